Source: an optimization exercise on an open RTL-to-GDS flow (aim: small area and a short achievable clock period). Production flows keep margins and buffers that such runs may drop.
RTL that was checked went through simulation tests only; none was proved equivalent to the original.
Order is by start time. A run may have started before the one above it ended, and the first run may already hold edits.
The series may have gaps, and a smaller design here may also do less where the tests do not look.
Function not checked in runs 4, 8 to 12, 17, 22, 27, 29, 30, 33, 35, 36, 38, 41 and 42: the RTL went through the layout flow alone.

==> design/flow/design.v <==
`timescale 1 ns / 1 ns
module IIR
          (clk,
           reset,
           clk_enable,
           In1,
           ce_out,
           Out1);
  input   clk;
  input   reset;
  input   clk_enable;
  input   [15:0] In1;   
  output  ce_out;
  output  [15:0] Out1;   
  reg  signed [15:0] s;     
  reg  signed [15:0] d1;    
  reg  signed [15:0] d2;    
  reg  signed [15:0] o;     
  wire signed [15:0] In1_signed = In1;
  wire signed [16:0] c_a3 = 17'sh0F268;
  wire signed [16:0] c_b1 = 17'sh0D9E8;
  wire signed [15:0] c_a2 = -16'sh5E65;
  wire signed [15:0] c_b3 = -16'sh6CF4;
  wire signed [32:0] a_3_mul_temp = c_a3 * d1;
  wire signed [15:0] a_3_out1 = a_3_mul_temp[30:15];
  wire signed [31:0] a_2_mul_temp = c_a2 * s;
  wire signed [15:0] a_2_out1 = a_2_mul_temp[29:14];
  wire signed [31:0] sub2_temp = {{16{In1_signed[15]}}, In1_signed} - {{11{a_2_out1[15]}}, a_2_out1, 5'b00000};
  wire signed [15:0] sub2 = sub2_temp[20:5];
  wire signed [31:0] sub1_temp = {{15{sub2[15]}}, sub2, 1'b0} - {{16{a_3_out1[15]}}, a_3_out1};
  wire signed [15:0] s_next = sub1_temp[16:1];
  wire signed [32:0] b_1_mul_temp = c_b1 * s;
  wire signed [15:0] b_1_out1 = b_1_mul_temp[30:15];
  wire signed [31:0] b_3_mul_temp = c_b3 * d2;
  wire signed [15:0] b_3_out1 = b_3_mul_temp[29:14];
  wire signed [31:0] sum_temp = {{16{b_1_out1[15]}}, b_1_out1} + {{16{b_3_out1[15]}}, b_3_out1};
  wire signed [15:0] o_next = sum_temp[16:1];
  always @(posedge clk or posedge reset)
    begin
      if (reset == 1'b1) begin
        s  <= 16'sh0000;
        d1 <= 16'sh0000;
        d2 <= 16'sh0000;
        o  <= 16'sh0000;
      end
      else if (clk_enable) begin
        s  <= s_next;
        d1 <= s;
        d2 <= d1;
        o  <= o_next;
      end
    end
  assign Out1 = o;
  assign ce_out = clk_enable;
endmodule   
==> design/flow/run.sh <==
#!/bin/bash
# synth_recipe.tcl (not shown) runs the flow's synth.tcl, then flattens the netlist and writes it again
# the make line also repeats each setting of config.mk as NAME=value (left out here)
make -C /OpenROAD-flow-scripts/flow DESIGN_CONFIG=/design/flow/config.mk WORK_HOME=/design/flow/orfs CLKGATE_MAP_FILE= SYNTH_SCRIPT=/design/flow/synth_recipe.tcl finish
==> design/flow/config.mk <==
export PLATFORM = sky130hd
export DESIGN_NAME = IIR
export DESIGN_NICKNAME = IIR
export VERILOG_FILES = /design/flow/design.v
export SDC_FILE = /design/flow/constraint.sdc
export NUM_CORES = 4
export LEC_CHECK = 0
export CAP_MARGIN = 20
export CORE_MARGIN = 2
export CORE_UTILIZATION = 40
export SLEW_MARGIN = 20
==> design/flow/constraint.sdc <==
create_clock -name core_clock -period 10.0 [get_ports {clk}]
set_input_delay 2.0000 -clock core_clock [delete_from_list [all_inputs] [get_ports {clk}]]
set_output_delay 2.0000 -clock core_clock [all_outputs]
set_load 0.01 [all_outputs]
==> summary.txt, run 1 <==
Yosys
  – Register area share after synthesis: 0.0782
  – Post-synth EDFFs: 0
  – Ys flop type: dfrtp_1
  – Ys async rst share: 1.00
  – Post-Syn Area per Cell: ~10 µm²
  – YS warnings: 1
  – Synthesized flop and latch total: 64
  – Synth Area in Adders: 0.631
  – Cells after Synth: 1998
  – Compound-Gate Fraction of Synth Area: 0.0708
  – Synth Area in XOR/XNOR: 0.0529
  – Synth Area in Simple Gates: 0.0508
  – Mux cell area share after synthesis: 0.0202
  – Largest family of logic cells by synthesized area: adder cells
  – Synth cell types: 66
  – Cell Area, Synth: a little over 20000 µm²

Setup path
  – End of the worst register-to-register path: s[15]$_DFFE_PP0P_
  – Slowest-stage cell, CP: dfrtp_1
  – RR Startpoint: s[5]$_DFFE_PP0P_
  – Type of origin of the critical path: flop
  – Most common cell on crit path: ha_1
  – Crit end category: flop
  – Critical Path AT: 9.53 ns
  – Worst Path Max Fanout: 11
  – Worst Path Required: 10.24 ns
  – Worst-case reg-to-reg path depth: 35
  – CP peak stage delay: between 0.7 and 0.8 ns
  – Flop2flop setup slack: 0.71 ns
  – WS Path Type: flop to flop

Timing
  – Unrepaired setup endpoints after global routing: false
  – Fin crit share: 0.929
  – Worst-margin pin slew: 0.938 ns
  – Rel. slew slack: 0.375
  – Final Critical Period: 9.29 ns
  – Hold Violations, Final: 0
  – Max frequency: approximately 110 MHz
  – Clock Skew: ~0.019 ns
  – Final Setup Violations: 0
  – Setup TNS: 0 ns
  – Max-slew violation count: 0

GRT
  – Initial antenna violation count: 0
  – GR Util All Layers: 0.180
  – Pin count of the biggest net entering global routing: 68
  – Vias in the first global route: 14600
  – Gr ovfl total: 0
  – First-pass GRT wire length: 75100 µm

Worst hold path
  – Hold_sp: o[2]$_DFFE_PP0P_
  – Hold path depth: 1
  – Worst hold path class: flop to flop
  – Hold EP: o[2]$_DFFE_PP0P_

Placement
  – Half-perimeter wire length after placement: 39500 µm
  – RePlAce Congestion: 0.902
  – Port bufs: 30

Clocking
  – Num CTS Buffers: 9
  – Post-cts resize count: 0
  – Setup bufs post-CTS: 0
  – CTS H-tree lvls: 3
  – # clock sinks: between 60 and 70
  – Clock buffer depth: 2
  – Hold-fix buffers, CTS: 0
  – Worst skew pair latency: 0.36 ns
  – CTS tree: yes
  – Root Driver: clkbuf_16
  – Reg clk slew, reported paths: 0.07 ns

Layout
  – Layout cells sized above 1: 0.0420
  – Layout area overhead: 7.40%
  – Commonest non-fill, non-tap cell in the layout: inv_1
  – N_diodes: 0
  – Final #Nets: 2877
  – Commonest non-fill, non-tap cells in the layout: 511 x inv_1, 450 x ha_1, 364 x fa_1

Drt
  – Final WL: 44700 µm
  – Drt initial violations: 572
  – Drc violations: 0
  – Vias per cell: ~5.0
  – Pre-Repair DR Iteration Count: 5
  – Via count: 13500
  – Mean routed wirelength per cell: 16.4 µm
  – ANT nets after route: 0

Outcome
  – Status: finished clean

Floorplan
  – Core Region: between 50000 and 60000 µm²
  – Number of I/O pins: 36
  – Horiz. Die Dim: 230 µm
  – Die area: 53000 µm²
  – Die Y: 230 µm
  – Row Count: 82
  – Starting Density: 0.406

Job
  – Max-cap check violation count: 0
routing by layer:
metal	GRT usage	up-vias	wire [µm]
li1	-	6465	-
met1	0.248	6811	21000
met2	0.307	166	21800
met3	0.0229	35	1240
met4	0.0304	0	643
met5	0	-	0
area by class of cell:
cell class / count / area (µm²)
Inverter: 512 / 1920
Fill cell: 4782 / 28400
Multi-Input combinational cell: 1411 / 16900
Timing Repair Buffer: 46 / 418
Clock buffer: 11 / 243
Clock inverter: 5 / 56.3
Tap cell: 672 / 841
Sequential cell: 64 / 1600
critical path: cells and delay by family, from the launching register on:
kind,cells,cell delay [ns]
AO/OA/AOI/OAI,13,2.48
adder cells (fa/ha/maj),9,3.42
flip-flops,1,0.78
AND/OR/NAND/NOR,4,0.92
multiplexers,1,0.27
XOR/XNOR,4,0.77
buffers and inverters,4,0.55
synth_stat cells, types with 3 or more instances:
master    count  share of area
clkbuf_1      7         0.0013
nand2b_1      8         0.0024
a21boi_0      6         0.0022
and2_1        3        0.00092
buf_1         3        0.00055
a21oi_1      67          0.016
inv_1       512          0.094
mux2i_1       3         0.0015
and3_1        6         0.0018
fa_1        364           0.36
o41ai_1       3         0.0013
nor2_1       52         0.0095
o21bai_1      4         0.0015
nor3_1       20         0.0049
dfrtp_1      64          0.078
a211oi_1      7         0.0026
mux2_2       34          0.019
o21ai_0      53          0.013
nand3_1      11         0.0027
nand2_1      57          0.010
nand4_1       8         0.0024
a211o_1       8         0.0034
or3_1         9         0.0028
ha_1        450           0.28
a31oi_1       8         0.0024
xnor2_1      83          0.036
a21o_1       22         0.0081
or2_2        12         0.0037
o21a_1       18         0.0066
xor2_1       38          0.016
nor2b_1      18         0.0055
state kept, by name (all words and copies together), names as in the netlist:
signal and cells:
d2 16, s 16, d1 16, o 16
metrics by stage:
step                cell area (µm²)  hold WS (ns)   util  setup slack [ns]  cells
floorplan                     20500         0.518      -              1.36   1998
detailed placement            21700         0.496  0.431             0.763   2705
global placement              21700         0.484  0.431             0.940   2705
finish                        22000         0.505  0.436             0.712   2721
CTS                           22000         0.511  0.436             0.741   2721
global route                  22000         0.530  0.436            0.0251   2721
worst max-delay path by stage:
stage,endpoint,startpoint
after floorplan,s[15]$_DFFE_PP0P_,s[15]$_DFFE_PP0P_
after global placement,s[15]$_DFFE_PP0P_,s[5]$_DFFE_PP0P_
after detailed placement,s[15]$_DFFE_PP0P_,s[5]$_DFFE_PP0P_
after CTS,s[15]$_DFFE_PP0P_,s[5]$_DFFE_PP0P_
after global routing,s[15]$_DFFE_PP0P_,s[5]$_DFFE_PP0P_
final,s[15]$_DFFE_PP0P_,s[5]$_DFFE_PP0P_
logic make-up after synthesis:
group | count (synthesis)
compound gates | 224
fa+ha+maj | 814
xor+xnor | 122
flops | 64
mux | 37
simple gates | 214
buf+inv | 523
Power of run 1 is not shown: default switching activity piles up to over one toggle a cycle in this logic, so the estimate is an artifact.
==> run 2: changes to the inputs <==
==> design/flow/design.v (replaced) <==
`timescale 1 ns / 1 ns
module IIR
          (clk,
           reset,
           clk_enable,
           In1,
           ce_out,
           Out1);
  input   clk;
  input   reset;
  input   clk_enable;
  input   [15:0] In1;   
  output  ce_out;
  output  [15:0] Out1;   
  reg  [15:0] s;      
  reg  [15:0] t;      
  reg         tk;     
  reg  [15:0] r;      
  reg         rnz;    
  reg  [15:0] v;      
  reg  [15:0] o;      
  wire [31:0] xs = {{16{s[15]}}, s};
  wire [31:0] m = (xs << 15) - (xs << 13) - (xs << 9) + (xs << 7)
                - (xs << 5) + (xs << 2) + xs + 32'd16383
                + ({{21{In1[15]}}, In1[15:5]} << 14) + ({16'd0, t} << 14);
  wire [15:0] s_next = {m[29] ^ tk, m[28:14]};
  wire [31:0] n = 32'd32767 - (xs << 16) + (xs << 12) - (xs << 9)
                - (xs << 7) + (xs << 5) - (xs << 3);
  wire tk_next = n[31] ^ (n[30] & (|n[29:15]));
  wire [31:0] q = (xs << 15) - (xs << 12) - (xs << 10) + (xs << 8)
                - (xs << 4) + (xs << 2);
  wire [15:0] w = q[29:14];
  wire        wnz = |q[13:0];
  wire [15:0] v_next = ~r + {15'd0, ~rnz};
  wire [16:0] sum = {w[15], w} + {v[15], v};
  always @(posedge clk or posedge reset)
    begin
      if (reset == 1'b1) begin
        s   <= 16'h0000;
        t   <= 16'h0000;
        tk  <= 1'b0;
        r   <= 16'h0000;
        rnz <= 1'b0;
        v   <= 16'h0000;
        o   <= 16'h0000;
      end
      else if (clk_enable) begin
        s   <= s_next;
        t   <= n[31:16];
        tk  <= tk_next;
        r   <= w;
        rnz <= wnz;
        v   <= v_next;
        o   <= sum[16:1];
      end
    end
  assign Out1 = o;
  assign ce_out = clk_enable;
endmodule   
==> run 2 against run 1 <==
Net effect: largest cell class unchanged; global-route usage fell by 0.89 points; design area fell by 30%; critical endpoint is now o[13]$_DFFE_PP0P_; hold slack got worse by 0.013 ns; via count fell by 30%; core utilization rose by 0.49 points; first-iteration DRC count fell by 41%; die area fell by 31%; register-to-register slack improved by 2.1 ns; synthesized area fell by 31%; maximum frequency rose by 30%; highest routed layer unchanged; sequential cell count rose by 18.
==> summary.txt, run 2 <==
Setup path
  – CP peak stage delay: 0.79 ns (about the same)
  – Critical path depth: 25 (-29%)
  – Crit end category: flop
  – Worst-case reg-to-reg path depth: 25 (-29%)
  – Critical Path AT: 7.40 ns (-2.13 ns)
  – Crit path max-delay family: compound AO/OA/AOI/OAI gates
  – Most common cell on crit path: a21oi_1
  – End of the worst register-to-register path: o[13]$_DFFE_PP0P_
  – Slowest-stage cell, CP: dfrtp_1
  – Flop2flop setup slack: 2.85 ns (+2.14 ns)
  – WS Path Type: flop to flop
  – Worst Path Max Fanout: 11 (unchanged)
  – Buf/Inv on CP: 3 (-1)
  – Worst Path Required: 10.25 ns (about the same)
  – Type of origin of the critical path: flop
  – RR Startpoint: s[2]$_DFFE_PP0P_

GRT
  – First-pass GRT wire length: 49600 µm (-34%)
  – Gr ovfl total: 0 (unchanged)
  – Met2 Resource Use GR: 0.307 (about the same)
  – Met1 usage: 0.227 (-0.0209)
  – GR Util All Layers: 0.171 (-0.00895)
  – Vias in the first global route: 10100 (-31%)
  – Initial antenna violation count: 0 (unchanged)
  – Busiest layer in global routing: met2
  – Global-route met3 utilization: 0.0165 (-0.00642)
  – Pin count of the biggest net entering global routing: 67 (-1.5%)

Clocking
  – Root Driver: clkbuf_16
  – Worst skew pair latency: 0.35 ns (about the same)
  – Post-cts resize count: 0 (unchanged)
  – # clock sinks: 82 (+28%)
  – Reg clk slew, reported paths: 0.07 ns (about the same)
  – Num CTS Buffers: 9 (unchanged)
  – CTS H-tree lvls: 3 (unchanged)
  – Setup bufs post-CTS: 0 (unchanged)
  – CTS tree: yes
  – Clock buffer depth: 2 (unchanged)
  – Hold-fix buffers, CTS: 0 (unchanged)

Yosys
  – Register area share after synthesis: 0.146 (+0.0676)
  – Yosys top cell area share: 0.290 (-0.0657)
  – Post-synth EDFFs: 0 (unchanged)
  – Post-Syn Area per Cell: 10.0 µm² (-2.1%)
  – Most instantiated library cell after synthesis: inv_1
  – Cells after Synth: 1402 (-30%)
  – YS warnings: 1 (unchanged)
  – Yosys top cell by area: fa_1
  – Ys async rst share: 1.00 (unchanged)
  – Synth cell types: 70 (+6.1%)
  – Main area contributors after synthesis: fa_1 29%, ha_1 21%, dfrtp_1 15%
  – Ys flop type: dfrtp_1
  – Cell Area, Synth: 14100 µm² (-31%)
  – Synth top cells by count: 302 x inv_1, 231 x ha_1, 204 x fa_1
  – Synthesized flop and latch total: 82 (+28%)

Layout
  – Layout area overhead: 8.62%
  – Fill count: 3291 (-31%)
  – Final core utilization: 0.441 (+0.00488)
  – FF/Latch Area: 2050 µm² (+28%)
  – N_diodes: 0 (unchanged)
  – Commonest non-fill, non-tap cell in the layout: inv_1
  – Area taken by multi-input logic gates: 10800 µm² (-36%)
  – Non-filler cells, final: 1899 (-30%)
  – Commonest non-fill, non-tap cells in the layout: 301 x inv_1, 231 x ha_1, 204 x fa_1
  – Final #Nets: 1893 (-34%)
  – Layout cells sized above 1: 0.0734 (+0.0314)

Timing
  – Hold Violations, Final: 0 (unchanged)
  – Setup TNS: 0 ns (unchanged)
  – Final Setup Violations: 0 (unchanged)
  – Fin crit share: 0.715 (-0.214)
  – Unrepaired setup endpoints after global routing: false
  – Max-slew violation count: 0 (unchanged)
  – Final Critical Period: 7.15 ns (-2.14 ns)
  – Rel. slew slack: 0.404 (+0.0290)
  – Clock Skew: 0.0116 ns (-0.00730 ns)
  – Max frequency: 140 MHz (+30%)
  – Worst-margin pin slew: 0.895 ns (-0.0435 ns)

Drt
  – Mean routed wirelength per cell: 15.0 µm (-8.3%)
  – ANT nets after route: 0 (unchanged)
  – Drc violations: 0 (unchanged)
  – Vias per cell: 4.95 (-0.16%)
  – Drt initial violations: 338 (-41%)
  – Via count: 9391 (-30%)
  – Final WL: 28600 µm (-36%)
  – Pre-Repair DR Iteration Count: 5 (unchanged)

Worst hold path
  – Hold_sp: t[14]$_DFFE_PP0P_
  – Hold EP: t[14]$_DFFE_PP0P_
  – Hold path depth: 1 (unchanged)
  – Worst hold path class: flop to flop

Floorplan
  – Die area: 36700 µm² (-31%)
  – Starting Density: 0.406 (about the same)
  – Die Y: 192 µm (-17%)
  – Horiz. Die Dim: 192 µm (-17%)
  – Row Count: 68 (-17%)
  – Core Region: 34600 µm² (-31%)
  – Number of I/O pins: 36 (unchanged)

Placement
  – Port bufs: 30 (unchanged)
  – RePlAce Congestion: 0.842 (-6.7%)
  – Placed Instances: 1883 (-30%)
  – Half-perimeter wire length after placement: 22800 µm (-42%)

Outcome
  – Status: finished clean

Job
  – Max-cap check violation count: 0 (unchanged)
==> run 2: cell count changes after synthesis, moves of 11 or more <==
cell,change
ha_1,-219
o21ai_0,-18
nor2b_1,-14
mux2_2,+14
xor2_1,-11
fa_1,-160
inv_1,-210
xnor2_1,-13
dfrtp_1,+18
==> run 2: kinds of logic after synthesis <==
| family | count (synthesis) | synth area share |
|---|---|---|
| XOR/XNOR | 97 | 0.0604 |
| AND/OR/NAND/NOR | 213 | 0.0760 |
| AO/OA/AOI/OAI | 204 | 0.0958 |
| buffers and inverters | 320 | 0.0857 |
| adder cells (fa/ha/maj) | 435 | 0.496 |
| multiplexers | 51 | 0.0406 |
| flip-flops | 82 | 0.146 |
==> run 2: area by class of cell <==
cell class,instances,area share
Clock buffer,10,0.0156
Clock inverter,6,0.00467
Inverter,302,0.0743
Multi-Input combinational cell,1000,0.707
Sequential cell,82,0.134
Tap cell,455,0.0373
Timing Repair Buffer,44,0.0264
==> run 2: metrics by stage <==
step / setup WS [ns] / cell area, µm² / hold WS (ns)
2_1_floorplan: 3.02 / 14100 / 0.459
3_3_place_gp: 2.84 / 15000 / 0.480
3_5_place_dp: 2.80 / 15000 / 0.484
4_1_cts: 2.78 / 15300 / 0.499
5_1_grt: 2.37 / 15300 / 0.527
6_report: 2.85 / 15300 / 0.491
==> run 2: how the worst max path moves through the flow <==
stage / start / end / slack, ns
floorplan: s[15]$_DFFE_PP0P_ / o[13]$_DFFE_PP0P_ / 3.02
global placement: s[2]$_DFFE_PP0P_ / o[13]$_DFFE_PP0P_ / 2.84
detailed placement: s[2]$_DFFE_PP0P_ / o[13]$_DFFE_PP0P_ / 2.80
CTS: s[2]$_DFFE_PP0P_ / o[13]$_DFFE_PP0P_ / 2.78
global route: s[2]$_DFFE_PP0P_ / o[13]$_DFFE_PP0P_ / 2.37
finish: s[2]$_DFFE_PP0P_ / o[13]$_DFFE_PP0P_ / 2.85
==> run 2: metal layers <==
layer  wire length (µm)  part of all wire
met1              13500              0.47
met2              14500              0.51
met3                429             0.015
met4                229            0.0080
met5                  0                 0
Power of run 2 is left out for the same reason.
==> run 3: changes to the inputs <==
--- a/design/flow/config.mk
+++ b/design/flow/config.mk
@@ -5,7 +5,9 @@
 export SDC_FILE = /design/flow/constraint.sdc
 export NUM_CORES = 4
 export LEC_CHECK = 0
+export ABC_CLOCK_PERIOD_IN_PS = 4000
 export CAP_MARGIN = 20
 export CORE_MARGIN = 2
 export CORE_UTILIZATION = 40
+export SETUP_SLACK_MARGIN = 5
 export SLEW_MARGIN = 20
==> run 3 against run 2 <==
Net effect: clock skew is essentially flat; non-clock buffer count rose by 87; worst setup slack improved by 1.3 ns; first-iteration DRC count fell by 15%; still clean; maximum frequency up 23%; synthesized area unchanged; count of clock-buffer cells in the layout unchanged; core utilization grew 5.3 points; sequential share of layout area down 1.3 points; global-route usage rose by 1.8 points.
==> summary.txt, run 3 <==
Yosys
  – Ys async rst share: 1.00 (unchanged)
  – Synth cell types: 70 (unchanged)
  – Post-synth EDFFs: 0 (unchanged)
  – Yosys top cell area share: 0.290 (unchanged)
  – Synthesized flop and latch total: 82 (unchanged)
  – Ys flop type: dfrtp_1
  – Register area share after synthesis: 0.146 (unchanged)
  – Most instantiated library cell after synthesis: inv_1
  – Cell Area, Synth: 14100 µm² (unchanged)
  – Post-Syn Area per Cell: 10.0 µm² (unchanged)
  – Synth top cells by count: 302 x inv_1, 231 x ha_1, 204 x fa_1
  – Cells after Synth: 1402 (unchanged)
  – YS warnings: 1 (unchanged)
  – Main area contributors after synthesis: fa_1 29%, ha_1 21%, dfrtp_1 15%
  – Yosys top cell by area: fa_1

Setup path
  – WS Path Type: flop to flop
  – Buf/Inv on CP: 3 (unchanged)
  – Slowest-stage cell, CP: fa_1
  – Cell Chain, Critical Path: clkinvlp_4, fa_1, fa_1, inv_1, fa_1, inv_2, ha_4, a21o_1, a21o_1, a21o_1, a211o_1, a21o_1, a21oi_2, xnor2_2, ha_4, or3_4, o211ai_1, o22ai_2, o41a_1, a211oi_2, xnor2_1, mux2_2
  – Critical Path AT: 6.06 ns (-1.34 ns)
  – Most common cell on crit path: a21o_1
  – Type of origin of the critical path: flop
  – Worst Path Required: 10.25 ns (about the same)
  – CP peak stage delay: 0.51 ns (-0.28 ns)
  – Crit end category: flop
  – Crit path max-delay family: compound AO/OA/AOI/OAI gates
  – Worst Path Max Fanout: 3 (-8)

Floorplan
  – Core Region: 34600 µm² (unchanged)
  – Number of I/O pins: 36 (unchanged)
  – Horiz. Die Dim: 192 µm (unchanged)
  – Die Y: 192 µm (unchanged)
  – Row Count: 68 (unchanged)
  – Die area: 36700 µm² (unchanged)
  – Starting Density: 0.406 (unchanged)

Placement
  – Half-perimeter wire length after placement: 23300 µm (+2.1%)
  – Port bufs: 30 (unchanged)
  – RePlAce Congestion: 0.793 (-5.8%)

Layout
  – Layout cells sized above 1: 0.247 (+0.173)
  – Commonest non-fill, non-tap cells in the layout: 267 x inv_1, 192 x ha_1, 191 x fa_1
  – Layout area overhead: 21.7%
  – Commonest non-fill, non-tap cell in the layout: inv_1
  – N_diodes: 0 (unchanged)
  – Fill count: 3150 (-4.3%)
  – Final #Nets: 1981 (+4.6%)

Clocking
  – Root Driver: clkbuf_16
  – CTS tree: yes
  – Num CTS Buffers: 9 (unchanged)
  – CTS H-tree lvls: 3 (unchanged)
  – # clock sinks: 82 (unchanged)
  – Clock buffer depth: 2 (unchanged)
  – Worst skew pair latency: 0.36 ns (about the same)
  – Reg clk slew, reported paths: 0.07 ns (about the same)

Timing
  – Max-slew violation count: 0 (unchanged)
  – Final Critical Period: 5.81 ns (-1.34 ns)
  – Fin crit share: 0.581 (-0.134)
  – Rel. slew slack: 0.458 (+0.0549)
  – Clock Skew: 0.0117 ns (+0.000131 ns)
  – Hold Violations, Final: 0 (unchanged)
  – Setup TNS: 0 ns (unchanged)
  – Max frequency: 172 MHz (+23%)
  – Unrepaired setup endpoints after global routing: true
  – Worst-margin pin slew: 0.812 ns (-0.0823 ns)
  – Final Setup Violations: 0 (unchanged)

GRT
  – First-pass GRT wire length: 54000 µm (+9.0%)
  – Pin count of the biggest net entering global routing: 60 (-10%)
  – Vias in the first global route: 10700 (+5.6%)
  – Gr ovfl total: 0 (unchanged)
  – Initial antenna violation count: 0 (unchanged)
  – GR Util All Layers: 0.189 (+0.0179)

Job
  – Max-cap check violation count: 0 (unchanged)

Drt
  – ANT nets after route: 0 (unchanged)
  – Mean routed wirelength per cell: 16.2 µm (+7.7%)
  – Pre-Repair DR Iteration Count: 4 (-1)
  – Drt initial violations: 287 (-15%)
  – Drc violations: 0 (unchanged)
  – Via count: 9940 (+5.8%)
  – Final WL: 32200 µm (+13%)
  – Vias per cell: 5.00 (+1.2%)

Worst hold path
  – Worst hold path class: flop to flop

Outcome
  – Status: finished clean
## run 3: per-stage QoR
stage	setup slack [ns]	hold slack [ns]	utilization	instance area (µm²)	instances
floorplan	3.80	0.459	-	14500	1402
global placement	3.20	0.481	0.443	15400	1882
detailed placement	3.19	0.483	0.443	15400	1882
CTS	4.23	0.499	0.485	16800	1971
global route	3.86	0.513	0.494	17100	1987
finish	4.19	0.496	0.494	17100	1987
## run 3: area by class of cell
| cell class | instances | area (µm²) | area share |
|---|---|---|---|
| Clock buffer | 10 | 229 | 0.0134 |
| Clock inverter | 6 | 51.3 | 0.00300 |
| Inverter | 302 | 1190 | 0.0697 |
| Multi-Input combinational cell | 1000 | 11800 | 0.692 |
| Sequential cell | 82 | 2080 | 0.121 |
| Tap cell | 455 | 569 | 0.0333 |
| Timing Repair Buffer | 131 | 1140 | 0.0668 |
| Timing Repair inverter | 1 | 7.51 | 0.000439 |
## run 3: what timing repair did
item / 4_1_cts / 5_1_grt
pin swaps: 149 / 75
buffers inserted: 72 / 16
hold buffers: 0 / 0
gates cloned: 1 / 0
gates resized for setup: 188 / 43
endpoints found under the setup margin: 58 / 38
## run 3: cells by family after synthesis
family,after synthesis,share of synthesized area
multiplexers,51,0.0406
XOR/XNOR,97,0.0604
adder cells (fa/ha/maj),435,0.496
AND/OR/NAND/NOR,213,0.0760
buffers and inverters,320,0.0857
flip-flops,82,0.146
AO/OA/AOI/OAI,204,0.0958
## run 3: per-layer routing
metal / vias to the layer above / wire [µm] / GRT usage
met5: - / 0 / 0
met4: 0 / 367 / 0.0399
met1: 5044 / 14500 / 0.248
li1: 4776 / - / -
met2: 97 / 16600 / 0.338
met3: 23 / 765 / 0.0178
## run 3: worst paths after layout
check	start	endpoint	slack, ns	depth (start not counted)
worst max-delay path	s[0]$_DFFE_PP0P_	o[12]$_DFFE_PP0P_	4.19	22
worst min-delay path	t[14]$_DFFE_PP0P_	t[14]$_DFFE_PP0P_	0.50	1
worst max register to register	s[0]$_DFFE_PP0P_	o[12]$_DFFE_PP0P_	4.19	22
worst min register to register	t[14]$_DFFE_PP0P_	t[14]$_DFFE_PP0P_	0.50	1
max in group asynchronous	reset	s[1]$_DFFE_PP0P_	6.81	3
min in group asynchronous	reset	o[1]$_DFFE_PP0P_	1.95	2
Power of run 3 is left out for the same reason.
==> run 4: changes to the inputs <==
==> design/flow/design.v (replaced) <==
`timescale 1 ns / 1 ns
module IIR
          (clk,
           reset,
           clk_enable,
           In1,
           ce_out,
           Out1);
  input   clk;
  input   reset;
  input   clk_enable;
  input   [15:0] In1;   
  output  ce_out;
  output  [15:0] Out1;   
  reg  [15:0] s;      
  reg  [15:0] t;      
  reg         tk;     
  reg  [15:0] r;      
  reg         rnz;    
  reg  [15:0] vr;     
  reg         vn;     
  reg  [15:0] o;      
  wire [10:0] In1s = In1[15:5];
  wire m_s1 = 1'b1 ^ s[2] ^ s[0];
  wire m_c2 = (1'b1 & s[2]) | (1'b1 & s[0]) | (s[2] & s[0]);
  wire m_s3 = 1'b1 ^ s[3] ^ s[1];
  wire m_c4 = (1'b1 & s[3]) | (1'b1 & s[1]) | (s[3] & s[1]);
  wire m_s5 = 1'b1 ^ s[4] ^ s[2];
  wire m_c6 = (1'b1 & s[4]) | (1'b1 & s[2]) | (s[4] & s[2]);
  wire m_s7 = s[5] ^ s[3] ^ ~s[0];
  wire m_c8 = (s[5] & s[3]) | (s[5] & ~s[0]) | (s[3] & ~s[0]);
  wire m_s9 = s[6] ^ s[4] ^ ~s[1];
  wire m_c10 = (s[6] & s[4]) | (s[6] & ~s[1]) | (s[4] & ~s[1]);
  wire m_s11 = s[7] ^ s[5] ^ ~s[2];
  wire m_c12 = (s[7] & s[5]) | (s[7] & ~s[2]) | (s[5] & ~s[2]);
  wire m_s13 = s[0] ^ m_c10 ^ m_s11;
  wire m_c14 = (s[0] & m_c10) | (s[0] & m_s11) | (m_c10 & m_s11);
  wire m_s15 = s[8] ^ s[6] ^ ~s[3];
  wire m_c16 = (s[8] & s[6]) | (s[8] & ~s[3]) | (s[6] & ~s[3]);
  wire m_s17 = s[1] ^ m_c12 ^ m_s15;
  wire m_c18 = (s[1] & m_c12) | (s[1] & m_s15) | (m_c12 & m_s15);
  wire m_s19 = 1'b1 ^ s[9] ^ s[7];
  wire m_c20 = (1'b1 & s[9]) | (1'b1 & s[7]) | (s[9] & s[7]);
  wire m_s21 = s[4] ^ ~s[2] ^ s[0];
  wire m_c22 = (s[4] & ~s[2]) | (s[4] & s[0]) | (~s[2] & s[0]);
  wire m_s23 = m_c16 ^ m_s19 ^ ~m_s21;
  wire m_c24 = (m_c16 & m_s19) | (m_c16 & ~m_s21) | (m_s19 & ~m_s21);
  wire m_s25 = s[10] ^ s[8] ^ ~s[5];
  wire m_c26 = (s[10] & s[8]) | (s[10] & ~s[5]) | (s[8] & ~s[5]);
  wire m_s27 = s[3] ^ ~s[1] ^ m_c20;
  wire m_c28 = (s[3] & ~s[1]) | (s[3] & m_c20) | (~s[1] & m_c20);
  wire m_s29 = ~m_c22 ^ m_s25 ^ m_c24;
  wire m_c30 = (~m_c22 & m_s25) | (~m_c22 & m_c24) | (m_s25 & m_c24);
  wire m_s31 = s[11] ^ s[9] ^ ~s[6];
  wire m_c32 = (s[11] & s[9]) | (s[11] & ~s[6]) | (s[9] & ~s[6]);
  wire m_s33 = s[4] ^ ~s[2] ^ m_c26;
  wire m_c34 = (s[4] & ~s[2]) | (s[4] & m_c26) | (~s[2] & m_c26);
  wire m_s35 = m_s31 ^ m_c28 ^ m_s33;
  wire m_c36 = (m_s31 & m_c28) | (m_s31 & m_s33) | (m_c28 & m_s33);
  wire m_s37 = s[12] ^ s[10] ^ ~s[7];
  wire m_c38 = (s[12] & s[10]) | (s[12] & ~s[7]) | (s[10] & ~s[7]);
  wire m_s39 = s[5] ^ ~s[3] ^ m_c32;
  wire m_c40 = (s[5] & ~s[3]) | (s[5] & m_c32) | (~s[3] & m_c32);
  wire m_s41 = m_s37 ^ m_c34 ^ m_s39;
  wire m_c42 = (m_s37 & m_c34) | (m_s37 & m_s39) | (m_c34 & m_s39);
  wire m_s43 = 1'b1 ^ s[13] ^ s[11];
  wire m_c44 = (1'b1 & s[13]) | (1'b1 & s[11]) | (s[13] & s[11]);
  wire m_s45 = s[8] ^ ~s[6] ^ s[4];
  wire m_c46 = (s[8] & ~s[6]) | (s[8] & s[4]) | (~s[6] & s[4]);
  wire m_s47 = ~s[0] ^ m_c38 ^ m_s43;
  wire m_c48 = (~s[0] & m_c38) | (~s[0] & m_s43) | (m_c38 & m_s43);
  wire m_s49 = ~m_s45 ^ m_c40 ^ m_s47;
  wire m_c50 = (~m_s45 & m_c40) | (~m_s45 & m_s47) | (m_c40 & m_s47);
  wire m_s51 = 1'b1 ^ s[14] ^ s[12];
  wire m_c52 = (1'b1 & s[14]) | (1'b1 & s[12]) | (s[14] & s[12]);
  wire m_s53 = s[9] ^ ~s[7] ^ s[5];
  wire m_c54 = (s[9] & ~s[7]) | (s[9] & s[5]) | (~s[7] & s[5]);
  wire m_s55 = ~s[1] ^ t[0] ^ m_c44;
  wire m_c56 = (~s[1] & t[0]) | (~s[1] & m_c44) | (t[0] & m_c44);
  wire m_s57 = m_c46 ^ ~m_s51 ^ m_s53;
  wire m_c58 = (m_c46 & ~m_s51) | (m_c46 & m_s53) | (~m_s51 & m_s53);
  wire m_s59 = m_c48 ^ m_s55 ^ ~m_s57;
  wire m_c60 = (m_c48 & m_s55) | (m_c48 & ~m_s57) | (m_s55 & ~m_s57);
  wire m_s61 = m_c50 ^ m_s59 ^ In1s[0];
  wire m_c62 = (m_c50 & m_s59) | (m_c50 & In1s[0]) | (m_s59 & In1s[0]);
  wire m_s63 = 1'b1 ^ ~s[15] ^ s[13];
  wire m_c64 = (1'b1 & ~s[15]) | (1'b1 & s[13]) | (~s[15] & s[13]);
  wire m_s65 = s[10] ^ ~s[8] ^ s[6];
  wire m_c66 = (s[10] & ~s[8]) | (s[10] & s[6]) | (~s[8] & s[6]);
  wire m_s67 = ~s[2] ^ s[0] ^ t[1];
  wire m_c68 = (~s[2] & s[0]) | (~s[2] & t[1]) | (s[0] & t[1]);
  wire m_s69 = m_c52 ^ ~m_c54 ^ m_s63;
  wire m_c70 = (m_c52 & ~m_c54) | (m_c52 & m_s63) | (~m_c54 & m_s63);
  wire m_s71 = ~m_s65 ^ m_s67 ^ m_c56;
  wire m_c72 = (~m_s65 & m_s67) | (~m_s65 & m_c56) | (m_s67 & m_c56);
  wire m_s73 = ~m_c58 ^ m_s69 ^ m_s71;
  wire m_c74 = (~m_c58 & m_s69) | (~m_c58 & m_s71) | (m_s69 & m_s71);
  wire m_s75 = m_c60 ^ m_s73 ^ In1s[1];
  wire m_c76 = (m_c60 & m_s73) | (m_c60 & In1s[1]) | (m_s73 & In1s[1]);
  wire m_s77 = 1'b1 ^ s[14] ^ ~s[11];
  wire m_c78 = (1'b1 & s[14]) | (1'b1 & ~s[11]) | (s[14] & ~s[11]);
  wire m_s79 = ~s[9] ^ s[7] ^ s[3];
  wire m_c80 = (~s[9] & s[7]) | (~s[9] & s[3]) | (s[7] & s[3]);
  wire m_s81 = s[1] ^ t[2] ^ m_c64;
  wire m_c82 = (s[1] & t[2]) | (s[1] & m_c64) | (t[2] & m_c64);
  wire m_s83 = ~m_c66 ^ m_c68 ^ m_s77;
  wire m_c84 = (~m_c66 & m_c68) | (~m_c66 & m_s77) | (m_c68 & m_s77);
  wire m_s85 = ~m_s79 ^ m_c70 ^ m_s81;
  wire m_c86 = (~m_s79 & m_c70) | (~m_s79 & m_s81) | (m_c70 & m_s81);
  wire m_s87 = m_s83 ^ m_c72 ^ m_s85;
  wire m_c88 = (m_s83 & m_c72) | (m_s83 & m_s85) | (m_c72 & m_s85);
  wire m_s89 = m_c74 ^ m_s87 ^ In1s[2];
  wire m_c90 = (m_c74 & m_s87) | (m_c74 & In1s[2]) | (m_s87 & In1s[2]);
  wire m_s91 = s[15] ^ s[12] ^ ~s[10];
  wire m_c92 = (s[15] & s[12]) | (s[15] & ~s[10]) | (s[12] & ~s[10]);
  wire m_s93 = s[8] ^ s[4] ^ ~s[2];
  wire m_c94 = (s[8] & s[4]) | (s[8] & ~s[2]) | (s[4] & ~s[2]);
  wire m_s95 = t[3] ^ m_c78 ^ ~m_c80;
  wire m_c96 = (t[3] & m_c78) | (t[3] & ~m_c80) | (m_c78 & ~m_c80);
  wire m_s97 = m_s91 ^ m_s93 ^ ~m_c82;
  wire m_c98 = (m_s91 & m_s93) | (m_s91 & ~m_c82) | (m_s93 & ~m_c82);
  wire m_s99 = m_c84 ^ m_s95 ^ ~m_s97;
  wire m_c100 = (m_c84 & m_s95) | (m_c84 & ~m_s97) | (m_s95 & ~m_s97);
  wire m_s101 = m_c86 ^ m_c88 ^ m_s99;
  wire m_c102 = (m_c86 & m_c88) | (m_c86 & m_s99) | (m_c88 & m_s99);
  wire m_s103 = In1s[3] ^ m_s101 ^ m_c90;
  wire m_c104 = (In1s[3] & m_s101) | (In1s[3] & m_c90) | (m_s101 & m_c90);
  wire m_s105 = 1'b1 ^ ~s[13] ^ s[11];
  wire m_c106 = (1'b1 & ~s[13]) | (1'b1 & s[11]) | (~s[13] & s[11]);
  wire m_s107 = s[9] ^ s[5] ^ ~s[3];
  wire m_c108 = (s[9] & s[5]) | (s[9] & ~s[3]) | (s[5] & ~s[3]);
  wire m_s109 = ~t[4] ^ m_c92 ^ m_c94;
  wire m_c110 = (~t[4] & m_c92) | (~t[4] & m_c94) | (m_c92 & m_c94);
  wire m_s111 = m_s105 ^ ~m_s107 ^ m_c96;
  wire m_c112 = (m_s105 & ~m_s107) | (m_s105 & m_c96) | (~m_s107 & m_c96);
  wire m_s113 = m_s109 ^ m_c98 ^ ~m_s111;
  wire m_c114 = (m_s109 & m_c98) | (m_s109 & ~m_s111) | (m_c98 & ~m_s111);
  wire m_s115 = m_c100 ^ ~m_s113 ^ In1s[4];
  wire m_c116 = (m_c100 & ~m_s113) | (m_c100 & In1s[4]) | (~m_s113 & In1s[4]);
  wire m_s117 = m_c102 ^ m_s115 ^ m_c104;
  wire m_c118 = (m_c102 & m_s115) | (m_c102 & m_c104) | (m_s115 & m_c104);
  wire m_s119 = 1'b1 ^ ~s[14] ^ s[12];
  wire m_c120 = (1'b1 & ~s[14]) | (1'b1 & s[12]) | (~s[14] & s[12]);
  wire m_s121 = s[10] ^ s[6] ^ ~s[4];
  wire m_c122 = (s[10] & s[6]) | (s[10] & ~s[4]) | (s[6] & ~s[4]);
  wire m_s123 = t[5] ^ m_c106 ^ ~m_c108;
  wire m_c124 = (t[5] & m_c106) | (t[5] & ~m_c108) | (m_c106 & ~m_c108);
  wire m_s125 = ~m_s119 ^ m_s121 ^ m_c110;
  wire m_c126 = (~m_s119 & m_s121) | (~m_s119 & m_c110) | (m_s121 & m_c110);
  wire m_s127 = m_s123 ^ m_c112 ^ ~m_s125;
  wire m_c128 = (m_s123 & m_c112) | (m_s123 & ~m_s125) | (m_c112 & ~m_s125);
  wire m_s129 = ~m_c114 ^ m_s127 ^ In1s[5];
  wire m_c130 = (~m_c114 & m_s127) | (~m_c114 & In1s[5]) | (m_s127 & In1s[5]);
  wire m_s131 = m_c116 ^ m_s129 ^ m_c118;
  wire m_c132 = (m_c116 & m_s129) | (m_c116 & m_c118) | (m_s129 & m_c118);
  wire m_s133 = s[15] ^ s[13] ^ ~s[11];
  wire m_c134 = (s[15] & s[13]) | (s[15] & ~s[11]) | (s[13] & ~s[11]);
  wire m_s135 = ~s[7] ^ s[5] ^ t[6];
  wire m_c136 = (~s[7] & s[5]) | (~s[7] & t[6]) | (s[5] & t[6]);
  wire m_s137 = m_c120 ^ ~m_c122 ^ m_s133;
  wire m_c138 = (m_c120 & ~m_c122) | (m_c120 & m_s133) | (~m_c122 & m_s133);
  wire m_s139 = m_s135 ^ m_c124 ^ m_s137;
  wire m_c140 = (m_s135 & m_c124) | (m_s135 & m_s137) | (m_c124 & m_s137);
  wire m_s141 = ~m_c126 ^ m_s139 ^ m_c128;
  wire m_c142 = (~m_c126 & m_s139) | (~m_c126 & m_c128) | (m_s139 & m_c128);
  wire m_s143 = In1s[6] ^ m_s141 ^ m_c130;
  wire m_c144 = (In1s[6] & m_s141) | (In1s[6] & m_c130) | (m_s141 & m_c130);
  wire m_s145 = 1'b1 ^ s[14] ^ ~s[12];
  wire m_c146 = (1'b1 & s[14]) | (1'b1 & ~s[12]) | (s[14] & ~s[12]);
  wire m_s147 = ~s[8] ^ s[6] ^ t[7];
  wire m_c148 = (~s[8] & s[6]) | (~s[8] & t[7]) | (s[6] & t[7]);
  wire m_s149 = m_c134 ^ m_c136 ^ m_s145;
  wire m_c150 = (m_c134 & m_c136) | (m_c134 & m_s145) | (m_c136 & m_s145);
  wire m_s151 = m_s147 ^ m_c138 ^ m_s149;
  wire m_c152 = (m_s147 & m_c138) | (m_s147 & m_s149) | (m_c138 & m_s149);
  wire m_s153 = m_c140 ^ m_s151 ^ In1s[7];
  wire m_c154 = (m_c140 & m_s151) | (m_c140 & In1s[7]) | (m_s151 & In1s[7]);
  wire m_s155 = m_c142 ^ m_s153 ^ m_c144;
  wire m_c156 = (m_c142 & m_s153) | (m_c142 & m_c144) | (m_s153 & m_c144);
  wire m_s157 = s[15] ^ s[13] ^ s[9];
  wire m_c158 = (s[15] & s[13]) | (s[15] & s[9]) | (s[13] & s[9]);
  wire m_s159 = s[7] ^ t[8] ^ m_c146;
  wire m_c160 = (s[7] & t[8]) | (s[7] & m_c146) | (t[8] & m_c146);
  wire m_s161 = m_c148 ^ ~m_s157 ^ m_c150;
  wire m_c162 = (m_c148 & ~m_s157) | (m_c148 & m_c150) | (~m_s157 & m_c150);
  wire m_s163 = m_s159 ^ m_c152 ^ m_s161;
  wire m_c164 = (m_s159 & m_c152) | (m_s159 & m_s161) | (m_c152 & m_s161);
  wire m_s165 = m_s163 ^ In1s[8] ^ m_c154;
  wire m_c166 = (m_s163 & In1s[8]) | (m_s163 & m_c154) | (In1s[8] & m_c154);
  wire m_s167 = ~1'b1 ^ s[14] ^ s[10];
  wire m_c168 = (~1'b1 & s[14]) | (~1'b1 & s[10]) | (s[14] & s[10]);
  wire m_s169 = s[8] ^ t[9] ^ ~m_c158;
  wire m_c170 = (s[8] & t[9]) | (s[8] & ~m_c158) | (t[9] & ~m_c158);
  wire m_s171 = ~m_s167 ^ m_c160 ^ m_s169;
  wire m_c172 = (~m_s167 & m_c160) | (~m_s167 & m_s169) | (m_c160 & m_s169);
  wire m_s173 = m_c162 ^ m_s171 ^ m_c164;
  wire m_c174 = (m_c162 & m_s171) | (m_c162 & m_c164) | (m_s171 & m_c164);
  wire m_s175 = In1s[9] ^ m_s173 ^ m_c166;
  wire m_c176 = (In1s[9] & m_s173) | (In1s[9] & m_c166) | (m_s173 & m_c166);
  wire m_s177 = 1'b1 ^ s[15] ^ ~s[11];
  wire m_c178 = (1'b1 & s[15]) | (1'b1 & ~s[11]) | (s[15] & ~s[11]);
  wire m_s179 = s[9] ^ t[10] ^ ~m_c168;
  wire m_c180 = (s[9] & t[10]) | (s[9] & ~m_c168) | (t[10] & ~m_c168);
  wire m_s181 = m_s177 ^ m_c170 ^ m_s179;
  wire m_c182 = (m_s177 & m_c170) | (m_s177 & m_s179) | (m_c170 & m_s179);
  wire m_s183 = m_c172 ^ m_s181 ^ ~In1s[10];
  wire m_c184 = (m_c172 & m_s181) | (m_c172 & ~In1s[10]) | (m_s181 & ~In1s[10]);
  wire m_s185 = m_c174 ^ m_s183 ^ m_c176;
  wire m_c186 = (m_c174 & m_s183) | (m_c174 & m_c176) | (m_s183 & m_c176);
  wire m_s187 = ~s[12] ^ s[10] ^ t[11];
  wire m_c188 = (~s[12] & s[10]) | (~s[12] & t[11]) | (s[10] & t[11]);
  wire m_s189 = m_c178 ^ m_s187 ^ m_c180;
  wire m_c190 = (m_c178 & m_s187) | (m_c178 & m_c180) | (m_s187 & m_c180);
  wire m_s191 = m_s189 ^ m_c182 ^ m_c184;
  wire m_c192 = (m_s189 & m_c182) | (m_s189 & m_c184) | (m_c182 & m_c184);
  wire m_s193 = 1'b1 ^ ~s[13] ^ s[11];
  wire m_c194 = (1'b1 & ~s[13]) | (1'b1 & s[11]) | (~s[13] & s[11]);
  wire m_s195 = t[12] ^ m_c188 ^ m_s193;
  wire m_c196 = (t[12] & m_c188) | (t[12] & m_s193) | (m_c188 & m_s193);
  wire m_s197 = m_s195 ^ m_c190 ^ m_c192;
  wire m_c198 = (m_s195 & m_c190) | (m_s195 & m_c192) | (m_c190 & m_c192);
  wire m_s199 = 1'b1 ^ ~s[14] ^ s[12];
  wire m_c200 = (1'b1 & ~s[14]) | (1'b1 & s[12]) | (~s[14] & s[12]);
  wire m_s201 = t[13] ^ m_c194 ^ m_s199;
  wire m_c202 = (t[13] & m_c194) | (t[13] & m_s199) | (m_c194 & m_s199);
  wire m_s203 = m_c196 ^ m_s201 ^ m_c198;
  wire m_c204 = (m_c196 & m_s201) | (m_c196 & m_c198) | (m_s201 & m_c198);
  wire m_s205 = s[15] ^ s[13] ^ t[14];
  wire m_c206 = (s[15] & s[13]) | (s[15] & t[14]) | (s[13] & t[14]);
  wire m_s207 = m_c200 ^ m_s205 ^ m_c202;
  wire m_c208 = (m_c200 & m_s205) | (m_c200 & m_c202) | (m_s205 & m_c202);
  wire m_s209 = 1'b1 ^ s[14] ^ t[15];
  wire m_c210 = (1'b1 & s[14]) | (1'b1 & t[15]) | (s[14] & t[15]);
  wire m_s211 = tk ^ m_c206 ^ m_s209;
  wire m_c212 = (tk & m_c206) | (tk & m_s209) | (m_c206 & m_s209);
  wire m_g213 = s[0] & 1'b1;
  wire m_p214 = s[0] ^ 1'b1;
  wire m_g215 = s[1] & 1'b1;
  wire m_p216 = s[1] ^ 1'b1;
  wire m_g217 = m_c2 & m_s3;
  wire m_p218 = m_c2 ^ m_s3;
  wire m_g219 = m_c4 & m_s5;
  wire m_p220 = m_c4 ^ m_s5;
  wire m_g221 = m_c6 & m_s7;
  wire m_p222 = m_c6 ^ m_s7;
  wire m_g223 = m_c8 & m_s9;
  wire m_p224 = m_c8 ^ m_s9;
  wire m_g225 = m_c14 & m_s17;
  wire m_p226 = m_c14 ^ m_s17;
  wire m_g227 = m_c18 & m_s23;
  wire m_p228 = m_c18 ^ m_s23;
  wire m_g229 = m_s27 & m_s29;
  wire m_p230 = m_s27 ^ m_s29;
  wire m_g231 = m_c30 & m_s35;
  wire m_p232 = m_c30 ^ m_s35;
  wire m_g233 = m_c36 & m_s41;
  wire m_p234 = m_c36 ^ m_s41;
  wire m_g235 = m_c42 & m_s49;
  wire m_p236 = m_c42 ^ m_s49;
  wire m_g237 = m_c62 & m_s75;
  wire m_p238 = m_c62 ^ m_s75;
  wire m_g239 = m_c76 & m_s89;
  wire m_p240 = m_c76 ^ m_s89;
  wire m_g241 = m_c132 & m_s143;
  wire m_p242 = m_c132 ^ m_s143;
  wire m_g243 = m_c156 & m_s165;
  wire m_p244 = m_c156 ^ m_s165;
  wire m_g245 = m_c186 & m_s191;
  wire m_p246 = m_c186 ^ m_s191;
  wire m_g247 = m_c204 & m_s207;
  wire m_p248 = m_c204 ^ m_s207;
  wire m_g249 = m_c208 & m_s211;
  wire m_p250 = m_c208 ^ m_s211;
  wire m_G251 = m_g215 | (m_p216 & m_g213);
  wire m_G252 = 1'b0 | (m_s1 & m_G251);
  wire m_G253 = m_g217 | (m_p218 & m_G252);
  wire m_G254 = m_g219 | (m_p220 & m_G253);
  wire m_G255 = m_g221 | (m_p222 & m_G254);
  wire m_G256 = m_g223 | (m_p224 & m_G255);
  wire m_G257 = 1'b0 | (m_s13 & m_G256);
  wire m_G258 = m_g225 | (m_p226 & m_G257);
  wire m_G259 = m_g227 | (m_p228 & m_G258);
  wire m_G260 = m_g229 | (m_p230 & m_G259);
  wire m_G261 = m_g231 | (m_p232 & m_G260);
  wire m_G262 = m_g233 | (m_p234 & m_G261);
  wire m_G263 = m_g235 | (m_p236 & m_G262);
  wire m_G264 = 1'b0 | (m_s61 & m_G263);
  wire m_G265 = m_g237 | (m_p238 & m_G264);
  wire m_G266 = m_g239 | (m_p240 & m_G265);
  wire m_G267 = 1'b0 | (m_s103 & m_G266);
  wire m_G268 = 1'b0 | (m_s117 & m_G267);
  wire m_G269 = 1'b0 | (m_s131 & m_G268);
  wire m_G270 = m_g241 | (m_p242 & m_G269);
  wire m_G271 = 1'b0 | (m_s155 & m_G270);
  wire m_G272 = m_g243 | (m_p244 & m_G271);
  wire m_G273 = 1'b0 | (m_s175 & m_G272);
  wire m_G274 = 1'b0 | (m_s185 & m_G273);
  wire m_G275 = m_g245 | (m_p246 & m_G274);
  wire m_G276 = 1'b0 | (m_s197 & m_G275);
  wire m_G277 = 1'b0 | (m_s203 & m_G276);
  wire m_G278 = m_g247 | (m_p248 & m_G277);
  wire m_G279 = m_g249 | (m_p250 & m_G278);
  wire m_o280 = m_s61 ^ m_G263;
  wire m_o281 = m_p238 ^ m_G264;
  wire m_o282 = m_p240 ^ m_G265;
  wire m_o283 = m_s103 ^ m_G266;
  wire m_o284 = m_s117 ^ m_G267;
  wire m_o285 = m_s131 ^ m_G268;
  wire m_o286 = m_p242 ^ m_G269;
  wire m_o287 = m_s155 ^ m_G270;
  wire m_o288 = m_p244 ^ m_G271;
  wire m_o289 = m_s175 ^ m_G272;
  wire m_o290 = m_s185 ^ m_G273;
  wire m_o291 = m_p246 ^ m_G274;
  wire m_o292 = m_s197 ^ m_G275;
  wire m_o293 = m_s203 ^ m_G276;
  wire m_o294 = m_p248 ^ m_G277;
  wire m_o295 = m_p250 ^ m_G278;
  wire n_s296 = 1'b1 ^ ~s[4] ^ s[2];
  wire n_c297 = (1'b1 & ~s[4]) | (1'b1 & s[2]) | (~s[4] & s[2]);
  wire n_s298 = s[5] ^ ~s[3] ^ s[1];
  wire n_c299 = (s[5] & ~s[3]) | (s[5] & s[1]) | (~s[3] & s[1]);
  wire n_s300 = 1'b1 ^ ~s[6] ^ s[4];
  wire n_c301 = (1'b1 & ~s[6]) | (1'b1 & s[4]) | (~s[6] & s[4]);
  wire n_s302 = s[2] ^ s[0] ^ n_c299;
  wire n_c303 = (s[2] & s[0]) | (s[2] & n_c299) | (s[0] & n_c299);
  wire n_s304 = s[7] ^ ~s[5] ^ s[3];
  wire n_c305 = (s[7] & ~s[5]) | (s[7] & s[3]) | (~s[5] & s[3]);
  wire n_s306 = s[1] ^ ~n_c301 ^ n_s304;
  wire n_c307 = (s[1] & ~n_c301) | (s[1] & n_s304) | (~n_c301 & n_s304);
  wire n_s308 = s[8] ^ ~s[6] ^ s[4];
  wire n_c309 = (s[8] & ~s[6]) | (s[8] & s[4]) | (~s[6] & s[4]);
  wire n_s310 = s[2] ^ n_c305 ^ n_s308;
  wire n_c311 = (s[2] & n_c305) | (s[2] & n_s308) | (n_c305 & n_s308);
  wire n_s312 = s[9] ^ ~s[7] ^ s[5];
  wire n_c313 = (s[9] & ~s[7]) | (s[9] & s[5]) | (~s[7] & s[5]);
  wire n_s314 = s[3] ^ ~s[0] ^ n_c309;
  wire n_c315 = (s[3] & ~s[0]) | (s[3] & n_c309) | (~s[0] & n_c309);
  wire n_s316 = n_s312 ^ n_c311 ^ n_s314;
  wire n_c317 = (n_s312 & n_c311) | (n_s312 & n_s314) | (n_c311 & n_s314);
  wire n_s318 = s[10] ^ ~s[8] ^ s[6];
  wire n_c319 = (s[10] & ~s[8]) | (s[10] & s[6]) | (~s[8] & s[6]);
  wire n_s320 = s[4] ^ ~s[1] ^ n_c313;
  wire n_c321 = (s[4] & ~s[1]) | (s[4] & n_c313) | (~s[1] & n_c313);
  wire n_s322 = n_s318 ^ n_c315 ^ n_s320;
  wire n_c323 = (n_s318 & n_c315) | (n_s318 & n_s320) | (n_c315 & n_s320);
  wire n_s324 = s[11] ^ ~s[9] ^ s[7];
  wire n_c325 = (s[11] & ~s[9]) | (s[11] & s[7]) | (~s[9] & s[7]);
  wire n_s326 = s[5] ^ ~s[2] ^ n_c319;
  wire n_c327 = (s[5] & ~s[2]) | (s[5] & n_c319) | (~s[2] & n_c319);
  wire n_s328 = n_s324 ^ n_c321 ^ n_s326;
  wire n_c329 = (n_s324 & n_c321) | (n_s324 & n_s326) | (n_c321 & n_s326);
  wire n_s330 = 1'b1 ^ ~s[12] ^ s[10];
  wire n_c331 = (1'b1 & ~s[12]) | (1'b1 & s[10]) | (~s[12] & s[10]);
  wire n_s332 = s[8] ^ s[6] ^ ~s[3];
  wire n_c333 = (s[8] & s[6]) | (s[8] & ~s[3]) | (s[6] & ~s[3]);
  wire n_s334 = n_c325 ^ ~n_s330 ^ n_s332;
  wire n_c335 = (n_c325 & ~n_s330) | (n_c325 & n_s332) | (~n_s330 & n_s332);
  wire n_s336 = n_c327 ^ n_s334 ^ n_c329;
  wire n_c337 = (n_c327 & n_s334) | (n_c327 & n_c329) | (n_s334 & n_c329);
  wire n_s338 = 1'b1 ^ ~s[13] ^ s[11];
  wire n_c339 = (1'b1 & ~s[13]) | (1'b1 & s[11]) | (~s[13] & s[11]);
  wire n_s340 = s[9] ^ s[7] ^ ~s[4];
  wire n_c341 = (s[9] & s[7]) | (s[9] & ~s[4]) | (s[7] & ~s[4]);
  wire n_s342 = s[0] ^ ~n_c331 ^ n_c333;
  wire n_c343 = (s[0] & ~n_c331) | (s[0] & n_c333) | (~n_c331 & n_c333);
  wire n_s344 = ~n_s338 ^ n_s340 ^ n_c335;
  wire n_c345 = (~n_s338 & n_s340) | (~n_s338 & n_c335) | (n_s340 & n_c335);
  wire n_s346 = n_s342 ^ n_s344 ^ n_c337;
  wire n_c347 = (n_s342 & n_s344) | (n_s342 & n_c337) | (n_s344 & n_c337);
  wire n_s348 = s[14] ^ ~s[12] ^ s[10];
  wire n_c349 = (s[14] & ~s[12]) | (s[14] & s[10]) | (~s[12] & s[10]);
  wire n_s350 = s[8] ^ ~s[5] ^ s[1];
  wire n_c351 = (s[8] & ~s[5]) | (s[8] & s[1]) | (~s[5] & s[1]);
  wire n_s352 = ~n_c339 ^ n_c341 ^ n_s348;
  wire n_c353 = (~n_c339 & n_c341) | (~n_c339 & n_s348) | (n_c341 & n_s348);
  wire n_s354 = n_s350 ^ n_c343 ^ n_s352;
  wire n_c355 = (n_s350 & n_c343) | (n_s350 & n_s352) | (n_c343 & n_s352);
  wire n_s356 = n_c345 ^ n_s354 ^ n_c347;
  wire n_c357 = (n_c345 & n_s354) | (n_c345 & n_c347) | (n_s354 & n_c347);
  wire n_s358 = 1'b1 ^ s[15] ^ s[13];
  wire n_c359 = (1'b1 & s[15]) | (1'b1 & s[13]) | (s[15] & s[13]);
  wire n_s360 = s[11] ^ s[9] ^ ~s[6];
  wire n_c361 = (s[11] & s[9]) | (s[11] & ~s[6]) | (s[9] & ~s[6]);
  wire n_s362 = s[2] ^ n_c349 ^ n_c351;
  wire n_c363 = (s[2] & n_c349) | (s[2] & n_c351) | (n_c349 & n_c351);
  wire n_s364 = ~n_s358 ^ n_s360 ^ n_c353;
  wire n_c365 = (~n_s358 & n_s360) | (~n_s358 & n_c353) | (n_s360 & n_c353);
  wire n_s366 = n_s362 ^ n_c355 ^ n_s364;
  wire n_c367 = (n_s362 & n_c355) | (n_s362 & n_s364) | (n_c355 & n_s364);
  wire n_s368 = 1'b1 ^ s[14] ^ ~s[12];
  wire n_c369 = (1'b1 & s[14]) | (1'b1 & ~s[12]) | (s[14] & ~s[12]);
  wire n_s370 = s[10] ^ ~s[7] ^ s[3];
  wire n_c371 = (s[10] & ~s[7]) | (s[10] & s[3]) | (~s[7] & s[3]);
  wire n_s372 = n_c359 ^ ~n_c361 ^ n_s368;
  wire n_c373 = (n_c359 & ~n_c361) | (n_c359 & n_s368) | (~n_c361 & n_s368);
  wire n_s374 = n_s370 ^ n_c363 ^ ~n_s372;
  wire n_c375 = (n_s370 & n_c363) | (n_s370 & ~n_s372) | (n_c363 & ~n_s372);
  wire n_s376 = n_c365 ^ n_s374 ^ n_c367;
  wire n_c377 = (n_c365 & n_s374) | (n_c365 & n_c367) | (n_s374 & n_c367);
  wire n_s378 = s[15] ^ s[13] ^ s[11];
  wire n_c379 = (s[15] & s[13]) | (s[15] & s[11]) | (s[13] & s[11]);
  wire n_s380 = s[8] ^ ~s[4] ^ n_c369;
  wire n_c381 = (s[8] & ~s[4]) | (s[8] & n_c369) | (~s[4] & n_c369);
  wire n_s382 = n_c371 ^ n_s378 ^ ~n_c373;
  wire n_c383 = (n_c371 & n_s378) | (n_c371 & ~n_c373) | (n_s378 & ~n_c373);
  wire n_s384 = ~n_s380 ^ n_c375 ^ n_s382;
  wire n_c385 = (~n_s380 & n_c375) | (~n_s380 & n_s382) | (n_c375 & n_s382);
  wire n_s386 = ~1'b1 ^ s[14] ^ s[12];
  wire n_c387 = (~1'b1 & s[14]) | (~1'b1 & s[12]) | (s[14] & s[12]);
  wire n_s388 = ~s[9] ^ s[5] ^ n_c379;
  wire n_c389 = (~s[9] & s[5]) | (~s[9] & n_c379) | (s[5] & n_c379);
  wire n_s390 = n_s386 ^ ~n_c381 ^ n_s388;
  wire n_c391 = (n_s386 & ~n_c381) | (n_s386 & n_s388) | (~n_c381 & n_s388);
  wire n_s392 = n_c383 ^ n_s390 ^ n_c385;
  wire n_c393 = (n_c383 & n_s390) | (n_c383 & n_c385) | (n_s390 & n_c385);
  wire n_s394 = s[15] ^ ~s[13] ^ s[10];
  wire n_c395 = (s[15] & ~s[13]) | (s[15] & s[10]) | (~s[13] & s[10]);
  wire n_s396 = s[6] ^ n_c387 ^ ~n_s394;
  wire n_c397 = (s[6] & n_c387) | (s[6] & ~n_s394) | (n_c387 & ~n_s394);
  wire n_s398 = n_c389 ^ n_s396 ^ n_c391;
  wire n_c399 = (n_c389 & n_s396) | (n_c389 & n_c391) | (n_s396 & n_c391);
  wire n_s400 = 1'b1 ^ ~s[14] ^ s[11];
  wire n_c401 = (1'b1 & ~s[14]) | (1'b1 & s[11]) | (~s[14] & s[11]);
  wire n_s402 = ~s[7] ^ n_c395 ^ n_s400;
  wire n_c403 = (~s[7] & n_c395) | (~s[7] & n_s400) | (n_c395 & n_s400);
  wire n_s404 = n_c397 ^ ~n_s402 ^ n_c399;
  wire n_c405 = (n_c397 & ~n_s402) | (n_c397 & n_c399) | (~n_s402 & n_c399);
  wire n_s406 = s[15] ^ s[12] ^ ~s[8];
  wire n_c407 = (s[15] & s[12]) | (s[15] & ~s[8]) | (s[12] & ~s[8]);
  wire n_s408 = n_c401 ^ n_s406 ^ n_c403;
  wire n_c409 = (n_c401 & n_s406) | (n_c401 & n_c403) | (n_s406 & n_c403);
  wire n_s410 = 1'b1 ^ s[13] ^ ~s[9];
  wire n_c411 = (1'b1 & s[13]) | (1'b1 & ~s[9]) | (s[13] & ~s[9]);
  wire n_s412 = n_c407 ^ n_s410 ^ n_c409;
  wire n_c413 = (n_c407 & n_s410) | (n_c407 & n_c409) | (n_s410 & n_c409);
  wire n_s414 = 1'b1 ^ s[14] ^ ~s[10];
  wire n_c415 = (1'b1 & s[14]) | (1'b1 & ~s[10]) | (s[14] & ~s[10]);
  wire n_s416 = n_c411 ^ n_s414 ^ n_c413;
  wire n_c417 = (n_c411 & n_s414) | (n_c411 & n_c413) | (n_s414 & n_c413);
  wire n_s418 = s[15] ^ s[11] ^ ~n_c415;
  wire n_c419 = (s[15] & s[11]) | (s[15] & ~n_c415) | (s[11] & ~n_c415);
  wire n_s420 = ~1'b1 ^ s[12] ^ n_c419;
  wire n_c421 = (~1'b1 & s[12]) | (~1'b1 & n_c419) | (s[12] & n_c419);
  wire n_s422 = ~1'b1 ^ s[13] ^ n_c421;
  wire n_c423 = (~1'b1 & s[13]) | (~1'b1 & n_c421) | (s[13] & n_c421);
  wire n_s424 = ~1'b1 ^ s[14] ^ n_c423;
  wire n_c425 = (~1'b1 & s[14]) | (~1'b1 & n_c423) | (s[14] & n_c423);
  wire n_g426 = ~s[2] & s[0];
  wire n_p427 = ~s[2] ^ s[0];
  wire n_g428 = ~s[3] & s[1];
  wire n_p429 = ~s[3] ^ s[1];
  wire n_g430 = ~s[0] & n_s296;
  wire n_p431 = ~s[0] ^ n_s296;
  wire n_g432 = n_c297 & ~n_s298;
  wire n_p433 = n_c297 ^ ~n_s298;
  wire n_g434 = n_s300 & ~n_s302;
  wire n_p435 = n_s300 ^ ~n_s302;
  wire n_g436 = ~n_c303 & ~n_s306;
  wire n_p437 = ~n_c303 ^ ~n_s306;
  wire n_g438 = ~n_c307 & ~n_s310;
  wire n_p439 = ~n_c307 ^ ~n_s310;
  wire n_g440 = ~n_c317 & ~n_s322;
  wire n_p441 = ~n_c317 ^ ~n_s322;
  wire n_g442 = ~n_c323 & ~n_s328;
  wire n_p443 = ~n_c323 ^ ~n_s328;
  wire n_g444 = ~n_c357 & ~n_s366;
  wire n_p445 = ~n_c357 ^ ~n_s366;
  wire n_g446 = ~n_c377 & ~n_s384;
  wire n_p447 = ~n_c377 ^ ~n_s384;
  wire n_g448 = ~n_c393 & ~n_s398;
  wire n_p449 = ~n_c393 ^ ~n_s398;
  wire n_g450 = ~n_c405 & n_s408;
  wire n_p451 = ~n_c405 ^ n_s408;
  wire n_g452 = n_c417 & ~n_s418;
  wire n_p453 = n_c417 ^ ~n_s418;
  wire n_g454 = s[15] & ~n_c425;
  wire n_p455 = s[15] ^ ~n_c425;
  wire n_G456 = 1'b0 | (1'b1 & 1'b0);
  wire n_G457 = 1'b0 | (1'b1 & n_G456);
  wire n_G458 = 1'b0 | (~s[0] & n_G457);
  wire n_G459 = 1'b0 | (~s[1] & n_G458);
  wire n_G460 = n_g426 | (n_p427 & n_G459);
  wire n_G461 = n_g428 | (n_p429 & n_G460);
  wire n_G462 = n_g430 | (n_p431 & n_G461);
  wire n_G463 = n_g432 | (n_p433 & n_G462);
  wire n_G464 = n_g434 | (n_p435 & n_G463);
  wire n_G465 = n_g436 | (n_p437 & n_G464);
  wire n_G466 = n_g438 | (n_p439 & n_G465);
  wire n_G467 = 1'b0 | (~n_s316 & n_G466);
  wire n_G468 = n_g440 | (n_p441 & n_G467);
  wire n_G469 = n_g442 | (n_p443 & n_G468);
  wire n_G470 = 1'b0 | (~n_s336 & n_G469);
  wire n_G471 = 1'b0 | (~n_s346 & n_G470);
  wire n_G472 = 1'b0 | (~n_s356 & n_G471);
  wire n_G473 = n_g444 | (n_p445 & n_G472);
  wire n_G474 = 1'b0 | (~n_s376 & n_G473);
  wire n_G475 = n_g446 | (n_p447 & n_G474);
  wire n_G476 = 1'b0 | (~n_s392 & n_G475);
  wire n_G477 = n_g448 | (n_p449 & n_G476);
  wire n_G478 = 1'b0 | (~n_s404 & n_G477);
  wire n_G479 = n_g450 | (n_p451 & n_G478);
  wire n_G480 = 1'b0 | (n_s412 & n_G479);
  wire n_G481 = 1'b0 | (n_s416 & n_G480);
  wire n_G482 = n_g452 | (n_p453 & n_G481);
  wire n_G483 = 1'b0 | (~n_s420 & n_G482);
  wire n_G484 = 1'b0 | (~n_s422 & n_G483);
  wire n_G485 = 1'b0 | (~n_s424 & n_G484);
  wire n_G486 = n_g454 | (n_p455 & n_G485);
  wire n_o487 = ~n_s336 ^ n_G469;
  wire n_o488 = ~n_s346 ^ n_G470;
  wire n_o489 = ~n_s356 ^ n_G471;
  wire n_o490 = n_p445 ^ n_G472;
  wire n_o491 = ~n_s376 ^ n_G473;
  wire n_o492 = n_p447 ^ n_G474;
  wire n_o493 = ~n_s392 ^ n_G475;
  wire n_o494 = n_p449 ^ n_G476;
  wire n_o495 = ~n_s404 ^ n_G477;
  wire n_o496 = n_p451 ^ n_G478;
  wire n_o497 = n_s412 ^ n_G479;
  wire n_o498 = n_s416 ^ n_G480;
  wire n_o499 = n_p453 ^ n_G481;
  wire n_o500 = ~n_s420 ^ n_G482;
  wire n_o501 = ~n_s422 ^ n_G483;
  wire n_o502 = ~n_s424 ^ n_G484;
  wire n_o503 = n_p455 ^ n_G485;
  wire q_s504 = 1'b1 ^ s[2] ^ ~s[0];
  wire q_c505 = (1'b1 & s[2]) | (1'b1 & ~s[0]) | (s[2] & ~s[0]);
  wire q_s506 = s[3] ^ ~s[1] ^ q_c505;
  wire q_c507 = (s[3] & ~s[1]) | (s[3] & q_c505) | (~s[1] & q_c505);
  wire q_s508 = s[4] ^ ~s[2] ^ q_c507;
  wire q_c509 = (s[4] & ~s[2]) | (s[4] & q_c507) | (~s[2] & q_c507);
  wire q_s510 = s[5] ^ ~s[3] ^ q_c509;
  wire q_c511 = (s[5] & ~s[3]) | (s[5] & q_c509) | (~s[3] & q_c509);
  wire q_s512 = s[6] ^ ~s[4] ^ s[0];
  wire q_c513 = (s[6] & ~s[4]) | (s[6] & s[0]) | (~s[4] & s[0]);
  wire q_s514 = s[7] ^ ~s[5] ^ s[1];
  wire q_c515 = (s[7] & ~s[5]) | (s[7] & s[1]) | (~s[5] & s[1]);
  wire q_s516 = 1'b1 ^ s[8] ^ ~s[6];
  wire q_c517 = (1'b1 & s[8]) | (1'b1 & ~s[6]) | (s[8] & ~s[6]);
  wire q_s518 = s[2] ^ ~s[0] ^ q_c515;
  wire q_c519 = (s[2] & ~s[0]) | (s[2] & q_c515) | (~s[0] & q_c515);
  wire q_s520 = s[9] ^ ~s[7] ^ s[3];
  wire q_c521 = (s[9] & ~s[7]) | (s[9] & s[3]) | (~s[7] & s[3]);
  wire q_s522 = ~s[1] ^ q_c517 ^ q_s520;
  wire q_c523 = (~s[1] & q_c517) | (~s[1] & q_s520) | (q_c517 & q_s520);
  wire q_s524 = 1'b1 ^ s[10] ^ ~s[8];
  wire q_c525 = (1'b1 & s[10]) | (1'b1 & ~s[8]) | (s[10] & ~s[8]);
  wire q_s526 = ~s[4] ^ s[2] ^ s[0];
  wire q_c527 = (~s[4] & s[2]) | (~s[4] & s[0]) | (s[2] & s[0]);
  wire q_s528 = q_c521 ^ q_s524 ^ ~q_s526;
  wire q_c529 = (q_c521 & q_s524) | (q_c521 & ~q_s526) | (q_s524 & ~q_s526);
  wire q_s530 = s[11] ^ ~s[9] ^ s[5];
  wire q_c531 = (s[11] & ~s[9]) | (s[11] & s[5]) | (~s[9] & s[5]);
  wire q_s532 = s[3] ^ s[1] ^ ~q_c525;
  wire q_c533 = (s[3] & s[1]) | (s[3] & ~q_c525) | (s[1] & ~q_c525);
  wire q_s534 = ~q_c527 ^ q_s530 ^ q_c529;
  wire q_c535 = (~q_c527 & q_s530) | (~q_c527 & q_c529) | (q_s530 & q_c529);
  wire q_s536 = s[12] ^ ~s[10] ^ s[6];
  wire q_c537 = (s[12] & ~s[10]) | (s[12] & s[6]) | (~s[10] & s[6]);
  wire q_s538 = s[4] ^ s[2] ^ ~q_c531;
  wire q_c539 = (s[4] & s[2]) | (s[4] & ~q_c531) | (s[2] & ~q_c531);
  wire q_s540 = ~q_s536 ^ q_c533 ^ q_s538;
  wire q_c541 = (~q_s536 & q_c533) | (~q_s536 & q_s538) | (q_c533 & q_s538);
  wire q_s542 = s[13] ^ ~s[11] ^ s[7];
  wire q_c543 = (s[13] & ~s[11]) | (s[13] & s[7]) | (~s[11] & s[7]);
  wire q_s544 = s[5] ^ s[3] ^ ~s[0];
  wire q_c545 = (s[5] & s[3]) | (s[5] & ~s[0]) | (s[3] & ~s[0]);
  wire q_s546 = q_c537 ^ q_s542 ^ ~q_s544;
  wire q_c547 = (q_c537 & q_s542) | (q_c537 & ~q_s544) | (q_s542 & ~q_s544);
  wire q_s548 = q_c539 ^ ~q_s546 ^ q_c541;
  wire q_c549 = (q_c539 & ~q_s546) | (q_c539 & q_c541) | (~q_s546 & q_c541);
  wire q_s550 = s[14] ^ ~s[12] ^ s[8];
  wire q_c551 = (s[14] & ~s[12]) | (s[14] & s[8]) | (~s[12] & s[8]);
  wire q_s552 = s[6] ^ s[4] ^ ~s[1];
  wire q_c553 = (s[6] & s[4]) | (s[6] & ~s[1]) | (s[4] & ~s[1]);
  wire q_s554 = q_c543 ^ ~q_c545 ^ q_s550;
  wire q_c555 = (q_c543 & ~q_c545) | (q_c543 & q_s550) | (~q_c545 & q_s550);
  wire q_s556 = ~q_s552 ^ q_c547 ^ q_s554;
  wire q_c557 = (~q_s552 & q_c547) | (~q_s552 & q_s554) | (q_c547 & q_s554);
  wire q_s558 = ~1'b1 ^ s[15] ^ s[13];
  wire q_c559 = (~1'b1 & s[15]) | (~1'b1 & s[13]) | (s[15] & s[13]);
  wire q_s560 = ~s[9] ^ s[7] ^ s[5];
  wire q_c561 = (~s[9] & s[7]) | (~s[9] & s[5]) | (s[7] & s[5]);
  wire q_s562 = s[2] ^ q_c551 ^ ~q_c553;
  wire q_c563 = (s[2] & q_c551) | (s[2] & ~q_c553) | (q_c551 & ~q_c553);
  wire q_s564 = q_s558 ^ q_s560 ^ ~q_c555;
  wire q_c565 = (q_s558 & q_s560) | (q_s558 & ~q_c555) | (q_s560 & ~q_c555);
  wire q_s566 = q_s562 ^ q_c557 ^ ~q_s564;
  wire q_c567 = (q_s562 & q_c557) | (q_s562 & ~q_s564) | (q_c557 & ~q_s564);
  wire q_s568 = 1'b1 ^ ~s[14] ^ s[10];
  wire q_c569 = (1'b1 & ~s[14]) | (1'b1 & s[10]) | (~s[14] & s[10]);
  wire q_s570 = s[8] ^ s[6] ^ ~s[3];
  wire q_c571 = (s[8] & s[6]) | (s[8] & ~s[3]) | (s[6] & ~s[3]);
  wire q_s572 = q_c559 ^ q_c561 ^ ~q_s568;
  wire q_c573 = (q_c559 & q_c561) | (q_c559 & ~q_s568) | (q_c561 & ~q_s568);
  wire q_s574 = q_s570 ^ ~q_c563 ^ q_s572;
  wire q_c575 = (q_s570 & ~q_c563) | (q_s570 & q_s572) | (~q_c563 & q_s572);
  wire q_s576 = q_c565 ^ q_s574 ^ ~q_c567;
  wire q_c577 = (q_c565 & q_s574) | (q_c565 & ~q_c567) | (q_s574 & ~q_c567);
  wire q_s578 = s[15] ^ s[11] ^ ~s[9];
  wire q_c579 = (s[15] & s[11]) | (s[15] & ~s[9]) | (s[11] & ~s[9]);
  wire q_s580 = ~s[7] ^ s[4] ^ q_c569;
  wire q_c581 = (~s[7] & s[4]) | (~s[7] & q_c569) | (s[4] & q_c569);
  wire q_s582 = q_c571 ^ ~q_s578 ^ q_c573;
  wire q_c583 = (q_c571 & ~q_s578) | (q_c571 & q_c573) | (~q_s578 & q_c573);
  wire q_s584 = ~q_s580 ^ q_c575 ^ q_s582;
  wire q_c585 = (~q_s580 & q_c575) | (~q_s580 & q_s582) | (q_c575 & q_s582);
  wire q_s586 = 1'b1 ^ s[12] ^ ~s[10];
  wire q_c587 = (1'b1 & s[12]) | (1'b1 & ~s[10]) | (s[12] & ~s[10]);
  wire q_s588 = ~s[8] ^ s[5] ^ q_c579;
  wire q_c589 = (~s[8] & s[5]) | (~s[8] & q_c579) | (s[5] & q_c579);
  wire q_s590 = q_s586 ^ q_c581 ^ q_s588;
  wire q_c591 = (q_s586 & q_c581) | (q_s586 & q_s588) | (q_c581 & q_s588);
  wire q_s592 = q_c583 ^ ~q_s590 ^ q_c585;
  wire q_c593 = (q_c583 & ~q_s590) | (q_c583 & q_c585) | (~q_s590 & q_c585);
  wire q_s594 = 1'b1 ^ s[13] ^ ~s[11];
  wire q_c595 = (1'b1 & s[13]) | (1'b1 & ~s[11]) | (s[13] & ~s[11]);
  wire q_s596 = ~s[9] ^ s[6] ^ q_c587;
  wire q_c597 = (~s[9] & s[6]) | (~s[9] & q_c587) | (s[6] & q_c587);
  wire q_s598 = q_s594 ^ q_c589 ^ q_s596;
  wire q_c599 = (q_s594 & q_c589) | (q_s594 & q_s596) | (q_c589 & q_s596);
  wire q_s600 = q_c591 ^ q_s598 ^ ~q_c593;
  wire q_c601 = (q_c591 & q_s598) | (q_c591 & ~q_c593) | (q_s598 & ~q_c593);
  wire q_s602 = 1'b1 ^ s[14] ^ ~s[12];
  wire q_c603 = (1'b1 & s[14]) | (1'b1 & ~s[12]) | (s[14] & ~s[12]);
  wire q_s604 = ~s[10] ^ s[7] ^ q_c595;
  wire q_c605 = (~s[10] & s[7]) | (~s[10] & q_c595) | (s[7] & q_c595);
  wire q_s606 = q_s602 ^ q_c597 ^ q_s604;
  wire q_c607 = (q_s602 & q_c597) | (q_s602 & q_s604) | (q_c597 & q_s604);
  wire q_s608 = q_c599 ^ q_s606 ^ q_c601;
  wire q_c609 = (q_c599 & q_s606) | (q_c599 & q_c601) | (q_s606 & q_c601);
  wire q_s610 = s[15] ^ s[13] ^ s[11];
  wire q_c611 = (s[15] & s[13]) | (s[15] & s[11]) | (s[13] & s[11]);
  wire q_s612 = s[8] ^ q_c603 ^ ~q_s610;
  wire q_c613 = (s[8] & q_c603) | (s[8] & ~q_s610) | (q_c603 & ~q_s610);
  wire q_s614 = q_c605 ^ q_s612 ^ q_c607;
  wire q_c615 = (q_c605 & q_s612) | (q_c605 & q_c607) | (q_s612 & q_c607);
  wire q_s616 = ~1'b1 ^ s[14] ^ s[12];
  wire q_c617 = (~1'b1 & s[14]) | (~1'b1 & s[12]) | (s[14] & s[12]);
  wire q_s618 = ~s[9] ^ q_c611 ^ q_s616;
  wire q_c619 = (~s[9] & q_c611) | (~s[9] & q_s616) | (q_c611 & q_s616);
  wire q_s620 = q_c613 ^ ~q_s618 ^ q_c615;
  wire q_c621 = (q_c613 & ~q_s618) | (q_c613 & q_c615) | (~q_s618 & q_c615);
  wire q_s622 = s[15] ^ ~s[13] ^ s[10];
  wire q_c623 = (s[15] & ~s[13]) | (s[15] & s[10]) | (~s[13] & s[10]);
  wire q_s624 = q_c617 ^ ~q_s622 ^ q_c619;
  wire q_c625 = (q_c617 & ~q_s622) | (q_c617 & q_c619) | (~q_s622 & q_c619);
  wire q_s626 = 1'b1 ^ ~s[14] ^ s[11];
  wire q_c627 = (1'b1 & ~s[14]) | (1'b1 & s[11]) | (~s[14] & s[11]);
  wire q_s628 = q_c623 ^ q_s626 ^ ~q_c625;
  wire q_c629 = (q_c623 & q_s626) | (q_c623 & ~q_c625) | (q_s626 & ~q_c625);
  wire q_s630 = s[15] ^ s[12] ^ q_c627;
  wire q_c631 = (s[15] & s[12]) | (s[15] & q_c627) | (s[12] & q_c627);
  wire q_s632 = 1'b1 ^ s[13] ^ q_c631;
  wire q_c633 = (1'b1 & s[13]) | (1'b1 & q_c631) | (s[13] & q_c631);
  wire q_s634 = 1'b1 ^ s[14] ^ q_c633;
  wire q_c635 = (1'b1 & s[14]) | (1'b1 & q_c633) | (s[14] & q_c633);
  wire q_g636 = q_c511 & q_s512;
  wire q_p637 = q_c511 ^ q_s512;
  wire q_g638 = q_c513 & q_s514;
  wire q_p639 = q_c513 ^ q_s514;
  wire q_g640 = q_s516 & q_s518;
  wire q_p641 = q_s516 ^ q_s518;
  wire q_g642 = q_c519 & q_s522;
  wire q_p643 = q_c519 ^ q_s522;
  wire q_g644 = q_c523 & q_s528;
  wire q_p645 = q_c523 ^ q_s528;
  wire q_g646 = ~q_s532 & q_s534;
  wire q_p647 = ~q_s532 ^ q_s534;
  wire q_g648 = q_c535 & ~q_s540;
  wire q_p649 = q_c535 ^ ~q_s540;
  wire q_g650 = ~q_c549 & q_s556;
  wire q_p651 = ~q_c549 ^ q_s556;
  wire q_g652 = ~q_c577 & ~q_s584;
  wire q_p653 = ~q_c577 ^ ~q_s584;
  wire q_g654 = q_c609 & q_s614;
  wire q_p655 = q_c609 ^ q_s614;
  wire q_g656 = q_c621 & ~q_s624;
  wire q_p657 = q_c621 ^ ~q_s624;
  wire q_g658 = q_c629 & q_s630;
  wire q_p659 = q_c629 ^ q_s630;
  wire q_G660 = 1'b0 | (1'b0 & 1'b0);
  wire q_G661 = 1'b0 | (s[0] & q_G660);
  wire q_G662 = 1'b0 | (s[1] & q_G661);
  wire q_G663 = 1'b0 | (q_s504 & q_G662);
  wire q_G664 = 1'b0 | (q_s506 & q_G663);
  wire q_G665 = 1'b0 | (q_s508 & q_G664);
  wire q_G666 = 1'b0 | (q_s510 & q_G665);
  wire q_G667 = q_g636 | (q_p637 & q_G666);
  wire q_G668 = q_g638 | (q_p639 & q_G667);
  wire q_G669 = q_g640 | (q_p641 & q_G668);
  wire q_G670 = q_g642 | (q_p643 & q_G669);
  wire q_G671 = q_g644 | (q_p645 & q_G670);
  wire q_G672 = q_g646 | (q_p647 & q_G671);
  wire q_G673 = q_g648 | (q_p649 & q_G672);
  wire q_G674 = 1'b0 | (~q_s548 & q_G673);
  wire q_G675 = q_g650 | (q_p651 & q_G674);
  wire q_G676 = 1'b0 | (q_s566 & q_G675);
  wire q_G677 = 1'b0 | (~q_s576 & q_G676);
  wire q_G678 = q_g652 | (q_p653 & q_G677);
  wire q_G679 = 1'b0 | (~q_s592 & q_G678);
  wire q_G680 = 1'b0 | (q_s600 & q_G679);
  wire q_G681 = 1'b0 | (q_s608 & q_G680);
  wire q_G682 = q_g654 | (q_p655 & q_G681);
  wire q_G683 = 1'b0 | (q_s620 & q_G682);
  wire q_G684 = q_g656 | (q_p657 & q_G683);
  wire q_G685 = 1'b0 | (q_s628 & q_G684);
  wire q_G686 = q_g658 | (q_p659 & q_G685);
  wire q_G687 = 1'b0 | (q_s632 & q_G686);
  wire q_G688 = 1'b0 | (q_s634 & q_G687);
  wire q_o689 = q_p649 ^ q_G672;
  wire q_o690 = ~q_s548 ^ q_G673;
  wire q_o691 = q_p651 ^ q_G674;
  wire q_o692 = q_s566 ^ q_G675;
  wire q_o693 = ~q_s576 ^ q_G676;
  wire q_o694 = q_p653 ^ q_G677;
  wire q_o695 = ~q_s592 ^ q_G678;
  wire q_o696 = q_s600 ^ q_G679;
  wire q_o697 = q_s608 ^ q_G680;
  wire q_o698 = q_p655 ^ q_G681;
  wire q_o699 = q_s620 ^ q_G682;
  wire q_o700 = q_p657 ^ q_G683;
  wire q_o701 = q_s628 ^ q_G684;
  wire q_o702 = q_p659 ^ q_G685;
  wire q_o703 = q_s632 ^ q_G686;
  wire q_o704 = q_s634 ^ q_G687;
  wire x_s705 = vr[0] ^ vn ^ ~q_c535;
  wire x_c706 = (vr[0] & vn) | (vr[0] & ~q_c535) | (vn & ~q_c535);
  wire x_s707 = vr[1] ^ x_c706 ^ q_s548;
  wire x_c708 = (vr[1] & x_c706) | (vr[1] & q_s548) | (x_c706 & q_s548);
  wire x_s709 = vr[2] ^ ~q_s556 ^ q_c549;
  wire x_c710 = (vr[2] & ~q_s556) | (vr[2] & q_c549) | (~q_s556 & q_c549);
  wire x_s711 = vr[3] ^ ~q_s566 ^ x_c710;
  wire x_c712 = (vr[3] & ~q_s566) | (vr[3] & x_c710) | (~q_s566 & x_c710);
  wire x_s713 = vr[4] ^ q_s576 ^ x_c712;
  wire x_c714 = (vr[4] & q_s576) | (vr[4] & x_c712) | (q_s576 & x_c712);
  wire x_s715 = vr[5] ^ q_s584 ^ q_c577;
  wire x_c716 = (vr[5] & q_s584) | (vr[5] & q_c577) | (q_s584 & q_c577);
  wire x_s717 = vr[6] ^ q_s592 ^ x_c716;
  wire x_c718 = (vr[6] & q_s592) | (vr[6] & x_c716) | (q_s592 & x_c716);
  wire x_s719 = vr[7] ^ ~q_s600 ^ x_c718;
  wire x_c720 = (vr[7] & ~q_s600) | (vr[7] & x_c718) | (~q_s600 & x_c718);
  wire x_s721 = vr[8] ^ ~q_s608 ^ x_c720;
  wire x_c722 = (vr[8] & ~q_s608) | (vr[8] & x_c720) | (~q_s608 & x_c720);
  wire x_s723 = ~vr[9] ^ q_s614 ^ q_c609;
  wire x_c724 = (~vr[9] & q_s614) | (~vr[9] & q_c609) | (q_s614 & q_c609);
  wire x_s725 = ~vr[10] ^ q_s620 ^ x_c724;
  wire x_c726 = (~vr[10] & q_s620) | (~vr[10] & x_c724) | (q_s620 & x_c724);
  wire x_s727 = vr[11] ^ q_s624 ^ ~q_c621;
  wire x_c728 = (vr[11] & q_s624) | (vr[11] & ~q_c621) | (q_s624 & ~q_c621);
  wire x_s729 = vr[12] ^ ~q_s628 ^ x_c728;
  wire x_c730 = (vr[12] & ~q_s628) | (vr[12] & x_c728) | (~q_s628 & x_c728);
  wire x_s731 = ~vr[13] ^ q_s630 ^ q_c629;
  wire x_c732 = (~vr[13] & q_s630) | (~vr[13] & q_c629) | (q_s630 & q_c629);
  wire x_s733 = ~vr[14] ^ q_s632 ^ x_c732;
  wire x_c734 = (~vr[14] & q_s632) | (~vr[14] & x_c732) | (q_s632 & x_c732);
  wire x_s735 = 1'b1 ^ vr[15] ^ q_s634;
  wire x_c736 = (1'b1 & vr[15]) | (1'b1 & q_s634) | (vr[15] & q_s634);
  wire x_s737 = 1'b1 ^ ~s[15] ^ s[15];
  wire x_c738 = (1'b1 & ~s[15]) | (1'b1 & s[15]) | (~s[15] & s[15]);
  wire x_s739 = x_s737 ^ q_c635 ^ x_c736;
  wire x_c740 = (x_s737 & q_c635) | (x_s737 & x_c736) | (q_c635 & x_c736);
  wire x_g741 = q_c511 & q_s512;
  wire x_p742 = q_c511 ^ q_s512;
  wire x_g743 = q_c513 & q_s514;
  wire x_p744 = q_c513 ^ q_s514;
  wire x_g745 = q_s516 & q_s518;
  wire x_p746 = q_s516 ^ q_s518;
  wire x_g747 = q_c519 & q_s522;
  wire x_p748 = q_c519 ^ q_s522;
  wire x_g749 = q_c523 & q_s528;
  wire x_p750 = q_c523 ^ q_s528;
  wire x_g751 = ~q_s532 & q_s534;
  wire x_p752 = ~q_s532 ^ q_s534;
  wire x_g753 = ~q_s540 & ~x_s705;
  wire x_p754 = ~q_s540 ^ ~x_s705;
  wire x_g755 = ~x_c708 & ~x_s709;
  wire x_p756 = ~x_c708 ^ ~x_s709;
  wire x_g757 = ~x_c714 & ~x_s715;
  wire x_p758 = ~x_c714 ^ ~x_s715;
  wire x_g759 = ~x_c722 & x_s723;
  wire x_p760 = ~x_c722 ^ x_s723;
  wire x_g761 = x_c726 & ~x_s727;
  wire x_p762 = x_c726 ^ ~x_s727;
  wire x_g763 = ~x_c730 & x_s731;
  wire x_p764 = ~x_c730 ^ x_s731;
  wire x_g765 = x_c734 & x_s735;
  wire x_p766 = x_c734 ^ x_s735;
  wire x_G767 = 1'b0 | (1'b0 & 1'b0);
  wire x_G768 = 1'b0 | (s[0] & x_G767);
  wire x_G769 = 1'b0 | (s[1] & x_G768);
  wire x_G770 = 1'b0 | (q_s504 & x_G769);
  wire x_G771 = 1'b0 | (q_s506 & x_G770);
  wire x_G772 = 1'b0 | (q_s508 & x_G771);
  wire x_G773 = 1'b0 | (q_s510 & x_G772);
  wire x_G774 = x_g741 | (x_p742 & x_G773);
  wire x_G775 = x_g743 | (x_p744 & x_G774);
  wire x_G776 = x_g745 | (x_p746 & x_G775);
  wire x_G777 = x_g747 | (x_p748 & x_G776);
  wire x_G778 = x_g749 | (x_p750 & x_G777);
  wire x_G779 = x_g751 | (x_p752 & x_G778);
  wire x_G780 = x_g753 | (x_p754 & x_G779);
  wire x_G781 = 1'b0 | (~x_s707 & x_G780);
  wire x_G782 = x_g755 | (x_p756 & x_G781);
  wire x_G783 = 1'b0 | (~x_s711 & x_G782);
  wire x_G784 = 1'b0 | (~x_s713 & x_G783);
  wire x_G785 = x_g757 | (x_p758 & x_G784);
  wire x_G786 = 1'b0 | (~x_s717 & x_G785);
  wire x_G787 = 1'b0 | (~x_s719 & x_G786);
  wire x_G788 = 1'b0 | (~x_s721 & x_G787);
  wire x_G789 = x_g759 | (x_p760 & x_G788);
  wire x_G790 = 1'b0 | (x_s725 & x_G789);
  wire x_G791 = x_g761 | (x_p762 & x_G790);
  wire x_G792 = 1'b0 | (~x_s729 & x_G791);
  wire x_G793 = x_g763 | (x_p764 & x_G792);
  wire x_G794 = 1'b0 | (x_s733 & x_G793);
  wire x_G795 = x_g765 | (x_p766 & x_G794);
  wire x_G796 = 1'b0 | (x_s739 & x_G795);
  wire x_o797 = ~x_s707 ^ x_G780;
  wire x_o798 = x_p756 ^ x_G781;
  wire x_o799 = ~x_s711 ^ x_G782;
  wire x_o800 = ~x_s713 ^ x_G783;
  wire x_o801 = x_p758 ^ x_G784;
  wire x_o802 = ~x_s717 ^ x_G785;
  wire x_o803 = ~x_s719 ^ x_G786;
  wire x_o804 = ~x_s721 ^ x_G787;
  wire x_o805 = x_p760 ^ x_G788;
  wire x_o806 = x_s725 ^ x_G789;
  wire x_o807 = x_p762 ^ x_G790;
  wire x_o808 = ~x_s729 ^ x_G791;
  wire x_o809 = x_p764 ^ x_G792;
  wire x_o810 = x_s733 ^ x_G793;
  wire x_o811 = x_p766 ^ x_G794;
  wire x_o812 = x_s739 ^ x_G795;
  wire [15:0] s_next = {m_o295, m_o294, m_o293, m_o292, m_o291, m_o290, m_o289, m_o288, m_o287, m_o286, m_o285, m_o284, m_o283, m_o282, m_o281, m_o280};
  wire [15:0] t_next = {n_o503, n_o502, n_o501, n_o500, n_o499, n_o498, n_o497, n_o496, n_o495, n_o494, n_o493, n_o492, n_o491, n_o490, n_o489, n_o488};
  wire        tk_next = n_o503 ^ (n_o502 & (n_o501 | n_o500 | n_o499 | n_o498 | n_o497 | n_o496 | n_o495 | n_o494 | n_o493 | n_o492 | n_o491 | n_o490 | n_o489 | n_o488 | n_o487));
  wire [15:0] w = {q_o704, q_o703, q_o702, q_o701, q_o700, q_o699, q_o698, q_o697, q_o696, q_o695, q_o694, q_o693, q_o692, q_o691, q_o690, q_o689};
  wire [15:0] o_next = {x_o812 ^ q_o704, x_o811, x_o810, x_o809, x_o808, x_o807, x_o806, x_o805, x_o804, x_o803, x_o802, x_o801, x_o800, x_o799, x_o798, x_o797};
  always @(posedge clk or posedge reset)
    begin
      if (reset == 1'b1) begin
        s   <= 16'h0000;
        t   <= 16'h0000;
        tk  <= 1'b0;
        r   <= 16'h0000;
        rnz <= 1'b0;
        vr  <= 16'h0000;
        vn  <= 1'b0;
        o   <= 16'h0000;
      end
      else if (clk_enable) begin
        s   <= s_next;
        t   <= t_next;
        tk  <= tk_next;
        r   <= w;
        rnz <= |s[11:0];
        vr  <= r;
        vn  <= rnz;
        o   <= o_next;
      end
    end
  assign Out1 = o;
  assign ce_out = clk_enable;
endmodule   
==> design/flow/config.mk (replaced) <==
export PLATFORM = sky130hd
export DESIGN_NAME = IIR
export DESIGN_NICKNAME = IIR
export VERILOG_FILES = /design/flow/design.v
export SDC_FILE = /design/flow/constraint.sdc
export NUM_CORES = 4
export LEC_CHECK = 0
export CAP_MARGIN = 20
export CORE_MARGIN = 2
export CORE_UTILIZATION = 40
export SLEW_MARGIN = 20
==> run 4 against run 3 <==
Net effect: sequential share of layout area up 6.2 points; hold slack worse by 0.019 ns; synthesized cell count down 35%; global-route usage down 0.99 points; cell count down 35%; via count down 40%; die area down 27%.
==> summary.txt, run 4 <==
Timing
  – Clock Skew: 0.0127 ns (+0.000937 ns)
  – Final Setup Violations: 0 (unchanged)
  – Final Critical Period: 8.39 ns (+2.58 ns)
  – Worst-margin pin slew: 0.847 ns (+0.0344 ns)
  – Fin crit share: 0.839 (+0.258)
  – Max frequency: 119 MHz (-31%)
  – Rel. slew slack: 0.436 (-0.0229)
  – Unrepaired setup endpoints after global routing: false
  – Hold Violations, Final: 0 (unchanged)
  – Final WS setup: 1.61 ns (-2.58 ns)
  – Max-slew violation count: 0 (unchanged)
  – Setup TNS: 0 ns (unchanged)

Yosys
  – Post-synth EDFFs: 0 (unchanged)
  – Yosys top cell by area: fa_1
  – Most instantiated library cell after synthesis: inv_1
  – Synthesized flop and latch total: 83 (+1.2%)
  – Synth cell types: 34 (-51%)
  – Main area contributors after synthesis: fa_1 43%, dfrtp_1 20%, ha_1 12%
  – YS warnings: 1 (unchanged)
  – Yosys top cell area share: 0.433 (+0.143)
  – Cells after Synth: 908 (-35%)
  – Ys async rst share: 1.00 (unchanged)
  – Cell Area, Synth: 10200 µm² (-27%)
  – Synth top cells by count: 309 x inv_1, 221 x fa_1, 101 x ha_1
  – Ys flop type: dfrtp_1
  – Register area share after synthesis: 0.203 (+0.0575)
  – Post-Syn Area per Cell: 11.3 µm² (+12%)

Setup path
  – Crit end category: flop
  – Most common cell on crit path: ha_1
  – End of the worst register-to-register path: tk$_DFFE_PP0P_
  – Critical Path AT: 8.63 ns (+2.57 ns)
  – Worst-case reg-to-reg path depth: 27 (+23%)
  – CP peak stage delay: 0.67 ns (+0.16 ns)
  – Worst Path Required: 10.24 ns (about the same)
  – Crit path max-delay family: adder cells
  – RR Startpoint: s[1]$_DFFE_PP0P_
  – Flop2flop setup slack: 1.61 ns (-2.58 ns)
  – WS Path Type: flop to flop
  – Slowest-stage cell, CP: dfrtp_1
  – Worst Path Max Fanout: 10 (+7)
  – Type of origin of the critical path: flop
  – Buf/Inv on CP: 1 (-2)

Clocking
  – Post-cts resize count: 0 (-100%)
  – Num CTS Buffers: 9 (unchanged)
  – CTS H-tree lvls: 3 (unchanged)
  – Setup bufs post-CTS: 0 (-100%)
  – Clock buffer depth: 2 (unchanged)
  – CTS tree: yes
  – Reg clk slew, reported paths: 0.07 ns (about the same)
  – Worst skew pair latency: 0.36 ns (about the same)
  – Root Driver: clkbuf_16
  – # clock sinks: 83 (+1.2%)
  – Hold-fix buffers, CTS: 0 (unchanged)

Worst hold path
  – Hold_sp: r[1]$_DFFE_PP0P_
  – Hold EP: vr[1]$_DFFE_PP0P_
  – Worst hold path class: flop to flop
  – Hold path depth: 2 (+1)

Floorplan
  – Horiz. Die Dim: 164 µm (-14%)
  – Row Count: 58 (-15%)
  – Starting Density: 0.407 (+0.000558)
  – Core Region: 25100 µm² (-27%)
  – Die area: 26800 µm² (-27%)
  – Die Y: 164 µm (-14%)
  – Number of I/O pins: 36 (unchanged)

Layout
  – Final #Nets: 1294 (-35%)
  – N_diodes: 0 (unchanged)
  – Commonest non-fill, non-tap cell in the layout: inv_1
  – Layout cells sized above 1: 0.0825 (-0.164)
  – Commonest non-fill, non-tap cells in the layout: 308 x inv_1, 221 x fa_1, 101 x ha_1
  – Layout area overhead: 10.7%
  – Fill count: 2392 (-24%)

Drt
  – ANT nets after route: 0 (unchanged)
  – Drc violations: 0 (unchanged)
  – Mean routed wirelength per cell: 16.5 µm (+1.8%)
  – Via count: 6001 (-40%)
  – Pre-Repair DR Iteration Count: 4 (unchanged)
  – Vias per cell: 4.66 (-6.9%)
  – Drt initial violations: 241 (-16%)
  – Final WL: 21300 µm (-34%)

GRT
  – First-pass GRT wire length: 35800 µm (-34%)
  – Gr ovfl total: 0 (unchanged)
  – Pin count of the biggest net entering global routing: 82 (+37%)
  – Initial antenna violation count: 0 (unchanged)
  – GR Util All Layers: 0.179 (-0.00992)
  – Vias in the first global route: 6817 (-36%)

Placement
  – Port bufs: 30 (unchanged)
  – RePlAce Congestion: 0.846 (+6.6%)
  – Post-placement worst setup slack: 1.64 ns (-1.55 ns)
  – Half-perimeter wire length after placement: 16500 µm (-29%)

Outcome
  – Status: finished clean

Job
  – Max-cap check violation count: 0 (unchanged)
run 4: tightest hold or removal path, stage by stage (launching register included):
cell,delay (ns)
dfrtp_1,0.34
nand2_1,0.05
o21ai_0,0.06
run 4: metrics by stage:
stage / cell area [µm²] / cells / hold slack [ns] / utilization
detailed placement: 11000 / 1272 / 0.469 / 0.438
floorplan: 10200 / 908 / 0.448 / -
finish: 11300 / 1288 / 0.477 / 0.450
global route: 11300 / 1288 / 0.509 / 0.450
global placement: 11000 / 1272 / 0.458 / 0.438
CTS: 11300 / 1288 / 0.484 / 0.450
run 4: final cells by class:
type                    instances  area, µm²  share of cell area
flip-flops and latches         83       2080               0.184
well taps                     330        413              0.0365
repair buffers                 48        433              0.0383
multi-input cells             502       6910               0.612
clock inverters                 7       82.6             0.00730
inverters                     309       1160               0.103
clock buffers                   9        225              0.0199
run 4: logic make-up after synthesis:
| kind of cell | synth area share |
|---|---|
| mux | 0.0474 |
| simple gates | 0.0249 |
| xor+xnor | 0.0102 |
| compound gates | 0.0376 |
| flops | 0.203 |
| buf+inv | 0.120 |
| fa+ha+maj | 0.557 |
run 4: layer usage:
layer	wire length (µm)	part of all wire	GRT usage	vias to the layer above
met1	9280	0.44	0.236	3162
met4	340	0.016	0.0423	0
li1	-	-	-	2745
met5	0	0	0	-
met2	11100	0.52	0.313	71
met3	589	0.028	0.0273	23
run 4: worst max-delay path by stage:
stage | start | end | slack (ns) | depth (start not counted)
2_1_floorplan | s[5]$_DFFE_PP0P_ | tk$_DFFE_PP0P_ | 1.96 | 31
3_3_place_gp | s[1]$_DFFE_PP0P_ | tk$_DFFE_PP0P_ | 1.75 | 27
3_5_place_dp | s[1]$_DFFE_PP0P_ | tk$_DFFE_PP0P_ | 1.64 | 27
4_1_cts | s[1]$_DFFE_PP0P_ | tk$_DFFE_PP0P_ | 1.56 | 27
5_1_grt | s[1]$_DFFE_PP0P_ | tk$_DFFE_PP0P_ | 1.17 | 27
6_report | s[1]$_DFFE_PP0P_ | tk$_DFFE_PP0P_ | 1.61 | 27
Power of run 4 is left out for the same reason.
==> run 5: too many edits to list; what changed since run 4 <==
design/flow/design.v: 866 -> 1169 lines; modules unchanged: 0
  IIR: edited, 865 -> 1168 lines, not shown
==> run 5 against run 4 <==
Net effect: register-to-register slack improved by 1.3 ns; largest cell class unchanged; worst setup slack improved by 1.3 ns; global-route usage rose by 0.92 points; critical path type unchanged; count of clock-buffer cells in the layout increased by 1.
==> summary.txt, run 5 <==
Floorplan
  – Row Count: 60 (+3.4%)
  – Die Y: 169 µm (+2.9%)
  – Horiz. Die Dim: 169 µm (+2.9%)
  – Core Region: 26800 µm² (+6.7%)
  – Number of I/O pins: 36 (unchanged)
  – Starting Density: 0.404 (-0.00271)
  – Die area: 28400 µm² (+5.9%)

Setup path
  – WS Path Type: flop to flop
  – Slowest-stage cell, CP: dfrtp_1
  – Crit end category: flop
  – Worst Path Required: 10.22 ns (-0.02 ns)
  – Flop2flop setup slack: 2.90 ns (+1.28 ns)
  – Critical Path AT: 7.32 ns (-1.31 ns)
  – Cell Chain, Critical Path: inv_1, fa_1, fa_1, inv_1, fa_1, fa_1, inv_1, fa_1, fa_1, inv_1, fa_1, inv_1, fa_1, ha_1, nand3_1, o31ai_1, nand4_1, a21oi_1, fa_1, xnor2_1, xnor2_1, xnor2_1, a21oi_1
  – Worst Path Max Fanout: 11 (+1)
  – Most common cell on crit path: fa_1
  – Type of origin of the critical path: flop
  – CP peak stage delay: 0.75 ns (+0.08 ns)

Clocking
  – Clock buffer depth: 2 (unchanged)
  – Post-cts resize count: 0 (unchanged)
  – Worst skew pair latency: 0.36 ns (about the same)
  – CTS H-tree lvls: 3 (unchanged)
  – CTS tree: yes
  – Hold-fix buffers, CTS: 0 (unchanged)
  – Setup bufs post-CTS: 0 (unchanged)
  – Num CTS Buffers: 9 (unchanged)
  – Reg clk slew, reported paths: 0.07 ns (about the same)
  – Root Driver: clkbuf_16
  – # clock sinks: 83 (unchanged)

Worst hold path
  – Worst hold path class: flop to flop

Layout
  – N_diodes: 0 (unchanged)
  – Layout area overhead: 9.88%
  – Final #Nets: 1403 (+8.4%)
  – Commonest non-fill, non-tap cell in the layout: inv_1
  – Commonest non-fill, non-tap cells in the layout: 288 x inv_1, 209 x fa_1, 106 x ha_1
  – Layout cells sized above 1: 0.0624 (-0.0201)

Yosys
  – Synth top cells by count: 289 x inv_1, 209 x fa_1, 106 x ha_1
  – Cells after Synth: 1030 (+13%)
  – Main area contributors after synthesis: fa_1 39%, dfrtp_1 19%, ha_1 12%
  – YS warnings: 1 (unchanged)
  – Yosys top cell by area: fa_1
  – Yosys top cell area share: 0.386 (-0.0468)
  – Post-synth EDFFs: 0 (unchanged)
  – Most instantiated library cell after synthesis: inv_1
  – Cell Area, Synth: 10800 µm² (+6.0%)
  – Ys flop type: dfrtp_1
  – Post-Syn Area per Cell: 10.5 µm² (-6.5%)
  – Synthesized flop and latch total: 83 (unchanged)
  – Ys async rst share: 1.00 (unchanged)
  – Synth cell types: 57 (+68%)
  – Register area share after synthesis: 0.192 (-0.0116)

Timing
  – Max-slew violation count: 0 (unchanged)
  – Hold Violations, Final: 0 (unchanged)
  – Worst-margin pin slew: 0.863 ns (+0.0167 ns)
  – Clock Skew: 0.0112 ns (-0.00148 ns)
  – Max frequency: 141 MHz (+18%)
  – Final Critical Period: 7.10 ns (-1.28 ns)
  – Setup TNS: 0 ns (unchanged)
  – Fin crit share: 0.710 (-0.128)
  – Rel. slew slack: 0.419 (-0.0161)
  – Unrepaired setup endpoints after global routing: false
  – Final Setup Violations: 0 (unchanged)

Drt
  – Mean routed wirelength per cell: 17.0 µm (+3.0%)
  – Drt initial violations: 286 (+19%)
  – Via count: 7003 (+17%)
  – ANT nets after route: 0 (unchanged)
  – Pre-Repair DR Iteration Count: 4 (unchanged)
  – Drc violations: 0 (unchanged)
  – Final WL: 24000 µm (+13%)
  – Vias per cell: 4.95 (+6.2%)

GRT
  – Pin count of the biggest net entering global routing: 77 (-6.1%)
  – First-pass GRT wire length: 40700 µm (+14%)
  – Vias in the first global route: 7606 (+12%)
  – GR Util All Layers: 0.188 (+0.00921)
  – Initial antenna violation count: 0 (unchanged)
  – Gr ovfl total: 0 (unchanged)

Outcome
  – Status: finished clean

Placement
  – Port bufs: 30 (unchanged)
  – RePlAce Congestion: 0.882 (+4.3%)
  – Half-perimeter wire length after placement: 18800 µm (+14%)

Job
  – Max-cap check violation count: 0 (unchanged)
[run 5: cell count changes after synthesis, moves of 12 or more]
cell / delta
nand2_1: +12
nor2_1: +25
xnor2_1: +24
inv_1: -20
fa_1: -12
a21oi_1: +20
[run 5: cell families after synthesis]
family	synth area share
AO/OA/AOI/OAI	0.0697
adder cells (fa/ha/maj)	0.509
XOR/XNOR	0.0307
buffers and inverters	0.106
multiplexers	0.0311
flip-flops	0.192
AND/OR/NAND/NOR	0.0620
[run 5: per-stage QoR]
step	instances	area [µm²]	hold WS [ns]	utilization	setup slack, ns
6_report	1415	11900	0.481	0.444	2.90
5_1_grt	1415	11900	0.503	0.444	2.31
4_1_cts	1415	11900	0.487	0.444	2.88
3_5_place_dp	1399	11600	0.474	0.433	2.90
3_3_place_gp	1399	11600	0.465	0.433	2.94
2_1_floorplan	1030	10800	0.449	-	3.84
[run 5: worst max-delay path, delay by kind of cell, from the launching register on]
family | cells | cell delay, ns
xor+xnor | 3 | 0.42
flops | 1 | 0.75
fa+ha+maj | 10 | 3.64
compound gates | 3 | 1.03
buf+inv | 5 | 0.81
simple gates | 2 | 0.28
[run 5: path summary, 6_finish.rpt]
kind,start,end,cells after the start
worst max register to register,s[9]$_DFFE_PP0P_,s[15]$_DFFE_PP0P_,23
min in group asynchronous,reset,o[3]$_DFFE_PP0P_,2
worst min-delay path,r[12]$_DFFE_PP0P_,vr[12]$_DFFE_PP0P_,2
worst max-delay path,s[9]$_DFFE_PP0P_,s[15]$_DFFE_PP0P_,23
max in group asynchronous,reset,t[1]$_DFFE_PP0P_,3
worst min register to register,r[12]$_DFFE_PP0P_,vr[12]$_DFFE_PP0P_,2
[run 5: layout make-up]
type / instances / area (µm²)
clock buffers: 10 / 229
repair buffers: 44 / 403
well taps: 341 / 427
fillers: 2509 / 14900
multi-input cells: 642 / 7610
clock inverters: 6 / 73.8
inverters: 289 / 1090
flip-flops and latches: 83 / 2080
[run 5: per-layer routing]
layer / global-route usage / routed length, µm / vias up
met3: 0.0386 / 1070 / 33
met5: 0 / 0 / -
li1: - / - / 3219
met2: 0.302 / 11500 / 141
met4: 0.0573 / 583 / 0
met1: 0.260 / 10900 / 3610
Power of run 5 is left out for the same reason.
==> run 6: changes to the inputs <==
--- a/design/flow/config.mk
+++ b/design/flow/config.mk
@@ -5,7 +5,9 @@
 export SDC_FILE = /design/flow/constraint.sdc
 export NUM_CORES = 4
 export LEC_CHECK = 0
+export ABC_CLOCK_PERIOD_IN_PS = 4500
 export CAP_MARGIN = 20
 export CORE_MARGIN = 2
 export CORE_UTILIZATION = 40
+export SETUP_SLACK_MARGIN = 5
 export SLEW_MARGIN = 20
==> run 6 against run 5 <==
Net effect: cell count grew 6.4%; synthesized cell count is the same; wire length grew 12%; worst setup slack better by 1.2 ns; non-clock buffer count increased by 91; synthesized area stayed put; via count rose by 7.1%; register-to-register slack better by 1.2 ns; critical path depth fell by 2; hold slack improved by 0.0071 ns; die area stayed put; highest routed layer unchanged; global-route usage is 1.3 points higher.
==> summary.txt, run 6 <==
Outcome
  – Status: finished clean

Timing
  – Fin crit share: 0.595 (-0.116)
  – Fin Hold WS: 0.488 ns (+0.00708 ns)
  – Setup TNS: 0 ns (unchanged)
  – Clock Skew: 0.0140 ns (+0.00281 ns)
  – Unrepaired setup endpoints after global routing: true
  – Max frequency: 168 MHz (+19%)
  – Final Setup Violations: 0 (unchanged)
  – Final Critical Period: 5.95 ns (-1.16 ns)
  – Worst-margin pin slew: 0.979 ns (+0.115 ns)
  – Hold Violations, Final: 0 (unchanged)
  – Max-slew violation count: 0 (unchanged)
  – Rel. slew slack: 0.348 (-0.0718)
  – Final WS setup: 4.05 ns (+1.16 ns)

Yosys
  – Synth cell types: 57 (unchanged)
  – Cells after Synth: 1030 (unchanged)
  – Yosys top cell by area: fa_1
  – Post-Syn Area per Cell: 10.5 µm² (unchanged)
  – Most instantiated library cell after synthesis: inv_1
  – Register area share after synthesis: 0.192 (unchanged)
  – Post-synth EDFFs: 0 (unchanged)
  – Cell Area, Synth: 10800 µm² (unchanged)
  – YS warnings: 1 (unchanged)
  – Ys async rst share: 1.00 (unchanged)
  – Synth top cells by count: 289 x inv_1, 209 x fa_1, 106 x ha_1
  – Synthesized flop and latch total: 83 (unchanged)
  – Yosys top cell area share: 0.386 (unchanged)
  – Main area contributors after synthesis: fa_1 39%, dfrtp_1 19%, ha_1 12%
  – Ys flop type: dfrtp_1

Clocking
  – CTS H-tree lvls: 3 (unchanged)
  – Root Driver: clkbuf_16
  – Clock buffer depth: 2 (unchanged)
  – Num CTS Buffers: 9 (unchanged)
  – Reg clk slew, reported paths: 0.07 ns (about the same)
  – # clock sinks: 83 (unchanged)
  – CTS tree: yes
  – Worst skew pair latency: 0.35 ns (about the same)

Layout
  – Layout area overhead: 23.8%
  – FF/Latch Area: 2120 µm² (+2.2%)
  – Final core utilization: 0.500 (+0.0562)
  – Area taken by multi-input logic gates: 8230 µm² (+8.2%)
  – Fill count: 2377 (-5.3%)
  – Commonest non-fill, non-tap cell in the layout: inv_1
  – Layout cells sized above 1: 0.278 (+0.216)
  – Final #Nets: 1494 (+6.5%)
  – Commonest non-fill, non-tap cells in the layout: 248 x inv_1, 164 x fa_1, 90 x ha_1
  – N_diodes: 0 (unchanged)

Setup path
  – Crit path max-delay family: adder cells
  – Slowest-stage cell, CP: fa_1
  – Critical Path AT: 6.14 ns (-1.18 ns)
  – Worst Path Max Fanout: 4 (-7)
  – Cell Chain, Critical Path: buf_12, clkinvlp_4, buf_6, fa_2, fa_1, inv_2, fa_2, fa_2, fa_2, fa_1, or3_4, or2_4, o31ai_4, nand3_2, and3_4, fa_2, xnor2_1, nor3_1, nand4_1, a222oi_1, o211ai_1
  – WS Path Type: flop to flop
  – Type of origin of the critical path: flop
  – CP peak stage delay: 0.52 ns (-0.23 ns)
  – Buf/Inv on CP: 4 (-1)
  – Crit end category: flop
  – Most common cell on crit path: fa_2
  – Worst Path Required: 10.19 ns (-0.03 ns)

Floorplan
  – Die area: 28400 µm² (unchanged)
  – Core Region: 26800 µm² (unchanged)
  – Row Count: 60 (unchanged)
  – Horiz. Die Dim: 169 µm (unchanged)
  – Starting Density: 0.404 (unchanged)
  – Die Y: 169 µm (unchanged)
  – Number of I/O pins: 36 (unchanged)

Drt
  – Pre-Repair DR Iteration Count: 7 (+3)
  – ANT nets after route: 0 (unchanged)
  – Drc violations: 0 (unchanged)
  – Vias per cell: 4.98 (+0.67%)
  – Drt initial violations: 414 (+45%)
  – Via count: 7503 (+7.1%)
  – Mean routed wirelength per cell: 17.9 µm (+5.2%)
  – Final WL: 26900 µm (+12%)

GRT
  – Initial antenna violation count: 0 (unchanged)
  – Pin count of the biggest net entering global routing: 92 (+19%)
  – Vias in the first global route: 8061 (+6.0%)
  – First-pass GRT wire length: 43000 µm (+5.7%)
  – Gr ovfl total: 0 (unchanged)
  – GR Util All Layers: 0.201 (+0.0126)

Placement
  – RePlAce Congestion: 0.907 (+2.8%)
  – Half-perimeter wire length after placement: 18600 µm (-0.75%)
  – Port bufs: 30 (unchanged)
  – Post-placement worst setup slack: 3.09 ns (+0.198 ns)

Job
  – Max-cap check violation count: 0 (unchanged)

Worst hold path
  – Worst hold path class: flop to flop
==> run 6: final timing paths <==
check	start	to	slack (ns)	cells past startpoint
worst min-delay path	r[12]$_DFFE_PP0P_	vr[12]$_DFFE_PP0P_	0.49	2
worst max register to register	s[10]$_DFFE_PP0P_	tk$_DFFE_PP0P_	4.05	21
max in group asynchronous	reset	s[9]$_DFFE_PP0P_	6.75	3
worst max-delay path	s[10]$_DFFE_PP0P_	tk$_DFFE_PP0P_	4.05	21
min in group asynchronous	reset	o[3]$_DFFE_PP0P_	1.98	2
worst min register to register	r[12]$_DFFE_PP0P_	vr[12]$_DFFE_PP0P_	0.49	2
==> run 6: cell families after synthesis <==
kind of cell | Yosys count | synth area share
AOI/OAI and AO/OA | 119 | 0.0697
muxes | 30 | 0.0311
and+or+nand+nor | 140 | 0.0620
xor gates and xnor gates | 38 | 0.0307
buffers and inverters | 305 | 0.106
adders and majority gates | 315 | 0.509
DFF | 83 | 0.192
==> run 6: routing by layer <==
| layer | GRT usage | up-vias | part of all wire |
|---|---|---|---|
| met5 | 0 | - | 0 |
| met4 | 0.0603 | 0 | 0.034 |
| met3 | 0.0421 | 50 | 0.057 |
| met2 | 0.346 | 185 | 0.50 |
| met1 | 0.257 | 3872 | 0.41 |
| li1 | - | 3396 | - |
==> run 6: cell type report <==
class / instances / share of cell area
Timing Repair Buffer: 135 / 0.0896
Inverter: 289 / 0.0855
Multi-Input combinational cell: 642 / 0.614
Clock buffer: 10 / 0.0171
Tap cell: 341 / 0.0318
Sequential cell: 83 / 0.158
Clock inverter: 6 / 0.00373
==> run 6: metrics by stage <==
step           area (µm²)  cells
2_1_floorplan       11100   1030
3_3_place_gp        11700   1388
3_5_place_dp        11700   1388
4_1_cts             13000   1486
5_1_grt             13400   1506
6_report            13400   1506
==> run 6: timing repair <==
action / in CTS / in global routing
pin swaps: 32 / 48
endpoints found under the setup margin: 52 / 40
hold buffers: 0 / 0
gates resized for setup: 74 / 86
buffers inserted: 82 / 20
==> run 6: tightest hold or removal path: cells and delay by family (launching register included) <==
family	cells	cell delay [ns]
flip-flops	1	0.34
AO/OA/AOI/OAI	1	0.07
AND/OR/NAND/NOR	1	0.05
Power of run 6 is left out for the same reason.
==> run 7: changes to the inputs <==
--- a/design/flow/config.mk
+++ b/design/flow/config.mk
@@ -5,7 +5,6 @@
 export SDC_FILE = /design/flow/constraint.sdc
 export NUM_CORES = 4
 export LEC_CHECK = 0
-export ABC_CLOCK_PERIOD_IN_PS = 4500
 export CAP_MARGIN = 20
 export CORE_MARGIN = 2
 export CORE_UTILIZATION = 40
==> run 7 against run 6 <==
Net effect: still clean; critical path depth is the same; core utilization unchanged; synthesized area stayed put; cell count stayed put; design area is the same; sequential cell count unchanged; die area unchanged; via count is the same; synthesized cell count unchanged; count of clock-buffer cells in the layout did not move; first-iteration DRC count unchanged; sequential share of layout area unchanged; critical endpoint unchanged; largest cell class unchanged; highest routed layer unchanged.
==> summary.txt, run 7 <==
GRT
  – Gr ovfl total: 0 (unchanged)
  – Met2 Resource Use GR: 0.346 (unchanged)
  – Vias in the first global route: 8061 (unchanged)
  – First-pass GRT wire length: 43000 µm (unchanged)
  – GR Util All Layers: 0.201 (unchanged)
  – Global-route met3 utilization: 0.0421 (unchanged)
  – Pin count of the biggest net entering global routing: 92 (unchanged)
  – Initial antenna violation count: 0 (unchanged)
  – Busiest layer in global routing: met2
  – Met1 usage: 0.257 (unchanged)

Clocking
  – Hold-fix buffers, CTS: 0 (unchanged)
  – Clock buffer depth: 2 (unchanged)
  – Reg clk slew, reported paths: 0.07 ns (about the same)
  – Root Driver: clkbuf_16
  – Num CTS Buffers: 9 (unchanged)
  – CTS H-tree lvls: 3 (unchanged)
  – CTS tree: yes
  – Worst skew pair latency: 0.35 ns (about the same)
  – # clock sinks: 83 (unchanged)

Setup path
  – Worst-case reg-to-reg path depth: 21 (unchanged)
  – Critical Path AT: 6.14 ns (about the same)
  – Crit end category: flop
  – Worst Path Max Fanout: 4 (unchanged)
  – Flop2flop setup slack: 4.05 ns (about the same)
  – Worst Setup EP: tk$_DFFE_PP0P_
  – Most common cell on crit path: fa_2
  – End of the worst register-to-register path: tk$_DFFE_PP0P_
  – Cell Chain, Critical Path: buf_12, clkinvlp_4, buf_6, fa_2, fa_1, inv_2, fa_2, fa_2, fa_2, fa_1, or3_4, or2_4, o31ai_4, nand3_2, and3_4, fa_2, xnor2_1, nor3_1, nand4_1, a222oi_1, o211ai_1
  – Worst setup path start: s[10]$_DFFE_PP0P_
  – CP peak stage delay: 0.52 ns (about the same)
  – RR Startpoint: s[10]$_DFFE_PP0P_
  – Type of origin of the critical path: flop
  – Worst Path Required: 10.19 ns (about the same)
  – WS Path Type: flop to flop
  – Slowest-stage cell, CP: fa_1

Floorplan
  – Die Y: 169 µm (unchanged)
  – Row Count: 60 (unchanged)
  – Horiz. Die Dim: 169 µm (unchanged)
  – Core Region: 26800 µm² (unchanged)
  – Die area: 28400 µm² (unchanged)
  – Number of I/O pins: 36 (unchanged)
  – Starting Density: 0.404 (unchanged)

Drt
  – Pre-Repair DR Iteration Count: 7 (unchanged)
  – Final WL: 26900 µm (unchanged)
  – Via count: 7503 (unchanged)
  – Drc violations: 0 (unchanged)
  – Vias per cell: 4.98 (unchanged)
  – Mean routed wirelength per cell: 17.9 µm (unchanged)
  – Drt initial violations: 414 (unchanged)
  – ANT nets after route: 0 (unchanged)

Layout
  – Layout cells sized above 1: 0.278 (unchanged)
  – Fill count: 2377 (unchanged)
  – Area taken by multi-input logic gates: 8230 µm² (unchanged)
  – N_diodes: 0 (unchanged)
  – FF/Latch Area: 2120 µm² (unchanged)
  – Commonest non-fill, non-tap cell in the layout: inv_1
  – Final #Nets: 1494 (unchanged)
  – Layout area overhead: 23.8% (unchanged)
  – Commonest non-fill, non-tap cells in the layout: 248 x inv_1, 164 x fa_1, 90 x ha_1

Yosys
  – Synth top cells by count: 289 x inv_1, 209 x fa_1, 106 x ha_1
  – YS warnings: 1 (unchanged)
  – Register area share after synthesis: 0.192 (unchanged)
  – Cells after Synth: 1030 (unchanged)
  – Main area contributors after synthesis: fa_1 39%, dfrtp_1 19%, ha_1 12%
  – Most instantiated library cell after synthesis: inv_1
  – Synthesized flop and latch total: 83 (unchanged)
  – Yosys top cell area share: 0.386 (unchanged)
  – Ys flop type: dfrtp_1
  – Post-Syn Area per Cell: 10.5 µm² (unchanged)
  – Yosys top cell by area: fa_1
  – Synth cell types: 57 (unchanged)
  – Cell Area, Synth: 10800 µm² (unchanged)
  – Post-synth EDFFs: 0 (unchanged)
  – Ys async rst share: 1.00 (unchanged)

Placement
  – Half-perimeter wire length after placement: 18600 µm (unchanged)
  – Port bufs: 30 (unchanged)
  – RePlAce Congestion: 0.907 (unchanged)

Timing
  – Clock Skew: 0.0140 ns (unchanged)
  – Final Setup Violations: 0 (unchanged)
  – Worst-margin pin slew: 0.979 ns (unchanged)
  – Rel. slew slack: 0.348 (unchanged)
  – Final Critical Period: 5.95 ns (unchanged)
  – Unrepaired setup endpoints after global routing: true
  – Fin crit share: 0.595 (unchanged)
  – Setup TNS: 0 ns (unchanged)
  – Hold Violations, Final: 0 (unchanged)
  – Max frequency: 168 MHz (unchanged)
  – Max-slew violation count: 0 (unchanged)

Job
  – Max-cap check violation count: 0 (unchanged)

Worst hold path
  – Hold_sp: r[12]$_DFFE_PP0P_
  – Worst hold path class: flop to flop

Outcome
  – Status: finished clean
run 7: cell counts in the layout (fill, tap and decap cells not counted):
No cell type changed its count.
run 7: worst max-delay path: cells and delay by family, from the launching register on:
family,cells,cell delay (ns)
xor+xnor,1,0.18
buf+inv,4,0.41
flops,1,0.43
compound gates,3,0.60
simple gates,6,1.41
fa+ha+maj,7,2.75
run 7: worst min path at each step:
stage	end	depth (start not counted)
2_1_floorplan	vr[12]$_DFFE_PP0P_	2
3_3_place_gp	vr[8]$_DFFE_PP0P_	2
3_5_place_dp	vr[12]$_DFFE_PP0P_	2
4_1_cts	vr[12]$_DFFE_PP0P_	2
5_1_grt	vr[15]$_DFFE_PP0P_	2
6_report	vr[12]$_DFFE_PP0P_	2
run 7: what timing repair did:
action / CTS / global route
buffers inserted: 82 / 20
pin swaps: 32 / 48
resized for setup: 74 / 86
endpoints found under the setup margin: 52 / 40
run 7: cell type report:
class,instances,area share
clock buffers,10,0.0171
inverters,289,0.0855
flip-flops and latches,83,0.158
multi-input cells,642,0.614
well taps,341,0.0318
repair buffers,135,0.0896
clock inverters,6,0.00373
run 7: kinds of logic (layout without fill, tap and decap cells):
logic type / after synthesis / in the layout / share of synthesized area
adder cells (fa/ha/maj): 315 / 315 / 0.509
buffers and inverters: 305 / 440 / 0.106
AND/OR/NAND/NOR: 140 / 140 / 0.0620
AO/OA/AOI/OAI: 119 / 119 / 0.0697
flip-flops: 83 / 83 / 0.192
XOR/XNOR: 38 / 38 / 0.0307
multiplexers: 30 / 30 / 0.0311
run 7: per-stage QoR:
| step | instances | hold slack, ns | instance area [µm²] | utilization | setup slack [ns] |
|---|---|---|---|---|---|
| after floorplan | 1030 | 0.449 | 11100 | - | 4.25 |
| after global placement | 1388 | 0.466 | 11700 | 0.438 | 3.14 |
| after detailed placement | 1388 | 0.478 | 11700 | 0.438 | 3.09 |
| after CTS | 1486 | 0.485 | 13000 | 0.484 | 4.15 |
| after global routing | 1506 | 0.519 | 13400 | 0.500 | 3.82 |
| final | 1506 | 0.488 | 13400 | 0.500 | 4.05 |
run 7: metal layers:
layer | vias to the layer above | routed length, µm
li1 | 3396 | -
met1 | 3872 | 11000
met2 | 185 | 13500
met3 | 50 | 1530
met4 | 0 | 905
met5 | - | 0
Power of run 7 is left out for the same reason.
## Run 8: large edit since run 7, in outline
design/flow/design.v: 1169 -> 1173 lines; modules unchanged: 0
  IIR: edited, 1168 -> 1168 lines, shown in part
  IIR_fa: new, 4 lines
==> module IIR as of run 8, first 39 of 1168 lines <==
module IIR
          (clk,
           reset,
           clk_enable,
           In1,
           ce_out,
           Out1);
  input   clk;
  input   reset;
  input   clk_enable;
  input   [15:0] In1;   
  output  ce_out;
  output  [15:0] Out1;   
  reg  [15:0] s;      
  reg  [16:0] t;      
  reg  [15:0] r;      
  reg         rnz;    
  reg  [15:0] vr;     
  reg         vn;     
  reg  [15:0] o;      
  wire [10:0] In1s = In1[15:5];
  wire [10:0] In1s_n = ~In1s;
  wire [15:0] s_n = ~s;
  wire [15:0] vr_n = ~vr;
  wire m_s1, m_c2;
  IIR_fa um_s1 (.a(1'b1), .b(s[2]), .c(s[0]), .s(m_s1), .co(m_c2));
  wire m_s3, m_c4;
  IIR_fa um_s3 (.a(1'b1), .b(s[3]), .c(s[1]), .s(m_s3), .co(m_c4));
  wire m_s5, m_c6;
  IIR_fa um_s5 (.a(1'b1), .b(s[4]), .c(s[2]), .s(m_s5), .co(m_c6));
  wire m_s7, m_c8;
  IIR_fa um_s7 (.a(s[5]), .b(s[3]), .c(s_n[0]), .s(m_s7), .co(m_c8));
  wire m_s9, m_c10;
  IIR_fa um_s9 (.a(s[6]), .b(s[4]), .c(s_n[1]), .s(m_s9), .co(m_c10));
  wire m_s11, m_c12;
  IIR_fa um_s11 (.a(s[7]), .b(s[5]), .c(s[0]), .s(m_s11), .co(m_c12));
  wire m_s13, m_c14;
  IIR_fa um_s13 (.a(s_n[2]), .b(m_s11), .c(m_c10), .s(m_s13), .co(m_c14));
  wire m_s15, m_c16;
==> module IIR_fa as of run 8 <==
module IIR_fa(input a, input b, input c, output s, output co);
  assign s = a ^ b ^ c;
  assign co = (a & b) | (a & c) | (b & c);
endmodule
--- a/design/flow/config.mk
+++ b/design/flow/config.mk
@@ -10,3 +10,5 @@
 export CORE_UTILIZATION = 40
 export SETUP_SLACK_MARGIN = 5
 export SLEW_MARGIN = 20
+export SYNTH_HIERARCHICAL = 1
+export SYNTH_MINIMUM_KEEP_SIZE = 0
==> run 8 against run 7 <==
Net effect: still clean; core utilization rose by 2.5 points; critical path depth fell by 2; global-route usage rose by 1.0 points; hold slack got worse by 0.0045 ns; maximum frequency rose by 1.7%; design area fell by 1.0%; clock skew fell by 0.0049 ns; non-clock buffer count rose by 24; wire length fell by 3.6%; critical path type unchanged; critical endpoint is now s[14]$_DFFE_PP0P_; highest routed layer unchanged.
==> summary.txt, run 8 <==
Layout
  – Non-filler cells, final: 1297 (-14%)
  – N_diodes: 0 (unchanged)
  – Final core utilization: 0.525 (+0.0251)
  – Max reg flops: 17
  – Layout cells sized above 1: 0.326 (+0.0476)
  – Commonest non-fill, non-tap cell in the layout: fa_1
  – Commonest non-fill, non-tap cells in the layout: 208 x fa_1, 96 x buf_4, 70 x dfrtp_1
  – Top reg by flops: t
  – Final #Nets: 1313 (-12%)
  – Fill count: 2159 (-9.2%)
  – Layout area overhead: 28.4%

Floorplan
  – Number of I/O pins: 36 (unchanged)
  – Die Y: 165 µm (-2.3%)
  – Horiz. Die Dim: 165 µm (-2.3%)
  – Row Count: 58 (-3.3%)
  – Core Region: 25300 µm² (-5.8%)
  – Starting Density: 0.409 (+0.00503)
  – Die area: 27100 µm² (-4.5%)

Clocking
  – Root Driver: clkbuf_16
  – Reg clk slew, reported paths: 0.07 ns (about the same)
  – # clock sinks: 83 (unchanged)
  – Worst skew pair latency: 0.35 ns (about the same)
  – CTS H-tree lvls: 3 (unchanged)
  – CTS tree: yes
  – Hold-fix buffers, CTS: 0 (unchanged)
  – Num CTS Buffers: 9 (unchanged)
  – Clock buffer depth: 2 (unchanged)

Yosys
  – Yosys top cell area share: 0.515 (+0.129)
  – Ys async rst share: 1.00 (unchanged)
  – Main area contributors after synthesis: fa_1 52%, dfrtp_1 20%, ha_1 8.0%
  – Largest family of logic cells by synthesized area: adder cells
  – Synth Area in XOR/XNOR: 0.0322 (+0.00148)
  – Yosys top cell by area: fa_1
  – Post-synth EDFFs: 0 (unchanged)
  – YS warnings: 7 (+6)
  – Synth top cells by count: 266 x fa_1, 83 x dfrtp_1, 66 x ha_1
  – Most instantiated library cell after synthesis: fa_1
  – Synth Area in Adders: 0.595 (+0.0865)
  – Compound-Gate Fraction of Synth Area: 0.0672 (-0.00246)
  – Register area share after synthesis: 0.201 (+0.00924)
  – Ys flop type: dfrtp_1
  – Cells after Synth: 766 (-26%)
  – Cell Area, Synth: 10300 µm² (-4.6%)
  – Mux cell area share after synthesis: 0.0308 (-0.000319)
  – Synth cell types: 50 (-12%)
  – Synthesized flop and latch total: 83 (unchanged)
  – Synth Area in Simple Gates: 0.0507 (-0.0113)
  – Post-Syn Area per Cell: 13.5 µm² (+28%)

Drt
  – Via count: 6629 (-12%)
  – Drt initial violations: 365 (-12%)
  – Drc violations: 0 (unchanged)
  – Pre-Repair DR Iteration Count: 4 (-3)
  – Vias per cell: 5.11 (+2.6%)
  – Mean routed wirelength per cell: 20.0 µm (+12%)
  – ANT nets after route: 0 (unchanged)
  – Final WL: 26000 µm (-3.6%)

Worst hold path
  – Worst hold path class: flop to flop

Job
  – Max-cap check violation count: 0 (unchanged)

Setup path
  – Type of origin of the critical path: flop
  – Worst Path Max Fanout: 5 (+1)
  – Critical Path AT: 6.04 ns (-0.10 ns)
  – WS Path Type: flop to flop
  – Crit end category: flop
  – Flop2flop setup slack: 4.15 ns (+0.10 ns)
  – Worst Path Required: 10.19 ns (about the same)

GRT
  – Gr ovfl total: 0 (unchanged)
  – Vias in the first global route: 7407 (-8.1%)
  – First-pass GRT wire length: 41900 µm (-2.7%)
  – Pin count of the biggest net entering global routing: 88 (-4.3%)
  – GR Util All Layers: 0.211 (+0.0103)
  – Initial antenna violation count: 0 (unchanged)

Timing
  – Rel. slew slack: 0.387 (+0.0396)
  – Final Setup Violations: 0 (unchanged)
  – Hold Violations, Final: 0 (unchanged)
  – Max-slew violation count: 0 (unchanged)
  – Unrepaired setup endpoints after global routing: true
  – Setup TNS: 0 ns (unchanged)
  – Clock Skew: 0.00910 ns (-0.00491 ns)
  – Final Critical Period: 5.85 ns (-0.0973 ns)
  – Fin crit share: 0.585 (-0.00973)
  – Max frequency: 171 MHz (+1.7%)
  – Worst-margin pin slew: 0.919 ns (-0.0593 ns)
  – Fin Hold WS: 0.483 ns (-0.00454 ns)

Placement
  – Placed Instances: 1157 (-17%)
  – Port bufs: 30 (unchanged)
  – Half-perimeter wire length after placement: 16400 µm (-12%)
  – RePlAce Congestion: 0.806 (-11%)

Outcome
  – Status: finished clean
-- run 8: cell count changes after synthesis, sizes merged, moves of 5 or more --
cell and change:
fa +57, nand2b -5, nor2b -6, nor2 -12, inv -244, a21oi +6
o21ai -5, ha -40, nand2 -7
-- run 8: cell type report --
class / instances / area (µm²) / area share
inverters: 45 / 226 / 0.0171
multi-input cells: 664 / 8730 / 0.658
repair buffers: 159 / 1470 / 0.111
clock inverters: 5 / 60.1 / 0.00453
flip-flops and latches: 83 / 2120 / 0.160
clock buffers: 11 / 243 / 0.0183
well taps: 330 / 413 / 0.0311
-- run 8: kinds of logic (layout without fill, tap and decap cells) --
logic type | count (synthesis) | count (layout)
adder cells (fa/ha/maj) | 332 | 332
multiplexers | 28 | 28
other | 1 | 43
flip-flops | 83 | 83
AO/OA/AOI/OAI | 112 | 112
AND/OR/NAND/NOR | 111 | 111
buffers and inverters | 61 | 220
XOR/XNOR | 38 | 38
-- run 8: stage by stage --
stage	instance area, µm²	setup slack [ns]
floorplan	10600	4.05
global placement	11300	3.26
detailed placement	11300	3.22
CTS	12800	4.13
global route	13300	3.99
finish	13300	4.15
-- run 8: timing repair --
item                                    4_1_cts  5_1_grt
cloned                                        0        0
pin swaps                                    38       42
endpoints found under the setup margin       48       39
gates resized for setup                     100       51
setup buffers                               102       22
-- run 8: critical path: stages, from the launching register on --
cell and delay, ns:
dfrtp_4 0.55, buf_12 0.16, clkinvlp_4 0.12, fa_1 0.45, fa_1 0.51, fa_1 0.55
fa_1 0.44, fa_2 0.35, fa_2 0.34, fa_2 0.38, ha_4 0.27, nand4_1 0.11
nor3b_2 0.22, a22oi_1 0.08, a21bo_2 0.23, a21o_1 0.16, and3_4 0.20, fa_2 0.42
nand2_1 0.07, o21ai_1 0.08
-- run 8: final timing paths --
check                                  startpoint            endpoint  cells after the start
worst max-delay path             s[8]$_DFFE_PP0P_   s[14]$_DFFE_PP0P_                     19
worst min-delay path            r[12]$_DFFE_PP0P_  vr[12]$_DFFE_PP0P_                      2
worst max register to register   s[8]$_DFFE_PP0P_   s[14]$_DFFE_PP0P_                     19
worst min register to register  r[12]$_DFFE_PP0P_  vr[12]$_DFFE_PP0P_                      2
max in group asynchronous                   reset    s[9]$_DFFE_PP0P_                      3
min in group asynchronous                   reset   r[13]$_DFFE_PP0P_                      2
-- run 8: Yosys stat by module (local to each module, per instance) --
module  flip-flops and latches  cells inside  area [µm²]
IIR                         83           511        5230
IIR_fa                       0             1        20.0
-- run 8: layer usage --
layer | share of wire | routed length, µm | vias up | track usage
li1 | - | - | 2899 | -
met1 | 0.44 | 11400 | 3578 | 0.299
met2 | 0.50 | 12900 | 126 | 0.346
met3 | 0.049 | 1260 | 26 | 0.0372
met4 | 0.015 | 402 | 0 | 0.0435
met5 | 0 | 0 | - | 0
Power of run 8 is left out for the same reason.
## Run 9: large edit since run 8, in outline
design/flow/design.v: 1173 -> 1226 lines; modules unchanged: 1
  IIR: edited, 1168 -> 1221 lines, shown in part
==> module IIR as of run 9, first 47 of 1221 lines <==
module IIR
          (clk,
           reset,
           clk_enable,
           In1,
           ce_out,
           Out1);
  input   clk;
  input   reset;
  input   clk_enable;
  input   [15:0] In1;   
  output  ce_out;
  output  [15:0] Out1;   
  reg  [15:0] s;      
  reg  [16:0] t;      
  reg  [15:0] r;      
  reg         rnz;    
  reg  [15:0] vr;     
  reg         vn;     
  reg  [15:0] o;      
  wire [10:0] In1s = In1[15:5];
  wire [10:0] In1s_n = ~In1s;
  wire [15:0] s_n = ~s;
  wire [15:0] vr_n = ~vr;
  wire m_s1, m_c2;
  IIR_fa um_s1 (.a(1'b1), .b(s[2]), .c(s[0]), .s(m_s1), .co(m_c2));
  wire m_s3, m_c4;
  IIR_fa um_s3 (.a(1'b1), .b(s[3]), .c(s[1]), .s(m_s3), .co(m_c4));
  wire m_s5, m_c6;
  IIR_fa um_s5 (.a(1'b1), .b(s[4]), .c(s[2]), .s(m_s5), .co(m_c6));
  wire m_s7, m_c8;
  IIR_fa um_s7 (.a(s[5]), .b(s[3]), .c(s_n[0]), .s(m_s7), .co(m_c8));
  wire m_s9, m_c10;
  IIR_fa um_s9 (.a(s[6]), .b(s[4]), .c(s_n[1]), .s(m_s9), .co(m_c10));
  wire m_s11, m_c12;
  IIR_fa um_s11 (.a(s[7]), .b(s[5]), .c(s[0]), .s(m_s11), .co(m_c12));
  wire m_s13, m_c14;
  IIR_fa um_s13 (.a(s_n[2]), .b(m_s11), .c(m_c10), .s(m_s13), .co(m_c14));
  wire m_s15, m_c16;
  IIR_fa um_s15 (.a(s[8]), .b(s[6]), .c(s[1]), .s(m_s15), .co(m_c16));
  wire m_s17, m_c18;
  IIR_fa um_s17 (.a(s_n[3]), .b(m_c12), .c(m_s15), .s(m_s17), .co(m_c18));
  wire m_s19, m_c20;
  IIR_fa um_s19 (.a(1'b1), .b(s[9]), .c(s[7]), .s(m_s19), .co(m_c20));
  wire m_s21, m_c22;
  IIR_fa um_s21 (.a(s[2]), .b(s_n[4]), .c(s_n[0]), .s(m_s21), .co(m_c22));
  wire m_s23, m_c24;
==> run 9 against run 8 <==
Net effect: still clean; via count increased by 4.9%; worst setup slack improved by 0.15 ns; hold slack improved by 0.0022 ns; design area decreased by 3.1%; maximum frequency increased by 2.6%; first-iteration DRC count increased by 1.4%; register-to-register slack improved by 0.15 ns; clock skew about the same; die area increased by 1.5%; global-route usage decreased by 0.81 points; sequential share of layout area increased by 0.53 points; critical endpoint is now o[15]$_DFFE_PP0P_.
==> summary.txt, run 9 <==
Timing
  – Final Setup Violations: 0 (unchanged)
  – Max frequency: 175 MHz (+2.6%)
  – Unrepaired setup endpoints after global routing: true
  – Setup TNS: 0 ns (unchanged)
  – Fin crit share: 0.570 (-0.0146)
  – Final Critical Period: 5.70 ns (-0.146 ns)
  – Worst-margin pin slew: 0.848 ns (-0.0713 ns)
  – Hold Violations, Final: 0 (unchanged)
  – Rel. slew slack: 0.434 (+0.0469)
  – Max-slew violation count: 0 (unchanged)
  – Clock Skew: 0.00885 ns (-0.000258 ns)

Clocking
  – Num CTS Buffers: 9 (unchanged)
  – Reg clk slew, reported paths: 0.08 ns (about the same)
  – # clock sinks: 83 (unchanged)
  – CTS tree: yes
  – CTS H-tree lvls: 3 (unchanged)
  – Root Driver: clkbuf_16
  – Clock buffer depth: 2 (unchanged)
  – Worst skew pair latency: 0.36 ns (about the same)
  – Hold-fix buffers, CTS: 0 (unchanged)

Floorplan
  – Core Region: 25900 µm² (+2.6%)
  – Row Count: 59 (+1.7%)
  – Die area: 27600 µm² (+1.5%)
  – Number of I/O pins: 36 (unchanged)
  – Horiz. Die Dim: 166 µm (+0.77%)
  – Starting Density: 0.405 (-0.00405)
  – Die Y: 166 µm (+0.77%)

Setup path
  – Worst-case reg-to-reg path depth: 17 (-2)
  – WS Path Type: flop to flop
  – Worst setup path start: s[8]$_DFFE_PP0P_
  – Most common cell on crit path: fa_2
  – Flop2flop setup slack: 4.30 ns (+0.15 ns)
  – End of the worst register-to-register path: o[15]$_DFFE_PP0P_
  – Critical path depth: 17 (-2)
  – Type of origin of the critical path: flop
  – Critical Path AT: 5.95 ns (-0.09 ns)
  – Buf/Inv on CP: 0 (-2)
  – Worst Path Required: 10.25 ns (+0.06 ns)
  – Crit path max-delay family: adder cells
  – Cell Chain, Critical Path: fa_1, fa_2, fa_2, fa_2, fa_2, fa_2, fa_2, fa_2, fa_2, ha_4, nand4_1, a21oi_2, a41oi_2, o21ai_2, xor2_1, xnor3_1, mux2_2
  – Worst Path Max Fanout: 2 (-3)
  – CP peak stage delay: 0.58 ns (+0.03 ns)
  – Worst Setup EP: o[15]$_DFFE_PP0P_
  – Crit end category: flop
  – Slowest-stage cell, CP: fa_1
  – RR Startpoint: s[8]$_DFFE_PP0P_

Drt
  – Via count: 6954 (+4.9%)
  – Final WL: 26100 µm (+0.62%)
  – Vias per cell: 5.20 (+1.7%)
  – ANT nets after route: 0 (unchanged)
  – Drt initial violations: 370 (+1.4%)
  – Mean routed wirelength per cell: 19.5 µm (-2.5%)
  – Drc violations: 0 (unchanged)
  – Pre-Repair DR Iteration Count: 7 (+3)

Layout
  – Layout cells sized above 1: 0.260 (-0.0655)
  – Commonest non-fill, non-tap cells in the layout: 216 x fa_1, 82 x buf_4, 70 x dfrtp_1
  – Final #Nets: 1323 (+0.76%)
  – Layout area overhead: 22.5%
  – N_diodes: 0 (unchanged)
  – Commonest non-fill, non-tap cell in the layout: fa_1
  – Fill count: 2271 (+5.2%)
  – Max reg flops: 17 (unchanged)
  – Top reg by flops: t

Placement
  – Half-perimeter wire length after placement: 16600 µm (+1.4%)
  – RePlAce Congestion: 0.793 (-1.6%)
  – Port bufs: 30 (unchanged)

Yosys
  – Ys async rst share: 1.00 (unchanged)
  – Yosys top cell by area: fa_1
  – Post-Syn Area per Cell: 12.6 µm² (-6.9%)
  – Synthesized flop and latch total: 83 (unchanged)
  – Ys flop type: dfrtp_1
  – Cells after Synth: 836 (+9.1%)
  – Synth cell types: 64 (+28%)
  – Yosys top cell area share: 0.492 (-0.0233)
  – Cell Area, Synth: 10500 µm² (+1.6%)
  – YS warnings: 7 (unchanged)
  – Post-synth EDFFs: 0 (unchanged)
  – Synth top cells by count: 258 x fa_1, 83 x dfrtp_1, 58 x nand2_1
  – Main area contributors after synthesis: fa_1 49%, dfrtp_1 20%, ha_1 5.7%
  – Register area share after synthesis: 0.198 (-0.00314)
  – Most instantiated library cell after synthesis: fa_1

Worst hold path
  – Worst hold path class: flop to flop

GRT
  – GR Util All Layers: 0.203 (-0.00812)
  – Vias in the first global route: 7762 (+4.8%)
  – Pin count of the biggest net entering global routing: 82 (-6.8%)
  – Initial antenna violation count: 0 (unchanged)
  – Gr ovfl total: 0 (unchanged)
  – First-pass GRT wire length: 42600 µm (+1.8%)

Job
  – Max-cap check violation count: 0 (unchanged)

Outcome
  – Status: finished clean
[run 9: changes by cell type after synthesis, moves of 4 or more]
cell	previous run	this run
xor2_1	1	30
nand2_1	32	58
ha_1	66	48
nor2_1	34	52
xnor2_1	37	22
mux2_2	26	16
inv_1	45	54
a21oi_1	42	50
fa_1	266	258
a21oi_2	1	6
nand4_1	7	12
a31o_2	0	4
and3_1	7	3
[run 9: worst register-to-register path: cells and delay by family (launching register included)]
family          cells  cell delay [ns]
fa+ha+maj          10             3.81
compound gates      3             0.55
flops               1             0.51
xor+xnor            2             0.39
mux                 1             0.26
simple gates        1             0.09
[run 9: cells by family (layout without fill, tap and decap cells)]
| logic type | after synthesis | after routing | synth area share |
|---|---|---|---|
| AO/OA/AOI/OAI | 138 | 138 | 0.0881 |
| XOR/XNOR | 53 | 53 | 0.0455 |
| adder cells (fa/ha/maj) | 306 | 306 | 0.549 |
| buffers and inverters | 72 | 197 | 0.0262 |
| flip-flops | 83 | 83 | 0.198 |
| multiplexers | 21 | 21 | 0.0224 |
| other | 1 | 43 | 0.000357 |
| AND/OR/NAND/NOR | 162 | 162 | 0.0703 |
[run 9: final cells by class]
class / instances / area (µm²) / share of cell area
Tap cell: 335 / 419 / 0.0326
Timing Repair Buffer: 127 / 1130 / 0.0881
Inverter: 54 / 249 / 0.0194
Sequential cell: 83 / 2130 / 0.165
Clock buffer: 9 / 225 / 0.0175
Clock inverter: 7 / 66.3 / 0.00516
Multi-Input combinational cell: 723 / 8640 / 0.672
[run 9: modules after synthesis (local to each module, per instance)]
module / copies in the design / flip-flops and latches
IIR: 1 / 83
IIR_fa: 255 / 0
[run 9: routing by layer]
layer,vias to the layer above,global-route usage,routed length [µm]
li1,3064,-,-
met1,3732,0.277,11200
met2,122,0.339,13200
met3,36,0.0307,1060
met4,0,0.0616,615
met5,-,0,0
[run 9: repair_timing]
item / in CTS / in global routing
gates resized for setup: 59 / 35
endpoints found under the setup margin: 45 / 29
buffers inserted: 74 / 16
pin swaps: 26 / 23
[run 9: worst min-delay path by stage]
stage	startpoint	to	slack, ns	cells past startpoint
floorplan	r[0]$_DFFE_PP0P_	r[0]$_DFFE_PP0P_	0.45	2
global placement	r[10]$_DFFE_PP0P_	vr[10]$_DFFE_PP0P_	0.46	2
detailed placement	r[4]$_DFFE_PP0P_	vr[4]$_DFFE_PP0P_	0.47	2
CTS	r[5]$_DFFE_PP0P_	vr[5]$_DFFE_PP0P_	0.49	2
global route	r[0]$_DFFE_PP0P_	r[0]$_DFFE_PP0P_	0.51	2
finish	r[1]$_DFFE_PP0P_	vr[1]$_DFFE_PP0P_	0.49	2
[run 9: per-stage QoR]
step / cell area [µm²] / instances / hold slack, ns / setup slack (ns) / util
2_1_floorplan: 10800 / 878 / 0.447 / 4.13 / -
3_3_place_gp: 11500 / 1232 / 0.457 / 3.37 / 0.444
3_5_place_dp: 11500 / 1232 / 0.469 / 3.31 / 0.444
4_1_cts: 12600 / 1322 / 0.491 / 4.20 / 0.486
5_1_grt: 12900 / 1338 / 0.514 / 4.09 / 0.496
6_report: 12900 / 1338 / 0.486 / 4.30 / 0.496
Power of run 9 is left out for the same reason.
--- run 10: outline of the changes from run 9 ---
design/flow/design.v: 1226 -> 1345 lines; modules unchanged: 1
  IIR: edited, 1221 -> 1340 lines, not shown
==> run 10 against run 9 <==
Net effect: still clean on timing, DRC and antenna; design area is 12% higher; non-clock buffer count is 44 higher; cell count is 16% higher; worst setup slack better by 0.28 ns; maximum frequency is 5.2% higher; wire length is 8.1% higher; register-to-register slack better by 0.28 ns; count of clock-buffer cells in the layout is 4 higher; sequential share of layout area is 1.8 points lower; critical path depth stayed put; critical path type unchanged; critical endpoint is now o[13]$_DFFE_PP0P_.
==> summary.txt, run 10 <==
Outcome
  – Status: finished clean

Floorplan
  – Horiz. Die Dim: 173 µm (+4.5%)
  – Core Region: 28500 µm² (+9.9%)
  – Number of I/O pins: 36 (unchanged)
  – Starting Density: 0.403 (-0.00196)
  – Die Y: 173 µm (+4.5%)
  – Die area: 30100 µm² (+9.1%)
  – Row Count: 62 (+5.1%)

Drt
  – Drc violations: 0 (unchanged)
  – Drt initial violations: 335 (-9.5%)
  – Pre-Repair DR Iteration Count: 5 (-2)
  – Vias per cell: 5.02 (-3.4%)
  – ANT nets after route: 0 (unchanged)
  – Final WL: 28200 µm (+8.1%)
  – Mean routed wirelength per cell: 18.3 µm (-6.5%)
  – Via count: 7764 (+12%)

Timing
  – Worst-margin pin slew: 0.962 ns (+0.114 ns)
  – Unrepaired setup endpoints after global routing: true
  – Max-slew violation count: 0 (unchanged)
  – Fin crit share: 0.542 (-0.0284)
  – Hold Violations, Final: 0 (unchanged)
  – Rel. slew slack: 0.359 (-0.0754)
  – Fin Hold WS: 0.488 ns (+0.00295 ns)
  – Clock Skew: 0.0142 ns (+0.00534 ns)
  – Setup TNS: 0 ns (unchanged)
  – Final Critical Period: 5.42 ns (-0.284 ns)
  – Final Setup Violations: 0 (unchanged)
  – Max frequency: 185 MHz (+5.2%)

Setup path
  – Crit end category: flop
  – End of the worst register-to-register path: o[13]$_DFFE_PP0P_
  – WS Path Type: flop to flop
  – Critical Path AT: 5.65 ns (-0.30 ns)
  – Flop2flop setup slack: 4.58 ns (+0.28 ns)
  – RR Startpoint: s[13]$_DFFE_PP0P_
  – Worst Path Max Fanout: 5 (+3)
  – Type of origin of the critical path: flop
  – Worst Path Required: 10.23 ns (-0.02 ns)
  – Worst-case reg-to-reg path depth: 17 (unchanged)

Placement
  – Placed cell areas: 12300 µm² (+6.8%)
  – RePlAce Congestion: 0.802 (+1.1%)
  – Half-perimeter wire length after placement: 18100 µm (+9.0%)
  – Placed Instances: 1393 (+13%)
  – Port bufs: 30 (unchanged)

Yosys
  – Post-Syn Area per Cell: 11.6 µm² (-7.9%)
  – Register area share after synthesis: 0.181 (-0.0169)
  – Yosys top cell area share: 0.384 (-0.108)
  – Yosys top cell by area: fa_1
  – Largest family of logic cells by synthesized area: adder cells
  – Synthesized flop and latch total: 83 (unchanged)
  – Synth Area in XOR/XNOR: 0.0320 (-0.0135)
  – Most instantiated library cell after synthesis: fa_1
  – Compound-Gate Fraction of Synth Area: 0.0816 (-0.00644)
  – Mux cell area share after synthesis: 0.0290 (+0.00659)
  – Ys async rst share: 1.00 (unchanged)
  – Post-synth EDFFs: 0 (unchanged)
  – Main area contributors after synthesis: fa_1 38%, ha_1 19%, dfrtp_1 18%
  – Synth Area in Simple Gates: 0.0493 (-0.0211)
  – Cells after Synth: 992 (+19%)
  – YS warnings: 7 (unchanged)
  – Synth top cells by count: 220 x fa_1, 172 x ha_1, 154 x inv_1
  – Ys flop type: dfrtp_1
  – Synth Area in Adders: 0.571 (+0.0220)
  – Cell Area, Synth: 11500 µm² (+9.3%)
  – Synth cell types: 49 (-23%)

Worst hold path
  – Hold EP: vr[8]$_DFFE_PP0P_
  – Worst hold path class: flop to flop
  – Hold_sp: r[8]$_DFFE_PP0P_
  – Hold path depth: 2 (unchanged)

Layout
  – Top reg by flops: t
  – Layout cells sized above 1: 0.268 (+0.00805)
  – Commonest non-fill, non-tap cells in the layout: 182 x fa_1, 153 x ha_1, 135 x inv_1
  – Non-filler cells, final: 1547 (+16%)
  – Final cell area excluding filler cells: 14400 µm² (+12%)
  – N_diodes: 0 (unchanged)
  – Max reg flops: 17 (unchanged)
  – Layout area overhead: 25.8%
  – Final #Nets: 1569 (+19%)
  – Commonest non-fill, non-tap cell in the layout: fa_1

Clocking
  – Reg clk slew, reported paths: 0.06 ns (-0.02 ns)
  – Worst skew pair latency: 0.35 ns (about the same)
  – Clock buffer depth: 2 (unchanged)
  – Num CTS Buffers: 9 (unchanged)
  – CTS H-tree lvls: 3 (unchanged)
  – Root Driver: clkbuf_16
  – CTS tree: yes
  – # clock sinks: 83 (unchanged)

GRT
  – Initial antenna violation count: 0 (unchanged)
  – Gr ovfl total: 0 (unchanged)
  – Pin count of the biggest net entering global routing: 81 (-1.2%)
  – First-pass GRT wire length: 44900 µm (+5.3%)
  – Vias in the first global route: 8433 (+8.6%)
  – GR Util All Layers: 0.195 (-0.00862)

Job
  – Max-cap check violation count: 0 (unchanged)
run 10: cell types whose count changed after synthesis, sizes merged, moves of 10 or more:
cell,previous run,this run
ha,48,172
nand2,58,36
a21o,7,27
inv,54,154
nor2,52,42
fa,258,220
xor2,30,2
xnor2,22,40
run 10: kinds of logic after synthesis:
| kind of cell | count (synthesis) |
|---|---|
| adders and majority gates | 392 |
| buffers and inverters | 170 |
| AOI/OAI and AO/OA | 152 |
| and+or+nand+nor | 123 |
| DFF | 83 |
| xor gates and xnor gates | 42 |
| muxes | 30 |
run 10: metrics by stage:
step                 util  setup slack (ns)
floorplan               -              4.58
global placement    0.432              3.74
detailed placement  0.432              3.70
CTS                 0.479              4.55
global route        0.507              4.37
finish              0.507              4.58
run 10: worst max path at each step:
stage | cells past startpoint | from | to
after floorplan | 19 | s[11]$_DFFE_PP0P_ | s[15]$_DFFE_PP0P_
final | 17 | s[13]$_DFFE_PP0P_ | o[13]$_DFFE_PP0P_
after detailed placement | 19 | s[2]$_DFFE_PP0P_ | s[15]$_DFFE_PP0P_
after CTS | 19 | s[7]$_DFFE_PP0P_ | s[15]$_DFFE_PP0P_
after global placement | 19 | s[2]$_DFFE_PP0P_ | s[15]$_DFFE_PP0P_
after global routing | 23 | s[14]$_DFFE_PP0P_ | t[16]$_DFFE_PP0P_
run 10: critical path: stages (launching register included):
cell and delay, ns:
dfrtp_4 0.46, buf_12 0.12, clkinvlp_4 0.07, buf_4 0.18, fa_1 0.57, fa_1 0.45
fa_2 0.63, buf_6 0.11, fa_1 0.44, ha_4 0.27, and2_4 0.16, or4_4 0.43
o21a_1 0.24, nor2_2 0.18, o21a_1 0.20, o21bai_2 0.08, fa_2 0.45, mux2_4 0.26
run 10: metal layers:
| metal | wire length (µm) | up-vias | track usage | part of all wire |
|---|---|---|---|---|
| li1 | - | 3589 | - | - |
| met1 | 11500 | 3971 | 0.245 | 0.41 |
| met2 | 14400 | 147 | 0.338 | 0.51 |
| met3 | 1300 | 57 | 0.0371 | 0.046 |
| met4 | 969 | 0 | 0.0639 | 0.034 |
| met5 | 0 | - | 0 | 0 |
run 10: cell type report:
class                      instances  area (µm²)
clock buffer                      13         270
sequential                        83        2130
fill                            2491       14000
inverter                         154         639
multi-input combinational        739        9290
tap                              384         480
timing repair buffer             171        1600
clock inverter                     3        21.3
run 10: repair_timing:
action	4_1_cts	5_1_grt
buffers inserted	92	46
pin swaps	40	63
setup endpoints to repair	53	36
gates resized for setup	74	94
gates cloned	0	0
hold buffers	0	0
run 10: Yosys stat by module (local to each module, per instance):
module,flops+latches,cells inside
IIR_fa,0,1
IIR,83,803
Power of run 10 is left out for the same reason.
==> run 11: too many edits to list; what changed since run 10 <==
design/flow/design.v: 1345 -> 1344 lines; modules unchanged: 1
  IIR: edited, 1340 -> 1335 lines, not shown
  IIR_ha: new, 4 lines
==> module IIR_ha as of run 11 <==
module IIR_ha(input a, input b, output s, output co);
  assign s = a ^ b;
  assign co = a & b;
endmodule
--- a/design/flow/config.mk
+++ b/design/flow/config.mk
@@ -8,7 +8,6 @@
 export CAP_MARGIN = 20
 export CORE_MARGIN = 2
 export CORE_UTILIZATION = 40
-export SETUP_SLACK_MARGIN = 5
 export SLEW_MARGIN = 20
 export SYNTH_HIERARCHICAL = 1
 export SYNTH_MINIMUM_KEEP_SIZE = 0
==> run 11 against run 10 <==
Net effect: via count down 7.2%; non-clock buffer count down 131; clock skew down 0.0045 ns; die area down 1.9%; synthesized cell count down 1.4%; sequential share of layout area up 2.1 points; maximum frequency down 12%; core utilization down 6.3 points; global-route usage down 1.7 points; first-iteration DRC count up 6.0%; critical endpoint is now o[15]$_DFFE_PP0P_; largest cell class unchanged.
==> summary.txt, run 11 <==
Layout
  – Layout cells sized above 1: 0.0817 (-0.187)
  – Non-filler cells, final: 1406 (-9.1%)
  – Fill count: 2660 (+6.8%)
  – Max reg flops: 17 (unchanged)
  – Commonest non-fill, non-tap cell in the layout: fa_1
  – Final core utilization: 0.444 (-0.0629)
  – Top reg by flops: t
  – Layout area overhead: 9.63%
  – N_diodes: 0 (unchanged)
  – Final #Nets: 1392 (-11%)
  – Commonest non-fill, non-tap cells in the layout: 190 x fa_1, 160 x ha_1, 130 x inv_1

Timing
  – Hold Violations, Final: 0 (unchanged)
  – Rel. slew slack: 0.307 (-0.0517)
  – Max frequency: 163 MHz (-12%)
  – Unrepaired setup endpoints after global routing: false
  – Final Critical Period: 6.14 ns (+0.716 ns)
  – Fin crit share: 0.614 (+0.0716)
  – Final WS setup: 3.86 ns (-0.716 ns)
  – Final Setup Violations: 0 (unchanged)
  – Worst-margin pin slew: 1.04 ns (+0.0775 ns)
  – Clock Skew: 0.00966 ns (-0.00452 ns)
  – Max-slew violation count: 0 (unchanged)
  – Setup TNS: 0 ns (unchanged)

Yosys
  – Ys flop type: dfrtp_1
  – Post-Syn Area per Cell: 11.5 µm² (-0.55%)
  – Yosys top cell by area: fa_1
  – Ys async rst share: 1.00 (unchanged)
  – Synth cell types: 62 (+27%)
  – Post-synth EDFFs: 0 (unchanged)
  – Main area contributors after synthesis: fa_1 34%, dfrtp_1 18%, ha_1 18%
  – Synth top cells by count: 190 x fa_1, 160 x ha_1, 131 x inv_1
  – Most instantiated library cell after synthesis: fa_1
  – YS warnings: 7 (unchanged)
  – Yosys top cell area share: 0.338 (-0.0457)
  – Cells after Synth: 978 (-1.4%)
  – Cell Area, Synth: 11300 µm² (-2.0%)
  – Register area share after synthesis: 0.185 (+0.00360)
  – Synthesized flop and latch total: 83 (unchanged)

Clocking
  – Setup bufs post-CTS: 0 (-100%)
  – Worst skew pair latency: 0.35 ns (about the same)
  – CTS H-tree lvls: 3 (unchanged)
  – Num CTS Buffers: 9 (unchanged)
  – # clock sinks: 83 (unchanged)
  – Post-cts resize count: 0 (-100%)
  – CTS tree: yes
  – Clock buffer depth: 2 (unchanged)
  – Reg clk slew, reported paths: 0.07 ns (about the same)
  – Hold-fix buffers, CTS: 0 (unchanged)
  – Root Driver: clkbuf_16

Job
  – Max-cap check violation count: 0 (unchanged)

Drt
  – Mean routed wirelength per cell: 16.7 µm (-8.7%)
  – Drc violations: 0 (unchanged)
  – Via count: 7206 (-7.2%)
  – ANT nets after route: 0 (unchanged)
  – Pre-Repair DR Iteration Count: 4 (-1)
  – Drt initial violations: 355 (+6.0%)
  – Vias per cell: 5.13 (+2.1%)
  – Final WL: 23400 µm (-17%)

Outcome
  – Status: finished clean

Setup path
  – WS Path Type: flop to flop
  – Critical Path AT: 6.32 ns (+0.67 ns)
  – Worst Path Required: 10.19 ns (-0.04 ns)
  – Worst setup path start: s[5]$_DFFE_PP0P_
  – RR Startpoint: s[5]$_DFFE_PP0P_
  – Worst Path Max Fanout: 12 (+7)
  – Crit end category: flop
  – Type of origin of the critical path: flop

Placement
  – RePlAce Congestion: 0.795 (-0.80%)
  – Post-placement worst setup slack: 3.80 ns (+0.0993 ns)
  – Half-perimeter wire length after placement: 18000 µm (-0.95%)
  – Port bufs: 30 (unchanged)
  – Placed Instances: 1390 (-0.22%)

Floorplan
  – Number of I/O pins: 36 (unchanged)
  – Die Y: 172 µm (-0.96%)
  – Horiz. Die Dim: 172 µm (-0.96%)
  – Starting Density: 0.405 (+0.00193)
  – Die area: 29500 µm² (-1.9%)
  – Core Region: 27800 µm² (-2.4%)
  – Row Count: 61 (-1.6%)

GRT
  – GR Util All Layers: 0.178 (-0.0171)
  – First-pass GRT wire length: 40300 µm (-10%)
  – Pin count of the biggest net entering global routing: 91 (+12%)
  – Initial antenna violation count: 0 (unchanged)
  – Gr ovfl total: 0 (unchanged)
  – Vias in the first global route: 7860 (-6.8%)

Worst hold path
  – Worst hold path class: flop to flop
  – Hold_sp: r[3]$_DFFE_PP0P_
## run 11: metrics by stage
step / instance area (µm²) / hold WS, ns
floorplan: 11300 / 0.446
detailed placement: 12100 / 0.471
CTS: 12300 / 0.486
global route: 12300 / 0.513
finish: 12300 / 0.478
global placement: 12100 / 0.458
## run 11: layer usage
metal	vias to the layer above	routed length [µm]	track usage
met5	-	0	0
met4	0	284	0.0358
met2	72	11600	0.306
met1	3734	10800	0.241
li1	3377	-	-
met3	23	729	0.0225
## run 11: layout make-up
cell class              count  area [µm²]  area share
clock inverters             5        30.0     0.00243
multi-input cells         758        8660       0.702
repair buffers             40         373      0.0302
flip-flops and latches     83        2080       0.168
inverters                 131         493      0.0400
clock buffers              11         233      0.0189
well taps                 378         473      0.0383
## run 11: worst paths after layout
path | to | slack (ns) | depth (start not counted)
min in group asynchronous | o[13]$_DFFE_PP0P_ | 2.10 | 2
max in group asynchronous | vr[15]$_DFFE_PP0P_ | 6.84 | 3
hold / removal | vr[3]$_DFFE_PP0P_ | 0.48 | 2
hold reg to reg | vr[3]$_DFFE_PP0P_ | 0.48 | 2
setup / recovery | o[15]$_DFFE_PP0P_ | 3.86 | 15
setup reg to reg | o[15]$_DFFE_PP0P_ | 3.86 | 15
## run 11: cells by family (layout without fill, tap and decap cells)
kind of cell / Yosys count / in the layout / share of synthesized area
adder cells (fa/ha/maj): 350 / 350 / 0.516
AO/OA/AOI/OAI: 149 / 149 / 0.0896
flip-flops: 83 / 83 / 0.185
multiplexers: 50 / 50 / 0.0488
buffers and inverters: 145 / 187 / 0.0487
other: 2 / 10 / 0.000667
AND/OR/NAND/NOR: 132 / 132 / 0.0597
XOR/XNOR: 67 / 67 / 0.0521
## run 11: worst max-delay path: stages, from the launching register on
cell and delay [ns]:
dfrtp_1 0.81, inv_1 0.63, fa_1 0.65, fa_1 0.40, fa_1 0.42, fa_1 0.56, fa_1 0.40, ha_1 0.39
nand4_1 0.12, or4b_2 0.67, nor3_1 0.20, nor3_1 0.13, a21oi_1 0.19, xnor2_1 0.16, xnor2_1 0.14, a21oi_1 0.08
## run 11: per-module statistics from Yosys (local to each module, per instance)
module | cells inside | flops+latches
IIR | 746 | 83
IIR_fa | 1 | 0
IIR_ha | 1 | 0
Power of run 11 is left out for the same reason.
==> run 12: changes to the inputs <==
--- a/design/flow/config.mk
+++ b/design/flow/config.mk
@@ -8,6 +8,7 @@
 export CAP_MARGIN = 20
 export CORE_MARGIN = 2
 export CORE_UTILIZATION = 40
+export SETUP_SLACK_MARGIN = 5
 export SLEW_MARGIN = 20
 export SYNTH_HIERARCHICAL = 1
 export SYNTH_MINIMUM_KEEP_SIZE = 0
==> run 12 against run 11 <==
Net effect: register-to-register slack better by 1.1 ns; worst setup slack better by 1.1 ns; first-iteration DRC count is 4.2% lower; cell count is 5.6% higher; via count is 4.9% higher; sequential cell count stayed put.
==> summary.txt, run 12 <==
Outcome
  – Status: finished clean

GRT
  – First-pass GRT wire length: 42900 µm (+6.3%)
  – Initial antenna violation count: 0 (unchanged)
  – GR Util All Layers: 0.191 (+0.0138)
  – Pin count of the biggest net entering global routing: 68 (-25%)
  – Gr ovfl total: 0 (unchanged)
  – Vias in the first global route: 8210 (+4.5%)

Setup path
  – Worst setup path start: s[14]$_DFFE_PP0P_
  – Flop2flop setup slack: 5.00 ns (+1.13 ns)
  – RR Startpoint: s[14]$_DFFE_PP0P_
  – Cell Chain, Critical Path: buf_12, fa_2, fa_2, fa_1, fa_2, fa_1, ha_4, nand4_1, or4b_4, nor3_4, nor3_4, buf_4, a21oi_4, xnor2_2, xnor2_1, a21oi_1
  – Worst-case reg-to-reg path depth: 16 (+1)
  – Crit end category: flop
  – Worst Path Max Fanout: 6 (-6)
  – Most common cell on crit path: fa_2
  – WS Path Type: flop to flop
  – CP peak stage delay: 0.57 ns (-0.24 ns)
  – Slowest-stage cell, CP: dfrtp_4
  – End of the worst register-to-register path: o[15]$_DFFE_PP0P_
  – Type of origin of the critical path: flop
  – Worst Path Required: 10.23 ns (+0.04 ns)
  – Critical Path AT: 5.23 ns (-1.09 ns)

Worst hold path
  – Hold path depth: 2 (unchanged)
  – Hold EP: vr[13]$_DFFE_PP0P_
  – Worst hold path class: flop to flop
  – Hold_sp: r[13]$_DFFE_PP0P_

Yosys
  – Most instantiated library cell after synthesis: fa_1
  – Register area share after synthesis: 0.185 (unchanged)
  – Post-Syn Area per Cell: 11.5 µm² (unchanged)
  – Synthesized flop and latch total: 83 (unchanged)
  – Yosys top cell by area: fa_1
  – Ys flop type: dfrtp_1
  – Synth cell types: 62 (unchanged)
  – Ys async rst share: 1.00 (unchanged)
  – Cells after Synth: 978 (unchanged)
  – Cell Area, Synth: 11300 µm² (unchanged)
  – YS warnings: 7 (unchanged)
  – Yosys top cell area share: 0.338 (unchanged)
  – Synth top cells by count: 190 x fa_1, 160 x ha_1, 131 x inv_1
  – Post-synth EDFFs: 0 (unchanged)
  – Main area contributors after synthesis: fa_1 34%, dfrtp_1 18%, ha_1 18%

Drt
  – Pre-Repair DR Iteration Count: 4 (unchanged)
  – Via count: 7559 (+4.9%)
  – Drt initial violations: 340 (-4.2%)
  – ANT nets after route: 0 (unchanged)
  – Vias per cell: 5.09 (-0.68%)
  – Final WL: 25800 µm (+10%)
  – Drc violations: 0 (unchanged)
  – Mean routed wirelength per cell: 17.4 µm (+4.3%)

Clocking
  – CTS tree: yes
  – Num CTS Buffers: 9 (unchanged)
  – Hold-fix buffers, CTS: 0 (unchanged)
  – CTS H-tree lvls: 3 (unchanged)
  – Root Driver: clkbuf_16
  – Worst skew pair latency: 0.35 ns (about the same)
  – Reg clk slew, reported paths: 0.07 ns (about the same)
  – # clock sinks: 83 (unchanged)
  – Clock buffer depth: 2 (unchanged)

Layout
  – Commonest non-fill, non-tap cell in the layout: fa_1
  – Final #Nets: 1471 (+5.7%)
  – Commonest non-fill, non-tap cells in the layout: 173 x fa_1, 154 x ha_1, 115 x inv_1
  – Layout area overhead: 19.0%
  – Top reg by flops: t
  – N_diodes: 0 (unchanged)
  – Fill count: 2566 (-3.5%)
  – Max reg flops: 17 (unchanged)
  – Layout cells sized above 1: 0.209 (+0.127)

Floorplan
  – Row Count: 61 (unchanged)
  – Horiz. Die Dim: 172 µm (unchanged)
  – Die Y: 172 µm (unchanged)
  – Starting Density: 0.405 (unchanged)
  – Number of I/O pins: 36 (unchanged)
  – Die area: 29500 µm² (unchanged)
  – Core Region: 27800 µm² (unchanged)

Timing
  – Final Setup Violations: 0 (unchanged)
  – Fin crit share: 0.500 (-0.113)
  – Worst-margin pin slew: 0.777 ns (-0.263 ns)
  – Hold Violations, Final: 0 (unchanged)
  – Final Critical Period: 5.00 ns (-1.13 ns)
  – Max-slew violation count: 0 (unchanged)
  – Rel. slew slack: 0.482 (+0.175)
  – Max frequency: 200 MHz (+23%)
  – Unrepaired setup endpoints after global routing: true
  – Setup TNS: 0 ns (unchanged)
  – Clock Skew: 0.0145 ns (+0.00484 ns)

Placement
  – RePlAce Congestion: 0.794 (-0.21%)
  – Half-perimeter wire length after placement: 18000 µm (+0.16%)
  – Port bufs: 30 (unchanged)

Job
  – Max-cap check violation count: 0 (unchanged)
==> run 12: cell types whose count changed in the layout (fill, tap and decap cells not counted), moves of 5 or more <==
| cell | previous run | this run |
|---|---|---|
| buf_4 | 11 | 80 |
| fa_1 | 190 | 173 |
| fa_2 | 0 | 17 |
| clkinvlp_4 | 2 | 17 |
| dfrtp_1 | 83 | 68 |
| inv_1 | 130 | 115 |
| dfrtp_4 | 0 | 11 |
| buf_12 | 0 | 7 |
| ha_1 | 160 | 154 |
| ha_4 | 0 | 6 |
| a21oi_1 | 48 | 43 |
==> run 12: kinds of logic after synthesis <==
logic type	share of synthesized area
buffers and inverters	0.0487
muxes	0.0488
xor gates and xnor gates	0.0521
DFF	0.185
adders and majority gates	0.516
and+or+nand+nor	0.0597
AOI/OAI and AO/OA	0.0896
other	0.000667
==> run 12: worst max path at each step <==
stage	depth (start not counted)	slack [ns]	to
final	16	5.00	o[15]$_DFFE_PP0P_
after global routing	17	4.84	s[14]$_DFFE_PP0P_
after detailed placement	17	4.16	o[14]$_DFFE_PP0P_
after global placement	17	4.19	o[14]$_DFFE_PP0P_
after CTS	16	5.01	s[14]$_DFFE_PP0P_
after floorplan	15	4.99	o[14]$_DFFE_PP0P_
==> run 12: metal layers <==
layer / vias to the layer above / wire length [µm] / global-route usage
li1: 3541 / - / -
met1: 3885 / 11300 / 0.251
met2: 102 / 13000 / 0.328
met3: 31 / 1020 / 0.0352
met4: 0 / 554 / 0.0475
met5: - / 0 / 0
==> run 12: Yosys stat by module, one instance, submodules excluded <==
module  area [µm²]  copies in the design  flip-flops and latches
IIR_ha        12.5                    45                       0
IIR_fa        20.0                   187                       0
IIR           6950                     1                      83
==> run 12: area by class of cell <==
cell class	instances	area (µm²)	area share
Clock buffer	10	229	0.0171
Clock inverter	6	71.3	0.00532
Inverter	131	549	0.0410
Multi-Input combinational cell	758	8880	0.663
Sequential cell	83	2120	0.158
Tap cell	378	473	0.0353
Timing Repair Buffer	119	1070	0.0800
==> run 12: stage by stage <==
step | instance area, µm² | hold slack [ns] | util | worst slack (ns) | cells
floorplan | 11400 | 0.446 | - | 4.99 | 986
global placement | 12100 | 0.457 | 0.436 | 4.19 | 1383
detailed placement | 12100 | 0.468 | 0.436 | 4.16 | 1383
CTS | 13200 | 0.483 | 0.474 | 5.01 | 1473
global route | 13400 | 0.506 | 0.482 | 4.84 | 1485
finish | 13400 | 0.475 | 0.482 | 5.00 | 1485
==> run 12: worst max-delay path: cells and delay by family, from the launching register on <==
family / cells / cell delay [ns]
flops: 1 / 0.57
compound gates: 2 / 0.21
buf+inv: 2 / 0.31
fa+ha+maj: 6 / 2.56
xor+xnor: 2 / 0.27
simple gates: 4 / 0.94
==> run 12: timing repair <==
item,4_1_cts,5_1_grt
pin swaps,9,14
gates resized for setup,41,25
setup buffers,74,11
endpoints found under the setup margin,43,17
Power of run 12 is left out for the same reason.
==> run 13: too many edits to list; what changed since run 12 <==
design/flow/design.v: 1344 -> 1324 lines; modules unchanged: 2
  IIR: edited, 1335 -> 1315 lines, not shown
==> run 13 against run 12 <==
Net effect: worst setup slack worse by 0.28 ns; synthesized area is 1.4% lower; maximum frequency is 5.3% lower; global-route usage is 0.59 points higher; via count is 2.6% higher; count of clock-buffer cells in the layout stayed put; non-clock buffer count is 1 higher; highest routed layer unchanged; core utilization is 0.79 points higher; still clean on timing, DRC and antenna; largest cell class unchanged; hold slack better by 0.0023 ns.
==> summary.txt, run 13 <==
GRT
  – Initial antenna violation count: 0 (unchanged)
  – Global-route met3 utilization: 0.0328 (-0.00236)
  – Pin count of the biggest net entering global routing: 81 (+19%)
  – Met2 Resource Use GR: 0.330 (+0.00213)
  – Met1 usage: 0.266 (+0.0154)
  – GR Util All Layers: 0.197 (+0.00592)
  – First-pass GRT wire length: 43600 µm (+1.8%)
  – Busiest layer in global routing: met2
  – Gr ovfl total: 0 (unchanged)
  – Vias in the first global route: 8266 (+0.68%)

Layout
  – Commonest non-fill, non-tap cells in the layout: 171 x fa_1, 144 x ha_1, 118 x inv_1
  – Fill count: 2488 (-3.0%)
  – Commonest non-fill, non-tap cell in the layout: fa_1
  – Top reg by flops: t
  – N_diodes: 0 (unchanged)
  – Layout cells sized above 1: 0.202 (-0.00653)
  – Area taken by multi-input logic gates: 8780 µm² (-1.1%)
  – Final #Nets: 1473 (+0.14%)
  – Final core utilization: 0.490 (+0.00791)
  – Max reg flops: 17 (unchanged)
  – Final cell area excluding filler cells: 13300 µm² (-0.85%)
  – FF/Latch Area: 2120 µm² (-0.12%)
  – Layout area overhead: 19.8%

Worst hold path
  – Worst hold path class: flop to flop
  – Hold path depth: 2 (unchanged)

Drt
  – Drc violations: 0 (unchanged)
  – Vias per cell: 5.21 (+2.3%)
  – Via count: 7758 (+2.6%)
  – Final WL: 26400 µm (+2.1%)
  – Mean routed wirelength per cell: 17.7 µm (+1.8%)
  – Pre-Repair DR Iteration Count: 4 (unchanged)
  – Drt initial violations: 337 (-0.88%)
  – ANT nets after route: 0 (unchanged)

Floorplan
  – Core Region: 27100 µm² (-2.4%)
  – Row Count: 60 (-1.6%)
  – Die area: 29100 µm² (-1.4%)
  – Starting Density: 0.409 (+0.00417)
  – Horiz. Die Dim: 171 µm (-0.71%)
  – Die Y: 171 µm (-0.71%)
  – Number of I/O pins: 36 (unchanged)

Clocking
  – # clock sinks: 83 (unchanged)
  – Root Driver: clkbuf_16
  – Reg clk slew, reported paths: 0.08 ns (about the same)
  – Hold-fix buffers, CTS: 0 (unchanged)
  – Worst skew pair latency: 0.36 ns (about the same)
  – Num CTS Buffers: 9 (unchanged)
  – Clock buffer depth: 2 (unchanged)
  – CTS H-tree lvls: 3 (unchanged)
  – CTS tree: yes

Placement
  – Placed cell areas: 12000 µm² (-0.77%)
  – Half-perimeter wire length after placement: 18600 µm (+3.1%)
  – Port bufs: 30 (unchanged)
  – RePlAce Congestion: 0.821 (+3.5%)
  – Post-placement worst setup slack: 3.82 ns (-0.342 ns)

Yosys
  – Cell Area, Synth: 11100 µm² (-1.4%)
  – Cells after Synth: 998 (+2.0%)
  – Ys async rst share: 1.00 (unchanged)
  – Yosys top cell by area: fa_1
  – Synth top cells by count: 189 x fa_1, 152 x ha_1, 133 x inv_1
  – Post-Syn Area per Cell: 11.1 µm² (-3.4%)
  – Most instantiated library cell after synthesis: fa_1
  – Synthesized flop and latch total: 83 (unchanged)
  – YS warnings: 7 (unchanged)
  – Main area contributors after synthesis: fa_1 34%, dfrtp_1 19%, ha_1 17%
  – Synth cell types: 65 (+4.8%)
  – Register area share after synthesis: 0.187 (+0.00271)
  – Ys flop type: dfrtp_1
  – Yosys top cell area share: 0.341 (+0.00315)
  – Post-synth EDFFs: 0 (unchanged)

Outcome
  – Status: finished clean

Timing
  – Hold Violations, Final: 0 (unchanged)
  – Final Setup Violations: 0 (unchanged)
  – Max-slew violation count: 0 (unchanged)
  – Setup TNS: 0 ns (unchanged)
  – Clock Skew: 0.0106 ns (-0.00394 ns)
  – Max frequency: 189 MHz (-5.3%)
  – Worst-margin pin slew: 0.908 ns (+0.131 ns)
  – Unrepaired setup endpoints after global routing: true
  – Final Critical Period: 5.28 ns (+0.280 ns)
  – Final WS setup: 4.72 ns (-0.280 ns)
  – Fin crit share: 0.528 (+0.0280)
  – Rel. slew slack: 0.395 (-0.0872)

Setup path
  – WS Path Type: flop to flop
  – Crit end category: flop
  – Type of origin of the critical path: flop
  – Critical Path AT: 5.53 ns (+0.30 ns)
  – Worst Path Required: 10.25 ns (+0.02 ns)
  – Worst-case reg-to-reg path depth: 15 (-1)
  – Worst Path Max Fanout: 3 (-3)

Job
  – Max-cap check violation count: 0 (unchanged)
[run 13: layer usage]
layer / wire length [µm] / vias to the layer above
met2: 12900 / 132
met5: 0 / -
li1: - / 3634
met1: 11600 / 3960
met4: 480 / 0
met3: 1380 / 32
[run 13: cell families after synthesis]
logic type | share of synthesized area
adder cells (fa/ha/maj) | 0.513
AO/OA/AOI/OAI | 0.104
AND/OR/NAND/NOR | 0.0754
buffers and inverters | 0.0511
flip-flops | 0.187
XOR/XNOR | 0.0360
multiplexers | 0.0332
other | 0.000338
[run 13: final timing paths]
kind                                        start           endpoint  slack (ns)
worst max-delay path            s[13]$_DFFE_PP0P_  o[15]$_DFFE_PP0P_        4.72
worst min-delay path             r[1]$_DFFE_PP0P_  vr[1]$_DFFE_PP0P_        0.48
worst max register to register  s[13]$_DFFE_PP0P_  o[15]$_DFFE_PP0P_        4.72
worst min register to register   r[1]$_DFFE_PP0P_  vr[1]$_DFFE_PP0P_        0.48
max in group asynchronous                   reset   s[3]$_DFFE_PP0P_        6.80
min in group asynchronous                   reset  o[15]$_DFFE_PP0P_        2.08
[run 13: Yosys stat by module (local to each module, per instance)]
module	cells inside	times used	flops+latches	cell area, µm²
IIR	776	1	83	6920
IIR_fa	1	186	0	20.0
IIR_ha	1	36	0	12.5
[run 13: metrics by stage]
stage / std cells / hold WS, ns
after global routing: 1490 / 0.495
final: 1490 / 0.477
after global placement: 1390 / 0.458
after detailed placement: 1390 / 0.467
after floorplan: 998 / 0.446
after CTS: 1470 / 0.480
[run 13: what timing repair did]
item                                    4_1_cts  5_1_grt
endpoints found under the setup margin       42       29
pin swaps                                    24       18
resized for setup                            50       37
buffers inserted                             64       20
[run 13: worst max-delay path, cell delays in order (launching register included)]
cell and delay [ns]:
dfrtp_4 0.47, clkinvlp_4 0.18, fa_2 0.38, fa_1 0.49, fa_2 0.38, fa_2 0.49
fa_1 0.55, ha_4 0.30, nand4_1 0.10, or2_1 0.26, a2111o_1 0.37, a31o_4 0.26
o211a_1 0.23, a311oi_2 0.21, xnor3_1 0.26, mux2_4 0.26
[run 13: final cells by class]
class                           instances  share of cell area
Clock buffer                           10              0.0180
Clock inverter                          6             0.00396
Inverter                              134              0.0419
Multi-Input combinational cell        765               0.661
Sequential cell                        83               0.160
Tap cell                              372              0.0350
Timing Repair Buffer                  120              0.0805
Power of run 13 is left out for the same reason.
==> run 14: changes to the inputs <==
--- a/design/flow/config.mk
+++ b/design/flow/config.mk
@@ -7,7 +7,7 @@
 export LEC_CHECK = 0
 export CAP_MARGIN = 20
 export CORE_MARGIN = 2
-export CORE_UTILIZATION = 40
+export CORE_UTILIZATION = 65
 export SETUP_SLACK_MARGIN = 5
 export SLEW_MARGIN = 20
 export SYNTH_HIERARCHICAL = 1
==> run 14 against run 13 <==
Net effect: still clean; design area shrank 2.7%; first-iteration DRC count grew 10%; cell count shrank 12%; core utilization grew 29 points; wire length grew 1.5%; sequential cell count is the same; via count grew 1.1%; die area shrank 38%; global-route usage grew 12 points; sequential share of layout area grew 0.46 points; largest cell class unchanged.
==> summary.txt, run 14 <==
Outcome
  – Status: finished clean

Drt
  – Mean routed wirelength per cell: 20.3 µm (+15%)
  – Drt initial violations: 372 (+10%)
  – Drc violations: 0 (unchanged)
  – Final WL: 26800 µm (+1.5%)
  – Pre-Repair DR Iteration Count: 5 (+1)
  – Via count: 7844 (+1.1%)
  – ANT nets after route: 0 (unchanged)
  – Vias per cell: 5.96 (+14%)

Yosys
  – Synth Area in Adders: 0.513 (unchanged)
  – Synthesized flop and latch total: 83 (unchanged)
  – Synth Area in Simple Gates: 0.0754 (unchanged)
  – Cells after Synth: 998 (unchanged)
  – Compound-Gate Fraction of Synth Area: 0.104 (unchanged)
  – Synth cell types: 65 (unchanged)
  – Ys flop type: dfrtp_1
  – Post-Syn Area per Cell: 11.1 µm² (unchanged)
  – Yosys top cell by area: fa_1
  – Yosys top cell area share: 0.341 (unchanged)
  – Main area contributors after synthesis: fa_1 34%, dfrtp_1 19%, ha_1 17%
  – Synth top cells by count: 189 x fa_1, 152 x ha_1, 133 x inv_1
  – Most instantiated library cell after synthesis: fa_1
  – Ys async rst share: 1.00 (unchanged)
  – Mux cell area share after synthesis: 0.0332 (unchanged)
  – Largest family of logic cells by synthesized area: adder cells
  – Synth Area in XOR/XNOR: 0.0360 (unchanged)
  – Register area share after synthesis: 0.187 (unchanged)
  – Post-synth EDFFs: 0 (unchanged)
  – Cell Area, Synth: 11100 µm² (unchanged)
  – YS warnings: 7 (unchanged)

Floorplan
  – Core Region: 16600 µm² (-39%)
  – Starting Density: 0.666 (+0.257)
  – Die Y: 135 µm (-21%)
  – Horiz. Die Dim: 135 µm (-21%)
  – Number of I/O pins: 36 (unchanged)
  – Row Count: 47 (-22%)
  – Die area: 18100 µm² (-38%)

Layout
  – N_diodes: 0 (unchanged)
  – Top reg by flops: t
  – Commonest non-fill, non-tap cells in the layout: 173 x fa_1, 143 x ha_1, 119 x inv_1
  – Commonest non-fill, non-tap cell in the layout: fa_1
  – Final core utilization: 0.777 (+0.287)
  – Non-filler cells, final: 1316 (-12%)
  – Layout cells sized above 1: 0.182 (-0.0197)
  – Max reg flops: 17 (unchanged)
  – Layout area overhead: 16.5%
  – Final #Nets: 1452 (-1.4%)

Placement
  – Port bufs: 30 (unchanged)
  – RePlAce Congestion: 0.861 (+4.8%)
  – Half-perimeter wire length after placement: 18200 µm (-1.8%)
  – Placed Instances: 1237 (-11%)

Timing
  – Final Critical Period: 5.29 ns (+0.00755 ns)
  – Rel. slew slack: 0.396 (+0.000946)
  – Clock Skew: 0.0114 ns (+0.000817 ns)
  – Max frequency: 189 MHz (-0.14%)
  – Final Setup Violations: 0 (unchanged)
  – Max-slew violation count: 0 (unchanged)
  – Hold Violations, Final: 0 (unchanged)
  – Worst-margin pin slew: 0.906 ns (-0.00142 ns)
  – Setup TNS: 0 ns (unchanged)
  – Unrepaired setup endpoints after global routing: true
  – Fin crit share: 0.529 (+0.000755)

GRT
  – Vias in the first global route: 8530 (+3.2%)
  – GR Util All Layers: 0.321 (+0.124)
  – Pin count of the biggest net entering global routing: 82 (+1.2%)
  – First-pass GRT wire length: 43900 µm (+0.63%)
  – Initial antenna violation count: 0 (unchanged)
  – Gr ovfl total: 0 (unchanged)

Setup path
  – Type of origin of the critical path: flop
  – Crit end category: flop
  – WS Path Type: flop to flop
  – Critical Path AT: 5.53 ns (about the same)
  – Worst Path Required: 10.24 ns (about the same)
  – Worst Path Max Fanout: 3 (unchanged)
  – Flop2flop setup slack: 4.71 ns (about the same)

Clocking
  – Worst skew pair latency: 0.35 ns (about the same)
  – Clock buffer depth: 2 (unchanged)
  – # clock sinks: 83 (unchanged)
  – Root Driver: clkbuf_16
  – Reg clk slew, reported paths: 0.07 ns (about the same)
  – CTS tree: yes
  – CTS H-tree lvls: 3 (unchanged)
  – Num CTS Buffers: 9 (unchanged)

Worst hold path
  – Worst hold path class: flop to flop

Job
  – Max-cap check violation count: 0 (unchanged)
==> run 14: cell counts after synthesis <==
No cell type changed its count.
==> run 14: final timing paths <==
check | startpoint | end | depth (start not counted)
min reg2reg | o[6]$_DFFE_PP0P_ | o[6]$_DFFE_PP0P_ | 2
max in group asynchronous | reset | s[3]$_DFFE_PP0P_ | 3
min in group asynchronous | reset | o[13]$_DFFE_PP0P_ | 2
max reg2reg | s[7]$_DFFE_PP0P_ | o[15]$_DFFE_PP0P_ | 15
min | o[6]$_DFFE_PP0P_ | o[6]$_DFFE_PP0P_ | 2
max | s[7]$_DFFE_PP0P_ | o[15]$_DFFE_PP0P_ | 15
==> run 14: metal layers <==
| metal | global-route usage | vias up | share of wire |
|---|---|---|---|
| met1 | 0.427 | 3986 | 0.42 |
| met5 | 0 | - | 0 |
| met3 | 0.0717 | 54 | 0.060 |
| met2 | 0.528 | 206 | 0.49 |
| met4 | 0.108 | 0 | 0.030 |
| li1 | - | 3598 | - |
==> run 14: repair_timing <==
action                     4_1_cts  5_1_grt
hold endpoints to repair         0        0
pin swaps                        8       21
hold buffers                     0        0
gates resized for setup         40       32
setup endpoints to repair       43       23
setup buffers                   57        7
==> run 14: through the flow <==
| stage | cell area (µm²) | worst slack (ns) | hold slack, ns |
|---|---|---|---|
| 2_1_floorplan | 11300 | 4.62 | 0.446 |
| 3_3_place_gp | 11800 | 3.90 | 0.460 |
| 3_5_place_dp | 11800 | 3.87 | 0.473 |
| 4_1_cts | 12700 | 4.76 | 0.489 |
| 5_1_grt | 12900 | 4.57 | 0.506 |
| 6_report | 12900 | 4.71 | 0.483 |
==> run 14: cell type report <==
type	instances	area [µm²]
multi-input cells	765	8790
fillers	1114	3710
flip-flops and latches	83	2120
repair buffers	99	872
inverters	134	553
well taps	220	275
clock buffers	9	225
clock inverters	6	88.8
==> run 14: Yosys stat by module (local to each module, per instance) <==
module | copies in the design | flip-flops and latches
IIR | 1 | 83
IIR_fa | 186 | 0
IIR_ha | 36 | 0
==> run 14: logic make-up after synthesis <==
family	after synthesis
buf+inv	150
other cells	1
flops	83
xor+xnor	44
compound gates	175
simple gates	171
fa+ha+maj	341
mux	33
==> run 14: worst max-delay path, cell delays in order (launching register included) <==
cell and delay [ns]:
dfrtp_4 0.45, clkinvlp_4 0.18, fa_2 0.40, fa_1 0.49
fa_2 0.37, fa_1 0.56, fa_1 0.49, ha_4 0.31
nand4_1 0.11, or2_1 0.27, a2111o_1 0.36, a31o_1 0.23
o211a_1 0.23, a311oi_2 0.20, xnor3_1 0.25, mux2_4 0.26
Power of run 14 is left out for the same reason.
==> run 15: changes to the inputs <==
--- a/design/flow/design.v
+++ b/design/flow/design.v
@@ -248,33 +248,33 @@
   wire m_s223, m_c224;
   IIR_ha um_s223 (.a(m_c190), .b(m_s191), .s(m_s223), .co(m_c224));
   wire m_g225 = s[0] & 1'b1;
-  wire m_p226 = s[0] ^ 1'b1;
+  wire m_p226 = s[0] | 1'b1;
   wire m_g227 = s[1] & 1'b1;
-  wire m_p228 = s[1] ^ 1'b1;
+  wire m_p228 = s[1] | 1'b1;
   wire m_g229 = m_s137 & 1'b1;
-  wire m_p230 = m_s137 ^ 1'b1;
+  wire m_p230 = m_s137 | 1'b1;
   wire m_g231 = m_c138 & m_s139;
-  wire m_p232 = m_c138 ^ m_s139;
+  wire m_p232 = m_c138 | m_s139;
   wire m_g233 = m_c140 & m_s141;
-  wire m_p234 = m_c140 ^ m_s141;
+  wire m_p234 = m_c140 | m_s141;
   wire m_g235 = m_c142 & m_s143;
-  wire m_p236 = m_c142 ^ m_s143;
+  wire m_p236 = m_c142 | m_s143;
   wire m_g237 = m_c144 & m_s145;
-  wire m_p238 = m_c144 ^ m_s145;
+  wire m_p238 = m_c144 | m_s145;
   wire m_g239 = m_c146 & m_s147;
-  wire m_p240 = m_c146 ^ m_s147;
+  wire m_p240 = m_c146 | m_s147;
   wire m_g241 = m_c148 & m_s149;
-  wire m_p242 = m_c148 ^ m_s149;
+  wire m_p242 = m_c148 | m_s149;
   wire m_g243 = m_c150 & m_s151;
-  wire m_p244 = m_c150 ^ m_s151;
+  wire m_p244 = m_c150 | m_s151;
   wire m_g245 = m_c152 & m_s153;
-  wire m_p246 = m_c152 ^ m_s153;
+  wire m_p246 = m_c152 | m_s153;
   wire m_g247 = m_c154 & m_s155;
-  wire m_p248 = m_c154 ^ m_s155;
+  wire m_p248 = m_c154 | m_s155;
   wire m_g249 = m_c156 & m_s157;
-  wire m_p250 = m_c156 ^ m_s157;
+  wire m_p250 = m_c156 | m_s157;
   wire m_g251 = m_c158 & m_s159;
-  wire m_p252 = m_c158 ^ m_s159;
+  wire m_p252 = m_c158 | m_s159;
   wire m_g253 = m_s193 & In1s[0];
   wire m_p254 = m_s193 ^ In1s[0];
   wire m_g255 = m_c194 & m_s195;
@@ -563,23 +563,23 @@
   wire n_s538 = ~(s_n[13] ^ s_n[12]);
   wire n_c539 = s_n[13] | s_n[12];
   wire n_g540 = s_n[2] & s[0];
-  wire n_p541 = s_n[2] ^ s[0];
+  wire n_p541 = s_n[2] | s[0];
   wire n_g542 = s_n[3] & s[1];
-  wire n_p543 = s_n[3] ^ s[1];
+  wire n_p543 = s_n[3] | s[1];
   wire n_g544 = s_n[0] & n_s414;
-  wire n_p545 = s_n[0] ^ n_s414;
+  wire n_p545 = s_n[0] | n_s414;
   wire n_g546 = n_c415 & n_s416;
-  wire n_p547 = n_c415 ^ n_s416;
+  wire n_p547 = n_c415 | n_s416;
   wire n_g548 = n_c417 & n_s420;
-  wire n_p549 = n_c417 ^ n_s420;
+  wire n_p549 = n_c417 | n_s420;
   wire n_g550 = n_c421 & n_s424;
-  wire n_p551 = n_c421 ^ n_s424;
+  wire n_p551 = n_c421 | n_s424;
   wire n_g552 = n_c425 & n_s428;
-  wire n_p553 = n_c425 ^ n_s428;
+  wire n_p553 = n_c425 | n_s428;
   wire n_g554 = n_c435 & n_s440;
-  wire n_p555 = n_c435 ^ n_s440;
+  wire n_p555 = n_c435 | n_s440;
   wire n_g556 = n_c441 & n_s446;
-  wire n_p557 = n_c441 ^ n_s446;
+  wire n_p557 = n_c441 | n_s446;
   wire n_g558 = n_c447 & n_s454;
   wire n_p559 = n_c447 ^ n_s454;
   wire n_g560 = n_c465 & n_s474;
@@ -885,25 +885,25 @@
   wire q_s860 = ~(s[14] ^ s[13]);
   wire q_c861 = s[14] | s[13];
   wire q_g862 = s_n[0] & ~s[2];
-  wire q_p863 = s_n[0] ^ ~s[2];
+  wire q_p863 = s_n[0] | ~s[2];
   wire q_g864 = s_n[1] & q_s734;
-  wire q_p865 = s_n[1] ^ q_s734;
+  wire q_p865 = s_n[1] | q_s734;
   wire q_g866 = q_c735 & q_s736;
-  wire q_p867 = q_c735 ^ q_s736;
+  wire q_p867 = q_c735 | q_s736;
   wire q_g868 = q_c737 & q_s738;
-  wire q_p869 = q_c737 ^ q_s738;
+  wire q_p869 = q_c737 | q_s738;
   wire q_g870 = q_c739 & q_s740;
-  wire q_p871 = q_c739 ^ q_s740;
+  wire q_p871 = q_c739 | q_s740;
   wire q_g872 = q_c741 & q_s742;
-  wire q_p873 = q_c741 ^ q_s742;
+  wire q_p873 = q_c741 | q_s742;
   wire q_g874 = q_c743 & q_s746;
-  wire q_p875 = q_c743 ^ q_s746;
+  wire q_p875 = q_c743 | q_s746;
   wire q_g876 = q_c747 & q_s750;
-  wire q_p877 = q_c747 ^ q_s750;
+  wire q_p877 = q_c747 | q_s750;
   wire q_g878 = q_c751 & q_s756;
-  wire q_p879 = q_c751 ^ q_s756;
+  wire q_p879 = q_c751 | q_s756;
   wire q_g880 = q_c757 & q_s762;
-  wire q_p881 = q_c757 ^ q_s762;
+  wire q_p881 = q_c757 | q_s762;
   wire q_g882 = q_c763 & q_s768;
   wire q_p883 = q_c763 ^ q_s768;
   wire q_g884 = q_c769 & q_s776;
@@ -1098,27 +1098,27 @@
   wire x_s1073, x_c1074;
   IIR_ha ux_s1073 (.a(q_c861), .b(x_s1071), .s(x_s1073), .co(x_c1074));
   wire x_g1075 = s_n[0] & s_n[2];
-  wire x_p1076 = s_n[0] ^ s_n[2];
+  wire x_p1076 = s_n[0] | s_n[2];
   wire x_g1077 = s_n[1] & q_s734;
-  wire x_p1078 = s_n[1] ^ q_s734;
+  wire x_p1078 = s_n[1] | q_s734;
   wire x_g1079 = q_c735 & q_s736;
-  wire x_p1080 = q_c735 ^ q_s736;
+  wire x_p1080 = q_c735 | q_s736;
   wire x_g1081 = q_c737 & q_s738;
-  wire x_p1082 = q_c737 ^ q_s738;
+  wire x_p1082 = q_c737 | q_s738;
   wire x_g1083 = q_c739 & q_s740;
-  wire x_p1084 = q_c739 ^ q_s740;
+  wire x_p1084 = q_c739 | q_s740;
   wire x_g1085 = q_c741 & q_s742;
-  wire x_p1086 = q_c741 ^ q_s742;
+  wire x_p1086 = q_c741 | q_s742;
   wire x_g1087 = q_c743 & q_s746;
-  wire x_p1088 = q_c743 ^ q_s746;
+  wire x_p1088 = q_c743 | q_s746;
   wire x_g1089 = q_c747 & q_s750;
-  wire x_p1090 = q_c747 ^ q_s750;
+  wire x_p1090 = q_c747 | q_s750;
   wire x_g1091 = q_c751 & q_s756;
-  wire x_p1092 = q_c751 ^ q_s756;
+  wire x_p1092 = q_c751 | q_s756;
   wire x_g1093 = q_c757 & q_s762;
-  wire x_p1094 = q_c757 ^ q_s762;
+  wire x_p1094 = q_c757 | q_s762;
   wire x_g1095 = q_s768 & x_s1039;
-  wire x_p1096 = q_s768 ^ x_s1039;
+  wire x_p1096 = q_s768 | x_s1039;
   wire x_g1097 = x_c1040 & x_s1041;
   wire x_p1098 = x_c1040 ^ x_s1041;
   wire x_g1099 = x_c1042 & x_s1043;
==> design/flow/flow/run.sh (new file) <==
#!/bin/bash
# Standard ORFS layout, with port buffers of a plain buffer cell and timing
# repair aimed below the clock period (the SDC is unchanged).
set -euo pipefail
bash standard.sh SETUP_SLACK_MARGIN=5.6 "BUFFER_PORTS_ARGS=-buffer_cell sky130_fd_sc_hd__buf_2" finish > flow_make.log 2>&1
==> design/flow/standard.sh (new file) <==
#!/bin/bash
# synth_recipe.tcl (not shown) runs the flow's synth.tcl, then flattens the netlist and writes it again
# the make line also repeats each setting of config.mk as NAME=value (left out here)
make -C /OpenROAD-flow-scripts/flow DESIGN_CONFIG=/design/flow/config.mk WORK_HOME=/design/flow/orfs CLKGATE_MAP_FILE= SYNTH_SCRIPT=/design/flow/synth_recipe.tcl "${@:-finish}"
--- a/design/flow/config.mk
+++ b/design/flow/config.mk
@@ -7,8 +7,7 @@
 export LEC_CHECK = 0
 export CAP_MARGIN = 20
 export CORE_MARGIN = 2
-export CORE_UTILIZATION = 65
-export SETUP_SLACK_MARGIN = 5
+export CORE_UTILIZATION = 40
 export SLEW_MARGIN = 20
 export SYNTH_HIERARCHICAL = 1
 export SYNTH_MINIMUM_KEEP_SIZE = 0
removed: design/flow/run.sh
==> run 15 against run 14 <==
Net effect: still clean on timing, DRC and antenna; sequential cell count unchanged; synthesized cell count is 2.9% lower; cell count grew 10%; maximum frequency up 9.0%; sequential share of layout area is 0.52 points lower; hold slack about the same; wire length decreased by 3.5%; global-route usage down 13 points; worst setup slack better by 0.44 ns; critical path depth grew 1; critical path type unchanged; critical endpoint is now s[15]$_DFFE_PP0P_.
==> summary.txt, run 15 <==
Drt
  – Drc violations: 0 (unchanged)
  – Drt initial violations: 356 (-4.3%)
  – Vias per cell: 5.26 (-12%)
  – Mean routed wirelength per cell: 17.8 µm (-12%)
  – Pre-Repair DR Iteration Count: 4 (-1)
  – Final WL: 25800 µm (-3.5%)
  – Via count: 7624 (-2.8%)
  – ANT nets after route: 0 (unchanged)

Yosys
  – Ys flop type: dfrtp_1
  – Synthesized flop and latch total: 83 (unchanged)
  – Post-synth EDFFs: 0 (unchanged)
  – Synth top cells by count: 189 x fa_1, 125 x ha_1, 123 x inv_1
  – Cells after Synth: 969 (-2.9%)
  – Ys async rst share: 1.00 (unchanged)
  – Main area contributors after synthesis: fa_1 35%, dfrtp_1 19%, ha_1 15%
  – Synth cell types: 57 (-12%)
  – Post-Syn Area per Cell: 11.1 µm² (about the same)
  – Register area share after synthesis: 0.193 (+0.00543)
  – Most instantiated library cell after synthesis: fa_1
  – Cell Area, Synth: 10800 µm² (-2.8%)
  – Yosys top cell by area: fa_1
  – Yosys top cell area share: 0.351 (+0.00990)
  – YS warnings: 7 (unchanged)

Clocking
  – Num CTS Buffers: 9 (unchanged)
  – Hold-fix buffers, CTS: 0 (unchanged)
  – Reg clk slew, reported paths: 0.07 ns (about the same)
  – CTS H-tree lvls: 3 (unchanged)
  – Root Driver: clkbuf_16
  – CTS tree: yes
  – Worst skew pair latency: 0.36 ns (about the same)
  – # clock sinks: 83 (unchanged)
  – Clock buffer depth: 2 (unchanged)

Setup path
  – End of the worst register-to-register path: s[15]$_DFFE_PP0P_
  – WS Path Type: flop to flop
  – Flop2flop setup slack: 5.15 ns (+0.44 ns)
  – Crit end category: flop
  – Worst Path Required: 10.27 ns (+0.03 ns)
  – Type of origin of the critical path: flop
  – RR Startpoint: s[14]$_DFFE_PP0P_
  – Worst Path Max Fanout: 5 (+2)
  – Critical Path AT: 5.13 ns (-0.40 ns)
  – Worst-case reg-to-reg path depth: 16 (+1)

Layout
  – Commonest non-fill, non-tap cell in the layout: fa_1
  – Commonest non-fill, non-tap cells in the layout: 162 x fa_1, 107 x inv_1, 104 x ha_1
  – Final core utilization: 0.500 (-0.277)
  – Layout area overhead: 23.9%
  – Layout cells sized above 1: 0.299 (+0.116)
  – Final #Nets: 1436 (-1.1%)
  – Max reg flops: 17 (unchanged)
  – N_diodes: 0 (unchanged)
  – Fill count: 2403 (+120%)
  – Top reg by flops: t
  – Non-filler cells, final: 1449 (+10%)

Placement
  – Port bufs: 30 (unchanged)
  – RePlAce Congestion: 0.813 (-5.6%)
  – Placed Instances: 1329 (+7.4%)
  – Post-placement worst setup slack: 4.38 ns (+0.510 ns)
  – Half-perimeter wire length after placement: 17600 µm (-3.7%)

Outcome
  – Status: finished clean

GRT
  – First-pass GRT wire length: 42700 µm (-2.7%)
  – Pin count of the biggest net entering global routing: 106 (+29%)
  – Vias in the first global route: 8036 (-5.8%)
  – GR Util All Layers: 0.196 (-0.125)
  – Gr ovfl total: 0 (unchanged)
  – Initial antenna violation count: 0 (unchanged)

Worst hold path
  – Hold path depth: 2 (unchanged)
  – Worst hold path class: flop to flop
  – Hold_sp: r[10]$_DFFE_PP0P_
  – Hold EP: vr[10]$_DFFE_PP0P_

Job
  – Max-cap check violation count: 0 (unchanged)

Timing
  – Final WS setup: 5.15 ns (+0.436 ns)
  – Max-slew violation count: 0 (unchanged)
  – Rel. slew slack: 0.417 (+0.0209)
  – Setup TNS: 0 ns (unchanged)
  – Fin crit share: 0.485 (-0.0436)
  – Unrepaired setup endpoints after global routing: true
  – Worst-margin pin slew: 0.875 ns (-0.0314 ns)
  – Clock Skew: 0.0119 ns (+0.000551 ns)
  – Max frequency: 206 MHz (+9.0%)
  – Final Critical Period: 4.85 ns (-0.436 ns)
  – Final Setup Violations: 0 (unchanged)
  – Hold Violations, Final: 0 (unchanged)

Floorplan
  – Die Y: 168 µm (+25%)
  – Row Count: 60 (+28%)
  – Number of I/O pins: 36 (unchanged)
  – Die area: 28300 µm² (+56%)
  – Core Region: 26700 µm² (+61%)
  – Horiz. Die Dim: 168 µm (+25%)
  – Starting Density: 0.403 (-0.263)
## run 15: changes by cell type in the layout (fill, tap and decap cells not counted), moves of 12 or more
cell / delta
inv_1: -12
buf_2: +29
buf_4: +20
ha_1: -39
ha_4: +13
buf_6: +18
clkdlybuf4s50_1: -29
## run 15: Yosys stat by module (local to each module, per instance)
module  cells  times used
IIR_fa      1         186
IIR_ha      1          36
IIR       747           1
## run 15: cell type report
class | count | area [µm²] | share of cell area
clock buffer | 10 | 239 | 0.0179
inverter | 124 | 519 | 0.0389
timing repair buffer | 138 | 1120 | 0.0837
clock inverter | 6 | 53.8 | 0.00403
tap | 341 | 427 | 0.0319
multi-input combinational | 747 | 8880 | 0.665
sequential | 83 | 2120 | 0.159
## run 15: cell families after synthesis
logic type	synth area share
adder cells (fa/ha/maj)	0.501
AO/OA/AOI/OAI	0.110
AND/OR/NAND/NOR	0.0644
buffers and inverters	0.0488
flip-flops	0.193
XOR/XNOR	0.0479
multiplexers	0.0353
other	0.000348
## run 15: how the worst max path moves through the flow
stage                     cells after the start           endpoint  slack [ns]               from
final                                        16  s[15]$_DFFE_PP0P_        5.15  s[14]$_DFFE_PP0P_
after global routing                         16   s[8]$_DFFE_PP0P_        4.94  s[14]$_DFFE_PP0P_
after CTS                                    19  o[15]$_DFFE_PP0P_        5.12  s[13]$_DFFE_PP0P_
after detailed placement                     18  o[15]$_DFFE_PP0P_        4.38   s[9]$_DFFE_PP0P_
after global placement                       17  o[15]$_DFFE_PP0P_        4.37  s[11]$_DFFE_PP0P_
after floorplan                              17  o[11]$_DFFE_PP0P_        5.02   s[3]$_DFFE_PP0P_
## run 15: layer usage
metal,global-route usage,part of all wire
met1,0.260,0.43
met2,0.333,0.50
met3,0.0393,0.049
met4,0.0431,0.018
met5,0,0
## run 15: per-stage QoR
step                hold WS [ns]  area [µm²]
floorplan                  0.449       11100
global placement           0.459       11600
detailed placement         0.469       11600
CTS                        0.487       13000
global route               0.514       13400
finish                     0.483       13400
## run 15: repair_timing
action                                  in CTS  in global routing
cloned                                       1                  0
setup buffers                               89                 14
gates resized for setup                     92                 41
pin swaps                                   56                 41
endpoints found under the hold margin        0                  0
endpoints found under the setup margin      57                 44
## run 15: critical path, cell delays in order (launching register included)
cell      delay (ns)
dfrtp_4         0.55
buf_6           0.14
buf_6           0.11
fa_2            0.47
fa_2            0.40
fa_1            0.51
fa_1            0.45
fa_1            0.55
ha_4            0.21
a21o_1          0.16
a21o_1          0.20
a21oi_2         0.20
o211ai_4        0.12
nand4_4         0.12
a211oi_2        0.08
or3_1           0.32
a31oi_1         0.16
Power of run 15 is left out for the same reason.
==> run 16: changes to the inputs <==
==> design/flow/flow/run.sh (replaced) <==
#!/bin/bash
# Standard ORFS layout, with port buffers of a plain buffer cell and timing
# repair aimed below the clock period (the SDC is unchanged).
set -euo pipefail
bash standard.sh SETUP_SLACK_MARGIN=5.3 "BUFFER_PORTS_ARGS=-buffer_cell sky130_fd_sc_hd__buf_2" finish > flow_make.log 2>&1
==> run 16 against run 15 <==
Net effect: still clean; sequential cell count stayed put; global-route usage is 0.31 points higher; hold slack worse by 0.0077 ns; maximum frequency is 0.13% lower; worst setup slack worse by 0.0065 ns; critical path depth stayed put; synthesized area stayed put; largest cell class unchanged.
==> summary.txt, run 16 <==
Setup path
  – Most common cell on crit path: fa_1
  – Crit end category: flop
  – Slowest-stage cell, CP: fa_1
  – Worst Path Max Fanout: 4 (-1)
  – Critical Path AT: 5.13 ns (about the same)
  – Worst Path Required: 10.27 ns (about the same)
  – Cell Chain, Critical Path: clkinvlp_4, buf_6, fa_1, fa_2, fa_1, fa_1, fa_1, ha_4, a21o_1, a21o_1, a21oi_2, o211ai_4, nand4_4, a211oi_2, or3_1, a31oi_1
  – Worst-case reg-to-reg path depth: 16 (unchanged)
  – Type of origin of the critical path: flop
  – WS Path Type: flop to flop
  – CP peak stage delay: 0.53 ns (-0.02 ns)

Layout
  – Fill count: 2436 (+1.4%)
  – Top reg by flops: t
  – Layout cells sized above 1: 0.281 (-0.0177)
  – Layout area overhead: 22.4%
  – Max reg flops: 17 (unchanged)
  – N_diodes: 0 (unchanged)
  – Commonest non-fill, non-tap cells in the layout: 167 x fa_1, 107 x inv_1, 105 x ha_1
  – Final #Nets: 1431 (-0.35%)
  – Commonest non-fill, non-tap cell in the layout: fa_1

Clocking
  – CTS tree: yes
  – Num CTS Buffers: 9 (unchanged)
  – Hold-fix buffers, CTS: 0 (unchanged)
  – # clock sinks: 83 (unchanged)
  – Worst skew pair latency: 0.36 ns (about the same)
  – CTS H-tree lvls: 3 (unchanged)
  – Reg clk slew, reported paths: 0.08 ns (about the same)
  – Root Driver: clkbuf_16
  – Clock buffer depth: 2 (unchanged)

Floorplan
  – Core Region: 26700 µm² (unchanged)
  – Row Count: 60 (unchanged)
  – Starting Density: 0.403 (unchanged)
  – Horiz. Die Dim: 168 µm (unchanged)
  – Die area: 28300 µm² (unchanged)
  – Number of I/O pins: 36 (unchanged)
  – Die Y: 168 µm (unchanged)

Yosys
  – Cells after Synth: 969 (unchanged)
  – Synth cell types: 57 (unchanged)
  – Most instantiated library cell after synthesis: fa_1
  – Main area contributors after synthesis: fa_1 35%, dfrtp_1 19%, ha_1 15%
  – Yosys top cell area share: 0.351 (unchanged)
  – Cell Area, Synth: 10800 µm² (unchanged)
  – Synthesized flop and latch total: 83 (unchanged)
  – Yosys top cell by area: fa_1
  – YS warnings: 7 (unchanged)
  – Ys flop type: dfrtp_1
  – Register area share after synthesis: 0.193 (unchanged)
  – Ys async rst share: 1.00 (unchanged)
  – Synth top cells by count: 189 x fa_1, 125 x ha_1, 123 x inv_1
  – Post-synth EDFFs: 0 (unchanged)
  – Post-Syn Area per Cell: 11.1 µm² (unchanged)

Timing
  – Final Setup Violations: 0 (unchanged)
  – Max frequency: 206 MHz (-0.13%)
  – Final Critical Period: 4.86 ns (+0.00652 ns)
  – Fin crit share: 0.486 (+0.000652)
  – Max-slew violation count: 0 (unchanged)
  – Rel. slew slack: 0.484 (+0.0673)
  – Hold Violations, Final: 0 (unchanged)
  – Worst-margin pin slew: 0.774 ns (-0.101 ns)
  – Clock Skew: 0.0113 ns (-0.000611 ns)
  – Setup TNS: 0 ns (unchanged)
  – Unrepaired setup endpoints after global routing: true

GRT
  – Gr ovfl total: 0 (unchanged)
  – Initial antenna violation count: 0 (unchanged)
  – Pin count of the biggest net entering global routing: 69 (-35%)
  – GR Util All Layers: 0.199 (+0.00307)
  – First-pass GRT wire length: 43600 µm (+2.1%)
  – Vias in the first global route: 8140 (+1.3%)

Placement
  – RePlAce Congestion: 0.840 (+3.2%)
  – Half-perimeter wire length after placement: 17600 µm (+0.30%)
  – Port bufs: 30 (unchanged)

Drt
  – Pre-Repair DR Iteration Count: 5 (+1)
  – Drc violations: 0 (unchanged)
  – Drt initial violations: 293 (-18%)
  – Final WL: 26500 µm (+2.5%)
  – Mean routed wirelength per cell: 18.3 µm (+2.8%)
  – ANT nets after route: 0 (unchanged)
  – Via count: 7654 (+0.39%)
  – Vias per cell: 5.30 (+0.74%)

Job
  – Max-cap check violation count: 0 (unchanged)

Worst hold path
  – Worst hold path class: flop to flop
  – Hold path depth: 2 (unchanged)

Outcome
  – Status: finished clean
run 16: cell families (layout without fill, tap and decap cells):
family | count (synthesis) | count (layout) | share of synthesized area
fa+ha+maj | 319 | 319 | 0.501
flops | 83 | 83 | 0.193
xor+xnor | 59 | 59 | 0.0479
simple gates | 148 | 148 | 0.0644
buf+inv | 139 | 273 | 0.0488
mux | 34 | 34 | 0.0353
compound gates | 186 | 186 | 0.110
other cells | 1 | 1 | 0.000348
run 16: worst paths after layout:
| check | slack [ns] | to | start |
|---|---|---|---|
| max | 5.14 | s[15]$_DFFE_PP0P_ | s[7]$_DFFE_PP0P_ |
| min | 0.48 | vr[3]$_DFFE_PP0P_ | r[3]$_DFFE_PP0P_ |
| max reg2reg | 5.14 | s[15]$_DFFE_PP0P_ | s[7]$_DFFE_PP0P_ |
| min reg2reg | 0.48 | vr[3]$_DFFE_PP0P_ | r[3]$_DFFE_PP0P_ |
| max in group asynchronous | 7.07 | s[4]$_DFFE_PP0P_ | reset |
| min in group asynchronous | 1.68 | r[15]$_DFFE_PP0P_ | reset |
run 16: layout make-up:
| type | count | area [µm²] | area share |
|---|---|---|---|
| Timing Repair Buffer | 133 | 1060 | 0.0801 |
| Tap cell | 341 | 427 | 0.0323 |
| Clock buffer | 10 | 239 | 0.0181 |
| Clock inverter | 6 | 72.6 | 0.00550 |
| Multi-Input combinational cell | 747 | 8750 | 0.663 |
| Inverter | 124 | 523 | 0.0396 |
| Sequential cell | 83 | 2130 | 0.161 |
run 16: repair_timing:
action | in CTS | in global routing
endpoints found under the setup margin | 52 | 27
endpoints found under the hold margin | 0 | 0
pin swaps | 18 | 36
buffers inserted | 80 | 19
resized for setup | 58 | 69
run 16: critical path, delay by kind of cell (launching register included):
family          cells  cell delay, ns
simple gates        2            0.45
compound gates      6            1.00
fa+ha+maj           6            2.50
buf+inv             2            0.34
flops               1            0.49
run 16: modules after synthesis (local to each module, per instance):
module  area [µm²]  copies in the design  cells
IIR           6610                     1    747
IIR_fa        20.0                   186      1
IIR_ha        12.5                    36      1
run 16: metrics by stage:
step | instance area [µm²] | cells | hold slack (ns) | utilization | worst slack, ns
floorplan | 11000 | 969 | 0.449 | - | 5.02
global placement | 11500 | 1329 | 0.458 | 0.431 | 4.31
detailed placement | 11500 | 1329 | 0.469 | 0.431 | 4.29
CTS | 12700 | 1425 | 0.480 | 0.475 | 5.13
global route | 13200 | 1444 | 0.513 | 0.494 | 5.00
finish | 13200 | 1444 | 0.475 | 0.494 | 5.14
run 16: metal layers:
metal,global-route usage,vias to the layer above,part of all wire
li1,-,3520,-
met1,0.270,3972,0.44
met2,0.340,128,0.50
met3,0.0282,34,0.041
met4,0.0450,0,0.019
met5,0,-,0
Power of run 16 is left out for the same reason.
==> run 17: too many edits to list; what changed since run 16 <==
design/flow/design.v: 1324 -> 1235 lines; modules unchanged: 2
  IIR: edited, 1315 -> 1226 lines, not shown
==> run 17 against run 16 <==
Net effect: clock skew grew 0.00079 ns; critical endpoint is now Out1[15]; synthesized area grew 0.85%; worst setup slack lost 0.32 ns; sequential share of layout area grew 0.085 points; core utilization grew 0.15 points; sequential cell count grew 1; hold slack gained 0.0020 ns.
==> summary.txt, run 17 <==
GRT
  – Pin count of the biggest net entering global routing: 74 (+7.2%)
  – GR Util All Layers: 0.185 (-0.0142)
  – Initial antenna violation count: 0 (unchanged)
  – First-pass GRT wire length: 41100 µm (-5.7%)
  – Vias in the first global route: 7984 (-1.9%)
  – Gr ovfl total: 0 (unchanged)

Timing
  – Unrepaired setup endpoints after global routing: true
  – Setup TNS: 0 ns (unchanged)
  – Final Critical Period: 5.18 ns (+0.320 ns)
  – Rel. slew slack: 0.392 (-0.0921)
  – Max frequency: 193 MHz (-6.2%)
  – Fin crit share: 0.518 (+0.0320)
  – Final WS setup: 4.82 ns (-0.320 ns)
  – Max-slew violation count: 0 (unchanged)
  – Final Setup Violations: 0 (unchanged)
  – Clock Skew: 0.0121 ns (+0.000791 ns)
  – Hold Violations, Final: 0 (unchanged)
  – Fin Hold WS: 0.477 ns (+0.00203 ns)
  – Worst-margin pin slew: 0.912 ns (+0.138 ns)

Floorplan
  – Die area: 28500 µm² (+0.83%)
  – Number of I/O pins: 36 (unchanged)
  – Die Y: 169 µm (+0.41%)
  – Horiz. Die Dim: 169 µm (+0.41%)
  – Starting Density: 0.406 (+0.00228)
  – Core Region: 26800 µm² (+0.28%)
  – Row Count: 60 (unchanged)

Layout
  – Layout cells sized above 1: 0.299 (+0.0182)
  – Layout area overhead: 22.1%
  – Fill count: 2348 (-3.6%)
  – Area taken by multi-input logic gates: 8690 µm² (-0.64%)
  – FF/Latch Area: 2150 µm² (+1.1%)
  – Final #Nets: 1436 (+0.35%)
  – Top reg by flops: t
  – Commonest non-fill, non-tap cell in the layout: fa_1
  – Max reg flops: 17 (unchanged)
  – Commonest non-fill, non-tap cells in the layout: 158 x fa_1, 126 x ha_1, 116 x inv_1
  – N_diodes: 0 (unchanged)

Yosys
  – Synthesized flop and latch total: 84 (+1.2%)
  – Yosys top cell area share: 0.326 (-0.0250)
  – Post-Syn Area per Cell: 11.1 µm² (about the same)
  – Synth top cells by count: 177 x fa_1, 139 x ha_1, 137 x inv_1
  – Cell Area, Synth: 10900 µm² (+0.85%)
  – Post-synth EDFFs: 0 (unchanged)
  – Ys flop type: dfrtp_1
  – Most instantiated library cell after synthesis: fa_1
  – YS warnings: 7 (unchanged)
  – Synth cell types: 66 (+16%)
  – Cells after Synth: 978 (+0.93%)
  – Register area share after synthesis: 0.193 (+0.000683)
  – Ys async rst share: 1.00 (unchanged)
  – Yosys top cell by area: fa_1
  – Main area contributors after synthesis: fa_1 33%, dfrtp_1 19%, ha_1 16%

Setup path
  – Critical Path AT: 3.18 ns (-1.95 ns)
  – Most common cell on crit path: a21oi_2
  – CP peak stage delay: 0.40 ns (-0.13 ns)
  – Type of origin of the critical path: flop
  – Worst Path Max Fanout: 3 (-1)
  – Worst Path Required: 8.00 ns (-2.27 ns)
  – Crit end category: output port
  – Cell Chain, Critical Path: inv_2, fa_2, ha_4, a21o_1, a21oi_2, o21bai_1, a21o_1, a21oi_2, o21ai_2, a2111oi_4, buf_4, o311ai_4, a21oi_2, xnor2_1, buf_2
  – Slowest-stage cell, CP: fa_2
  – WS Path Type: flop to output port

Clocking
  – Reg clk slew, reported paths: 0.06 ns (-0.02 ns)
  – # clock sinks: 84 (+1.2%)
  – Root Driver: clkbuf_16
  – Hold-fix buffers, CTS: 0 (unchanged)
  – Num CTS Buffers: 9 (unchanged)
  – CTS H-tree lvls: 3 (unchanged)
  – Clock buffer depth: 2 (unchanged)
  – Worst skew pair latency: 0.35 ns (about the same)
  – CTS tree: yes

Job
  – Max-cap check violation count: 0 (unchanged)

Placement
  – Post-placement worst setup slack: 4.24 ns (-0.0568 ns)
  – Half-perimeter wire length after placement: 16600 µm (-5.6%)
  – RePlAce Congestion: 0.784 (-6.6%)
  – Port bufs: 30 (unchanged)

Worst hold path
  – Worst hold path class: flop to flop

Drt
  – Vias per cell: 5.18 (-2.2%)
  – Drt initial violations: 325 (+11%)
  – Final WL: 24900 µm (-6.0%)
  – Pre-Repair DR Iteration Count: 4 (-1)
  – Drc violations: 0 (unchanged)
  – Mean routed wirelength per cell: 17.2 µm (-6.2%)
  – ANT nets after route: 0 (unchanged)
  – Via count: 7501 (-2.0%)

Outcome
  – Status: finished clean
-- run 17: cell types whose count changed after synthesis, moves of 5 or more --
cell,change
a21oi_1,-14
fa_1,-12
a31o_2,-5
and2_1,+6
xnor2_1,-8
buf_4,+16
o21ai_0,-8
a21o_1,-11
mux2_2,+5
nor2_1,-14
inv_1,+14
ha_1,+14
-- run 17: per-layer routing --
metal	wire length, µm	GRT usage	vias up	part of all wire
met4	388	0.0397	0	0.016
met3	971	0.0344	24	0.039
met2	12700	0.320	117	0.51
met1	10800	0.242	3841	0.44
met5	0	0	-	0
li1	-	-	3519	-
-- run 17: worst max-delay path: cells and delay by family, from the launching register on --
| family | cells | cell delay (ns) |
|---|---|---|
| XOR/XNOR | 1 | 0.13 |
| adder cells (fa/ha/maj) | 2 | 0.57 |
| buffers and inverters | 3 | 0.39 |
| AO/OA/AOI/OAI | 9 | 1.41 |
| flip-flops | 1 | 0.34 |
-- run 17: cell type report --
class,instances,area share
Clock buffer,9,0.0170
Clock inverter,7,0.00575
Inverter,137,0.0431
Multi-Input combinational cell,726,0.655
Sequential cell,84,0.162
Tap cell,341,0.0321
Timing Repair Buffer,143,0.0850
-- run 17: what timing repair did --
item                       4_1_cts  5_1_grt
pin swaps                       41       57
cloned                           0        0
setup endpoints to repair       43       34
resized for setup               86       57
setup buffers                   97       13
-- run 17: logic make-up after synthesis --
| logic type | after synthesis | synth area share |
|---|---|---|
| xor gates and xnor gates | 49 | 0.0395 |
| buffers and inverters | 168 | 0.0639 |
| and+or+nand+nor | 148 | 0.0676 |
| muxes | 42 | 0.0429 |
| DFF | 84 | 0.193 |
| adders and majority gates | 322 | 0.491 |
| AOI/OAI and AO/OA | 165 | 0.101 |
-- run 17: final timing paths --
kind / start / to / slack [ns] / depth (start not counted)
setup / recovery: vn2$_DFFE_PP0P_ / Out1[15] / 4.82 / 15
hold / removal: vr[1]$_DFFE_PP0P_ / vr2[1]$_DFFE_PP0P_ / 0.48 / 2
setup reg to reg: s[11]$_DFFE_PP0P_ / s[14]$_DFFE_PP0P_ / 5.05 / 14
hold reg to reg: vr[1]$_DFFE_PP0P_ / vr2[1]$_DFFE_PP0P_ / 0.48 / 2
max in group asynchronous: reset / s[13]$_DFFE_PP0P_ / 7.10 / 3
min in group asynchronous: reset / vr[4]$_DFFE_PP0P_ / 1.59 / 2
-- run 17: per-module statistics from Yosys (local to each module, per instance) --
module	area, µm²	flops+latches	cells	times used
IIR	6790	84	755	1
IIR_fa	20.0	0	1	172
IIR_ha	12.5	0	1	51
-- run 17: per-stage QoR --
stage | std cells | cell area [µm²] | utilization
final | 1447 | 13300 | 0.495
after global placement | 1321 | 11400 | 0.426
after floorplan | 978 | 11000 | -
after global routing | 1447 | 13300 | 0.495
after CTS | 1434 | 12900 | 0.480
after detailed placement | 1321 | 11400 | 0.426
Power of run 17 is left out for the same reason.
==> run 18: changes to the inputs <==
==> design/flow/design.v: back to that of run 15 <==
--- a/design/flow/config.mk
+++ b/design/flow/config.mk
@@ -7,7 +7,8 @@
 export LEC_CHECK = 0
 export CAP_MARGIN = 20
 export CORE_MARGIN = 2
-export CORE_UTILIZATION = 40
+export CORE_UTILIZATION = 65
 export SLEW_MARGIN = 20
 export SYNTH_HIERARCHICAL = 1
 export SYNTH_MINIMUM_KEEP_SIZE = 0
+export TNS_END_PERCENT = 0
==> run 18 against run 17 <==
Net effect: still clean; sequential cell count fell by 1; first-iteration DRC count is 48% higher; register-to-register slack better by 0.05 ns; largest cell class unchanged; critical endpoint is now o[13]$_DFFE_PP0P_; sequential share of layout area up 0.53 points; design area decreased by 4.4%; via count grew 5.8%; highest routed layer unchanged.
==> summary.txt, run 18 <==
Placement
  – Port bufs: 30 (unchanged)
  – RePlAce Congestion: 0.878 (+12%)
  – Half-perimeter wire length after placement: 17900 µm (+7.8%)
  – Placed Instances: 1208 (-8.6%)
  – Placed cell areas: 11300 µm² (-0.93%)

Outcome
  – Status: finished clean

Layout
  – Commonest non-fill, non-tap cell in the layout: fa_1
  – Final cell area excluding filler cells: 12700 µm² (-4.4%)
  – Top reg by flops: t
  – Non-filler cells, final: 1319 (-8.8%)
  – Final #Nets: 1427 (-0.63%)
  – Commonest non-fill, non-tap cells in the layout: 177 x fa_1, 113 x ha_1, 106 x inv_1
  – Layout area overhead: 17.7%
  – Fill count: 1042 (-56%)
  – N_diodes: 0 (unchanged)
  – Max reg flops: 17 (unchanged)
  – Layout cells sized above 1: 0.239 (-0.0600)

Clocking
  – Worst skew pair latency: 0.36 ns (about the same)
  – Reg clk slew, reported paths: 0.07 ns (about the same)
  – Clock buffer depth: 2 (unchanged)
  – CTS H-tree lvls: 3 (unchanged)
  – # clock sinks: 83 (-1.2%)
  – Num CTS Buffers: 9 (unchanged)
  – CTS tree: yes
  – Hold-fix buffers, CTS: 0 (unchanged)
  – Root Driver: clkbuf_16

Yosys
  – Yosys top cell area share: 0.351 (+0.0250)
  – YS warnings: 7 (unchanged)
  – Synthesized flop and latch total: 83 (-1.2%)
  – Post-Syn Area per Cell: 11.1 µm² (about the same)
  – Most instantiated library cell after synthesis: fa_1
  – Post-synth EDFFs: 0 (unchanged)
  – Cells after Synth: 969 (-0.92%)
  – Main area contributors after synthesis: fa_1 35%, dfrtp_1 19%, ha_1 15%
  – Yosys top cell by area: fa_1
  – Ys async rst share: 1.00 (unchanged)
  – Register area share after synthesis: 0.193 (-0.000683)
  – Synth cell types: 57 (-14%)
  – Cell Area, Synth: 10800 µm² (-0.84%)
  – Synth top cells by count: 189 x fa_1, 125 x ha_1, 123 x inv_1
  – Ys flop type: dfrtp_1

GRT
  – GR Util All Layers: 0.334 (+0.150)
  – Initial antenna violation count: 0 (unchanged)
  – Vias in the first global route: 8878 (+11%)
  – Gr ovfl total: 0 (unchanged)
  – First-pass GRT wire length: 44700 µm (+8.8%)
  – Pin count of the biggest net entering global routing: 81 (+9.5%)

Setup path
  – CP peak stage delay: 0.55 ns (+0.15 ns)
  – WS Path Type: flop to flop
  – Worst Setup EP: o[13]$_DFFE_PP0P_
  – RR Startpoint: s[11]$_DFFE_PP0P_
  – Worst Path Required: 10.25 ns (+2.25 ns)
  – Critical Path AT: 5.15 ns (+1.97 ns)
  – Worst Path Max Fanout: 4 (+1)
  – Worst setup path start: s[11]$_DFFE_PP0P_
  – Flop2flop setup slack: 5.10 ns (+0.05 ns)
  – End of the worst register-to-register path: o[13]$_DFFE_PP0P_
  – Crit end category: flop
  – Type of origin of the critical path: flop
  – Cell Chain, Critical Path: clkinvlp_4, buf_4, buf_4, buf_4, fa_1, fa_1, ha_1, fa_1, ha_1, a21o_1, a21oi_1, o21ai_1, a21o_1, a31o_4, a41oi_2, nor2b_1, nor2_1, xnor2_1, mux2_2
  – Worst-case reg-to-reg path depth: 19 (+5)
  – Slowest-stage cell, CP: fa_1

Floorplan
  – Starting Density: 0.657 (+0.251)
  – Row Count: 47 (-22%)
  – Number of I/O pins: 36 (unchanged)
  – Core Region: 16400 µm² (-39%)
  – Die Y: 133 µm (-21%)
  – Horiz. Die Dim: 133 µm (-21%)
  – Die area: 17600 µm² (-38%)

Timing
  – Max-slew violation count: 0 (unchanged)
  – Clock Skew: 0.0125 ns (+0.000442 ns)
  – Final Critical Period: 4.90 ns (-0.276 ns)
  – Worst-margin pin slew: 0.846 ns (-0.0662 ns)
  – Max frequency: 204 MHz (+5.6%)
  – Fin crit share: 0.490 (-0.0276)
  – Final Setup Violations: 0 (unchanged)
  – Hold Violations, Final: 0 (unchanged)
  – Unrepaired setup endpoints after global routing: true
  – Setup TNS: 0 ns (unchanged)
  – Rel. slew slack: 0.436 (+0.0441)

Drt
  – Mean routed wirelength per cell: 20.9 µm (+22%)
  – Pre-Repair DR Iteration Count: 5 (+1)
  – Via count: 7937 (+5.8%)
  – ANT nets after route: 0 (unchanged)
  – Vias per cell: 6.02 (+16%)
  – Drt initial violations: 482 (+48%)
  – Final WL: 27600 µm (+11%)
  – Drc violations: 0 (unchanged)

Worst hold path
  – Worst hold path class: flop to flop

Job
  – Max-cap check violation count: 0 (unchanged)
-- run 18: cell count changes after synthesis, moves of 5 or more --
cell     previous run  this run
a21o_1              9        20
a21oi_1            40        54
a31o_2              2         7
and2_1              8         2
buf_4              17         1
fa_1              177       189
ha_1              139       125
inv_1             137       123
mux2_2             37        32
nor2_1             30        44
o21ai_0            38        46
xnor2_1            29        37
-- run 18: worst min-delay path by stage --
stage,startpoint,end,slack (ns),cells past startpoint
2_1_floorplan,r[10]$_DFFE_PP0P_,vr[10]$_DFFE_PP0P_,0.45,2
3_3_place_gp,r[13]$_DFFE_PP0P_,vr[13]$_DFFE_PP0P_,0.46,2
3_5_place_dp,r[11]$_DFFE_PP0P_,vr[11]$_DFFE_PP0P_,0.47,2
4_1_cts,r[3]$_DFFE_PP0P_,vr[3]$_DFFE_PP0P_,0.49,2
5_1_grt,r[3]$_DFFE_PP0P_,vr[3]$_DFFE_PP0P_,0.51,2
6_report,r[3]$_DFFE_PP0P_,vr[3]$_DFFE_PP0P_,0.48,2
-- run 18: through the flow --
step / worst slack, ns / utilization / hold WS, ns
final: 5.10 / 0.773 / 0.483
after global routing: 4.94 / 0.773 / 0.509
after CTS: 5.16 / 0.765 / 0.486
after detailed placement: 4.12 / 0.689 / 0.473
after global placement: 4.19 / 0.689 / 0.458
after floorplan: 5.02 / - / 0.449
-- run 18: final cells by class --
type | count | area (µm²) | share of cell area
Clock buffer | 10 | 239 | 0.0188
Inverter | 124 | 523 | 0.0412
Timing Repair Buffer | 129 | 1010 | 0.0794
Sequential cell | 83 | 2120 | 0.167
Clock inverter | 6 | 68.8 | 0.00543
Tap cell | 220 | 275 | 0.0217
Multi-Input combinational cell | 747 | 8450 | 0.666
-- run 18: cell families after synthesis --
family	share of synthesized area
adder cells (fa/ha/maj)	0.501
XOR/XNOR	0.0479
multiplexers	0.0353
flip-flops	0.193
buffers and inverters	0.0488
other	0.000348
AND/OR/NAND/NOR	0.0644
AO/OA/AOI/OAI	0.110
-- run 18: per-module statistics from Yosys, one instance, submodules excluded --
module | copies in the design | area (µm²) | flops+latches
IIR_fa | 186 | 20.0 | 0
IIR | 1 | 6610 | 83
IIR_ha | 36 | 12.5 | 0
-- run 18: routing by layer --
layer / track usage / share of wire
met1: 0.415 / 0.39
met2: 0.564 / 0.51
met3: 0.0782 / 0.062
met5: 0 / 0
met4: 0.144 / 0.035
-- run 18: what timing repair did --
action,4_1_cts,5_1_grt
resized for setup,50,11
cloned,0,0
setup buffers,86,9
pin swaps,13,18
endpoints found under the setup margin,51,31
-- run 18: critical path, delay by kind of cell, from the launching register on --
family / cells / cell delay, ns
AOI/OAI and AO/OA: 6 / 1.03
and+or+nand+nor: 2 / 0.23
muxes: 1 / 0.26
buffers and inverters: 4 / 0.60
DFF: 1 / 0.46
adders and majority gates: 5 / 2.12
xor gates and xnor gates: 1 / 0.09
Power of run 18 is left out for the same reason.
==> run 19: changes to the inputs <==
--- a/design/flow/config.mk
+++ b/design/flow/config.mk
@@ -7,7 +7,7 @@
 export LEC_CHECK = 0
 export CAP_MARGIN = 20
 export CORE_MARGIN = 2
-export CORE_UTILIZATION = 65
+export CORE_UTILIZATION = 40
 export SLEW_MARGIN = 20
 export SYNTH_HIERARCHICAL = 1
 export SYNTH_MINIMUM_KEEP_SIZE = 0
==> run 19 against run 18 <==
Net effect: clock skew about the same; still clean; sequential share of layout area grew 0.055 points; via count decreased by 6.3%; worst setup slack got worse by 0.020 ns; critical path type unchanged; highest routed layer unchanged.
==> summary.txt, run 19 <==
Drt
  – ANT nets after route: 0 (unchanged)
  – Vias per cell: 5.22 (-13%)
  – Final WL: 25300 µm (-8.2%)
  – Pre-Repair DR Iteration Count: 4 (-1)
  – Mean routed wirelength per cell: 17.8 µm (-15%)
  – Drc violations: 0 (unchanged)
  – Via count: 7440 (-6.3%)
  – Drt initial violations: 318 (-34%)

Setup path
  – Type of origin of the critical path: flop
  – RR Startpoint: s[14]$_DFFE_PP0P_
  – Flop2flop setup slack: 5.08 ns (-0.02 ns)
  – Worst Path Required: 10.23 ns (-0.02 ns)
  – CP peak stage delay: 0.54 ns (about the same)
  – Slowest-stage cell, CP: fa_1
  – WS Path Type: flop to flop
  – Most common cell on crit path: fa_1
  – Worst-case reg-to-reg path depth: 18 (-1)
  – Critical Path AT: 5.16 ns (about the same)
  – Crit end category: flop
  – Worst Path Max Fanout: 11 (+7)
  – End of the worst register-to-register path: t[13]$_DFFE_PP0P_
  – Cell Chain, Critical Path: buf_12, clkinvlp_4, fa_1, fa_1, fa_1, fa_1, ha_2, a21o_1, a21oi_2, o21ai_0, a21oi_1, o21ai_1, a21o_1, a41oi_2, nand2b_1, a21oi_2, xnor2_1, mux2_2

Floorplan
  – Horiz. Die Dim: 168 µm (+27%)
  – Core Region: 26700 µm² (+63%)
  – Number of I/O pins: 36 (unchanged)
  – Die Y: 168 µm (+27%)
  – Die area: 28300 µm² (+60%)
  – Starting Density: 0.403 (-0.254)
  – Row Count: 60 (+28%)

Yosys
  – YS warnings: 7 (unchanged)
  – Cell Area, Synth: 10800 µm² (unchanged)
  – Most instantiated library cell after synthesis: fa_1
  – Yosys top cell area share: 0.351 (unchanged)
  – Cells after Synth: 969 (unchanged)
  – Yosys top cell by area: fa_1
  – Main area contributors after synthesis: fa_1 35%, dfrtp_1 19%, ha_1 15%
  – Synthesized flop and latch total: 83 (unchanged)
  – Post-Syn Area per Cell: 11.1 µm² (unchanged)
  – Register area share after synthesis: 0.193 (unchanged)
  – Synth top cells by count: 189 x fa_1, 125 x ha_1, 123 x inv_1
  – Post-synth EDFFs: 0 (unchanged)
  – Ys flop type: dfrtp_1
  – Ys async rst share: 1.00 (unchanged)
  – Synth cell types: 57 (unchanged)

Timing
  – Max-slew violation count: 0 (unchanged)
  – Clock Skew: 0.0126 ns (+0.0000147 ns)
  – Setup TNS: 0 ns (unchanged)
  – Max frequency: 203 MHz (-0.41%)
  – Final WS setup: 5.08 ns (-0.0201 ns)
  – Unrepaired setup endpoints after global routing: true
  – Final Setup Violations: 0 (unchanged)
  – Final Critical Period: 4.92 ns (+0.0201 ns)
  – Hold Violations, Final: 0 (unchanged)
  – Rel. slew slack: 0.500 (+0.0642)
  – Worst-margin pin slew: 0.749 ns (-0.0972 ns)
  – Fin crit share: 0.492 (+0.00201)

Layout
  – N_diodes: 0 (unchanged)
  – Top reg by flops: t
  – Commonest non-fill, non-tap cells in the layout: 182 x fa_1, 117 x ha_1, 107 x inv_1
  – Layout area overhead: 16.9%
  – Final #Nets: 1413 (-0.98%)
  – Max reg flops: 17 (unchanged)
  – Commonest non-fill, non-tap cell in the layout: fa_1
  – Layout cells sized above 1: 0.219 (-0.0200)

Outcome
  – Status: finished clean

Placement
  – Post-placement worst setup slack: 4.28 ns (+0.162 ns)
  – RePlAce Congestion: 0.816 (-7.1%)
  – Port bufs: 30 (unchanged)
  – Half-perimeter wire length after placement: 17700 µm (-1.2%)

GRT
  – Pin count of the biggest net entering global routing: 51 (-37%)
  – Vias in the first global route: 7982 (-10%)
  – Initial antenna violation count: 0 (unchanged)
  – Gr ovfl total: 0 (unchanged)
  – GR Util All Layers: 0.192 (-0.142)
  – First-pass GRT wire length: 42200 µm (-5.7%)

Worst hold path
  – Hold path depth: 2 (unchanged)
  – Hold EP: vr[3]$_DFFE_PP0P_
  – Worst hold path class: flop to flop
  – Hold_sp: r[3]$_DFFE_PP0P_

Clocking
  – Hold-fix buffers, CTS: 0 (unchanged)
  – Reg clk slew, reported paths: 0.07 ns (about the same)
  – CTS tree: yes
  – Num CTS Buffers: 9 (unchanged)
  – Clock buffer depth: 2 (unchanged)
  – # clock sinks: 83 (unchanged)
  – CTS H-tree lvls: 3 (unchanged)
  – Worst skew pair latency: 0.35 ns (about the same)
  – Root Driver: clkbuf_16

Job
  – Max-cap check violation count: 0 (unchanged)
==> run 19: per-stage QoR <==
step / area (µm²) / hold slack (ns) / utilization / std cells
6_report: 12600 / 0.479 / 0.472 / 1426
5_1_grt: 12600 / 0.495 / 0.472 / 1426
4_1_cts: 12400 / 0.484 / 0.465 / 1416
3_5_place_dp: 11500 / 0.468 / 0.429 / 1331
3_3_place_gp: 11500 / 0.457 / 0.429 / 1331
2_1_floorplan: 10900 / 0.449 / - / 969
==> run 19: routing by layer <==
metal / vias up / wire [µm] / global-route usage
met4: 0 / 455 / 0.0476
met2: 87 / 12600 / 0.330
li1: 3479 / - / -
met1: 3850 / 11600 / 0.261
met5: - / 0 / 0
met3: 24 / 673 / 0.0249
==> run 19: worst max-delay path: cells and delay by family, from the launching register on <==
| kind | cells | cell delay (ns) |
|---|---|---|
| AOI/OAI and AO/OA | 8 | 1.43 |
| muxes | 1 | 0.26 |
| adders and majority gates | 5 | 2.18 |
| and+or+nand+nor | 1 | 0.14 |
| DFF | 1 | 0.38 |
| xor gates and xnor gates | 1 | 0.08 |
| buffers and inverters | 2 | 0.34 |
==> run 19: worst max-delay path by stage <==
stage | start | endpoint | slack [ns]
2_1_floorplan | s[3]$_DFFE_PP0P_ | o[11]$_DFFE_PP0P_ | 5.02
3_3_place_gp | s[5]$_DFFE_PP0P_ | o[15]$_DFFE_PP0P_ | 4.31
3_5_place_dp | s[11]$_DFFE_PP0P_ | s[15]$_DFFE_PP0P_ | 4.28
4_1_cts | s[9]$_DFFE_PP0P_ | o[15]$_DFFE_PP0P_ | 5.05
5_1_grt | s[14]$_DFFE_PP0P_ | t[13]$_DFFE_PP0P_ | 4.91
6_report | s[14]$_DFFE_PP0P_ | t[13]$_DFFE_PP0P_ | 5.08
==> run 19: area by class of cell <==
cell class | count | area [µm²]
clock buffer | 9 | 225
fill | 2496 | 14100
clock inverter | 7 | 53.8
multi-input combinational | 747 | 8370
sequential | 83 | 2120
inverter | 124 | 523
timing repair buffer | 115 | 893
tap | 341 | 427
==> run 19: cells by family after synthesis <==
logic type / count (synthesis) / share of synthesized area
adder cells (fa/ha/maj): 319 / 0.501
AND/OR/NAND/NOR: 148 / 0.0644
AO/OA/AOI/OAI: 186 / 0.110
flip-flops: 83 / 0.193
buffers and inverters: 139 / 0.0488
XOR/XNOR: 59 / 0.0479
multiplexers: 34 / 0.0353
other: 1 / 0.000348
==> run 19: Yosys stat by module, one instance, submodules excluded <==
module / cells inside / flops+latches / area (µm²) / times used
IIR: 747 / 83 / 6610 / 1
IIR_fa: 1 / 0 / 20.0 / 186
IIR_ha: 1 / 0 / 12.5 / 36
==> run 19: what timing repair did <==
action	in CTS	in global routing
resized for setup	29	19
setup endpoints to repair	51	30
buffers inserted	69	10
pin swaps	7	14
Power of run 19 is left out for the same reason.
==> run 20: changes to the inputs <==
==> design/flow/flow/run.sh (replaced) <==
#!/bin/bash
# Standard ORFS layout, with port buffers of a plain buffer cell and timing
# repair aimed below the clock period (the SDC is unchanged).
set -euo pipefail
bash standard.sh SETUP_SLACK_MARGIN=5.3 "BUFFER_PORTS_ARGS=-buffer_cell sky130_fd_sc_hd__buf_2" MATCH_CELL_FOOTPRINT=0 finish > flow_make.log 2>&1
==> run 20 against run 19 <==
Net effect: via count is the same; worst setup slack is the same; synthesized cell count is the same; count of clock-buffer cells in the layout is the same; sequential cell count is the same; global-route usage is the same; core utilization is the same; synthesized area is the same; hold slack is the same; wire length is the same.
==> summary.txt, run 20 <==
Outcome
  – Status: finished clean

Timing
  – Hold Violations, Final: 0 (unchanged)
  – Max frequency: 203 MHz (unchanged)
  – Max-slew violation count: 0 (unchanged)
  – Final WS setup: 5.08 ns (unchanged)
  – Fin crit share: 0.492 (unchanged)
  – Unrepaired setup endpoints after global routing: true
  – Clock Skew: 0.0126 ns (unchanged)
  – Final Setup Violations: 0 (unchanged)
  – Worst-margin pin slew: 0.749 ns (unchanged)
  – Setup TNS: 0 ns (unchanged)
  – Rel. slew slack: 0.500 (unchanged)
  – Final Critical Period: 4.92 ns (unchanged)

Setup path
  – RR Startpoint: s[14]$_DFFE_PP0P_
  – Worst Path Max Fanout: 11 (unchanged)
  – Worst-case reg-to-reg path depth: 18 (unchanged)
  – Worst Path Required: 10.23 ns (about the same)
  – Type of origin of the critical path: flop
  – WS Path Type: flop to flop
  – Crit end category: flop
  – Flop2flop setup slack: 5.08 ns (about the same)
  – Critical Path AT: 5.16 ns (about the same)
  – End of the worst register-to-register path: t[13]$_DFFE_PP0P_

Yosys
  – Yosys top cell area share: 0.351 (unchanged)
  – YS warnings: 7 (unchanged)
  – Yosys top cell by area: fa_1
  – Most instantiated library cell after synthesis: fa_1
  – Synth top cells by count: 189 x fa_1, 125 x ha_1, 123 x inv_1
  – Post-Syn Area per Cell: 11.1 µm² (unchanged)
  – Ys async rst share: 1.00 (unchanged)
  – Post-synth EDFFs: 0 (unchanged)
  – Ys flop type: dfrtp_1
  – Register area share after synthesis: 0.193 (unchanged)
  – Synth cell types: 57 (unchanged)
  – Main area contributors after synthesis: fa_1 35%, dfrtp_1 19%, ha_1 15%
  – Cell Area, Synth: 10800 µm² (unchanged)
  – Cells after Synth: 969 (unchanged)
  – Synthesized flop and latch total: 83 (unchanged)

Drt
  – Final WL: 25300 µm (unchanged)
  – Vias per cell: 5.22 (unchanged)
  – Drt initial violations: 318 (unchanged)
  – Pre-Repair DR Iteration Count: 4 (unchanged)
  – Mean routed wirelength per cell: 17.8 µm (unchanged)
  – Via count: 7440 (unchanged)
  – Drc violations: 0 (unchanged)
  – ANT nets after route: 0 (unchanged)

Floorplan
  – Number of I/O pins: 36 (unchanged)
  – Die Y: 168 µm (unchanged)
  – Horiz. Die Dim: 168 µm (unchanged)
  – Die area: 28300 µm² (unchanged)
  – Row Count: 60 (unchanged)
  – Starting Density: 0.403 (unchanged)
  – Core Region: 26700 µm² (unchanged)

Placement
  – Port bufs: 30 (unchanged)
  – Half-perimeter wire length after placement: 17700 µm (unchanged)
  – RePlAce Congestion: 0.816 (unchanged)
  – Post-placement worst setup slack: 4.28 ns (unchanged)

GRT
  – Vias in the first global route: 7982 (unchanged)
  – GR Util All Layers: 0.192 (unchanged)
  – First-pass GRT wire length: 42200 µm (unchanged)
  – Pin count of the biggest net entering global routing: 51 (unchanged)
  – Initial antenna violation count: 0 (unchanged)
  – Gr ovfl total: 0 (unchanged)

Clocking
  – # clock sinks: 83 (unchanged)
  – Num CTS Buffers: 9 (unchanged)
  – CTS H-tree lvls: 3 (unchanged)
  – Hold-fix buffers, CTS: 0 (unchanged)
  – Reg clk slew, reported paths: 0.07 ns (about the same)
  – CTS tree: yes
  – Worst skew pair latency: 0.35 ns (about the same)
  – Clock buffer depth: 2 (unchanged)
  – Root Driver: clkbuf_16

Layout
  – N_diodes: 0 (unchanged)
  – Commonest non-fill, non-tap cell in the layout: fa_1
  – Final #Nets: 1413 (unchanged)
  – Max reg flops: 17 (unchanged)
  – Top reg by flops: t
  – Area taken by multi-input logic gates: 8370 µm² (unchanged)
  – Fill count: 2496 (unchanged)
  – Layout cells sized above 1: 0.219 (unchanged)
  – Layout area overhead: 16.9% (unchanged)
  – Commonest non-fill, non-tap cells in the layout: 182 x fa_1, 117 x ha_1, 107 x inv_1
  – FF/Latch Area: 2120 µm² (unchanged)

Worst hold path
  – Hold EP: vr[3]$_DFFE_PP0P_
  – Worst hold path class: flop to flop
  – Hold_sp: r[3]$_DFFE_PP0P_
  – Hold path depth: 2 (unchanged)

Job
  – Max-cap check violation count: 0 (unchanged)
## run 20: logic make-up after synthesis
family | share of synthesized area
adders and majority gates | 0.501
muxes | 0.0353
DFF | 0.193
AOI/OAI and AO/OA | 0.110
other | 0.000348
xor gates and xnor gates | 0.0479
buffers and inverters | 0.0488
and+or+nand+nor | 0.0644
## run 20: cell type report
cell class / count / area share
Clock buffer: 9 / 0.0179
Clock inverter: 7 / 0.00427
Inverter: 124 / 0.0415
Multi-Input combinational cell: 747 / 0.664
Sequential cell: 83 / 0.168
Tap cell: 341 / 0.0338
Timing Repair Buffer: 115 / 0.0709
## run 20: worst max-delay path by stage
stage | from | end | slack [ns] | depth (start not counted)
finish | s[14]$_DFFE_PP0P_ | t[13]$_DFFE_PP0P_ | 5.08 | 18
global route | s[14]$_DFFE_PP0P_ | t[13]$_DFFE_PP0P_ | 4.91 | 18
CTS | s[9]$_DFFE_PP0P_ | o[15]$_DFFE_PP0P_ | 5.05 | 18
detailed placement | s[11]$_DFFE_PP0P_ | s[15]$_DFFE_PP0P_ | 4.28 | 15
global placement | s[5]$_DFFE_PP0P_ | o[15]$_DFFE_PP0P_ | 4.31 | 17
floorplan | s[3]$_DFFE_PP0P_ | o[11]$_DFFE_PP0P_ | 5.02 | 17
## run 20: per-stage QoR
stage          area [µm²]  hold slack, ns  cells   util
6_report            12600           0.479   1426  0.472
2_1_floorplan       10900           0.449    969      -
3_5_place_dp        11500           0.468   1331  0.429
3_3_place_gp        11500           0.457   1331  0.429
4_1_cts             12400           0.484   1416  0.465
5_1_grt             12600           0.495   1426  0.472
## run 20: what timing repair did
action | CTS | global route
setup buffers | 69 | 10
gates cloned | 0 | 0
resized for setup | 29 | 19
endpoints found under the setup margin | 51 | 30
pin swaps | 7 | 14
## run 20: per-module statistics from Yosys (local to each module, per instance)
module / copies in the design / area, µm²
IIR_ha: 36 / 12.5
IIR_fa: 186 / 20.0
IIR: 1 / 6610
## run 20: worst max-delay path, stage by stage, from the launching register on
cell and delay (ns):
dfrtp_1 0.38, buf_12 0.17, clkinvlp_4 0.17, fa_1 0.47, fa_1 0.39, fa_1 0.47
fa_1 0.54, ha_2 0.31, a21o_1 0.18, a21oi_2 0.15, o21ai_0 0.09, a21oi_1 0.23
o21ai_1 0.10, a21o_1 0.23, a41oi_2 0.28, nand2b_1 0.14, a21oi_2 0.17, xnor2_1 0.08
mux2_2 0.26
## run 20: routing by layer
layer,routed length (µm),share of wire,GRT usage,up-vias
met5,0,0,0,-
met4,455,0.018,0.0476,0
met3,673,0.027,0.0249,24
met2,12600,0.50,0.330,87
met1,11600,0.46,0.261,3850
li1,-,-,-,3479
Power of run 20 is left out for the same reason.
==> run 21: changes to the inputs <==
==> design/flow/flow/run.sh (replaced) <==
#!/bin/bash
# Standard ORFS layout, with port buffers of a plain buffer cell and timing
# repair aimed below the clock period (the SDC is unchanged).
set -euo pipefail
bash standard.sh SETUP_SLACK_MARGIN=5.6 "BUFFER_PORTS_ARGS=-buffer_cell sky130_fd_sc_hd__buf_2"  finish > flow_make.log 2>&1
==> run 21 against run 20 <==
Net effect: still clean; worst setup slack stayed put; hold slack is the same; design area unchanged; sequential cell count stayed put; wire length is the same; maximum frequency unchanged; die area unchanged; core utilization unchanged; register-to-register slack about the same; via count did not move; non-clock buffer count unchanged; sequential share of layout area unchanged; largest cell class unchanged.
==> summary.txt, run 21 <==
Outcome
  – Status: finished clean

Drt
  – Vias per cell: 5.22 (unchanged)
  – ANT nets after route: 0 (unchanged)
  – Drt initial violations: 318 (unchanged)
  – Final WL: 25300 µm (unchanged)
  – Mean routed wirelength per cell: 17.8 µm (unchanged)
  – Via count: 7440 (unchanged)
  – Drc violations: 0 (unchanged)
  – Pre-Repair DR Iteration Count: 4 (unchanged)

Timing
  – Final Critical Period: 4.92 ns (unchanged)
  – Rel. slew slack: 0.500 (unchanged)
  – Final Setup Violations: 0 (unchanged)
  – Worst-margin pin slew: 0.749 ns (unchanged)
  – Fin Hold WS: 0.479 ns (unchanged)
  – Fin crit share: 0.492 (unchanged)
  – Clock Skew: 0.0126 ns (unchanged)
  – Max-slew violation count: 0 (unchanged)
  – Max frequency: 203 MHz (unchanged)
  – Unrepaired setup endpoints after global routing: true
  – Setup TNS: 0 ns (unchanged)
  – Hold Violations, Final: 0 (unchanged)

Yosys
  – Main area contributors after synthesis: fa_1 35%, dfrtp_1 19%, ha_1 15%
  – Yosys top cell area share: 0.351 (unchanged)
  – Ys async rst share: 1.00 (unchanged)
  – Synth cell types: 57 (unchanged)
  – Cell Area, Synth: 10800 µm² (unchanged)
  – Post-synth EDFFs: 0 (unchanged)
  – Register area share after synthesis: 0.193 (unchanged)
  – Synthesized flop and latch total: 83 (unchanged)
  – Post-Syn Area per Cell: 11.1 µm² (unchanged)
  – Most instantiated library cell after synthesis: fa_1
  – Synth top cells by count: 189 x fa_1, 125 x ha_1, 123 x inv_1
  – YS warnings: 7 (unchanged)
  – Ys flop type: dfrtp_1
  – Cells after Synth: 969 (unchanged)
  – Yosys top cell by area: fa_1

Setup path
  – RR Startpoint: s[14]$_DFFE_PP0P_
  – Worst Path Max Fanout: 11 (unchanged)
  – Type of origin of the critical path: flop
  – Most common cell on crit path: fa_1
  – Worst Path Required: 10.23 ns (about the same)
  – Slowest-stage cell, CP: fa_1
  – Cell Chain, Critical Path: buf_12, clkinvlp_4, fa_1, fa_1, fa_1, fa_1, ha_2, a21o_1, a21oi_2, o21ai_0, a21oi_1, o21ai_1, a21o_1, a41oi_2, nand2b_1, a21oi_2, xnor2_1, mux2_2
  – Flop2flop setup slack: 5.08 ns (about the same)
  – Crit end category: flop
  – Worst-case reg-to-reg path depth: 18 (unchanged)
  – CP peak stage delay: 0.54 ns (about the same)
  – Worst setup path start: s[14]$_DFFE_PP0P_
  – WS Path Type: flop to flop
  – End of the worst register-to-register path: t[13]$_DFFE_PP0P_
  – Critical Path AT: 5.16 ns (about the same)

Layout
  – Commonest non-fill, non-tap cell in the layout: fa_1
  – Top reg by flops: t
  – Layout cells sized above 1: 0.219 (unchanged)
  – Final #Nets: 1413 (unchanged)
  – Max reg flops: 17 (unchanged)
  – Fill count: 2496 (unchanged)
  – N_diodes: 0 (unchanged)
  – Commonest non-fill, non-tap cells in the layout: 182 x fa_1, 117 x ha_1, 107 x inv_1
  – Layout area overhead: 16.9% (unchanged)

Clocking
  – # clock sinks: 83 (unchanged)
  – Root Driver: clkbuf_16
  – Num CTS Buffers: 9 (unchanged)
  – Worst skew pair latency: 0.35 ns (about the same)
  – Reg clk slew, reported paths: 0.07 ns (about the same)
  – Clock buffer depth: 2 (unchanged)
  – CTS H-tree lvls: 3 (unchanged)
  – CTS tree: yes

GRT
  – Pin count of the biggest net entering global routing: 51 (unchanged)
  – Initial antenna violation count: 0 (unchanged)
  – Gr ovfl total: 0 (unchanged)
  – GR Util All Layers: 0.192 (unchanged)
  – Vias in the first global route: 7982 (unchanged)
  – First-pass GRT wire length: 42200 µm (unchanged)

Worst hold path
  – Hold_sp: r[3]$_DFFE_PP0P_
  – Hold EP: vr[3]$_DFFE_PP0P_
  – Worst hold path class: flop to flop
  – Hold path depth: 2 (unchanged)

Floorplan
  – Starting Density: 0.403 (unchanged)
  – Core Region: 26700 µm² (unchanged)
  – Number of I/O pins: 36 (unchanged)
  – Die Y: 168 µm (unchanged)
  – Row Count: 60 (unchanged)
  – Horiz. Die Dim: 168 µm (unchanged)
  – Die area: 28300 µm² (unchanged)

Placement
  – RePlAce Congestion: 0.816 (unchanged)
  – Port bufs: 30 (unchanged)
  – Half-perimeter wire length after placement: 17700 µm (unchanged)

Job
  – Max-cap check violation count: 0 (unchanged)
[run 21: cell counts after synthesis]
Identical to the previous run, type by type.
[run 21: worst max-delay path, delay by kind of cell, from the launching register on]
family | cells | cell delay [ns]
XOR/XNOR | 1 | 0.08
buffers and inverters | 2 | 0.34
AO/OA/AOI/OAI | 8 | 1.43
flip-flops | 1 | 0.38
adder cells (fa/ha/maj) | 5 | 2.18
multiplexers | 1 | 0.26
AND/OR/NAND/NOR | 1 | 0.14
[run 21: cell families (layout without fill, tap and decap cells)]
logic type,count (synthesis),after routing,share of synthesized area
fa+ha+maj,319,319,0.501
compound gates,186,186,0.110
simple gates,148,148,0.0644
buf+inv,139,255,0.0488
flops,83,83,0.193
xor+xnor,59,59,0.0479
mux,34,34,0.0353
other cells,1,1,0.000348
[run 21: what timing repair did]
action,in CTS,in global routing
endpoints found under the setup margin,57,50
hold buffers,0,0
gates resized for setup,29,19
setup buffers,69,10
pin swaps,7,14
[run 21: area by class of cell]
type	instances	area (µm²)	area share
Multi-Input combinational cell	747	8370	0.664
Sequential cell	83	2120	0.168
Timing Repair Buffer	115	893	0.0709
Inverter	124	523	0.0415
Tap cell	341	427	0.0338
Clock buffer	9	225	0.0179
Clock inverter	7	53.8	0.00427
[run 21: per-module statistics from Yosys, one instance, submodules excluded]
module  flops+latches  cells
IIR_ha              0      1
IIR                83    747
IIR_fa              0      1
[run 21: how the worst max path moves through the flow]
stage	slack, ns	cells after the start	to
5_1_grt	4.91	18	t[13]$_DFFE_PP0P_
6_report	5.08	18	t[13]$_DFFE_PP0P_
2_1_floorplan	5.02	17	o[11]$_DFFE_PP0P_
3_5_place_dp	4.28	15	s[15]$_DFFE_PP0P_
4_1_cts	5.05	18	o[15]$_DFFE_PP0P_
3_3_place_gp	4.31	17	o[15]$_DFFE_PP0P_
[run 21: metal layers]
layer	up-vias	routed length (µm)	track usage
li1	3479	-	-
met1	3850	11600	0.261
met2	87	12600	0.330
met3	24	673	0.0249
met4	0	455	0.0476
met5	-	0	0
[run 21: stage by stage]
stage	setup WS, ns	std cells	util	cell area [µm²]
floorplan	5.02	969	-	10900
global placement	4.31	1331	0.429	11500
detailed placement	4.28	1331	0.429	11500
CTS	5.05	1416	0.465	12400
global route	4.91	1426	0.472	12600
finish	5.08	1426	0.472	12600
Power of run 21 is left out for the same reason.
--- run 22: outline of the changes from run 21 ---
design/flow/design.v: 1324 -> 796 lines; modules unchanged: 2
  IIR: edited, 1315 -> 787 lines, not shown
==> design/flow/flow/run.sh (replaced) <==
#!/bin/bash
# Standard ORFS layout, with port buffers of a plain buffer cell and timing
# repair aimed below the clock period (the SDC is unchanged).
set -euo pipefail
bash standard.sh SETUP_SLACK_MARGIN=5.3 "BUFFER_PORTS_ARGS=-buffer_cell sky130_fd_sc_hd__buf_2"  finish > flow_make.log 2>&1
==> run 22 against run 21 <==
Net effect: still clean; first-iteration DRC count increased by 52%; die area increased by 3.1%; core utilization increased by 0.77 points; via count increased by 5.8%; register-to-register slack about the same; highest routed layer unchanged.
==> summary.txt, run 22 <==
Setup path
  – WS Path Type: flop to flop
  – Worst-case reg-to-reg path depth: 15 (-3)
  – Worst Path Max Fanout: 4 (-7)
  – Worst setup path start: s[7]$_DFFE_PP0P_
  – Worst Path Required: 10.25 ns (+0.02 ns)
  – Type of origin of the critical path: flop
  – RR Startpoint: s[7]$_DFFE_PP0P_
  – Crit end category: flop
  – Critical Path AT: 5.17 ns (about the same)

Timing
  – Fin crit share: 0.492 (-0.000753)
  – Hold Violations, Final: 0 (unchanged)
  – Unrepaired setup endpoints after global routing: true
  – Setup TNS: 0 ns (unchanged)
  – Fin Hold WS: 0.487 ns (+0.00773 ns)
  – Final Critical Period: 4.92 ns (-0.00753 ns)
  – Rel. slew slack: 0.347 (-0.153)
  – Max frequency: 203 MHz (+0.15%)
  – Final WS setup: 5.08 ns (+0.00753 ns)
  – Max-slew violation count: 0 (unchanged)
  – Clock Skew: 0.00947 ns (-0.00309 ns)
  – Final Setup Violations: 0 (unchanged)
  – Worst-margin pin slew: 0.979 ns (+0.231 ns)

Placement
  – Port bufs: 30 (unchanged)
  – Post-placement worst setup slack: 4.33 ns (+0.0496 ns)
  – Half-perimeter wire length after placement: 18300 µm (+3.5%)
  – RePlAce Congestion: 0.819 (+0.36%)

Floorplan
  – Die Y: 171 µm (+1.5%)
  – Row Count: 61 (+1.7%)
  – Number of I/O pins: 36 (unchanged)
  – Die area: 29200 µm² (+3.1%)
  – Starting Density: 0.404 (about the same)
  – Core Region: 27600 µm² (+3.1%)
  – Horiz. Die Dim: 171 µm (+1.5%)

Yosys
  – Compound-Gate Fraction of Synth Area: 0.109 (-0.00103)
  – Cells after Synth: 996 (+2.8%)
  – Main area contributors after synthesis: fa_1 33%, dfrtp_1 19%, ha_1 17%
  – Mux cell area share after synthesis: 0.0418 (+0.00656)
  – Synth cell types: 61 (+7.0%)
  – Synth Area in Adders: 0.505 (+0.00374)
  – Synth Area in Simple Gates: 0.0648 (+0.000369)
  – Synth Area in XOR/XNOR: 0.0465 (-0.00148)
  – Cell Area, Synth: 11100 µm² (+3.2%)
  – Post-synth EDFFs: 0 (unchanged)
  – Ys flop type: dfrtp_1
  – Yosys top cell by area: fa_1
  – Register area share after synthesis: 0.187 (-0.00596)
  – Synth top cells by count: 186 x fa_1, 151 x ha_1, 122 x inv_1
  – Synthesized flop and latch total: 83 (unchanged)
  – Ys async rst share: 1.00 (unchanged)
  – Largest family of logic cells by synthesized area: adder cells
  – Most instantiated library cell after synthesis: fa_1
  – YS warnings: 7 (unchanged)
  – Post-Syn Area per Cell: 11.2 µm² (+0.39%)
  – Yosys top cell area share: 0.335 (-0.0163)

Worst hold path
  – Worst hold path class: flop to flop
  – Hold_sp: r[11]$_DFFE_PP0P_
  – Hold path depth: 2 (unchanged)

Drt
  – Vias per cell: 5.22 (about the same)
  – Mean routed wirelength per cell: 17.7 µm (-0.47%)
  – Via count: 7870 (+5.8%)
  – Drc violations: 0 (unchanged)
  – ANT nets after route: 0 (unchanged)
  – Pre-Repair DR Iteration Count: 5 (+1)
  – Drt initial violations: 483 (+52%)
  – Final WL: 26700 µm (+5.3%)

Outcome
  – Status: finished clean

Job
  – Max-cap check violation count: 0 (unchanged)

Layout
  – Layout cells sized above 1: 0.239 (+0.0194)
  – Top reg by flops: t
  – FF/Latch Area: 2130 µm² (+0.65%)
  – Final #Nets: 1482 (+4.9%)
  – Layout area overhead: 18.7%
  – Commonest non-fill, non-tap cells in the layout: 174 x fa_1, 139 x ha_1, 105 x inv_1
  – Commonest non-fill, non-tap cell in the layout: fa_1
  – Area taken by multi-input logic gates: 8790 µm² (+5.0%)
  – N_diodes: 0 (unchanged)
  – Fill count: 2535 (+1.6%)
  – Final core utilization: 0.479 (+0.00773)
  – Max reg flops: 17 (unchanged)

GRT
  – First-pass GRT wire length: 44000 µm (+4.3%)
  – Vias in the first global route: 8529 (+6.9%)
  – Initial antenna violation count: 0 (unchanged)
  – Pin count of the biggest net entering global routing: 73 (+43%)
  – Gr ovfl total: 0 (unchanged)
  – GR Util All Layers: 0.198 (+0.00590)

Clocking
  – # clock sinks: 83 (unchanged)
  – CTS tree: yes
  – Worst skew pair latency: 0.36 ns (about the same)
  – CTS H-tree lvls: 3 (unchanged)
  – Reg clk slew, reported paths: 0.07 ns (about the same)
  – Num CTS Buffers: 9 (unchanged)
  – Root Driver: clkbuf_16
  – Clock buffer depth: 2 (unchanged)
[run 22: layout make-up]
type	count	share of cell area
sequential	83	0.161
timing repair buffer	134	0.0763
multi-input combinational	776	0.665
clock inverter	5	0.00455
clock buffer	11	0.0176
inverter	122	0.0393
tap	378	0.0358
[run 22: repair_timing]
item,CTS,global route
setup endpoints to repair,50,41
pin swaps,27,22
setup buffers,91,11
hold buffers,0,0
resized for setup,41,16
[run 22: per-stage QoR]
step	instances	cell area, µm²
after global routing	1509	13200
after floorplan	996	11300
final	1509	13200
after CTS	1498	13000
after detailed placement	1391	11900
after global placement	1391	11900
[run 22: kinds of logic (layout without fill, tap and decap cells)]
family | count (synthesis) | in the layout
AOI/OAI and AO/OA | 188 | 188
xor gates and xnor gates | 59 | 59
adders and majority gates | 337 | 337
buffers and inverters | 137 | 272
DFF | 83 | 83
muxes | 42 | 42
other | 1 | 1
and+or+nand+nor | 149 | 149
[run 22: worst max-delay path, stage by stage, from the launching register on]
cell and delay, ns:
dfrtp_4 0.52, buf_12 0.14, buf_4 0.14, fa_1 0.48, fa_1 0.45, fa_1 0.53, fa_1 0.42, fa_1 0.40
ha_1 0.36, nand4_1 0.12, a221o_2 0.40, nor2_2 0.20, a2111oi_4 0.05, xnor2_1 0.21, xnor2_1 0.09, mux2_2 0.27
[run 22: per-layer routing]
metal / share of wire / track usage / wire [µm]
met4: 0.015 / 0.0628 / 412
met3: 0.042 / 0.0243 / 1120
met2: 0.51 / 0.340 / 13500
met5: 0 / 0 / 0
met1: 0.44 / 0.262 / 11600
[run 22: path summary, 6_finish.rpt]
| kind | endpoint | slack (ns) |
|---|---|---|
| min reg2reg | vr[11]$_DFFE_PP0P_ | 0.49 |
| min | vr[11]$_DFFE_PP0P_ | 0.49 |
| min in group asynchronous | s[15]$_DFFE_PP0P_ | 1.53 |
| max reg2reg | o[15]$_DFFE_PP0P_ | 5.08 |
| max in group asynchronous | s[3]$_DFFE_PP0P_ | 7.18 |
| max | o[15]$_DFFE_PP0P_ | 5.08 |
[run 22: per-module statistics from Yosys (local to each module, per instance)]
| module | cell area [µm²] | flip-flops and latches | times used |
|---|---|---|---|
| IIR_ha | 12.5 | 0 | 36 |
| IIR_fa | 20.0 | 0 | 186 |
| IIR | 6950 | 83 | 1 |
Power of run 22 is left out for the same reason.
==> run 23: changes to the inputs <==
==> design/flow/design.v: back to that of run 15 <==
--- a/design/flow/config.mk
+++ b/design/flow/config.mk
@@ -5,6 +5,7 @@
 export SDC_FILE = /design/flow/constraint.sdc
 export NUM_CORES = 4
 export LEC_CHECK = 0
+export ABC_AREA = 1
 export CAP_MARGIN = 20
 export CORE_MARGIN = 2
 export CORE_UTILIZATION = 40
==> run 23 against run 22 <==
Net effect: worst setup slack improved by 0.34 ns; cell count increased by 22%; hold slack got worse by 0.0058 ns; wire length increased by 5.6%; global-route usage decreased by 0.26 points; die area increased by 6.1%; first-iteration DRC count increased by 1.9%; sequential cell count unchanged; critical path depth decreased by 1; non-clock buffer count decreased by 45; via count increased by 17%; critical path type unchanged.
==> summary.txt, run 23 <==
Floorplan
  – Row Count: 62 (+1.6%)
  – Horiz. Die Dim: 176 µm (+3.0%)
  – Starting Density: 0.409 (+0.00484)
  – Die Y: 176 µm (+3.0%)
  – Die area: 30900 µm² (+6.1%)
  – Core Region: 28900 µm² (+5.0%)
  – Number of I/O pins: 36 (unchanged)

Yosys
  – YS warnings: 7 (unchanged)
  – Yosys top cell area share: 0.320 (-0.0147)
  – Ys flop type: dfrtp_1
  – Synth cell types: 42 (-31%)
  – Ys async rst share: 1.00 (unchanged)
  – Yosys top cell by area: fa_1
  – Main area contributors after synthesis: fa_1 32%, dfrtp_1 18%, ha_1 13%
  – Post-synth EDFFs: 0 (unchanged)
  – Post-Syn Area per Cell: 8.58 µm² (-23%)
  – Synthesized flop and latch total: 83 (unchanged)
  – Cells after Synth: 1378 (+38%)
  – Synth top cells by count: 360 x nand2_1, 198 x inv_1, 189 x fa_1
  – Cell Area, Synth: 11800 µm² (+6.3%)
  – Register area share after synthesis: 0.176 (-0.0110)
  – Most instantiated library cell after synthesis: nand2_1

Setup path
  – Worst Path Max Fanout: 11 (+7)
  – Worst-case reg-to-reg path depth: 14 (-1)
  – Worst setup path start: s[12]$_DFFE_PP0P_
  – Critical Path AT: 4.84 ns (-0.33 ns)
  – Worst Path Required: 10.27 ns (+0.02 ns)
  – Flop2flop setup slack: 5.43 ns (+0.34 ns)
  – Type of origin of the critical path: flop
  – End of the worst register-to-register path: s[2]$_DFFE_PP0P_
  – WS Path Type: flop to flop
  – Crit end category: flop
  – RR Startpoint: s[12]$_DFFE_PP0P_

Drt
  – Via count: 9176 (+17%)
  – Pre-Repair DR Iteration Count: 5 (unchanged)
  – ANT nets after route: 0 (unchanged)
  – Vias per cell: 4.97 (-4.7%)
  – Drt initial violations: 492 (+1.9%)
  – Final WL: 28200 µm (+5.6%)
  – Drc violations: 0 (unchanged)
  – Mean routed wirelength per cell: 15.3 µm (-14%)

Worst hold path
  – Worst hold path class: flop to flop
  – Hold path depth: 2 (unchanged)
  – Hold_sp: r[13]$_DFFE_PP0P_
  – Hold EP: r[13]$_DFFE_PP0P_

Timing
  – Final Critical Period: 4.57 ns (-0.344 ns)
  – Hold Violations, Final: 0 (unchanged)
  – Max frequency: 219 MHz (+7.5%)
  – Worst-margin pin slew: 0.989 ns (+0.00940 ns)
  – Fin Hold WS: 0.481 ns (-0.00580 ns)
  – Max-slew violation count: 0 (unchanged)
  – Clock Skew: 0.0121 ns (+0.00264 ns)
  – Setup TNS: 0 ns (unchanged)
  – Rel. slew slack: 0.341 (-0.00626)
  – Fin crit share: 0.457 (-0.0344)
  – Unrepaired setup endpoints after global routing: true
  – Final Setup Violations: 0 (unchanged)

GRT
  – Met2 Resource Use GR: 0.335 (-0.00510)
  – Gr ovfl total: 0 (unchanged)
  – Vias in the first global route: 9421 (+10%)
  – GR Util All Layers: 0.196 (-0.00263)
  – Pin count of the biggest net entering global routing: 90 (+23%)
  – Busiest layer in global routing: met2
  – Met1 usage: 0.265 (+0.00266)
  – First-pass GRT wire length: 47200 µm (+7.4%)
  – Global-route met3 utilization: 0.0277 (+0.00342)
  – Initial antenna violation count: 0 (unchanged)

Job
  – Max-cap check violation count: 0 (unchanged)

Placement
  – RePlAce Congestion: 0.800 (-2.3%)
  – Port bufs: 30 (unchanged)
  – Half-perimeter wire length after placement: 20200 µm (+10%)
  – Placed Instances: 1783 (+28%)

Layout
  – Non-filler cells, final: 1846 (+22%)
  – N_diodes: 0 (unchanged)
  – Commonest non-fill, non-tap cell in the layout: nand2_1
  – Top reg by flops: t
  – Fill count: 2795 (+10%)
  – Max reg flops: 17 (unchanged)
  – Final core utilization: 0.463 (-0.0165)
  – Layout cells sized above 1: 0.141 (-0.0978)
  – Commonest non-fill, non-tap cells in the layout: 355 x nand2_1, 185 x fa_1, 182 x inv_1
  – Final #Nets: 1790 (+21%)
  – Layout area overhead: 13.3%

Clocking
  – Hold-fix buffers, CTS: 0 (unchanged)
  – Root Driver: clkbuf_16
  – Clock buffer depth: 2 (unchanged)
  – Num CTS Buffers: 9 (unchanged)
  – # clock sinks: 83 (unchanged)
  – Worst skew pair latency: 0.36 ns (about the same)
  – CTS H-tree lvls: 3 (unchanged)
  – Reg clk slew, reported paths: 0.07 ns (about the same)
  – CTS tree: yes

Outcome
  – Status: finished clean
run 23: cell count changes after synthesis, moves of 8 or more:
| cell | delta |
|---|---|
| a21o_1 | -18 |
| ha_1 | -26 |
| inv_1 | +76 |
| inv_2 | +8 |
| mux2_2 | -36 |
| nand2_1 | +305 |
| nand2_2 | +15 |
| nand3_1 | +86 |
| nand3b_1 | +8 |
| nor2_1 | +58 |
| xnor2_1 | -20 |
| xor2_1 | -23 |
run 23: kinds of logic after synthesis:
logic type	count (synthesis)	share of synthesized area
xor gates and xnor gates	16	0.0119
other	1	0.000317
AOI/OAI and AO/OA	133	0.0654
and+or+nand+nor	604	0.220
buffers and inverters	227	0.0745
adders and majority gates	314	0.452
DFF	83	0.176
run 23: per-module statistics from Yosys, one instance, submodules excluded:
module,flops+latches,area (µm²),cells
IIR_fa,0,20.0,1
IIR_ha,0,12.5,1
IIR,83,7650,1156
run 23: final cells by class:
cell class	count	area, µm²	share of cell area
repair buffers	89	641	0.0478
flip-flops and latches	83	2100	0.157
multi-input cells	1068	9030	0.674
inverters	206	823	0.0615
well taps	384	480	0.0359
clock buffers	10	239	0.0178
clock inverters	6	71.3	0.00533
run 23: critical path: stages, from the launching register on:
cell	delay, ns
dfrtp_1	0.43
buf_8	0.19
fa_1	0.43
fa_1	0.48
fa_1	0.52
fa_1	0.43
fa_1	0.55
ha_4	0.23
a21oi_1	0.13
o21ai_0	0.09
a21oi_1	0.22
nand2_4	0.09
inv_2	0.12
fa_1	0.41
o21ai_0	0.16
run 23: what timing repair did:
item / in CTS / in global routing
pin swaps: 1 / 8
hold endpoints to repair: 0 / 0
gates resized for setup: 27 / 45
setup buffers: 37 / 10
setup endpoints to repair: 46 / 29
run 23: worst max-delay path by stage:
stage,to,slack [ns]
2_1_floorplan,s[15]$_DFFE_PP0P_,5.32
3_3_place_gp,s[15]$_DFFE_PP0P_,4.39
3_5_place_dp,s[15]$_DFFE_PP0P_,4.32
4_1_cts,o[15]$_DFFE_PP0P_,5.24
5_1_grt,o[15]$_DFFE_PP0P_,5.24
6_report,s[2]$_DFFE_PP0P_,5.43
run 23: per-layer routing:
layer | vias up | share of wire
li1 | 4509 | -
met4 | 0 | 0.011
met3 | 22 | 0.034
met2 | 118 | 0.49
met5 | - | 0
met1 | 4527 | 0.46
run 23: per-stage QoR:
step / setup slack (ns) / area (µm²)
6_report: 5.43 / 13400
3_3_place_gp: 4.39 / 12400
2_1_floorplan: 5.32 / 11800
5_1_grt: 5.24 / 13400
3_5_place_dp: 4.32 / 12400
4_1_cts: 5.24 / 13100
Power of run 23 is left out for the same reason.
==> run 24: changes to the inputs <==
==> design/flow/flow/run.sh (replaced) <==
#!/bin/bash
# Standard ORFS layout, with port buffers of a plain buffer cell and timing
# repair aimed below the clock period (the SDC is unchanged).
set -euo pipefail
bash standard.sh SETUP_SLACK_MARGIN=5.6 "BUFFER_PORTS_ARGS=-buffer_cell sky130_fd_sc_hd__buf_2" ABC_AREA=1 finish > flow_make.log 2>&1
--- a/design/flow/config.mk
+++ b/design/flow/config.mk
@@ -5,7 +5,6 @@
 export SDC_FILE = /design/flow/constraint.sdc
 export NUM_CORES = 4
 export LEC_CHECK = 0
-export ABC_AREA = 1
 export CAP_MARGIN = 20
 export CORE_MARGIN = 2
 export CORE_UTILIZATION = 40
==> run 24 against run 23 <==
Net effect: sequential share of layout area down 0.44 points; still clean; hold slack got worse by 0.0031 ns; count of clock-buffer cells in the layout up 1; largest cell class unchanged; core utilization increased by 1.5 points.
==> summary.txt, run 24 <==
Yosys
  – Synth cell types: 42 (unchanged)
  – Most instantiated library cell after synthesis: nand2_1
  – Main area contributors after synthesis: fa_1 32%, dfrtp_1 18%, ha_1 13%
  – Synth top cells by count: 360 x nand2_1, 198 x inv_1, 189 x fa_1
  – Cells after Synth: 1378 (unchanged)
  – Yosys top cell by area: fa_1
  – Synthesized flop and latch total: 83 (unchanged)
  – YS warnings: 7 (unchanged)
  – Ys async rst share: 1.00 (unchanged)
  – Cell Area, Synth: 11800 µm² (unchanged)
  – Post-synth EDFFs: 0 (unchanged)
  – Ys flop type: dfrtp_1
  – Yosys top cell area share: 0.320 (unchanged)
  – Post-Syn Area per Cell: 8.58 µm² (unchanged)
  – Register area share after synthesis: 0.176 (unchanged)

Drt
  – Final WL: 29900 µm (+6.3%)
  – Drc violations: 0 (unchanged)
  – Via count: 9415 (+2.6%)
  – Drt initial violations: 532 (+8.1%)
  – Vias per cell: 5.01 (+0.86%)
  – Pre-Repair DR Iteration Count: 5 (unchanged)
  – Mean routed wirelength per cell: 15.9 µm (+4.5%)
  – ANT nets after route: 0 (unchanged)

Timing
  – Rel. slew slack: 0.479 (+0.139)
  – Setup TNS: 0 ns (unchanged)
  – Worst-margin pin slew: 0.781 ns (-0.208 ns)
  – Clock Skew: 0.00896 ns (-0.00315 ns)
  – Hold Violations, Final: 0 (unchanged)
  – Final Setup Violations: 0 (unchanged)
  – Fin crit share: 0.452 (-0.00568)
  – Max frequency: 221 MHz (+1.3%)
  – Final Critical Period: 4.52 ns (-0.0568 ns)
  – Max-slew violation count: 0 (unchanged)
  – Unrepaired setup endpoints after global routing: true

GRT
  – Gr ovfl total: 0 (unchanged)
  – Initial antenna violation count: 1 (+1)
  – GR Util All Layers: 0.208 (+0.0128)
  – Vias in the first global route: 9778 (+3.8%)
  – First-pass GRT wire length: 50100 µm (+6.1%)
  – Pin count of the biggest net entering global routing: 68 (-24%)

Setup path
  – Flop2flop setup slack: 5.48 ns (+0.06 ns)
  – Crit end category: flop
  – Worst Path Max Fanout: 5 (-6)
  – Critical Path AT: 4.75 ns (-0.09 ns)
  – Type of origin of the critical path: flop
  – WS Path Type: flop to flop
  – Worst Path Required: 10.23 ns (-0.04 ns)

Job
  – Max-cap check violation count: 0 (unchanged)

Layout
  – Max reg flops: 17 (unchanged)
  – Fill count: 2759 (-1.3%)
  – Commonest non-fill, non-tap cells in the layout: 354 x nand2_1, 182 x inv_1, 178 x fa_1
  – Layout cells sized above 1: 0.171 (+0.0298)
  – N_diodes: 0 (unchanged)
  – Layout area overhead: 17.1%
  – Final #Nets: 1822 (+1.8%)
  – Non-filler cells, final: 1878 (+1.7%)
  – Commonest non-fill, non-tap cell in the layout: nand2_1
  – Top reg by flops: t

Clocking
  – Root Driver: clkbuf_16
  – Clock buffer depth: 2 (unchanged)
  – # clock sinks: 83 (unchanged)
  – Reg clk slew, reported paths: 0.07 ns (about the same)
  – Hold-fix buffers, CTS: 0 (unchanged)
  – CTS tree: yes
  – Num CTS Buffers: 9 (unchanged)
  – CTS H-tree lvls: 3 (unchanged)
  – Worst skew pair latency: 0.35 ns (about the same)

Floorplan
  – Row Count: 62 (unchanged)
  – Core Region: 28900 µm² (unchanged)
  – Number of I/O pins: 36 (unchanged)
  – Horiz. Die Dim: 176 µm (unchanged)
  – Die Y: 176 µm (unchanged)
  – Die area: 30900 µm² (unchanged)
  – Starting Density: 0.409 (unchanged)

Placement
  – Half-perimeter wire length after placement: 20500 µm (+1.3%)
  – Port bufs: 30 (unchanged)
  – RePlAce Congestion: 0.804 (+0.54%)
  – Placed Instances: 1781 (-0.11%)

Outcome
  – Status: finished clean

Worst hold path
  – Worst hold path class: flop to flop
-- run 24: through the flow --
step,utilization,setup WS [ns],hold WS [ns],cell area [µm²]
after global routing,0.478,5.31,0.501,13800
after detailed placement,0.431,4.43,0.461,12500
final,0.478,5.48,0.478,13800
after floorplan,-,5.39,0.449,11900
after global placement,0.431,4.48,0.461,12500
after CTS,0.471,5.51,0.483,13600
-- run 24: critical path: stages (launching register included) --
cell	delay (ns)
dfrtp_2	0.44
buf_12	0.15
fa_2	0.39
fa_1	0.46
fa_1	0.50
fa_1	0.57
fa_1	0.46
ha_4	0.31
nand2_1	0.08
nor2_2	0.15
nand3_1	0.13
nand2_4	0.12
inv_4	0.04
fa_1	0.36
xor2_1	0.14
o21ai_1	0.07
-- run 24: final cells by class --
| type | count | area, µm² | share of cell area |
|---|---|---|---|
| inverter | 206 | 830 | 0.0600 |
| timing repair buffer | 121 | 990 | 0.0715 |
| sequential | 83 | 2110 | 0.153 |
| clock buffer | 11 | 243 | 0.0175 |
| clock inverter | 5 | 85.1 | 0.00615 |
| multi-input combinational | 1068 | 9100 | 0.657 |
| tap | 384 | 480 | 0.0347 |
-- run 24: routing by layer --
layer | routed length [µm] | global-route usage
met2 | 14400 | 0.347
met1 | 14000 | 0.285
met4 | 554 | 0.0548
met3 | 970 | 0.0318
met5 | 11 | 0
-- run 24: Yosys stat by module (local to each module, per instance) --
module,flip-flops and latches,area [µm²],copies in the design,cells inside
IIR_ha,0,12.5,36,1
IIR,83,7650,1,1156
IIR_fa,0,20.0,186,1
-- run 24: repair_timing --
| item | CTS | global route |
|---|---|---|
| gates resized for setup | 77 | 23 |
| gates cloned | 1 | 0 |
| pin swaps | 22 | 15 |
| setup buffers | 65 | 15 |
| setup endpoints to repair | 57 | 36 |
-- run 24: worst paths after layout --
kind / endpoint / cells after the start / from
worst min register to register: o[14]$_DFFE_PP0P_ / 2 / o[14]$_DFFE_PP0P_
max in group asynchronous: r[2]$_DFFE_PP0P_ / 3 / reset
worst max-delay path: s[3]$_DFFE_PP0P_ / 15 / s[14]$_DFFE_PP0P_
min in group asynchronous: r[12]$_DFFE_PP0P_ / 2 / reset
worst min-delay path: o[14]$_DFFE_PP0P_ / 2 / o[14]$_DFFE_PP0P_
worst max register to register: s[3]$_DFFE_PP0P_ / 15 / s[14]$_DFFE_PP0P_
-- run 24: cells by family (layout without fill, tap and decap cells) --
kind of cell / Yosys count / in the layout / share of synthesized area
and+or+nand+nor: 604 / 604 / 0.220
adders and majority gates: 314 / 314 / 0.452
buffers and inverters: 227 / 343 / 0.0745
AOI/OAI and AO/OA: 133 / 133 / 0.0654
DFF: 83 / 83 / 0.176
xor gates and xnor gates: 16 / 16 / 0.0119
other: 1 / 1 / 0.000317
Power of run 24 is left out for the same reason.
==> run 25: too many edits to list; what changed since run 24 <==
design/flow/design.v: 1324 -> 1307 lines; modules unchanged: 2
  IIR: edited, 1315 -> 1298 lines, not shown
==> design/flow/flow/run.sh (replaced) <==
#!/bin/bash
# Standard ORFS layout, with port buffers of a plain buffer cell and timing
# repair aimed below the clock period (the SDC is unchanged).
set -euo pipefail
bash standard.sh SETUP_SLACK_MARGIN=5.0 "BUFFER_PORTS_ARGS=-buffer_cell sky130_fd_sc_hd__buf_2" ABC_AREA=1 finish > flow_make.log 2>&1
==> run 25 against run 24 <==
Net effect: synthesized area down 1.3%; non-clock buffer count fell by 44; cell count shrank 3.6%; critical path type unchanged.
==> summary.txt, run 25 <==
Outcome
  – Status: finished clean

Drt
  – Via count: 8974 (-4.7%)
  – Pre-Repair DR Iteration Count: 5 (unchanged)
  – Mean routed wirelength per cell: 15.0 µm (-5.9%)
  – ANT nets after route: 0 (unchanged)
  – Final WL: 27200 µm (-9.3%)
  – Vias per cell: 4.96 (-1.2%)
  – Drt initial violations: 404 (-24%)
  – Drc violations: 0 (unchanged)

Floorplan
  – Row Count: 62 (unchanged)
  – Starting Density: 0.407 (-0.00196)
  – Die Y: 175 µm (-0.63%)
  – Core Region: 28700 µm² (-0.80%)
  – Horiz. Die Dim: 175 µm (-0.63%)
  – Die area: 30600 µm² (-1.3%)
  – Number of I/O pins: 36 (unchanged)

Yosys
  – Main area contributors after synthesis: fa_1 32%, dfrtp_1 15%, ha_1 13%
  – Synth Area in Simple Gates: 0.217 (-0.00315)
  – Cell Area, Synth: 11700 µm² (-1.3%)
  – Synth Area in Adders: 0.450 (-0.00249)
  – Post-Syn Area per Cell: 8.62 µm² (+0.47%)
  – Register area share after synthesis: 0.179 (+0.00346)
  – Mux cell area share after synthesis: 0 (unchanged)
  – Post-synth EDFFs: 0 (unchanged)
  – Synth cell types: 43 (+2.4%)
  – Synth Area in XOR/XNOR: 0.0120 (+0.000154)
  – Cells after Synth: 1354 (-1.7%)
  – Synthesized flop and latch total: 83 (unchanged)
  – Synth top cells by count: 351 x nand2_1, 191 x inv_1, 186 x fa_1
  – Ys flop type: dfrtp_1
  – Most instantiated library cell after synthesis: nand2_1
  – Yosys top cell by area: fa_1
  – Largest family of logic cells by synthesized area: adder cells
  – YS warnings: 7 (unchanged)
  – Compound-Gate Fraction of Synth Area: 0.0707 (+0.00524)
  – Yosys top cell area share: 0.319 (-0.000994)
  – Ys async rst share: 1.00 (unchanged)

Clocking
  – Clock buffer depth: 2 (unchanged)
  – Num CTS Buffers: 9 (unchanged)
  – Hold-fix buffers, CTS: 0 (unchanged)
  – CTS H-tree lvls: 3 (unchanged)
  – Reg clk slew, reported paths: 0.07 ns (about the same)
  – # clock sinks: 83 (unchanged)
  – Root Driver: clkbuf_16
  – CTS tree: yes
  – Worst skew pair latency: 0.35 ns (about the same)

Setup path
  – Worst Path Max Fanout: 10 (+5)
  – WS Path Type: flop to flop
  – Crit end category: flop
  – Worst Path Required: 10.20 ns (-0.03 ns)
  – Worst-case reg-to-reg path depth: 17 (+2)
  – Critical Path AT: 4.95 ns (+0.20 ns)
  – Type of origin of the critical path: flop

Layout
  – N_diodes: 0 (unchanged)
  – Final #Nets: 1749 (-4.0%)
  – Top reg by flops: t
  – Max reg flops: 17 (unchanged)
  – Commonest non-fill, non-tap cell in the layout: nand2_1
  – Fill count: 2831 (+2.6%)
  – Layout cells sized above 1: 0.119 (-0.0516)
  – Commonest non-fill, non-tap cells in the layout: 350 x nand2_1, 186 x fa_1, 181 x inv_1
  – Layout area overhead: 10.8%

Timing
  – Rel. slew slack: 0.394 (-0.0852)
  – Fin crit share: 0.475 (+0.0233)
  – Hold Violations, Final: 0 (unchanged)
  – Unrepaired setup endpoints after global routing: true
  – Clock Skew: 0.00917 ns (+0.000218 ns)
  – Max-slew violation count: 0 (unchanged)
  – Max frequency: 211 MHz (-4.9%)
  – Final Critical Period: 4.75 ns (+0.233 ns)
  – Setup TNS: 0 ns (unchanged)
  – Worst-margin pin slew: 0.909 ns (+0.128 ns)
  – Final Setup Violations: 0 (unchanged)

Worst hold path
  – Worst hold path class: flop to flop
  – Hold path depth: 2 (unchanged)

GRT
  – Gr ovfl total: 0 (unchanged)
  – Pin count of the biggest net entering global routing: 80 (+18%)
  – First-pass GRT wire length: 46100 µm (-8.0%)
  – Vias in the first global route: 9252 (-5.4%)
  – Initial antenna violation count: 0 (-1)
  – GR Util All Layers: 0.191 (-0.0174)

Job
  – Max-cap check violation count: 0 (unchanged)

Placement
  – Port bufs: 30 (unchanged)
  – Half-perimeter wire length after placement: 20100 µm (-2.1%)
  – RePlAce Congestion: 0.779 (-3.1%)
## run 25: cell count changes after synthesis, sizes merged, moves of 4 or more
cell   before  now
or2         8    4
nand2     375  371
inv       206  195
nor3       16    7
dfstp       0   11
a31oi       3    8
nor2       85   89
dfrtp      83   72
## run 25: stage by stage
step,util,hold WS [ns],cells,setup WS (ns),area (µm²)
floorplan,-,0.449,1354,5.41,11700
global placement,0.429,0.461,1764,4.52,12300
detailed placement,0.429,0.464,1764,4.50,12300
CTS,0.447,0.482,1800,4.97,12800
global route,0.451,0.502,1811,4.97,12900
finish,0.451,0.476,1811,5.25,12900
## run 25: per-layer routing
metal	vias to the layer above	wire, µm	GRT usage
li1	4418	-	-
met1	4443	13000	0.263
met2	98	13300	0.328
met3	15	540	0.0235
met4	0	281	0.0344
met5	-	0	0
## run 25: path summary, 6_finish.rpt
| kind | startpoint | to | slack, ns |
|---|---|---|---|
| min in group asynchronous | reset | o[2]$_DFFE_PP0P_ | 1.70 |
| max in group asynchronous | reset | s[15]$_DFFE_PP0P_ | 7.09 |
| hold reg to reg | o[0]$_DFFE_PP0P_ | o[0]$_DFFE_PP0P_ | 0.48 |
| setup / recovery | s[14]$_DFFE_PP0P_ | s[3]$_DFFE_PP0P_ | 5.25 |
| hold / removal | o[0]$_DFFE_PP0P_ | o[0]$_DFFE_PP0P_ | 0.48 |
| setup reg to reg | s[14]$_DFFE_PP0P_ | s[3]$_DFFE_PP0P_ | 5.25 |
## run 25: critical path, cell delays in order (launching register included)
cell,delay (ns)
dfrtp_1,0.36
buf_4,0.21
fa_1,0.52
fa_1,0.39
fa_1,0.54
fa_1,0.46
fa_1,0.48
ha_1,0.34
nand2_1,0.07
inv_1,0.06
nand2_1,0.07
nor2_1,0.12
nand2_1,0.07
nand2_2,0.21
inv_1,0.09
fa_1,0.37
xor2_1,0.14
o21ai_0,0.08
## run 25: cell type report
type | instances | area [µm²] | share of cell area
Inverter | 196 | 771 | 0.0596
Tap cell | 384 | 480 | 0.0372
Sequential cell | 83 | 2110 | 0.163
Clock inverter | 5 | 38.8 | 0.00300
Clock buffer | 11 | 243 | 0.0188
Timing Repair Buffer | 77 | 532 | 0.0411
Multi-Input combinational cell | 1055 | 8760 | 0.677
## run 25: kinds of logic after synthesis
| group | count (synthesis) |
|---|---|
| compound gates | 142 |
| xor+xnor | 16 |
| fa+ha+maj | 308 |
| buf+inv | 216 |
| flops | 83 |
| other cells | 1 |
| simple gates | 588 |
## run 25: what timing repair did
| action | CTS | global route |
|---|---|---|
| buffers inserted | 20 | 11 |
| resized for setup | 12 | 12 |
| endpoints found under the setup margin | 21 | 22 |
## run 25: per-module statistics from Yosys, one instance, submodules excluded
| module | area (µm²) | cells | flops+latches | times used |
|---|---|---|---|---|
| IIR_fa | 20.0 | 1 | 0 | 182 |
| IIR | 7510 | 1131 | 83 | 1 |
| IIR_ha | 12.5 | 1 | 0 | 41 |
Power of run 25 is left out for the same reason.
==> run 26: changes to the inputs <==
==> design/flow/flow/run.sh (replaced) <==
#!/bin/bash
# Standard ORFS layout, with port buffers of a plain buffer cell and timing
# repair aimed below the clock period (the SDC is unchanged).
set -euo pipefail
bash standard.sh SETUP_SLACK_MARGIN=5.3 "BUFFER_PORTS_ARGS=-buffer_cell sky130_fd_sc_hd__buf_2" ABC_AREA=1 finish > flow_make.log 2>&1
==> run 26 against run 25 <==
Net effect: via count rose by 0.74%; sequential share of layout area fell by 0.35 points; highest routed layer unchanged; hold slack is essentially flat; cell count rose by 0.94%; still clean; sequential cell count is the same; clock skew up 0.00061 ns.
==> summary.txt, run 26 <==
Outcome
  – Status: finished clean

Setup path
  – Worst Path Required: 10.24 ns (+0.04 ns)
  – WS Path Type: flop to flop
  – RR Startpoint: s[11]$_DFFE_PP0P_
  – Worst Setup EP: s[14]$_DFFE_PP0P_
  – Worst Path Max Fanout: 10 (unchanged)
  – End of the worst register-to-register path: s[14]$_DFFE_PP0P_
  – Worst-case reg-to-reg path depth: 19 (+2)
  – Type of origin of the critical path: flop
  – Worst setup path start: s[11]$_DFFE_PP0P_
  – Critical Path AT: 4.76 ns (-0.19 ns)
  – Crit end category: flop
  – Flop2flop setup slack: 5.48 ns (+0.22 ns)

Placement
  – Half-perimeter wire length after placement: 20100 µm (unchanged)
  – RePlAce Congestion: 0.779 (unchanged)
  – Placed Instances: 1764 (unchanged)
  – Port bufs: 30 (unchanged)

Timing
  – Hold Violations, Final: 0 (unchanged)
  – Unrepaired setup endpoints after global routing: true
  – Setup TNS: 0 ns (unchanged)
  – Rel. slew slack: 0.410 (+0.0162)
  – Worst-margin pin slew: 0.884 ns (-0.0244 ns)
  – Max-slew violation count: 0 (unchanged)
  – Max frequency: 221 MHz (+5.0%)
  – Clock Skew: 0.00979 ns (+0.000614 ns)
  – Fin crit share: 0.452 (-0.0224)
  – Final Critical Period: 4.52 ns (-0.224 ns)
  – Final Setup Violations: 0 (unchanged)

Yosys
  – YS warnings: 7 (unchanged)
  – Post-synth EDFFs: 0 (unchanged)
  – Yosys top cell area share: 0.319 (unchanged)
  – Ys async rst share: 1.00 (unchanged)
  – Main area contributors after synthesis: fa_1 32%, dfrtp_1 15%, ha_1 13%
  – Synth top cells by count: 351 x nand2_1, 191 x inv_1, 186 x fa_1
  – Post-Syn Area per Cell: 8.62 µm² (unchanged)
  – Ys flop type: dfrtp_1
  – Most instantiated library cell after synthesis: nand2_1
  – Synthesized flop and latch total: 83 (unchanged)
  – Cell Area, Synth: 11700 µm² (unchanged)
  – Register area share after synthesis: 0.179 (unchanged)
  – Yosys top cell by area: fa_1
  – Synth cell types: 43 (unchanged)
  – Cells after Synth: 1354 (unchanged)

GRT
  – Pin count of the biggest net entering global routing: 80 (unchanged)
  – Vias in the first global route: 9326 (+0.80%)
  – First-pass GRT wire length: 46600 µm (+1.1%)
  – Initial antenna violation count: 0 (unchanged)
  – GR Util All Layers: 0.193 (+0.00248)
  – Gr ovfl total: 0 (unchanged)

Floorplan
  – Horiz. Die Dim: 175 µm (unchanged)
  – Die Y: 175 µm (unchanged)
  – Starting Density: 0.407 (unchanged)
  – Row Count: 62 (unchanged)
  – Die area: 30600 µm² (unchanged)
  – Number of I/O pins: 36 (unchanged)
  – Core Region: 28700 µm² (unchanged)

Job
  – Max-cap check violation count: 0 (unchanged)

Layout
  – Final #Nets: 1766 (+0.97%)
  – Top reg by flops: t
  – Layout cells sized above 1: 0.138 (+0.0187)
  – Commonest non-fill, non-tap cell in the layout: nand2_1
  – Final core utilization: 0.461 (+0.0101)
  – Layout area overhead: 13.3%
  – N_diodes: 0 (unchanged)
  – Commonest non-fill, non-tap cells in the layout: 349 x nand2_1, 184 x fa_1, 179 x inv_1
  – Non-filler cells, final: 1828 (+0.94%)
  – Max reg flops: 17 (unchanged)
  – Fill count: 2803 (-0.99%)

Drt
  – ANT nets after route: 0 (unchanged)
  – Final WL: 27600 µm (+1.8%)
  – Vias per cell: 4.95 (-0.20%)
  – Drc violations: 0 (unchanged)
  – Via count: 9040 (+0.74%)
  – Drt initial violations: 495 (+23%)
  – Mean routed wirelength per cell: 15.1 µm (+0.84%)
  – Pre-Repair DR Iteration Count: 5 (unchanged)

Clocking
  – Reg clk slew, reported paths: 0.07 ns (about the same)
  – Num CTS Buffers: 9 (unchanged)
  – Root Driver: clkbuf_16
  – Worst skew pair latency: 0.35 ns (about the same)
  – CTS tree: yes
  – CTS H-tree lvls: 3 (unchanged)
  – Hold-fix buffers, CTS: 0 (unchanged)
  – # clock sinks: 83 (unchanged)
  – Clock buffer depth: 2 (unchanged)

Worst hold path
  – Worst hold path class: flop to flop
[run 26: worst min-delay path by stage]
stage	start	end	slack, ns	depth (start not counted)
final	o[0]$_DFFE_PP0P_	o[0]$_DFFE_PP0P_	0.48	2
after global placement	o[4]$_DFFE_PP0P_	o[4]$_DFFE_PP0P_	0.46	2
after detailed placement	o[4]$_DFFE_PP0P_	o[4]$_DFFE_PP0P_	0.46	2
after floorplan	r[12]$_DFFE_PP0P_	r[12]$_DFFE_PP0P_	0.45	2
after global routing	t[14]$_DFFE_PP1P_	t[14]$_DFFE_PP1P_	0.50	2
after CTS	t[13]$_DFFE_PP1P_	t[13]$_DFFE_PP1P_	0.48	2
[run 26: per-stage QoR]
step | hold slack [ns] | instance area (µm²) | worst slack [ns]
6_report | 0.476 | 13200 | 5.48
3_5_place_dp | 0.464 | 12300 | 4.50
3_3_place_gp | 0.461 | 12300 | 4.52
4_1_cts | 0.482 | 13000 | 5.29
2_1_floorplan | 0.449 | 11700 | 5.41
5_1_grt | 0.502 | 13200 | 5.22
[run 26: routing by layer]
metal | routed length (µm) | part of all wire | global-route usage
met5 | 0 | 0 | 0
met4 | 304 | 0.011 | 0.0389
met3 | 672 | 0.024 | 0.0222
met2 | 13500 | 0.49 | 0.331
met1 | 13100 | 0.47 | 0.266
[run 26: Yosys stat by module, one instance, submodules excluded]
module  copies in the design  cells inside  flops+latches  cell area [µm²]
IIR                        1          1131             83             7510
IIR_fa                   182             1              0             20.0
IIR_ha                    41             1              0             12.5
[run 26: area by class of cell]
cell class	instances	area, µm²	area share
multi-input cells	1055	8820	0.667
inverters	196	774	0.0586
clock inverters	5	38.8	0.00293
well taps	384	480	0.0363
flip-flops and latches	83	2110	0.160
clock buffers	11	243	0.0184
repair buffers	94	756	0.0572
[run 26: critical path: stages, from the launching register on]
cell	delay (ns)
dfrtp_4	0.50
buf_6	0.19
fa_1	0.51
fa_1	0.39
fa_1	0.53
fa_1	0.44
fa_1	0.51
ha_4	0.30
nand2_1	0.08
o21bai_1	0.17
nand2_1	0.14
nand2_1	0.08
nand2_2	0.11
inv_1	0.06
nand2_2	0.12
nand2_2	0.08
nand2_1	0.06
nand2_1	0.05
nand3_1	0.06
nand2_1	0.05
[run 26: cell families after synthesis]
logic type               after synthesis  share of synthesized area
AND/OR/NAND/NOR                      588                      0.217
adder cells (fa/ha/maj)              308                      0.450
buffers and inverters                216                     0.0713
AO/OA/AOI/OAI                        142                     0.0707
flip-flops                            83                      0.179
XOR/XNOR                              16                     0.0120
other                                  1                   0.000321
[run 26: timing repair]
item	in CTS	in global routing
gates cloned	0	0
gates resized for setup	26	27
pin swaps	0	7
setup endpoints to repair	32	23
buffers inserted	32	16
Power of run 26 is left out for the same reason.
## Run 27: large edit since run 26, in outline
design/flow/design.v: 1307 -> 1359 lines; modules unchanged: 2
  IIR: edited, 1298 -> 1350 lines, not shown
==> run 27 against run 26 <==
Net effect: die area increased by 4.8%; maximum frequency shrank 0.14%; core utilization is 0.98 points higher; worst setup slack lost 0.0063 ns; via count up 9.1%; critical endpoint is now s[10]$_DFFE_PP0P_; highest routed layer unchanged.
==> summary.txt, run 27 <==
Clocking
  – Clock buffer depth: 2 (unchanged)
  – Root Driver: clkbuf_16
  – Reg clk slew, reported paths: 0.07 ns (about the same)
  – CTS tree: yes
  – CTS H-tree lvls: 3 (unchanged)
  – # clock sinks: 83 (unchanged)
  – Hold-fix buffers, CTS: 0 (unchanged)
  – Num CTS Buffers: 9 (unchanged)
  – Worst skew pair latency: 0.36 ns (about the same)

Setup path
  – Buf/Inv on CP: 3 (+1)
  – CP peak stage delay: 0.52 ns (about the same)
  – Worst setup path start: s[10]$_DFFE_PP0P_
  – Cell Chain, Critical Path: buf_4, fa_1, fa_1, fa_1, fa_1, fa_1, ha_4, inv_1, nor3_4, nand2_2, inv_2, nand2_1, nand2_1, nand2_1, nand3_1, o21ai_0
  – Worst Path Max Fanout: 5 (-5)
  – Flop2flop setup slack: 5.47 ns (about the same)
  – Slowest-stage cell, CP: dfrtp_4
  – WS Path Type: flop to flop
  – Critical Path AT: 4.73 ns (-0.03 ns)
  – End of the worst register-to-register path: s[10]$_DFFE_PP0P_
  – Critical path depth: 16 (-3)
  – Type of origin of the critical path: flop
  – Worst Path Required: 10.20 ns (-0.04 ns)
  – Worst-case reg-to-reg path depth: 16 (-3)
  – Worst Setup EP: s[10]$_DFFE_PP0P_
  – Most common cell on crit path: fa_1
  – Crit path max-delay family: adder cells
  – RR Startpoint: s[10]$_DFFE_PP0P_
  – Crit end category: flop

Drt
  – Vias per cell: 5.04 (+2.0%)
  – ANT nets after route: 0 (unchanged)
  – Mean routed wirelength per cell: 15.4 µm (+1.7%)
  – Final WL: 30100 µm (+8.8%)
  – Pre-Repair DR Iteration Count: 5 (unchanged)
  – Drc violations: 0 (unchanged)
  – Via count: 9862 (+9.1%)
  – Drt initial violations: 504 (+1.8%)

Yosys
  – Synth Area in XOR/XNOR: 0.00858 (-0.00342)
  – YS warnings: 7 (unchanged)
  – Cell Area, Synth: 12200 µm² (+4.9%)
  – Mux cell area share after synthesis: 0 (unchanged)
  – Largest family of logic cells by synthesized area: adder cells
  – Most instantiated library cell after synthesis: nand2_1
  – Synth cell types: 49 (+14%)
  – Synth top cells by count: 365 x nand2_1, 219 x inv_1, 190 x fa_1
  – Register area share after synthesis: 0.171 (-0.00839)
  – Post-synth EDFFs: 0 (unchanged)
  – Synthesized flop and latch total: 83 (unchanged)
  – Synth Area in Simple Gates: 0.215 (-0.00197)
  – Cells after Synth: 1431 (+5.7%)
  – Main area contributors after synthesis: fa_1 31%, ha_1 15%, dfrtp_1 15%
  – Post-Syn Area per Cell: 8.56 µm² (-0.73%)
  – Yosys top cell area share: 0.311 (-0.00839)
  – Yosys top cell by area: fa_1
  – Ys async rst share: 1.00 (unchanged)
  – Synth Area in Adders: 0.459 (+0.00899)
  – Compound-Gate Fraction of Synth Area: 0.0706 (about the same)
  – Ys flop type: dfrtp_1

Placement
  – Placed Instances: 1853 (+5.0%)
  – RePlAce Congestion: 0.812 (+4.2%)
  – Half-perimeter wire length after placement: 21200 µm (+5.6%)
  – Port bufs: 30 (unchanged)

GRT
  – GR Util All Layers: 0.200 (+0.00674)
  – Pin count of the biggest net entering global routing: 93 (+16%)
  – Initial antenna violation count: 0 (unchanged)
  – First-pass GRT wire length: 49400 µm (+6.0%)
  – Gr ovfl total: 0 (unchanged)
  – Vias in the first global route: 9915 (+6.3%)

Worst hold path
  – Hold path depth: 2 (unchanged)
  – Worst hold path class: flop to flop

Floorplan
  – Die Y: 179 µm (+2.4%)
  – Number of I/O pins: 36 (unchanged)
  – Starting Density: 0.403 (-0.00318)
  – Row Count: 64 (+3.2%)
  – Core Region: 30300 µm² (+5.7%)
  – Die area: 32000 µm² (+4.8%)
  – Horiz. Die Dim: 179 µm (+2.4%)

Layout
  – Non-filler cells, final: 1956 (+7.0%)
  – Final #Nets: 1909 (+8.1%)
  – FF/Latch Area: 2110 µm² (-0.30%)
  – Top reg by flops: t
  – Layout area overhead: 16.6%
  – Area taken by multi-input logic gates: 9380 µm² (+6.4%)
  – Max reg flops: 17 (unchanged)
  – Commonest non-fill, non-tap cells in the layout: 361 x nand2_1, 199 x inv_1, 180 x fa_1
  – Fill count: 2898 (+3.4%)
  – Commonest non-fill, non-tap cell in the layout: nand2_1
  – N_diodes: 0 (unchanged)
  – Layout cells sized above 1: 0.160 (+0.0224)

Timing
  – Max-slew violation count: 0 (unchanged)
  – Worst-margin pin slew: 0.974 ns (+0.0900 ns)
  – Fin Hold WS: 0.473 ns (-0.00282 ns)
  – Final Setup Violations: 0 (unchanged)
  – Clock Skew: 0.0137 ns (+0.00392 ns)
  – Hold Violations, Final: 0 (unchanged)
  – Max frequency: 221 MHz (-0.14%)
  – Setup TNS: 0 ns (unchanged)
  – Unrepaired setup endpoints after global routing: true
  – Final Critical Period: 4.53 ns (+0.00631 ns)
  – Fin crit share: 0.453 (+0.000631)
  – Rel. slew slack: 0.350 (-0.0600)

Outcome
  – Status: finished clean

Job
  – Max-cap check violation count: 0 (unchanged)
run 27: worst register-to-register path, stage by stage (launching register included):
cell and delay (ns):
dfrtp_4 0.52, buf_4 0.17, fa_1 0.49, fa_1 0.40, fa_1 0.51, fa_1 0.46
fa_1 0.52, ha_4 0.32, inv_1 0.08, nor3_4 0.33, nand2_2 0.14, inv_2 0.11
nand2_1 0.07, nand2_1 0.06, nand2_1 0.04, nand3_1 0.06, o21ai_0 0.10
run 27: routing by layer:
metal / vias to the layer above / global-route usage / part of all wire
met4: 0 / 0.0444 / 0.013
met3: 25 / 0.0335 / 0.038
li1: 4809 / - / -
met2: 174 / 0.347 / 0.51
met1: 4854 / 0.263 / 0.44
met5: - / 0 / 0
run 27: metrics by stage:
step                      setup WS [ns]   util  instance area, µm²
final                              5.47  0.470               14300
after global routing               5.26  0.470               14300
after CTS                          5.24  0.451               13700
after detailed placement           4.67  0.426               12900
after global placement             4.74  0.426               12900
after floorplan                    5.39      -               12200
run 27: timing repair:
item                       CTS  global route
hold endpoints to repair     0             0
pin swaps                    0            17
gates cloned                 0             0
buffers inserted            42            45
setup endpoints to repair   29            24
resized for setup           23            59
run 27: kinds of logic after synthesis:
group                    after synthesis
AND/OR/NAND/NOR                      607
adder cells (fa/ha/maj)              335
buffers and inverters                243
AO/OA/AOI/OAI                        151
flip-flops                            83
XOR/XNOR                              12
run 27: how the worst min path moves through the flow:
| stage | from | endpoint |
|---|---|---|
| final | r[15]$_DFFE_PP0P_ | vr[15]$_DFFE_PP0P_ |
| after global routing | r[15]$_DFFE_PP0P_ | vr[15]$_DFFE_PP0P_ |
| after CTS | r[15]$_DFFE_PP0P_ | vr[15]$_DFFE_PP0P_ |
| after detailed placement | r[15]$_DFFE_PP0P_ | vr[15]$_DFFE_PP0P_ |
| after global placement | r[15]$_DFFE_PP0P_ | vr[15]$_DFFE_PP0P_ |
| after floorplan | r[15]$_DFFE_PP0P_ | vr[15]$_DFFE_PP0P_ |
run 27: final cells by class:
class	instances	share of cell area
multi-input cells	1105	0.657
flip-flops and latches	83	0.147
repair buffers	134	0.0749
clock buffers	10	0.0167
well taps	396	0.0347
clock inverters	6	0.00675
inverters	222	0.0624
run 27: modules after synthesis (local to each module, per instance):
| module | flops+latches | cell area, µm² | cells | times used |
|---|---|---|---|---|
| IIR_fa | 0 | 20.0 | 1 | 186 |
| IIR_ha | 0 | 12.5 | 1 | 65 |
| IIR | 83 | 7710 | 1180 | 1 |
Power of run 27 is left out for the same reason.
==> run 28: changes to the inputs <==
==> design/flow/design.v: back to that of run 25 <==
==> design/flow/flow/run.sh (replaced) <==
#!/bin/bash
# Standard ORFS layout, with port buffers of a plain buffer cell and timing
# repair aimed below the clock period (the SDC is unchanged).
set -euo pipefail
bash standard.sh SETUP_SLACK_MARGIN=5.3 "BUFFER_PORTS_ARGS=-buffer_cell sky130_fd_sc_hd__buf_2" ABC_AREA=1 CORE_UTILIZATION=55 finish > flow_make.log 2>&1
==> run 28 against run 27 <==
Net effect: first-iteration DRC count decreased by 28%; still clean; core utilization increased by 16 points; clock skew increased by 0.0015 ns; hold slack improved by 0.0044 ns; cell count decreased by 12%; critical path type unchanged; critical path depth increased by 4; non-clock buffer count decreased by 36; die area decreased by 30%; synthesized cell count decreased by 5.4%.
==> summary.txt, run 28 <==
Clocking
  – # clock sinks: 83 (unchanged)
  – Worst skew pair latency: 0.35 ns (about the same)
  – CTS H-tree lvls: 3 (unchanged)
  – Num CTS Buffers: 9 (unchanged)
  – Root Driver: clkbuf_16
  – Reg clk slew, reported paths: 0.08 ns (about the same)
  – Clock buffer depth: 2 (unchanged)
  – CTS tree: yes

Setup path
  – Worst Path Max Fanout: 5 (unchanged)
  – Crit end category: flop
  – Worst Path Required: 10.25 ns (+0.05 ns)
  – Type of origin of the critical path: flop
  – Critical Path AT: 4.77 ns (+0.04 ns)
  – WS Path Type: flop to flop

Yosys
  – Register area share after synthesis: 0.179 (+0.00839)
  – Yosys top cell by area: fa_1
  – Main area contributors after synthesis: fa_1 32%, dfrtp_1 15%, ha_1 13%
  – Synthesized flop and latch total: 83 (unchanged)
  – Cell Area, Synth: 11700 µm² (-4.7%)
  – Post-synth EDFFs: 0 (unchanged)
  – Synth top cells by count: 351 x nand2_1, 191 x inv_1, 186 x fa_1
  – Yosys top cell area share: 0.319 (+0.00839)
  – Ys async rst share: 1.00 (unchanged)
  – Ys flop type: dfrtp_1
  – Cells after Synth: 1354 (-5.4%)
  – Post-Syn Area per Cell: 8.62 µm² (+0.74%)
  – YS warnings: 7 (unchanged)
  – Synth cell types: 43 (-12%)
  – Most instantiated library cell after synthesis: nand2_1

Drt
  – Mean routed wirelength per cell: 15.8 µm (+2.8%)
  – Drt initial violations: 365 (-28%)
  – Vias per cell: 5.19 (+3.0%)
  – Final WL: 27200 µm (-9.5%)
  – ANT nets after route: 0 (unchanged)
  – Via count: 8949 (-9.3%)
  – Drc violations: 0 (unchanged)
  – Pre-Repair DR Iteration Count: 5 (unchanged)

Layout
  – Fill count: 1877 (-35%)
  – Layout area overhead: 12.4%
  – FF/Latch Area: 2120 µm² (+0.53%)
  – Area taken by multi-input logic gates: 8820 µm² (-5.9%)
  – Layout cells sized above 1: 0.140 (-0.0201)
  – Final #Nets: 1770 (-7.3%)
  – Max reg flops: 17 (unchanged)
  – N_diodes: 0 (unchanged)
  – Commonest non-fill, non-tap cell in the layout: nand2_1
  – Commonest non-fill, non-tap cells in the layout: 349 x nand2_1, 184 x fa_1, 179 x inv_1
  – Top reg by flops: t
  – Non-filler cells, final: 1723 (-12%)

Timing
  – Fin Hold WS: 0.478 ns (+0.00444 ns)
  – Clock Skew: 0.0152 ns (+0.00152 ns)
  – Rel. slew slack: 0.409 (+0.0584)
  – Final WS setup: 5.48 ns (+0.0126 ns)
  – Max-slew violation count: 0 (unchanged)
  – Unrepaired setup endpoints after global routing: true
  – Final Critical Period: 4.52 ns (-0.0126 ns)
  – Worst-margin pin slew: 0.887 ns (-0.0876 ns)
  – Setup TNS: 0 ns (unchanged)
  – Hold Violations, Final: 0 (unchanged)
  – Final Setup Violations: 0 (unchanged)
  – Fin crit share: 0.452 (-0.00126)
  – Max frequency: 221 MHz (+0.28%)

GRT
  – GR Util All Layers: 0.264 (+0.0640)
  – Vias in the first global route: 9054 (-8.7%)
  – Gr ovfl total: 0 (unchanged)
  – Initial antenna violation count: 0 (unchanged)
  – Pin count of the biggest net entering global routing: 80 (-14%)
  – First-pass GRT wire length: 45400 µm (-8.1%)

Floorplan
  – Die Y: 150 µm (-16%)
  – Core Region: 21000 µm² (-31%)
  – Horiz. Die Dim: 150 µm (-16%)
  – Die area: 22400 µm² (-30%)
  – Number of I/O pins: 36 (unchanged)
  – Row Count: 53 (-17%)
  – Starting Density: 0.557 (+0.153)

Placement
  – Placed Instances: 1657 (-11%)
  – Post-placement worst setup slack: 4.67 ns (-0.000720 ns)
  – RePlAce Congestion: 0.838 (+3.2%)
  – Half-perimeter wire length after placement: 19800 µm (-6.6%)
  – Port bufs: 30 (unchanged)

Job
  – Max-cap check violation count: 0 (unchanged)

Outcome
  – Status: finished clean

Worst hold path
  – Worst hold path class: flop to flop
run 28: worst paths after layout:
path / start / endpoint / slack [ns] / cells past startpoint
setup / recovery: s[11]$_DFFE_PP0P_ / s[14]$_DFFE_PP0P_ / 5.48 / 20
hold / removal: o[0]$_DFFE_PP0P_ / o[0]$_DFFE_PP0P_ / 0.48 / 2
setup reg to reg: s[11]$_DFFE_PP0P_ / s[14]$_DFFE_PP0P_ / 5.48 / 20
hold reg to reg: o[0]$_DFFE_PP0P_ / o[0]$_DFFE_PP0P_ / 0.48 / 2
max in group asynchronous: reset / s[3]$_DFFE_PP0P_ / 7.05 / 3
min in group asynchronous: reset / vr[3]$_DFFE_PP0P_ / 1.74 / 2
run 28: cells by family after synthesis:
family,after synthesis,share of synthesized area
flops,83,0.179
compound gates,142,0.0707
xor+xnor,16,0.0120
simple gates,588,0.217
other cells,1,0.000321
buf+inv,216,0.0713
fa+ha+maj,308,0.450
run 28: area by class of cell:
cell class / count / share of cell area
multi-input combinational: 1055 / 0.673
tap: 275 / 0.0262
clock inverter: 6 / 0.00553
timing repair buffer: 98 / 0.0577
sequential: 83 / 0.161
clock buffer: 10 / 0.0175
inverter: 196 / 0.0588
run 28: layer usage:
metal / up-vias / global-route usage / part of all wire
li1: 4461 / - / -
met1: 4309 / 0.378 / 0.47
met2: 159 / 0.439 / 0.47
met3: 20 / 0.0341 / 0.043
met4: 0 / 0.0505 / 0.011
met5: - / 0 / 0
run 28: through the flow:
stage | util | area (µm²)
finish | 0.626 | 13100
global route | 0.626 | 13100
CTS | 0.609 | 12800
detailed placement | 0.582 | 12200
global placement | 0.582 | 12200
floorplan | - | 11700
run 28: modules after synthesis (local to each module, per instance):
| module | cells | cell area (µm²) | times used |
|---|---|---|---|
| IIR | 1131 | 7510 | 1 |
| IIR_fa | 1 | 20.0 | 182 |
| IIR_ha | 1 | 12.5 | 41 |
run 28: what timing repair did:
item,CTS,global route
buffers inserted,22,28
pin swaps,0,6
endpoints found under the setup margin,28,26
hold buffers,0,0
gates resized for setup,29,31
run 28: worst max-delay path, stage by stage (launching register included):
cell,delay [ns]
dfrtp_1,0.40
buf_12,0.14
buf_4,0.16
fa_1,0.49
fa_1,0.40
fa_1,0.51
fa_1,0.45
fa_1,0.47
ha_1,0.34
nand2_1,0.09
o21bai_1,0.16
nand2_1,0.13
nand2_1,0.08
nand2_2,0.11
inv_1,0.06
nand2_2,0.12
nand2_2,0.08
nand2_1,0.06
nand2_1,0.04
nand3_1,0.06
nand2_1,0.05
Power of run 28 is left out for the same reason.
--- run 29: outline of the changes from run 28 ---
design/flow/design.v: 1307 -> 1265 lines; modules unchanged: 2
  IIR: edited, 1298 -> 1256 lines, shown in part
==> module IIR, changes in run 29, first 29 of 1380 lines <==
@@ -458,7 +458,7 @@
   wire n_s434, n_c435;
   IIR_fa un_s434 (.a(n_s430), .b(n_c425), .c(n_s432), .s(n_s434), .co(n_c435));
   wire n_s436, n_c437;
-  IIR_ha un_s436 (.a(n_c427), .b(n_s434), .s(n_s436), .co(n_c437));
+  IIR_fa un_s436 (.a(n_c427), .b(n_s434), .c(n_c429), .s(n_s436), .co(n_c437));
   wire n_s438, n_c439;
   IIR_fa un_s438 (.a(s[11]), .b(s[4]), .c(s_n[13]), .s(n_s438), .co(n_c439));
   wire n_s440, n_c441;
@@ -500,7 +500,7 @@
   wire n_s476, n_c477;
   IIR_fa un_s476 (.a(n_s472), .b(n_c467), .c(n_s474), .s(n_s476), .co(n_c477));
   wire n_s478, n_c479;
-  IIR_ha un_s478 (.a(n_c469), .b(n_s476), .s(n_s478), .co(n_c479));
+  IIR_fa un_s478 (.a(n_c469), .b(n_s476), .c(n_c471), .s(n_s478), .co(n_c479));
   wire n_s480 = ~(s[9] ^ s_n[14]);
   wire n_c481 = s[9] | s_n[14];
   wire n_s482, n_c483;
@@ -516,7 +516,7 @@
   wire n_s492, n_c493;
   IIR_fa un_s492 (.a(n_c481), .b(n_s490), .c(n_c483), .s(n_s492), .co(n_c493));
   wire n_s494, n_c495;
-  IIR_ha un_s494 (.a(n_s492), .b(n_c485), .s(n_s494), .co(n_c495));
+  IIR_fa un_s494 (.a(n_s492), .b(n_c485), .c(n_c487), .s(n_s494), .co(n_c495));
   wire n_s496, n_c497;
   IIR_fa un_s496 (.a(s[11]), .b(s_n[14]), .c(s_n[7]), .s(n_s496), .co(n_c497));
   wire n_s498, n_c499;
@@ -528,7 +528,7 @@
   wire n_s504, n_c505;
==> design/flow/flow/run.sh (replaced) <==
#!/bin/bash
# Standard ORFS layout, with port buffers of a plain buffer cell and timing
# repair aimed below the clock period (the SDC is unchanged).
set -euo pipefail
bash standard.sh SETUP_SLACK_MARGIN=5.3 "BUFFER_PORTS_ARGS=-buffer_cell sky130_fd_sc_hd__buf_2" ABC_AREA=1 finish > flow_make.log 2>&1
==> run 29 against run 28 <==
Net effect: cell count is 2.3% higher; global-route usage is 7.0 points lower; hold slack worse by 0.0039 ns; first-iteration DRC count is 28% higher; largest cell class unchanged.
==> summary.txt, run 29 <==
Setup path
  – Cell Chain, Critical Path: clkinvlp_4, fa_2, fa_1, fa_2, fa_2, fa_1, fa_1, fa_1, ha_4, nand2_2, nor2_4, nand2_2, nor2_1, nand2_1, nand2_1, nand2_1, nand2_1, nand2_1, nand3_1, nand2_1
  – Critical Path AT: 5.09 ns (+0.32 ns)
  – Worst Path Required: 10.24 ns (about the same)
  – Most common cell on crit path: nand2_1
  – Worst Path Max Fanout: 5 (unchanged)
  – Crit path max-delay family: adder cells
  – CP peak stage delay: 0.46 ns (-0.05 ns)
  – Crit end category: flop
  – Buf/Inv on CP: 1 (-2)
  – Slowest-stage cell, CP: fa_1
  – WS Path Type: flop to flop
  – Type of origin of the critical path: flop

Layout
  – Final cell area excluding filler cells: 12900 µm² (-1.6%)
  – N_diodes: 0 (unchanged)
  – Layout cells sized above 1: 0.156 (+0.0159)
  – Top reg by flops: t
  – Final #Nets: 1691 (-4.5%)
  – Commonest non-fill, non-tap cells in the layout: 341 x nand2_1, 186 x fa_1, 184 x inv_1
  – Max reg flops: 17 (unchanged)
  – Commonest non-fill, non-tap cell in the layout: nand2_1
  – Layout area overhead: 13.5%

Job
  – Max-cap check violation count: 0 (unchanged)

Yosys
  – Synthesized flop and latch total: 83 (unchanged)
  – Synth Area in Adders: 0.454 (+0.00401)
  – Synth cell types: 47 (+9.3%)
  – Synth Area in Simple Gates: 0.216 (-0.00108)
  – Synth top cells by count: 346 x nand2_1, 199 x fa_1, 197 x inv_1
  – Yosys top cell area share: 0.350 (+0.0314)
  – Yosys top cell by area: fa_1
  – Mux cell area share after synthesis: 0 (unchanged)
  – Synth Area in XOR/XNOR: 0.00924 (-0.00276)
  – Ys flop type: dfrtp_1
  – Most instantiated library cell after synthesis: nand2_1
  – YS warnings: 7 (unchanged)
  – Main area contributors after synthesis: fa_1 35%, dfrtp_1 16%, nand2_1 11%
  – Compound-Gate Fraction of Synth Area: 0.0609 (-0.00979)
  – Post-synth EDFFs: 0 (unchanged)
  – Cells after Synth: 1297 (-4.2%)
  – Post-Syn Area per Cell: 8.77 µm² (+1.7%)
  – Register area share after synthesis: 0.184 (+0.00475)
  – Cell Area, Synth: 11400 µm² (-2.6%)
  – Ys async rst share: 1.00 (unchanged)
  – Largest family of logic cells by synthesized area: adder cells

GRT
  – Gr ovfl total: 0 (unchanged)
  – Pin count of the biggest net entering global routing: 85 (+6.3%)
  – Vias in the first global route: 9004 (-0.55%)
  – GR Util All Layers: 0.194 (-0.0704)
  – Initial antenna violation count: 0 (unchanged)
  – First-pass GRT wire length: 45600 µm (+0.29%)

Drt
  – Via count: 8580 (-4.1%)
  – Final WL: 27000 µm (-0.92%)
  – ANT nets after route: 0 (unchanged)
  – Pre-Repair DR Iteration Count: 5 (unchanged)
  – Drc violations: 0 (unchanged)
  – Mean routed wirelength per cell: 15.3 µm (-3.1%)
  – Vias per cell: 4.87 (-6.2%)
  – Drt initial violations: 467 (+28%)

Timing
  – Rel. slew slack: 0.360 (-0.0491)
  – Worst-margin pin slew: 0.960 ns (+0.0736 ns)
  – Clock Skew: 0.0123 ns (-0.00291 ns)
  – Max-slew violation count: 0 (unchanged)
  – Unrepaired setup endpoints after global routing: true
  – Final Critical Period: 4.85 ns (+0.328 ns)
  – Hold Violations, Final: 0 (unchanged)
  – Fin crit share: 0.485 (+0.0328)
  – Final Setup Violations: 0 (unchanged)
  – Max frequency: 206 MHz (-6.8%)
  – Setup TNS: 0 ns (unchanged)

Placement
  – Placed cell areas: 12000 µm² (-1.3%)
  – RePlAce Congestion: 0.825 (-1.6%)
  – Port bufs: 30 (unchanged)
  – Half-perimeter wire length after placement: 19000 µm (-4.0%)

Clocking
  – Root Driver: clkbuf_16
  – CTS H-tree lvls: 3 (unchanged)
  – CTS tree: yes
  – Reg clk slew, reported paths: 0.07 ns (about the same)
  – # clock sinks: 83 (unchanged)
  – Clock buffer depth: 2 (unchanged)
  – Worst skew pair latency: 0.36 ns (about the same)
  – Hold-fix buffers, CTS: 0 (unchanged)
  – Num CTS Buffers: 9 (unchanged)

Floorplan
  – Horiz. Die Dim: 173 µm (+15%)
  – Die Y: 173 µm (+15%)
  – Number of I/O pins: 36 (unchanged)
  – Row Count: 61 (+15%)
  – Die area: 29800 µm² (+33%)
  – Starting Density: 0.408 (-0.149)
  – Core Region: 27900 µm² (+33%)

Worst hold path
  – Worst hold path class: flop to flop

Outcome
  – Status: finished clean
==> run 29: changes by cell type after synthesis, sizes merged, moves of 3 or more <==
cell / delta
nand3b: -4
a21o: -3
nand2: -13
nor3: -4
fa: +13
ha: -28
a21boi: +3
nor2: -5
xor2: -4
a21oi: -19
inv: +7
a31oi: -3
==> run 29: final timing paths <==
path,start,slack (ns),end,cells after the start
max in group asynchronous,reset,7.10,s[1]$_DFFE_PP0P_,3
setup reg to reg,s[9]$_DFFE_PP0P_,5.15,o[15]$_DFFE_PP0P_,20
hold / removal,o[8]$_DFFE_PP0P_,0.47,o[8]$_DFFE_PP0P_,2
hold reg to reg,o[8]$_DFFE_PP0P_,0.47,o[8]$_DFFE_PP0P_,2
min in group asynchronous,reset,1.55,o[0]$_DFFE_PP0P_,2
setup / recovery,s[9]$_DFFE_PP0P_,5.15,o[15]$_DFFE_PP0P_,20
==> run 29: what timing repair did <==
action	in CTS	in global routing
endpoints found under the hold margin	0	0
resized for setup	48	6
pin swaps	10	4
buffers inserted	47	2
endpoints found under the setup margin	45	32
==> run 29: layout make-up <==
| class | count | area (µm²) |
|---|---|---|
| fill | 2715 | 14900 |
| inverter | 204 | 822 |
| tap | 378 | 473 |
| multi-input combinational | 990 | 8540 |
| timing repair buffer | 91 | 668 |
| clock buffer | 9 | 225 |
| sequential | 83 | 2120 |
| clock inverter | 7 | 58.8 |
==> run 29: worst reg2reg max path, cell delays in order, from the launching register on <==
cell,delay [ns]
dfrtp_4,0.45
clkinvlp_4,0.21
fa_2,0.44
fa_1,0.46
fa_2,0.35
fa_2,0.38
fa_1,0.40
fa_1,0.39
fa_1,0.41
ha_4,0.30
nand2_2,0.09
nor2_4,0.16
nand2_2,0.09
nor2_1,0.10
nand2_1,0.10
nand2_1,0.07
nand2_1,0.04
nand2_1,0.07
nand2_1,0.05
nand3_1,0.07
nand2_1,0.07
==> run 29: per-module statistics from Yosys (local to each module, per instance) <==
module,flip-flops and latches,times used,cells inside
IIR,83,1,1074
IIR_ha,0,28,1
IIR_fa,0,195,1
==> run 29: per-stage QoR <==
stage                     instances  hold slack, ns  setup WS [ns]  utilization
after global placement         1697           0.459           4.31        0.432
after floorplan                1297           0.449           5.10            -
final                          1762           0.474           5.15        0.463
after CTS                      1760           0.482           5.17        0.462
after detailed placement       1697           0.461           4.30        0.432
after global routing           1762           0.496           4.98        0.463
==> run 29: cells by family after synthesis <==
logic type,after synthesis
flops,83
fa+ha+maj,293
simple gates,564
buf+inv,224
xor+xnor,12
other cells,1
compound gates,120
==> run 29: routing by layer <==
metal  share of wire  wire (µm)  track usage  vias up
met5               0          0            0        -
met3           0.037        997       0.0270       44
met4           0.025        685       0.0616        0
li1                -          -            -     4213
met1            0.44      11900        0.251     4186
met2            0.50      13400        0.336      137
Power of run 29 is left out for the same reason.
## Run 30: large edit since run 29, in outline
design/flow/design.v: 1265 -> 1327 lines; modules unchanged: 2
  IIR: edited, 1256 -> 558 lines, shown in part
  IIR_cpa_m: new, 192 lines, not shown
  IIR_cpa_n: new, 197 lines, not shown
  IIR_cpa_q: new, 180 lines, not shown
  IIR_cpa_x: new, 191 lines, not shown
==> module IIR as of run 30, first 39 of 558 lines <==
module IIR
          (clk,
           reset,
           clk_enable,
           In1,
           ce_out,
           Out1);
  input   clk;
  input   reset;
  input   clk_enable;
  input   [15:0] In1;   
  output  ce_out;
  output  [15:0] Out1;   
  reg  [15:0] s;      
  reg  [16:0] t;      
  reg  [15:0] r;      
  reg         rnz;    
  reg  [15:0] vr;     
  reg         vn;     
  reg  [15:0] o;      
  wire [10:0] In1s = In1[15:5];
  wire [10:0] In1s_n = ~In1s;
  wire [15:0] s_n = ~s;
  wire [15:0] vr_n = ~vr;
  wire m_s1, m_c2;
  IIR_ha um_s1 (.a(s[13]), .b(s[11]), .s(m_s1), .co(m_c2));
  wire m_s3, m_c4;
  IIR_fa um_s3 (.a(s[14]), .b(s[12]), .c(s[7]), .s(m_s3), .co(m_c4));
  wire m_s5, m_c6;
  IIR_fa um_s5 (.a(s[13]), .b(s[8]), .c(s[0]), .s(m_s5), .co(m_c6));
  wire m_s7, m_c8;
  IIR_ha um_s7 (.a(t[2]), .b(s_n[15]), .s(m_s7), .co(m_c8));
  wire m_s9, m_c10;
  IIR_fa um_s9 (.a(s[14]), .b(s[9]), .c(s[1]), .s(m_s9), .co(m_c10));
  wire m_s11, m_c12;
  IIR_ha um_s11 (.a(t[3]), .b(s_n[11]), .s(m_s11), .co(m_c12));
  wire m_s13, m_c14;
  IIR_fa um_s13 (.a(s[10]), .b(s[2]), .c(t[4]), .s(m_s13), .co(m_c14));
  wire m_s15, m_c16;
==> design/flow/flow/run.sh (replaced) <==
#!/bin/bash
# Standard ORFS layout, with port buffers of a plain buffer cell and timing
# repair aimed below the clock period (the SDC is unchanged).
set -euo pipefail
bash standard.sh SETUP_SLACK_MARGIN=5.3 "BUFFER_PORTS_ARGS=-buffer_cell sky130_fd_sc_hd__buf_2"  finish > flow_make.log 2>&1
==> run 30 against run 29 <==
Net effect: critical path type unchanged; worst setup slack got worse by 0.23 ns; global-route usage down 1.1 points; largest cell class unchanged; critical endpoint is now s[15]$_DFFE_PP0P_; hold slack improved by 0.0039 ns.
==> summary.txt, run 30 <==
Outcome
  – Status: finished clean

Drt
  – Pre-Repair DR Iteration Count: 5 (unchanged)
  – Via count: 7933 (-7.5%)
  – Vias per cell: 5.31 (+9.0%)
  – Final WL: 26400 µm (-2.3%)
  – ANT nets after route: 0 (unchanged)
  – Drt initial violations: 386 (-17%)
  – Mean routed wirelength per cell: 17.6 µm (+15%)
  – Drc violations: 0 (unchanged)

Setup path
  – CP peak stage delay: 0.57 ns (+0.11 ns)
  – Crit end category: flop
  – Worst Path Required: 10.21 ns (-0.03 ns)
  – End of the worst register-to-register path: s[15]$_DFFE_PP0P_
  – Type of origin of the critical path: flop
  – Critical Path AT: 5.28 ns (+0.19 ns)
  – Slowest-stage cell, CP: fa_1
  – Worst-case reg-to-reg path depth: 16 (-20%)
  – Flop2flop setup slack: 4.93 ns (-0.23 ns)
  – Worst Path Max Fanout: 4 (-1)
  – WS Path Type: flop to flop
  – Cell Chain, Critical Path: fa_2, fa_1, fa_1, fa_1, fa_1, ha_4, and2_1, a221o_1, a21o_4, inv_6, o31ai_4, a221oi_2, xnor2_1, xnor2_2, xnor2_1, a21oi_1
  – Most common cell on crit path: fa_1
  – RR Startpoint: s[14]$_DFFE_PP0P_

Clocking
  – # clock sinks: 83 (unchanged)
  – Num CTS Buffers: 9 (unchanged)
  – Worst skew pair latency: 0.35 ns (about the same)
  – Hold-fix buffers, CTS: 0 (unchanged)
  – Clock buffer depth: 2 (unchanged)
  – Reg clk slew, reported paths: 0.07 ns (about the same)
  – CTS tree: yes
  – CTS H-tree lvls: 3 (unchanged)
  – Root Driver: clkbuf_16

Yosys
  – Cells after Synth: 1068 (-18%)
  – Post-synth EDFFs: 0 (unchanged)
  – Yosys top cell area share: 0.317 (-0.0333)
  – YS warnings: 7 (unchanged)
  – Ys flop type: dfrtp_1
  – Yosys top cell by area: fa_1
  – Post-Syn Area per Cell: 11.0 µm² (+25%)
  – Ys async rst share: 1.00 (unchanged)
  – Synth cell types: 80 (+70%)
  – Register area share after synthesis: 0.178 (-0.00582)
  – Cell Area, Synth: 11700 µm² (+3.3%)
  – Most instantiated library cell after synthesis: fa_1
  – Main area contributors after synthesis: fa_1 32%, dfrtp_1 15%, ha_1 13%
  – Synthesized flop and latch total: 83 (unchanged)
  – Synth top cells by count: 186 x fa_1, 121 x ha_1, 106 x inv_1

Floorplan
  – Die Y: 175 µm (+1.6%)
  – Core Region: 28800 µm² (+3.3%)
  – Row Count: 62 (+1.6%)
  – Starting Density: 0.408 (about the same)
  – Die area: 30700 µm² (+3.2%)
  – Horiz. Die Dim: 175 µm (+1.6%)
  – Number of I/O pins: 36 (unchanged)

Layout
  – Layout area overhead: 10.5%
  – Final #Nets: 1431 (-15%)
  – Max reg flops: 17 (unchanged)
  – Fill count: 2615 (-3.7%)
  – Commonest non-fill, non-tap cell in the layout: fa_1
  – Top reg by flops: t
  – Layout cells sized above 1: 0.241 (+0.0845)
  – N_diodes: 0 (unchanged)
  – Commonest non-fill, non-tap cells in the layout: 177 x fa_1, 115 x ha_1, 93 x inv_1

Timing
  – Rel. slew slack: 0.468 (+0.108)
  – Final Critical Period: 5.07 ns (+0.227 ns)
  – Worst-margin pin slew: 0.798 ns (-0.162 ns)
  – Setup TNS: 0 ns (unchanged)
  – Final Setup Violations: 0 (unchanged)
  – Fin crit share: 0.507 (+0.0227)
  – Clock Skew: 0.00966 ns (-0.00266 ns)
  – Hold Violations, Final: 0 (unchanged)
  – Unrepaired setup endpoints after global routing: true
  – Max-slew violation count: 0 (unchanged)
  – Max frequency: 197 MHz (-4.5%)

Placement
  – RePlAce Congestion: 0.844 (+2.4%)
  – Half-perimeter wire length after placement: 18700 µm (-1.8%)
  – Port bufs: 30 (unchanged)

GRT
  – Vias in the first global route: 8379 (-6.9%)
  – First-pass GRT wire length: 43800 µm (-3.9%)
  – Gr ovfl total: 0 (unchanged)
  – Pin count of the biggest net entering global routing: 63 (-26%)
  – GR Util All Layers: 0.183 (-0.0107)
  – Initial antenna violation count: 0 (unchanged)

Worst hold path
  – Hold EP: vr[15]$_DFFE_PP0P_
  – Worst hold path class: flop to flop
  – Hold_sp: r[15]$_DFFE_PP0P_
  – Hold path depth: 2 (unchanged)

Job
  – Max-cap check violation count: 0 (unchanged)
run 30: changes by cell type after synthesis, moves of 13 or more:
cell / before / now
a31oi_1: 5 / 24
o21ai_0: 30 / 43
fa_1: 199 / 186
buf_4: 1 / 66
o21ai_1: 21 / 5
ha_1: 94 / 121
xnor2_1: 7 / 43
nand2_1: 346 / 47
mux2_2: 0 / 47
nand3_1: 86 / 12
inv_1: 197 / 106
a21o_1: 3 / 23
nor2_1: 75 / 48
run 30: logic make-up after synthesis:
group / synth area share
mux: 0.0459
fa+ha+maj: 0.448
xor+xnor: 0.0440
buf+inv: 0.0816
flops: 0.178
other cells: 0.000319
compound gates: 0.132
simple gates: 0.0696
run 30: metrics by stage:
| stage | util | hold slack (ns) | cells | area, µm² | setup slack [ns] |
|---|---|---|---|---|---|
| 6_report | 0.451 | 0.478 | 1494 | 13000 | 4.93 |
| 5_1_grt | 0.451 | 0.499 | 1494 | 13000 | 4.73 |
| 4_1_cts | 0.450 | 0.484 | 1493 | 13000 | 4.89 |
| 3_5_place_dp | 0.415 | 0.469 | 1410 | 12000 | 3.95 |
| 3_3_place_gp | 0.415 | 0.458 | 1410 | 12000 | 3.98 |
| 2_1_floorplan | - | 0.446 | 1068 | 11800 | 4.85 |
run 30: layout make-up:
cell class	count	area, µm²	area share
multi-input combinational	799	8830	0.681
sequential	83	2140	0.165
timing repair buffer	105	748	0.0577
tap	384	480	0.0370
inverter	107	453	0.0349
clock buffer	10	229	0.0176
clock inverter	6	88.8	0.00685
run 30: per-module statistics from Yosys, one instance, submodules excluded:
module | times used | area (µm²)
IIR | 1 | 3720
IIR_cpa_m | 1 | 1000
IIR_cpa_n | 1 | 998
IIR_cpa_q | 1 | 921
IIR_cpa_x | 1 | 937
IIR_fa | 182 | 20.0
IIR_ha | 41 | 12.5
run 30: repair_timing:
| item | in CTS | in global routing |
|---|---|---|
| endpoints found under the hold margin | 0 | 0 |
| gates resized for setup | 43 | 2 |
| setup buffers | 67 | 1 |
| setup endpoints to repair | 56 | 43 |
| pin swaps | 14 | 8 |
| cloned | 0 | 0 |
run 30: how the worst max path moves through the flow:
stage / from / to / depth (start not counted)
after detailed placement: s[10]$_DFFE_PP0P_ / o[15]$_DFFE_PP0P_ / 17
after floorplan: s[11]$_DFFE_PP0P_ / s[15]$_DFFE_PP0P_ / 19
final: s[14]$_DFFE_PP0P_ / s[15]$_DFFE_PP0P_ / 16
after global placement: s[10]$_DFFE_PP0P_ / o[15]$_DFFE_PP0P_ / 17
after global routing: s[13]$_DFFE_PP0P_ / s[15]$_DFFE_PP0P_ / 17
after CTS: s[14]$_DFFE_PP0P_ / s[15]$_DFFE_PP0P_ / 17
run 30: routing by layer:
layer / up-vias / GRT usage / share of wire
li1: 3699 / - / -
met1: 4083 / 0.247 / 0.46
met2: 125 / 0.305 / 0.49
met3: 26 / 0.0333 / 0.040
met4: 0 / 0.0476 / 0.018
met5: - / 0 / 0
run 30: worst max-delay path, delay by kind of cell, from the launching register on:
family	cells	cell delay [ns]
AOI/OAI and AO/OA	5	1.05
adders and majority gates	6	2.61
DFF	1	0.54
and+or+nand+nor	1	0.16
buffers and inverters	1	0.09
xor gates and xnor gates	3	0.49
Power of run 30 is left out for the same reason.
==> run 31: too many edits to list; what changed since run 30 <==
design/flow/design.v: 1327 -> 1218 lines; modules unchanged: 2
  IIR: edited, 558 -> 1209 lines, shown in part
  removed: IIR_cpa_m, IIR_cpa_n, IIR_cpa_q, IIR_cpa_x
==> module IIR, changes in run 31, first 26 of 1255 lines <==
@@ -17,11 +17,13 @@
   reg         rnz;    
   reg  [15:0] vr;     
   reg         vn;     
-  reg  [15:0] o;      
+  reg  [15:0] vr2;    
+  reg         vn2;    
   wire [10:0] In1s = In1[15:5];
   wire [10:0] In1s_n = ~In1s;
   wire [15:0] s_n = ~s;
-  wire [15:0] vr_n = ~vr;
+  wire [15:0] vr2_n = ~vr2;
+  wire        vn2_n = ~vn2;
   wire m_s1, m_c2;
   IIR_ha um_s1 (.a(s[13]), .b(s[11]), .s(m_s1), .co(m_c2));
   wire m_s3, m_c4;
@@ -228,310 +230,958 @@
   IIR_ha um_s203 (.a(m_c170), .b(m_s171), .s(m_s203), .co(m_c204));
   wire m_s205, m_c206;
   IIR_ha um_s205 (.a(m_c172), .b(m_s173), .s(m_s205), .co(m_c206));
-  wire [15:0] m_cs396;
-  IIR_cpa_m um_cs396 (.i({m_s205, m_c204, m_s203, m_c202, m_s201, m_c200, m_s199, m_c198, m_s197, m_c196, m_s195, m_c194, m_s193, m_c192, m_s191, m_c190, m_s189, m_c188, m_s187, m_c186, m_s185, m_c184, m_s183, m_c182, m_s181, m_c180, m_s179, m_c178, m_s177, m_c176, In1s[0], m_s175, m_s141, m_c140, m_s139, m_c138, m_s137, m_c136, m_s135, m_c134, m_s133, m_c132, m_s131, m_c130, m_s129, m_c128, m_s127, m_c126, m_s125, m_c124, m_s123, m_c122, m_s121, m_c120, m_s119, s[1], s[0]}), .o(m_cs396));
-  wire n_s397 = ~(s[2] ^ s_n[4]);
-  wire n_c398 = s[2] | s_n[4];
-  wire n_s399, n_c400;
-  IIR_fa un_s399 (.a(s[3]), .b(s_n[5]), .c(s_n[1]), .s(n_s399), .co(n_c400));
==> design/flow/flow/run.sh (replaced) <==
#!/bin/bash
# Standard ORFS layout, with port buffers of a plain buffer cell and timing
# repair aimed below the clock period (the SDC is unchanged).
set -euo pipefail
bash standard.sh SETUP_SLACK_MARGIN=5.3 "BUFFER_PORTS_ARGS=-buffer_cell sky130_fd_sc_hd__buf_2" ABC_AREA=1 finish > flow_make.log 2>&1
==> run 31 against run 30 <==
Net effect: maximum frequency increased by 10%; clock skew increased by 0.0054 ns; critical path type is now input port to output port; register-to-register slack improved by 0.56 ns; still clean on timing, DRC and antenna; core utilization decreased by 0.60 points; synthesized cell count increased by 27%; global-route usage increased by 0.051 points.
==> summary.txt, run 31 <==
Timing
  – Max-slew violation count: 0 (unchanged)
  – Fin Hold WS: 0.475 ns (-0.00255 ns)
  – Max frequency: 217 MHz (+10%)
  – Unrepaired setup endpoints after global routing: true
  – Setup TNS: 0 ns (unchanged)
  – Rel. slew slack: 0.430 (-0.0382)
  – Final Critical Period: 4.60 ns (-0.475 ns)
  – Final Setup Violations: 0 (unchanged)
  – Fin crit share: 0.460 (-0.0475)
  – Clock Skew: 0.0151 ns (+0.00542 ns)
  – Hold Violations, Final: 0 (unchanged)
  – Worst-margin pin slew: 0.854 ns (+0.0561 ns)

GRT
  – Gr ovfl total: 0 (unchanged)
  – Pin count of the biggest net entering global routing: 56 (-11%)
  – GR Util All Layers: 0.184 (+0.000511)
  – First-pass GRT wire length: 44600 µm (+1.8%)
  – Initial antenna violation count: 0 (unchanged)
  – Vias in the first global route: 8973 (+7.1%)

Layout
  – Layout cells sized above 1: 0.127 (-0.114)
  – Final #Nets: 1725 (+21%)
  – Commonest non-fill, non-tap cell in the layout: nand2_1
  – Area taken by multi-input logic gates: 8730 µm² (-1.1%)
  – N_diodes: 0 (unchanged)
  – FF/Latch Area: 2140 µm² (-0.23%)
  – Max reg flops: 17 (unchanged)
  – Final core utilization: 0.445 (-0.00596)
  – Fill count: 2833 (+8.3%)
  – Layout area overhead: 9.36%
  – Top reg by flops: t
  – Commonest non-fill, non-tap cells in the layout: 373 x nand2_1, 173 x fa_1, 151 x inv_1

Setup path
  – Slowest-stage cell, CP: buf_4
  – Type of origin of the critical path: input port
  – CP peak stage delay: 0.38 ns (-0.19 ns)
  – Crit end category: output port
  – Cell Chain, Critical Path: buf_4, buf_2
  – Flop2flop setup slack: 5.49 ns (+0.56 ns)
  – Crit path max-delay family: buffers and inverters
  – End of the worst register-to-register path: s[10]$_DFFE_PP0P_
  – Buf/Inv on CP: 2 (+1)
  – Critical path depth: 2 (-14)
  – Worst Path Required: 8.00 ns (-2.21 ns)
  – Worst-case reg-to-reg path depth: 16 (unchanged)
  – RR Startpoint: s[9]$_DFFE_PP0P_
  – Critical Path AT: 2.60 ns (-2.68 ns)
  – Worst Path Max Fanout: 39 (+35)
  – WS Path Type: input port to output port
  – Worst setup path start: clk_enable
  – Worst Setup EP: ce_out

Yosys
  – Main area contributors after synthesis: fa_1 30%, dfrtp_1 16%, ha_1 15%
  – Register area share after synthesis: 0.181 (+0.00265)
  – Synth top cells by count: 373 x nand2_1, 174 x fa_1, 165 x inv_1
  – Post-Syn Area per Cell: 8.66 µm² (-21%)
  – Yosys top cell area share: 0.298 (-0.0196)
  – Ys async rst share: 1.00 (unchanged)
  – Cell Area, Synth: 11700 µm² (-0.29%)
  – Most instantiated library cell after synthesis: nand2_1
  – Synthesized flop and latch total: 84 (+1.2%)
  – Ys flop type: dfrtp_1
  – Cells after Synth: 1352 (+27%)
  – Post-synth EDFFs: 0 (unchanged)
  – Synth cell types: 47 (-41%)
  – YS warnings: 7 (unchanged)
  – Yosys top cell by area: fa_1

Drt
  – Final WL: 26500 µm (+0.60%)
  – Met1 wire length: 11900 µm (-1.5%)
  – Vias per cell: 5.01 (-5.6%)
  – Via count: 8941 (+13%)
  – Drc violations: 0 (unchanged)
  – Mean routed wirelength per cell: 14.9 µm (-16%)
  – WL met3: 990 µm (-5.3%)
  – Drt initial violations: 389 (+0.78%)
  – Pre-Repair DR Iteration Count: 7 (+2)
  – DR WL met2: 13300 µm (+3.6%)
  – ANT nets after route: 0 (unchanged)
  – Top layer in use: met4

Clocking
  – Hold-fix buffers, CTS: 0 (unchanged)
  – Reg clk slew, reported paths: 0.07 ns (about the same)
  – Root Driver: clkbuf_16
  – Clock buffer depth: 2 (unchanged)
  – Worst skew pair latency: 0.35 ns (about the same)
  – Num CTS Buffers: 9 (unchanged)
  – # clock sinks: 84 (+1.2%)
  – CTS H-tree lvls: 3 (unchanged)
  – CTS tree: yes

Floorplan
  – Row Count: 62 (unchanged)
  – Starting Density: 0.407 (-0.00117)
  – Horiz. Die Dim: 175 µm (-0.14%)
  – Number of I/O pins: 36 (unchanged)
  – Die area: 30600 µm² (-0.28%)
  – Core Region: 28800 µm² (unchanged)
  – Die Y: 175 µm (-0.14%)

Placement
  – RePlAce Congestion: 0.817 (-3.3%)
  – Port bufs: 30 (unchanged)
  – Half-perimeter wire length after placement: 19400 µm (+4.0%)

Outcome
  – Status: finished clean

Job
  – Max-cap check violation count: 0 (unchanged)

Worst hold path
  – Worst hold path class: flop to flop
run 31: cell types whose count changed in the layout (fill, tap and decap cells not counted), moves of 14 or more:
cell,previous run,this run
nand2_1,47,373
nand3_1,12,87
inv_1,93,151
mux2_2,47,0
buf_4,72,36
xnor2_1,42,7
a31oi_1,24,4
ha_1,115,135
nor2_1,48,67
a21o_1,23,6
nand3b_1,1,15
run 31: modules after synthesis, one instance, submodules excluded:
module,cells,area (µm²),copies in the design,flops+latches
IIR,1128,7640,1,84
IIR_ha,1,12.5,56,0
IIR_fa,1,20.0,168,0
run 31: area by class of cell:
type / instances / share of cell area
multi-input combinational: 1054 / 0.682
sequential: 84 / 0.167
inverter: 177 / 0.0559
tap: 384 / 0.0375
timing repair buffer: 69 / 0.0363
clock buffer: 9 / 0.0176
clock inverter: 6 / 0.00381
run 31: worst min path at each step:
stage | startpoint | to | slack, ns | depth (start not counted)
6_report | vr[0]$_DFFE_PP0P_ | vr[0]$_DFFE_PP0P_ | 0.48 | 2
4_1_cts | vr[0]$_DFFE_PP0P_ | vr[0]$_DFFE_PP0P_ | 0.48 | 2
3_5_place_dp | vr[0]$_DFFE_PP0P_ | vr[0]$_DFFE_PP0P_ | 0.46 | 2
5_1_grt | vr[0]$_DFFE_PP0P_ | vr[0]$_DFFE_PP0P_ | 0.50 | 2
2_1_floorplan | vn$_DFFE_PP0P_ | vn$_DFFE_PP0P_ | 0.44 | 2
3_3_place_gp | vr[0]$_DFFE_PP0P_ | vr[0]$_DFFE_PP0P_ | 0.45 | 2
run 31: what timing repair did:
| action | 4_1_cts | 5_1_grt |
|---|---|---|
| pin swaps | 0 | 3 |
| setup endpoints to repair | 29 | 39 |
| gates resized for setup | 13 | 26 |
| buffers inserted | 13 | 16 |
run 31: routing by layer:
metal / GRT usage / vias to the layer above
met3: 0.0298 / 25
met5: 0 / -
li1: - / 4372
met1: 0.239 / 4415
met4: 0.0434 / 0
met2: 0.320 / 129
run 31: per-stage QoR:
stage,instance area (µm²),cells,setup slack [ns]
after floorplan,11700,1352,5.40
after global placement,12200,1739,4.82
after detailed placement,12200,1739,4.75
after CTS,12600,1767,5.12
after global routing,12800,1783,5.21
final,12800,1783,5.40
run 31: kinds of logic after synthesis:
logic type | Yosys count | synth area share
adders and majority gates | 311 | 0.444
DFF | 84 | 0.181
AOI/OAI and AO/OA | 141 | 0.0724
buffers and inverters | 214 | 0.0764
xor gates and xnor gates | 17 | 0.0127
and+or+nand+nor | 585 | 0.214
Power of run 31 is left out for the same reason.
==> run 32: changes to the inputs <==
==> design/flow/flow/run.sh (replaced) <==
#!/bin/bash
# Standard ORFS layout, with port buffers of a plain buffer cell and timing
# repair aimed below the clock period (the SDC is unchanged).
set -euo pipefail
bash standard.sh SETUP_SLACK_MARGIN=5.5 "BUFFER_PORTS_ARGS=-buffer_cell sky130_fd_sc_hd__buf_2" ABC_AREA=1 finish > flow_make.log 2>&1
==> run 32 against run 31 <==
Net effect: register-to-register slack improved by 0.07 ns; core utilization rose by 0.82 points; die area did not move; global-route usage rose by 0.63 points; worst setup slack improved by 0.12 ns; synthesized area did not move; sequential share of layout area fell by 0.14 points.
==> summary.txt, run 32 <==
Setup path
  – End of the worst register-to-register path: s[3]$_DFFE_PP0P_
  – Worst-case reg-to-reg path depth: 16 (unchanged)
  – Slowest-stage cell, CP: buf_6
  – Type of origin of the critical path: input port
  – Flop2flop setup slack: 5.56 ns (+0.07 ns)
  – WS Path Type: input port to output port
  – CP peak stage delay: 0.28 ns (-0.10 ns)
  – RR Startpoint: s[6]$_DFFE_PP0P_
  – Crit end category: output port
  – Worst Path Max Fanout: 39 (unchanged)
  – Cell Chain, Critical Path: buf_6, buf_2
  – Worst setup path start: clk_enable
  – Buf/Inv on CP: 2 (unchanged)
  – Critical Path AT: 2.48 ns (-0.12 ns)
  – Worst Path Required: 8.00 ns (about the same)
  – Crit path max-delay family: buffers and inverters

Drt
  – DR WL met2: 13500 µm (+1.9%)
  – Drt initial violations: 415 (+6.7%)
  – Via count: 8928 (-0.15%)
  – Mean routed wirelength per cell: 15.3 µm (+2.6%)
  – Met1 wire length: 12100 µm (+1.9%)
  – Final WL: 27300 µm (+2.9%)
  – WL met3: 1080 µm (+8.7%)
  – Top layer in use: met4
  – Drc violations: 0 (unchanged)
  – Vias per cell: 5.00 (-0.37%)
  – ANT nets after route: 0 (unchanged)
  – Pre-Repair DR Iteration Count: 5 (-2)

Layout
  – Final #Nets: 1728 (+0.17%)
  – Fill count: 2824 (-0.32%)
  – Layout area overhead: 11.4%
  – Layout cells sized above 1: 0.143 (+0.0167)
  – Area taken by multi-input logic gates: 8870 µm² (+1.6%)
  – Non-filler cells, final: 1787 (+0.22%)
  – Commonest non-fill, non-tap cell in the layout: nand2_1
  – Top reg by flops: t
  – Max reg flops: 17 (unchanged)
  – FF/Latch Area: 2160 µm² (+1.0%)
  – N_diodes: 0 (unchanged)
  – Commonest non-fill, non-tap cells in the layout: 372 x nand2_1, 171 x fa_1, 149 x inv_1

GRT
  – First-pass GRT wire length: 46200 µm (+3.6%)
  – Pin count of the biggest net entering global routing: 78 (+39%)
  – Initial antenna violation count: 0 (unchanged)
  – GR Util All Layers: 0.190 (+0.00632)
  – Vias in the first global route: 9419 (+5.0%)
  – Gr ovfl total: 0 (unchanged)

Yosys
  – Main area contributors after synthesis: fa_1 30%, dfrtp_1 16%, ha_1 15%
  – Ys flop type: dfrtp_1
  – Post-synth EDFFs: 0 (unchanged)
  – Synth cell types: 47 (unchanged)
  – Register area share after synthesis: 0.181 (unchanged)
  – Synth top cells by count: 373 x nand2_1, 174 x fa_1, 165 x inv_1
  – Yosys top cell by area: fa_1
  – Cells after Synth: 1352 (unchanged)
  – Ys async rst share: 1.00 (unchanged)
  – Most instantiated library cell after synthesis: nand2_1
  – Synthesized flop and latch total: 84 (unchanged)
  – Post-Syn Area per Cell: 8.66 µm² (unchanged)
  – Yosys top cell area share: 0.298 (unchanged)
  – YS warnings: 7 (unchanged)
  – Cell Area, Synth: 11700 µm² (unchanged)

Timing
  – Rel. slew slack: 0.451 (+0.0210)
  – Setup TNS: 0 ns (unchanged)
  – Max-slew violation count: 0 (unchanged)
  – Final Setup Violations: 0 (unchanged)
  – Final Critical Period: 4.48 ns (-0.120 ns)
  – Clock Skew: 0.00832 ns (-0.00676 ns)
  – Max frequency: 223 MHz (+2.7%)
  – Fin crit share: 0.448 (-0.0120)
  – Worst-margin pin slew: 0.824 ns (-0.0303 ns)
  – Hold Violations, Final: 0 (unchanged)
  – Unrepaired setup endpoints after global routing: true

Worst hold path
  – Worst hold path class: flop to flop
  – Hold_sp: vr[3]$_DFFE_PP0P_
  – Hold path depth: 2 (unchanged)
  – Hold EP: vr[3]$_DFFE_PP0P_

Placement
  – RePlAce Congestion: 0.820 (+0.40%)
  – Placed Instances: 1737 (-0.12%)
  – Port bufs: 30 (unchanged)
  – Half-perimeter wire length after placement: 19300 µm (-0.81%)

Clocking
  – CTS H-tree lvls: 3 (unchanged)
  – Reg clk slew, reported paths: 0.07 ns (about the same)
  – Clock buffer depth: 2 (unchanged)
  – # clock sinks: 84 (unchanged)
  – Hold-fix buffers, CTS: 0 (unchanged)
  – Num CTS Buffers: 9 (unchanged)
  – CTS tree: yes
  – Root Driver: clkbuf_16
  – Worst skew pair latency: 0.35 ns (about the same)

Floorplan
  – Starting Density: 0.407 (unchanged)
  – Die area: 30600 µm² (unchanged)
  – Row Count: 62 (unchanged)
  – Number of I/O pins: 36 (unchanged)
  – Core Region: 28800 µm² (unchanged)
  – Horiz. Die Dim: 175 µm (unchanged)
  – Die Y: 175 µm (unchanged)

Outcome
  – Status: finished clean

Job
  – Max-cap check violation count: 0 (unchanged)
## run 32: area by class of cell
| type | instances | share of cell area |
|---|---|---|
| repair buffers | 72 | 0.0394 |
| clock inverters | 6 | 0.00557 |
| inverters | 177 | 0.0549 |
| clock buffers | 10 | 0.0176 |
| multi-input cells | 1054 | 0.680 |
| flip-flops and latches | 84 | 0.166 |
| well taps | 384 | 0.0368 |
## run 32: logic make-up (layout without fill, tap and decap cells)
kind of cell / Yosys count / in the layout / share of synthesized area
flip-flops: 84 / 84 / 0.181
XOR/XNOR: 17 / 17 / 0.0127
AO/OA/AOI/OAI: 141 / 141 / 0.0724
AND/OR/NAND/NOR: 585 / 585 / 0.214
adder cells (fa/ha/maj): 311 / 311 / 0.444
buffers and inverters: 214 / 265 / 0.0764
## run 32: repair_timing
action / CTS / global route
pin swaps: 2 / 11
gates resized for setup: 39 / 36
buffers inserted: 22 / 12
endpoints found under the setup margin: 42 / 39
## run 32: metrics by stage
| step | hold slack, ns | area (µm²) | util | setup WS (ns) |
|---|---|---|---|---|
| after floorplan | 0.442 | 11700 | - | 5.51 |
| after detailed placement | 0.462 | 12200 | 0.423 | 4.73 |
| after CTS | 0.479 | 12800 | 0.444 | 5.39 |
| after global placement | 0.454 | 12200 | 0.423 | 4.83 |
| after global routing | 0.505 | 13000 | 0.453 | 5.35 |
| final | 0.473 | 13000 | 0.453 | 5.52 |
## run 32: worst max-delay path by stage
stage | slack, ns | cells after the start | end
2_1_floorplan | 5.51 | 15 | s[14]$_DFFE_PP0P_
3_3_place_gp | 4.83 | 16 | s[3]$_DFFE_PP0P_
4_1_cts | 5.39 | 13 | Out1[14]
3_5_place_dp | 4.73 | 16 | s[3]$_DFFE_PP0P_
6_report | 5.52 | 2 | ce_out
5_1_grt | 5.35 | 14 | Out1[12]
## run 32: worst register-to-register path, delay by kind of cell, from the launching register on
| kind | cells | cell delay, ns |
|---|---|---|
| adders and majority gates | 6 | 2.65 |
| DFF | 1 | 0.65 |
| and+or+nand+nor | 5 | 0.41 |
| buffers and inverters | 3 | 0.34 |
| xor gates and xnor gates | 1 | 0.16 |
| AOI/OAI and AO/OA | 1 | 0.08 |
## run 32: metal layers
metal / GRT usage / vias up
met3: 0.0311 / 38
met2: 0.330 / 129
li1: - / 4380
met4: 0.0569 / 0
met1: 0.244 / 4381
met5: 0 / -
## run 32: per-module statistics from Yosys (local to each module, per instance)
module	flops+latches	times used
IIR	84	1
IIR_fa	0	168
IIR_ha	0	56
Power of run 32 is left out for the same reason.
==> run 33: changes to the inputs <==
--- a/design/flow/design.v
+++ b/design/flow/design.v
@@ -1112,77 +1112,119 @@
   wire y_g1085 = y_c1052 & y_s1053;
   wire y_p1086 = y_c1052 ^ y_s1053;
   wire y_G1087 = y_g1055 | (y_p1056 & 1'b0);
-  wire y_G1088 = y_g1059 | (y_p1060 & y_g1057);
-  wire y_P1089 = y_p1060 & y_p1058;
-  wire y_G1090 = y_g1063 | (y_p1064 & y_g1061);
-  wire y_P1091 = y_p1064 & y_p1062;
-  wire y_G1092 = y_g1067 | (y_p1068 & y_g1065);
-  wire y_P1093 = y_p1068 & y_p1066;
-  wire y_G1094 = y_g1071 | (y_p1072 & y_g1069);
-  wire y_P1095 = y_p1072 & y_p1070;
-  wire y_G1096 = y_g1075 | (y_p1076 & y_g1073);
-  wire y_P1097 = y_p1076 & y_p1074;
-  wire y_G1098 = y_g1079 | (y_p1080 & y_g1077);
-  wire y_P1099 = y_p1080 & y_p1078;
-  wire y_G1100 = y_g1083 | (y_p1084 & y_g1081);
-  wire y_P1101 = y_p1084 & y_p1082;
-  wire y_G1102 = y_g1057 | (y_p1058 & y_G1087);
-  wire y_G1103 = y_G1088 | (y_P1089 & y_G1087);
-  wire y_G1104 = y_g1065 | (y_p1066 & y_G1090);
-  wire y_P1105 = y_p1066 & y_P1091;
-  wire y_G1106 = y_G1092 | (y_P1093 & y_G1090);
-  wire y_P1107 = y_P1093 & y_P1091;
-  wire y_G1108 = y_g1073 | (y_p1074 & y_G1094);
-  wire y_P1109 = y_p1074 & y_P1095;
-  wire y_G1110 = y_G1096 | (y_P1097 & y_G1094);
-  wire y_P1111 = y_P1097 & y_P1095;
-  wire y_G1112 = y_g1081 | (y_p1082 & y_G1098);
-  wire y_P1113 = y_p1082 & y_P1099;
-  wire y_G1114 = y_G1100 | (y_P1101 & y_G1098);
-  wire y_P1115 = y_P1101 & y_P1099;
-  wire y_G1116 = y_g1061 | (y_p1062 & y_G1103);
-  wire y_G1117 = y_G1090 | (y_P1091 & y_G1103);
-  wire y_G1118 = y_G1104 | (y_P1105 & y_G1103);
-  wire y_G1119 = y_G1106 | (y_P1107 & y_G1103);
-  wire y_G1120 = y_g1077 | (y_p1078 & y_G1110);
-  wire y_P1121 = y_p1078 & y_P1111;
-  wire y_G1122 = y_G1098 | (y_P1099 & y_G1110);
-  wire y_P1123 = y_P1099 & y_P1111;
-  wire y_G1124 = y_G1112 | (y_P1113 & y_G1110);
-  wire y_P1125 = y_P1113 & y_P1111;
-  wire y_G1126 = y_G1114 | (y_P1115 & y_G1110);
-  wire y_P1127 = y_P1115 & y_P1111;
-  wire y_G1128 = y_g1069 | (y_p1070 & y_G1119);
-  wire y_G1129 = y_G1094 | (y_P1095 & y_G1119);
-  wire y_G1130 = y_G1108 | (y_P1109 & y_G1119);
-  wire y_G1131 = y_G1110 | (y_P1111 & y_G1119);
-  wire y_G1132 = y_G1120 | (y_P1121 & y_G1119);
-  wire y_G1133 = y_G1122 | (y_P1123 & y_G1119);
-  wire y_G1134 = y_G1124 | (y_P1125 & y_G1119);
-  wire y_G1135 = y_G1126 | (y_P1127 & y_G1119);
-  wire y_G1136 = y_g1085 | (y_p1086 & y_G1135);
-  wire y_o1137 = y_p1056 ^ 1'b0;
-  wire y_o1138 = y_p1058 ^ y_G1087;
-  wire y_o1139 = y_p1060 ^ y_G1102;
-  wire y_o1140 = y_p1062 ^ y_G1103;
-  wire y_o1141 = y_p1064 ^ y_G1116;
-  wire y_o1142 = y_p1066 ^ y_G1117;
-  wire y_o1143 = y_p1068 ^ y_G1118;
-  wire y_o1144 = y_p1070 ^ y_G1119;
-  wire y_o1145 = y_p1072 ^ y_G1128;
-  wire y_o1146 = y_p1074 ^ y_G1129;
-  wire y_o1147 = y_p1076 ^ y_G1130;
-  wire y_o1148 = y_p1078 ^ y_G1131;
-  wire y_o1149 = y_p1080 ^ y_G1132;
-  wire y_o1150 = y_p1082 ^ y_G1133;
-  wire y_o1151 = y_p1084 ^ y_G1134;
-  wire y_o1152 = y_p1086 ^ y_G1135;
+  wire y_G1088 = y_g1057 | (y_p1058 & y_g1055);
+  wire y_P1089 = y_p1058 & y_p1056;
+  wire y_G1090 = y_g1059 | (y_p1060 & y_g1057);
+  wire y_P1091 = y_p1060 & y_p1058;
+  wire y_G1092 = y_g1061 | (y_p1062 & y_g1059);
+  wire y_P1093 = y_p1062 & y_p1060;
+  wire y_G1094 = y_g1063 | (y_p1064 & y_g1061);
+  wire y_P1095 = y_p1064 & y_p1062;
+  wire y_G1096 = y_g1065 | (y_p1066 & y_g1063);
+  wire y_P1097 = y_p1066 & y_p1064;
+  wire y_G1098 = y_g1067 | (y_p1068 & y_g1065);
+  wire y_P1099 = y_p1068 & y_p1066;
+  wire y_G1100 = y_g1069 | (y_p1070 & y_g1067);
+  wire y_P1101 = y_p1070 & y_p1068;
+  wire y_G1102 = y_g1071 | (y_p1072 & y_g1069);
+  wire y_P1103 = y_p1072 & y_p1070;
+  wire y_G1104 = y_g1073 | (y_p1074 & y_g1071);
+  wire y_P1105 = y_p1074 & y_p1072;
+  wire y_G1106 = y_g1075 | (y_p1076 & y_g1073);
+  wire y_P1107 = y_p1076 & y_p1074;
+  wire y_G1108 = y_g1077 | (y_p1078 & y_g1075);
+  wire y_P1109 = y_p1078 & y_p1076;
+  wire y_G1110 = y_g1079 | (y_p1080 & y_g1077);
+  wire y_P1111 = y_p1080 & y_p1078;
+  wire y_G1112 = y_g1081 | (y_p1082 & y_g1079);
+  wire y_P1113 = y_p1082 & y_p1080;
+  wire y_G1114 = y_g1083 | (y_p1084 & y_g1081);
+  wire y_P1115 = y_p1084 & y_p1082;
+  wire y_G1116 = y_g1085 | (y_p1086 & y_g1083);
+  wire y_P1117 = y_p1086 & y_p1084;
+  wire y_G1118 = y_G1088 | (y_P1089 & 1'b0);
+  wire y_G1119 = y_G1090 | (y_P1091 & y_G1087);
+  wire y_G1120 = y_G1092 | (y_P1093 & y_G1088);
+  wire y_P1121 = y_P1093 & y_P1089;
+  wire y_G1122 = y_G1094 | (y_P1095 & y_G1090);
+  wire y_P1123 = y_P1095 & y_P1091;
+  wire y_G1124 = y_G1096 | (y_P1097 & y_G1092);
+  wire y_P1125 = y_P1097 & y_P1093;
+  wire y_G1126 = y_G1098 | (y_P1099 & y_G1094);
+  wire y_P1127 = y_P1099 & y_P1095;
+  wire y_G1128 = y_G1100 | (y_P1101 & y_G1096);
+  wire y_P1129 = y_P1101 & y_P1097;
+  wire y_G1130 = y_G1102 | (y_P1103 & y_G1098);
+  wire y_P1131 = y_P1103 & y_P1099;
+  wire y_G1132 = y_G1104 | (y_P1105 & y_G1100);
+  wire y_P1133 = y_P1105 & y_P1101;
+  wire y_G1134 = y_G1106 | (y_P1107 & y_G1102);
+  wire y_P1135 = y_P1107 & y_P1103;
+  wire y_G1136 = y_G1108 | (y_P1109 & y_G1104);
+  wire y_P1137 = y_P1109 & y_P1105;
+  wire y_G1138 = y_G1110 | (y_P1111 & y_G1106);
+  wire y_P1139 = y_P1111 & y_P1107;
+  wire y_G1140 = y_G1112 | (y_P1113 & y_G1108);
+  wire y_P1141 = y_P1113 & y_P1109;
+  wire y_G1142 = y_G1114 | (y_P1115 & y_G1110);
+  wire y_P1143 = y_P1115 & y_P1111;
+  wire y_G1144 = y_G1116 | (y_P1117 & y_G1112);
+  wire y_P1145 = y_P1117 & y_P1113;
+  wire y_G1146 = y_G1120 | (y_P1121 & 1'b0);
+  wire y_G1147 = y_G1122 | (y_P1123 & y_G1087);
+  wire y_G1148 = y_G1124 | (y_P1125 & y_G1118);
+  wire y_G1149 = y_G1126 | (y_P1127 & y_G1119);
+  wire y_G1150 = y_G1128 | (y_P1129 & y_G1120);
+  wire y_P1151 = y_P1129 & y_P1121;
+  wire y_G1152 = y_G1130 | (y_P1131 & y_G1122);
+  wire y_P1153 = y_P1131 & y_P1123;
+  wire y_G1154 = y_G1132 | (y_P1133 & y_G1124);
+  wire y_P1155 = y_P1133 & y_P1125;
+  wire y_G1156 = y_G1134 | (y_P1135 & y_G1126);
+  wire y_P1157 = y_P1135 & y_P1127;
+  wire y_G1158 = y_G1136 | (y_P1137 & y_G1128);
+  wire y_P1159 = y_P1137 & y_P1129;
+  wire y_G1160 = y_G1138 | (y_P1139 & y_G1130);
+  wire y_P1161 = y_P1139 & y_P1131;
+  wire y_G1162 = y_G1140 | (y_P1141 & y_G1132);
+  wire y_P1163 = y_P1141 & y_P1133;
+  wire y_G1164 = y_G1142 | (y_P1143 & y_G1134);
+  wire y_P1165 = y_P1143 & y_P1135;
+  wire y_G1166 = y_G1144 | (y_P1145 & y_G1136);
+  wire y_P1167 = y_P1145 & y_P1137;
+  wire y_G1168 = y_G1150 | (y_P1151 & 1'b0);
+  wire y_G1169 = y_G1152 | (y_P1153 & y_G1087);
+  wire y_G1170 = y_G1154 | (y_P1155 & y_G1118);
+  wire y_G1171 = y_G1156 | (y_P1157 & y_G1119);
+  wire y_G1172 = y_G1158 | (y_P1159 & y_G1146);
+  wire y_G1173 = y_G1160 | (y_P1161 & y_G1147);
+  wire y_G1174 = y_G1162 | (y_P1163 & y_G1148);
+  wire y_G1175 = y_G1164 | (y_P1165 & y_G1149);
+  wire y_G1176 = y_G1166 | (y_P1167 & y_G1150);
+  wire y_P1177 = y_P1167 & y_P1151;
+  wire y_G1178 = y_G1176 | (y_P1177 & 1'b0);
+  wire y_o1179 = y_p1056 ^ 1'b0;
+  wire y_o1180 = y_p1058 ^ y_G1087;
+  wire y_o1181 = y_p1060 ^ y_G1118;
+  wire y_o1182 = y_p1062 ^ y_G1119;
+  wire y_o1183 = y_p1064 ^ y_G1146;
+  wire y_o1184 = y_p1066 ^ y_G1147;
+  wire y_o1185 = y_p1068 ^ y_G1148;
+  wire y_o1186 = y_p1070 ^ y_G1149;
+  wire y_o1187 = y_p1072 ^ y_G1168;
+  wire y_o1188 = y_p1074 ^ y_G1169;
+  wire y_o1189 = y_p1076 ^ y_G1170;
+  wire y_o1190 = y_p1078 ^ y_G1171;
+  wire y_o1191 = y_p1080 ^ y_G1172;
+  wire y_o1192 = y_p1082 ^ y_G1173;
+  wire y_o1193 = y_p1084 ^ y_G1174;
+  wire y_o1194 = y_p1086 ^ y_G1175;
   wire [15:0] s_next = {m_o395 ^ tk, m_o394, m_o393, m_o392, m_o391, m_o390, m_o389, m_o388, m_o387, m_o386, m_o385, m_o384, m_o383, m_o382, m_o381, m_o380};
   wire [16:0] t_next = {n_o715, n_o714, n_o713, n_o712, n_o711, n_o710, n_o709, n_o708, n_o707, n_o706, n_o705, n_o704, n_o703, n_o702, n_o701, n_o700, n_o699};
   wire [15:0] tn = t[16:1] - 16'd46775;
   wire        tk = tn[15] ^ (tn[14] & (t[0] | (t[14:1] != 14'd14007)));
   wire [15:0] w = {q_o1020, q_o1019, q_o1018, q_o1017, q_o1016, q_o1015, q_o1014, q_o1013, q_o1012, q_o1011, q_o1010, q_o1009, q_o1008, q_o1007, q_o1006, q_o1005};
-  assign Out1 = {y_o1152, y_o1151, y_o1150, y_o1149, y_o1148, y_o1147, y_o1146, y_o1145, y_o1144, y_o1143, y_o1142, y_o1141, y_o1140, y_o1139, y_o1138, y_o1137};
+  assign Out1 = {y_o1194, y_o1193, y_o1192, y_o1191, y_o1190, y_o1189, y_o1188, y_o1187, y_o1186, y_o1185, y_o1184, y_o1183, y_o1182, y_o1181, y_o1180, y_o1179};
   always @(posedge clk or posedge reset)
     begin
       if (reset == 1'b1) begin
==> design/flow/flow/run.sh (replaced) <==
#!/bin/bash
# Standard ORFS layout, with port buffers of a plain buffer cell and timing
# repair aimed below the clock period (the SDC is unchanged).
set -euo pipefail
bash standard.sh SETUP_SLACK_MARGIN=5.3 "BUFFER_PORTS_ARGS=-buffer_cell sky130_fd_sc_hd__buf_2" ABC_AREA=1 finish > flow_make.log 2>&1
==> run 33 against run 32 <==
Net effect: highest routed layer unchanged; design area rose by 0.12%; core utilization fell by 0.90 points; via count rose by 0.88%; first-iteration DRC count rose by 20%.
==> summary.txt, run 33 <==
Timing
  – Max frequency: 217 MHz (-2.6%)
  – Unrepaired setup endpoints after global routing: true
  – Clock Skew: 0.0108 ns (+0.00247 ns)
  – Worst-margin pin slew: 0.808 ns (-0.0155 ns)
  – Rel. slew slack: 0.461 (+0.0103)
  – Setup TNS: 0 ns (unchanged)
  – Final Critical Period: 4.60 ns (+0.120 ns)
  – Hold Violations, Final: 0 (unchanged)
  – Max-slew violation count: 0 (unchanged)
  – Fin crit share: 0.460 (+0.0120)
  – Fin Hold WS: 0.474 ns (+0.00107 ns)
  – Final Setup Violations: 0 (unchanged)

Clocking
  – Reg clk slew, reported paths: 0.07 ns (about the same)
  – # clock sinks: 84 (unchanged)
  – CTS H-tree lvls: 3 (unchanged)
  – Worst skew pair latency: 0.35 ns (about the same)
  – Num CTS Buffers: 9 (unchanged)
  – Root Driver: clkbuf_16
  – CTS tree: yes
  – Clock buffer depth: 2 (unchanged)

Layout
  – Commonest non-fill, non-tap cell in the layout: nand2_1
  – Fill count: 2880 (+2.0%)
  – Final core utilization: 0.444 (-0.00903)
  – Max reg flops: 17 (unchanged)
  – Layout cells sized above 1: 0.140 (-0.00322)
  – Commonest non-fill, non-tap cells in the layout: 353 x nand2_1, 171 x fa_1, 161 x inv_1
  – Top reg by flops: t
  – Layout area overhead: 10.1%
  – Final #Nets: 1745 (+0.98%)
  – N_diodes: 0 (unchanged)

Floorplan
  – Core Region: 29400 µm² (+2.2%)
  – Starting Density: 0.403 (-0.00333)
  – Die area: 31000 µm² (+1.3%)
  – Row Count: 63 (+1.6%)
  – Die Y: 176 µm (+0.65%)
  – Number of I/O pins: 36 (unchanged)
  – Horiz. Die Dim: 176 µm (+0.65%)

Yosys
  – Synthesized flop and latch total: 84 (unchanged)
  – Ys async rst share: 1.00 (unchanged)
  – Post-Syn Area per Cell: 8.63 µm² (-0.30%)
  – Cells after Synth: 1374 (+1.6%)
  – Synth top cells by count: 354 x nand2_1, 173 x inv_1, 172 x fa_1
  – Post-synth EDFFs: 0 (unchanged)
  – Main area contributors after synthesis: fa_1 29%, dfrtp_1 15%, ha_1 14%
  – Register area share after synthesis: 0.178 (-0.00236)
  – Ys flop type: dfrtp_1
  – YS warnings: 7 (unchanged)
  – Cell Area, Synth: 11900 µm² (+1.3%)
  – Synth cell types: 49 (+4.3%)
  – Yosys top cell by area: fa_1
  – Yosys top cell area share: 0.290 (-0.00727)
  – Most instantiated library cell after synthesis: nand2_1

GRT
  – GR Util All Layers: 0.182 (-0.00779)
  – Initial antenna violation count: 0 (unchanged)
  – Busiest layer in global routing: met2
  – Pin count of the biggest net entering global routing: 58 (-26%)
  – Met1 usage: 0.247 (+0.00357)
  – Vias in the first global route: 9123 (-3.1%)
  – Gr ovfl total: 0 (unchanged)
  – Global-route met3 utilization: 0.0308 (-0.000322)
  – First-pass GRT wire length: 44800 µm (-2.9%)
  – Met2 Resource Use GR: 0.306 (-0.0237)

Setup path
  – Worst setup path start: r[0]$_DFFE_PP0P_
  – Worst Path Required: 8.00 ns (about the same)
  – Type of origin of the critical path: flop
  – Worst Path Max Fanout: 3 (-92%)
  – RR Startpoint: s[9]$_DFFE_PP0P_
  – WS Path Type: flop to output port
  – Crit end category: output port
  – Critical Path AT: 2.60 ns (+0.12 ns)

Drt
  – Vias per cell: 4.97 (-0.45%)
  – Via count: 9007 (+0.88%)
  – Pre-Repair DR Iteration Count: 5 (unchanged)
  – Final WL: 26600 µm (-2.6%)
  – Mean routed wirelength per cell: 14.7 µm (-3.9%)
  – Drt initial violations: 496 (+20%)
  – ANT nets after route: 0 (unchanged)
  – Drc violations: 0 (unchanged)

Job
  – Max-cap check violation count: 0 (unchanged)

Placement
  – Half-perimeter wire length after placement: 19600 µm (+1.7%)
  – Port bufs: 30 (unchanged)
  – RePlAce Congestion: 0.862 (+5.1%)

Worst hold path
  – Hold_sp: vr[12]$_DFFE_PP0P_
  – Worst hold path class: flop to flop

Outcome
  – Status: finished clean
## run 33: changes by cell type after synthesis, moves of 4 or more
cell      previous run  this run
xnor2_1              7        11
nand2_1            373       354
buf_1                6         1
a21oi_1             53        58
o21ai_0             37        46
clkbuf_1             8        13
xor2_1              10        15
inv_1              165       173
a21oi_2              6        12
## run 33: layer usage
| layer | vias up | part of all wire |
|---|---|---|
| met2 | 119 | 0.49 |
| met4 | 0 | 0.014 |
| met1 | 4406 | 0.46 |
| met5 | - | 0 |
| li1 | 4455 | - |
| met3 | 27 | 0.040 |
## run 33: area by class of cell
class,count,area (µm²),share of cell area
clock buffers,9,225,0.0173
clock inverters,6,51.3,0.00393
inverters,185,736,0.0564
multi-input cells,1068,8940,0.685
flip-flops and latches,84,2140,0.164
well taps,390,488,0.0374
repair buffers,69,472,0.0361
## run 33: through the flow
stage,cells,cell area [µm²],setup WS (ns)
floorplan,1374,11900,5.40
global placement,1771,12400,4.55
detailed placement,1771,12400,4.56
CTS,1797,12800,5.26
global route,1811,13100,5.26
finish,1811,13100,5.40
## run 33: Yosys stat by module (local to each module, per instance)
module / flops+latches / area [µm²] / cells
IIR: 84 / 7800 / 1150
IIR_fa: 0 / 20.0 / 1
IIR_ha: 0 / 12.5 / 1
## run 33: cells by family after synthesis
kind of cell               share of synthesized area
AOI/OAI and AO/OA                             0.0771
xor gates and xnor gates                      0.0192
adders and majority gates                      0.435
buffers and inverters                         0.0773
DFF                                            0.178
and+or+nand+nor                                0.213
## run 33: repair_timing
action	4_1_cts	5_1_grt
hold buffers	0	0
buffers inserted	11	14
setup endpoints to repair	33	28
pin swaps	0	9
resized for setup	17	37
## run 33: final timing paths
check	to	slack, ns	depth (start not counted)
max	Out1[14]	5.40	10
min	vr[12]$_DFFE_PP0P_	0.47	2
max reg2reg	s[15]$_DFFE_PP0P_	5.52	18
min reg2reg	vr[12]$_DFFE_PP0P_	0.47	2
max in group asynchronous	s[5]$_DFFE_PP0P_	7.08	3
min in group asynchronous	vr[15]$_DFFE_PP0P_	1.65	2
## run 33: worst max-delay path, stage by stage, from the launching register on
cell     delay [ns]
dfrtp_1        0.42
fa_1           0.46
ha_2           0.21
inv_1          0.08
fa_2           0.28
o31ai_4        0.08
nand2_1        0.10
nand3_2        0.11
a31oi_4        0.22
xor2_1         0.15
buf_2          0.14
Power of run 33 is left out for the same reason.
==> run 34: changes to the inputs <==
==> design/flow/design.v: back to that of run 31 <==
==> design/flow/flow/run.sh (replaced) <==
#!/bin/bash
# Standard ORFS layout, with port buffers of a plain buffer cell and timing
# repair aimed below the clock period (the SDC is unchanged).
set -euo pipefail
bash standard.sh SETUP_SLACK_MARGIN=5.8 "BUFFER_PORTS_ARGS=-buffer_cell sky130_fd_sc_hd__buf_2" ABC_AREA=1 finish > flow_make.log 2>&1
==> run 34 against run 33 <==
Net effect: synthesized cell count shrank 1.6%; maximum frequency grew 4.9%; wire length grew 0.30%; largest cell class unchanged; critical endpoint is now s[15]$_DFFE_PP0P_.
==> summary.txt, run 34 <==
Outcome
  – Status: finished clean

Floorplan
  – Die area: 30600 µm² (-1.3%)
  – Number of I/O pins: 36 (unchanged)
  – Row Count: 62 (-1.6%)
  – Core Region: 28800 µm² (-2.1%)
  – Die Y: 175 µm (-0.64%)
  – Starting Density: 0.407 (+0.00333)
  – Horiz. Die Dim: 175 µm (-0.64%)

Layout
  – Max reg flops: 17 (unchanged)
  – Commonest non-fill, non-tap cell in the layout: nand2_1
  – N_diodes: 0 (unchanged)
  – Layout cells sized above 1: 0.159 (+0.0188)
  – Commonest non-fill, non-tap cells in the layout: 370 x nand2_1, 169 x fa_1, 147 x inv_1
  – Final #Nets: 1748 (+0.17%)
  – Fill count: 2790 (-3.1%)
  – Layout area overhead: 12.8%
  – Top reg by flops: t

Setup path
  – Worst Path Max Fanout: 8 (+5)
  – Most common cell on crit path: nand2_1
  – Crit path max-delay family: adder cells
  – Worst Path Required: 10.28 ns (+2.28 ns)
  – Type of origin of the critical path: flop
  – Slowest-stage cell, CP: dfrtp_4
  – Critical Path AT: 4.67 ns (+2.07 ns)
  – CP peak stage delay: 0.60 ns (+0.14 ns)
  – Cell Chain, Critical Path: fa_1, fa_1, fa_1, fa_1, fa_1, ha_1, a21oi_1, o21ai_2, nand2_1, nand2_1, nand2_1, nand2_1, a21oi_1, nand3_1, nand2_1, nand2_1, nand2_1
  – Crit end category: flop
  – WS Path Type: flop to flop
  – Buf/Inv on CP: 0 (-2)

GRT
  – Vias in the first global route: 9377 (+2.8%)
  – First-pass GRT wire length: 46000 µm (+2.6%)
  – Gr ovfl total: 0 (unchanged)
  – Initial antenna violation count: 0 (unchanged)
  – GR Util All Layers: 0.188 (+0.00625)
  – Pin count of the biggest net entering global routing: 92 (+59%)

Worst hold path
  – Worst hold path class: flop to flop

Timing
  – Final Setup Violations: 0 (unchanged)
  – Unrepaired setup endpoints after global routing: true
  – Final Critical Period: 4.39 ns (-0.214 ns)
  – Hold Violations, Final: 0 (unchanged)
  – Rel. slew slack: 0.371 (-0.0900)
  – Max frequency: 228 MHz (+4.9%)
  – Max-slew violation count: 0 (unchanged)
  – Worst-margin pin slew: 0.943 ns (+0.135 ns)
  – Fin crit share: 0.439 (-0.0214)
  – Clock Skew: 0.0117 ns (+0.000941 ns)
  – Setup TNS: 0 ns (unchanged)

Yosys
  – YS warnings: 7 (unchanged)
  – Ys flop type: dfrtp_1
  – Post-Syn Area per Cell: 8.66 µm² (+0.30%)
  – Cell Area, Synth: 11700 µm² (-1.3%)
  – Synth top cells by count: 373 x nand2_1, 174 x fa_1, 165 x inv_1
  – Yosys top cell area share: 0.298 (+0.00727)
  – Synth cell types: 47 (-4.1%)
  – Post-synth EDFFs: 0 (unchanged)
  – Synthesized flop and latch total: 84 (unchanged)
  – Register area share after synthesis: 0.181 (+0.00236)
  – Most instantiated library cell after synthesis: nand2_1
  – Main area contributors after synthesis: fa_1 30%, dfrtp_1 16%, ha_1 15%
  – Cells after Synth: 1352 (-1.6%)
  – Yosys top cell by area: fa_1
  – Ys async rst share: 1.00 (unchanged)

Placement
  – Port bufs: 30 (unchanged)
  – RePlAce Congestion: 0.824 (-4.5%)
  – Half-perimeter wire length after placement: 19100 µm (-2.7%)

Clocking
  – CTS tree: yes
  – Clock buffer depth: 2 (unchanged)
  – CTS H-tree lvls: 3 (unchanged)
  – Hold-fix buffers, CTS: 0 (unchanged)
  – Root Driver: clkbuf_16
  – # clock sinks: 84 (unchanged)
  – Worst skew pair latency: 0.35 ns (about the same)
  – Reg clk slew, reported paths: 0.07 ns (about the same)
  – Num CTS Buffers: 9 (unchanged)

Drt
  – Vias per cell: 5.00 (+0.46%)
  – Mean routed wirelength per cell: 14.7 µm (+0.53%)
  – Drc violations: 0 (unchanged)
  – Final WL: 26600 µm (+0.30%)
  – ANT nets after route: 0 (unchanged)
  – Pre-Repair DR Iteration Count: 5 (unchanged)
  – Via count: 9028 (+0.23%)
  – Drt initial violations: 527 (+6.3%)

Job
  – Max-cap check violation count: 0 (unchanged)
## run 34: changes by cell type in the layout (fill, tap and decap cells not counted), sizes merged, moves of 4 or more
| cell | previous run | this run |
|---|---|---|
| nand2 | 367 | 384 |
| inv | 175 | 166 |
| a21boi | 2 | 6 |
| nor3 | 12 | 8 |
| xnor2 | 11 | 7 |
| xor2 | 15 | 10 |
| buf | 69 | 92 |
| nor2 | 82 | 76 |
| a21oi | 70 | 60 |
| o21ai | 62 | 49 |
## run 34: Yosys stat by module (local to each module, per instance)
module | cell area [µm²] | cells | flip-flops and latches | copies in the design
IIR | 7640 | 1128 | 84 | 1
IIR_ha | 12.5 | 1 | 0 | 56
IIR_fa | 20.0 | 1 | 0 | 168
## run 34: layout make-up
class | count | area, µm² | area share
repair buffers | 92 | 644 | 0.0488
multi-input cells | 1054 | 8840 | 0.670
inverters | 177 | 716 | 0.0542
clock buffers | 10 | 239 | 0.0181
flip-flops and latches | 84 | 2160 | 0.164
clock inverters | 6 | 118 | 0.00891
well taps | 384 | 480 | 0.0364
## run 34: worst paths after layout
kind / startpoint / end / slack, ns / cells after the start
max in group asynchronous: reset / s[13]$_DFFE_PP0P_ / 7.12 / 3
min in group asynchronous: reset / vr2[1]$_DFFE_PP0P_ / 1.76 / 2
min reg2reg: vr[15]$_DFFE_PP0P_ / vr[15]$_DFFE_PP0P_ / 0.47 / 2
min: vr[15]$_DFFE_PP0P_ / vr[15]$_DFFE_PP0P_ / 0.47 / 2
max reg2reg: s[10]$_DFFE_PP0P_ / s[15]$_DFFE_PP0P_ / 5.61 / 17
max: s[10]$_DFFE_PP0P_ / s[15]$_DFFE_PP0P_ / 5.61 / 17
## run 34: stage by stage
stage                     hold slack [ns]  utilization  instances  instance area (µm²)  setup slack (ns)
after CTS                           0.475        0.454       1793                13100              5.55
after global placement              0.455        0.424       1734                12200              4.78
after global routing                0.497        0.459       1807                13200              5.43
final                               0.474        0.459       1807                13200              5.61
after detailed placement            0.459        0.424       1734                12200              4.73
after floorplan                     0.442            -       1352                11800              5.60
## run 34: per-layer routing
layer | track usage | wire length (µm) | vias up
li1 | - | - | 4421
met1 | 0.251 | 12300 | 4464
met2 | 0.324 | 13000 | 120
met3 | 0.0322 | 961 | 23
met4 | 0.0365 | 333 | 0
met5 | 0 | 0 | -
## run 34: cell families after synthesis
logic type,count (synthesis),synth area share
XOR/XNOR,17,0.0127
AND/OR/NAND/NOR,585,0.214
flip-flops,84,0.181
buffers and inverters,214,0.0764
adder cells (fa/ha/maj),311,0.444
AO/OA/AOI/OAI,141,0.0724
## run 34: worst min-delay path: cells and delay by family, from the launching register on
family,cells,cell delay [ns]
and+or+nand+nor,2,0.10
DFF,1,0.34
## run 34: repair_timing
action,4_1_cts,5_1_grt
gates resized for setup,45,14
setup endpoints to repair,58,49
setup buffers,43,14
pin swaps,14,10
Power of run 34 is left out for the same reason.
--- run 35: outline of the changes from run 34 ---
design/flow/design.v: 1218 -> 1238 lines; modules unchanged: 2
  IIR: edited, 1209 -> 1229 lines, not shown
==> design/flow/flow/run.sh (replaced) <==
#!/bin/bash
# Standard ORFS layout, with port buffers of a plain buffer cell and timing
# repair aimed below the clock period (the SDC is unchanged).
set -euo pipefail
bash standard.sh SETUP_SLACK_MARGIN=5.5 "BUFFER_PORTS_ARGS=-buffer_cell sky130_fd_sc_hd__buf_2" ABC_AREA=1 finish > flow_make.log 2>&1
==> run 35 against run 34 <==
Net effect: still clean on timing, DRC and antenna; sequential share of layout area is 0.36 points lower; clock skew rose by 0.0055 ns; die area up 1.4%; hold slack lost 0.0033 ns; worst setup slack got worse by 0.20 ns; design area grew 1.2%; wire length is 6.8% higher; highest routed layer unchanged.
==> summary.txt, run 35 <==
Timing
  – Unrepaired setup endpoints after global routing: true
  – Setup TNS: 0 ns (unchanged)
  – Final Critical Period: 4.59 ns (+0.201 ns)
  – Final Setup Violations: 0 (unchanged)
  – Worst-margin pin slew: 0.753 ns (-0.191 ns)
  – Max-slew violation count: 0 (unchanged)
  – Max frequency: 218 MHz (-4.4%)
  – Clock Skew: 0.0172 ns (+0.00549 ns)
  – Fin crit share: 0.459 (+0.0201)
  – Hold Violations, Final: 0 (unchanged)
  – Rel. slew slack: 0.498 (+0.127)

Drt
  – Mean routed wirelength per cell: 15.5 µm (+4.8%)
  – ANT nets after route: 0 (unchanged)
  – Drt initial violations: 555 (+5.3%)
  – Pre-Repair DR Iteration Count: 5 (unchanged)
  – Via count: 9233 (+2.3%)
  – Final WL: 28400 µm (+6.8%)
  – Drc violations: 0 (unchanged)
  – Vias per cell: 5.02 (+0.44%)

Yosys
  – Main area contributors after synthesis: fa_1 30%, dfrtp_1 15%, ha_1 15%
  – Synth top cells by count: 349 x nand2_1, 193 x inv_1, 177 x fa_1
  – Synth Area in Adders: 0.451 (+0.00710)
  – Post-Syn Area per Cell: 8.63 µm² (-0.36%)
  – Synth Area in XOR/XNOR: 0.0148 (+0.00204)
  – Cell Area, Synth: 11900 µm² (+1.4%)
  – Most instantiated library cell after synthesis: nand2_1
  – Ys async rst share: 1.00 (unchanged)
  – Yosys top cell by area: fa_1
  – Mux cell area share after synthesis: 0 (unchanged)
  – Synthesized flop and latch total: 84 (unchanged)
  – Synth cell types: 47 (unchanged)
  – Yosys top cell area share: 0.298 (+0.000919)
  – Cells after Synth: 1376 (+1.8%)
  – Synth Area in Simple Gates: 0.207 (-0.00708)
  – Ys flop type: dfrtp_1
  – Largest family of logic cells by synthesized area: adder cells
  – YS warnings: 7 (unchanged)
  – Compound-Gate Fraction of Synth Area: 0.0670 (-0.00533)
  – Post-synth EDFFs: 0 (unchanged)
  – Register area share after synthesis: 0.178 (-0.00251)

Floorplan
  – Die area: 31100 µm² (+1.4%)
  – Core Region: 29400 µm² (+2.2%)
  – Row Count: 63 (+1.6%)
  – Number of I/O pins: 36 (unchanged)
  – Horiz. Die Dim: 176 µm (+0.69%)
  – Starting Density: 0.404 (-0.00299)
  – Die Y: 176 µm (+0.69%)

GRT
  – Gr ovfl total: 0 (unchanged)
  – Vias in the first global route: 9329 (-0.51%)
  – Initial antenna violation count: 0 (unchanged)
  – GR Util All Layers: 0.196 (+0.00792)
  – Pin count of the biggest net entering global routing: 53 (-42%)
  – First-pass GRT wire length: 47400 µm (+3.1%)

Setup path
  – Crit end category: output port
  – WS Path Type: flop to output port
  – End of the worst register-to-register path: s[15]$_DFFE_PP0P_
  – RR Startpoint: s[11]$_DFFE_PP0P_
  – Critical Path AT: 2.59 ns (-2.08 ns)
  – Worst-case reg-to-reg path depth: 18 (+1)
  – Worst Path Max Fanout: 4 (-4)
  – Type of origin of the critical path: flop
  – Worst Path Required: 8.00 ns (-2.28 ns)
  – Flop2flop setup slack: 5.54 ns (-0.07 ns)

Layout
  – Max reg flops: 17 (unchanged)
  – Fill count: 2867 (+2.8%)
  – Layout cells sized above 1: 0.141 (-0.0181)
  – Layout area overhead: 12.6%
  – Final #Nets: 1785 (+2.1%)
  – Commonest non-fill, non-tap cells in the layout: 347 x nand2_1, 179 x inv_1, 176 x fa_1
  – N_diodes: 0 (unchanged)
  – Non-filler cells, final: 1840 (+1.8%)
  – FF/Latch Area: 2140 µm² (-1.0%)
  – Area taken by multi-input logic gates: 8870 µm² (+0.34%)
  – Commonest non-fill, non-tap cell in the layout: nand2_1
  – Top reg by flops: t

Worst hold path
  – Hold path depth: 2 (unchanged)
  – Worst hold path class: flop to flop
  – Hold_sp: vr[8]$_DFFE_PP0P_
  – Hold EP: vr[8]$_DFFE_PP0P_

Clocking
  – # clock sinks: 84 (unchanged)
  – Clock buffer depth: 2 (unchanged)
  – Hold-fix buffers, CTS: 0 (unchanged)
  – Reg clk slew, reported paths: 0.07 ns (about the same)
  – Root Driver: clkbuf_16
  – CTS tree: yes
  – CTS H-tree lvls: 3 (unchanged)
  – Worst skew pair latency: 0.36 ns (about the same)
  – Num CTS Buffers: 9 (unchanged)

Job
  – Max-cap check violation count: 0 (unchanged)

Placement
  – RePlAce Congestion: 0.804 (-2.4%)
  – Port bufs: 30 (unchanged)
  – Half-perimeter wire length after placement: 19500 µm (+2.2%)
  – Placed Instances: 1775 (+2.4%)

Outcome
  – Status: finished clean
run 35: cell types whose count changed after synthesis, moves of 6 or more:
cell / previous run / this run
inv_1: 165 / 193
ha_1: 137 / 144
nand3b_1: 15 / 9
nand2_1: 373 / 349
nor2_1: 67 / 76
inv_2: 11 / 4
o21ai_1: 11 / 5
a21oi_1: 53 / 59
nand2_2: 9 / 25
o21ai_0: 37 / 43
run 35: worst max-delay path by stage:
stage | from | to | slack [ns] | depth (start not counted)
3_5_place_dp | s[12]$_DFFE_PP0P_ | s[12]$_DFFE_PP0P_ | 4.78 | 16
2_1_floorplan | s[5]$_DFFE_PP0P_ | s[3]$_DFFE_PP0P_ | 5.51 | 16
4_1_cts | r[0]$_DFFE_PP0P_ | Out1[7] | 5.34 | 10
5_1_grt | r[1]$_DFFE_PP0P_ | Out1[7] | 5.31 | 10
6_report | r[1]$_DFFE_PP0P_ | Out1[7] | 5.41 | 10
3_3_place_gp | s[12]$_DFFE_PP0P_ | s[12]$_DFFE_PP0P_ | 4.85 | 16
run 35: critical path, stage by stage (launching register included):
cell	delay (ns)
dfrtp_1	0.39
ha_1	0.28
inv_1	0.05
fa_2	0.37
o21ai_2	0.19
nand3_2	0.09
nand2_2	0.11
nand3_2	0.09
nand2_4	0.11
fa_1	0.41
buf_2	0.15
run 35: per-module statistics from Yosys (local to each module, per instance):
module | copies in the design | flops+latches | cell area [µm²]
IIR | 1 | 84 | 7640
IIR_fa | 170 | 0 | 20.0
IIR_ha | 66 | 0 | 12.5
run 35: metal layers:
metal	share of wire	vias up	track usage	routed length [µm]
met5	0	-	0	0
met1	0.45	4554	0.260	12900
met3	0.042	27	0.0282	1210
met4	0.015	0	0.0551	438
met2	0.49	174	0.336	13900
li1	-	4478	-	-
run 35: cell type report:
| cell class | count | share of cell area |
|---|---|---|
| well taps | 390 | 0.0365 |
| multi-input cells | 1057 | 0.664 |
| clock inverters | 6 | 0.00543 |
| flip-flops and latches | 84 | 0.160 |
| repair buffers | 95 | 0.0566 |
| clock buffers | 10 | 0.0179 |
| inverters | 198 | 0.0594 |
run 35: cell families (layout without fill, tap and decap cells):
logic type / after synthesis / in the layout
xor+xnor: 20 / 20
simple gates: 575 / 575
flops: 84 / 84
buf+inv: 235 / 309
compound gates: 140 / 140
fa+ha+maj: 322 / 322
run 35: repair_timing:
item / in CTS / in global routing
setup endpoints to repair: 51 / 26
pin swaps: 7 / 8
gates resized for setup: 34 / 21
buffers inserted: 29 / 19
cloned: 1 / 0
run 35: metrics by stage:
step           hold WS, ns  setup slack [ns]   util  area, µm²
4_1_cts              0.474              5.34  0.446      13100
6_report             0.471              5.41  0.455      13400
3_3_place_gp         0.454              4.85  0.422      12400
2_1_floorplan        0.442              5.51      -      11900
5_1_grt              0.492              5.31  0.455      13400
3_5_place_dp         0.458              4.78  0.422      12400
Power of run 35 is left out for the same reason.
--- run 36: outline of the changes from run 35 ---
design/flow/design.v: 1238 -> 1222 lines; modules unchanged: 2
  IIR: edited, 1229 -> 1213 lines, not shown
==> run 36 against run 35 <==
Net effect: still clean; core utilization decreased by 0.92 points; sequential share of layout area rose by 0.66 points; critical path depth increased by 3; global-route usage decreased by 1.6 points; first-iteration DRC count down 17%.
==> summary.txt, run 36 <==
Outcome
  – Status: finished clean

Drt
  – ANT nets after route: 0 (unchanged)
  – Pre-Repair DR Iteration Count: 5 (unchanged)
  – Via count: 8637 (-6.5%)
  – Mean routed wirelength per cell: 14.7 µm (-5.0%)
  – Drc violations: 0 (unchanged)
  – Vias per cell: 4.96 (-1.2%)
  – Drt initial violations: 463 (-17%)
  – Final WL: 25600 µm (-10%)

Yosys
  – Register area share after synthesis: 0.181 (+0.00302)
  – YS warnings: 7 (unchanged)
  – Post-synth EDFFs: 0 (unchanged)
  – Synth top cells by count: 338 x nand2_1, 178 x fa_1, 170 x inv_1
  – Yosys top cell area share: 0.305 (+0.00677)
  – Ys flop type: dfrtp_1
  – Main area contributors after synthesis: fa_1 31%, dfrtp_1 16%, ha_1 15%
  – Synthesized flop and latch total: 84 (unchanged)
  – Synth cell types: 49 (+4.3%)
  – Yosys top cell by area: fa_1
  – Cells after Synth: 1316 (-4.4%)
  – Most instantiated library cell after synthesis: nand2_1
  – Post-Syn Area per Cell: 8.87 µm² (+2.8%)
  – Ys async rst share: 1.00 (unchanged)
  – Cell Area, Synth: 11700 µm² (-1.7%)

Setup path
  – Critical Path AT: 2.90 ns (+0.31 ns)
  – Worst Path Required: 8.00 ns (about the same)
  – Worst setup path start: r[3]$_DFFE_PP0P_
  – RR Startpoint: s[13]$_DFFE_PP0P_
  – WS Path Type: flop to output port
  – Crit end category: output port
  – Type of origin of the critical path: flop
  – Worst Path Max Fanout: 3 (-1)

Timing
  – Max frequency: 204 MHz (-6.4%)
  – Max-slew violation count: 0 (unchanged)
  – Clock Skew: 0.00755 ns (-0.00967 ns)
  – Rel. slew slack: 0.396 (-0.102)
  – Final Setup Violations: 0 (unchanged)
  – Worst-margin pin slew: 0.905 ns (+0.152 ns)
  – Unrepaired setup endpoints after global routing: true
  – Hold Violations, Final: 0 (unchanged)
  – Final Critical Period: 4.90 ns (+0.312 ns)
  – Fin crit share: 0.490 (+0.0312)
  – Setup TNS: 0 ns (unchanged)

Clocking
  – # clock sinks: 84 (unchanged)
  – Reg clk slew, reported paths: 0.06 ns (about the same)
  – CTS H-tree lvls: 3 (unchanged)
  – CTS tree: yes
  – Num CTS Buffers: 9 (unchanged)
  – Clock buffer depth: 2 (unchanged)
  – Worst skew pair latency: 0.35 ns (about the same)
  – Root Driver: clkbuf_16

GRT
  – Gr ovfl total: 0 (unchanged)
  – GR Util All Layers: 0.180 (-0.0159)
  – Initial antenna violation count: 0 (unchanged)
  – Vias in the first global route: 8918 (-4.4%)
  – First-pass GRT wire length: 43800 µm (-7.8%)
  – Pin count of the biggest net entering global routing: 71 (+34%)

Job
  – Max-cap check violation count: 0 (unchanged)

Floorplan
  – Die Y: 175 µm (-0.82%)
  – Row Count: 62 (-1.6%)
  – Die area: 30600 µm² (-1.6%)
  – Number of I/O pins: 36 (unchanged)
  – Core Region: 28700 µm² (-2.4%)
  – Horiz. Die Dim: 175 µm (-0.82%)
  – Starting Density: 0.407 (+0.00295)

Layout
  – N_diodes: 0 (unchanged)
  – Layout area overhead: 9.50%
  – Commonest non-fill, non-tap cell in the layout: nand2_1
  – Max reg flops: 17 (unchanged)
  – Commonest non-fill, non-tap cells in the layout: 335 x nand2_1, 176 x fa_1, 155 x inv_1
  – Area taken by multi-input logic gates: 8750 µm² (-1.4%)
  – Layout cells sized above 1: 0.141 (about the same)
  – Final #Nets: 1687 (-5.5%)
  – FF/Latch Area: 2130 µm² (-0.41%)
  – Fill count: 2829 (-1.3%)
  – Top reg by flops: t

Worst hold path
  – Hold_sp: vn$_DFFE_PP0P_
  – Worst hold path class: flop to flop

Placement
  – Port bufs: 30 (unchanged)
  – Half-perimeter wire length after placement: 18500 µm (-4.8%)
  – RePlAce Congestion: 0.827 (+2.9%)
## run 36: final timing paths
check / to / slack, ns / depth (start not counted)
max in group asynchronous: s[11]$_DFFE_PP0P_ / 7.15 / 3
max: Out1[9] / 5.10 / 13
min reg2reg: vn$_DFFE_PP0P_ / 0.47 / 2
max reg2reg: s[15]$_DFFE_PP0P_ / 5.26 / 18
min in group asynchronous: vr2[5]$_DFFE_PP0P_ / 1.75 / 2
min: vn$_DFFE_PP0P_ / 0.47 / 2
## run 36: through the flow
stage	util	instances	setup slack [ns]	hold WS (ns)	area, µm²
4_1_cts	0.441	1734	5.05	0.476	12700
5_1_grt	0.445	1742	4.96	0.503	12800
2_1_floorplan	-	1316	5.49	0.442	11700
3_3_place_gp	0.423	1702	4.46	0.455	12200
6_report	0.445	1742	5.10	0.469	12800
3_5_place_dp	0.423	1702	4.41	0.458	12200
## run 36: critical path, cell delays in order, from the launching register on
cell	delay [ns]
dfrtp_1	0.42
ha_4	0.27
ha_4	0.28
nand2_1	0.07
nor2_2	0.10
a211oi_2	0.04
buf_4	0.15
o21ai_4	0.15
nand2_2	0.08
nand2_4	0.07
inv_1	0.08
o31ai_4	0.24
fa_1	0.43
buf_2	0.15
## run 36: layout make-up
class	instances	area share
clock buffers	10	0.0179
clock inverters	6	0.00568
inverters	182	0.0562
multi-input cells	1013	0.684
flip-flops and latches	84	0.167
well taps	384	0.0376
repair buffers	63	0.0316
## run 36: Yosys stat by module, one instance, submodules excluded
module	area [µm²]	cells	flops+latches	copies in the design
IIR_ha	12.5	1	0	56
IIR_fa	20.0	1	0	168
IIR	7610	1092	84	1
## run 36: cell families (layout without fill, tap and decap cells)
group                    Yosys count  count (layout)  share of synthesized area
AND/OR/NAND/NOR                  541             541                      0.205
adder cells (fa/ha/maj)          316             316                      0.453
buffers and inverters            219             261                     0.0782
AO/OA/AOI/OAI                    134             134                     0.0659
flip-flops                        84              84                      0.181
XOR/XNOR                          22              22                     0.0165
## run 36: timing repair
action / in CTS / in global routing
gates resized for setup: 22 / 18
cloned: 0 / 0
pin swaps: 4 / 8
setup buffers: 16 / 8
endpoints found under the hold margin: 0 / 0
hold buffers: 0 / 0
setup endpoints to repair: 55 / 55
## run 36: layer usage
metal / global-route usage / vias to the layer above / part of all wire
met2: 0.309 / 116 / 0.49
li1: - / 4235 / -
met4: 0.0385 / 0 / 0.013
met3: 0.0320 / 22 / 0.039
met1: 0.240 / 4264 / 0.46
met5: 0 / - / 0
Power of run 36 is left out for the same reason.
==> run 37: changes to the inputs <==
==> design/flow/design.v: back to that of run 31 <==
==> design/flow/flow/run.sh (replaced) <==
#!/bin/bash
# Standard ORFS layout, with port buffers of a plain buffer cell and timing
# repair aimed below the clock period (the SDC is unchanged).
set -euo pipefail
bash standard.sh SETUP_SLACK_MARGIN=5.5 "BUFFER_PORTS_ARGS=-buffer_cell sky130_fd_sc_hd__buf_2" ABC_AREA=1 CAP_MARGIN=0 SLEW_MARGIN=0 finish > flow_make.log 2>&1
==> run 37 against run 36 <==
Net effect: sequential share of layout area decreased by 0.12 points; via count up 3.4%; synthesized cell count increased by 2.7%; global-route usage grew 0.96 points; die area rose by 0.27%; sequential cell count unchanged; critical path type is now input port to output port; critical endpoint is now ce_out.
==> summary.txt, run 37 <==
Outcome
  – Status: finished clean

Setup path
  – Crit end category: output port
  – Worst Path Required: 8.00 ns (about the same)
  – Worst Path Max Fanout: 39 (+36)
  – Slowest-stage cell, CP: buf_6
  – Buf/Inv on CP: 2 (-1)
  – Cell Chain, Critical Path: buf_6, buf_2
  – Critical Path AT: 2.48 ns (-0.42 ns)
  – Critical path depth: 2 (-11)
  – Crit path max-delay family: buffers and inverters
  – Worst-case reg-to-reg path depth: 16 (-2)
  – WS Path Type: input port to output port
  – CP peak stage delay: 0.28 ns (-0.15 ns)
  – Type of origin of the critical path: input port

Timing
  – Final Setup Violations: 0 (unchanged)
  – Worst-margin pin slew: 0.824 ns (-0.0811 ns)
  – Setup TNS: 0 ns (unchanged)
  – Final Critical Period: 4.48 ns (-0.419 ns)
  – Hold Violations, Final: 0 (unchanged)
  – Clock Skew: 0.00832 ns (+0.000769 ns)
  – Max frequency: 223 MHz (+9.4%)
  – Rel. slew slack: 0.451 (+0.0547)
  – Fin crit share: 0.448 (-0.0419)
  – Unrepaired setup endpoints after global routing: true
  – Max-slew violation count: 0 (unchanged)

Clocking
  – CTS H-tree lvls: 3 (unchanged)
  – Reg clk slew, reported paths: 0.07 ns (about the same)
  – # clock sinks: 84 (unchanged)
  – CTS tree: yes
  – Root Driver: clkbuf_16
  – Worst skew pair latency: 0.35 ns (about the same)
  – Num CTS Buffers: 9 (unchanged)
  – Clock buffer depth: 2 (unchanged)

Layout
  – FF/Latch Area: 2160 µm² (+1.3%)
  – Fill count: 2824 (-0.18%)
  – Layout area overhead: 11.4%
  – Commonest non-fill, non-tap cells in the layout: 372 x nand2_1, 171 x fa_1, 149 x inv_1
  – Top reg by flops: t
  – N_diodes: 0 (unchanged)
  – Commonest non-fill, non-tap cell in the layout: nand2_1
  – Area taken by multi-input logic gates: 8870 µm² (+1.4%)
  – Final #Nets: 1728 (+2.4%)
  – Layout cells sized above 1: 0.143 (+0.00262)
  – Max reg flops: 17 (unchanged)

Yosys
  – Synth top cells by count: 373 x nand2_1, 174 x fa_1, 165 x inv_1
  – Register area share after synthesis: 0.181 (-0.000504)
  – YS warnings: 7 (unchanged)
  – Synth cell types: 47 (-4.1%)
  – Main area contributors after synthesis: fa_1 30%, dfrtp_1 16%, ha_1 15%
  – Yosys top cell area share: 0.298 (-0.00769)
  – Post-Syn Area per Cell: 8.66 µm² (-2.4%)
  – Synthesized flop and latch total: 84 (unchanged)
  – Post-synth EDFFs: 0 (unchanged)
  – Ys async rst share: 1.00 (unchanged)
  – Most instantiated library cell after synthesis: nand2_1
  – Cells after Synth: 1352 (+2.7%)
  – Yosys top cell by area: fa_1
  – Cell Area, Synth: 11700 µm² (+0.28%)
  – Ys flop type: dfrtp_1

Floorplan
  – Die Y: 175 µm (+0.13%)
  – Core Region: 28800 µm² (+0.27%)
  – Row Count: 62 (unchanged)
  – Starting Density: 0.407 (about the same)
  – Number of I/O pins: 36 (unchanged)
  – Horiz. Die Dim: 175 µm (+0.13%)
  – Die area: 30600 µm² (+0.27%)

Drt
  – Final WL: 27300 µm (+6.6%)
  – ANT nets after route: 0 (unchanged)
  – Mean routed wirelength per cell: 15.3 µm (+3.9%)
  – Via count: 8928 (+3.4%)
  – Drc violations: 0 (unchanged)
  – Pre-Repair DR Iteration Count: 5 (unchanged)
  – Vias per cell: 5.00 (+0.77%)
  – Drt initial violations: 415 (-10%)

GRT
  – Gr ovfl total: 0 (unchanged)
  – GR Util All Layers: 0.190 (+0.00955)
  – Initial antenna violation count: 0 (unchanged)
  – Vias in the first global route: 9419 (+5.6%)
  – Pin count of the biggest net entering global routing: 78 (+9.9%)
  – First-pass GRT wire length: 46200 µm (+5.5%)

Placement
  – Port bufs: 30 (unchanged)
  – RePlAce Congestion: 0.820 (-0.87%)
  – Half-perimeter wire length after placement: 19300 µm (+3.8%)

Worst hold path
  – Hold path depth: 2 (unchanged)
  – Worst hold path class: flop to flop

Job
  – Max-cap check violation count: 0 (unchanged)
[run 37: cell types whose count changed after synthesis, moves of 5 or more]
cell and delta:
nand2_1 +35, nor2_1 +5, nand3_1 +11, o21ai_1 -5, inv_1 -5, clkbuf_1 -5, nand2_2 -6, buf_1 +6
[run 37: what timing repair did]
action | in CTS | in global routing
pin swaps | 2 | 11
hold buffers | 0 | 0
gates resized for setup | 39 | 36
buffers inserted | 22 | 12
setup endpoints to repair | 42 | 39
[run 37: metal layers]
layer / routed length (µm) / vias up / GRT usage / part of all wire
li1: - / 4380 / - / -
met1: 12100 / 4381 / 0.244 / 0.44
met2: 13500 / 129 / 0.330 / 0.50
met3: 1080 / 38 / 0.0311 / 0.039
met4: 603 / 0 / 0.0569 / 0.022
met5: 0 / - / 0 / 0
[run 37: cell type report]
type / count / area share
Tap cell: 384 / 0.0368
Clock buffer: 10 / 0.0176
Timing Repair Buffer: 72 / 0.0394
Multi-Input combinational cell: 1054 / 0.680
Clock inverter: 6 / 0.00557
Sequential cell: 84 / 0.166
Inverter: 177 / 0.0549
[run 37: final timing paths]
| check | start | endpoint | slack (ns) |
|---|---|---|---|
| max in group asynchronous | reset | s[13]$_DFFE_PP0P_ | 7.09 |
| hold reg to reg | vr[3]$_DFFE_PP0P_ | vr[3]$_DFFE_PP0P_ | 0.47 |
| hold / removal | vr[3]$_DFFE_PP0P_ | vr[3]$_DFFE_PP0P_ | 0.47 |
| setup / recovery | clk_enable | ce_out | 5.52 |
| setup reg to reg | s[6]$_DFFE_PP0P_ | s[3]$_DFFE_PP0P_ | 5.56 |
| min in group asynchronous | reset | vr2[1]$_DFFE_PP0P_ | 1.75 |
[run 37: kinds of logic after synthesis]
family	synth area share
flip-flops	0.181
AND/OR/NAND/NOR	0.214
AO/OA/AOI/OAI	0.0724
buffers and inverters	0.0764
adder cells (fa/ha/maj)	0.444
XOR/XNOR	0.0127
[run 37: per-module statistics from Yosys (local to each module, per instance)]
module / cell area (µm²) / flops+latches
IIR_fa: 20.0 / 0
IIR: 7640 / 84
IIR_ha: 12.5 / 0
[run 37: metrics by stage]
stage / cells / area (µm²) / hold WS, ns / setup WS, ns / util
after CTS: 1775 / 12800 / 0.479 / 5.39 / 0.444
after floorplan: 1352 / 11700 / 0.442 / 5.51 / -
after global routing: 1787 / 13000 / 0.505 / 5.35 / 0.453
after global placement: 1737 / 12200 / 0.454 / 4.83 / 0.423
after detailed placement: 1737 / 12200 / 0.462 / 4.73 / 0.423
final: 1787 / 13000 / 0.473 / 5.52 / 0.453
Power of run 37 is left out for the same reason.
## Run 38: large edit since run 37, in outline
design/flow/design.v: 1218 -> 1194 lines; modules unchanged: 2
  IIR: edited, 1209 -> 1185 lines, shown in part
==> module IIR as of run 38, first 43 of 1185 lines <==
module IIR
          (clk,
           reset,
           clk_enable,
           In1,
           ce_out,
           Out1);
  input   clk;
  input   reset;
  input   clk_enable;
  input   [15:0] In1;   
  output  ce_out;
  output  [15:0] Out1;   
  reg  [15:0] s;      
  reg  [16:0] t;      
  reg  [15:0] r;      
  reg         rnz;    
  reg  [15:0] vr;     
  reg         vn;     
  reg  [15:0] vr2;    
  reg         vn2;    
  wire [10:0] In1s = In1[15:5];
  wire [10:0] In1s_n = ~In1s;
  wire [15:0] s_n = ~s;
  wire [15:0] vr2_n = ~vr2;
  wire        vn2_n = ~vn2;
  wire m_s1, m_c2;
  IIR_ha um_s1 (.a(s[13]), .b(s[11]), .s(m_s1), .co(m_c2));
  wire m_s3, m_c4;
  IIR_fa um_s3 (.a(s[14]), .b(s[12]), .c(s[7]), .s(m_s3), .co(m_c4));
  wire m_s5, m_c6;
  IIR_fa um_s5 (.a(s[13]), .b(s[8]), .c(s[0]), .s(m_s5), .co(m_c6));
  wire m_s7, m_c8;
  IIR_ha um_s7 (.a(t[2]), .b(s_n[15]), .s(m_s7), .co(m_c8));
  wire m_s9, m_c10;
  IIR_fa um_s9 (.a(s[14]), .b(s[9]), .c(s[1]), .s(m_s9), .co(m_c10));
  wire m_s11, m_c12;
  IIR_ha um_s11 (.a(t[3]), .b(s_n[11]), .s(m_s11), .co(m_c12));
  wire m_s13, m_c14;
  IIR_fa um_s13 (.a(s[10]), .b(s[2]), .c(t[4]), .s(m_s13), .co(m_c14));
  wire m_s15, m_c16;
  IIR_ha um_s15 (.a(s_n[15]), .b(s_n[12]), .s(m_s15), .co(m_c16));
  wire m_s17, m_c18;
==> design/flow/flow/run.sh (replaced) <==
#!/bin/bash
# Standard ORFS layout, with port buffers of a plain buffer cell and timing
# repair aimed below the clock period (the SDC is unchanged).
set -euo pipefail
bash standard.sh SETUP_SLACK_MARGIN=5.6 "BUFFER_PORTS_ARGS=-buffer_cell sky130_fd_sc_hd__buf_2" ABC_AREA=1 finish > flow_make.log 2>&1
==> run 38 against run 37 <==
Net effect: clock skew rose by 0.0020 ns; wire length fell by 2.7%; design area fell by 0.89%; hold slack got worse by 0.0032 ns; sequential cell count did not move; via count fell by 0.92%; non-clock buffer count rose by 4; worst setup slack got worse by 0.15 ns.
==> summary.txt, run 38 <==
Layout
  – Layout cells sized above 1: 0.150 (+0.00627)
  – Top reg by flops: t
  – Commonest non-fill, non-tap cell in the layout: nand2_1
  – Commonest non-fill, non-tap cells in the layout: 362 x nand2_1, 181 x fa_1, 151 x inv_1
  – Final #Nets: 1707 (-1.2%)
  – Max reg flops: 17 (unchanged)
  – Layout area overhead: 10.9%

Floorplan
  – Row Count: 62 (unchanged)
  – Die Y: 175 µm (-0.23%)
  – Die area: 30500 µm² (-0.46%)
  – Number of I/O pins: 36 (unchanged)
  – Starting Density: 0.406 (-0.000819)
  – Horiz. Die Dim: 175 µm (-0.23%)
  – Core Region: 28700 µm² (-0.27%)

GRT
  – Pin count of the biggest net entering global routing: 102 (+31%)
  – Initial antenna violation count: 0 (unchanged)
  – First-pass GRT wire length: 44500 µm (-3.5%)
  – Global-route met3 utilization: 0.0239 (-0.00718)
  – Busiest layer in global routing: met2
  – Met1 usage: 0.253 (+0.00925)
  – Gr ovfl total: 0 (unchanged)
  – GR Util All Layers: 0.184 (-0.00623)
  – Vias in the first global route: 8937 (-5.1%)
  – Met2 Resource Use GR: 0.310 (-0.0198)

Yosys
  – Yosys top cell area share: 0.314 (+0.0169)
  – Ys flop type: dfrtp_1
  – Cells after Synth: 1337 (-1.1%)
  – Post-Syn Area per Cell: 8.71 µm² (+0.65%)
  – Most instantiated library cell after synthesis: nand2_1
  – Synth top cells by count: 365 x nand2_1, 183 x fa_1, 168 x inv_1
  – Synth cell types: 48 (+2.1%)
  – Ys async rst share: 1.00 (unchanged)
  – Post-synth EDFFs: 0 (unchanged)
  – Cell Area, Synth: 11700 µm² (-0.47%)
  – YS warnings: 7 (unchanged)
  – Register area share after synthesis: 0.182 (+0.000854)
  – Yosys top cell by area: fa_1
  – Main area contributors after synthesis: fa_1 31%, dfrtp_1 16%, ha_1 13%
  – Synthesized flop and latch total: 84 (unchanged)

Timing
  – Fin crit share: 0.463 (+0.0151)
  – Rel. slew slack: 0.293 (-0.158)
  – Worst-margin pin slew: 1.06 ns (+0.237 ns)
  – Final Critical Period: 4.63 ns (+0.151 ns)
  – Setup TNS: 0 ns (unchanged)
  – Max-slew violation count: 0 (unchanged)
  – Clock Skew: 0.0103 ns (+0.00197 ns)
  – Max frequency: 216 MHz (-3.3%)
  – Final Setup Violations: 0 (unchanged)
  – Unrepaired setup endpoints after global routing: true
  – Hold Violations, Final: 0 (unchanged)

Clocking
  – Hold-fix buffers, CTS: 0 (unchanged)
  – Reg clk slew, reported paths: 0.07 ns (about the same)
  – Num CTS Buffers: 9 (unchanged)
  – Root Driver: clkbuf_16
  – Worst skew pair latency: 0.36 ns (about the same)
  – CTS tree: yes
  – Clock buffer depth: 2 (unchanged)
  – CTS H-tree lvls: 3 (unchanged)
  – # clock sinks: 84 (unchanged)

Drt
  – Drt initial violations: 515 (+24%)
  – Pre-Repair DR Iteration Count: 5 (unchanged)
  – Final WL: 26500 µm (-2.7%)
  – Drc violations: 0 (unchanged)
  – Mean routed wirelength per cell: 14.9 µm (-2.1%)
  – Via count: 8846 (-0.92%)
  – Vias per cell: 4.98 (-0.30%)
  – ANT nets after route: 0 (unchanged)

Setup path
  – Critical Path AT: 2.63 ns (+0.15 ns)
  – Worst Path Max Fanout: 8 (-79%)
  – WS Path Type: flop to output port
  – Type of origin of the critical path: flop
  – End of the worst register-to-register path: s[12]$_DFFE_PP0P_
  – Most common cell on crit path: ha_4
  – CP peak stage delay: 0.40 ns (+0.12 ns)
  – Critical path depth: 11 (+9)
  – Cell Chain, Critical Path: ha_2, fa_2, ha_4, a31o_4, a31oi_4, nor2_4, nand2_2, nand2_4, ha_4, xor2_1, buf_2
  – RR Startpoint: s[8]$_DFFE_PP0P_
  – Worst-case reg-to-reg path depth: 15 (-1)
  – Crit path max-delay family: adder cells
  – Buf/Inv on CP: 1 (-1)
  – Crit end category: output port
  – Worst setup path start: r[1]$_DFFE_PP0P_
  – Flop2flop setup slack: 5.47 ns (-0.09 ns)
  – Slowest-stage cell, CP: dfrtp_1
  – Worst Path Required: 8.00 ns (about the same)

Worst hold path
  – Hold EP: vr[13]$_DFFE_PP0P_
  – Hold path depth: 2 (unchanged)
  – Hold_sp: vr[13]$_DFFE_PP0P_
  – Worst hold path class: flop to flop

Placement
  – Half-perimeter wire length after placement: 18900 µm (-1.7%)
  – Port bufs: 30 (unchanged)
  – RePlAce Congestion: 0.844 (+2.9%)

Outcome
  – Status: finished clean

Job
  – Max-cap check violation count: 0 (unchanged)
run 38: what timing repair did:
action	in CTS	in global routing
gates cloned	0	0
setup endpoints to repair	56	53
setup buffers	28	12
pin swaps	9	6
gates resized for setup	32	25
run 38: how the worst max path moves through the flow:
stage                        end  slack [ns]
2_1_floorplan   s[2]$_DFFE_PP0P_        5.48
3_3_place_gp   s[10]$_DFFE_PP0P_        4.57
3_5_place_dp   s[12]$_DFFE_PP0P_        4.50
4_1_cts                  Out1[8]        5.30
5_1_grt        s[15]$_DFFE_PP0P_        5.24
6_report                 Out1[8]        5.37
run 38: routing by layer:
metal  vias up  wire (µm)  part of all wire
met4         0        434             0.016
met3        34       1010             0.038
met1      4332      12200              0.46
met5         -          0                 0
met2       145      12900              0.49
li1       4335          -                 -
run 38: stage by stage:
stage	hold slack (ns)	utilization	setup slack (ns)	cells	cell area [µm²]
detailed placement	0.459	0.422	4.50	1719	12100
finish	0.470	0.450	5.37	1776	12900
CTS	0.476	0.443	5.30	1763	12700
global placement	0.454	0.422	4.57	1719	12100
floorplan	0.442	-	5.48	1337	11700
global route	0.497	0.450	5.24	1775	12900
run 38: worst reg2reg max path, cell delays in order, from the launching register on:
cell	delay (ns)
dfrtp_4	0.62
clkinvlp_4	0.21
buf_4	0.18
fa_1	0.58
fa_1	0.44
fa_1	0.53
fa_1	0.42
ha_1	0.33
a21oi_2	0.28
o21ai_4	0.11
nand2_1	0.09
nand2_2	0.10
a21boi_0	0.24
nand3_1	0.11
nand3_1	0.10
nand2_1	0.07
run 38: logic make-up after synthesis:
kind of cell               synth area share
AOI/OAI and AO/OA                    0.0706
xor gates and xnor gates            0.00827
adders and majority gates             0.442
buffers and inverters                0.0796
DFF                                   0.182
and+or+nand+nor                       0.218
run 38: modules after synthesis, one instance, submodules excluded:
module / cell area [µm²] / flops+latches / cells inside
IIR: 7500 / 84 / 1113
IIR_fa: 20.0 / 0 / 1
IIR_ha: 12.5 / 0 / 1
run 38: layout make-up:
class,count,area [µm²]
fillers,2815,15800
inverters,180,722
clock buffers,9,225
multi-input cells,1035,8750
flip-flops and latches,84,2160
diodes,1,2.50
clock inverters,7,56.3
repair buffers,76,523
well taps,384,480
Power of run 38 is left out for the same reason.
==> run 39: changes to the inputs <==
==> design/flow/design.v: back to that of run 31 <==
==> design/flow/flow/run.sh (replaced) <==
#!/bin/bash
# Standard ORFS layout, with port buffers of a plain buffer cell and timing
# repair aimed below the clock period (the SDC is unchanged).
set -euo pipefail
bash standard.sh SETUP_SLACK_MARGIN=5.6 "BUFFER_PORTS_ARGS=-buffer_cell sky130_fd_sc_hd__buf_2" ABC_AREA=1 GPL_ROUTABILITY_DRIVEN=0 finish > flow_make.log 2>&1
==> run 39 against run 38 <==
Net effect: still clean on timing, DRC and antenna; die area is 0.46% higher; clock skew is 0.0024 ns lower; synthesized cell count is 1.1% higher; critical path depth is 4 higher; design area is 0.59% higher; critical endpoint is now s[2]$_DFFE_PP0P_; highest routed layer unchanged.
==> summary.txt, run 39 <==
Layout
  – N_diodes: 0 (-1)
  – Fill count: 2774 (-1.5%)
  – Area taken by multi-input logic gates: 8830 µm² (+0.93%)
  – Final core utilization: 0.452 (+0.00144)
  – Commonest non-fill, non-tap cells in the layout: 369 x nand2_1, 170 x fa_1, 148 x inv_1
  – Commonest non-fill, non-tap cell in the layout: nand2_1
  – Layout area overhead: 11.0%
  – Top reg by flops: t
  – Max reg flops: 17 (unchanged)
  – Final #Nets: 1730 (+1.3%)
  – FF/Latch Area: 2160 µm² (about the same)
  – Layout cells sized above 1: 0.147 (-0.00281)

Timing
  – Unrepaired setup endpoints after global routing: true
  – Final Critical Period: 4.47 ns (-0.157 ns)
  – Fin crit share: 0.447 (-0.0157)
  – Setup TNS: 0 ns (unchanged)
  – Rel. slew slack: 0.426 (+0.134)
  – Fin Hold WS: 0.475 ns (+0.00459 ns)
  – Hold Violations, Final: 0 (unchanged)
  – Max frequency: 224 MHz (+3.5%)
  – Clock Skew: 0.00787 ns (-0.00243 ns)
  – Max-slew violation count: 0 (unchanged)
  – Worst-margin pin slew: 0.861 ns (-0.200 ns)
  – Final Setup Violations: 0 (unchanged)

Setup path
  – Flop2flop setup slack: 5.53 ns (+0.06 ns)
  – WS Path Type: flop to flop
  – CP peak stage delay: 0.57 ns (+0.17 ns)
  – Worst setup path start: s[14]$_DFFE_PP0P_
  – End of the worst register-to-register path: s[2]$_DFFE_PP0P_
  – Crit end category: flop
  – Buf/Inv on CP: 2 (+1)
  – Crit path max-delay family: adder cells
  – Worst Path Required: 10.21 ns (+2.21 ns)
  – Slowest-stage cell, CP: fa_1
  – Worst-case reg-to-reg path depth: 15 (unchanged)
  – Type of origin of the critical path: flop
  – Worst Path Max Fanout: 4 (-4)
  – Most common cell on crit path: fa_1
  – Critical path depth: 15 (+4)
  – Critical Path AT: 4.68 ns (+2.05 ns)
  – Cell Chain, Critical Path: fa_1, fa_2, fa_1, fa_1, fa_1, ha_4, nand2_2, inv_2, nand2_2, nor2_1, nand2_1, nand2_4, inv_2, fa_2, o21ai_1
  – RR Startpoint: s[14]$_DFFE_PP0P_

Placement
  – Port bufs: 30 (unchanged)
  – Half-perimeter wire length after placement: 19200 µm (+1.5%)

Yosys
  – Ys async rst share: 1.00 (unchanged)
  – Post-synth EDFFs: 0 (unchanged)
  – Synth top cells by count: 373 x nand2_1, 174 x fa_1, 165 x inv_1
  – Most instantiated library cell after synthesis: nand2_1
  – Synthesized flop and latch total: 84 (unchanged)
  – Yosys top cell area share: 0.298 (-0.0169)
  – Synth cell types: 47 (-2.1%)
  – Post-Syn Area per Cell: 8.66 µm² (-0.64%)
  – Ys flop type: dfrtp_1
  – Register area share after synthesis: 0.181 (-0.000854)
  – Cell Area, Synth: 11700 µm² (+0.47%)
  – Main area contributors after synthesis: fa_1 30%, dfrtp_1 16%, ha_1 15%
  – Cells after Synth: 1352 (+1.1%)
  – Yosys top cell by area: fa_1
  – YS warnings: 7 (unchanged)

GRT
  – GR Util All Layers: 0.187 (+0.00345)
  – Gr ovfl total: 0 (unchanged)
  – Initial antenna violation count: 0 (unchanged)
  – Pin count of the biggest net entering global routing: 52 (-49%)
  – First-pass GRT wire length: 45600 µm (+2.3%)
  – Vias in the first global route: 9244 (+3.4%)

Floorplan
  – Die area: 30600 µm² (+0.46%)
  – Starting Density: 0.407 (+0.000819)
  – Row Count: 62 (unchanged)
  – Number of I/O pins: 36 (unchanged)
  – Core Region: 28800 µm² (+0.27%)
  – Die Y: 175 µm (+0.23%)
  – Horiz. Die Dim: 175 µm (+0.23%)

Clocking
  – Root Driver: clkbuf_16
  – Hold-fix buffers, CTS: 0 (unchanged)
  – CTS H-tree lvls: 3 (unchanged)
  – # clock sinks: 84 (unchanged)
  – Worst skew pair latency: 0.35 ns (about the same)
  – CTS tree: yes
  – Clock buffer depth: 2 (unchanged)
  – Reg clk slew, reported paths: 0.07 ns (about the same)
  – Num CTS Buffers: 9 (unchanged)

Drt
  – Drt initial violations: 480 (-6.8%)
  – Vias per cell: 4.99 (+0.19%)
  – Pre-Repair DR Iteration Count: 5 (unchanged)
  – Drc violations: 0 (unchanged)
  – Via count: 8923 (+0.87%)
  – ANT nets after route: 0 (unchanged)
  – Final WL: 26600 µm (+0.26%)
  – Mean routed wirelength per cell: 14.9 µm (-0.41%)

Job
  – Max-cap check violation count: 0 (unchanged)

Outcome
  – Status: finished clean

Worst hold path
  – Hold EP: vr[2]$_DFFE_PP0P_
  – Hold_sp: vr[2]$_DFFE_PP0P_
  – Hold path depth: 2 (unchanged)
  – Worst hold path class: flop to flop
==> run 39: cell types whose count changed after synthesis, moves of 4 or more <==
cell / before / now
ha_1: 119 / 137
a21oi_1: 42 / 53
fa_1: 183 / 174
nand2_1: 365 / 373
nand3_2: 13 / 5
o21ai_1: 19 / 11
nor2_1: 62 / 67
a21o_1: 2 / 6
==> run 39: worst min-delay path: stages (launching register included) <==
cell and delay, ns:
dfrtp_1 0.35, nand2_1 0.05, nand2_1 0.05
==> run 39: worst max-delay path by stage <==
stage	to	slack, ns
5_1_grt	s[3]$_DFFE_PP0P_	5.31
4_1_cts	Out1[15]	5.53
6_report	s[2]$_DFFE_PP0P_	5.53
2_1_floorplan	s[3]$_DFFE_PP0P_	5.55
3_5_place_dp	s[15]$_DFFE_PP0P_	4.73
3_3_place_gp	s[15]$_DFFE_PP0P_	4.80
==> run 39: repair_timing <==
action / in CTS / in global routing
pin swaps: 11 / 10
gates resized for setup: 55 / 18
setup buffers: 30 / 7
hold endpoints to repair: 0 / 0
setup endpoints to repair: 48 / 41
==> run 39: cell families after synthesis <==
group	after synthesis	share of synthesized area
AND/OR/NAND/NOR	585	0.214
adder cells (fa/ha/maj)	311	0.444
buffers and inverters	214	0.0764
AO/OA/AOI/OAI	141	0.0724
flip-flops	84	0.181
XOR/XNOR	17	0.0127
==> run 39: area by class of cell <==
class	count	share of cell area
clock buffer	9	0.0173
tap	384	0.0370
multi-input combinational	1054	0.680
inverter	177	0.0551
sequential	84	0.166
clock inverter	6	0.00375
timing repair buffer	74	0.0412
==> run 39: metal layers <==
metal | part of all wire | GRT usage | wire length [µm] | vias to the layer above
met3 | 0.038 | 0.0283 | 1010 | 22
li1 | - | - | - | 4376
met1 | 0.45 | 0.243 | 11900 | 4412
met2 | 0.50 | 0.333 | 13300 | 113
met5 | 0 | 0 | 0 | -
met4 | 0.012 | 0.0354 | 317 | 0
==> run 39: modules after synthesis (local to each module, per instance) <==
module	cell area [µm²]	flops+latches	cells	times used
IIR	7640	84	1128	1
IIR_fa	20.0	0	1	168
IIR_ha	12.5	0	1	56
==> run 39: metrics by stage <==
stage | setup slack [ns] | instances | cell area [µm²]
4_1_cts | 5.53 | 1781 | 12900
3_5_place_dp | 4.73 | 1736 | 12200
2_1_floorplan | 5.55 | 1352 | 11700
6_report | 5.53 | 1788 | 13000
5_1_grt | 5.31 | 1788 | 13000
3_3_place_gp | 4.80 | 1736 | 12200
Power of run 39 is left out for the same reason.
==> run 40: changes to the inputs <==
==> design/flow/flow/run.sh (replaced) <==
#!/bin/bash
# Standard ORFS layout (standard.sh), with port buffers of a plain
# buffer cell and timing repair aimed below the clock period. The SDC and the
# clock period are unchanged; only the repair target differs. make's full
# output goes to flow_make.log, each ORFS step's log to orfs/logs.
set -euo pipefail
bash standard.sh SETUP_SLACK_MARGIN=5.6 "BUFFER_PORTS_ARGS=-buffer_cell sky130_fd_sc_hd__buf_2" finish > flow_make.log 2>&1
--- a/design/flow/config.mk
+++ b/design/flow/config.mk
@@ -5,9 +5,11 @@
 export SDC_FILE = /design/flow/constraint.sdc
 export NUM_CORES = 4
 export LEC_CHECK = 0
+export ABC_AREA = 1
 export CAP_MARGIN = 20
 export CORE_MARGIN = 2
 export CORE_UTILIZATION = 40
+export GPL_ROUTABILITY_DRIVEN = 0
 export SLEW_MARGIN = 20
 export SYNTH_HIERARCHICAL = 1
 export SYNTH_MINIMUM_KEEP_SIZE = 0
==> run 40 against run 39 <==
Net effect: still clean on timing, DRC and antenna; worst setup slack stayed put; via count stayed put; design area stayed put; sequential share of layout area stayed put; synthesized cell count stayed put; critical path type unchanged; largest cell class unchanged.
==> summary.txt, run 40 <==
Drt
  – Via count: 8923 (unchanged)
  – Vias per cell: 4.99 (unchanged)
  – Pre-Repair DR Iteration Count: 5 (unchanged)
  – Final WL: 26600 µm (unchanged)
  – Drc violations: 0 (unchanged)
  – Mean routed wirelength per cell: 14.9 µm (unchanged)
  – Drt initial violations: 480 (unchanged)
  – ANT nets after route: 0 (unchanged)

Layout
  – N_diodes: 0 (unchanged)
  – Commonest non-fill, non-tap cell in the layout: nand2_1
  – Layout cells sized above 1: 0.147 (unchanged)
  – Max reg flops: 17 (unchanged)
  – Top reg by flops: t
  – Non-filler cells, final: 1788 (unchanged)
  – Fill count: 2774 (unchanged)
  – Final #Nets: 1730 (unchanged)
  – Layout area overhead: 11.0% (unchanged)
  – Final cell area excluding filler cells: 13000 µm² (unchanged)
  – Commonest non-fill, non-tap cells in the layout: 369 x nand2_1, 170 x fa_1, 148 x inv_1

Worst hold path
  – Worst hold path class: flop to flop
  – Hold_sp: vr[2]$_DFFE_PP0P_
  – Hold EP: vr[2]$_DFFE_PP0P_
  – Hold path depth: 2 (unchanged)

Timing
  – Rel. slew slack: 0.426 (unchanged)
  – Fin crit share: 0.447 (unchanged)
  – Unrepaired setup endpoints after global routing: true
  – Max frequency: 224 MHz (unchanged)
  – Setup TNS: 0 ns (unchanged)
  – Fin Hold WS: 0.475 ns (unchanged)
  – Clock Skew: 0.00787 ns (unchanged)
  – Final Critical Period: 4.47 ns (unchanged)
  – Final Setup Violations: 0 (unchanged)
  – Hold Violations, Final: 0 (unchanged)
  – Max-slew violation count: 0 (unchanged)
  – Worst-margin pin slew: 0.861 ns (unchanged)

Clocking
  – Clock buffer depth: 2 (unchanged)
  – Reg clk slew, reported paths: 0.07 ns (about the same)
  – Worst skew pair latency: 0.35 ns (about the same)
  – CTS tree: yes
  – # clock sinks: 84 (unchanged)
  – Num CTS Buffers: 9 (unchanged)
  – CTS H-tree lvls: 3 (unchanged)
  – Root Driver: clkbuf_16

Floorplan
  – Starting Density: 0.407 (unchanged)
  – Number of I/O pins: 36 (unchanged)
  – Die area: 30600 µm² (unchanged)
  – Row Count: 62 (unchanged)
  – Core Region: 28800 µm² (unchanged)
  – Die Y: 175 µm (unchanged)
  – Horiz. Die Dim: 175 µm (unchanged)

Outcome
  – Status: finished clean

Yosys
  – Ys flop type: dfrtp_1
  – Post-Syn Area per Cell: 8.66 µm² (unchanged)
  – Synthesized flop and latch total: 84 (unchanged)
  – Ys async rst share: 1.00 (unchanged)
  – Most instantiated library cell after synthesis: nand2_1
  – Cells after Synth: 1352 (unchanged)
  – YS warnings: 7 (unchanged)
  – Synth cell types: 47 (unchanged)
  – Post-synth EDFFs: 0 (unchanged)
  – Yosys top cell by area: fa_1
  – Synth top cells by count: 373 x nand2_1, 174 x fa_1, 165 x inv_1
  – Register area share after synthesis: 0.181 (unchanged)
  – Cell Area, Synth: 11700 µm² (unchanged)
  – Yosys top cell area share: 0.298 (unchanged)
  – Main area contributors after synthesis: fa_1 30%, dfrtp_1 16%, ha_1 15%

Setup path
  – Worst Path Max Fanout: 4 (unchanged)
  – Flop2flop setup slack: 5.53 ns (about the same)
  – Critical Path AT: 4.68 ns (about the same)
  – Worst Path Required: 10.21 ns (about the same)
  – End of the worst register-to-register path: s[2]$_DFFE_PP0P_
  – Crit end category: flop
  – WS Path Type: flop to flop
  – Worst-case reg-to-reg path depth: 15 (unchanged)
  – Type of origin of the critical path: flop
  – RR Startpoint: s[14]$_DFFE_PP0P_
  – Worst setup path start: s[14]$_DFFE_PP0P_

Placement
  – Placed cell areas: 12200 µm² (unchanged)
  – Port bufs: 30 (unchanged)
  – Placed Instances: 1736 (unchanged)
  – Half-perimeter wire length after placement: 19200 µm (unchanged)

GRT
  – Initial antenna violation count: 0 (unchanged)
  – GR Util All Layers: 0.187 (unchanged)
  – First-pass GRT wire length: 45600 µm (unchanged)
  – Vias in the first global route: 9244 (unchanged)
  – Gr ovfl total: 0 (unchanged)
  – Pin count of the biggest net entering global routing: 52 (unchanged)

Job
  – Max-cap check violation count: 0 (unchanged)
## run 40: cell counts in the layout (fill, tap and decap cells not counted)
Identical to the previous run, type by type.
## run 40: stage by stage
stage / setup slack, ns / util
global route: 5.31 / 0.452
finish: 5.53 / 0.452
floorplan: 5.55 / -
detailed placement: 4.73 / 0.423
CTS: 5.53 / 0.448
global placement: 4.80 / 0.423
## run 40: final cells by class
class                           instances  area, µm²  share of cell area
Multi-Input combinational cell       1054       8830               0.680
Sequential cell                        84       2160               0.166
Inverter                              177        716              0.0551
Timing Repair Buffer                   74        536              0.0412
Tap cell                              384        480              0.0370
Clock inverter                          6       48.8             0.00375
Clock buffer                            9        225              0.0173
## run 40: Yosys stat by module, one instance, submodules excluded
module  cell area, µm²  cells inside  flip-flops and latches
IIR_ha            12.5             1                       0
IIR_fa            20.0             1                       0
IIR               7640          1128                      84
## run 40: worst max-delay path: stages (launching register included)
cell and delay [ns]:
dfrtp_4 0.52, fa_1 0.52, fa_2 0.38, fa_1 0.50, fa_1 0.57, fa_1 0.47
ha_4 0.32, nand2_2 0.05, inv_2 0.06, nand2_2 0.06, nor2_1 0.09, nand2_1 0.09
nand2_4 0.09, inv_2 0.04, fa_2 0.51, o21ai_1 0.07
## run 40: repair_timing
item / CTS / global route
resized for setup: 55 / 18
setup buffers: 30 / 7
setup endpoints to repair: 48 / 41
pin swaps: 11 / 10
hold buffers: 0 / 0
## run 40: worst max-delay path by stage
stage	end	slack, ns	depth (start not counted)
floorplan	s[3]$_DFFE_PP0P_	5.55	16
global placement	s[15]$_DFFE_PP0P_	4.80	18
detailed placement	s[15]$_DFFE_PP0P_	4.73	18
CTS	Out1[15]	5.53	14
global route	s[3]$_DFFE_PP0P_	5.31	17
finish	s[2]$_DFFE_PP0P_	5.53	15
## run 40: metal layers
| layer | GRT usage | vias up | share of wire |
|---|---|---|---|
| met2 | 0.333 | 113 | 0.50 |
| met1 | 0.243 | 4412 | 0.45 |
| met5 | 0 | - | 0 |
| met3 | 0.0283 | 22 | 0.038 |
| li1 | - | 4376 | - |
| met4 | 0.0354 | 0 | 0.012 |
## run 40: cell families after synthesis
| family | Yosys count | synth area share |
|---|---|---|
| AO/OA/AOI/OAI | 141 | 0.0724 |
| AND/OR/NAND/NOR | 585 | 0.214 |
| flip-flops | 84 | 0.181 |
| buffers and inverters | 214 | 0.0764 |
| XOR/XNOR | 17 | 0.0127 |
| adder cells (fa/ha/maj) | 311 | 0.444 |
Power of run 40 is left out for the same reason.
==> run 41: too many edits to list; what changed since run 40 <==
design/flow/design.v: 1218 -> 1181 lines; modules unchanged: 2
  IIR: edited, 1209 -> 1172 lines, shown in part
==> module IIR as of run 41, first 35 of 1172 lines <==
module IIR
          (clk,
           reset,
           clk_enable,
           In1,
           ce_out,
           Out1);
  input   clk;
  input   reset;
  input   clk_enable;
  input   [15:0] In1;   
  output  ce_out;
  output  [15:0] Out1;   
  reg  [15:0] s;      
  reg  [16:0] t;      
  reg  [15:0] r;      
  reg         rnz;    
  reg  [15:0] vr;     
  reg         vn;     
  reg  [15:0] vr2;    
  reg         vn2;    
  wire [10:0] In1s = In1[15:5];
  wire [10:0] In1s_n = ~In1s;
  wire [15:0] s_n = ~s;
  wire [15:0] vr2_n = ~vr2;
  wire        vn2_n = ~vn2;
  wire m_s1, m_c2;
  IIR_ha um_s1 (.a(s[13]), .b(s[11]), .s(m_s1), .co(m_c2));
  wire m_s3, m_c4;
  IIR_fa um_s3 (.a(s[14]), .b(s[12]), .c(s[7]), .s(m_s3), .co(m_c4));
  wire m_s5, m_c6;
  IIR_fa um_s5 (.a(s[13]), .b(s[8]), .c(s[0]), .s(m_s5), .co(m_c6));
  wire m_s7, m_c8;
  IIR_ha um_s7 (.a(t[2]), .b(s_n[15]), .s(m_s7), .co(m_c8));
  wire m_s9, m_c10;
==> design/flow/flow/run.sh (replaced) <==
#!/bin/bash
# Standard ORFS layout, with port buffers of a plain buffer cell and timing
# repair aimed below the clock period (the SDC is unchanged).
set -euo pipefail
bash standard.sh SETUP_SLACK_MARGIN=5.6 "BUFFER_PORTS_ARGS=-buffer_cell sky130_fd_sc_hd__buf_2" ABC_AREA=1 GPL_ROUTABILITY_DRIVEN=0 finish > flow_make.log 2>&1
--- a/design/flow/config.mk
+++ b/design/flow/config.mk
@@ -5,11 +5,9 @@
 export SDC_FILE = /design/flow/constraint.sdc
 export NUM_CORES = 4
 export LEC_CHECK = 0
-export ABC_AREA = 1
 export CAP_MARGIN = 20
 export CORE_MARGIN = 2
 export CORE_UTILIZATION = 40
-export GPL_ROUTABILITY_DRIVEN = 0
 export SLEW_MARGIN = 20
 export SYNTH_HIERARCHICAL = 1
 export SYNTH_MINIMUM_KEEP_SIZE = 0
==> run 41 against run 40 <==
Net effect: clock skew up 0.0066 ns; largest cell class unchanged; critical endpoint is now s[15]$_DFFE_PP0P_; wire length down 4.9%; core utilization increased by 0.79 points; critical path type unchanged; synthesized area is 6.2% lower.
==> summary.txt, run 41 <==
Setup path
  – Worst Path Max Fanout: 4 (unchanged)
  – Slowest-stage cell, CP: fa_1
  – Type of origin of the critical path: flop
  – Critical Path AT: 5.21 ns (+0.53 ns)
  – Worst Path Required: 10.25 ns (+0.04 ns)
  – Worst setup path start: s[11]$_DFFE_PP0P_
  – Worst-case reg-to-reg path depth: 22 (+7)
  – Cell Chain, Critical Path: fa_1, fa_1, fa_1, fa_1, fa_1, ha_4, nand2_1, nor2_1, a211oi_2, nor2_1, nor2_1, nand2_2, nand2_1, nand2_2, fa_2, xnor2_2, inv_1, nand4_1, nand2_1, nand2_1, nand3_1, nand2_1
  – CP peak stage delay: 0.56 ns (about the same)
  – RR Startpoint: s[11]$_DFFE_PP0P_
  – Crit end category: flop
  – WS Path Type: flop to flop
  – End of the worst register-to-register path: s[15]$_DFFE_PP0P_
  – Flop2flop setup slack: 5.04 ns (-0.49 ns)

Timing
  – Final Critical Period: 4.96 ns (+0.488 ns)
  – Worst-margin pin slew: 0.813 ns (-0.0475 ns)
  – Fin crit share: 0.496 (+0.0488)
  – Setup TNS: 0 ns (unchanged)
  – Rel. slew slack: 0.458 (+0.0317)
  – Unrepaired setup endpoints after global routing: true
  – Max-slew violation count: 0 (unchanged)
  – Max frequency: 202 MHz (-9.8%)
  – Clock Skew: 0.0145 ns (+0.00664 ns)
  – Hold Violations, Final: 0 (unchanged)
  – Final Setup Violations: 0 (unchanged)

Layout
  – Commonest non-fill, non-tap cell in the layout: nand2_1
  – Max reg flops: 17 (unchanged)
  – Layout area overhead: 12.8%
  – Commonest non-fill, non-tap cells in the layout: 231 x nand2_1, 184 x fa_1, 129 x ha_1
  – Fill count: 2541 (-8.4%)
  – Layout cells sized above 1: 0.174 (+0.0277)
  – Top reg by flops: t
  – N_diodes: 0 (unchanged)
  – Final #Nets: 1525 (-12%)

Yosys
  – Ys async rst share: 1.00 (unchanged)
  – Yosys top cell area share: 0.354 (+0.0562)
  – Post-Syn Area per Cell: 9.90 µm² (+14%)
  – Cells after Synth: 1109 (-18%)
  – Main area contributors after synthesis: fa_1 35%, dfrtp_1 17%, ha_1 16%
  – Post-synth EDFFs: 0 (unchanged)
  – Most instantiated library cell after synthesis: nand2_1
  – Yosys top cell by area: fa_1
  – YS warnings: 7 (unchanged)
  – Ys flop type: dfrtp_1
  – Register area share after synthesis: 0.193 (+0.0120)
  – Synthesized flop and latch total: 84 (unchanged)
  – Cell Area, Synth: 11000 µm² (-6.2%)
  – Synth cell types: 42 (-11%)
  – Synth top cells by count: 233 x nand2_1, 194 x fa_1, 138 x inv_1

Floorplan
  – Number of I/O pins: 36 (unchanged)
  – Die Y: 170 µm (-3.1%)
  – Die area: 28800 µm² (-6.1%)
  – Core Region: 27000 µm² (-6.4%)
  – Starting Density: 0.407 (+0.000542)
  – Horiz. Die Dim: 170 µm (-3.1%)
  – Row Count: 60 (-3.2%)

GRT
  – Vias in the first global route: 8163 (-12%)
  – Gr ovfl total: 0 (unchanged)
  – Initial antenna violation count: 0 (unchanged)
  – Pin count of the biggest net entering global routing: 81 (+56%)
  – GR Util All Layers: 0.195 (+0.00773)
  – First-pass GRT wire length: 43000 µm (-5.7%)

Outcome
  – Status: finished clean

Job
  – Max-cap check violation count: 0 (unchanged)

Drt
  – Drc violations: 0 (unchanged)
  – Via count: 7527 (-16%)
  – Vias per cell: 4.95 (-0.90%)
  – Mean routed wirelength per cell: 16.6 µm (+12%)
  – Drt initial violations: 421 (-12%)
  – ANT nets after route: 0 (unchanged)
  – Pre-Repair DR Iteration Count: 5 (unchanged)
  – Final WL: 25300 µm (-4.9%)

Clocking
  – Root Driver: clkbuf_16
  – Clock buffer depth: 2 (unchanged)
  – Hold-fix buffers, CTS: 0 (unchanged)
  – CTS tree: yes
  – Num CTS Buffers: 9 (unchanged)
  – Worst skew pair latency: 0.36 ns (about the same)
  – Reg clk slew, reported paths: 0.08 ns (about the same)
  – # clock sinks: 84 (unchanged)
  – CTS H-tree lvls: 3 (unchanged)

Worst hold path
  – Worst hold path class: flop to flop
  – Hold path depth: 2 (unchanged)
  – Hold EP: vr[8]$_DFFE_PP0P_
  – Hold_sp: vr[8]$_DFFE_PP0P_

Placement
  – Half-perimeter wire length after placement: 18000 µm (-6.2%)
  – Port bufs: 30 (unchanged)
-- run 41: worst max-delay path by stage --
stage                     slack [ns]  cells after the start                end
after floorplan                 5.05                     22  s[15]$_DFFE_PP0P_
after global placement          4.03                     21  s[15]$_DFFE_PP0P_
after detailed placement        4.04                     21  s[15]$_DFFE_PP0P_
after CTS                       4.94                     22  s[15]$_DFFE_PP0P_
after global routing            4.84                     22  s[15]$_DFFE_PP0P_
final                           5.04                     22  s[15]$_DFFE_PP0P_
-- run 41: Yosys stat by module (local to each module, per instance) --
module | cells | flops+latches | area [µm²] | times used
IIR | 885 | 84 | 6910 | 1
IIR_ha | 1 | 0 | 12.5 | 56
IIR_fa | 1 | 0 | 20.0 | 168
-- run 41: what timing repair did --
action,4_1_cts,5_1_grt
endpoints found under the setup margin,49,47
pin swaps,10,15
setup buffers,48,7
gates resized for setup,49,6
-- run 41: critical path: cells and delay by family, from the launching register on --
family	cells	cell delay, ns
and+or+nand+nor	12	0.90
DFF	1	0.54
xor gates and xnor gates	1	0.14
adders and majority gates	7	3.03
buffers and inverters	1	0.05
AOI/OAI and AO/OA	1	0.19
-- run 41: per-stage QoR --
stage	worst slack [ns]	utilization	cell area, µm²	std cells	hold slack [ns]
3_5_place_dp	4.04	0.425	11500	1450	0.458
6_report	5.04	0.460	12400	1522	0.474
4_1_cts	4.94	0.456	12300	1514	0.478
5_1_grt	4.84	0.460	12400	1522	0.498
3_3_place_gp	4.03	0.425	11500	1450	0.454
2_1_floorplan	5.05	-	11000	1109	0.442
-- run 41: area by class of cell --
type / instances / area [µm²] / area share
clock buffer: 9 / 225 / 0.0182
clock inverter: 7 / 76.3 / 0.00616
inverter: 148 / 608 / 0.0491
multi-input combinational: 842 / 8230 / 0.665
sequential: 84 / 2170 / 0.175
tap: 341 / 427 / 0.0345
timing repair buffer: 91 / 644 / 0.0520
-- run 41: per-layer routing --
layer | vias up | routed length, µm | share of wire | global-route usage
met5 | - | 0 | 0 | 0
met4 | 0 | 393 | 0.016 | 0.0461
met3 | 23 | 869 | 0.034 | 0.0287
met2 | 111 | 12400 | 0.49 | 0.332
met1 | 3750 | 11600 | 0.46 | 0.263
li1 | 3643 | - | - | -
-- run 41: cells by family (layout without fill, tap and decap cells) --
logic type | count (synthesis) | in the layout | synth area share
fa+ha+maj | 330 | 330 | 0.509
xor+xnor | 38 | 38 | 0.0303
flops | 84 | 84 | 0.193
buf+inv | 183 | 255 | 0.0690
compound gates | 130 | 130 | 0.0679
simple gates | 344 | 344 | 0.131
Power of run 41 is left out for the same reason.
==> run 42: too many edits to list; what changed since run 41 <==
design/flow/design.v: 1181 -> 1508 lines; modules unchanged: 2
  IIR: edited, 1172 -> 1499 lines, not shown
==> run 42 against run 41 <==
Net effect: still clean on timing, DRC and antenna; cell count is 44% higher; maximum frequency is 10% higher; clock skew hardly changed; first-iteration DRC count is 130% higher.
==> summary.txt, run 42 <==
Timing
  – Final Critical Period: 4.50 ns (-0.462 ns)
  – Hold Violations, Final: 0 (unchanged)
  – Unrepaired setup endpoints after global routing: true
  – Fin Hold WS: 0.472 ns (-0.00203 ns)
  – Final Setup Violations: 0 (unchanged)
  – Clock Skew: 0.0150 ns (+0.000474 ns)
  – Max-slew violation count: 0 (unchanged)
  – Worst-margin pin slew: 0.735 ns (-0.0778 ns)
  – Max frequency: 222 MHz (+10%)
  – Setup TNS: 0 ns (unchanged)
  – Fin crit share: 0.450 (-0.0462)
  – Rel. slew slack: 0.510 (+0.0519)
  – Final WS setup: 5.50 ns (+0.462 ns)

Yosys
  – Cell Area, Synth: 13000 µm² (+18%)
  – Mux cell area share after synthesis: 0 (unchanged)
  – Synth Area in Adders: 0.395 (-0.114)
  – Synth Area in Simple Gates: 0.248 (+0.116)
  – Ys async rst share: 1.00 (unchanged)
  – Compound-Gate Fraction of Synth Area: 0.103 (+0.0347)
  – Main area contributors after synthesis: fa_1 26%, dfrtp_1 14%, ha_1 13%
  – Register area share after synthesis: 0.163 (-0.0300)
  – Synthesized flop and latch total: 84 (unchanged)
  – Synth cell types: 49 (+17%)
  – YS warnings: 7 (unchanged)
  – Post-Syn Area per Cell: 7.83 µm² (-21%)
  – Cells after Synth: 1661 (+50%)
  – Yosys top cell by area: fa_1
  – Synth Area in XOR/XNOR: 0.0115 (-0.0189)
  – Most instantiated library cell after synthesis: nand2_1
  – Post-synth EDFFs: 0 (unchanged)
  – Ys flop type: dfrtp_1
  – Largest family of logic cells by synthesized area: adder cells
  – Synth top cells by count: 417 x nand2_1, 207 x inv_1, 171 x fa_1
  – Yosys top cell area share: 0.263 (-0.0905)

Drt
  – Drt initial violations: 976 (+130%)
  – Vias per cell: 5.21 (+5.3%)
  – Mean routed wirelength per cell: 16.7 µm (+0.65%)
  – Via count: 11400 (+51%)
  – Drc violations: 0 (unchanged)
  – Final WL: 36600 µm (+45%)
  – Pre-Repair DR Iteration Count: 5 (unchanged)
  – ANT nets after route: 0 (unchanged)

Floorplan
  – Row Count: 66 (+10%)
  – Starting Density: 0.403 (-0.00467)
  – Core Region: 32300 µm² (+20%)
  – Die area: 34000 µm² (+18%)
  – Number of I/O pins: 36 (unchanged)
  – Die Y: 184 µm (+8.6%)
  – Horiz. Die Dim: 184 µm (+8.6%)

Clocking
  – CTS tree: yes
  – Hold-fix buffers, CTS: 0 (unchanged)
  – CTS H-tree lvls: 3 (unchanged)
  – Root Driver: clkbuf_16
  – Num CTS Buffers: 9 (unchanged)
  – Clock buffer depth: 2 (unchanged)
  – # clock sinks: 84 (unchanged)
  – Worst skew pair latency: 0.37 ns (about the same)
  – Reg clk slew, reported paths: 0.06 ns (-0.02 ns)

Layout
  – Fill count: 3182 (+25%)
  – Layout cells sized above 1: 0.134 (-0.0403)
  – Layout area overhead: 13.3%
  – Commonest non-fill, non-tap cells in the layout: 413 x nand2_1, 190 x inv_1, 169 x fa_1
  – Final core utilization: 0.456 (-0.00327)
  – Final #Nets: 2067 (+36%)
  – Commonest non-fill, non-tap cell in the layout: nand2_1
  – Top reg by flops: t
  – Max reg flops: 17 (unchanged)

GRT
  – Pin count of the biggest net entering global routing: 59 (-27%)
  – Met2 Resource Use GR: 0.365 (+0.0331)
  – Vias in the first global route: 11100 (+36%)
  – Global-route met3 utilization: 0.0403 (+0.0116)
  – GR Util All Layers: 0.227 (+0.0318)
  – First-pass GRT wire length: 59000 µm (+37%)
  – Met1 usage: 0.312 (+0.0489)
  – Gr ovfl total: 0 (unchanged)
  – Busiest layer in global routing: met2
  – Initial antenna violation count: 0 (unchanged)

Setup path
  – Type of origin of the critical path: flop
  – Worst Path Max Fanout: 5 (+1)
  – Critical Path AT: 2.50 ns (-2.71 ns)
  – Crit end category: output port
  – Worst-case reg-to-reg path depth: 16 (-27%)
  – Worst Path Required: 8.00 ns (-2.25 ns)
  – WS Path Type: flop to output port

Placement
  – Port bufs: 30 (unchanged)
  – Half-perimeter wire length after placement: 27600 µm (+53%)
  – Post-placement worst setup slack: 4.65 ns (+0.617 ns)

Job
  – Max-cap check violation count: 0 (unchanged)

Outcome
  – Status: finished clean

Worst hold path
  – Hold path depth: 2 (unchanged)
  – Worst hold path class: flop to flop
[run 42: changes by cell type after synthesis, sizes merged, moves of 8 or more]
cell,change
o21bai,+8
inv,+71
xnor2,-19
o21ai,+35
fa,-23
nand2,+181
nor3,+19
a21oi,+58
nand3b,+10
nand3,+72
nor2,+108
nand4,+18
[run 42: worst max-delay path, stage by stage, from the launching register on]
cell	delay (ns)
dfrtp_1	0.39
ha_1	0.30
ha_1	0.31
a21o_1	0.19
a31oi_1	0.13
o21ai_1	0.12
a21oi_4	0.25
buf_6	0.14
o21ai_1	0.05
nand2_1	0.06
nand2_1	0.05
buf_2	0.14
[run 42: logic make-up (layout without fill, tap and decap cells)]
group           Yosys count  in the layout
buf+inv                 255            339
flops                    84             84
fa+ha+maj               308            308
other cells               0              1
compound gates          238            238
xor+xnor                 17             17
simple gates            759            759
[run 42: modules after synthesis, one instance, submodules excluded]
module / area (µm²) / flip-flops and latches / cells inside / times used
IIR_fa: 20.0 / 0 / 1 / 168
IIR_ha: 12.5 / 0 / 1 / 56
IIR: 8940 / 84 / 1437 / 1
[run 42: layer usage]
| layer | part of all wire | up-vias |
|---|---|---|
| li1 | - | 5524 |
| met3 | 0.069 | 46 |
| met4 | 0.022 | 0 |
| met5 | 0 | - |
| met2 | 0.46 | 348 |
| met1 | 0.45 | 5480 |
[run 42: metrics by stage]
stage | instances | cell area [µm²]
after detailed placement | 2106 | 13600
final | 2188 | 14700
after global routing | 2187 | 14700
after CTS | 2170 | 14500
after global placement | 2106 | 13600
after floorplan | 1661 | 13100
[run 42: final cells by class]
cell class / count / area [µm²] / share of cell area
flip-flops and latches: 84 / 2160 / 0.146
diodes: 1 / 2.50 / 0.000170
clock buffers: 9 / 225 / 0.0153
clock inverters: 7 / 95.1 / 0.00645
inverters: 220 / 872 / 0.0592
multi-input cells: 1322 / 10100 / 0.684
well taps: 442 / 553 / 0.0375
repair buffers: 103 / 744 / 0.0505
[run 42: final timing paths]
path,slack [ns],start,to
worst max-delay path,5.50,r[9]$_DFFE_PP0P_,Out1[15]
worst min-delay path,0.47,vr[10]$_DFFE_PP0P_,vr[10]$_DFFE_PP0P_
worst max register to register,5.52,s[13]$_DFFE_PP0P_,s[9]$_DFFE_PP0P_
worst min register to register,0.47,vr[10]$_DFFE_PP0P_,vr[10]$_DFFE_PP0P_
max in group asynchronous,7.11,reset,s[0]$_DFFE_PP0P_
min in group asynchronous,1.72,reset,vr2[15]$_DFFE_PP0P_
[run 42: repair_timing]
item,4_1_cts,5_1_grt
pin swaps,11,3
setup buffers,48,17
endpoints found under the setup margin,54,43
gates resized for setup,62,14
Power of run 42 is left out for the same reason.

## re-timing with driven ports
The results above use ideal ports. As a check the final layouts listed here were re-extracted and re-timed, cells and wires unchanged. Step 1 sets driving cells, clkbuf_16 on the clock port and buf_2 on the other inputs (assumed; they add their load-dependent delay and slew). Step 2 times the ports against the registers' clock, not the clock port: input delays grow and output delays shrink by t, the midpoint of the rising clock arrivals with the driver on. Slacks: ideal ports / drivers / drivers and shift; pairs: ideal ports / drivers.
| run | t, ns | slack for setup (ns) | latest minus earliest clock arrival (ns) | slew at the worst register clock pin (ns) | worst slew at a driven data input, ns |
|---|---|---|---|---|---|
| run 1 | 0.394 | 0.712 / 0.712 / 0.712 | 0.019 / 0.019 | 0.07 / 0.07 | 0.03 |
| run 2 | 0.391 | 2.850 / 2.850 / 2.850 | 0.012 / 0.012 | 0.07 / 0.07 | 0.03 |
| run 3 | 0.399 | 4.193 / 4.193 / 4.100 | 0.012 / 0.012 | 0.07 / 0.07 | 0.06 |
| run 4 | 0.396 | 1.612 / 1.612 / 1.612 | 0.013 / 0.012 | 0.08 / 0.08 | 0.03 |
| run 5 | 0.400 | 2.896 / 2.896 / 2.896 | 0.012 / 0.013 | 0.07 / 0.07 | 0.04 |
| run 6 | 0.394 | 4.053 / 4.053 / 4.053 | 0.014 / 0.014 | 0.07 / 0.07 | 0.04 |
| run 7 | 0.394 | 4.053 / 4.053 / 4.053 | 0.014 / 0.014 | 0.07 / 0.07 | 0.04 |
| run 8 | 0.392 | 4.150 / 4.150 / 4.048 | 0.009 / 0.010 | 0.07 / 0.07 | 0.05 |
| run 9 | 0.401 | 4.296 / 4.296 / 4.296 | 0.010 / 0.010 | 0.08 / 0.08 | 0.04 |
| run 10 | 0.390 | 4.581 / 4.581 / 4.581 | 0.014 / 0.014 | 0.07 / 0.07 | 0.05 |
| run 11 | 0.392 | 3.865 / 3.865 / 3.865 | 0.009 / 0.010 | 0.07 / 0.07 | 0.03 |
| run 12 | 0.386 | 4.998 / 4.998 / 4.998 | 0.014 / 0.014 | 0.07 / 0.07 | 0.05 |
| run 13 | 0.400 | 4.718 / 4.718 / 4.718 | 0.012 / 0.011 | 0.08 / 0.08 | 0.03 |
| run 14 | 0.394 | 4.710 / 4.710 / 4.710 | 0.011 / 0.012 | 0.07 / 0.07 | 0.04 |
| run 15 | 0.394 | 5.146 / 5.146 / 5.146 | 0.015 / 0.014 | 0.08 / 0.08 | 0.04 |
| run 16 | 0.397 | 5.140 / 5.140 / 5.140 | 0.014 / 0.014 | 0.08 / 0.08 | 0.04 |
| run 17 | 0.385 | 4.820 / 4.780 / 5.052 | 0.012 / 0.012 | 0.07 / 0.07 | 0.04 |
| run 18 | 0.401 | 5.096 / 5.096 / 5.096 | 0.013 / 0.013 | 0.07 / 0.07 | 0.03 |
| run 19 | 0.392 | 5.076 / 5.076 / 5.076 | 0.013 / 0.012 | 0.07 / 0.07 | 0.03 |
| run 20 | 0.392 | 5.076 / 5.076 / 5.076 | 0.013 / 0.012 | 0.07 / 0.07 | 0.03 |
| run 21 | 0.392 | 5.076 / 5.076 / 5.076 | 0.013 / 0.012 | 0.07 / 0.07 | 0.03 |
| run 22 | 0.404 | 5.083 / 5.083 / 5.083 | 0.009 / 0.009 | 0.07 / 0.07 | 0.03 |
| run 23 | 0.396 | 5.427 / 5.427 / 5.427 | 0.014 / 0.014 | 0.07 / 0.07 | 0.03 |
| run 24 | 0.395 | 5.484 / 5.484 / 5.484 | 0.010 / 0.009 | 0.07 / 0.07 | 0.03 |
| run 25 | 0.395 | 5.251 / 5.251 / 5.251 | 0.009 / 0.009 | 0.07 / 0.07 | 0.03 |
| run 26 | 0.395 | 5.475 / 5.475 / 5.475 | 0.010 / 0.010 | 0.07 / 0.07 | 0.03 |
| run 27 | 0.398 | 5.469 / 5.469 / 5.469 | 0.013 / 0.014 | 0.08 / 0.08 | 0.03 |
| run 28 | 0.395 | 5.482 / 5.482 / 5.482 | 0.018 / 0.019 | 0.08 / 0.08 | 0.03 |
| run 29 | 0.400 | 5.153 / 5.153 / 5.153 | 0.016 / 0.015 | 0.08 / 0.08 | 0.03 |
| run 30 | 0.391 | 4.926 / 4.926 / 4.926 | 0.010 / 0.010 | 0.07 / 0.07 | 0.03 |
| run 31 | 0.390 | 5.401 / 5.369 / 5.378 | 0.015 / 0.015 | 0.07 / 0.07 | 0.03 |
| run 32 | 0.395 | 5.521 / 5.472 / 5.472 | 0.010 / 0.010 | 0.07 / 0.07 | 0.05 |
| run 33 | 0.390 | 5.401 / 5.357 / 5.395 | 0.011 / 0.011 | 0.07 / 0.07 | 0.03 |
| run 34 | 0.389 | 5.615 / 5.572 / 5.615 | 0.012 / 0.011 | 0.07 / 0.07 | 0.03 |
| run 35 | 0.402 | 5.414 / 5.366 / 5.426 | 0.018 / 0.018 | 0.08 / 0.08 | 0.04 |
| run 36 | 0.396 | 5.102 / 5.054 / 5.261 | 0.009 / 0.010 | 0.07 / 0.07 | 0.03 |
| run 37 | 0.395 | 5.521 / 5.472 / 5.472 | 0.010 / 0.010 | 0.07 / 0.07 | 0.05 |
| run 38 | 0.399 | 5.370 / 5.323 / 5.470 | 0.012 / 0.012 | 0.07 / 0.07 | 0.03 |
| run 39 | 0.392 | 5.527 / 5.504 / 5.504 | 0.009 / 0.008 | 0.07 / 0.07 | 0.05 |
| run 40 | 0.392 | 5.527 / 5.504 / 5.504 | 0.009 / 0.008 | 0.07 / 0.07 | 0.05 |
| run 41 | 0.403 | 5.039 / 5.039 / 5.039 | 0.016 / 0.016 | 0.08 / 0.08 | 0.04 |
| run 42 | 0.412 | 5.501 / 5.454 / 5.501 | 0.016 / 0.016 | 0.08 / 0.08 | 0.05 |
After both steps setup and hold are still met in every run listed. For run 8, which loses most, drivers alone change the setup slack by 0.000 ns; drivers and shift together by -0.102 ns.
